From an optimization exercise on the open Yosys and OpenROAD flow, aimed at small area, a short achievable clock period and few clock cycles; shortcuts taken in it are not production practice.
RTL that was checked went through simulation tests only; none was proved equivalent to the original.
The runs stand in the order in which they began. Some may have run side by side, so a run need not build on the results above it, and the first need not be the original design.
Some runs may be left out. An edit can pass the tests and still lose a function that they never use.
Function not checked in runs 7 to 10 and 20: the RTL went through the layout flow alone.
No activity file was given, so power comes from the tool's default toggle rates.

==> design/flow/run.sh <==
#!/bin/bash
# synth_recipe.tcl (not shown) runs the flow's synth.tcl, then flattens the netlist and writes it again
# the make line also repeats each setting of config.mk as NAME=value (left out here)
make -C /OpenROAD-flow-scripts/flow DESIGN_CONFIG=/design/flow/config.mk WORK_HOME=/design/flow/orfs CLKGATE_MAP_FILE= SYNTH_SCRIPT=/design/flow/synth_recipe.tcl finish
==> design/flow/config.mk <==
export PLATFORM = sky130hd
export DESIGN_NAME = chip8_cpu
export DESIGN_NICKNAME = chip8_cpu
export VERILOG_FILES = /design/flow/design.v
export SDC_FILE = /design/flow/constraint.sdc
export NUM_CORES = 4
export LEC_CHECK = 0
export CAP_MARGIN = 20
export CORE_MARGIN = 2
export CORE_UTILIZATION = 40
export SLEW_MARGIN = 20
==> design/flow/design.v <==
    `timescale 1ns / 1ps
    module chip8_cpu (
        input wire clk,
        input wire reset,
        input wire [7:0] mem_data_in,
        input wire [15:0] key_pressed,
        output reg mem_read,
        output reg [11:0] mem_addr_out,
        output reg [7:0] mem_data_out,
        output reg mem_write
    );
        reg [11:0]    pc;
        reg [11:0]    I;
        reg [7:0]     V[0:15];
        reg [15:0]    opcode;
        reg [3:0]     state;
        reg [3:0]     pc_data;
        reg [11:0]    stack[0:15];
        reg [7:0]     opcode_fh;
        reg [7:0]     opcode_sh;
        reg [7:0]     delay_timer,sound_timer; 
        reg [20:0]    one_hz;
        reg [3:0]     i;
        reg [15:0]    lfsr;       
        reg [1:0]     bcd_step;   
        wire [7:0]    vx = V[opcode[11:8]];
        wire [7:0]    vy = V[opcode[7:4]];
        wire [8:0]    add_xy = {1'b0, vx} + {1'b0, vy};
        wire [7:0]    bcd_h = vx / 8'd100;
        wire [7:0]    bcd_t = (vx / 8'd10) % 8'd10;
        wire [7:0]    bcd_o = vx % 8'd10;
        reg  [3:0]    key_idx;
        integer       k;
        always @(*) begin
            key_idx = 4'd0;
            for (k = 15; k >= 0; k = k - 1)
                if (key_pressed[k]) key_idx = k[3:0];
        end
        localparam FETCH1 = 0;
        localparam FETCH1_WAIT = 1;
        localparam FETCH2 = 2;
        localparam FETCH2_WAIT = 3;
        localparam LASTFETCH = 4;
        localparam EXECUTE = 5;
        localparam LASTFETCH_WAIT = 6;
        localparam STORE = 7;
        localparam RETRIEVE = 8;
        localparam RETRIEVE_WAIT = 9;
        localparam RETRIEVE_WAIT2 = 10;
        localparam BCD = 11;
        localparam KEYWAIT = 12;
        always @(posedge clk or posedge reset) begin
            if(reset) begin
                pc <= 12'h200;
                state <= FETCH1;
                opcode <= 0;
                I <= 12'd0;
                opcode_fh <= 0;
                opcode_sh <= 0;
                mem_read <= 0;
                mem_write <= 0;
                delay_timer <= 0;
                pc_data <= 0;
                one_hz <= 0;
                sound_timer <= 0;
                lfsr <= 16'hACE1;
                bcd_step <= 0;
            end else begin
                if (one_hz == 833333) begin  
                    one_hz <= 0;
                    if (delay_timer > 0)
                        delay_timer <= delay_timer - 1;
                    if (sound_timer > 0)
                        sound_timer <= sound_timer - 1;
                end else begin
                    one_hz <= one_hz + 1;
                end
                mem_read <= 0;
                mem_write <= 0;
            case(state)
                FETCH1: begin
                    mem_addr_out <= pc;
                    mem_read <= 1;
                    state <= FETCH1_WAIT;
                end
                FETCH1_WAIT: begin
                    state <= FETCH2;
                end
                FETCH2: begin
                    opcode_fh <= mem_data_in;
                    mem_addr_out <= pc + 1;
                    mem_read <= 1;
                    state <= FETCH2_WAIT;
                end
                FETCH2_WAIT: begin
                    state <= LASTFETCH;
                end
                LASTFETCH: begin
                    opcode_sh <= mem_data_in;
                    state <= LASTFETCH_WAIT;
                end 
                LASTFETCH_WAIT: begin
                    opcode <= {opcode_fh, opcode_sh};
                    state <= EXECUTE;
                end
                EXECUTE: begin
                    pc <= pc + 2;
                    state <= FETCH1;
                    case(opcode[15:12])                     
                        4'h6: begin
                            V[opcode[11:8]] <= opcode[7:0];
                        end
                        4'h7: begin
                            V[opcode[11:8]] <= V[opcode[11:8]] + opcode[7:0];
                        end
                        4'h1: begin
                            pc <= opcode[11:0];
                        end 
                        4'h2: begin
                            stack[pc_data] <= pc + 2;
                            pc <= opcode[11:0];
                            pc_data <= pc_data + 1;
                        end
                        4'h9: begin
                            if (vx != vy)
                                pc <= pc + 4;
                        end
                        4'h5: begin
                            if (vx == vy)
                                pc <= pc + 4;
                        end
                        4'h3: begin
                            if (vx == opcode[7:0])
                                pc <= pc + 4;
                        end
                        4'h4: begin
                            if (vx != opcode[7:0])
                                pc <= pc + 4;
                        end
                        4'h8: begin
                            case(opcode[3:0])
                                4'h0: V[opcode[11:8]] <= vy;
                                4'h1: V[opcode[11:8]] <= vx | vy;
                                4'h2: V[opcode[11:8]] <= vx & vy;
                                4'h3: V[opcode[11:8]] <= vx ^ vy;
                                4'h4: begin
                                    V[opcode[11:8]] <= add_xy[7:0];
                                    V[15] <= {7'd0, add_xy[8]};
                                end
                                4'h5: begin
                                    V[opcode[11:8]] <= vx - vy;
                                    V[15] <= {7'd0, vx >= vy};
                                end
                                4'h6: begin
                                    V[opcode[11:8]] <= vx >> 1;
                                    V[15] <= {7'd0, vx[0]};
                                end 
                                4'h7: begin
                                    V[opcode[11:8]] <= vy - vx;
                                    V[15] <= {7'd0, vy >= vx};
                                end
                                4'hE: begin
                                    V[opcode[11:8]] <= vx << 1;
                                    V[15] <= {7'd0, vx[7]};
                                end
                                default: ;
                            endcase
                        end
                        4'hA: begin 
                            I <= opcode[11:0];
                        end
                        4'hB: begin
                            pc <= opcode[11:0] + {4'd0, V[0]};
                        end
                        4'hC: begin
                            V[opcode[11:8]] <= opcode[7:0] & lfsr[7:0];
                            lfsr <= {lfsr[14:0], lfsr[15] ^ lfsr[13] ^ lfsr[12] ^ lfsr[10]};
                        end
                        4'hE: begin
                            case(opcode[7:0])
                                8'h9E: begin
                                    if (key_pressed[vx[3:0]])
                                        pc <= pc + 4;
                                end
                                8'hA1: begin
                                    if (key_pressed[vx[3:0]] != 1)
                                        pc <= pc + 4;
                                end
                                default: ;
                            endcase        
                        end    
                        4'hF: begin
                            case(opcode[7:0])
                                8'h07: begin
                                    V[opcode[11:8]] <= delay_timer;
                                end
                                8'h0A: begin
                                    pc <= pc;
                                    state <= KEYWAIT;
                                end
                                8'h15: begin
                                    delay_timer <= V[opcode[11:8]];
                                end
                                8'h18: begin
                                    sound_timer <= V[opcode[11:8]];
                                end
                                8'h1E: begin
                                    I <= I + V[opcode[11:8]];
                                end
                                8'h29: begin
                                    I <= {8'd0, vx[3:0]} * 12'd5;
                                end
                                8'h33: begin
                                    pc <= pc;
                                    bcd_step <= 0;
                                    state <= BCD;
                                end
                                8'h55: begin
                                    pc <= pc;
                                    i <= 0;
                                    state <= STORE;
                                end
                                8'h65: begin
                                    pc <= pc;
                                    i <= 0;
                                    state <= RETRIEVE;
                                end 
                                default: ;
                            endcase
                        end
                        4'hD: begin    
                        end
                        4'h0: begin
                            if (opcode[11:0] == 12'h0EE) begin
                                pc <= stack[pc_data - 1];
                                pc_data <= pc_data - 1;
                            end
                        end
                        default: ;
                    endcase 
                end
                STORE: begin 
                    mem_addr_out <= I + i;
                    mem_data_out <= V[i];
                    mem_write <= 1;
                    if (i == opcode[11:8]) begin
                        pc <= pc + 2;
                        state <= FETCH1;
                    end else begin
                        i <= i+1;
                        state <= STORE;
                    end
                end
                RETRIEVE: begin
                    mem_addr_out <= I + i;
                    mem_read <= 1;
                    state <= RETRIEVE_WAIT;
                end
                RETRIEVE_WAIT: begin
                    state <= RETRIEVE_WAIT2;
                end
                RETRIEVE_WAIT2: begin
                  V[i] <= mem_data_in;
                  if (i == opcode[11:8]) begin
                      pc <= pc + 2;
                      state <= FETCH1;
                  end else begin
                      i <= i + 1;
                      state <= RETRIEVE;
                  end
                end
                BCD: begin
                    mem_addr_out <= I + bcd_step;
                    mem_data_out <= (bcd_step == 0) ? bcd_h : (bcd_step == 1) ? bcd_t : bcd_o;
                    mem_write <= 1;
                    if (bcd_step == 2) begin
                        pc <= pc + 2;
                        state <= FETCH1;
                    end else begin
                        bcd_step <= bcd_step + 1;
                    end
                end
                KEYWAIT: begin
                    if (key_pressed != 16'd0) begin
                        V[opcode[11:8]] <= {4'd0, key_idx};
                        pc <= pc + 2;
                        state <= FETCH1;
                    end
                end
                default: state <= FETCH1;
            endcase
          end
        end
    endmodule
==> design/flow/constraint.sdc <==
create_clock -name core_clock -period 12.0 [get_ports {clk}]
set_input_delay 2.4000 -clock core_clock [delete_from_list [all_inputs] [get_ports {clk}]]
set_output_delay 2.4000 -clock core_clock [all_outputs]
set_load 0.01 [all_outputs]
==> results of run 1 <==
-- metrics by stage --
step                      instances  worst slack [ns]  util (%)  instance area, um2
after floorplan                2767              5.15         -               28000
after global placement         3649              3.91      42.9               29600
after detailed placement       3651              3.76      43.0               29600
after CTS                      3744              3.78      45.4               31300
after global routing           3744              3.11      45.4               31300
final                          3747              3.44      45.4               31300
-- sequential cells by signal (all words and copies together), names as in the netlist, 8 cells and up --
| signal | count |
|---|---|
| delay_timer | 8 |
| opcode | 16 |
| mem_addr_out | 12 |
| lfsr | 16 |
| pc | 12 |
| V | 128 |
| mem_data_out | 8 |
| opcode_fh | 8 |
| opcode_sh | 8 |
| I | 12 |
| stack | 192 |
| one_hz | 21 |
-- worst max-delay path, delay by kind of cell (launching register included) --
kind / cells / cell delay (ns)
AO/OA/AOI/OAI: 11 / 3.55
buffers and inverters: 4 / 1.40
flip-flops: 1 / 1.05
AND/OR/NAND/NOR: 3 / 0.83
multiplexers: 1 / 0.41
adder cells (fa/ha/maj): 3 / 0.88
XOR/XNOR: 1 / 0.21
-- per-layer routing --
layer	up-vias	GRT usage, %	share of wire [%]
met5	-	0	0.063
met4	10	11.3	4.3
met3	275	8.21	12
met2	1648	43.1	41
met1	12000	43.2	42
li1	10600	-	-
-- cells in the final DEF, fill, tap and decap left out, drive strengths merged, types with 60 or more instances in the layout --
cell,netlist,routed
inv,87,88
a22oi,94,94
nand2,254,254
mux2,60,60
dfrtp,104,104
edfxtp,344,344
a21oi,178,178
nand3,85,85
ha,97,97
clkbuf,139,62
xnor2,65,65
nor2,216,216
o21ai,181,181
a221oi,66,66
buf,46,91
-- logic make-up after synthesis --
family          count (synthesis)
xor+xnor                       96
simple gates                  849
buf+inv                       274
mux                           115
compound gates                871
flops                         457
fa+ha+maj                     105
-- path summary, 6_finish.rpt --
path                                    from               to  slack (ns)  depth (start not counted)
worst max-delay path               opcode[8]  mem_data_out[3]        3.44                         23
min in group asynchronous              reset         mem_read        2.56                          2
worst max register to register     opcode[8]  mem_data_out[3]        3.44                         23
worst min-delay path            opcode_fh[6]     opcode_fh[6]        0.47                          2
max in group asynchronous              reset       opcode[10]        7.96                          3
worst min register to register  opcode_fh[6]     opcode_fh[6]        0.47                          2
-- cell type report --
| class | count | area, um2 | share of cell area, % |
|---|---|---|---|
| Multi-Input combinational cell | 2036 | 13800 | 44.1 |
| Tap cell | 931 | 1160 | 3.72 |
| Sequential cell | 457 | 13200 | 42.1 |
| Clock buffer | 62 | 1340 | 4.28 |
| Inverter | 89 | 338 | 1.08 |
| Timing Repair Buffer | 138 | 1150 | 3.67 |
| Antenna cell | 3 | 7.51 | 0.0240 |
| Clock inverter | 31 | 339 | 1.08 |
==> insert_results.sql, run 1 <==
INSERT INTO impl_metrics (metric_group, metric, value, unit) VALUES
('placement', 'portBuffers', '47', ''),
('sta', 'period_minus_slack', '8.56', 'ns'),
('cts', 'clock_tree.root_cell', 'sky130_fd_sc_hd__clkbuf_16', ''),
('global_routing', 'global_route_wire_length_before_repair', '159000', 'um'),
('cts', 'cts_buffer_depth', '3', ''),
('placement', 'gp_routability_congestion', '1.04', ''),
('layout', 'fill_cells', '6481', ''),
('logic_synthesis', 'post_synth_mux_area_share', '4.72', '%'),
('logic_synthesis', 'synth.most_common_cell', 'sky130_fd_sc_hd__edfxtp_1', ''),
('global_routing', 'grt_pass1_vias', '23000', ''),
('sta', 'setup-tns-final', '0', 'ns'),
('sta', 'clock.fmax', '117', 'MHz'),
('layout', 'syn_to_final_growth', '11.9', '%'),
('logic_synthesis', 'yosys_register_bits', '457', ''),
('sta', 'rsz0062_at_grt', 'no', ''),
('logic_synthesis', 'yosys.cell_types.count', '106', ''),
('route', 'via_count', '24500', ''),
('worst_setup_path', 'cp_common_cell', 'sky130_fd_sc_hd__ha_1', ''),
('cts', 'clkSinkCount', '457', ''),
('sta', 'slew_viol_final', '0', ''),
('cts', 'post_cts_resize_count', '0', ''),
('logic_synthesis', 'synth_warnings', '3', ''),
('cts', 'cts_htree_levels', '2', ''),
('global_routing', 'initial_antenna_violation_count', '10', ''),
('min_path', 'worst_hold_path_type', 'reg2reg', ''),
('worst_setup_path', 'worst_stage_delay_on_the_critical_path', '1.05', 'ns'),
('cts', 'cts_hold_buf', '0', ''),
('die', 'chipWidth', '269', 'um'),
('die', 'num_rows', '96', ''),
('worst_setup_path', 'critical_path_peak_fanout', '48', ''),
('global_routing', 'pin_count_of_the_biggest_net_entering_global_routing', '76', ''),
('worst_setup_path', 'crit_required', '12.39', 'ns'),
('sta', 'max-slew-margin-rel', '15.9', '%'),
('logic_synthesis', 'synth_top_family_by_area', 'compound AO/OA/AOI/OAI gates', ''),
('die', 'start_util', '40.6', '%'),
('logic_synthesis', 'post_synth_most_frequent_cells', 'sky130_fd_sc_hd__edfxtp_1, sky130_fd_sc_hd__nand2_1, sky130_fd_sc_hd__nor2_1, sky130_fd_sc_hd__a21oi_1, sky130_fd_sc_hd__o21ai_0', ''),
('sta', 'period_utilisation_layout', '71.4', '%'),
('logic_synthesis', 'syn_avg_cell_area', '10.1', 'um2'),
('cts', 'clock_insertion_delay_worst_skew', '0.64', 'ns'),
('worst_setup_path', 'arrival', '8.96', 'ns'),
('route', 'routedWlPerCell', '29.4', 'um'),
('logic_synthesis', 'synth_fa_ha_area_share', '4.91', '%'),
('worst_setup_path', 'crit_slowest_cell', 'sky130_fd_sc_hd__dfrtp_2', ''),
('cts', 'clock_pin_slew_worst_setup_and_hold_paths', '0.06', 'ns'),
('die', 'floorplan.io_pins', '48', ''),
('logic_synthesis', 'synthXorXnorAreaFrac', '3.00', '%'),
('logic_synthesis', 'area_share_of_the_largest_cell_type_after_synthesis', '36.9', '%'),
('worst_setup_path', 'worst_setup_path_start_kind', 'flop', ''),
('logic_synthesis', 'synth.top_cells.by_area', 'sky130_fd_sc_hd__edfxtp_1, sky130_fd_sc_hd__dfrtp_1, sky130_fd_sc_hd__ha_1', ''),
('route', 'ratio_of_routed_vias_to_standard_cells', '6.54', ''),
('logic_synthesis', 'post_synth_instance_area', '28000', 'um2'),
('global_routing', 'grt_use_total', '30.1', '%'),
('worst_setup_path', 'timing.critical_path.cells', 'clkinv_1, o221a_2, a2111oi_2, a21oi_2, inv_1, ha_1, inv_1, a211oi_2, nor3_1, mux2_2, o41ai_1, a211o_1, inv_2, ha_1, or2_2, o32ai_1, a21oi_1, o31a_1, o21ai_1, xnor2_1, ha_1, or3b_1, a32o_1', ''),
('route', 'detail-route-antenna-nets', '0', ''),
('worst_setup_path', 'criticalPathCategory', 'reg2reg', ''),
('logic_synthesis', 'synth-seq-area-share', '47.0', '%'),
('worst_setup_path', 'timing.critical_path.to_type', 'flop', ''),
('die', 'floorplan.core_area', '68900', 'um2'),
('status', 'run_status', 'complete, no violations', ''),
('cts', 'cts_tree', 'yes', ''),
('logic_synthesis', 'async_flop_share', '24.7', '%'),
('sta', 'report.final.setup_viol', '0', ''),
('placement', 'post-dp-hpwl', '78000', 'um'),
('route', 'detailed_route_wl', '110000', 'um'),
('route', 'detail_route.drc_violations', '0', ''),
('logic_synthesis', 'top_cell_type_by_total_area_after_synthesis', 'sky130_fd_sc_hd__edfxtp_1', ''),
('cts', 'cts_buffers', '51', ''),
('logic_synthesis', 'yosys.area_share.simple', '14.7', '%'),
('die', 'dieHeight', '269', 'um'),
('sta', 'fin_skew', '0.0321', 'ns'),
('die', 'design.die.area', '72100', 'um2');
Testbench counts, summed over its fixed seeds: cycles 579,722.
Power of run 1 is not shown: the default activity estimate is doubtful for this run.
==> inputs of run 2 (changes only) <==
==> design/flow/design.v (replaced) <==
`timescale 1ns / 1ps
module chip8_cpu (
    input wire clk,
    input wire reset,
    input wire [7:0] mem_data_in,
    input wire [15:0] key_pressed,
    output reg mem_read,
    output reg [11:0] mem_addr_out,
    output reg [7:0] mem_data_out,
    output reg mem_write
);
    localparam K_NONE = 2'd0;
    localparam K_HI   = 2'd1;
    localparam K_LO   = 2'd2;
    localparam K_LD   = 2'd3;
    localparam M_STREAM = 3'd0;
    localparam M_STORE  = 3'd1;
    localparam M_LOAD   = 3'd2;
    localparam M_BCD    = 3'd3;
    localparam M_KEY    = 3'd4;
    localparam M_RESUME = 3'd5;
    reg [1:0]  qk;           
    reg [1:0]  tk;           
    reg [2:0]  mode;
    reg [3:0]  i;            
    reg [3:0]  mx;           
    reg [11:0] pcs;          
    reg [7:0]  ir_hi, ir_lo;
    reg        ev;           
    reg [11:0] I;
    reg [7:0]  V[0:15];
    reg [11:0] stack[0:15];
    reg [3:0]  sp;
    reg [7:0]  delay_timer, sound_timer;
    reg [20:0] one_hz;
    reg [15:0] lfsr;
    wire       dcy = (tk == K_LO);             
    wire [7:0] din = mem_data_in;
    wire [3:0] xa = (mode == M_STREAM) ? ir_hi[3:0] : (mode == M_STORE) ? i : mx;
    wire [3:0] yb = dcy ? din[7:4] : ir_lo[7:4];
    wire [7:0] vx = V[xa];
    wire [7:0] vy = V[yb];
    reg  [3:0] key_idx;
    integer    k;
    always @(*) begin
        key_idx = 4'd0;
        for (k = 15; k >= 0; k = k - 1)
            if (key_pressed[k]) key_idx = k[3:0];
    end
    wire any_key = |key_pressed;
    reg [19:0] dd;
    integer    b;
    always @(*) begin
        dd = {12'd0, vx};
        for (b = 0; b < 8; b = b + 1) begin
            if (dd[11:8]  >= 4'd5) dd[11:8]  = dd[11:8]  + 4'd3;
            if (dd[15:12] >= 4'd5) dd[15:12] = dd[15:12] + 4'd3;
            dd = dd << 1;
        end
    end
    wire [3:0] bcd_h = dd[19:16];
    wire [3:0] bcd_t = dd[15:12];
    wire [3:0] bcd_o = dd[11:8];
    wire [3:0]  dop   = ir_hi[7:4];
    wire [11:0] nnn   = {ir_hi[3:0], din};
    wire        d_jmp = (dop == 4'h1) || (dop == 4'h2);
    wire        d_bnn = (dop == 4'hB);
    wire        d_ret = (ir_hi == 8'h00) && (din == 8'hEE);
    wire        eq_nn = (vx == din);
    wire        eq_xy = (vx == vy);
    wire        key_x = key_pressed[vx[3:0]];
    reg         d_skip;
    always @(*) begin
        case (dop)
            4'h3: d_skip = eq_nn;
            4'h4: d_skip = !eq_nn;
            4'h5: d_skip = eq_xy;
            4'h9: d_skip = !eq_xy;
            4'hE: d_skip = ((din == 8'h9E) && key_x) || ((din == 8'hA1) && !key_x);
            default: d_skip = 1'b0;
        endcase
    end
    wire d_f    = (dop == 4'hF);
    wire d_st   = d_f && (din == 8'h55);
    wire d_ld   = d_f && (din == 8'h65);
    wire d_bcd  = d_f && (din == 8'h33);
    wire d_key  = d_f && (din == 8'h0A);
    wire d_redir = d_jmp || d_bnn || d_ret || d_skip;
    reg [11:0] target;
    always @(*) begin
        if (d_jmp)      target = nnn;
        else if (d_bnn) target = nnn + {4'd0, V[0]};
        else if (d_ret) target = stack[sp - 4'd1];
        else            target = mem_addr_out + 12'd2;
    end
    wire [3:0] eop = ir_hi[7:4];
    wire [3:0] en  = ir_lo[3:0];
    wire [7:0] nn  = ir_lo;
    wire       sub_xy = (eop == 4'h8) && (en == 4'h5);
    wire       sub_yx = (eop == 4'h8) && (en == 4'h7);
    wire [7:0] a_op = sub_yx ? ~vx : vx;
    wire [7:0] b_op = (eop == 4'h7) ? nn : sub_xy ? ~vy : vy;
    wire [8:0] sum  = {1'b0, a_op} + {1'b0, b_op} + {8'd0, sub_xy | sub_yx};
    reg        e_we, e_wf;
    reg [7:0]  e_wd;
    reg        e_f;
    always @(*) begin
        e_we = 1'b0; e_wf = 1'b0; e_wd = 8'd0; e_f = 1'b0;
        if (ev) begin
            case (eop)
                4'h6: begin e_we = 1'b1; e_wd = nn; end
                4'h7: begin e_we = 1'b1; e_wd = sum[7:0]; end
                4'h8: case (en)
                    4'h0: begin e_we = 1'b1; e_wd = vy; end
                    4'h1: begin e_we = 1'b1; e_wd = vx | vy; end
                    4'h2: begin e_we = 1'b1; e_wd = vx & vy; end
                    4'h3: begin e_we = 1'b1; e_wd = vx ^ vy; end
                    4'h4, 4'h5, 4'h7: begin e_we = 1'b1; e_wd = sum[7:0]; e_wf = 1'b1; e_f = sum[8]; end
                    4'h6: begin e_we = 1'b1; e_wd = {1'b0, vx[7:1]}; e_wf = 1'b1; e_f = vx[0]; end
                    4'hE: begin e_we = 1'b1; e_wd = {vx[6:0], 1'b0}; e_wf = 1'b1; e_f = vx[7]; end
                    default: ;
                endcase
                4'hC: begin e_we = 1'b1; e_wd = nn & lfsr[7:0]; end
                4'hF: if (nn == 8'h07) begin e_we = 1'b1; e_wd = delay_timer; end
                default: ;
            endcase
        end
    end
    reg        w_en;
    reg [3:0]  w_idx;
    reg [7:0]  w_dat;
    always @(*) begin
        w_en = 1'b0; w_idx = ir_hi[3:0]; w_dat = e_wd;
        if (tk == K_LD) begin
            w_en = 1'b1; w_idx = i - 4'd2; w_dat = din;
        end else if (mode == M_KEY) begin
            w_en = any_key; w_idx = mx; w_dat = {4'd0, key_idx};
        end else if (dcy && d_key) begin
            w_en = any_key; w_dat = {4'd0, key_idx};
        end else begin
            w_en = e_we;
        end
    end
    integer r;
    always @(posedge clk) begin
        for (r = 0; r < 16; r = r + 1)
            if (r == 15 && e_wf)
                V[r] <= {7'd0, e_f};
            else if (w_en && w_idx == r[3:0])
                V[r] <= w_dat;
        if (dcy && dop == 4'h2)
            stack[sp] <= mem_addr_out;
    end
    always @(posedge clk or posedge reset) begin
        if (reset) begin
            mem_addr_out <= 12'h200;
            mem_read <= 1'b1;
            mem_write <= 1'b0;
            qk <= K_HI;
            tk <= K_NONE;
            mode <= M_STREAM;
            ev <= 1'b0;
            I <= 12'd0;
            sp <= 4'd0;
            delay_timer <= 8'd0;
            sound_timer <= 8'd0;
            one_hz <= 21'd0;
            lfsr <= 16'hACE1;
        end else begin
            if (one_hz == 21'd833333) begin
                one_hz <= 21'd0;
                if (delay_timer != 8'd0) delay_timer <= delay_timer - 8'd1;
                if (sound_timer != 8'd0) sound_timer <= sound_timer - 8'd1;
            end else begin
                one_hz <= one_hz + 21'd1;
            end
            tk <= qk;
            ev <= dcy;
            mem_write <= 1'b0;
            case (mode)
                M_STREAM: begin
                    mem_read <= 1'b1;
                    mem_addr_out <= mem_addr_out + 12'd1;
                    qk <= (qk == K_HI) ? K_LO : K_HI;
                    if (dcy) begin
                        if (d_redir) begin
                            mem_addr_out <= target;
                            qk <= K_HI;
                            tk <= K_NONE;
                        end else if (d_st || d_ld || d_bcd || (d_key && !any_key)) begin
                            mx <= ir_hi[3:0];
                            pcs <= mem_addr_out + 12'd1;
                            mem_addr_out <= I;
                            i <= 4'd1;
                            if (d_st) begin
                                mem_read <= 1'b0;
                                mem_write <= 1'b1;
                                mem_data_out <= V[0];
                                qk <= K_NONE;
                                mode <= (ir_hi[3:0] == 4'd0) ? M_RESUME : M_STORE;
                            end else if (d_ld) begin
                                qk <= K_LD;
                                mode <= (ir_hi[3:0] == 4'd0) ? M_RESUME : M_LOAD;
                            end else if (d_bcd) begin
                                mem_read <= 1'b0;
                                mem_write <= 1'b1;
                                mem_data_out <= {4'd0, bcd_h};
                                qk <= K_NONE;
                                mode <= M_BCD;
                            end else begin
                                mem_read <= 1'b0;
                                qk <= K_NONE;
                                mode <= M_KEY;
                            end
                        end
                        if (dop == 4'h2) sp <= sp + 4'd1;
                        if (d_ret) sp <= sp - 4'd1;
                    end
                end
                M_STORE: begin
                    mem_read <= 1'b0;
                    mem_write <= 1'b1;
                    mem_addr_out <= mem_addr_out + 12'd1;
                    mem_data_out <= vx;
                    qk <= K_NONE;
                    i <= i + 4'd1;
                    if (i == mx) mode <= M_RESUME;
                end
                M_LOAD: begin
                    mem_read <= 1'b1;
                    mem_addr_out <= mem_addr_out + 12'd1;
                    qk <= K_LD;
                    i <= i + 4'd1;
                    if (i == mx) mode <= M_RESUME;
                end
                M_BCD: begin
                    mem_read <= 1'b0;
                    mem_write <= 1'b1;
                    mem_addr_out <= mem_addr_out + 12'd1;
                    mem_data_out <= {4'd0, (i == 4'd1) ? bcd_t : bcd_o};
                    qk <= K_NONE;
                    i <= i + 4'd1;
                    if (i == 4'd2) mode <= M_RESUME;
                end
                M_KEY: begin
                    mem_read <= 1'b0;
                    qk <= K_NONE;
                    if (any_key) begin
                        mem_read <= 1'b1;
                        mem_addr_out <= pcs;
                        qk <= K_LO;
                        mode <= M_STREAM;
                    end
                end
                default: begin  
                    mem_read <= 1'b1;
                    mem_addr_out <= pcs;
                    qk <= K_LO;
                    i <= i + 4'd1;
                    mode <= M_STREAM;
                end
            endcase
            if (ev) begin
                case (eop)
                    4'hA: I <= {ir_hi[3:0], ir_lo};
                    4'hC: lfsr <= {lfsr[14:0], lfsr[15] ^ lfsr[13] ^ lfsr[12] ^ lfsr[10]};
                    4'hF: case (nn)
                        8'h15: delay_timer <= vx;
                        8'h18: sound_timer <= vx;
                        8'h1E: I <= I + {4'd0, vx};
                        8'h29: I <= {6'd0, vx[3:0], 2'd0} + {8'd0, vx[3:0]};
                        default: ;
                    endcase
                    default: ;
                endcase
            end
        end
    end
    always @(posedge clk) begin
        if (tk == K_HI) ir_hi <= din;
        if (dcy) ir_lo <= din;
    end
endmodule
==> run 2 against run 1 <==
Still clean on timing, DRC and antenna. Register-to-register slack better by 0.04 ns. Synthesized area down 12%. Setup slack better by 0.035 ns. Clock skew up 0.0068 ns.
==> insert_results.sql, run 2 <==
INSERT INTO impl_metrics (metric_group, metric, value, unit) VALUES
('worst_setup_path', 'criticalPathCategory', 'reg2reg', ''),
('placement', 'placed_cells', '2947', ''),
('worst_setup_path', 'cp_common_cell', 'sky130_fd_sc_hd__ha_1', ''),
('die', 'design.die.area', '63400', 'um2'),
('layout', 'syn_to_final_growth', '13.7', '%'),
('sta', 'period_utilisation_layout', '71.1', '%'),
('logic_synthesis', 'yosys.cell_types.count', '98', ''),
('placement', 'gp_routability_congestion', '0.984', ''),
('logic_synthesis', 'synth.net_count', '2239', ''),
('logic_synthesis', 'synth.top_cells.by_area', 'sky130_fd_sc_hd__edfxtp_1, sky130_fd_sc_hd__dfrtp_1, sky130_fd_sc_hd__mux4_2', ''),
('pwr', 'leakagePower', '9.97', 'nW'),
('layout', 'layoutNonFillerInstCount', '3038', ''),
('logic_synthesis', 'async_flop_share', '18.6', '%'),
('die', 'start_util', '40.5', '%'),
('worst_setup_path', 'crit_required', '12.42', 'ns'),
('sta', 'finalHoldViolCount', '0', ''),
('global_routing', 'met2_usage', '37.4', '%'),
('cts', 'clock_pin_slew_worst_setup_and_hold_paths', '0.07', 'ns'),
('sta', 'setup-tns-final', '0', 'ns'),
('pwr', 'power.density', '294', 'nW/um2'),
('logic_synthesis', 'synth-main-ff-cell', 'sky130_fd_sc_hd__edfxtp_1', ''),
('logic_synthesis', 'top_cell_type_by_total_area_after_synthesis', 'sky130_fd_sc_hd__edfxtp_1', ''),
('global_routing', 'initial_antenna_violation_count', '3', ''),
('sta', 'max-slew-margin-rel', '31.8', '%'),
('cts', 'clkSinkCount', '447', ''),
('die', 'chipWidth', '252', 'um'),
('route', 'via_count', '18700', ''),
('sta', 'setup_slack', '3.47', 'ns'),
('layout', 'regMostFlops', 'stack', ''),
('cts', 'cts_tree', 'yes', ''),
('cts', 'cts_hold_buf', '0', ''),
('route', 'detailed_route_wl', '80000', 'um'),
('run', 'drv_cap', '0', ''),
('logic_synthesis', 'synth_warnings', '2', ''),
('sta', 'clock.fmax', '117', 'MHz'),
('die', 'num_rows', '90', ''),
('global_routing', 'grt_pass1_vias', '18000', ''),
('die', 'floorplan.io_pins', '48', ''),
('layout', 'fill_cells', '5518', ''),
('layout', 'antenna-diode-count', '0', ''),
('route', 'routedWlPerCell', '26.3', 'um'),
('sta', 'period_minus_slack', '8.53', 'ns'),
('worst_setup_path', 'crit_slowest_cell', 'sky130_fd_sc_hd__dfrtp_1', ''),
('placement', 'dpl_worst_slack', '3.31', 'ns'),
('worst_setup_path', 'worst_stage_delay_on_the_critical_path', '0.98', 'ns'),
('worst_setup_path', 'critical_path_peak_fanout', '36', ''),
('layout', 'fin_util', '46.1', '%'),
('route', 'ratio_of_routed_vias_to_standard_cells', '6.15', ''),
('sta', 'fin_skew', '0.0388', 'ns'),
('layout', 'largest_registers', 'stack (192), V (128), one_hz (21)', ''),
('layout', 'multiInputGateArea', '11000', 'um2'),
('cts', 'post_cts_resize_count', '0', ''),
('cts', 'cts_htree_levels', '2', ''),
('global_routing', 'total_overflow_reported_by_the_global_router', '0', ''),
('global_routing', 'global_route_wire_length_before_repair', '118000', 'um'),
('global_routing', 'pin_count_of_the_biggest_net_entering_global_routing', '68', ''),
('pwr', 'vdd_ir_drop_max', '0.299', 'mV'),
('sta', 'report.final.setup_viol', '0', ''),
('global_routing', 'top_usage_layer', 'met2', ''),
('placement', 'post-dp-hpwl', '56500', 'um'),
('layout', 'layout.area.seq', '13000', 'um2'),
('logic_synthesis', 'post_synth_most_frequent_cells', 'sky130_fd_sc_hd__edfxtp_1, sky130_fd_sc_hd__nor2_1, sky130_fd_sc_hd__nand2_1, sky130_fd_sc_hd__a21oi_1, sky130_fd_sc_hd__o21ai_0', ''),
('status', 'run_status', 'complete, no violations', ''),
('route', 'detail_route.drc_violations', '0', ''),
('die', 'dieHeight', '252', 'um'),
('layout', 'layout_commonest_cell', 'sky130_fd_sc_hd__edfxtp_1', ''),
('route', 'detail-route-antenna-nets', '0', ''),
('layout', 'largest_register_ff_count', '192', ''),
('cts', 'clock_insertion_delay_worst_skew', '0.62', 'ns'),
('pwr', 'report.power.total', '8.21', 'mW'),
('worst_setup_path', 'timing.critical_path.to_type', 'flop', ''),
('global_routing', 'grt.met3_usage', '4.38', '%'),
('die', 'floorplan.core_area', '60600', 'um2'),
('layout', 'layout-drive-gt1-share', '14.0', '%'),
('worst_setup_path', 'arrival', '8.95', 'ns'),
('min_path', 'worst_hold_path_type', 'reg2reg', ''),
('sta', 'slew_viol_final', '0', ''),
('route', 'detailedRoute.firstPassIterationCount', '7', ''),
('logic_synthesis', 'netlist_instances', '2141', ''),
('layout', 'layout.cells.most_common_list', 'sky130_fd_sc_hd__edfxtp_1, sky130_fd_sc_hd__nor2_1, sky130_fd_sc_hd__nand2_1, sky130_fd_sc_hd__o21ai_0, sky130_fd_sc_hd__a21oi_1', ''),
('layout', 'numnets_final', '2314', ''),
('sta', 'worst_slew_pin_slew', '1.02', 'ns'),
('logic_synthesis', 'synth-seq-area-share', '52.7', '%'),
('logic_synthesis', 'synth.most_common_cell', 'sky130_fd_sc_hd__edfxtp_1', ''),
('cts', 'cts_buffers', '49', ''),
('logic_synthesis', 'yosys_register_bits', '447', ''),
('logic_synthesis', 'edff_count_synth', '357', ''),
('route', 'drt_first_iter_violations', '1957', ''),
('logic_synthesis', 'area_share_of_the_largest_cell_type_after_synthesis', '43.6', '%'),
('placement', 'portBuffers', '47', ''),
('worst_setup_path', 'worst_setup_path_start_kind', 'flop', ''),
('cts', 'buffers_inserted_during_post_cts_setup_optimization', '0', ''),
('cts', 'clock_tree.root_cell', 'sky130_fd_sc_hd__clkbuf_16', ''),
('global_routing', 'met1_usage', '35.9', '%'),
('logic_synthesis', 'syn_avg_cell_area', '11.5', 'um2'),
('logic_synthesis', 'post_synth_instance_area', '24600', 'um2'),
('sta', 'rsz0062_at_grt', 'no', ''),
('global_routing', 'grt_use_total', '25.0', '%'),
('cts', 'cts_buffer_depth', '3', '');
run 2: changes by cell type in the layout (fill, tap and decap cells not counted), moves of 28 or more:
cell	change
sky130_fd_sc_hd__ha_1	-31
sky130_fd_sc_hd__a21oi_1	-68
sky130_fd_sc_hd__dfrtp_1	-28
sky130_fd_sc_hd__o21ai_0	-65
sky130_fd_sc_hd__a221oi_1	-39
sky130_fd_sc_hd__mux4_2	+48
sky130_fd_sc_hd__nand2_1	-76
sky130_fd_sc_hd__a22oi_1	-53
run 2: power breakdown:
part | internal (mW) | switching (mW)
sequential | 1.93 | 0.167
clock | 0.882 | 0.650
combinational | 1.81 | 2.77
run 2: per-layer routing:
layer	share of wire, %	vias up
met1	44	9306
met2	44	854
met3	7.8	187
met5	0.043	-
li1	-	8319
met4	4.5	6
run 2: metrics by stage:
step	hold slack [ns]	instance area, um2
after floorplan	0.421	24600
after global placement	0.464	26200
after detailed placement	0.465	26300
after CTS	0.479	27900
after global routing	0.487	27900
final	0.475	27900
run 2: critical path, delay by kind of cell (launching register included):
family | cells | cell delay (ns)
AOI/OAI and AO/OA | 14 | 3.14
and+or+nand+nor | 6 | 1.57
buffers and inverters | 7 | 1.33
adders and majority gates | 6 | 1.30
DFF | 1 | 0.98
run 2: cell type report:
class / instances / area share, %
tap: 782 / 3.50
multi-input combinational: 1526 / 39.5
clock buffer: 57 / 4.61
inverter: 64 / 0.865
sequential: 447 / 46.4
timing repair buffer: 128 / 3.86
clock inverter: 34 / 1.25
run 2: kinds of logic (layout without fill, tap and decap cells):
| group | Yosys count | in the layout | synth area share, % |
|---|---|---|---|
| DFF | 447 | 447 | 52.7 |
| xor gates and xnor gates | 105 | 105 | 3.80 |
| AOI/OAI and AO/OA | 515 | 515 | 14.4 |
| muxes | 149 | 149 | 9.12 |
| buffers and inverters | 168 | 283 | 2.90 |
| and+or+nand+nor | 685 | 685 | 13.2 |
| adders and majority gates | 72 | 72 | 3.82 |
run 2: worst paths after layout:
check	from	to	slack, ns	cells after the start
max	mode[1]	mem_data_out[2]	3.47	33
min	one_hz[20]	one_hz[20]	0.47	1
max reg2reg	mode[1]	mem_data_out[2]	3.47	33
min reg2reg	one_hz[20]	one_hz[20]	0.47	1
max in group asynchronous	reset	one_hz[9]	8.49	3
min in group asynchronous	reset	mem_addr_out[6]	2.29	2
Testbench counts for the RTL of run 2, summed over its fixed seeds: cycles 201,128.
==> inputs of run 3 (changes only) <==
--- a/design/flow/design.v
+++ b/design/flow/design.v
@@ -37,7 +37,7 @@
     wire       dcy = (tk == K_LO);             
     wire [7:0] din = mem_data_in;
     wire [3:0] xa = (mode == M_STREAM) ? ir_hi[3:0] : (mode == M_STORE) ? i : mx;
-    wire [3:0] yb = dcy ? din[7:4] : ir_lo[7:4];
+    wire [3:0] yb = ir_lo[7:4];
     wire [7:0] vx = V[xa];
     wire [7:0] vy = V[yb];
     reg  [3:0] key_idx;
@@ -48,34 +48,286 @@
             if (key_pressed[k]) key_idx = k[3:0];
     end
     wire any_key = |key_pressed;
-    reg [19:0] dd;
-    integer    b;
-    always @(*) begin
-        dd = {12'd0, vx};
-        for (b = 0; b < 8; b = b + 1) begin
-            if (dd[11:8]  >= 4'd5) dd[11:8]  = dd[11:8]  + 4'd3;
-            if (dd[15:12] >= 4'd5) dd[15:12] = dd[15:12] + 4'd3;
-            dd = dd << 1;
+    function [9:0] bcd8;
+        input [7:0] v;
+        begin
+            case (v)
+                8'd0: bcd8 = {2'd0, 4'd0, 4'd0};
+                8'd1: bcd8 = {2'd0, 4'd0, 4'd1};
+                8'd2: bcd8 = {2'd0, 4'd0, 4'd2};
+                8'd3: bcd8 = {2'd0, 4'd0, 4'd3};
+                8'd4: bcd8 = {2'd0, 4'd0, 4'd4};
+                8'd5: bcd8 = {2'd0, 4'd0, 4'd5};
+                8'd6: bcd8 = {2'd0, 4'd0, 4'd6};
+                8'd7: bcd8 = {2'd0, 4'd0, 4'd7};
+                8'd8: bcd8 = {2'd0, 4'd0, 4'd8};
+                8'd9: bcd8 = {2'd0, 4'd0, 4'd9};
+                8'd10: bcd8 = {2'd0, 4'd1, 4'd0};
+                8'd11: bcd8 = {2'd0, 4'd1, 4'd1};
+                8'd12: bcd8 = {2'd0, 4'd1, 4'd2};
+                8'd13: bcd8 = {2'd0, 4'd1, 4'd3};
+                8'd14: bcd8 = {2'd0, 4'd1, 4'd4};
+                8'd15: bcd8 = {2'd0, 4'd1, 4'd5};
+                8'd16: bcd8 = {2'd0, 4'd1, 4'd6};
+                8'd17: bcd8 = {2'd0, 4'd1, 4'd7};
+                8'd18: bcd8 = {2'd0, 4'd1, 4'd8};
+                8'd19: bcd8 = {2'd0, 4'd1, 4'd9};
+                8'd20: bcd8 = {2'd0, 4'd2, 4'd0};
+                8'd21: bcd8 = {2'd0, 4'd2, 4'd1};
+                8'd22: bcd8 = {2'd0, 4'd2, 4'd2};
+                8'd23: bcd8 = {2'd0, 4'd2, 4'd3};
+                8'd24: bcd8 = {2'd0, 4'd2, 4'd4};
+                8'd25: bcd8 = {2'd0, 4'd2, 4'd5};
+                8'd26: bcd8 = {2'd0, 4'd2, 4'd6};
+                8'd27: bcd8 = {2'd0, 4'd2, 4'd7};
+                8'd28: bcd8 = {2'd0, 4'd2, 4'd8};
+                8'd29: bcd8 = {2'd0, 4'd2, 4'd9};
+                8'd30: bcd8 = {2'd0, 4'd3, 4'd0};
+                8'd31: bcd8 = {2'd0, 4'd3, 4'd1};
+                8'd32: bcd8 = {2'd0, 4'd3, 4'd2};
+                8'd33: bcd8 = {2'd0, 4'd3, 4'd3};
+                8'd34: bcd8 = {2'd0, 4'd3, 4'd4};
+                8'd35: bcd8 = {2'd0, 4'd3, 4'd5};
+                8'd36: bcd8 = {2'd0, 4'd3, 4'd6};
+                8'd37: bcd8 = {2'd0, 4'd3, 4'd7};
+                8'd38: bcd8 = {2'd0, 4'd3, 4'd8};
+                8'd39: bcd8 = {2'd0, 4'd3, 4'd9};
+                8'd40: bcd8 = {2'd0, 4'd4, 4'd0};
+                8'd41: bcd8 = {2'd0, 4'd4, 4'd1};
+                8'd42: bcd8 = {2'd0, 4'd4, 4'd2};
+                8'd43: bcd8 = {2'd0, 4'd4, 4'd3};
+                8'd44: bcd8 = {2'd0, 4'd4, 4'd4};
+                8'd45: bcd8 = {2'd0, 4'd4, 4'd5};
+                8'd46: bcd8 = {2'd0, 4'd4, 4'd6};
+                8'd47: bcd8 = {2'd0, 4'd4, 4'd7};
+                8'd48: bcd8 = {2'd0, 4'd4, 4'd8};
+                8'd49: bcd8 = {2'd0, 4'd4, 4'd9};
+                8'd50: bcd8 = {2'd0, 4'd5, 4'd0};
+                8'd51: bcd8 = {2'd0, 4'd5, 4'd1};
+                8'd52: bcd8 = {2'd0, 4'd5, 4'd2};
+                8'd53: bcd8 = {2'd0, 4'd5, 4'd3};
+                8'd54: bcd8 = {2'd0, 4'd5, 4'd4};
+                8'd55: bcd8 = {2'd0, 4'd5, 4'd5};
+                8'd56: bcd8 = {2'd0, 4'd5, 4'd6};
+                8'd57: bcd8 = {2'd0, 4'd5, 4'd7};
+                8'd58: bcd8 = {2'd0, 4'd5, 4'd8};
+                8'd59: bcd8 = {2'd0, 4'd5, 4'd9};
+                8'd60: bcd8 = {2'd0, 4'd6, 4'd0};
+                8'd61: bcd8 = {2'd0, 4'd6, 4'd1};
+                8'd62: bcd8 = {2'd0, 4'd6, 4'd2};
+                8'd63: bcd8 = {2'd0, 4'd6, 4'd3};
+                8'd64: bcd8 = {2'd0, 4'd6, 4'd4};
+                8'd65: bcd8 = {2'd0, 4'd6, 4'd5};
+                8'd66: bcd8 = {2'd0, 4'd6, 4'd6};
+                8'd67: bcd8 = {2'd0, 4'd6, 4'd7};
+                8'd68: bcd8 = {2'd0, 4'd6, 4'd8};
+                8'd69: bcd8 = {2'd0, 4'd6, 4'd9};
+                8'd70: bcd8 = {2'd0, 4'd7, 4'd0};
+                8'd71: bcd8 = {2'd0, 4'd7, 4'd1};
+                8'd72: bcd8 = {2'd0, 4'd7, 4'd2};
+                8'd73: bcd8 = {2'd0, 4'd7, 4'd3};
+                8'd74: bcd8 = {2'd0, 4'd7, 4'd4};
+                8'd75: bcd8 = {2'd0, 4'd7, 4'd5};
+                8'd76: bcd8 = {2'd0, 4'd7, 4'd6};
+                8'd77: bcd8 = {2'd0, 4'd7, 4'd7};
+                8'd78: bcd8 = {2'd0, 4'd7, 4'd8};
+                8'd79: bcd8 = {2'd0, 4'd7, 4'd9};
+                8'd80: bcd8 = {2'd0, 4'd8, 4'd0};
+                8'd81: bcd8 = {2'd0, 4'd8, 4'd1};
+                8'd82: bcd8 = {2'd0, 4'd8, 4'd2};
+                8'd83: bcd8 = {2'd0, 4'd8, 4'd3};
+                8'd84: bcd8 = {2'd0, 4'd8, 4'd4};
+                8'd85: bcd8 = {2'd0, 4'd8, 4'd5};
+                8'd86: bcd8 = {2'd0, 4'd8, 4'd6};
+                8'd87: bcd8 = {2'd0, 4'd8, 4'd7};
+                8'd88: bcd8 = {2'd0, 4'd8, 4'd8};
+                8'd89: bcd8 = {2'd0, 4'd8, 4'd9};
+                8'd90: bcd8 = {2'd0, 4'd9, 4'd0};
+                8'd91: bcd8 = {2'd0, 4'd9, 4'd1};
+                8'd92: bcd8 = {2'd0, 4'd9, 4'd2};
+                8'd93: bcd8 = {2'd0, 4'd9, 4'd3};
+                8'd94: bcd8 = {2'd0, 4'd9, 4'd4};
+                8'd95: bcd8 = {2'd0, 4'd9, 4'd5};
+                8'd96: bcd8 = {2'd0, 4'd9, 4'd6};
+                8'd97: bcd8 = {2'd0, 4'd9, 4'd7};
+                8'd98: bcd8 = {2'd0, 4'd9, 4'd8};
+                8'd99: bcd8 = {2'd0, 4'd9, 4'd9};
+                8'd100: bcd8 = {2'd1, 4'd0, 4'd0};
+                8'd101: bcd8 = {2'd1, 4'd0, 4'd1};
+                8'd102: bcd8 = {2'd1, 4'd0, 4'd2};
+                8'd103: bcd8 = {2'd1, 4'd0, 4'd3};
+                8'd104: bcd8 = {2'd1, 4'd0, 4'd4};
+                8'd105: bcd8 = {2'd1, 4'd0, 4'd5};
+                8'd106: bcd8 = {2'd1, 4'd0, 4'd6};
+                8'd107: bcd8 = {2'd1, 4'd0, 4'd7};
+                8'd108: bcd8 = {2'd1, 4'd0, 4'd8};
+                8'd109: bcd8 = {2'd1, 4'd0, 4'd9};
+                8'd110: bcd8 = {2'd1, 4'd1, 4'd0};
+                8'd111: bcd8 = {2'd1, 4'd1, 4'd1};
+                8'd112: bcd8 = {2'd1, 4'd1, 4'd2};
+                8'd113: bcd8 = {2'd1, 4'd1, 4'd3};
+                8'd114: bcd8 = {2'd1, 4'd1, 4'd4};
+                8'd115: bcd8 = {2'd1, 4'd1, 4'd5};
+                8'd116: bcd8 = {2'd1, 4'd1, 4'd6};
+                8'd117: bcd8 = {2'd1, 4'd1, 4'd7};
+                8'd118: bcd8 = {2'd1, 4'd1, 4'd8};
+                8'd119: bcd8 = {2'd1, 4'd1, 4'd9};
+                8'd120: bcd8 = {2'd1, 4'd2, 4'd0};
+                8'd121: bcd8 = {2'd1, 4'd2, 4'd1};
+                8'd122: bcd8 = {2'd1, 4'd2, 4'd2};
+                8'd123: bcd8 = {2'd1, 4'd2, 4'd3};
+                8'd124: bcd8 = {2'd1, 4'd2, 4'd4};
+                8'd125: bcd8 = {2'd1, 4'd2, 4'd5};
+                8'd126: bcd8 = {2'd1, 4'd2, 4'd6};
+                8'd127: bcd8 = {2'd1, 4'd2, 4'd7};
+                8'd128: bcd8 = {2'd1, 4'd2, 4'd8};
+                8'd129: bcd8 = {2'd1, 4'd2, 4'd9};
+                8'd130: bcd8 = {2'd1, 4'd3, 4'd0};
+                8'd131: bcd8 = {2'd1, 4'd3, 4'd1};
+                8'd132: bcd8 = {2'd1, 4'd3, 4'd2};
+                8'd133: bcd8 = {2'd1, 4'd3, 4'd3};
+                8'd134: bcd8 = {2'd1, 4'd3, 4'd4};
+                8'd135: bcd8 = {2'd1, 4'd3, 4'd5};
+                8'd136: bcd8 = {2'd1, 4'd3, 4'd6};
+                8'd137: bcd8 = {2'd1, 4'd3, 4'd7};
+                8'd138: bcd8 = {2'd1, 4'd3, 4'd8};
+                8'd139: bcd8 = {2'd1, 4'd3, 4'd9};
+                8'd140: bcd8 = {2'd1, 4'd4, 4'd0};
+                8'd141: bcd8 = {2'd1, 4'd4, 4'd1};
+                8'd142: bcd8 = {2'd1, 4'd4, 4'd2};
+                8'd143: bcd8 = {2'd1, 4'd4, 4'd3};
+                8'd144: bcd8 = {2'd1, 4'd4, 4'd4};
+                8'd145: bcd8 = {2'd1, 4'd4, 4'd5};
+                8'd146: bcd8 = {2'd1, 4'd4, 4'd6};
+                8'd147: bcd8 = {2'd1, 4'd4, 4'd7};
+                8'd148: bcd8 = {2'd1, 4'd4, 4'd8};
+                8'd149: bcd8 = {2'd1, 4'd4, 4'd9};
+                8'd150: bcd8 = {2'd1, 4'd5, 4'd0};
+                8'd151: bcd8 = {2'd1, 4'd5, 4'd1};
+                8'd152: bcd8 = {2'd1, 4'd5, 4'd2};
+                8'd153: bcd8 = {2'd1, 4'd5, 4'd3};
+                8'd154: bcd8 = {2'd1, 4'd5, 4'd4};
+                8'd155: bcd8 = {2'd1, 4'd5, 4'd5};
+                8'd156: bcd8 = {2'd1, 4'd5, 4'd6};
+                8'd157: bcd8 = {2'd1, 4'd5, 4'd7};
+                8'd158: bcd8 = {2'd1, 4'd5, 4'd8};
+                8'd159: bcd8 = {2'd1, 4'd5, 4'd9};
+                8'd160: bcd8 = {2'd1, 4'd6, 4'd0};
+                8'd161: bcd8 = {2'd1, 4'd6, 4'd1};
+                8'd162: bcd8 = {2'd1, 4'd6, 4'd2};
+                8'd163: bcd8 = {2'd1, 4'd6, 4'd3};
+                8'd164: bcd8 = {2'd1, 4'd6, 4'd4};
+                8'd165: bcd8 = {2'd1, 4'd6, 4'd5};
+                8'd166: bcd8 = {2'd1, 4'd6, 4'd6};
+                8'd167: bcd8 = {2'd1, 4'd6, 4'd7};
+                8'd168: bcd8 = {2'd1, 4'd6, 4'd8};
+                8'd169: bcd8 = {2'd1, 4'd6, 4'd9};
+                8'd170: bcd8 = {2'd1, 4'd7, 4'd0};
+                8'd171: bcd8 = {2'd1, 4'd7, 4'd1};
+                8'd172: bcd8 = {2'd1, 4'd7, 4'd2};
+                8'd173: bcd8 = {2'd1, 4'd7, 4'd3};
+                8'd174: bcd8 = {2'd1, 4'd7, 4'd4};
+                8'd175: bcd8 = {2'd1, 4'd7, 4'd5};
+                8'd176: bcd8 = {2'd1, 4'd7, 4'd6};
+                8'd177: bcd8 = {2'd1, 4'd7, 4'd7};
+                8'd178: bcd8 = {2'd1, 4'd7, 4'd8};
+                8'd179: bcd8 = {2'd1, 4'd7, 4'd9};
+                8'd180: bcd8 = {2'd1, 4'd8, 4'd0};
+                8'd181: bcd8 = {2'd1, 4'd8, 4'd1};
+                8'd182: bcd8 = {2'd1, 4'd8, 4'd2};
+                8'd183: bcd8 = {2'd1, 4'd8, 4'd3};
+                8'd184: bcd8 = {2'd1, 4'd8, 4'd4};
+                8'd185: bcd8 = {2'd1, 4'd8, 4'd5};
+                8'd186: bcd8 = {2'd1, 4'd8, 4'd6};
+                8'd187: bcd8 = {2'd1, 4'd8, 4'd7};
+                8'd188: bcd8 = {2'd1, 4'd8, 4'd8};
+                8'd189: bcd8 = {2'd1, 4'd8, 4'd9};
+                8'd190: bcd8 = {2'd1, 4'd9, 4'd0};
+                8'd191: bcd8 = {2'd1, 4'd9, 4'd1};
+                8'd192: bcd8 = {2'd1, 4'd9, 4'd2};
+                8'd193: bcd8 = {2'd1, 4'd9, 4'd3};
+                8'd194: bcd8 = {2'd1, 4'd9, 4'd4};
+                8'd195: bcd8 = {2'd1, 4'd9, 4'd5};
+                8'd196: bcd8 = {2'd1, 4'd9, 4'd6};
+                8'd197: bcd8 = {2'd1, 4'd9, 4'd7};
+                8'd198: bcd8 = {2'd1, 4'd9, 4'd8};
+                8'd199: bcd8 = {2'd1, 4'd9, 4'd9};
+                8'd200: bcd8 = {2'd2, 4'd0, 4'd0};
+                8'd201: bcd8 = {2'd2, 4'd0, 4'd1};
+                8'd202: bcd8 = {2'd2, 4'd0, 4'd2};
+                8'd203: bcd8 = {2'd2, 4'd0, 4'd3};
+                8'd204: bcd8 = {2'd2, 4'd0, 4'd4};
+                8'd205: bcd8 = {2'd2, 4'd0, 4'd5};
+                8'd206: bcd8 = {2'd2, 4'd0, 4'd6};
+                8'd207: bcd8 = {2'd2, 4'd0, 4'd7};
+                8'd208: bcd8 = {2'd2, 4'd0, 4'd8};
+                8'd209: bcd8 = {2'd2, 4'd0, 4'd9};
+                8'd210: bcd8 = {2'd2, 4'd1, 4'd0};
+                8'd211: bcd8 = {2'd2, 4'd1, 4'd1};
+                8'd212: bcd8 = {2'd2, 4'd1, 4'd2};
+                8'd213: bcd8 = {2'd2, 4'd1, 4'd3};
+                8'd214: bcd8 = {2'd2, 4'd1, 4'd4};
+                8'd215: bcd8 = {2'd2, 4'd1, 4'd5};
+                8'd216: bcd8 = {2'd2, 4'd1, 4'd6};
+                8'd217: bcd8 = {2'd2, 4'd1, 4'd7};
+                8'd218: bcd8 = {2'd2, 4'd1, 4'd8};
+                8'd219: bcd8 = {2'd2, 4'd1, 4'd9};
+                8'd220: bcd8 = {2'd2, 4'd2, 4'd0};
+                8'd221: bcd8 = {2'd2, 4'd2, 4'd1};
+                8'd222: bcd8 = {2'd2, 4'd2, 4'd2};
+                8'd223: bcd8 = {2'd2, 4'd2, 4'd3};
+                8'd224: bcd8 = {2'd2, 4'd2, 4'd4};
+                8'd225: bcd8 = {2'd2, 4'd2, 4'd5};
+                8'd226: bcd8 = {2'd2, 4'd2, 4'd6};
+                8'd227: bcd8 = {2'd2, 4'd2, 4'd7};
+                8'd228: bcd8 = {2'd2, 4'd2, 4'd8};
+                8'd229: bcd8 = {2'd2, 4'd2, 4'd9};
+                8'd230: bcd8 = {2'd2, 4'd3, 4'd0};
+                8'd231: bcd8 = {2'd2, 4'd3, 4'd1};
+                8'd232: bcd8 = {2'd2, 4'd3, 4'd2};
+                8'd233: bcd8 = {2'd2, 4'd3, 4'd3};
+                8'd234: bcd8 = {2'd2, 4'd3, 4'd4};
+                8'd235: bcd8 = {2'd2, 4'd3, 4'd5};
+                8'd236: bcd8 = {2'd2, 4'd3, 4'd6};
+                8'd237: bcd8 = {2'd2, 4'd3, 4'd7};
+                8'd238: bcd8 = {2'd2, 4'd3, 4'd8};
+                8'd239: bcd8 = {2'd2, 4'd3, 4'd9};
+                8'd240: bcd8 = {2'd2, 4'd4, 4'd0};
+                8'd241: bcd8 = {2'd2, 4'd4, 4'd1};
+                8'd242: bcd8 = {2'd2, 4'd4, 4'd2};
+                8'd243: bcd8 = {2'd2, 4'd4, 4'd3};
+                8'd244: bcd8 = {2'd2, 4'd4, 4'd4};
+                8'd245: bcd8 = {2'd2, 4'd4, 4'd5};
+                8'd246: bcd8 = {2'd2, 4'd4, 4'd6};
+                8'd247: bcd8 = {2'd2, 4'd4, 4'd7};
+                8'd248: bcd8 = {2'd2, 4'd4, 4'd8};
+                8'd249: bcd8 = {2'd2, 4'd4, 4'd9};
+                8'd250: bcd8 = {2'd2, 4'd5, 4'd0};
+                8'd251: bcd8 = {2'd2, 4'd5, 4'd1};
+                8'd252: bcd8 = {2'd2, 4'd5, 4'd2};
+                8'd253: bcd8 = {2'd2, 4'd5, 4'd3};
+                8'd254: bcd8 = {2'd2, 4'd5, 4'd4};
+                8'd255: bcd8 = {2'd2, 4'd5, 4'd5};
+                default: bcd8 = 10'd0;
+            endcase
         end
-    end
-    wire [3:0] bcd_h = dd[19:16];
-    wire [3:0] bcd_t = dd[15:12];
-    wire [3:0] bcd_o = dd[11:8];
+    endfunction
+    wire [9:0] bcd = bcd8(vx);
+    wire [3:0] bcd_h = {2'd0, bcd[9:8]};
+    wire [3:0] bcd_t = bcd[7:4];
+    wire [3:0] bcd_o = bcd[3:0];
     wire [3:0]  dop   = ir_hi[7:4];
     wire [11:0] nnn   = {ir_hi[3:0], din};
     wire        d_jmp = (dop == 4'h1) || (dop == 4'h2);
     wire        d_bnn = (dop == 4'hB);
     wire        d_ret = (ir_hi == 8'h00) && (din == 8'hEE);
     wire        eq_nn = (vx == din);
-    wire        eq_xy = (vx == vy);
     wire        key_x = key_pressed[vx[3:0]];
     reg         d_skip;
     always @(*) begin
         case (dop)
             4'h3: d_skip = eq_nn;
             4'h4: d_skip = !eq_nn;
-            4'h5: d_skip = eq_xy;
-            4'h9: d_skip = !eq_xy;
             4'hE: d_skip = ((din == 8'h9E) && key_x) || ((din == 8'hA1) && !key_x);
             default: d_skip = 1'b0;
         endcase
@@ -174,7 +426,7 @@
             end else begin
                 one_hz <= one_hz + 21'd1;
             end
-            tk <= qk;
+            tk <= (ev && ((eop == 4'h5 && vx == vy) || (eop == 4'h9 && vx != vy))) ? K_NONE : qk;
             ev <= dcy;
             mem_write <= 1'b0;
             case (mode)
--- a/design/flow/config.mk
+++ b/design/flow/config.mk
@@ -7,5 +7,6 @@
 export LEC_CHECK = 0
 export CAP_MARGIN = 20
 export CORE_MARGIN = 2
-export CORE_UTILIZATION = 40
+export CORE_UTILIZATION = 60
+export SETUP_SLACK_MARGIN = 5
 export SLEW_MARGIN = 20
==> run 3 against run 2 <==
Clock-buffer cell count unchanged. Combinational power decreased by 12%. Routed wire length shrank 0.69%. Sequential cell count unchanged. Global-route usage up 11 points. Clock power about the same. Sequential power increased by 4%. Final area fell by 0.73%. Die area fell by 32%. Critical endpoint is now V[10][6].
==> insert_results.sql, run 3 <==
INSERT INTO impl_metrics (metric_group, metric, value, unit) VALUES
('logic_synthesis', 'synth_warnings', '2', ''),
('sta', 'worst_slew_pin_slew', '1.14', 'ns'),
('sta', 'slew_viol_final', '0', ''),
('layout', 'numnets_final', '2328', ''),
('logic_synthesis', 'yosys_register_bits', '447', ''),
('logic_synthesis', 'yosys.cell_types.count', '88', ''),
('pwr', 'leakagePower', '9.82', 'nW'),
('logic_synthesis', 'synth.most_common_cell', 'sky130_fd_sc_hd__edfxtp_1', ''),
('die', 'num_rows', '74', ''),
('global_routing', 'grt_pass1_vias', '18800', ''),
('placement', 'dpl_worst_slack', '5.28', 'ns'),
('layout', 'layout-drive-gt1-share', '13.7', '%'),
('worst_setup_path', 'critical_path_peak_fanout', '36', ''),
('logic_synthesis', 'post_synth_instance_area', '25000', 'um2'),
('route', 'drt_first_iter_violations', '2923', ''),
('global_routing', 'pin_count_of_the_biggest_net_entering_global_routing', '65', ''),
('logic_synthesis', 'netlist_instances', '2208', ''),
('logic_synthesis', 'area_share_of_the_largest_cell_type_after_synthesis', '42.9', '%'),
('sta', 'report.final.setup_viol', '0', ''),
('cts', 'buffers_inserted_during_post_cts_setup_optimization', '0', ''),
('min_path', 'worst_hold_path_type', 'reg2reg', ''),
('die', 'design.die.area', '43300', 'um2'),
('logic_synthesis', 'async_flop_share', '18.6', '%'),
('layout', 'postLayoutCellArea', '27700', 'um2'),
('layout', 'layoutNonFillerInstCount', '2806', ''),
('die', 'floorplan.core_area', '40900', 'um2'),
('route', 'detailed_route_wl', '79400', 'um'),
('logic_synthesis', 'top_cell_type_by_total_area_after_synthesis', 'sky130_fd_sc_hd__edfxtp_1', ''),
('cts', 'clkSinkCount', '447', ''),
('layout', 'layout_commonest_cell', 'sky130_fd_sc_hd__edfxtp_1', ''),
('global_routing', 'initial_antenna_violation_count', '1', ''),
('worst_setup_path', 'criticalPathCategory', 'reg2reg', ''),
('logic_synthesis', 'synth.top_cells.by_area', 'sky130_fd_sc_hd__edfxtp_1, sky130_fd_sc_hd__dfrtp_1, sky130_fd_sc_hd__mux4_2', ''),
('die', 'start_util', '61.0', '%'),
('sta', 'finalHoldViolCount', '0', ''),
('sta', 'setup-tns-final', '0', 'ns'),
('die', 'chipWidth', '208', 'um'),
('min_path', 'hold-path-cell-count', '1', ''),
('sta', 'setup_slack', '5.53', 'ns'),
('sta', 'period_minus_slack', '6.47', 'ns'),
('logic_synthesis', 'post_synth_most_frequent_cells', 'sky130_fd_sc_hd__edfxtp_1, sky130_fd_sc_hd__nor2_1, sky130_fd_sc_hd__nand2_1, sky130_fd_sc_hd__a21oi_1, sky130_fd_sc_hd__o21ai_0', ''),
('layout', 'largest_register_ff_count', '192', ''),
('cts', 'cts_htree_levels', '2', ''),
('logic_synthesis', 'synth-seq-area-share', '51.8', '%'),
('cts', 'clock_insertion_delay_worst_skew', '0.62', 'ns'),
('sta', 'fin_skew', '0.0344', 'ns'),
('placement', 'gp_routability_congestion', '1.02', ''),
('logic_synthesis', 'synth.net_count', '2301', ''),
('cts', 'clock_tree.root_cell', 'sky130_fd_sc_hd__clkbuf_16', ''),
('worst_setup_path', 'crit_slowest_cell', 'sky130_fd_sc_hd__dfrtp_2', ''),
('route', 'detail_route.drc_violations', '0', ''),
('sta', 'max-slew-margin-rel', '23.5', '%'),
('pwr', 'vdd_ir_drop_max', '0.176', 'mV'),
('cts', 'cts_tree', 'yes', ''),
('layout', 'layout.cells.most_common_list', 'sky130_fd_sc_hd__edfxtp_1, sky130_fd_sc_hd__nor2_1, sky130_fd_sc_hd__nand2_1, sky130_fd_sc_hd__a21oi_1, sky130_fd_sc_hd__o21ai_0', ''),
('global_routing', 'global_route_wire_length_before_repair', '119000', 'um'),
('die', 'dieHeight', '208', 'um'),
('run', 'drv_cap', '0', ''),
('route', 'detail-route-antenna-nets', '0', ''),
('worst_setup_path', 'worst_setup_path_start_kind', 'flop', ''),
('layout', 'syn_to_final_growth', '10.9', '%'),
('route', 'ratio_of_routed_vias_to_standard_cells', '7.02', ''),
('cts', 'cts_buffers', '47', ''),
('global_routing', 'total_overflow_reported_by_the_global_router', '0', ''),
('layout', 'fill_cells', '3040', ''),
('cts', 'clock_pin_slew_worst_setup_and_hold_paths', '0.06', 'ns'),
('logic_synthesis', 'edff_count_synth', '357', ''),
('pwr', 'report.power.total', '7.68', 'mW'),
('pwr', 'power.density', '277', 'nW/um2'),
('worst_setup_path', 'reg2regPathDepth', '24', ''),
('worst_setup_path', 'arrival', '6.79', 'ns'),
('worst_setup_path', 'timing.critical_path.to_type', 'flop', ''),
('route', 'detailedRoute.firstPassIterationCount', '6', ''),
('layout', 'largest_registers', 'stack (192), V (128), one_hz (21)', ''),
('route', 'routedWlPerCell', '28.3', 'um'),
('status', 'run_status', 'complete, no violations', ''),
('placement', 'placed_cells', '2718', ''),
('worst_setup_path', 'worst_stage_delay_on_the_critical_path', '0.64', 'ns'),
('worst_setup_path', 'crit_required', '12.31', 'ns'),
('die', 'floorplan.io_pins', '48', ''),
('logic_synthesis', 'syn_avg_cell_area', '11.3', 'um2'),
('worst_setup_path', 'timing.critical_path.cells', 'or2_0, o21a_1, buf_4, nor3_1, a221o_1, o21ai_1, nand4_1, and2_1, xnor2_1, fa_1, inv_1, fa_1, inv_1, a21oi_1, o21bai_1, a21oi_1, o21bai_1, xnor2_1, nor2_1, a21oi_1, a211oi_1, a31oi_1, o221ai_1, a22o_1', ''),
('cts', 'cts_buffer_depth', '3', ''),
('global_routing', 'grt_use_total', '36.3', '%'),
('placement', 'post-dp-hpwl', '53800', 'um'),
('placement', 'placed_cell_area', '26100', 'um2'),
('layout', 'fin_util', '67.7', '%'),
('sta', 'rsz0062_at_grt', 'no', ''),
('sta', 'clock.fmax', '154', 'MHz'),
('worst_setup_path', 'cp_common_cell', 'sky130_fd_sc_hd__a21oi_1', ''),
('layout', 'regMostFlops', 'stack', ''),
('sta', 'period_utilisation_layout', '53.9', '%'),
('route', 'via_count', '19700', ''),
('logic_synthesis', 'synth-main-ff-cell', 'sky130_fd_sc_hd__edfxtp_1', ''),
('sta', 'finalHoldWorstSlack', '0.479', 'ns'),
('placement', 'portBuffers', '47', '');
-- run 3: cell types whose count changed after synthesis, sizes merged, moves of 12 or more --
cell and change:
a21oi +25, a22oi -24, nand2 -23, buf +21, nand2b -19, xor2 -17
clkbuf +15, nand3 +12, xnor2 +12
-- run 3: routing by layer --
layer  global-route usage [%]  routed length, um  part of all wire (%)
met1                     52.0              31800                    40
met2                     54.6              35300                    44
met3                     7.09               8730                    11
met4                     15.4               3590                   4.5
met5                        0                  0                     0
-- run 3: timing repair --
| action | 4_1_cts | 5_1_grt |
|---|---|---|
| hold buffers | 0 | 0 |
| setup endpoints to repair | 0 | 32 |
| gates resized for setup | 0 | 2 |
-- run 3: logic make-up after synthesis --
group	synth area share (%)
simple gates	12.8
compound gates	15.1
flops	51.8
buf+inv	3.62
mux	9.66
xor+xnor	3.47
fa+ha+maj	3.55
-- run 3: final cells by class --
cell class | instances | area [um2] | share of cell area, %
flip-flops and latches | 447 | 13000 | 46.8
multi-input cells | 1554 | 11200 | 40.6
clock buffers | 57 | 1240 | 4.49
repair buffers | 118 | 1010 | 3.65
well taps | 532 | 666 | 2.40
clock inverters | 30 | 335 | 1.21
inverters | 67 | 255 | 0.921
diodes | 1 | 2.50 | 0.00903
-- run 3: path summary, 6_finish.rpt --
kind,startpoint,end,slack [ns]
worst max-delay path,mode[2],V[10][6],5.53
worst min-delay path,qk[1],tk[1],0.48
worst max register to register,mode[2],V[10][6],5.53
worst min register to register,qk[1],tk[1],0.48
max in group asynchronous,reset,sp[0],8.39
min in group asynchronous,reset,I[6],2.34
-- run 3: power by group --
| group | total, mW | switching (mW) | internal [mW] |
|---|---|---|---|
| Sequential | 2.18 | 0.209 | 1.97 |
| Clock | 1.50 | 0.638 | 0.858 |
| Combinational | 4.01 | 2.51 | 1.50 |
| Total | 7.68 | 3.36 | 4.33 |
-- run 3: worst max-delay path: cells and delay by family (launching register included) --
family	cells	cell delay [ns]
buffers and inverters	3	0.55
AND/OR/NAND/NOR	5	1.59
adder cells (fa/ha/maj)	2	0.68
flip-flops	1	0.64
XOR/XNOR	2	0.38
AO/OA/AOI/OAI	12	2.34
Testbench counts for the RTL of run 3, summed over its fixed seeds: cycles 202,604.
==> inputs of run 4 (changes only) <==
--- a/design/flow/config.mk
+++ b/design/flow/config.mk
@@ -7,6 +7,5 @@
 export LEC_CHECK = 0
 export CAP_MARGIN = 20
 export CORE_MARGIN = 2
-export CORE_UTILIZATION = 60
-export SETUP_SLACK_MARGIN = 5
+export CORE_UTILIZATION = 40
 export SLEW_MARGIN = 20
==> run 4 against run 3 <==
Still clean. Sequential share of layout area fell by 0.97 points. Final cell count is 11% higher. Setup slack got worse by 0.57 ns. Critical endpoint is now V[15][1]. Highest routed layer is now met5.
==> insert_results.sql, run 4 <==
INSERT INTO impl_metrics (metric_group, metric, value, unit) VALUES
('logic_synthesis', 'post_synth_most_frequent_cells', 'sky130_fd_sc_hd__edfxtp_1, sky130_fd_sc_hd__nor2_1, sky130_fd_sc_hd__nand2_1, sky130_fd_sc_hd__a21oi_1, sky130_fd_sc_hd__o21ai_0', ''),
('min_path', 'worst_hold_path_type', 'reg2reg', ''),
('route', 'routedWlPerCell', '26.5', 'um'),
('worst_setup_path', 'timing.critical_path.to_type', 'flop', ''),
('sta', 'rsz0062_at_grt', 'no', ''),
('die', 'design.die.area', '64500', 'um2'),
('global_routing', 'grt_use_total', '25.6', '%'),
('logic_synthesis', 'top_cell_type_by_total_area_after_synthesis', 'sky130_fd_sc_hd__edfxtp_1', ''),
('logic_synthesis', 'syn_avg_cell_area', '11.3', 'um2'),
('worst_setup_path', 'crit_slowest_cell', 'sky130_fd_sc_hd__dfrtp_1', ''),
('layout', 'numnets_final', '2340', ''),
('logic_synthesis', 'synth.top_cells.by_area', 'sky130_fd_sc_hd__edfxtp_1, sky130_fd_sc_hd__dfrtp_1, sky130_fd_sc_hd__mux4_2', ''),
('sta', 'clock.fmax', '142', 'MHz'),
('pwr', 'power.density', '276', 'nW/um2'),
('layout', 'regMostFlops', 'stack', ''),
('layout', 'postLayoutCellArea', '28300', 'um2'),
('die', 'floorplan.io_pins', '48', ''),
('cts', 'clock_pin_slew_worst_setup_and_hold_paths', '0.06', 'ns'),
('sta', 'max-slew-margin-rel', '24.1', '%'),
('worst_setup_path', 'regToRegStartpoint', 'mode[1]', ''),
('placement', 'gp_routability_congestion', '1.00', ''),
('sta', 'slew_viol_final', '0', ''),
('route', 'detailed_route_wl', '82700', 'um'),
('route', 'ratio_of_routed_vias_to_standard_cells', '6.22', ''),
('layout', 'layout.cells.most_common_list', 'sky130_fd_sc_hd__edfxtp_1, sky130_fd_sc_hd__nor2_1, sky130_fd_sc_hd__nand2_1, sky130_fd_sc_hd__a21oi_1, sky130_fd_sc_hd__o21ai_0', ''),
('route', 'detail-route-antenna-nets', '0', ''),
('cts', 'cts_tree', 'yes', ''),
('layout', 'largest_register_ff_count', '192', ''),
('logic_synthesis', 'yosys_register_bits', '447', ''),
('logic_synthesis', 'edff_count_synth', '357', ''),
('sta', 'report.final.setup_viol', '0', ''),
('die', 'num_rows', '91', ''),
('logic_synthesis', 'area_share_of_the_largest_cell_type_after_synthesis', '42.9', '%'),
('status', 'run_status', 'complete, no violations', ''),
('cts', 'cts_htree_levels', '2', ''),
('logic_synthesis', 'synth_warnings', '2', ''),
('cts', 'cts_buffers', '51', ''),
('worst_setup_path', 'critical_path_peak_fanout', '36', ''),
('route', 'detailedRoute.firstPassIterationCount', '8', ''),
('worst_setup_path', 'criticalPathCategory', 'reg2reg', ''),
('placement', 'post-dp-hpwl', '57100', 'um'),
('logic_synthesis', 'synth.net_count', '2301', ''),
('pwr', 'report.power.total', '7.80', 'mW'),
('logic_synthesis', 'yosys.cell_types.count', '88', ''),
('layout', 'largest_registers', 'stack (192), V (128), one_hz (21)', ''),
('logic_synthesis', 'post_synth_instance_area', '25000', 'um2'),
('sta', 'period_minus_slack', '7.04', 'ns'),
('sta', 'fin_skew', '0.0344', 'ns'),
('die', 'floorplan.core_area', '61700', 'um2'),
('logic_synthesis', 'synth-main-ff-cell', 'sky130_fd_sc_hd__edfxtp_1', ''),
('placement', 'placed_cell_area', '26500', 'um2'),
('min_path', 'hold_start', 'one_hz[20]', ''),
('layout', 'layout_commonest_cell', 'sky130_fd_sc_hd__edfxtp_1', ''),
('cts', 'clock_tree.root_cell', 'sky130_fd_sc_hd__clkbuf_16', ''),
('worst_setup_path', 'setup.worst_path.start', 'mode[1]', ''),
('cts', 'post_cts_resize_count', '0', ''),
('sta', 'setup-tns-final', '0', 'ns'),
('route', 'drt_first_iter_violations', '2325', ''),
('route', 'detail_route.drc_violations', '0', ''),
('cts', 'cts_hold_buf', '0', ''),
('global_routing', 'pin_count_of_the_biggest_net_entering_global_routing', '55', ''),
('logic_synthesis', 'async_flop_share', '18.6', '%'),
('layout', 'layout-drive-gt1-share', '13.8', '%'),
('pwr', 'leakagePower', '9.99', 'nW'),
('logic_synthesis', 'netlist_instances', '2208', ''),
('sta', 'worst_slew_pin_slew', '1.14', 'ns'),
('global_routing', 'initial_antenna_violation_count', '6', ''),
('logic_synthesis', 'synth.most_common_cell', 'sky130_fd_sc_hd__edfxtp_1', ''),
('global_routing', 'total_overflow_reported_by_the_global_router', '0', ''),
('layout', 'syn_to_final_growth', '13.3', '%'),
('die', 'start_util', '40.5', '%'),
('worst_setup_path', 'worst_setup_path_start_kind', 'flop', ''),
('worst_setup_path', 'worst_stage_delay_on_the_critical_path', '0.82', 'ns'),
('worst_setup_path', 'timing.critical_path.cells', 'or2_0, o21a_1, buf_4, nor3_1, a221o_1, o21ai_1, nand4_1, and2_1, xnor2_1, fa_1, inv_1, fa_1, nand2b_1, o31ai_1, a2bb2oi_1, o32ai_1, a221oi_1, o22ai_1, a221oi_1, o211ai_1, o21a_1, a22o_1', ''),
('cts', 'cts_buffer_depth', '3', ''),
('layout', 'antenna-diode-count', '0', ''),
('cts', 'clock_insertion_delay_worst_skew', '0.62', 'ns'),
('sta', 'period_utilisation_layout', '58.7', '%'),
('global_routing', 'grt_pass1_vias', '18900', ''),
('worst_setup_path', 'arrival', '7.55', 'ns'),
('pwr', 'vdd_ir_drop_max', '0.188', 'mV'),
('route', 'via_count', '19500', ''),
('run', 'drv_cap', '0', ''),
('logic_synthesis', 'synth-seq-area-share', '51.8', '%'),
('cts', 'buffers_inserted_during_post_cts_setup_optimization', '0', ''),
('worst_setup_path', 'crit_required', '12.51', 'ns'),
('sta', 'finalHoldViolCount', '0', ''),
('placement', 'portBuffers', '47', ''),
('die', 'chipWidth', '254', 'um'),
('cts', 'clkSinkCount', '447', ''),
('die', 'dieHeight', '254', 'um'),
('global_routing', 'global_route_wire_length_before_repair', '124000', 'um');
-- run 4: cell type report --
class                      instances  area, um2
multi-input combinational       1554      11200
fill                            5650      33400
clock inverter                    33        442
tap                              837       1050
sequential                       447      13000
clock buffer                      63       1340
inverter                          67        255
timing repair buffer             126       1070
-- run 4: kinds of logic after synthesis --
family,share of synthesized area [%]
multiplexers,9.66
adder cells (fa/ha/maj),3.55
buffers and inverters,3.62
flip-flops,51.8
XOR/XNOR,3.47
AND/OR/NAND/NOR,12.8
AO/OA/AOI/OAI,15.1
-- run 4: worst paths after layout --
path                              endpoint  slack, ns  depth (start not counted)
worst max-delay path              V[15][1]       4.96                         22
worst min-delay path            one_hz[20]       0.48                          1
worst max register to register    V[15][1]       4.96                         22
worst min register to register  one_hz[20]       0.48                          1
max in group asynchronous          lfsr[4]       8.44                          3
min in group asynchronous             I[8]       2.48                          2
-- run 4: critical path: cells and delay by family, from the launching register on --
family,cells,cell delay [ns]
and+or+nand+nor,5,1.65
AOI/OAI and AO/OA,12,2.89
buffers and inverters,2,0.46
adders and majority gates,2,0.80
DFF,1,0.82
xor gates and xnor gates,1,0.26
-- run 4: where the power goes --
| group | total [mW] | internal, mW | switching, mW |
|---|---|---|---|
| sequential | 2.16 | 1.97 | 0.191 |
| combinational | 3.98 | 1.49 | 2.49 |
| clock | 1.66 | 0.994 | 0.661 |
| total | 7.80 | 4.46 | 3.34 |
-- run 4: routing by layer --
metal  GRT usage (%)  up-vias  wire (um)
met2            40.6     1028      37900
met5               0        -         67
met1            35.2     9697      34600
met4            9.45       10       3200
li1                -     8525          -
met3            4.72      199       6960
-- run 4: through the flow --
| step | worst slack [ns] | std cells | hold slack, ns | util, % |
|---|---|---|---|---|
| 6_report | 4.96 | 3127 | 0.476 | 45.9 |
| 3_5_place_dp | 5.19 | 3031 | 0.472 | 43.0 |
| 5_1_grt | 4.61 | 3127 | 0.509 | 45.9 |
| 3_3_place_gp | 5.31 | 3031 | 0.467 | 43.0 |
| 2_1_floorplan | 6.51 | 2208 | 0.424 | - |
| 4_1_cts | 5.14 | 3127 | 0.479 | 45.9 |
==> inputs of run 5 (changes only) <==
--- a/design/flow/design.v
+++ b/design/flow/design.v
@@ -4,24 +4,14 @@
     input wire reset,
     input wire [7:0] mem_data_in,
     input wire [15:0] key_pressed,
-    output reg mem_read,
+    output wire mem_read,
     output reg [11:0] mem_addr_out,
     output reg [7:0] mem_data_out,
     output reg mem_write
 );
-    localparam K_NONE = 2'd0;
-    localparam K_HI   = 2'd1;
-    localparam K_LO   = 2'd2;
-    localparam K_LD   = 2'd3;
-    localparam M_STREAM = 3'd0;
-    localparam M_STORE  = 3'd1;
-    localparam M_LOAD   = 3'd2;
-    localparam M_BCD    = 3'd3;
-    localparam M_KEY    = 3'd4;
-    localparam M_RESUME = 3'd5;
-    reg [1:0]  qk;           
-    reg [1:0]  tk;           
-    reg [2:0]  mode;
+    reg        q_hi, q_lo, q_ld;
+    reg        t_hi, t_lo, t_ld;
+    reg        m_st, m_ld, m_bcd, m_key, m_res;
     reg [3:0]  i;            
     reg [3:0]  mx;           
     reg [11:0] pcs;          
@@ -34,12 +24,18 @@
     reg [7:0]  delay_timer, sound_timer;
     reg [20:0] one_hz;
     reg [15:0] lfsr;
-    wire       dcy = (tk == K_LO);             
+    wire       dcy = t_lo;               
     wire [7:0] din = mem_data_in;
-    wire [3:0] xa = (mode == M_STREAM) ? ir_hi[3:0] : (mode == M_STORE) ? i : mx;
-    wire [3:0] yb = ir_lo[7:4];
+    wire       stream = !(m_st || m_ld || m_bcd || m_key || m_res);
+    assign mem_read = !mem_write;        
+    wire [3:0] xa = m_st ? i : ir_hi[3:0];
     wire [7:0] vx = V[xa];
-    wire [7:0] vy = V[yb];
+    wire [7:0] vy = V[din[7:4]];
+    reg  [7:0] opx, opy;
+    always @(posedge clk) begin
+        opx <= vx;
+        opy <= vy;
+    end
     reg  [3:0] key_idx;
     integer    k;
     always @(*) begin
@@ -312,14 +308,10 @@
             endcase
         end
     endfunction
-    wire [9:0] bcd = bcd8(vx);
-    wire [3:0] bcd_h = {2'd0, bcd[9:8]};
-    wire [3:0] bcd_t = bcd[7:4];
-    wire [3:0] bcd_o = bcd[3:0];
+    wire [9:0] bcd_d = bcd8(vx);         
+    wire [9:0] bcd_e = bcd8(opx);        
     wire [3:0]  dop   = ir_hi[7:4];
-    wire [11:0] nnn   = {ir_hi[3:0], din};
     wire        d_jmp = (dop == 4'h1) || (dop == 4'h2);
-    wire        d_bnn = (dop == 4'hB);
     wire        d_ret = (ir_hi == 8'h00) && (din == 8'hEE);
     wire        eq_nn = (vx == din);
     wire        key_x = key_pressed[vx[3:0]];
@@ -332,44 +324,54 @@
             default: d_skip = 1'b0;
         endcase
     end
-    wire d_f    = (dop == 4'hF);
-    wire d_st   = d_f && (din == 8'h55);
-    wire d_ld   = d_f && (din == 8'h65);
-    wire d_bcd  = d_f && (din == 8'h33);
-    wire d_key  = d_f && (din == 8'h0A);
-    wire d_redir = d_jmp || d_bnn || d_ret || d_skip;
+    wire d_f     = (dop == 4'hF);
+    wire d_st    = d_f && (din == 8'h55);
+    wire d_ld    = d_f && (din == 8'h65);
+    wire d_bcd   = d_f && (din == 8'h33);
+    wire d_key   = d_f && (din == 8'h0A);
+    wire d_mem   = d_st || d_ld || d_bcd || d_key;
+    wire d_redir = d_jmp || d_ret || d_skip;
+    wire x_zero  = (ir_hi[3:0] == 4'd0);
     reg [11:0] target;
     always @(*) begin
-        if (d_jmp)      target = nnn;
-        else if (d_bnn) target = nnn + {4'd0, V[0]};
+        if (d_jmp)      target = {ir_hi[3:0], din};
         else if (d_ret) target = stack[sp - 4'd1];
-        else            target = mem_addr_out + 12'd2;
+        else            target = mem_addr_out + 12'd2;     
+    end
+    wire       d8     = (dop == 4'h8);
+    reg        c_sub_xy, c_sub_yx, c_nn, c_flag;
+    always @(posedge clk) begin
+        c_sub_xy <= d8 && (din[3:0] == 4'h5);
+        c_sub_yx <= d8 && (din[3:0] == 4'h7);
+        c_nn     <= (dop == 4'h7);
+        c_flag   <= dcy && d8 && (din[3:0] == 4'h4 || din[3:0] == 4'h5 || din[3:0] == 4'h6 ||
+                                  din[3:0] == 4'h7 || din[3:0] == 4'hE);
     end
     wire [3:0] eop = ir_hi[7:4];
     wire [3:0] en  = ir_lo[3:0];
     wire [7:0] nn  = ir_lo;
-    wire       sub_xy = (eop == 4'h8) && (en == 4'h5);
-    wire       sub_yx = (eop == 4'h8) && (en == 4'h7);
-    wire [7:0] a_op = sub_yx ? ~vx : vx;
-    wire [7:0] b_op = (eop == 4'h7) ? nn : sub_xy ? ~vy : vy;
-    wire [8:0] sum  = {1'b0, a_op} + {1'b0, b_op} + {8'd0, sub_xy | sub_yx};
+    wire [7:0] a_op = c_sub_yx ? ~opx : opx;
+    wire [7:0] b_op = c_nn ? nn : c_sub_xy ? ~opy : opy;
+    wire [8:0] sum  = {1'b0, a_op} + {1'b0, b_op} + {8'd0, c_sub_xy | c_sub_yx};
+    wire       e_bnn  = ev && (eop == 4'hB);
+    wire       e_skip = ev && (((eop == 4'h5) && (opx == opy)) || ((eop == 4'h9) && (opx != opy)));
     reg        e_we, e_wf;
     reg [7:0]  e_wd;
     reg        e_f;
     always @(*) begin
-        e_we = 1'b0; e_wf = 1'b0; e_wd = 8'd0; e_f = 1'b0;
+        e_we = 1'b0; e_wf = c_flag; e_wd = 8'd0; e_f = 1'b0;
         if (ev) begin
             case (eop)
                 4'h6: begin e_we = 1'b1; e_wd = nn; end
                 4'h7: begin e_we = 1'b1; e_wd = sum[7:0]; end
                 4'h8: case (en)
-                    4'h0: begin e_we = 1'b1; e_wd = vy; end
-                    4'h1: begin e_we = 1'b1; e_wd = vx | vy; end
-                    4'h2: begin e_we = 1'b1; e_wd = vx & vy; end
-                    4'h3: begin e_we = 1'b1; e_wd = vx ^ vy; end
-                    4'h4, 4'h5, 4'h7: begin e_we = 1'b1; e_wd = sum[7:0]; e_wf = 1'b1; e_f = sum[8]; end
-                    4'h6: begin e_we = 1'b1; e_wd = {1'b0, vx[7:1]}; e_wf = 1'b1; e_f = vx[0]; end
-                    4'hE: begin e_we = 1'b1; e_wd = {vx[6:0], 1'b0}; e_wf = 1'b1; e_f = vx[7]; end
+                    4'h0: begin e_we = 1'b1; e_wd = opy; end
+                    4'h1: begin e_we = 1'b1; e_wd = opx | opy; end
+                    4'h2: begin e_we = 1'b1; e_wd = opx & opy; end
+                    4'h3: begin e_we = 1'b1; e_wd = opx ^ opy; end
+                    4'h4, 4'h5, 4'h7: begin e_we = 1'b1; e_wd = sum[7:0]; e_f = sum[8]; end
+                    4'h6: begin e_we = 1'b1; e_wd = {1'b0, opx[7:1]}; e_f = opx[0]; end
+                    4'hE: begin e_we = 1'b1; e_wd = {opx[6:0], 1'b0}; e_f = opx[7]; end
                     default: ;
                 endcase
                 4'hC: begin e_we = 1'b1; e_wd = nn & lfsr[7:0]; end
@@ -382,15 +384,12 @@
     reg [3:0]  w_idx;
     reg [7:0]  w_dat;
     always @(*) begin
-        w_en = 1'b0; w_idx = ir_hi[3:0]; w_dat = e_wd;
-        if (tk == K_LD) begin
+        if (t_ld) begin
             w_en = 1'b1; w_idx = i - 4'd2; w_dat = din;
-        end else if (mode == M_KEY) begin
+        end else if (m_key) begin
             w_en = any_key; w_idx = mx; w_dat = {4'd0, key_idx};
-        end else if (dcy && d_key) begin
-            w_en = any_key; w_dat = {4'd0, key_idx};
         end else begin
-            w_en = e_we;
+            w_en = e_we; w_idx = ir_hi[3:0]; w_dat = e_wd;
         end
     end
     integer r;
@@ -403,14 +402,30 @@
         if (dcy && dop == 4'h2)
             stack[sp] <= mem_addr_out;
     end
+    always @(posedge clk) begin
+        if (t_hi) ir_hi <= din;
+        if (dcy) begin
+            ir_lo <= din;
+            mx <= ir_hi[3:0];
+            pcs <= mem_addr_out + 12'd1;
+            mem_data_out <= din[6] ? V[0] : {6'd0, bcd_d[9:8]};    
+        end else if (m_st) begin
+            mem_data_out <= vx;
+        end else if (m_bcd) begin
+            mem_data_out <= {4'd0, i[0] ? bcd_e[7:4] : bcd_e[3:0]};
+        end
+        if (dcy)
+            i <= 4'd1;
+        else if (m_st || m_ld || m_bcd || m_res)
+            i <= i + 4'd1;
+    end
     always @(posedge clk or posedge reset) begin
         if (reset) begin
             mem_addr_out <= 12'h200;
-            mem_read <= 1'b1;
             mem_write <= 1'b0;
-            qk <= K_HI;
-            tk <= K_NONE;
-            mode <= M_STREAM;
+            q_hi <= 1'b1; q_lo <= 1'b0; q_ld <= 1'b0;
+            t_hi <= 1'b0; t_lo <= 1'b0; t_ld <= 1'b0;
+            m_st <= 1'b0; m_ld <= 1'b0; m_bcd <= 1'b0; m_key <= 1'b0; m_res <= 1'b0;
             ev <= 1'b0;
             I <= 12'd0;
             sp <= 4'd0;
@@ -426,101 +441,73 @@
             end else begin
                 one_hz <= one_hz + 21'd1;
             end
-            tk <= (ev && ((eop == 4'h5 && vx == vy) || (eop == 4'h9 && vx != vy))) ? K_NONE : qk;
             ev <= dcy;
+            t_hi <= q_hi && !(dcy && d_redir);
+            t_lo <= q_lo && !e_skip && !e_bnn;
+            t_ld <= q_ld;
             mem_write <= 1'b0;
-            case (mode)
-                M_STREAM: begin
-                    mem_read <= 1'b1;
-                    mem_addr_out <= mem_addr_out + 12'd1;
-                    qk <= (qk == K_HI) ? K_LO : K_HI;
-                    if (dcy) begin
-                        if (d_redir) begin
-                            mem_addr_out <= target;
-                            qk <= K_HI;
-                            tk <= K_NONE;
-                        end else if (d_st || d_ld || d_bcd || (d_key && !any_key)) begin
-                            mx <= ir_hi[3:0];
-                            pcs <= mem_addr_out + 12'd1;
-                            mem_addr_out <= I;
-                            i <= 4'd1;
-                            if (d_st) begin
-                                mem_read <= 1'b0;
-                                mem_write <= 1'b1;
-                                mem_data_out <= V[0];
-                                qk <= K_NONE;
-                                mode <= (ir_hi[3:0] == 4'd0) ? M_RESUME : M_STORE;
-                            end else if (d_ld) begin
-                                qk <= K_LD;
-                                mode <= (ir_hi[3:0] == 4'd0) ? M_RESUME : M_LOAD;
-                            end else if (d_bcd) begin
-                                mem_read <= 1'b0;
-                                mem_write <= 1'b1;
-                                mem_data_out <= {4'd0, bcd_h};
-                                qk <= K_NONE;
-                                mode <= M_BCD;
-                            end else begin
-                                mem_read <= 1'b0;
-                                qk <= K_NONE;
-                                mode <= M_KEY;
-                            end
-                        end
-                        if (dop == 4'h2) sp <= sp + 4'd1;
-                        if (d_ret) sp <= sp - 4'd1;
+            q_ld <= 1'b0;
+            if (stream) begin
+                mem_addr_out <= mem_addr_out + 12'd1;
+                q_hi <= q_lo;
+                q_lo <= q_hi;
+                if (dcy) begin
+                    if (d_redir) begin
+                        mem_addr_out <= target;
+                        q_hi <= 1'b1;
+                        q_lo <= 1'b0;
+                    end else if (d_mem) begin
+                        mem_addr_out <= I;
+                        q_hi <= 1'b0;
+                        q_lo <= 1'b0;
+                        q_ld <= d_ld;
+                        mem_write <= d_st || d_bcd;
+                        m_st <= d_st && !x_zero;
+                        m_ld <= d_ld && !x_zero;
+                        m_bcd <= d_bcd;
+                        m_key <= d_key;
+                        m_res <= (d_st || d_ld) && x_zero;
                     end
+                    if (dop == 4'h2) sp <= sp + 4'd1;
+                    if (d_ret) sp <= sp - 4'd1;
                 end
-                M_STORE: begin
-                    mem_read <= 1'b0;
-                    mem_write <= 1'b1;
-                    mem_addr_out <= mem_addr_out + 12'd1;
-                    mem_data_out <= vx;
-                    qk <= K_NONE;
-                    i <= i + 4'd1;
-                    if (i == mx) mode <= M_RESUME;
+                if (e_bnn) begin
+                    mem_addr_out <= {ir_hi[3:0], ir_lo} + {4'd0, V[0]};
+                    q_hi <= 1'b1;
+                    q_lo <= 1'b0;
                 end
-                M_LOAD: begin
-                    mem_read <= 1'b1;
+            end else begin
+                if (m_st || m_ld || m_bcd)
                     mem_addr_out <= mem_addr_out + 12'd1;
-                    qk <= K_LD;
-                    i <= i + 4'd1;
-                    if (i == mx) mode <= M_RESUME;
-                end
-                M_BCD: begin
-                    mem_read <= 1'b0;
+                if (m_st || m_bcd)
                     mem_write <= 1'b1;
-                    mem_addr_out <= mem_addr_out + 12'd1;
-                    mem_data_out <= {4'd0, (i == 4'd1) ? bcd_t : bcd_o};
-                    qk <= K_NONE;
-                    i <= i + 4'd1;
-                    if (i == 4'd2) mode <= M_RESUME;
+                if (m_ld)
+                    q_ld <= 1'b1;
+                if ((m_st || m_ld) && i == mx) begin
+                    m_st <= 1'b0;
+                    m_ld <= 1'b0;
+                    m_res <= 1'b1;
                 end
-                M_KEY: begin
-                    mem_read <= 1'b0;
-                    qk <= K_NONE;
-                    if (any_key) begin
-                        mem_read <= 1'b1;
-                        mem_addr_out <= pcs;
-                        qk <= K_LO;
-                        mode <= M_STREAM;
-                    end
+                if (m_bcd && i[1]) begin
+                    m_bcd <= 1'b0;
+                    m_res <= 1'b1;
                 end
-                default: begin  
-                    mem_read <= 1'b1;
+                if (m_res || (m_key && any_key)) begin
                     mem_addr_out <= pcs;
-                    qk <= K_LO;
-                    i <= i + 4'd1;
-                    mode <= M_STREAM;
+                    q_lo <= 1'b1;
+                    m_res <= 1'b0;
+                    m_key <= 1'b0;
                 end
-            endcase
+            end
             if (ev) begin
                 case (eop)
                     4'hA: I <= {ir_hi[3:0], ir_lo};
                     4'hC: lfsr <= {lfsr[14:0], lfsr[15] ^ lfsr[13] ^ lfsr[12] ^ lfsr[10]};
                     4'hF: case (nn)
-                        8'h15: delay_timer <= vx;
-                        8'h18: sound_timer <= vx;
-                        8'h1E: I <= I + {4'd0, vx};
-                        8'h29: I <= {6'd0, vx[3:0], 2'd0} + {8'd0, vx[3:0]};
+                        8'h15: delay_timer <= opx;
+                        8'h18: sound_timer <= opx;
+                        8'h1E: I <= I + {4'd0, opx};
+                        8'h29: I <= {6'd0, opx[3:0], 2'd0} + {8'd0, opx[3:0]};
                         default: ;
                     endcase
                     default: ;
@@ -528,8 +515,4 @@
             end
         end
     end
-    always @(posedge clk) begin
-        if (tk == K_HI) ir_hi <= din;
-        if (dcy) ir_lo <= din;
-    end
 endmodule
==> run 5 against run 4 <==
Combinational power decreased by about 10%. Synthesized area grew 3.0%. Synthesized cell count is 3.8% higher. Final cell count grew 2.4%. Total power down 1.6%. Non-clock buffer count shrank 14. Utilization barely moved. Worst hold slack got worse by 0.11 ns. Setup slack improved by 0.85 ns. First-iteration DRC count rose by 3.2%. Sequential cell count is 30 higher. Critical endpoint is now mem_addr_out[4]. Clock power about the same.
==> insert_results.sql, run 5 <==
INSERT INTO impl_metrics (metric_group, metric, value, unit) VALUES
('status', 'run_status', 'complete, no violations', ''),
('pwr', 'netSwitchingFraction', '42.1', '%'),
('worst_setup_path', 'crit_slowest_cell', 'sky130_fd_sc_hd__a21oi_1', ''),
('sta', 'rsz0062_at_grt', 'no', ''),
('logic_synthesis', 'post_synth_most_frequent_cells', 'sky130_fd_sc_hd__edfxtp_1, sky130_fd_sc_hd__nor2_1, sky130_fd_sc_hd__nand2_1, sky130_fd_sc_hd__o21ai_0, sky130_fd_sc_hd__a21oi_1', ''),
('route', 'detailedRoute.firstPassIterationCount', '6', ''),
('cts', 'cts_hold_buf', '0', ''),
('die', 'num_rows', '92', ''),
('cts', 'cts_buffer_depth', '3', ''),
('logic_synthesis', 'post_synth_instance_area', '25700', 'um2'),
('placement', 'post-dp-hpwl', '62700', 'um'),
('sta', 'clock.fmax', '162', 'MHz'),
('cts', 'clock_pin_slew_worst_setup_and_hold_paths', '0.07', 'ns'),
('pwr', 'comb_power_share', '46.5', '%'),
('die', 'chipWidth', '258', 'um'),
('route', 'ratio_of_routed_vias_to_standard_cells', '6.28', ''),
('route', 'detail-route-antenna-nets', '0', ''),
('min_path', 'holdPathEnd', 't_ld', ''),
('worst_setup_path', 'critical_path_peak_fanout', '41', ''),
('logic_synthesis', 'synth_warnings', '2', ''),
('layout', 'largest_register_ff_count', '192', ''),
('route', 'routedWlPerCell', '27.5', 'um'),
('cts', 'clock_tree.root_cell', 'sky130_fd_sc_hd__clkbuf_16', ''),
('worst_setup_path', 'worst_setup_path_start_kind', 'flop', ''),
('pwr', 'internal_pwr_total', '4.45', 'mW'),
('route', 'via_count', '20100', ''),
('sta', 'finalHoldViolCount', '0', ''),
('route', 'drt_first_iter_violations', '2399', ''),
('worst_setup_path', 'arrival', '6.71', 'ns'),
('sta', 'worst_slew_pin_slew', '1.10', 'ns'),
('worst_setup_path', 'timing.critical_path.to_type', 'flop', ''),
('sta', 'slew_viol_final', '0', ''),
('sta', 'finalHoldWorstSlack', '0.367', 'ns'),
('layout', 'antenna-diode-count', '0', ''),
('min_path', 'hold-path-cell-count', '0', ''),
('min_path', 'hold_start', 'q_ld', ''),
('logic_synthesis', 'area_share_of_the_largest_cell_type_after_synthesis', '41.2', '%'),
('global_routing', 'global_route_wire_length_before_repair', '130000', 'um'),
('global_routing', 'pin_count_of_the_biggest_net_entering_global_routing', '70', ''),
('layout', 'layout.cells.most_common_list', 'sky130_fd_sc_hd__edfxtp_1, sky130_fd_sc_hd__nor2_1, sky130_fd_sc_hd__nand2_1, sky130_fd_sc_hd__o21ai_0, sky130_fd_sc_hd__a21oi_1', ''),
('die', 'floorplan.io_pins', '48', ''),
('logic_synthesis', 'yosys_register_bits', '477', ''),
('cts', 'buffers_inserted_during_post_cts_setup_optimization', '0', ''),
('sta', 'setup-tns-final', '0', 'ns'),
('layout', 'numnets_final', '2403', ''),
('placement', 'gp_routability_congestion', '0.992', ''),
('cts', 'clkSinkCount', '477', ''),
('layout', 'layout_commonest_cell', 'sky130_fd_sc_hd__edfxtp_1', ''),
('run', 'drv_cap', '0', ''),
('logic_synthesis', 'synth.top_cells.by_area', 'sky130_fd_sc_hd__edfxtp_1, sky130_fd_sc_hd__dfrtp_1, sky130_fd_sc_hd__mux4_2', ''),
('global_routing', 'grt_pass1_vias', '19100', ''),
('worst_setup_path', 'criticalPathCategory', 'reg2reg', ''),
('worst_setup_path', 'regToRegStartpoint', 'm_st', ''),
('worst_setup_path', 'timing.critical_path.cells', 'buf_4, nor3b_1, or2_1, o2bb2ai_1, a221oi_2, a21oi_1, mux4_2, a22o_1, or4_1, a211oi_2, or3_1, mux2_1, a31oi_1', ''),
('pwr', 'clock_power_share', '21.4', '%'),
('worst_setup_path', 'rr_endpoint', 'mem_addr_out[4]', ''),
('die', 'floorplan.core_area', '63300', 'um2'),
('die', 'start_util', '40.7', '%'),
('route', 'detailed_route_wl', '87900', 'um'),
('pwr', 'power.net_switching', '3.23', 'mW'),
('global_routing', 'total_overflow_reported_by_the_global_router', '0', ''),
('die', 'design.die.area', '66400', 'um2'),
('logic_synthesis', 'synth.net_count', '2381', ''),
('layout', 'syn_to_final_growth', '12.9', '%'),
('cts', 'clock_insertion_delay_worst_skew', '0.63', 'ns'),
('layout', 'layout-drive-gt1-share', '13.0', '%'),
('cts', 'cts_buffers', '53', ''),
('worst_setup_path', 'reg2regPathDepth', '13', ''),
('layout', 'fill_cells', '5769', ''),
('worst_setup_path', 'crit_required', '12.52', 'ns'),
('layout', 'largest_registers', 'stack (192), V (128), one_hz (21)', ''),
('pwr', 'vdd_ir_drop_max', '0.121', 'mV'),
('global_routing', 'grt_use_total', '26.1', '%'),
('sta', 'period_utilisation_layout', '51.6', '%'),
('cts', 'cts_tree', 'yes', ''),
('sta', 'fin_skew', '0.0337', 'ns'),
('pwr', 'report.power.total', '7.68', 'mW'),
('global_routing', 'initial_antenna_violation_count', '2', ''),
('die', 'dieHeight', '258', 'um'),
('logic_synthesis', 'netlist_instances', '2291', ''),
('worst_setup_path', 'reg2reg_slack', '5.81', 'ns'),
('logic_synthesis', 'synth-seq-area-share', '52.6', '%'),
('logic_synthesis', 'synth.most_common_cell', 'sky130_fd_sc_hd__edfxtp_1', ''),
('logic_synthesis', 'syn_avg_cell_area', '11.2', 'um2'),
('route', 'detail_route.drc_violations', '0', ''),
('logic_synthesis', 'yosys.cell_types.count', '88', ''),
('sta', 'report.final.setup_viol', '0', ''),
('pwr', 'leakagePower', '10.6', 'nW'),
('sta', 'period_minus_slack', '6.19', 'ns'),
('layout', 'regMostFlops', 'stack', ''),
('logic_synthesis', 'async_flop_share', '18.0', '%'),
('logic_synthesis', 'edff_count_synth', '353', ''),
('cts', 'post_cts_resize_count', '0', ''),
('pwr', 'share_seq_of_total_power', '32.1', '%'),
('min_path', 'worst_hold_path_type', 'reg2reg', ''),
('layout', 'layout.area.seq', '13500', 'um2'),
('pwr', 'power.density', '264', 'nW/um2'),
('sta', 'max-slew-margin-rel', '26.5', '%'),
('layout', 'multiInputGateArea', '11400', 'um2'),
('cts', 'cts_htree_levels', '2', ''),
('logic_synthesis', 'top_cell_type_by_total_area_after_synthesis', 'sky130_fd_sc_hd__edfxtp_1', ''),
('placement', 'portBuffers', '47', ''),
('worst_setup_path', 'worst_stage_delay_on_the_critical_path', '0.73', 'ns'),
('logic_synthesis', 'synth-main-ff-cell', 'sky130_fd_sc_hd__edfxtp_1', '');
==> run 5: cell types whose count changed in the layout (fill, tap and decap cells not counted), moves of 24 or more <==
cell                      before  now
sky130_fd_sc_hd__nor2_1      226  202
sky130_fd_sc_hd__dfxtp_1       7   38
sky130_fd_sc_hd__o21ai_0     112  149
sky130_fd_sc_hd__inv_1        57   84
sky130_fd_sc_hd__mux2i_1      44   68
==> run 5: power by group through the flow <==
stage / Combinational (mW) / Sequential [mW] / Clock, mW
after floorplan: 2.40 / 2.37 / 0
after global placement: 3.46 / 2.49 / 0
after detailed placement: 3.49 / 2.49 / 0
after CTS: 3.51 / 2.46 / 1.67
after global routing: 3.86 / 2.49 / 1.74
final: 3.57 / 2.47 / 1.64
==> run 5: routing by layer <==
layer	vias to the layer above	global-route usage (%)	share of wire, %
li1	8753	-	-
met1	10200	38.9	44
met2	1041	39.1	44
met3	148	4.33	9.2
met4	0	7.42	2.6
met5	-	0	0
==> run 5: layout make-up <==
cell class | instances | share of cell area [%]
repair buffers | 112 | 3.28
inverters | 86 | 1.12
clock inverters | 36 | 1.24
multi-input cells | 1583 | 39.3
flip-flops and latches | 477 | 46.6
clock buffers | 63 | 4.80
well taps | 846 | 3.64
==> run 5: cells by family after synthesis <==
group | synth area share [%]
AND/OR/NAND/NOR | 12.0
AO/OA/AOI/OAI | 15.1
flip-flops | 52.6
buffers and inverters | 3.46
multiplexers | 10.2
XOR/XNOR | 3.40
adder cells (fa/ha/maj) | 3.26
==> run 5: worst max-delay path by stage <==
stage,startpoint,end,slack (ns),depth (start not counted)
2_1_floorplan,mem_data_in[5],mem_addr_out[1],7.19,11
3_3_place_gp,mem_data_in[5],mem_addr_out[4],5.72,10
3_5_place_dp,mem_data_in[5],mem_addr_out[4],5.55,10
4_1_cts,m_st,mem_addr_out[4],5.99,13
5_1_grt,m_st,mem_addr_out[10],5.59,15
6_report,m_st,mem_addr_out[4],5.81,13
==> run 5: metrics by stage <==
stage / utilization, % / instance area [um2] / setup WS (ns) / std cells
2_1_floorplan: - / 25700 / 7.19 / 2291
5_1_grt: 45.9 / 29000 / 5.59 / 3203
3_5_place_dp: 43.1 / 27300 / 5.55 / 3103
4_1_cts: 45.8 / 29000 / 5.99 / 3202
3_3_place_gp: 43.0 / 27200 / 5.72 / 3103
6_report: 45.9 / 29000 / 5.81 / 3203
==> run 5: critical path: cells and delay by family, from the launching register on <==
kind                   cells  cell delay, ns
and+or+nand+nor            4            2.23
AOI/OAI and AO/OA          6            1.96
muxes                      2            0.98
DFF                        1            0.54
buffers and inverters      1            0.36
Testbench counts for the RTL of run 5, summed over its fixed seeds: cycles 204,165.
==> inputs of run 6 (changes only) <==
--- a/design/flow/design.v
+++ b/design/flow/design.v
@@ -22,7 +22,7 @@
     reg [11:0] stack[0:15];
     reg [3:0]  sp;
     reg [7:0]  delay_timer, sound_timer;
-    reg [20:0] one_hz;
+    reg [20:0] one_hz;       
     reg [15:0] lfsr;
     wire       dcy = t_lo;               
     wire [7:0] din = mem_data_in;
@@ -431,15 +431,15 @@
             sp <= 4'd0;
             delay_timer <= 8'd0;
             sound_timer <= 8'd0;
-            one_hz <= 21'd0;
+            one_hz <= 21'h1FFFFF;
             lfsr <= 16'hACE1;
         end else begin
-            if (one_hz == 21'd833333) begin
-                one_hz <= 21'd0;
+            if (one_hz == 21'h0E2A3E) begin
+                one_hz <= 21'h1FFFFF;
                 if (delay_timer != 8'd0) delay_timer <= delay_timer - 8'd1;
                 if (sound_timer != 8'd0) sound_timer <= sound_timer - 8'd1;
             end else begin
-                one_hz <= one_hz + 21'd1;
+                one_hz <= {one_hz[19:0], one_hz[20] ^ one_hz[18]};
             end
             ev <= dcy;
             t_hi <= q_hi && !(dcy && d_redir);
--- a/design/flow/config.mk
+++ b/design/flow/config.mk
@@ -7,5 +7,6 @@
 export LEC_CHECK = 0
 export CAP_MARGIN = 20
 export CORE_MARGIN = 2
-export CORE_UTILIZATION = 40
+export CORE_UTILIZATION = 60
+export SETUP_SLACK_MARGIN = 5
 export SLEW_MARGIN = 20
==> run 6 against run 5 <==
Sequential power barely moved. Routed wire length fell by 2.4%. Clock power barely moved. Combinational power rose by 3%. First-iteration DRC count rose by 23%. Utilization rose by 21 points. Die area fell by 33%. Final cell count fell by 9.9%. Clock-buffer cell count fell by 5. Still clean. Worst hold slack got worse by 0.015 ns. Final area fell by 0.94%. Setup slack improved by 0.36 ns.
==> insert_results.sql, run 6 <==
INSERT INTO impl_metrics (metric_group, metric, value, unit) VALUES
('route', 'detailedRoute.firstPassIterationCount', '10', ''),
('cts', 'post_cts_resize_count', '0', ''),
('placement', 'portBuffers', '47', ''),
('route', 'via_count', '20500', ''),
('global_routing', 'grt_use_total', '38.8', '%'),
('die', 'floorplan.core_area', '42800', 'um2'),
('pwr', 'report.power.total', '7.74', 'mW'),
('run', 'drv_cap', '0', ''),
('cts', 'clock_pin_slew_worst_setup_and_hold_paths', '0.07', 'ns'),
('route', 'ratio_of_routed_vias_to_standard_cells', '7.09', ''),
('logic_synthesis', 'synth.top_cells.by_area', 'sky130_fd_sc_hd__edfxtp_1, sky130_fd_sc_hd__mux4_2, sky130_fd_sc_hd__dfrtp_1', ''),
('pwr', 'internal_pwr_total', '4.48', 'mW'),
('worst_setup_path', 'worst_setup_path_start_kind', 'flop', ''),
('global_routing', 'initial_antenna_violation_count', '2', ''),
('layout', 'largest_registers', 'stack (192), V (128), one_hz (21)', ''),
('route', 'detailed_route_wl', '85800', 'um'),
('layout', 'numnets_final', '2387', ''),
('layout', 'largest_register_ff_count', '192', ''),
('pwr', 'netSwitchingFraction', '42.1', '%'),
('min_path', 'worst_hold_path_type', 'reg2reg', ''),
('route', 'detail_route.drc_violations', '0', ''),
('logic_synthesis', 'top_cell_type_by_total_area_after_synthesis', 'sky130_fd_sc_hd__edfxtp_1', ''),
('worst_setup_path', 'critical_path_peak_fanout', '31', ''),
('status', 'run_status', 'complete, no violations', ''),
('cts', 'cts_tree', 'yes', ''),
('sta', 'setup-tns-final', '0', 'ns'),
('sta', 'rsz0062_at_grt', 'no', ''),
('layout', 'layout-drive-gt1-share', '15.0', '%'),
('logic_synthesis', 'post_synth_most_frequent_cells', 'sky130_fd_sc_hd__edfxtp_1, sky130_fd_sc_hd__nor2_1, sky130_fd_sc_hd__nand2_1, sky130_fd_sc_hd__o21ai_0, sky130_fd_sc_hd__a21oi_1', ''),
('route', 'detail-route-antenna-nets', '0', ''),
('worst_setup_path', 'criticalPathCategory', 'reg2reg', ''),
('route', 'routedWlPerCell', '29.7', 'um'),
('pwr', 'share_seq_of_total_power', '31.5', '%'),
('layout', 'antenna-diode-count', '0', ''),
('cts', 'cts_buffer_depth', '3', ''),
('sta', 'max-slew-margin-rel', '30.0', '%'),
('cts', 'clkSinkCount', '477', ''),
('pwr', 'vdd_ir_drop_max', '0.179', 'mV'),
('pwr', 'leakagePower', '10.5', 'nW'),
('global_routing', 'total_overflow_reported_by_the_global_router', '0', ''),
('sta', 'period_utilisation_layout', '48.5', '%'),
('worst_setup_path', 'arrival', '6.33', 'ns'),
('logic_synthesis', 'yosys.cell_types.count', '100', ''),
('logic_synthesis', 'yosys_register_bits', '477', ''),
('logic_synthesis', 'synth-main-ff-cell', 'sky130_fd_sc_hd__edfxtp_1', ''),
('layout', 'syn_to_final_growth', '11.2', '%'),
('sta', 'period_minus_slack', '5.82', 'ns'),
('global_routing', 'global_route_wire_length_before_repair', '127000', 'um'),
('logic_synthesis', 'synth_warnings', '2', ''),
('route', 'drt_first_iter_violations', '2952', ''),
('die', 'chipWidth', '212', 'um'),
('logic_synthesis', 'synth.most_common_cell', 'sky130_fd_sc_hd__edfxtp_1', ''),
('logic_synthesis', 'syn_avg_cell_area', '11.4', 'um2'),
('cts', 'clock_tree.root_cell', 'sky130_fd_sc_hd__clkbuf_16', ''),
('global_routing', 'pin_count_of_the_biggest_net_entering_global_routing', '70', ''),
('pwr', 'power.net_switching', '3.26', 'mW'),
('cts', 'cts_htree_levels', '2', ''),
('sta', 'report.final.setup_viol', '0', ''),
('die', 'dieHeight', '212', 'um'),
('cts', 'clock_insertion_delay_worst_skew', '0.63', 'ns'),
('sta', 'slew_viol_final', '0', ''),
('cts', 'cts_hold_buf', '0', ''),
('die', 'start_util', '60.4', '%'),
('pwr', 'power.density', '269', 'nW/um2'),
('layout', 'layout_commonest_cell', 'sky130_fd_sc_hd__edfxtp_1', ''),
('layout', 'layout.cells.most_common_list', 'sky130_fd_sc_hd__edfxtp_1, sky130_fd_sc_hd__nor2_1, sky130_fd_sc_hd__nand2_1, sky130_fd_sc_hd__o21ai_0, sky130_fd_sc_hd__a21oi_1', ''),
('cts', 'cts_buffers', '49', ''),
('pwr', 'clock_power_share', '21.0', '%'),
('logic_synthesis', 'netlist_instances', '2270', ''),
('die', 'floorplan.io_pins', '48', ''),
('layout', 'regMostFlops', 'stack', ''),
('worst_setup_path', 'timing.critical_path.to_type', 'flop', ''),
('placement', 'gp_routability_congestion', '1.06', ''),
('sta', 'clock.fmax', '172', 'MHz'),
('die', 'design.die.area', '44800', 'um2'),
('pwr', 'comb_power_share', '47.5', '%'),
('placement', 'post-dp-hpwl', '59200', 'um'),
('sta', 'fin_skew', '0.0314', 'ns'),
('worst_setup_path', 'crit_required', '12.51', 'ns'),
('global_routing', 'grt_pass1_vias', '19300', ''),
('logic_synthesis', 'synth.net_count', '2358', ''),
('sta', 'worst_slew_pin_slew', '1.05', 'ns'),
('logic_synthesis', 'synth-seq-area-share', '52.4', '%'),
('logic_synthesis', 'area_share_of_the_largest_cell_type_after_synthesis', '41.0', '%'),
('sta', 'finalHoldViolCount', '0', ''),
('cts', 'buffers_inserted_during_post_cts_setup_optimization', '0', ''),
('logic_synthesis', 'edff_count_synth', '353', ''),
('logic_synthesis', 'post_synth_instance_area', '25900', 'um2'),
('logic_synthesis', 'async_flop_share', '18.0', '%'),
('die', 'num_rows', '76', '');
[run 6: stage by stage]
stage,cells,setup WS (ns),utilization (%),cell area [um2],hold WS [ns]
4_1_cts,2885,6.44,67.2,28800,0.349
3_3_place_gp,2794,6.06,63.2,27000,0.335
5_1_grt,2885,5.99,67.2,28800,0.366
6_report,2885,6.18,67.2,28800,0.352
2_1_floorplan,2270,6.86,-,25900,0.331
3_5_place_dp,2794,5.99,63.2,27000,0.335
[run 6: final timing paths]
check / end / slack (ns) / from / depth (start not counted)
setup / recovery: mem_addr_out[1] / 6.18 / m_st / 15
hold / removal: t_ld / 0.35 / q_ld / 0
setup reg to reg: mem_addr_out[1] / 6.18 / m_st / 15
hold reg to reg: t_ld / 0.35 / q_ld / 0
max in group asynchronous: sp[0] / 8.68 / reset / 3
min in group asynchronous: one_hz[6] / 2.29 / reset / 2
[run 6: worst max-delay path: stages (launching register included)]
cell and delay, ns:
sky130_fd_sc_hd__dfrtp_2 0.62, sky130_fd_sc_hd__buf_4 0.37, sky130_fd_sc_hd__nor3b_1 0.24, sky130_fd_sc_hd__buf_4 0.20
sky130_fd_sc_hd__or2_1 0.55, sky130_fd_sc_hd__a32oi_1 0.20, sky130_fd_sc_hd__o211ai_1 0.29, sky130_fd_sc_hd__o22a_1 0.67
sky130_fd_sc_hd__inv_1 0.33, sky130_fd_sc_hd__nand2_1 0.20, sky130_fd_sc_hd__a211oi_1 0.08, sky130_fd_sc_hd__nor4_2 0.47
sky130_fd_sc_hd__mux2_4 0.40, sky130_fd_sc_hd__nor2_1 0.54, sky130_fd_sc_hd__a211oi_1 0.15, sky130_fd_sc_hd__o41ai_1 0.36
[run 6: area by class of cell]
type	instances	area, um2
clock inverters	33	420
inverters	90	352
well taps	546	683
fillers	3202	14000
flip-flops and latches	477	13600
multi-input cells	1553	11400
repair buffers	128	1060
clock buffers	58	1300
[run 6: logic make-up (layout without fill, tap and decap cells)]
group / after synthesis / after routing / synth area share (%)
xor gates and xnor gates: 89 / 89 / 3.01
adders and majority gates: 62 / 62 / 3.14
buffers and inverters: 240 / 309 / 3.76
muxes: 164 / 164 / 9.63
DFF: 477 / 477 / 52.4
and+or+nand+nor: 643 / 643 / 12.4
AOI/OAI and AO/OA: 595 / 595 / 15.6
[run 6: metal layers]
metal  track usage (%)  up-vias  routed length [um]
li1                  -     8705                   -
met1              54.5    10000               33100
met2              57.4     1426               37800
met3              10.4      272               10800
met4              16.0        4                4000
met5                 0        -                  22
[run 6: power groups by stage]
| stage | Clock, mW | Combinational, mW | Sequential, mW |
|---|---|---|---|
| after CTS | 1.63 | 3.57 | 2.43 |
| after detailed placement | 0 | 3.55 | 2.46 |
| final | 1.63 | 3.67 | 2.44 |
| after global routing | 1.69 | 3.94 | 2.46 |
| after floorplan | 0 | 2.50 | 2.37 |
| after global placement | 0 | 3.48 | 2.46 |
Testbench counts for the RTL of run 6, summed over its fixed seeds: cycles 204,165.
==> inputs of run 7 (changes only) <==
==> design/flow/design.v (replaced) <==
`timescale 1ns / 1ps
module chip8_cpu (
    input wire clk,
    input wire reset,
    input wire [7:0] mem_data_in,
    input wire [15:0] key_pressed,
    output wire mem_read,
    output reg [11:0] mem_addr_out,
    output reg [7:0] mem_data_out,
    output reg mem_write
);
    reg        q_hi, q_lo, q_ld;
    reg        t_hi, t_lo, t_ld;
    reg        m_st, m_ld, m_bcd, m_key, m_res;
    reg [3:0]  i;            
    reg [3:0]  mx;           
    reg [11:0] pcs;          
    reg [7:0]  ir_hi, ir_lo;
    reg        ev;           
    reg [11:0] I;
    reg [7:0]  V[0:15];
    reg [11:0] stack[0:15];
    reg [3:0]  sp;
    reg [7:0]  delay_timer, sound_timer;
    reg [20:0] one_hz;       
    reg [15:0] lfsr;
    wire       dcy = t_lo;               
    wire [7:0] din = mem_data_in;
    wire       stream = !(m_st || m_ld || m_bcd || m_key || m_res);
    assign mem_read = !mem_write;        
    wire [7:0] vx = V[ir_hi[3:0]];
    wire [7:0] vy = V[m_st ? i : din[7:4]];
    reg  [7:0] opx, opy;
    always @(posedge clk) begin
        opx <= vx;
        opy <= vy;
    end
    reg  [3:0] key_idx;
    integer    k;
    always @(*) begin
        key_idx = 4'd0;
        for (k = 15; k >= 0; k = k - 1)
            if (key_pressed[k]) key_idx = k[3:0];
    end
    wire any_key = |key_pressed;
    wire [1:0] bcd_h = (vx >= 8'd200) ? 2'd2 : (vx >= 8'd100) ? 2'd1 : 2'd0;
    reg [19:0] dd;
    integer    b;
    always @(*) begin
        dd = {12'd0, opx};
        for (b = 0; b < 8; b = b + 1) begin
            if (dd[11:8]  >= 4'd5) dd[11:8]  = dd[11:8]  + 4'd3;
            if (dd[15:12] >= 4'd5) dd[15:12] = dd[15:12] + 4'd3;
            dd = dd << 1;
        end
    end
    wire [3:0] bcd_t = dd[15:12];
    wire [3:0] bcd_o = dd[11:8];
    wire [3:0]  dop   = ir_hi[7:4];
    wire        d_jmp = (dop == 4'h1) || (dop == 4'h2);
    wire        d_ret = (ir_hi == 8'h00) && (din == 8'hEE);
    wire        eq_nn = (vx == din);
    wire        key_x = key_pressed[vx[3:0]];
    reg         d_skip;
    always @(*) begin
        case (dop)
            4'h3: d_skip = eq_nn;
            4'h4: d_skip = !eq_nn;
            4'hE: d_skip = ((din == 8'h9E) && key_x) || ((din == 8'hA1) && !key_x);
            default: d_skip = 1'b0;
        endcase
    end
    wire d_f     = (dop == 4'hF);
    wire d_st    = d_f && (din == 8'h55);
    wire d_ld    = d_f && (din == 8'h65);
    wire d_bcd   = d_f && (din == 8'h33);
    wire d_key   = d_f && (din == 8'h0A);
    wire d_mem   = d_st || d_ld || d_bcd || d_key;
    wire d_redir = d_jmp || d_ret || d_skip;
    wire x_zero  = (ir_hi[3:0] == 4'd0);
    reg [11:0] target;
    always @(*) begin
        if (d_jmp)      target = {ir_hi[3:0], din};
        else if (d_ret) target = stack[sp - 4'd1];
        else            target = mem_addr_out + 12'd2;     
    end
    wire       d8     = (dop == 4'h8);
    reg        c_sub_xy, c_sub_yx, c_nn, c_flag;
    always @(posedge clk) begin
        c_sub_xy <= d8 && (din[3:0] == 4'h5);
        c_sub_yx <= d8 && (din[3:0] == 4'h7);
        c_nn     <= (dop == 4'h7);
        c_flag   <= dcy && d8 && (din[3:0] == 4'h4 || din[3:0] == 4'h5 || din[3:0] == 4'h6 ||
                                  din[3:0] == 4'h7 || din[3:0] == 4'hE);
    end
    wire [3:0] eop = ir_hi[7:4];
    wire [3:0] en  = ir_lo[3:0];
    wire [7:0] nn  = ir_lo;
    wire [7:0] a_op = c_sub_yx ? ~opx : opx;
    wire [7:0] b_op = c_nn ? nn : c_sub_xy ? ~opy : opy;
    wire [8:0] sum  = {1'b0, a_op} + {1'b0, b_op} + {8'd0, c_sub_xy | c_sub_yx};
    wire       e_bnn  = ev && (eop == 4'hB);
    wire       e_skip = ev && (((eop == 4'h5) && (opx == opy)) || ((eop == 4'h9) && (opx != opy)));
    reg        e_we, e_wf;
    reg [7:0]  e_wd;
    reg        e_f;
    always @(*) begin
        e_we = 1'b0; e_wf = c_flag; e_wd = 8'd0; e_f = 1'b0;
        if (ev) begin
            case (eop)
                4'h6: begin e_we = 1'b1; e_wd = nn; end
                4'h7: begin e_we = 1'b1; e_wd = sum[7:0]; end
                4'h8: case (en)
                    4'h0: begin e_we = 1'b1; e_wd = opy; end
                    4'h1: begin e_we = 1'b1; e_wd = opx | opy; end
                    4'h2: begin e_we = 1'b1; e_wd = opx & opy; end
                    4'h3: begin e_we = 1'b1; e_wd = opx ^ opy; end
                    4'h4, 4'h5, 4'h7: begin e_we = 1'b1; e_wd = sum[7:0]; e_f = sum[8]; end
                    4'h6: begin e_we = 1'b1; e_wd = {1'b0, opx[7:1]}; e_f = opx[0]; end
                    4'hE: begin e_we = 1'b1; e_wd = {opx[6:0], 1'b0}; e_f = opx[7]; end
                    default: ;
                endcase
                4'hC: begin e_we = 1'b1; e_wd = nn & lfsr[7:0]; end
                4'hF: if (nn == 8'h07) begin e_we = 1'b1; e_wd = delay_timer; end
                default: ;
            endcase
        end
    end
    reg        w_en;
    reg [3:0]  w_idx;
    reg [7:0]  w_dat;
    always @(*) begin
        if (t_ld) begin
            w_en = 1'b1; w_idx = i - 4'd2; w_dat = din;
        end else if (m_key) begin
            w_en = any_key; w_idx = mx; w_dat = {4'd0, key_idx};
        end else begin
            w_en = e_we; w_idx = ir_hi[3:0]; w_dat = e_wd;
        end
    end
    integer r;
    always @(posedge clk) begin
        for (r = 0; r < 16; r = r + 1)
            if (r == 15 && e_wf)
                V[r] <= {7'd0, e_f};
            else if (w_en && w_idx == r[3:0])
                V[r] <= w_dat;
        if (dcy && dop == 4'h2)
            stack[sp] <= mem_addr_out;
    end
    always @(posedge clk) begin
        if (t_hi) ir_hi <= din;
        if (dcy) begin
            ir_lo <= din;
            mx <= ir_hi[3:0];
            pcs <= mem_addr_out + 12'd1;
            mem_data_out <= din[6] ? V[0] : {6'd0, bcd_h};    
        end else if (m_st) begin
            mem_data_out <= vy;
        end else if (m_bcd) begin
            mem_data_out <= {4'd0, i[0] ? bcd_t : bcd_o};
        end
        if (dcy)
            i <= 4'd1;
        else if (m_st || m_ld || m_bcd || m_res)
            i <= i + 4'd1;
    end
    always @(posedge clk or posedge reset) begin
        if (reset) begin
            mem_addr_out <= 12'h200;
            mem_write <= 1'b0;
            q_hi <= 1'b1; q_lo <= 1'b0; q_ld <= 1'b0;
            t_hi <= 1'b0; t_lo <= 1'b0; t_ld <= 1'b0;
            m_st <= 1'b0; m_ld <= 1'b0; m_bcd <= 1'b0; m_key <= 1'b0; m_res <= 1'b0;
            ev <= 1'b0;
            I <= 12'd0;
            sp <= 4'd0;
            delay_timer <= 8'd0;
            sound_timer <= 8'd0;
            one_hz <= 21'h1FFFFF;
            lfsr <= 16'hACE1;
        end else begin
            if (one_hz == 21'h0E2A3E) begin
                one_hz <= 21'h1FFFFF;
                if (delay_timer != 8'd0) delay_timer <= delay_timer - 8'd1;
                if (sound_timer != 8'd0) sound_timer <= sound_timer - 8'd1;
            end else begin
                one_hz <= {one_hz[19:0], one_hz[20] ^ one_hz[18]};
            end
            ev <= dcy;
            t_hi <= q_hi && !(dcy && d_redir);
            t_lo <= q_lo && !e_skip && !e_bnn;
            t_ld <= q_ld;
            mem_write <= 1'b0;
            q_ld <= 1'b0;
            if (stream) begin
                mem_addr_out <= mem_addr_out + 12'd1;
                q_hi <= q_lo;
                q_lo <= q_hi;
                if (dcy) begin
                    if (d_redir) begin
                        mem_addr_out <= target;
                        q_hi <= 1'b1;
                        q_lo <= 1'b0;
                    end else if (d_mem) begin
                        mem_addr_out <= I;
                        q_hi <= 1'b0;
                        q_lo <= 1'b0;
                        q_ld <= d_ld;
                        mem_write <= d_st || d_bcd;
                        m_st <= d_st && !x_zero;
                        m_ld <= d_ld && !x_zero;
                        m_bcd <= d_bcd;
                        m_key <= d_key;
                        m_res <= (d_st || d_ld) && x_zero;
                    end
                    if (dop == 4'h2) sp <= sp + 4'd1;
                    if (d_ret) sp <= sp - 4'd1;
                end
                if (e_bnn) begin
                    mem_addr_out <= {ir_hi[3:0], ir_lo} + {4'd0, V[0]};
                    q_hi <= 1'b1;
                    q_lo <= 1'b0;
                end
            end else begin
                if (m_st || m_ld || m_bcd)
                    mem_addr_out <= mem_addr_out + 12'd1;
                if (m_st || m_bcd)
                    mem_write <= 1'b1;
                if (m_ld)
                    q_ld <= 1'b1;
                if ((m_st || m_ld) && i == mx) begin
                    m_st <= 1'b0;
                    m_ld <= 1'b0;
                    m_res <= 1'b1;
                end
                if (m_bcd && i[1]) begin
                    m_bcd <= 1'b0;
                    m_res <= 1'b1;
                end
                if (m_res || (m_key && any_key)) begin
                    mem_addr_out <= pcs;
                    q_lo <= 1'b1;
                    m_res <= 1'b0;
                    m_key <= 1'b0;
                end
            end
            if (ev) begin
                case (eop)
                    4'hA: I <= {ir_hi[3:0], ir_lo};
                    4'hC: lfsr <= {lfsr[14:0], lfsr[15] ^ lfsr[13] ^ lfsr[12] ^ lfsr[10]};
                    4'hF: case (nn)
                        8'h15: delay_timer <= opx;
                        8'h18: sound_timer <= opx;
                        8'h1E: I <= I + {4'd0, opx};
                        8'h29: I <= {6'd0, opx[3:0], 2'd0} + {8'd0, opx[3:0]};
                        default: ;
                    endcase
                    default: ;
                endcase
            end
        end
    end
endmodule
==> design/flow/flow/run.sh (new file) <==
#!/bin/bash
set -euo pipefail
export SETUP_SLACK_MARGIN=8.5
bash standard.sh > standard_make.log 2>&1
==> design/flow/standard.sh (new file) <==
#!/bin/bash
# synth_recipe.tcl (not shown) runs the flow's synth.tcl, then flattens the netlist and writes it again
# the make line also repeats each setting of config.mk as NAME=value (left out here)
make -C /OpenROAD-flow-scripts/flow DESIGN_CONFIG=/design/flow/config.mk WORK_HOME=/design/flow/orfs CLKGATE_MAP_FILE= SYNTH_SCRIPT=/design/flow/synth_recipe.tcl "${@:-finish}"
--- a/design/flow/config.mk
+++ b/design/flow/config.mk
@@ -8,5 +8,4 @@
 export CAP_MARGIN = 20
 export CORE_MARGIN = 2
 export CORE_UTILIZATION = 60
-export SETUP_SLACK_MARGIN = 5
 export SLEW_MARGIN = 20
removed: design/flow/run.sh
==> run 7 against run 6 <==
Setup slack better by 1.4 ns. Synthesized cell count is 7.7% lower. Still clean. Fmax is 31% higher. Final area is 8.3% higher. Combinational power is 21% higher. Critical endpoint is now mem_data_out[1]. Sequential power is 7% lower. Clock-buffer cell count is 7 higher. Critical path type unchanged. Final cell count hardly changed.
==> insert_results.sql, run 7 <==
INSERT INTO impl_metrics (metric_group, metric, value, unit) VALUES
('die', 'design.die.area', '42900', 'um2'),
('logic_synthesis', 'synth.most_common_cell', 'sky130_fd_sc_hd__edfxtp_1', ''),
('pwr', 'power.density', '263', 'nW/um2'),
('sta', 'clock.fmax', '226', 'MHz'),
('worst_setup_path', 'worst_setup_path_start_kind', 'flop', ''),
('sta', 'finalHoldViolCount', '0', ''),
('die', 'num_rows', '74', ''),
('sta', 'max-slew-margin-rel', '17.0', '%'),
('global_routing', 'met1_usage', '53.1', '%'),
('die', 'dieHeight', '207', 'um'),
('worst_setup_path', 'crit_required', '12.42', 'ns'),
('die', 'floorplan.core_area', '40800', 'um2'),
('logic_synthesis', 'synth.net_count', '2188', ''),
('worst_setup_path', 'worst_setup_path_endpoint', 'mem_data_out[1]', ''),
('route', 'drt_first_iter_violations', '3243', ''),
('sta', 'period_minus_slack', '4.43', 'ns'),
('logic_synthesis', 'async_flop_share', '18.3', '%'),
('cts', 'clock_pin_slew_worst_setup_and_hold_paths', '0.07', 'ns'),
('worst_setup_path', 'reg2regPathDepth', '24', ''),
('global_routing', 'grt.met3_usage', '7.38', '%'),
('worst_setup_path', 'timing.critical_path.to_type', 'flop', ''),
('die', 'start_util', '60.7', '%'),
('route', 'detail-route-antenna-nets', '0', ''),
('placement', 'post-dp-hpwl', '52100', 'um'),
('sta', 'report.final.setup_viol', '0', ''),
('route', 'ratio_of_routed_vias_to_standard_cells', '6.93', ''),
('logic_synthesis', 'yosys_register_bits', '470', ''),
('sta', 'period_utilisation_layout', '36.9', '%'),
('worst_setup_path', 'reg2reg_slack', '7.57', 'ns'),
('cts', 'cts_buffers', '50', ''),
('global_routing', 'grt_pass1_vias', '18600', ''),
('global_routing', 'met2_usage', '58.9', '%'),
('route', 'detailed_route_wl', '85100', 'um'),
('run', 'drv_cap', '0', ''),
('die', 'chipWidth', '207', 'um'),
('placement', 'gp_routability_congestion', '0.962', ''),
('cts', 'cts_hold_buf', '0', ''),
('pwr', 'vdd_ir_drop_max', '0.676', 'mV'),
('logic_synthesis', 'post_synth_mux_area_share', '9.05', '%'),
('global_routing', 'grt_use_total', '38.1', '%'),
('logic_synthesis', 'area_share_of_the_largest_cell_type_after_synthesis', '42.8', '%'),
('logic_synthesis', 'yosys.area_share.simple', '11.4', '%'),
('logic_synthesis', 'post_synth_instance_area', '24800', 'um2'),
('global_routing', 'total_overflow_reported_by_the_global_router', '0', ''),
('logic_synthesis', 'synth_compound_area_share', '14.9', '%'),
('logic_synthesis', 'netlist_instances', '2095', ''),
('cts', 'cts_tree', 'yes', ''),
('cts', 'clock_insertion_delay_worst_skew', '0.61', 'ns'),
('layout', 'largest_register_ff_count', '192', ''),
('logic_synthesis', 'yosys.cell_types.count', '98', ''),
('global_routing', 'global_route_wire_length_before_repair', '122000', 'um'),
('logic_synthesis', 'syn_avg_cell_area', '11.8', 'um2'),
('layout', 'syn_to_final_growth', '25.8', '%'),
('pwr', 'report.power.total', '8.20', 'mW'),
('global_routing', 'top_usage_layer', 'met2', ''),
('worst_setup_path', 'arrival', '4.86', 'ns'),
('cts', 'cts_htree_levels', '2', ''),
('layout', 'layout.cells.most_common_list', 'sky130_fd_sc_hd__edfxtp_1, sky130_fd_sc_hd__buf_4, sky130_fd_sc_hd__nand2_1, sky130_fd_sc_hd__nor2_1, sky130_fd_sc_hd__a21oi_1', ''),
('logic_synthesis', 'synth_top_family_by_area', 'compound AO/OA/AOI/OAI gates', ''),
('layout', 'numnets_final', '2405', ''),
('layout', 'layout_commonest_cell', 'sky130_fd_sc_hd__edfxtp_1', ''),
('cts', 'clkSinkCount', '470', ''),
('layout', 'largest_registers', 'stack (192), V (128), one_hz (21)', ''),
('logic_synthesis', 'synth_warnings', '2', ''),
('layout', 'fill_cells', '2504', ''),
('layout', 'regMostFlops', 'stack', ''),
('logic_synthesis', 'synth_fa_ha_area_share', '3.54', '%'),
('layout', 'antenna-diode-count', '0', ''),
('layout', 'layout-drive-gt1-share', '31.0', '%'),
('route', 'detailedRoute.firstPassIterationCount', '6', ''),
('status', 'run_status', 'complete, no violations', ''),
('global_routing', 'initial_antenna_violation_count', '1', ''),
('worst_setup_path', 'worst_stage_delay_on_the_critical_path', '0.41', 'ns'),
('worst_setup_path', 'criticalPathCategory', 'reg2reg', ''),
('placement', 'portBuffers', '47', ''),
('global_routing', 'pin_count_of_the_biggest_net_entering_global_routing', '60', ''),
('sta', 'setup-tns-final', '0', 'ns'),
('logic_synthesis', 'synth-main-ff-cell', 'sky130_fd_sc_hd__edfxtp_1', ''),
('die', 'floorplan.io_pins', '48', ''),
('worst_setup_path', 'regToRegStartpoint', 'opx[6]', ''),
('sta', 'fin_skew', '0.0338', 'ns'),
('worst_setup_path', 'rr_endpoint', 'mem_data_out[1]', ''),
('logic_synthesis', 'post_synth_most_frequent_cells', 'sky130_fd_sc_hd__edfxtp_1, sky130_fd_sc_hd__nor2_1, sky130_fd_sc_hd__nand2_1, sky130_fd_sc_hd__a21oi_1, sky130_fd_sc_hd__o21ai_0', ''),
('logic_synthesis', 'synthXorXnorAreaFrac', '3.43', '%'),
('pwr', 'leakagePower', '11.4', 'nW'),
('sta', 'slew_viol_final', '0', ''),
('cts', 'cts_buffer_depth', '3', ''),
('logic_synthesis', 'synth-seq-area-share', '54.1', '%'),
('worst_setup_path', 'critical_path_peak_fanout', '4', ''),
('worst_setup_path', 'timing.critical_path.cells', 'inv_4, ha_4, o21ai_4, xnor2_2, ha_1, nand2b_1, a32oi_2, xnor2_2, inv_2, buf_6, a21oi_4, mux2i_4, inv_1, nand2_2, ha_4, a21oi_4, xor2_2, ha_1, nand2b_1, a21boi_2, xnor2_1, nor2_1, a311o_1, a22oi_1', ''),
('route', 'detail_route.drc_violations', '0', ''),
('cts', 'clock_tree.root_cell', 'sky130_fd_sc_hd__clkbuf_16', ''),
('worst_setup_path', 'cp.depth', '24', ''),
('sta', 'worst_slew_pin_slew', '1.24', 'ns'),
('min_path', 'worst_hold_path_type', 'reg2reg', ''),
('sta', 'rsz0062_at_grt', 'yes', ''),
('route', 'routedWlPerCell', '29.5', 'um'),
('logic_synthesis', 'top_cell_type_by_total_area_after_synthesis', 'sky130_fd_sc_hd__edfxtp_1', ''),
('worst_setup_path', 'crit_slowest_cell', 'sky130_fd_sc_hd__a311o_1', ''),
('logic_synthesis', 'edff_count_synth', '353', ''),
('logic_synthesis', 'synth.top_cells.by_area', 'sky130_fd_sc_hd__edfxtp_1, sky130_fd_sc_hd__dfrtp_1, sky130_fd_sc_hd__mux4_2', ''),
('route', 'via_count', '20000', ''),
('worst_setup_path', 'setup.worst_path.start', 'opx[6]', ''),
('worst_setup_path', 'path_delay_family', 'compound AO/OA/AOI/OAI gates', ''),
('worst_setup_path', 'crit_buf_inv', '4', '');
-- run 7: cell types whose count changed after synthesis, moves of 9 or more --
cell and change:
sky130_fd_sc_hd__clkbuf_1 -20, sky130_fd_sc_hd__o22a_1 +10, sky130_fd_sc_hd__nand3_1 -13, sky130_fd_sc_hd__o21ai_0 -49
sky130_fd_sc_hd__a22o_1 +11, sky130_fd_sc_hd__mux4_2 -9, sky130_fd_sc_hd__and3_1 -12, sky130_fd_sc_hd__buf_4 +9
sky130_fd_sc_hd__o22ai_1 -19, sky130_fd_sc_hd__a22oi_1 +12, sky130_fd_sc_hd__a21oi_1 -19, sky130_fd_sc_hd__nand2_1 -11
sky130_fd_sc_hd__nor3b_1 -10
-- run 7: kinds of logic after synthesis --
logic type                 after synthesis
AOI/OAI and AO/OA                      530
adders and majority gates               67
muxes                                  150
xor gates and xnor gates                97
DFF                                    470
buffers and inverters                  208
and+or+nand+nor                        573
-- run 7: layout make-up --
type,instances,area (um2),area share (%)
sequential,470,13400,43.1
multi-input combinational,1420,12000,38.5
timing repair buffer,290,3160,10.1
clock buffer,65,1360,4.36
tap,532,666,2.14
inverter,79,335,1.08
clock inverter,27,203,0.650
timing repair inverter,1,5.00,0.0161
-- run 7: metrics by stage --
step	area (um2)	hold WS (ns)	utilization (%)	cells	setup slack [ns]
floorplan	25500	0.331	-	2095	7.61
global placement	26300	0.335	64.5	2591	6.27
detailed placement	26400	0.347	64.5	2591	6.22
CTS	30000	0.352	73.6	2819	7.65
global route	31200	0.357	76.3	2884	7.38
finish	31200	0.353	76.3	2884	7.57
-- run 7: timing repair --
item	4_1_cts	5_1_grt
gates resized for setup	448	114
buffers inserted	127	55
cloned	9	9
setup endpoints to repair	361	340
pin swaps	77	81
hold endpoints to repair	0	0
-- run 7: worst reg2reg max path, stage by stage, from the launching register on --
cell                       delay [ns]
sky130_fd_sc_hd__dfxtp_4         0.39
sky130_fd_sc_hd__inv_4           0.05
sky130_fd_sc_hd__ha_4            0.16
sky130_fd_sc_hd__o21ai_4         0.13
sky130_fd_sc_hd__xnor2_2         0.12
sky130_fd_sc_hd__ha_1            0.19
sky130_fd_sc_hd__nand2b_1        0.16
sky130_fd_sc_hd__a32oi_2         0.27
sky130_fd_sc_hd__xnor2_2         0.18
sky130_fd_sc_hd__inv_2           0.13
sky130_fd_sc_hd__buf_6           0.15
sky130_fd_sc_hd__a21oi_4         0.18
sky130_fd_sc_hd__mux2i_4         0.28
sky130_fd_sc_hd__inv_1           0.07
sky130_fd_sc_hd__nand2_2         0.08
sky130_fd_sc_hd__ha_4            0.15
sky130_fd_sc_hd__a21oi_4         0.05
sky130_fd_sc_hd__xor2_2          0.22
sky130_fd_sc_hd__ha_1            0.20
sky130_fd_sc_hd__nand2b_1        0.15
sky130_fd_sc_hd__a21boi_2        0.17
sky130_fd_sc_hd__xnor2_1         0.14
sky130_fd_sc_hd__nor2_1          0.07
sky130_fd_sc_hd__a311o_1         0.41
sky130_fd_sc_hd__a22oi_1         0.19
-- run 7: worst min path at each step --
stage               from   end  depth (start not counted)
global route        q_ld  t_ld                          0
detailed placement  q_ld  t_ld                          0
global placement    q_ld  t_ld                          0
finish              q_ld  t_ld                          0
floorplan           q_ld  t_ld                          0
CTS                 q_ld  t_ld                          0
-- run 7: metal layers --
metal  vias to the layer above  wire [um]
met5                         -          8
met2                      1476      38500
met1                      9702      32100
li1                       8460          -
met3                       339       9500
met4                         2       4960
-- run 7: where the power goes --
group,internal [mW],switching [mW]
logic,1.98,2.47
clock network,0.842,0.651
registers,2.02,0.232
==> inputs of run 8 (changes only) <==
==> design/flow/flow/run.sh (replaced) <==
#!/bin/bash
set -euo pipefail
export SETUP_SLACK_MARGIN=7
bash standard.sh > standard_make.log 2>&1
==> run 8 against run 7 <==
Still clean. Fmax fell by 11%. Global-route usage is 3.1 points lower. Final cell count is 6.2% lower. Combinational power shrank 25%. Setup slack got worse by 0.52 ns. Worst hold slack barely moved. Critical path type is now in2reg. Critical endpoint unchanged. Highest routed layer is now met4.
==> insert_results.sql, run 8 <==
INSERT INTO impl_metrics (metric_group, metric, value, unit) VALUES
('global_routing', 'grt_use_total', '35.0', '%'),
('logic_synthesis', 'netlist_instances', '2095', ''),
('logic_synthesis', 'post_synth_instance_area', '24800', 'um2'),
('cts', 'clock_tree.root_cell', 'sky130_fd_sc_hd__clkbuf_16', ''),
('layout', 'layout.area.seq', '13400', 'um2'),
('worst_setup_path', 'arrival', '5.26', 'ns'),
('min_path', 'worst_hold_path_type', 'reg2reg', ''),
('logic_synthesis', 'yosys_register_bits', '470', ''),
('sta', 'worst_slew_pin_slew', '1.17', 'ns'),
('layout', 'numnets_final', '2224', ''),
('cts', 'clock_insertion_delay_worst_skew', '0.62', 'ns'),
('die', 'design.die.area', '42900', 'um2'),
('sta', 'max-slew-margin-rel', '21.5', '%'),
('die', 'chipWidth', '207', 'um'),
('sta', 'slew_viol_final', '0', ''),
('cts', 'clkSinkCount', '470', ''),
('sta', 'finalHoldViolCount', '0', ''),
('logic_synthesis', 'edff_count_synth', '353', ''),
('logic_synthesis', 'post_synth_most_frequent_cells', 'sky130_fd_sc_hd__edfxtp_1, sky130_fd_sc_hd__nor2_1, sky130_fd_sc_hd__nand2_1, sky130_fd_sc_hd__a21oi_1, sky130_fd_sc_hd__o21ai_0', ''),
('die', 'num_rows', '74', ''),
('placement', 'post-dp-hpwl', '51800', 'um'),
('route', 'drt_first_iter_violations', '2326', ''),
('layout', 'layout.cells.most_common_list', 'sky130_fd_sc_hd__edfxtp_1, sky130_fd_sc_hd__nand2_1, sky130_fd_sc_hd__nor2_1, sky130_fd_sc_hd__a21oi_1, sky130_fd_sc_hd__o21ai_0', ''),
('layout', 'postLayoutCellArea', '27700', 'um2'),
('logic_synthesis', 'synth.net_count', '2188', ''),
('logic_synthesis', 'synth-seq-area-share', '54.1', '%'),
('worst_setup_path', 'worst_setup_path_start_kind', 'input port', ''),
('placement', 'dpl_worst_slack', '6.25', 'ns'),
('global_routing', 'grt_pass1_vias', '17900', ''),
('layout', 'layout-drive-gt1-share', '15.4', '%'),
('worst_setup_path', 'criticalPathCategory', 'in2reg', ''),
('die', 'floorplan.core_area', '40800', 'um2'),
('layout', 'largest_registers', 'stack (192), V (128), one_hz (21)', ''),
('sta', 'report.final.setup_viol', '0', ''),
('layout', 'fill_cells', '2940', ''),
('layout', 'largest_register_ff_count', '192', ''),
('layout', 'antenna-diode-count', '0', ''),
('sta', 'setup-tns-final', '0', 'ns'),
('global_routing', 'global_route_wire_length_before_repair', '114000', 'um'),
('pwr', 'leakagePower', '9.98', 'nW'),
('logic_synthesis', 'synth_warnings', '2', ''),
('route', 'detail-route-antenna-nets', '0', ''),
('sta', 'fin_skew', '0.0272', 'ns'),
('logic_synthesis', 'syn_avg_cell_area', '11.8', 'um2'),
('global_routing', 'pin_count_of_the_biggest_net_entering_global_routing', '68', ''),
('sta', 'finalHoldWorstSlack', '0.353', 'ns'),
('worst_setup_path', 'crit_required', '12.31', 'ns'),
('route', 'detail_route.drc_violations', '0', ''),
('status', 'run_status', 'complete, no violations', ''),
('logic_synthesis', 'synth-main-ff-cell', 'sky130_fd_sc_hd__edfxtp_1', ''),
('run', 'drv_cap', '0', ''),
('cts', 'cts_buffers', '49', ''),
('sta', 'setup_slack', '7.05', 'ns'),
('sta', 'clock.fmax', '202', 'MHz'),
('cts', 'cts_htree_levels', '2', ''),
('worst_setup_path', 'timing.critical_path.to_type', 'flop', ''),
('logic_synthesis', 'top_cell_type_by_total_area_after_synthesis', 'sky130_fd_sc_hd__edfxtp_1', ''),
('cts', 'cts_buffer_depth', '3', ''),
('placement', 'placed_cell_area', '25800', 'um2'),
('die', 'dieHeight', '207', 'um'),
('sta', 'rsz0062_at_grt', 'yes', ''),
('cts', 'cts_hold_buf', '0', ''),
('logic_synthesis', 'async_flop_share', '18.3', '%'),
('global_routing', 'total_overflow_reported_by_the_global_router', '0', ''),
('layout', 'syn_to_final_growth', '11.9', '%'),
('logic_synthesis', 'area_share_of_the_largest_cell_type_after_synthesis', '42.8', '%'),
('sta', 'period_utilisation_layout', '41.3', '%'),
('route', 'routedWlPerCell', '28.2', 'um'),
('layout', 'regMostFlops', 'stack', ''),
('global_routing', 'initial_antenna_violation_count', '0', ''),
('route', 'via_count', '18600', ''),
('cts', 'clock_pin_slew_worst_setup_and_hold_paths', '0.06', 'ns'),
('placement', 'gp_routability_congestion', '0.949', ''),
('pwr', 'vdd_ir_drop_max', '0.204', 'mV'),
('layout', 'multiInputGateArea', '10700', 'um2'),
('worst_setup_path', 'critical_path_peak_fanout', '12', ''),
('logic_synthesis', 'synth.most_common_cell', 'sky130_fd_sc_hd__edfxtp_1', ''),
('pwr', 'power.density', '258', 'nW/um2'),
('layout', 'layout_commonest_cell', 'sky130_fd_sc_hd__edfxtp_1', ''),
('placement', 'portBuffers', '47', ''),
('die', 'floorplan.io_pins', '48', ''),
('route', 'detailed_route_wl', '76200', 'um'),
('die', 'start_util', '60.7', '%'),
('route', 'detailedRoute.firstPassIterationCount', '6', ''),
('sta', 'period_minus_slack', '4.95', 'ns'),
('logic_synthesis', 'synth.top_cells.by_area', 'sky130_fd_sc_hd__edfxtp_1, sky130_fd_sc_hd__dfrtp_1, sky130_fd_sc_hd__mux4_2', ''),
('route', 'ratio_of_routed_vias_to_standard_cells', '6.89', ''),
('cts', 'cts_tree', 'yes', ''),
('logic_synthesis', 'yosys.cell_types.count', '98', '');
## run 8: metrics by stage
| step | power (mW) | cells | utilization [%] |
|---|---|---|---|
| 2_1_floorplan | 4.46 | 2095 | - |
| 3_3_place_gp | 5.33 | 2599 | 63.1 |
| 3_5_place_dp | 5.40 | 2602 | 63.2 |
| 4_1_cts | 7.01 | 2699 | 67.5 |
| 5_1_grt | 7.54 | 2704 | 67.9 |
| 6_report | 7.16 | 2704 | 67.9 |
## run 8: cell type report
class	count	share of cell area [%]
Tap cell	532	2.40
Clock inverter	29	1.31
Inverter	79	1.09
Timing Repair Buffer	114	3.66
Clock buffer	63	4.65
Sequential cell	470	48.4
Multi-Input combinational cell	1417	38.5
## run 8: timing repair
| action | 4_1_cts | 5_1_grt |
|---|---|---|
| buffers inserted | 5 | 5 |
| setup endpoints to repair | 36 | 117 |
| pin swaps | 2 | 5 |
| resized for setup | 14 | 37 |
| hold endpoints to repair | 0 | 0 |
## run 8: worst max-delay path, cell delays in order
cell and delay (ns):
sky130_fd_sc_hd__dlygate4sd2_1 0.42, sky130_fd_sc_hd__nand2b_1 0.27, sky130_fd_sc_hd__nor2_1 0.06, sky130_fd_sc_hd__a31oi_1 0.48
sky130_fd_sc_hd__nor2_1 0.37, sky130_fd_sc_hd__a22o_1 0.32, sky130_fd_sc_hd__a221oi_1 0.23, sky130_fd_sc_hd__nand4_1 0.14
sky130_fd_sc_hd__o22a_1 0.28, sky130_fd_sc_hd__a21oi_1 0.17, sky130_fd_sc_hd__a22oi_1 0.11
## run 8: layer usage
layer | share of wire, % | global-route usage (%) | vias to the layer above
li1 | - | - | 8065
met3 | 11 | 7.23 | 224
met1 | 40 | 49.9 | 9242
met2 | 45 | 52.6 | 1111
met5 | 0 | 0 | -
met4 | 4.4 | 14.8 | 0
## run 8: power breakdown
group          leakage, nW  switching [mW]  internal, mW
registers             4.52           0.217          2.02
logic                 4.65            1.99          1.36
clock network        0.809           0.660         0.915
total                 9.98            2.87          4.30
## run 8: logic make-up (layout without fill, tap and decap cells)
| logic type | count (synthesis) | in the layout | share of synthesized area (%) |
|---|---|---|---|
| fa+ha+maj | 67 | 67 | 3.54 |
| flops | 470 | 470 | 54.1 |
| xor+xnor | 97 | 97 | 3.43 |
| compound gates | 530 | 530 | 14.9 |
| simple gates | 573 | 573 | 11.4 |
| mux | 150 | 150 | 9.05 |
| buf+inv | 208 | 285 | 3.57 |
## run 8: path summary, 6_finish.rpt
kind | endpoint | start | slack (ns) | cells after the start
setup / recovery | mem_data_out[1] | mem_data_in[5] | 7.05 | 11
hold / removal | t_ld | q_ld | 0.35 | 0
setup reg to reg | mem_addr_out[4] | ir_hi[0] | 7.11 | 14
hold reg to reg | t_ld | q_ld | 0.35 | 0
max in group asynchronous | t_lo | reset | 8.62 | 3
min in group asynchronous | mem_addr_out[1] | reset | 2.10 | 2
==> inputs of run 9 (changes only) <==
--- a/design/flow/design.v
+++ b/design/flow/design.v
@@ -29,7 +29,7 @@
     wire       stream = !(m_st || m_ld || m_bcd || m_key || m_res);
     assign mem_read = !mem_write;        
     wire [7:0] vx = V[ir_hi[3:0]];
-    wire [7:0] vy = V[m_st ? i : din[7:4]];
+    wire [7:0] vy = V[din[7:4]];
     reg  [7:0] opx, opy;
     always @(posedge clk) begin
         opx <= vx;
@@ -44,18 +44,273 @@
     end
     wire any_key = |key_pressed;
     wire [1:0] bcd_h = (vx >= 8'd200) ? 2'd2 : (vx >= 8'd100) ? 2'd1 : 2'd0;
-    reg [19:0] dd;
-    integer    b;
-    always @(*) begin
-        dd = {12'd0, opx};
-        for (b = 0; b < 8; b = b + 1) begin
-            if (dd[11:8]  >= 4'd5) dd[11:8]  = dd[11:8]  + 4'd3;
-            if (dd[15:12] >= 4'd5) dd[15:12] = dd[15:12] + 4'd3;
-            dd = dd << 1;
+    function [7:0] bcd_to;
+        input [7:0] v;
+        begin
+            case (v)
+                8'd0: bcd_to = {4'd0, 4'd0};
+                8'd1: bcd_to = {4'd0, 4'd1};
+                8'd2: bcd_to = {4'd0, 4'd2};
+                8'd3: bcd_to = {4'd0, 4'd3};
+                8'd4: bcd_to = {4'd0, 4'd4};
+                8'd5: bcd_to = {4'd0, 4'd5};
+                8'd6: bcd_to = {4'd0, 4'd6};
+                8'd7: bcd_to = {4'd0, 4'd7};
+                8'd8: bcd_to = {4'd0, 4'd8};
+                8'd9: bcd_to = {4'd0, 4'd9};
+                8'd10: bcd_to = {4'd1, 4'd0};
+                8'd11: bcd_to = {4'd1, 4'd1};
+                8'd12: bcd_to = {4'd1, 4'd2};
+                8'd13: bcd_to = {4'd1, 4'd3};
+                8'd14: bcd_to = {4'd1, 4'd4};
+                8'd15: bcd_to = {4'd1, 4'd5};
+                8'd16: bcd_to = {4'd1, 4'd6};
+                8'd17: bcd_to = {4'd1, 4'd7};
+                8'd18: bcd_to = {4'd1, 4'd8};
+                8'd19: bcd_to = {4'd1, 4'd9};
+                8'd20: bcd_to = {4'd2, 4'd0};
+                8'd21: bcd_to = {4'd2, 4'd1};
+                8'd22: bcd_to = {4'd2, 4'd2};
+                8'd23: bcd_to = {4'd2, 4'd3};
+                8'd24: bcd_to = {4'd2, 4'd4};
+                8'd25: bcd_to = {4'd2, 4'd5};
+                8'd26: bcd_to = {4'd2, 4'd6};
+                8'd27: bcd_to = {4'd2, 4'd7};
+                8'd28: bcd_to = {4'd2, 4'd8};
+                8'd29: bcd_to = {4'd2, 4'd9};
+                8'd30: bcd_to = {4'd3, 4'd0};
+                8'd31: bcd_to = {4'd3, 4'd1};
+                8'd32: bcd_to = {4'd3, 4'd2};
+                8'd33: bcd_to = {4'd3, 4'd3};
+                8'd34: bcd_to = {4'd3, 4'd4};
+                8'd35: bcd_to = {4'd3, 4'd5};
+                8'd36: bcd_to = {4'd3, 4'd6};
+                8'd37: bcd_to = {4'd3, 4'd7};
+                8'd38: bcd_to = {4'd3, 4'd8};
+                8'd39: bcd_to = {4'd3, 4'd9};
+                8'd40: bcd_to = {4'd4, 4'd0};
+                8'd41: bcd_to = {4'd4, 4'd1};
+                8'd42: bcd_to = {4'd4, 4'd2};
+                8'd43: bcd_to = {4'd4, 4'd3};
+                8'd44: bcd_to = {4'd4, 4'd4};
+                8'd45: bcd_to = {4'd4, 4'd5};
+                8'd46: bcd_to = {4'd4, 4'd6};
+                8'd47: bcd_to = {4'd4, 4'd7};
+                8'd48: bcd_to = {4'd4, 4'd8};
+                8'd49: bcd_to = {4'd4, 4'd9};
+                8'd50: bcd_to = {4'd5, 4'd0};
+                8'd51: bcd_to = {4'd5, 4'd1};
+                8'd52: bcd_to = {4'd5, 4'd2};
+                8'd53: bcd_to = {4'd5, 4'd3};
+                8'd54: bcd_to = {4'd5, 4'd4};
+                8'd55: bcd_to = {4'd5, 4'd5};
+                8'd56: bcd_to = {4'd5, 4'd6};
+                8'd57: bcd_to = {4'd5, 4'd7};
+                8'd58: bcd_to = {4'd5, 4'd8};
+                8'd59: bcd_to = {4'd5, 4'd9};
+                8'd60: bcd_to = {4'd6, 4'd0};
+                8'd61: bcd_to = {4'd6, 4'd1};
+                8'd62: bcd_to = {4'd6, 4'd2};
+                8'd63: bcd_to = {4'd6, 4'd3};
+                8'd64: bcd_to = {4'd6, 4'd4};
+                8'd65: bcd_to = {4'd6, 4'd5};
+                8'd66: bcd_to = {4'd6, 4'd6};
+                8'd67: bcd_to = {4'd6, 4'd7};
+                8'd68: bcd_to = {4'd6, 4'd8};
+                8'd69: bcd_to = {4'd6, 4'd9};
+                8'd70: bcd_to = {4'd7, 4'd0};
+                8'd71: bcd_to = {4'd7, 4'd1};
+                8'd72: bcd_to = {4'd7, 4'd2};
+                8'd73: bcd_to = {4'd7, 4'd3};
+                8'd74: bcd_to = {4'd7, 4'd4};
+                8'd75: bcd_to = {4'd7, 4'd5};
+                8'd76: bcd_to = {4'd7, 4'd6};
+                8'd77: bcd_to = {4'd7, 4'd7};
+                8'd78: bcd_to = {4'd7, 4'd8};
+                8'd79: bcd_to = {4'd7, 4'd9};
+                8'd80: bcd_to = {4'd8, 4'd0};
+                8'd81: bcd_to = {4'd8, 4'd1};
+                8'd82: bcd_to = {4'd8, 4'd2};
+                8'd83: bcd_to = {4'd8, 4'd3};
+                8'd84: bcd_to = {4'd8, 4'd4};
+                8'd85: bcd_to = {4'd8, 4'd5};
+                8'd86: bcd_to = {4'd8, 4'd6};
+                8'd87: bcd_to = {4'd8, 4'd7};
+                8'd88: bcd_to = {4'd8, 4'd8};
+                8'd89: bcd_to = {4'd8, 4'd9};
+                8'd90: bcd_to = {4'd9, 4'd0};
+                8'd91: bcd_to = {4'd9, 4'd1};
+                8'd92: bcd_to = {4'd9, 4'd2};
+                8'd93: bcd_to = {4'd9, 4'd3};
+                8'd94: bcd_to = {4'd9, 4'd4};
+                8'd95: bcd_to = {4'd9, 4'd5};
+                8'd96: bcd_to = {4'd9, 4'd6};
+                8'd97: bcd_to = {4'd9, 4'd7};
+                8'd98: bcd_to = {4'd9, 4'd8};
+                8'd99: bcd_to = {4'd9, 4'd9};
+                8'd100: bcd_to = {4'd0, 4'd0};
+                8'd101: bcd_to = {4'd0, 4'd1};
+                8'd102: bcd_to = {4'd0, 4'd2};
+                8'd103: bcd_to = {4'd0, 4'd3};
+                8'd104: bcd_to = {4'd0, 4'd4};
+                8'd105: bcd_to = {4'd0, 4'd5};
+                8'd106: bcd_to = {4'd0, 4'd6};
+                8'd107: bcd_to = {4'd0, 4'd7};
+                8'd108: bcd_to = {4'd0, 4'd8};
+                8'd109: bcd_to = {4'd0, 4'd9};
+                8'd110: bcd_to = {4'd1, 4'd0};
+                8'd111: bcd_to = {4'd1, 4'd1};
+                8'd112: bcd_to = {4'd1, 4'd2};
+                8'd113: bcd_to = {4'd1, 4'd3};
+                8'd114: bcd_to = {4'd1, 4'd4};
+                8'd115: bcd_to = {4'd1, 4'd5};
+                8'd116: bcd_to = {4'd1, 4'd6};
+                8'd117: bcd_to = {4'd1, 4'd7};
+                8'd118: bcd_to = {4'd1, 4'd8};
+                8'd119: bcd_to = {4'd1, 4'd9};
+                8'd120: bcd_to = {4'd2, 4'd0};
+                8'd121: bcd_to = {4'd2, 4'd1};
+                8'd122: bcd_to = {4'd2, 4'd2};
+                8'd123: bcd_to = {4'd2, 4'd3};
+                8'd124: bcd_to = {4'd2, 4'd4};
+                8'd125: bcd_to = {4'd2, 4'd5};
+                8'd126: bcd_to = {4'd2, 4'd6};
+                8'd127: bcd_to = {4'd2, 4'd7};
+                8'd128: bcd_to = {4'd2, 4'd8};
+                8'd129: bcd_to = {4'd2, 4'd9};
+                8'd130: bcd_to = {4'd3, 4'd0};
+                8'd131: bcd_to = {4'd3, 4'd1};
+                8'd132: bcd_to = {4'd3, 4'd2};
+                8'd133: bcd_to = {4'd3, 4'd3};
+                8'd134: bcd_to = {4'd3, 4'd4};
+                8'd135: bcd_to = {4'd3, 4'd5};
+                8'd136: bcd_to = {4'd3, 4'd6};
+                8'd137: bcd_to = {4'd3, 4'd7};
+                8'd138: bcd_to = {4'd3, 4'd8};
+                8'd139: bcd_to = {4'd3, 4'd9};
+                8'd140: bcd_to = {4'd4, 4'd0};
+                8'd141: bcd_to = {4'd4, 4'd1};
+                8'd142: bcd_to = {4'd4, 4'd2};
+                8'd143: bcd_to = {4'd4, 4'd3};
+                8'd144: bcd_to = {4'd4, 4'd4};
+                8'd145: bcd_to = {4'd4, 4'd5};
+                8'd146: bcd_to = {4'd4, 4'd6};
+                8'd147: bcd_to = {4'd4, 4'd7};
+                8'd148: bcd_to = {4'd4, 4'd8};
+                8'd149: bcd_to = {4'd4, 4'd9};
+                8'd150: bcd_to = {4'd5, 4'd0};
+                8'd151: bcd_to = {4'd5, 4'd1};
+                8'd152: bcd_to = {4'd5, 4'd2};
+                8'd153: bcd_to = {4'd5, 4'd3};
+                8'd154: bcd_to = {4'd5, 4'd4};
+                8'd155: bcd_to = {4'd5, 4'd5};
+                8'd156: bcd_to = {4'd5, 4'd6};
+                8'd157: bcd_to = {4'd5, 4'd7};
+                8'd158: bcd_to = {4'd5, 4'd8};
+                8'd159: bcd_to = {4'd5, 4'd9};
+                8'd160: bcd_to = {4'd6, 4'd0};
+                8'd161: bcd_to = {4'd6, 4'd1};
+                8'd162: bcd_to = {4'd6, 4'd2};
+                8'd163: bcd_to = {4'd6, 4'd3};
+                8'd164: bcd_to = {4'd6, 4'd4};
+                8'd165: bcd_to = {4'd6, 4'd5};
+                8'd166: bcd_to = {4'd6, 4'd6};
+                8'd167: bcd_to = {4'd6, 4'd7};
+                8'd168: bcd_to = {4'd6, 4'd8};
+                8'd169: bcd_to = {4'd6, 4'd9};
+                8'd170: bcd_to = {4'd7, 4'd0};
+                8'd171: bcd_to = {4'd7, 4'd1};
+                8'd172: bcd_to = {4'd7, 4'd2};
+                8'd173: bcd_to = {4'd7, 4'd3};
+                8'd174: bcd_to = {4'd7, 4'd4};
+                8'd175: bcd_to = {4'd7, 4'd5};
+                8'd176: bcd_to = {4'd7, 4'd6};
+                8'd177: bcd_to = {4'd7, 4'd7};
+                8'd178: bcd_to = {4'd7, 4'd8};
+                8'd179: bcd_to = {4'd7, 4'd9};
+                8'd180: bcd_to = {4'd8, 4'd0};
+                8'd181: bcd_to = {4'd8, 4'd1};
+                8'd182: bcd_to = {4'd8, 4'd2};
+                8'd183: bcd_to = {4'd8, 4'd3};
+                8'd184: bcd_to = {4'd8, 4'd4};
+                8'd185: bcd_to = {4'd8, 4'd5};
+                8'd186: bcd_to = {4'd8, 4'd6};
+                8'd187: bcd_to = {4'd8, 4'd7};
+                8'd188: bcd_to = {4'd8, 4'd8};
+                8'd189: bcd_to = {4'd8, 4'd9};
+                8'd190: bcd_to = {4'd9, 4'd0};
+                8'd191: bcd_to = {4'd9, 4'd1};
+                8'd192: bcd_to = {4'd9, 4'd2};
+                8'd193: bcd_to = {4'd9, 4'd3};
+                8'd194: bcd_to = {4'd9, 4'd4};
+                8'd195: bcd_to = {4'd9, 4'd5};
+                8'd196: bcd_to = {4'd9, 4'd6};
+                8'd197: bcd_to = {4'd9, 4'd7};
+                8'd198: bcd_to = {4'd9, 4'd8};
+                8'd199: bcd_to = {4'd9, 4'd9};
+                8'd200: bcd_to = {4'd0, 4'd0};
+                8'd201: bcd_to = {4'd0, 4'd1};
+                8'd202: bcd_to = {4'd0, 4'd2};
+                8'd203: bcd_to = {4'd0, 4'd3};
+                8'd204: bcd_to = {4'd0, 4'd4};
+                8'd205: bcd_to = {4'd0, 4'd5};
+                8'd206: bcd_to = {4'd0, 4'd6};
+                8'd207: bcd_to = {4'd0, 4'd7};
+                8'd208: bcd_to = {4'd0, 4'd8};
+                8'd209: bcd_to = {4'd0, 4'd9};
+                8'd210: bcd_to = {4'd1, 4'd0};
+                8'd211: bcd_to = {4'd1, 4'd1};
+                8'd212: bcd_to = {4'd1, 4'd2};
+                8'd213: bcd_to = {4'd1, 4'd3};
+                8'd214: bcd_to = {4'd1, 4'd4};
+                8'd215: bcd_to = {4'd1, 4'd5};
+                8'd216: bcd_to = {4'd1, 4'd6};
+                8'd217: bcd_to = {4'd1, 4'd7};
+                8'd218: bcd_to = {4'd1, 4'd8};
+                8'd219: bcd_to = {4'd1, 4'd9};
+                8'd220: bcd_to = {4'd2, 4'd0};
+                8'd221: bcd_to = {4'd2, 4'd1};
+                8'd222: bcd_to = {4'd2, 4'd2};
+                8'd223: bcd_to = {4'd2, 4'd3};
+                8'd224: bcd_to = {4'd2, 4'd4};
+                8'd225: bcd_to = {4'd2, 4'd5};
+                8'd226: bcd_to = {4'd2, 4'd6};
+                8'd227: bcd_to = {4'd2, 4'd7};
+                8'd228: bcd_to = {4'd2, 4'd8};
+                8'd229: bcd_to = {4'd2, 4'd9};
+                8'd230: bcd_to = {4'd3, 4'd0};
+                8'd231: bcd_to = {4'd3, 4'd1};
+                8'd232: bcd_to = {4'd3, 4'd2};
+                8'd233: bcd_to = {4'd3, 4'd3};
+                8'd234: bcd_to = {4'd3, 4'd4};
+                8'd235: bcd_to = {4'd3, 4'd5};
+                8'd236: bcd_to = {4'd3, 4'd6};
+                8'd237: bcd_to = {4'd3, 4'd7};
+                8'd238: bcd_to = {4'd3, 4'd8};
+                8'd239: bcd_to = {4'd3, 4'd9};
+                8'd240: bcd_to = {4'd4, 4'd0};
+                8'd241: bcd_to = {4'd4, 4'd1};
+                8'd242: bcd_to = {4'd4, 4'd2};
+                8'd243: bcd_to = {4'd4, 4'd3};
+                8'd244: bcd_to = {4'd4, 4'd4};
+                8'd245: bcd_to = {4'd4, 4'd5};
+                8'd246: bcd_to = {4'd4, 4'd6};
+                8'd247: bcd_to = {4'd4, 4'd7};
+                8'd248: bcd_to = {4'd4, 4'd8};
+                8'd249: bcd_to = {4'd4, 4'd9};
+                8'd250: bcd_to = {4'd5, 4'd0};
+                8'd251: bcd_to = {4'd5, 4'd1};
+                8'd252: bcd_to = {4'd5, 4'd2};
+                8'd253: bcd_to = {4'd5, 4'd3};
+                8'd254: bcd_to = {4'd5, 4'd4};
+                8'd255: bcd_to = {4'd5, 4'd5};
+                default: bcd_to = 8'd0;
+            endcase
         end
-    end
-    wire [3:0] bcd_t = dd[15:12];
-    wire [3:0] bcd_o = dd[11:8];
+    endfunction
+    wire [7:0] bcd_e = bcd_to(opx);
+    wire [3:0] bcd_t = bcd_e[7:4];
+    wire [3:0] bcd_o = bcd_e[3:0];
     wire [3:0]  dop   = ir_hi[7:4];
     wire        d_jmp = (dop == 4'h1) || (dop == 4'h2);
     wire        d_ret = (ir_hi == 8'h00) && (din == 8'hEE);
@@ -149,14 +404,23 @@
             stack[sp] <= mem_addr_out;
     end
     always @(posedge clk) begin
-        if (t_hi) ir_hi <= din;
+        if (t_hi && stream)
+            ir_hi <= din;
+        else if (m_res || (m_key && any_key))
+            ir_hi <= t_hi ? din : ir_lo;
+        else if (dcy && d_st)
+            ir_hi[3:0] <= 4'd1;
+        else if (m_st)
+            ir_hi[3:0] <= ir_hi[3:0] + 4'd1;
+        if (t_hi && !stream)
+            ir_lo <= din;
         if (dcy) begin
             ir_lo <= din;
             mx <= ir_hi[3:0];
             pcs <= mem_addr_out + 12'd1;
             mem_data_out <= din[6] ? V[0] : {6'd0, bcd_h};    
         end else if (m_st) begin
-            mem_data_out <= vy;
+            mem_data_out <= vx;
         end else if (m_bcd) begin
             mem_data_out <= {4'd0, i[0] ? bcd_t : bcd_o};
         end
@@ -229,7 +493,7 @@
                     mem_write <= 1'b1;
                 if (m_ld)
                     q_ld <= 1'b1;
-                if ((m_st || m_ld) && i == mx) begin
+                if ((m_st && ir_hi[3:0] == mx) || (m_ld && i == mx)) begin
                     m_st <= 1'b0;
                     m_ld <= 1'b0;
                     m_res <= 1'b1;
==> design/flow/flow/run.sh (replaced) <==
#!/bin/bash
set -euo pipefail
export SETUP_SLACK_MARGIN=8
bash standard.sh > standard_make.log 2>&1
==> run 9 against run 8 <==
Still clean. First-iteration DRC count is 25% higher. Synthesized cell count increased by 4.9%. Combinational power up 46%. Synthesized area is 2.2% higher. Register-to-register slack gained 0.57 ns. Global-route usage grew 2.7 points. Clock power about the same. Sequential power up 5%. Largest power group unchanged.
==> insert_results.sql, run 9 <==
INSERT INTO impl_metrics (metric_group, metric, value, unit) VALUES
('layout', 'multiInputGateArea', '11900', 'um2'),
('cts', 'clock_insertion_delay_worst_skew', '0.60', 'ns'),
('worst_setup_path', 'cp_common_cell', 'sky130_fd_sc_hd__buf_6', ''),
('route', 'detailed_route_wl', '84400', 'um'),
('logic_synthesis', 'synth-main-ff-cell', 'sky130_fd_sc_hd__edfxtp_1', ''),
('sta', 'period_utilisation_layout', '36.0', '%'),
('sta', 'clock.fmax', '231', 'MHz'),
('sta', 'slew_viol_final', '0', ''),
('layout', 'layout_commonest_cell', 'sky130_fd_sc_hd__edfxtp_1', ''),
('sta', 'finalHoldViolCount', '0', ''),
('worst_setup_path', 'worst_setup_path_start_kind', 'flop', ''),
('die', 'dieHeight', '209', 'um'),
('route', 'via_count', '20300', ''),
('cts', 'cts_htree_levels', '2', ''),
('cts', 'clock_tree.root_cell', 'sky130_fd_sc_hd__clkbuf_16', ''),
('route', 'detailedRoute.firstPassIterationCount', '8', ''),
('layout', 'numnets_final', '2425', ''),
('logic_synthesis', 'edff_count_synth', '353', ''),
('global_routing', 'grt_use_total', '37.7', '%'),
('pwr', 'leakagePower', '11.3', 'nW'),
('logic_synthesis', 'synth-seq-area-share', '53.6', '%'),
('layout', 'layout.area.seq', '13600', 'um2'),
('layout', 'syn_to_final_growth', '19.5', '%'),
('sta', 'period_minus_slack', '4.32', 'ns'),
('worst_setup_path', 'timing.critical_path.to_type', 'flop', ''),
('logic_synthesis', 'post_synth_most_frequent_cells', 'sky130_fd_sc_hd__edfxtp_1, sky130_fd_sc_hd__nand2_1, sky130_fd_sc_hd__nor2_1, sky130_fd_sc_hd__a21oi_1, sky130_fd_sc_hd__clkbuf_1', ''),
('layout', 'antenna-diode-count', '0', ''),
('worst_setup_path', 'criticalPathCategory', 'reg2reg', ''),
('logic_synthesis', 'syn_avg_cell_area', '11.5', 'um2'),
('layout', 'layout-drive-gt1-share', '25.4', '%'),
('sta', 'fin_skew', '0.0260', 'ns'),
('die', 'design.die.area', '43800', 'um2'),
('route', 'ratio_of_routed_vias_to_standard_cells', '6.98', ''),
('logic_synthesis', 'top_cell_type_by_total_area_after_synthesis', 'sky130_fd_sc_hd__edfxtp_1', ''),
('sta', 'max-slew-margin-rel', '30.0', '%'),
('global_routing', 'pin_count_of_the_biggest_net_entering_global_routing', '80', ''),
('status', 'run_status', 'complete, no violations', ''),
('route', 'detail-route-antenna-nets', '0', ''),
('logic_synthesis', 'post_synth_instance_area', '25300', 'um2'),
('sta', 'worst_slew_pin_slew', '1.04', 'ns'),
('pwr', 'power.density', '291', 'nW/um2'),
('layout', 'fill_cells', '2871', ''),
('worst_setup_path', 'worst_stage_delay_on_the_critical_path', '0.68', 'ns'),
('logic_synthesis', 'area_share_of_the_largest_cell_type_after_synthesis', '41.9', '%'),
('route', 'detail_route.drc_violations', '0', ''),
('cts', 'cts_tree', 'yes', ''),
('cts', 'clkSinkCount', '477', ''),
('logic_synthesis', 'async_flop_share', '18.0', '%'),
('layout', 'largest_registers', 'stack (192), V (128), one_hz (21)', ''),
('placement', 'placed_cell_area', '26600', 'um2'),
('worst_setup_path', 'crit_required', '12.47', 'ns'),
('route', 'routedWlPerCell', '29.0', 'um'),
('worst_setup_path', 'timing.critical_path.cells', 'buf_6, nor2b_1, a21oi_2, a41oi_4, xnor2_2, nand4_1, buf_6, or4_4, a21oi_4, or3_4, buf_12, nor3_2, o32a_1', ''),
('global_routing', 'global_route_wire_length_before_repair', '123000', 'um'),
('cts', 'clock_pin_slew_worst_setup_and_hold_paths', '0.06', 'ns'),
('sta', 'finalHoldWorstSlack', '0.364', 'ns'),
('placement', 'gp_routability_congestion', '0.980', ''),
('logic_synthesis', 'netlist_instances', '2197', ''),
('route', 'drt_first_iter_violations', '2896', ''),
('logic_synthesis', 'synth.most_common_cell', 'sky130_fd_sc_hd__edfxtp_1', ''),
('cts', 'cts_buffer_depth', '3', ''),
('sta', 'setup-tns-final', '0', 'ns'),
('pwr', 'vdd_ir_drop_max', '0.365', 'mV'),
('die', 'num_rows', '75', ''),
('sta', 'report.final.setup_viol', '0', ''),
('layout', 'postLayoutCellArea', '30200', 'um2'),
('global_routing', 'grt_pass1_vias', '19400', ''),
('die', 'floorplan.core_area', '41800', 'um2'),
('cts', 'cts_buffers', '50', ''),
('placement', 'post-dp-hpwl', '52600', 'um'),
('run', 'drv_cap', '0', ''),
('global_routing', 'initial_antenna_violation_count', '0', ''),
('die', 'start_util', '60.6', '%'),
('worst_setup_path', 'arrival', '4.79', 'ns'),
('layout', 'regMostFlops', 'stack', ''),
('min_path', 'worst_hold_path_type', 'reg2reg', ''),
('logic_synthesis', 'yosys.cell_types.count', '95', ''),
('sta', 'rsz0062_at_grt', 'yes', ''),
('logic_synthesis', 'synth_warnings', '2', ''),
('layout', 'largest_register_ff_count', '192', ''),
('placement', 'portBuffers', '47', ''),
('global_routing', 'total_overflow_reported_by_the_global_router', '0', ''),
('die', 'floorplan.io_pins', '48', ''),
('logic_synthesis', 'yosys_register_bits', '477', ''),
('layout', 'layout.cells.most_common_list', 'sky130_fd_sc_hd__edfxtp_1, sky130_fd_sc_hd__nand2_1, sky130_fd_sc_hd__nor2_1, sky130_fd_sc_hd__buf_4, sky130_fd_sc_hd__a21oi_1', ''),
('logic_synthesis', 'synth.top_cells.by_area', 'sky130_fd_sc_hd__edfxtp_1, sky130_fd_sc_hd__dfrtp_1, sky130_fd_sc_hd__mux4_2', ''),
('logic_synthesis', 'synth.net_count', '2289', ''),
('die', 'chipWidth', '209', 'um'),
('worst_setup_path', 'crit_slowest_cell', 'sky130_fd_sc_hd__nor2b_1', ''),
('worst_setup_path', 'critical_path_peak_fanout', '44', ''),
('layout', 'fin_util', '72.4', '%');
run 9: layout make-up:
class,instances,share of cell area [%]
clock buffers,59,4.37
clock inverters,34,0.977
inverters,79,1.07
multi-input cells,1498,39.3
flip-flops and latches,477,44.9
well taps,539,2.23
repair buffers,226,7.12
repair inverters,1,0.0166
run 9: cell families (layout without fill, tap and decap cells):
logic type | after synthesis | count (layout) | synth area share [%]
muxes | 175 | 176 | 10.0
DFF | 477 | 477 | 53.6
AOI/OAI and AO/OA | 556 | 560 | 15.0
buffers and inverters | 228 | 399 | 3.57
and+or+nand+nor | 601 | 602 | 11.2
adders and majority gates | 66 | 66 | 3.41
xor gates and xnor gates | 94 | 94 | 3.25
run 9: worst paths after layout:
kind	startpoint	to	slack, ns	cells after the start
setup / recovery	ir_hi[2]	mem_addr_out[3]	7.68	13
min in group asynchronous	reset	one_hz[7]	2.47	2
hold / removal	one_hz[1]	one_hz[2]	0.36	0
hold reg to reg	one_hz[1]	one_hz[2]	0.36	0
max in group asynchronous	reset	mem_addr_out[11]	8.48	3
setup reg to reg	ir_hi[2]	mem_addr_out[3]	7.68	13
run 9: what timing repair did:
action	CTS	global route
pin swaps	52	48
setup buffers	75	41
setup endpoints to repair	222	202
gates cloned	9	5
resized for setup	220	83
hold buffers	0	0
run 9: report_power, final:
part           total, mW  internal [mW]  switching [mW]
Combinational       4.89           2.03            2.86
Clock               1.54          0.876           0.666
Sequential          2.36           2.09           0.269
Total               8.80           5.00            3.79
run 9: per-stage QoR:
stage	setup WS, ns	std cells	total power [mW]
after global routing	7.70	2913	9.16
final	7.68	2913	8.80
after global placement	6.25	2688	6.15
after floorplan	7.72	2197	5.12
after detailed placement	6.18	2690	6.22
after CTS	7.82	2867	8.40
run 9: worst max-delay path, delay by kind of cell, from the launching register on:
| kind | cells | cell delay, ns |
|---|---|---|
| DFF | 1 | 0.37 |
| buffers and inverters | 3 | 0.51 |
| AOI/OAI and AO/OA | 4 | 1.48 |
| and+or+nand+nor | 5 | 1.60 |
| xor gates and xnor gates | 1 | 0.19 |
run 9: metal layers:
metal | routed length [um] | vias up | global-route usage [%]
met1 | 31000 | 9779 | 50.0
li1 | - | 8611 | -
met4 | 5960 | 0 | 20.3
met3 | 10000 | 402 | 8.16
met5 | 0 | - | 0
met2 | 37400 | 1548 | 58.7
==> inputs of run 10 (changes only) <==
--- a/design/flow/design.v
+++ b/design/flow/design.v
@@ -29,12 +29,9 @@
     wire       stream = !(m_st || m_ld || m_bcd || m_key || m_res);
     assign mem_read = !mem_write;        
     wire [7:0] vx = V[ir_hi[3:0]];
-    wire [7:0] vy = V[din[7:4]];
-    reg  [7:0] opx, opy;
-    always @(posedge clk) begin
-        opx <= vx;
-        opy <= vy;
-    end
+    wire [7:0] vy = V[ir_lo[7:4]];
+    wire [7:0] opx = vx;
+    wire [7:0] opy = vy;
     reg  [3:0] key_idx;
     integer    k;
     always @(*) begin
==> run 10 against run 9 <==
Still clean. Final area is 2.0% higher. Synthesized cell count increased by 1.5%. Worst hold slack worse by 0.013 ns. Sequential share of layout area fell by 2.4 points. Clock-buffer cell count decreased by 3. Die area fell by 0.39%. Register-to-register slack worse by 0.71 ns. Setup slack got worse by 0.71 ns. Critical path type unchanged. First-iteration DRC count increased by 8.4%. Global-route usage is 2.5 points higher. Non-clock buffer count increased by 50.
==> insert_results.sql, run 10 <==
INSERT INTO impl_metrics (metric_group, metric, value, unit) VALUES
('status', 'run_status', 'complete, no violations', ''),
('die', 'chipWidth', '209', 'um'),
('worst_setup_path', 'timing.critical_path.cells', 'buf_6, inv_8, ha_4, bufbuf_16, buf_4, a22oi_1, a311oi_1, nor3_1, a22oi_2, buf_12, xor2_1, inv_1, fa_2, xnor2_2, a31oi_1, o22ai_1, a21oi_1, o221ai_1, a221o_1, a222oi_1, buf_4, clkinvlp_4', ''),
('sta', 'worst_slew_pin_slew', '1.16', 'ns'),
('route', 'detail-route-antenna-nets', '0', ''),
('logic_synthesis', 'synth_warnings', '2', ''),
('route', 'detail_route.drc_violations', '0', ''),
('logic_synthesis', 'synth-seq-area-share', '51.9', '%'),
('sta', 'report.final.setup_viol', '0', ''),
('layout', 'largest_register_ff_count', '192', ''),
('die', 'floorplan.core_area', '41700', 'um2'),
('logic_synthesis', 'top_cell_type_by_total_area_after_synthesis', 'sky130_fd_sc_hd__edfxtp_1', ''),
('cts', 'clock_pin_slew_worst_setup_and_hold_paths', '0.06', 'ns'),
('sta', 'finalHoldViolCount', '0', ''),
('layout', 'layout.cells.most_common_list', 'sky130_fd_sc_hd__edfxtp_1, sky130_fd_sc_hd__nand2_1, sky130_fd_sc_hd__buf_4, sky130_fd_sc_hd__nor2_1, sky130_fd_sc_hd__a21oi_1', ''),
('worst_setup_path', 'worst_setup_path_start_kind', 'flop', ''),
('placement', 'gp_routability_congestion', '0.999', ''),
('route', 'detailed_route_wl', '88900', 'um'),
('layout', 'layout_commonest_cell', 'sky130_fd_sc_hd__edfxtp_1', ''),
('layout', 'layout-drive-gt1-share', '27.9', '%'),
('run', 'drv_cap', '0', ''),
('placement', 'placed_cells', '2716', ''),
('route', 'detailedRoute.firstPassIterationCount', '7', ''),
('sta', 'period_utilisation_layout', '41.9', '%'),
('global_routing', 'grt_use_total', '40.3', '%'),
('min_path', 'worst_hold_path_type', 'reg2reg', ''),
('worst_setup_path', 'arrival', '5.32', 'ns'),
('logic_synthesis', 'synth.net_count', '2322', ''),
('logic_synthesis', 'post_synth_instance_area', '25200', 'um2'),
('cts', 'cts_hold_buf', '0', ''),
('worst_setup_path', 'timing.critical_path.to_type', 'flop', ''),
('logic_synthesis', 'yosys.cell_types.count', '90', ''),
('layout', 'largest_registers', 'stack (192), V (128), one_hz (21)', ''),
('sta', 'max-slew-margin-rel', '22.0', '%'),
('logic_synthesis', 'edff_count_synth', '353', ''),
('worst_setup_path', 'worst_stage_delay_on_the_critical_path', '0.50', 'ns'),
('cts', 'cts_tree', 'yes', ''),
('route', 'drt_first_iter_violations', '3140', ''),
('die', 'num_rows', '75', ''),
('sta', 'setup_slack', '6.97', 'ns'),
('global_routing', 'pin_count_of_the_biggest_net_entering_global_routing', '62', ''),
('sta', 'rsz0062_at_grt', 'yes', ''),
('logic_synthesis', 'syn_avg_cell_area', '11.3', 'um2'),
('layout', 'numnets_final', '2486', ''),
('sta', 'slew_viol_final', '0', ''),
('sta', 'fin_skew', '0.0304', 'ns'),
('placement', 'dpl_worst_slack', '5.69', 'ns'),
('cts', 'clock_insertion_delay_worst_skew', '0.61', 'ns'),
('sta', 'period_minus_slack', '5.03', 'ns'),
('worst_setup_path', 'crit_required', '12.29', 'ns'),
('worst_setup_path', 'criticalPathCategory', 'reg2reg', ''),
('layout', 'layoutNonFillerInstCount', '2972', ''),
('placement', 'post-dp-hpwl', '54800', 'um'),
('die', 'start_util', '60.5', '%'),
('worst_setup_path', 'crit_buf_inv', '8', ''),
('cts', 'cts_buffers', '48', ''),
('cts', 'cts_buffer_depth', '3', ''),
('die', 'dieHeight', '209', 'um'),
('logic_synthesis', 'yosys_register_bits', '454', ''),
('route', 'ratio_of_routed_vias_to_standard_cells', '7.06', ''),
('die', 'design.die.area', '43700', 'um2'),
('logic_synthesis', 'area_share_of_the_largest_cell_type_after_synthesis', '42.1', '%'),
('logic_synthesis', 'synth-main-ff-cell', 'sky130_fd_sc_hd__edfxtp_1', ''),
('logic_synthesis', 'synth.top_cells.by_area', 'sky130_fd_sc_hd__edfxtp_1, sky130_fd_sc_hd__mux4_2, sky130_fd_sc_hd__dfrtp_1', ''),
('logic_synthesis', 'post_synth_most_frequent_cells', 'sky130_fd_sc_hd__edfxtp_1, sky130_fd_sc_hd__nand2_1, sky130_fd_sc_hd__nor2_1, sky130_fd_sc_hd__a21oi_1, sky130_fd_sc_hd__clkbuf_1', ''),
('placement', 'portBuffers', '47', ''),
('logic_synthesis', 'netlist_instances', '2229', ''),
('placement', 'placed_cell_area', '26500', 'um2'),
('global_routing', 'global_route_wire_length_before_repair', '130000', 'um'),
('worst_setup_path', 'cp_common_cell', 'sky130_fd_sc_hd__buf_4', ''),
('route', 'via_count', '21000', ''),
('logic_synthesis', 'async_flop_share', '18.9', '%'),
('cts', 'cts_htree_levels', '2', ''),
('layout', 'regMostFlops', 'stack', ''),
('global_routing', 'initial_antenna_violation_count', '2', ''),
('worst_setup_path', 'path_delay_family', 'compound AO/OA/AOI/OAI gates', ''),
('sta', 'clock.fmax', '199', 'MHz'),
('cts', 'clock_tree.root_cell', 'sky130_fd_sc_hd__clkbuf_16', ''),
('worst_setup_path', 'critical_path_peak_fanout', '20', ''),
('logic_synthesis', 'synth.most_common_cell', 'sky130_fd_sc_hd__edfxtp_1', ''),
('worst_setup_path', 'crit_slowest_cell', 'sky130_fd_sc_hd__edfxtp_1', ''),
('layout', 'syn_to_final_growth', '22.3', '%'),
('sta', 'setup-tns-final', '0', 'ns'),
('global_routing', 'total_overflow_reported_by_the_global_router', '0', ''),
('cts', 'clkSinkCount', '454', ''),
('layout', 'postLayoutCellArea', '30800', 'um2'),
('route', 'routedWlPerCell', '29.9', 'um'),
('die', 'floorplan.io_pins', '48', ''),
('global_routing', 'grt_pass1_vias', '20200', '');
[run 10: worst register-to-register path: stages, from the launching register on]
cell	delay (ns)
sky130_fd_sc_hd__edfxtp_1	0.50
sky130_fd_sc_hd__buf_6	0.18
sky130_fd_sc_hd__inv_8	0.06
sky130_fd_sc_hd__ha_4	0.17
sky130_fd_sc_hd__bufbuf_16	0.28
sky130_fd_sc_hd__buf_4	0.12
sky130_fd_sc_hd__a22oi_1	0.07
sky130_fd_sc_hd__a311oi_1	0.33
sky130_fd_sc_hd__nor3_1	0.11
sky130_fd_sc_hd__a22oi_2	0.18
sky130_fd_sc_hd__buf_12	0.22
sky130_fd_sc_hd__xor2_1	0.22
sky130_fd_sc_hd__inv_1	0.10
sky130_fd_sc_hd__fa_2	0.43
sky130_fd_sc_hd__xnor2_2	0.16
sky130_fd_sc_hd__a31oi_1	0.18
sky130_fd_sc_hd__o22ai_1	0.09
sky130_fd_sc_hd__a21oi_1	0.13
sky130_fd_sc_hd__o221ai_1	0.12
sky130_fd_sc_hd__a221o_1	0.32
sky130_fd_sc_hd__a222oi_1	0.30
sky130_fd_sc_hd__buf_4	0.25
sky130_fd_sc_hd__clkinvlp_4	0.19
[run 10: final timing paths]
path | from | end | slack [ns] | cells past startpoint
max | ir_hi[0] | V[1][2] | 6.97 | 22
min | q_ld | t_ld | 0.35 | 0
max reg2reg | ir_hi[0] | V[1][2] | 6.97 | 22
min reg2reg | q_ld | t_ld | 0.35 | 0
max in group asynchronous | reset | mem_addr_out[10] | 8.29 | 3
min in group asynchronous | reset | lfsr[14] | 2.26 | 2
[run 10: layout make-up]
type / instances / area (um2)
Clock buffer: 56 / 1290
Fill cell: 2744 / 10800
Multi-Input combinational cell: 1540 / 12200
Antenna cell: 2 / 5.00
Sequential cell: 454 / 13100
Inverter: 71 / 344
Timing Repair inverter: 2 / 18.8
Clock inverter: 32 / 327
Tap cell: 539 / 674
Timing Repair Buffer: 276 / 2820
[run 10: cells by family after synthesis]
family / synth area share [%]
simple gates: 11.9
compound gates: 15.6
flops: 51.9
buf+inv: 3.80
mux: 9.65
xor+xnor: 3.65
fa+ha+maj: 3.47
[run 10: per-layer routing]
layer  GRT usage (%)  up-vias  routed length (um)
met5               0        -                   0
met4            25.4        0                6720
met3            11.1      406               11600
met2            59.8     1622               38400
met1            52.6    10200               32200
li1                -     8793                   -
[run 10: what timing repair did]
item	in CTS	in global routing
cloned	11	2
gates resized for setup	282	91
pin swaps	76	58
buffers inserted	121	31
setup endpoints to repair	316	271
[run 10: through the flow]
| stage | util (%) | hold slack [ns] |
|---|---|---|
| 2_1_floorplan | - | 0.331 |
| 3_3_place_gp | 63.5 | 0.334 |
| 3_5_place_dp | 63.6 | 0.336 |
| 4_1_cts | 72.5 | 0.349 |
| 5_1_grt | 74.0 | 0.357 |
| 6_report | 74.0 | 0.351 |
Power of run 10 is not shown: the default activity estimate is doubtful for this run.
==> inputs of run 11 (changes only) <==
--- a/design/flow/design.v
+++ b/design/flow/design.v
@@ -29,9 +29,12 @@
     wire       stream = !(m_st || m_ld || m_bcd || m_key || m_res);
     assign mem_read = !mem_write;        
     wire [7:0] vx = V[ir_hi[3:0]];
-    wire [7:0] vy = V[ir_lo[7:4]];
-    wire [7:0] opx = vx;
-    wire [7:0] opy = vy;
+    wire [7:0] vy = V[m_st ? i : din[7:4]];
+    reg  [7:0] opx, opy;
+    always @(posedge clk) begin
+        opx <= vx;
+        opy <= vy;
+    end
     reg  [3:0] key_idx;
     integer    k;
     always @(*) begin
@@ -401,23 +404,14 @@
             stack[sp] <= mem_addr_out;
     end
     always @(posedge clk) begin
-        if (t_hi && stream)
-            ir_hi <= din;
-        else if (m_res || (m_key && any_key))
-            ir_hi <= t_hi ? din : ir_lo;
-        else if (dcy && d_st)
-            ir_hi[3:0] <= 4'd1;
-        else if (m_st)
-            ir_hi[3:0] <= ir_hi[3:0] + 4'd1;
-        if (t_hi && !stream)
-            ir_lo <= din;
+        if (t_hi) ir_hi <= din;
         if (dcy) begin
             ir_lo <= din;
             mx <= ir_hi[3:0];
             pcs <= mem_addr_out + 12'd1;
             mem_data_out <= din[6] ? V[0] : {6'd0, bcd_h};    
         end else if (m_st) begin
-            mem_data_out <= vx;
+            mem_data_out <= vy;
         end else if (m_bcd) begin
             mem_data_out <= {4'd0, i[0] ? bcd_t : bcd_o};
         end
@@ -490,7 +484,7 @@
                     mem_write <= 1'b1;
                 if (m_ld)
                     q_ld <= 1'b1;
-                if ((m_st && ir_hi[3:0] == mx) || (m_ld && i == mx)) begin
+                if ((m_st || m_ld) && i == mx) begin
                     m_st <= 1'b0;
                     m_ld <= 1'b0;
                     m_res <= 1'b1;
==> run 11 against run 10 <==
Still clean. Clock-buffer cell count increased by 11. Final area decreased by 4.5%. Non-clock buffer count decreased by 111. Fmax increased by 26%. Critical path type is now in2reg. Critical endpoint is now V[15][1]. Largest cell class unchanged.
==> insert_results.sql, run 11 <==
INSERT INTO impl_metrics (metric_group, metric, value, unit) VALUES
('status', 'run_status', 'complete, no violations', ''),
('placement', 'portBuffers', '47', ''),
('sta', 'report.final.setup_viol', '0', ''),
('sta', 'finalHoldWorstSlack', '0.363', 'ns'),
('worst_setup_path', 'crit_slowest_cell', 'sky130_fd_sc_hd__nor4_4', ''),
('worst_setup_path', 'worst_stage_delay_on_the_critical_path', '0.36', 'ns'),
('logic_synthesis', 'synth.net_count', '2204', ''),
('logic_synthesis', 'edff_count_synth', '353', ''),
('die', 'chipWidth', '208', 'um'),
('worst_setup_path', 'arrival', '4.53', 'ns'),
('route', 'detailed_route_wl', '79100', 'um'),
('placement', 'dpl_worst_slack', '6.39', 'ns'),
('die', 'num_rows', '74', ''),
('sta', 'slew_viol_final', '0', ''),
('route', 'via_count', '19300', ''),
('logic_synthesis', 'post_synth_instance_area', '25000', 'um2'),
('cts', 'cts_htree_levels', '2', ''),
('route', 'route.top_layer_used', 'met4', ''),
('global_routing', 'pin_count_of_the_biggest_net_entering_global_routing', '64', ''),
('die', 'design.die.area', '43300', 'um2'),
('sta', 'period_minus_slack', '3.99', 'ns'),
('sta', 'setup-tns-final', '0', 'ns'),
('placement', 'gp_routability_congestion', '0.955', ''),
('route', 'met1_wire_length', '31000', 'um'),
('sta', 'setup_slack', '8.01', 'ns'),
('route', 'detailedRoute.firstPassIterationCount', '5', ''),
('logic_synthesis', 'netlist_instances', '2116', ''),
('route', 'met3WireLength', '8270', 'um'),
('global_routing', 'grt_pass1_vias', '18200', ''),
('layout', 'largest_register_ff_count', '192', ''),
('logic_synthesis', 'synth-main-ff-cell', 'sky130_fd_sc_hd__edfxtp_1', ''),
('cts', 'clkSinkCount', '477', ''),
('placement', 'post-dp-hpwl', '51800', 'um'),
('sta', 'worst_slew_pin_slew', '1.16', 'ns'),
('layout', 'layout.cells.most_common_list', 'sky130_fd_sc_hd__edfxtp_1, sky130_fd_sc_hd__nand2_1, sky130_fd_sc_hd__nor2_1, sky130_fd_sc_hd__o21ai_0, sky130_fd_sc_hd__a21oi_1', ''),
('layout', 'fill_cells', '2801', ''),
('cts', 'clock_tree.root_cell', 'sky130_fd_sc_hd__clkbuf_16', ''),
('die', 'dieHeight', '208', 'um'),
('sta', 'rsz0062_at_grt', 'yes', ''),
('pwr', 'vdd_ir_drop_max', '0.312', 'mV'),
('global_routing', 'initial_antenna_violation_count', '1', ''),
('run', 'drv_cap', '0', ''),
('route', 'routedWlPerCell', '28.5', 'um'),
('logic_synthesis', 'synth.most_common_cell', 'sky130_fd_sc_hd__edfxtp_1', ''),
('logic_synthesis', 'syn_avg_cell_area', '11.8', 'um2'),
('worst_setup_path', 'crit_buf_inv', '2', ''),
('logic_synthesis', 'synth.top_cells.by_area', 'sky130_fd_sc_hd__edfxtp_1, sky130_fd_sc_hd__mux4_2, sky130_fd_sc_hd__dfrtp_1', ''),
('worst_setup_path', 'timing.critical_path.to_type', 'flop', ''),
('global_routing', 'total_overflow_reported_by_the_global_router', '0', ''),
('logic_synthesis', 'yosys.cell_types.count', '101', ''),
('cts', 'cts_buffer_depth', '3', ''),
('layout', 'antenna-diode-count', '0', ''),
('sta', 'clock.fmax', '251', 'MHz'),
('sta', 'period_utilisation_layout', '33.2', '%'),
('layout', 'layout-drive-gt1-share', '22.9', '%'),
('worst_setup_path', 'crit_required', '12.54', 'ns'),
('cts', 'clock_pin_slew_worst_setup_and_hold_paths', '0.06', 'ns'),
('logic_synthesis', 'async_flop_share', '18.0', '%'),
('worst_setup_path', 'timing.critical_path.cells', 'dlygate4sd2_1, nor4_4, nand2b_4, o31a_4, nor2_4, o21ai_4, nor2b_4, nand4_1, nor2b_4, buf_12, a22o_1', ''),
('layout', 'numnets_final', '2289', ''),
('worst_setup_path', 'criticalPathCategory', 'in2reg', ''),
('min_path', 'worst_hold_path_type', 'reg2reg', ''),
('die', 'floorplan.core_area', '40900', 'um2'),
('cts', 'clock_insertion_delay_worst_skew', '0.61', 'ns'),
('route', 'ratio_of_routed_vias_to_standard_cells', '6.95', ''),
('worst_setup_path', 'worst_setup_path_start_kind', 'input port', ''),
('logic_synthesis', 'yosys_register_bits', '477', ''),
('worst_setup_path', 'cp_common_cell', 'sky130_fd_sc_hd__nor2b_4', ''),
('global_routing', 'global_route_wire_length_before_repair', '116000', 'um'),
('layout', 'syn_to_final_growth', '17.9', '%'),
('route', 'drt_first_iter_violations', '2652', ''),
('sta', 'max-slew-margin-rel', '22.1', '%'),
('sta', 'finalHoldViolCount', '0', ''),
('pwr', 'power.density', '257', 'nW/um2'),
('layout', 'layout_commonest_cell', 'sky130_fd_sc_hd__edfxtp_1', ''),
('route', 'wl_met2', '36100', 'um'),
('cts', 'cts_tree', 'yes', ''),
('sta', 'fin_skew', '0.0435', 'ns'),
('logic_synthesis', 'synth_warnings', '2', ''),
('logic_synthesis', 'top_cell_type_by_total_area_after_synthesis', 'sky130_fd_sc_hd__edfxtp_1', ''),
('route', 'detail-route-antenna-nets', '0', ''),
('layout', 'regMostFlops', 'stack', ''),
('pwr', 'leakagePower', '10.9', 'nW'),
('layout', 'fin_util', '71.9', '%'),
('worst_setup_path', 'critical_path_peak_fanout', '7', ''),
('global_routing', 'grt_use_total', '35.7', '%'),
('die', 'floorplan.io_pins', '48', ''),
('cts', 'cts_buffers', '49', ''),
('logic_synthesis', 'post_synth_most_frequent_cells', 'sky130_fd_sc_hd__edfxtp_1, sky130_fd_sc_hd__nor2_1, sky130_fd_sc_hd__nand2_1, sky130_fd_sc_hd__o21ai_0, sky130_fd_sc_hd__a21oi_1', ''),
('route', 'detail_route.drc_violations', '0', ''),
('logic_synthesis', 'area_share_of_the_largest_cell_type_after_synthesis', '42.4', '%'),
('logic_synthesis', 'synth-seq-area-share', '54.3', '%'),
('worst_setup_path', 'path_delay_family', 'simple AND/OR/NAND/NOR gates', ''),
('die', 'start_util', '61.0', '%'),
('layout', 'largest_registers', 'stack (192), V (128), one_hz (21)', '');
[run 11: final timing paths]
kind	end	cells after the start	from	slack [ns]
max	V[15][1]	11	key_pressed[6]	8.01
min	one_hz[2]	0	one_hz[1]	0.36
max reg2reg	t_hi	13	ir_hi[1]	8.07
min reg2reg	one_hz[2]	0	one_hz[1]	0.36
max in group asynchronous	sp[0]	3	reset	8.50
min in group asynchronous	lfsr[2]	2	reset	2.23
[run 11: logic make-up after synthesis]
| family | count (synthesis) | share of synthesized area [%] |
|---|---|---|
| compound gates | 531 | 14.6 |
| xor+xnor | 98 | 3.44 |
| buf+inv | 222 | 3.72 |
| mux | 155 | 9.66 |
| simple gates | 571 | 11.0 |
| fa+ha+maj | 62 | 3.26 |
| flops | 477 | 54.3 |
[run 11: repair_timing]
item / CTS / global route
endpoints found under the setup margin: 201 / 187
hold buffers: 0 / 0
pin swaps: 21 / 33
resized for setup: 179 / 89
gates cloned: 4 / 1
buffers inserted: 43 / 26
[run 11: per-layer routing]
layer / vias to the layer above / track usage [%]
met5: - / 0
met4: 0 / 15.4
met3: 247 / 6.57
met2: 1228 / 54.2
met1: 9550 / 51.0
li1: 8227 / -
[run 11: area by class of cell]
type,instances,area (um2),share of cell area (%)
Clock buffer,67,1380,4.68
Clock inverter,23,262,0.888
Inverter,90,353,1.20
Multi-Input combinational cell,1418,11500,39.0
Sequential cell,477,13600,46.1
Tap cell,532,666,2.26
Timing Repair Buffer,165,1730,5.87
[run 11: through the flow]
stage                     power [mW]  cells  instance area (um2)
after floorplan                 4.61   2116                25400
after global placement          5.58   2607                26300
after detailed placement        5.64   2608                26300
after CTS                       7.37   2745                28900
after global routing            7.86   2772                29400
final                           7.55   2772                29400
[run 11: power breakdown]
part / switching (mW) / total, mW / internal [mW]
Combinational: 2.18 / 3.59 / 1.41
Clock: 0.658 / 1.55 / 0.894
Sequential: 0.281 / 2.41 / 2.13
[run 11: worst reg2reg max path, cell delays in order (launching register included)]
cell,delay (ns)
sky130_fd_sc_hd__edfxtp_1,0.52
sky130_fd_sc_hd__buf_12,0.24
sky130_fd_sc_hd__and2b_1,0.33
sky130_fd_sc_hd__a22o_1,0.21
sky130_fd_sc_hd__a222oi_1,0.54
sky130_fd_sc_hd__o221ai_2,0.15
sky130_fd_sc_hd__buf_4,0.26
sky130_fd_sc_hd__xnor2_1,0.20
sky130_fd_sc_hd__nor3_1,0.20
sky130_fd_sc_hd__and4_4,0.29
sky130_fd_sc_hd__mux2_4,0.39
sky130_fd_sc_hd__nand2_4,0.17
sky130_fd_sc_hd__nand2_1,0.09
sky130_fd_sc_hd__and2_1,0.21
Testbench counts for the RTL of run 11, summed over its fixed seeds: cycles 204,165.
==> inputs of run 12 (changes only) <==
--- a/design/flow/design.v
+++ b/design/flow/design.v
@@ -43,6 +43,12 @@
             if (key_pressed[k]) key_idx = k[3:0];
     end
     wire any_key = |key_pressed;
+    reg  [3:0] key_idx_r;
+    reg        any_key_r;
+    always @(posedge clk) begin
+        key_idx_r <= key_idx;
+        any_key_r <= any_key;
+    end
     wire [1:0] bcd_h = (vx >= 8'd200) ? 2'd2 : (vx >= 8'd100) ? 2'd1 : 2'd0;
     function [7:0] bcd_to;
         input [7:0] v;
@@ -388,7 +394,7 @@
         if (t_ld) begin
             w_en = 1'b1; w_idx = i - 4'd2; w_dat = din;
         end else if (m_key) begin
-            w_en = any_key; w_idx = mx; w_dat = {4'd0, key_idx};
+            w_en = any_key_r; w_idx = mx; w_dat = {4'd0, key_idx_r};
         end else begin
             w_en = e_we; w_idx = ir_hi[3:0]; w_dat = e_wd;
         end
@@ -493,7 +499,7 @@
                     m_bcd <= 1'b0;
                     m_res <= 1'b1;
                 end
-                if (m_res || (m_key && any_key)) begin
+                if (m_res || (m_key && any_key_r)) begin
                     mem_addr_out <= pcs;
                     q_lo <= 1'b1;
                     m_res <= 1'b0;
==> run 12 against run 11 <==
Final cell count about the same. Setup slack got worse by 0.076 ns. Register-to-register slack got worse by 0.12 ns. Critical path depth unchanged. Via count decreased by 1.1%. Clock-buffer cell count decreased by 4. Fmax decreased by 1.9%. Clock power about the same. Largest power group unchanged.
==> insert_results.sql, run 12 <==
INSERT INTO impl_metrics (metric_group, metric, value, unit) VALUES
('status', 'run_status', 'complete, no violations', ''),
('logic_synthesis', 'yosys_register_bits', '482', ''),
('worst_setup_path', 'critical_path_peak_fanout', '11', ''),
('sta', 'finalHoldViolCount', '0', ''),
('logic_synthesis', 'synth-main-ff-cell', 'sky130_fd_sc_hd__edfxtp_1', ''),
('layout', 'numnets_final', '2286', ''),
('route', 'ratio_of_routed_vias_to_standard_cells', '6.87', ''),
('die', 'design.die.area', '43000', 'um2'),
('die', 'num_rows', '74', ''),
('global_routing', 'grt_use_total', '35.6', '%'),
('die', 'floorplan.core_area', '40800', 'um2'),
('worst_setup_path', 'crit_buf_inv', '2', ''),
('sta', 'finalHoldWorstSlack', '0.365', 'ns'),
('route', 'detailed_route_wl', '78500', 'um'),
('worst_setup_path', 'worst_setup_path_start_kind', 'input port', ''),
('layout', 'regMostFlops', 'stack', ''),
('logic_synthesis', 'synth-seq-area-share', '55.0', '%'),
('global_routing', 'initial_antenna_violation_count', '1', ''),
('layout', 'layout_commonest_cell', 'sky130_fd_sc_hd__edfxtp_1', ''),
('cts', 'clkSinkCount', '482', ''),
('global_routing', 'pin_count_of_the_biggest_net_entering_global_routing', '67', ''),
('cts', 'clock_insertion_delay_worst_skew', '0.61', 'ns'),
('sta', 'slew_viol_final', '0', ''),
('worst_setup_path', 'timing.critical_path.cells', 'clkdlybuf4s18_2, nand2_1, nor3_2, nand4_1, buf_12, nand2_8, nor3_4, nand3_4, mux2_4, a31oi_4, o22a_1', ''),
('pwr', 'internal_pwr_total', '4.22', 'mW'),
('die', 'floorplan.io_pins', '48', ''),
('logic_synthesis', 'post_synth_most_frequent_cells', 'sky130_fd_sc_hd__edfxtp_1, sky130_fd_sc_hd__nor2_1, sky130_fd_sc_hd__nand2_1, sky130_fd_sc_hd__o21ai_0, sky130_fd_sc_hd__a21oi_1', ''),
('logic_synthesis', 'async_flop_share', '17.8', '%'),
('pwr', 'netSwitchingFraction', '38.7', '%'),
('pwr', 'leakagePower', '10.7', 'nW'),
('logic_synthesis', 'edff_count_synth', '353', ''),
('route', 'detail_route.drc_violations', '0', ''),
('logic_synthesis', 'area_share_of_the_largest_cell_type_after_synthesis', '42.7', '%'),
('global_routing', 'global_route_wire_length_before_repair', '115000', 'um'),
('layout', 'largest_registers', 'stack (192), V (128), one_hz (21)', ''),
('logic_synthesis', 'top_cell_type_by_total_area_after_synthesis', 'sky130_fd_sc_hd__edfxtp_1', ''),
('route', 'detail-route-antenna-nets', '0', ''),
('pwr', 'report.power.total', '6.88', 'mW'),
('sta', 'max-slew-margin-rel', '23.8', '%'),
('layout', 'postLayoutCellArea', '29000', 'um2'),
('sta', 'report.final.setup_viol', '0', ''),
('worst_setup_path', 'criticalPathCategory', 'in2reg', ''),
('placement', 'portBuffers', '47', ''),
('cts', 'cts_buffer_depth', '3', ''),
('die', 'dieHeight', '207', 'um'),
('cts', 'cts_buffers', '49', ''),
('layout', 'layout.cells.most_common_list', 'sky130_fd_sc_hd__edfxtp_1, sky130_fd_sc_hd__nand2_1, sky130_fd_sc_hd__nor2_1, sky130_fd_sc_hd__o21ai_0, sky130_fd_sc_hd__a21oi_1', ''),
('layout', 'layout-drive-gt1-share', '21.6', '%'),
('global_routing', 'total_overflow_reported_by_the_global_router', '0', ''),
('run', 'drv_cap', '0', ''),
('pwr', 'comb_power_share', '43.5', '%'),
('sta', 'fin_skew', '0.0140', 'ns'),
('logic_synthesis', 'post_synth_instance_area', '24800', 'um2'),
('logic_synthesis', 'synth_warnings', '2', ''),
('cts', 'cts_htree_levels', '2', ''),
('sta', 'setup-tns-final', '0', 'ns'),
('placement', 'post-dp-hpwl', '50900', 'um'),
('sta', 'period_utilisation_layout', '33.9', '%'),
('sta', 'period_minus_slack', '4.06', 'ns'),
('worst_setup_path', 'crit_required', '12.54', 'ns'),
('pwr', 'clock_power_share', '22.8', '%'),
('route', 'detailedRoute.firstPassIterationCount', '9', ''),
('logic_synthesis', 'netlist_instances', '2106', ''),
('layout', 'fin_util', '71.1', '%'),
('route', 'drt_first_iter_violations', '2748', ''),
('placement', 'gp_routability_congestion', '0.962', ''),
('placement', 'placed_cell_area', '26200', 'um2'),
('layout', 'largest_register_ff_count', '192', ''),
('cts', 'clock_pin_slew_worst_setup_and_hold_paths', '0.06', 'ns'),
('logic_synthesis', 'synth.most_common_cell', 'sky130_fd_sc_hd__edfxtp_1', ''),
('logic_synthesis', 'syn_avg_cell_area', '11.8', 'um2'),
('route', 'via_count', '19000', ''),
('min_path', 'worst_hold_path_type', 'reg2reg', ''),
('sta', 'worst_slew_pin_slew', '1.14', 'ns'),
('sta', 'clock.fmax', '246', 'MHz'),
('sta', 'rsz0062_at_grt', 'yes', ''),
('logic_synthesis', 'synth.net_count', '2194', ''),
('global_routing', 'grt_pass1_vias', '18100', ''),
('worst_setup_path', 'worst_stage_delay_on_the_critical_path', '0.35', 'ns'),
('pwr', 'power.density', '237', 'nW/um2'),
('pwr', 'share_seq_of_total_power', '33.6', '%'),
('logic_synthesis', 'yosys.cell_types.count', '99', ''),
('die', 'chipWidth', '207', 'um'),
('pwr', 'vdd_ir_drop_max', '0.266', 'mV'),
('layout', 'antenna-diode-count', '0', ''),
('pwr', 'power.net_switching', '2.66', 'mW'),
('route', 'routedWlPerCell', '28.3', 'um'),
('worst_setup_path', 'crit_slowest_cell', 'sky130_fd_sc_hd__clkdlybuf4s18_2', ''),
('die', 'start_util', '60.7', '%'),
('worst_setup_path', 'timing.critical_path.to_type', 'flop', ''),
('logic_synthesis', 'synth.top_cells.by_area', 'sky130_fd_sc_hd__edfxtp_1, sky130_fd_sc_hd__mux4_2, sky130_fd_sc_hd__dfrtp_1', ''),
('worst_setup_path', 'path_delay_family', 'simple AND/OR/NAND/NOR gates', ''),
('cts', 'cts_tree', 'yes', ''),
('worst_setup_path', 'arrival', '4.61', 'ns'),
('layout', 'syn_to_final_growth', '17.0', '%'),
('cts', 'clock_tree.root_cell', 'sky130_fd_sc_hd__clkbuf_16', '');
-- run 12: stage by stage --
step           worst slack, ns  std cells
2_1_floorplan             7.77       2106
6_report                  7.94       2771
4_1_cts                   7.97       2744
5_1_grt                   7.88       2771
3_5_place_dp              6.44       2619
3_3_place_gp              6.52       2619
-- run 12: kinds of logic after synthesis --
group,Yosys count,synth area share [%]
and+or+nand+nor,587,11.1
AOI/OAI and AO/OA,533,14.6
adders and majority gates,62,3.28
buffers and inverters,210,3.67
DFF,482,55.0
muxes,140,9.03
xor gates and xnor gates,92,3.28
-- run 12: power groups by stage --
stage	logic (mW)	registers, mW	clock network (mW)
floorplan	1.89	2.29	0
global placement	2.62	2.34	0
detailed placement	2.67	2.35	0
CTS	2.83	2.30	1.58
global route	3.21	2.33	1.64
finish	2.99	2.31	1.57
-- run 12: area by class of cell --
type	instances	area [um2]
Tap cell	532	666
Inverter	81	328
Clock inverter	29	328
Fill cell	2909	11800
Clock buffer	63	1310
Timing Repair Buffer	166	1660
Sequential cell	482	13700
Timing Repair inverter	1	5.00
Multi-Input combinational cell	1417	11100
-- run 12: worst reg2reg max path, delay by kind of cell, from the launching register on --
family	cells	cell delay, ns
AND/OR/NAND/NOR	2	0.46
multiplexers	1	0.35
buffers and inverters	3	0.64
flip-flops	1	0.38
AO/OA/AOI/OAI	8	2.17
-- run 12: final timing paths --
path | start | to | slack, ns | cells past startpoint
max | mem_data_in[2] | mem_addr_out[3] | 7.94 | 11
min | q_ld | t_ld | 0.37 | 0
max reg2reg | ir_hi[2] | mem_addr_out[3] | 7.95 | 14
min reg2reg | q_ld | t_ld | 0.37 | 0
max in group asynchronous | reset | sp[0] | 8.49 | 3
min in group asynchronous | reset | one_hz[15] | 2.42 | 2
-- run 12: metal layers --
metal	global-route usage [%]	up-vias	wire, um
li1	-	8177	-
met1	50.9	9316	31300
met2	53.7	1308	34900
met3	6.58	230	8810
met4	15.4	0	3570
met5	0	-	0
-- run 12: timing repair --
action / 4_1_cts / 5_1_grt
buffers inserted: 27 / 24
gates resized for setup: 151 / 80
setup endpoints to repair: 129 / 73
pin swaps: 20 / 47
hold buffers: 0 / 0
gates cloned: 6 / 3
Testbench counts for the RTL of run 12, summed over its fixed seeds: cycles 204,165.
==> inputs of run 13 (changes only) <==
==> design/flow/flow/run.sh (replaced) <==
#!/bin/bash
# Standard ORFS layout (standard.sh: unchanged synthesis and steps), with
# - the port buffers that buffer_ports adds made buf_4 instead of its default
#   (a slow delay buffer), so input and output paths start from a fast buffer.
set -euo pipefail
export SETUP_SLACK_MARGIN=8
export BUFFER_PORTS_ARGS="-buffer_cell sky130_fd_sc_hd__buf_4"
bash standard.sh > standard_make.log 2>&1
--- a/design/flow/config.mk
+++ b/design/flow/config.mk
@@ -8,4 +8,7 @@
 export CAP_MARGIN = 20
 export CORE_MARGIN = 2
 export CORE_UTILIZATION = 60
+export CTS_BUF_LIST = sky130_fd_sc_hd__clkbuf_16
+export CTS_CLUSTER_DIAMETER = 60
+export CTS_CLUSTER_SIZE = 30
 export SLEW_MARGIN = 20
==> run 13 against run 12 <==
Critical endpoint is now mem_data_out[3]. Clock-buffer cell count decreased by 26. Register-to-register slack improved by 0.04 ns. Highest routed layer unchanged. Sequential share of layout area is 1.2 points higher. Critical path depth did not move. Worst hold slack got worse by 0.0077 ns. First-iteration DRC count decreased by 6.0%. Largest power group unchanged. Clock skew rose by 0.013 ns. Still clean. Synthesized area unchanged. Die area is the same. Utilization shrank 1.7 points.
==> insert_results.sql, run 13 <==
INSERT INTO impl_metrics (metric_group, metric, value, unit) VALUES
('status', 'run_status', 'complete, no violations', ''),
('logic_synthesis', 'yosys.cell_types.count', '99', ''),
('layout', 'multiInputGateArea', '11000', 'um2'),
('worst_setup_path', 'worst_setup_path_start_kind', 'input port', ''),
('sta', 'rsz0062_at_grt', 'yes', ''),
('die', 'floorplan.core_area', '40800', 'um2'),
('worst_setup_path', 'reg2reg_slack', '7.99', 'ns'),
('logic_synthesis', 'synth-main-ff-cell', 'sky130_fd_sc_hd__edfxtp_1', ''),
('worst_setup_path', 'crit_buf_inv', '2', ''),
('global_routing', 'initial_antenna_violation_count', '1', ''),
('sta', 'period_minus_slack', '4.02', 'ns'),
('layout', 'largest_register_ff_count', '192', ''),
('route', 'detail_route.drc_violations', '0', ''),
('logic_synthesis', 'post_synth_instance_area', '24800', 'um2'),
('layout', 'numnets_final', '2265', ''),
('pwr', 'internal_pwr_total', '3.89', 'mW'),
('layout', 'layout.area.seq', '13700', 'um2'),
('logic_synthesis', 'area_share_of_the_largest_cell_type_after_synthesis', '42.7', '%'),
('min_path', 'hold-path-cell-count', '0', ''),
('worst_setup_path', 'timing.critical_path.to_type', 'flop', ''),
('logic_synthesis', 'synth.net_count', '2194', ''),
('worst_setup_path', 'rr_endpoint', 'mem_addr_out[4]', ''),
('global_routing', 'grt_use_total', '33.9', '%'),
('layout', 'syn_to_final_growth', '14.1', '%'),
('cts', 'clkSinkCount', '482', ''),
('worst_setup_path', 'critical_path_peak_fanout', '11', ''),
('logic_synthesis', 'synth_warnings', '2', ''),
('sta', 'fin_skew', '0.0269', 'ns'),
('cts', 'cts_buffer_depth', '3', ''),
('cts', 'cts_hold_buf', '0', ''),
('min_path', 'holdPathEnd', 't_ld', ''),
('route', 'routedWlPerCell', '27.9', 'um'),
('sta', 'clock.fmax', '249', 'MHz'),
('global_routing', 'pin_count_of_the_biggest_net_entering_global_routing', '54', ''),
('logic_synthesis', 'synth-seq-area-share', '55.0', '%'),
('route', 'drt_first_iter_violations', '2584', ''),
('layout', 'layout_commonest_cell', 'sky130_fd_sc_hd__edfxtp_1', ''),
('worst_setup_path', 'arrival', '4.43', 'ns'),
('layout', 'layoutNonFillerInstCount', '2735', ''),
('pwr', 'netSwitchingFraction', '40.1', '%'),
('die', 'dieHeight', '207', 'um'),
('worst_setup_path', 'reg2regPathDepth', '15', ''),
('layout', 'regMostFlops', 'stack', ''),
('pwr', 'leakagePower', '10.4', 'nW'),
('min_path', 'hold_start', 'q_ld', ''),
('logic_synthesis', 'edff_count_synth', '353', ''),
('cts', 'cts_htree_levels', '2', ''),
('route', 'detailedRoute.firstPassIterationCount', '8', ''),
('sta', 'finalHoldViolCount', '0', ''),
('pwr', 'share_seq_of_total_power', '35.4', '%'),
('logic_synthesis', 'synth.top_cells.by_area', 'sky130_fd_sc_hd__edfxtp_1, sky130_fd_sc_hd__mux4_2, sky130_fd_sc_hd__dfrtp_1', ''),
('worst_setup_path', 'crit_required', '12.41', 'ns'),
('pwr', 'power.density', '230', 'nW/um2'),
('die', 'floorplan.io_pins', '48', ''),
('worst_setup_path', 'timing.critical_path.cells', 'buf_12, nand2b_4, nor2_1, a31oi_4, buf_4, nor2_4, a22oi_1, nand3_1, o22a_1, a21oi_1, o21ai_0', ''),
('layout', 'antenna-diode-count', '0', ''),
('route', 'detailed_route_wl', '76300', 'um'),
('worst_setup_path', 'path_delay_family', 'simple AND/OR/NAND/NOR gates', ''),
('logic_synthesis', 'top_cell_type_by_total_area_after_synthesis', 'sky130_fd_sc_hd__edfxtp_1', ''),
('worst_setup_path', 'crit_slowest_cell', 'sky130_fd_sc_hd__nor2_4', ''),
('die', 'start_util', '60.7', '%'),
('sta', 'max-slew-margin-rel', '23.0', '%'),
('placement', 'placed_cells', '2614', ''),
('pwr', 'comb_power_share', '44.5', '%'),
('cts', 'clock_pin_slew_worst_setup_and_hold_paths', '0.08', 'ns'),
('die', 'chipWidth', '207', 'um'),
('route', 'ratio_of_routed_vias_to_standard_cells', '6.88', ''),
('sta', 'slew_viol_final', '0', ''),
('route', 'via_count', '18800', ''),
('min_path', 'worst_hold_path_type', 'reg2reg', ''),
('layout', 'largest_registers', 'stack (192), V (128), one_hz (21)', ''),
('global_routing', 'grt_pass1_vias', '17600', ''),
('logic_synthesis', 'post_synth_most_frequent_cells', 'sky130_fd_sc_hd__edfxtp_1, sky130_fd_sc_hd__nor2_1, sky130_fd_sc_hd__nand2_1, sky130_fd_sc_hd__o21ai_0, sky130_fd_sc_hd__a21oi_1', ''),
('logic_synthesis', 'syn_avg_cell_area', '11.8', 'um2'),
('placement', 'gp_routability_congestion', '0.990', ''),
('worst_setup_path', 'criticalPathCategory', 'in2reg', ''),
('pwr', 'vdd_ir_drop_max', '0.205', 'mV'),
('cts', 'cts_buffers', '36', ''),
('sta', 'report.final.setup_viol', '0', ''),
('cts', 'cts_tree', 'yes', ''),
('cts', 'clock_tree.root_cell', 'sky130_fd_sc_hd__clkbuf_16', ''),
('pwr', 'clock_power_share', '20.1', '%'),
('sta', 'period_utilisation_layout', '33.5', '%'),
('placement', 'post-dp-hpwl', '50200', 'um'),
('logic_synthesis', 'synth.most_common_cell', 'sky130_fd_sc_hd__edfxtp_1', ''),
('die', 'num_rows', '74', ''),
('placement', 'portBuffers', '47', ''),
('global_routing', 'global_route_wire_length_before_repair', '110000', 'um'),
('logic_synthesis', 'netlist_instances', '2106', ''),
('sta', 'worst_slew_pin_slew', '1.16', 'ns'),
('pwr', 'power.net_switching', '2.61', 'mW'),
('run', 'drv_cap', '0', ''),
('worst_setup_path', 'regToRegStartpoint', 'ir_hi[2]', ''),
('global_routing', 'total_overflow_reported_by_the_global_router', '0', ''),
('sta', 'finalHoldWorstSlack', '0.358', 'ns'),
('die', 'design.die.area', '43000', 'um2'),
('layout', 'fill_cells', '2965', ''),
('route', 'detail-route-antenna-nets', '0', ''),
('cts', 'clock_insertion_delay_worst_skew', '0.58', 'ns'),
('logic_synthesis', 'yosys_register_bits', '482', ''),
('sta', 'setup-tns-final', '0', 'ns'),
('layout', 'layout.cells.most_common_list', 'sky130_fd_sc_hd__edfxtp_1, sky130_fd_sc_hd__nand2_1, sky130_fd_sc_hd__nor2_1, sky130_fd_sc_hd__buf_4, sky130_fd_sc_hd__o21ai_0', ''),
('worst_setup_path', 'worst_stage_delay_on_the_critical_path', '0.37', 'ns'),
('layout', 'layout-drive-gt1-share', '22.0', '%'),
('logic_synthesis', 'async_flop_share', '17.8', '%');
## run 13: kinds of logic (layout without fill, tap and decap cells)
logic type / Yosys count / after routing / synth area share, %
AND/OR/NAND/NOR: 587 / 587 / 11.1
multiplexers: 140 / 140 / 9.03
adder cells (fa/ha/maj): 62 / 62 / 3.28
buffers and inverters: 210 / 305 / 3.67
XOR/XNOR: 92 / 92 / 3.28
flip-flops: 482 / 482 / 55.0
AO/OA/AOI/OAI: 533 / 535 / 14.6
## run 13: worst max-delay path by stage
stage	depth (start not counted)	start	slack, ns	to
after CTS	13	ir_hi[3]	7.92	mem_addr_out[3]
after global placement	13	mem_data_in[0]	7.14	mem_addr_out[3]
after floorplan	10	mem_data_in[6]	7.77	mem_data_out[1]
final	11	mem_data_in[4]	7.98	mem_data_out[3]
after detailed placement	15	ir_hi[2]	7.10	mem_addr_out[3]
after global routing	15	ir_hi[1]	7.92	mem_addr_out[4]
## run 13: layout make-up
cell class / count / area share [%]
timing repair inverter: 1 / 0.0177
sequential: 482 / 48.3
clock inverter: 27 / 1.22
inverter: 81 / 1.15
multi-input combinational: 1416 / 38.7
clock buffer: 37 / 3.27
tap: 532 / 2.35
timing repair buffer: 159 / 5.00
## run 13: worst reg2reg max path, stage by stage, from the launching register on
cell and delay, ns:
sky130_fd_sc_hd__edfxtp_1 0.40, sky130_fd_sc_hd__buf_12 0.22, sky130_fd_sc_hd__inv_1 0.07, sky130_fd_sc_hd__buf_4 0.23, sky130_fd_sc_hd__a31oi_1 0.28, sky130_fd_sc_hd__o211ai_1 0.16
sky130_fd_sc_hd__o32a_4 0.50, sky130_fd_sc_hd__nand2b_1 0.18, sky130_fd_sc_hd__a22oi_1 0.27, sky130_fd_sc_hd__a22oi_1 0.23, sky130_fd_sc_hd__a2111o_1 0.49, sky130_fd_sc_hd__nand3_4 0.17
sky130_fd_sc_hd__buf_6 0.14, sky130_fd_sc_hd__o21ai_2 0.06, sky130_fd_sc_hd__a222oi_1 0.35, sky130_fd_sc_hd__o31ai_1 0.11
## run 13: what timing repair did
| action | CTS | global route |
|---|---|---|
| gates resized for setup | 42 | 65 |
| setup endpoints to repair | 60 | 54 |
| pin swaps | 7 | 30 |
| buffers inserted | 13 | 36 |
| cloned | 1 | 7 |
## run 13: power by group through the flow
stage          clock network (mW)  logic [mW]  registers (mW)
2_1_floorplan                   0        1.89            2.29
3_3_place_gp                    0        2.62            2.32
3_5_place_dp                    0        2.66            2.32
4_1_cts                      1.32        2.71            2.29
5_1_grt                      1.38        3.10            2.32
6_report                     1.31        2.89            2.30
## run 13: layer usage
| layer | wire, um | global-route usage (%) | part of all wire [%] | up-vias |
|---|---|---|---|---|
| li1 | - | - | - | 8116 |
| met1 | 30600 | 49.1 | 40 | 9277 |
| met2 | 34100 | 51.6 | 45 | 1178 |
| met3 | 8250 | 6.19 | 11 | 234 |
| met4 | 3330 | 13.2 | 4.4 | 0 |
| met5 | 0 | 0 | 0 | - |
## run 13: through the flow
| step | total power, mW | worst slack (ns) | area (um2) | util (%) |
|---|---|---|---|---|
| after floorplan | 4.18 | 7.77 | 25200 | - |
| after global placement | 4.94 | 7.14 | 26000 | 63.8 |
| after detailed placement | 4.98 | 7.10 | 26100 | 63.8 |
| after CTS | 6.33 | 7.92 | 27600 | 67.6 |
| after global routing | 6.79 | 7.92 | 28300 | 69.3 |
| final | 6.50 | 7.98 | 28300 | 69.3 |
==> inputs of run 14 (changes only) <==
==> design/flow/flow/run.sh (replaced) <==
#!/bin/bash
# Standard ORFS layout (standard.sh: unchanged synthesis and steps), with
# - the port buffers that buffer_ports adds made buf_4 instead of its default
#   (a slow delay buffer), so input and output paths start from a fast buffer.
set -euo pipefail
export SETUP_SLACK_MARGIN=8.7
export BUFFER_PORTS_ARGS="-buffer_cell sky130_fd_sc_hd__buf_4"
bash standard.sh > standard_make.log 2>&1
--- a/design/flow/config.mk
+++ b/design/flow/config.mk
@@ -8,7 +8,7 @@
 export CAP_MARGIN = 20
 export CORE_MARGIN = 2
 export CORE_UTILIZATION = 60
-export CTS_BUF_LIST = sky130_fd_sc_hd__clkbuf_16
-export CTS_CLUSTER_DIAMETER = 60
-export CTS_CLUSTER_SIZE = 30
+export CTS_BUF_LIST = sky130_fd_sc_hd__clkbuf_8
+export CTS_CLUSTER_DIAMETER = 50
+export CTS_CLUSTER_SIZE = 16
 export SLEW_MARGIN = 20
==> run 14 against run 13 <==
Still clean on timing, DRC and antenna. Fmax down 2.9%. Via count grew 9.9%. Total power grew 12%. Global-route usage up 6.1 points. First-iteration DRC count rose by 18%. Final cell count grew 6.2%. Worst hold slack gained 0.0036 ns. Clock skew rose by 0.015 ns. Clock power fell by 19%. Sequential power about the same. Final area increased by 9.7%.
==> insert_results.sql, run 14 <==
INSERT INTO impl_metrics (metric_group, metric, value, unit) VALUES
('route', 'routedWlPerCell', '30.6', 'um'),
('sta', 'fin_skew', '0.0414', 'ns'),
('worst_setup_path', 'crit_slowest_cell', 'sky130_fd_sc_hd__a2111o_1', ''),
('sta', 'setup-tns-final', '0', 'ns'),
('worst_setup_path', 'timing.critical_path.to_type', 'flop', ''),
('global_routing', 'total_overflow_reported_by_the_global_router', '0', ''),
('layout', 'largest_register_ff_count', '192', ''),
('placement', 'gp_routability_congestion', '0.981', ''),
('logic_synthesis', 'syn_avg_cell_area', '11.8', 'um2'),
('die', 'floorplan.io_pins', '48', ''),
('pwr', 'power.net_switching', '3.04', 'mW'),
('worst_setup_path', 'criticalPathCategory', 'reg2reg', ''),
('route', 'ratio_of_routed_vias_to_standard_cells', '7.12', ''),
('die', 'num_rows', '74', ''),
('logic_synthesis', 'netlist_instances', '2106', ''),
('layout', 'layout-drive-gt1-share', '33.2', '%'),
('cts', 'cts_buffers', '45', ''),
('logic_synthesis', 'area_share_of_the_largest_cell_type_after_synthesis', '42.7', '%'),
('layout', 'syn_to_final_growth', '25.2', '%'),
('sta', 'worst_slew_pin_slew', '1.01', 'ns'),
('logic_synthesis', 'edff_count_synth', '353', ''),
('min_path', 'hold_start', 'q_ld', ''),
('die', 'chipWidth', '207', 'um'),
('logic_synthesis', 'synth.top_cells.by_area', 'sky130_fd_sc_hd__edfxtp_1, sky130_fd_sc_hd__mux4_2, sky130_fd_sc_hd__dfrtp_1', ''),
('logic_synthesis', 'synth-main-ff-cell', 'sky130_fd_sc_hd__edfxtp_1', ''),
('worst_setup_path', 'setup.worst_path.start', 'ir_hi[1]', ''),
('route', 'detailed_route_wl', '88900', 'um'),
('route', 'detail-route-antenna-nets', '0', ''),
('run', 'drv_cap', '0', ''),
('worst_setup_path', 'worst_stage_delay_on_the_critical_path', '0.54', 'ns'),
('worst_setup_path', 'path_delay_family', 'compound AO/OA/AOI/OAI gates', ''),
('logic_synthesis', 'post_synth_instance_area', '24800', 'um2'),
('worst_setup_path', 'crit_required', '12.53', 'ns'),
('cts', 'cts_htree_levels', '2', ''),
('logic_synthesis', 'async_flop_share', '17.8', '%'),
('route', 'detail_route.drc_violations', '0', ''),
('global_routing', 'global_route_wire_length_before_repair', '128000', 'um'),
('pwr', 'internal_pwr_total', '4.25', 'mW'),
('status', 'run_status', 'complete, no violations', ''),
('layout', 'fill_cells', '2533', ''),
('route', 'detailedRoute.firstPassIterationCount', '7', ''),
('pwr', 'clock_power_share', '14.5', '%'),
('global_routing', 'grt_use_total', '40.0', '%'),
('cts', 'cts_buffer_depth', '3', ''),
('layout', 'layout_commonest_cell', 'sky130_fd_sc_hd__edfxtp_1', ''),
('placement', 'portBuffers', '47', ''),
('sta', 'slew_viol_final', '0', ''),
('layout', 'layout.cells.most_common_list', 'sky130_fd_sc_hd__edfxtp_1, sky130_fd_sc_hd__buf_4, sky130_fd_sc_hd__nand2_1, sky130_fd_sc_hd__nor2_1, sky130_fd_sc_hd__o21ai_0', ''),
('logic_synthesis', 'yosys_register_bits', '482', ''),
('sta', 'clock.fmax', '242', 'MHz'),
('logic_synthesis', 'synth.net_count', '2194', ''),
('min_path', 'worst_hold_path_type', 'reg2reg', ''),
('pwr', 'power.density', '235', 'nW/um2'),
('sta', 'finalHoldViolCount', '0', ''),
('pwr', 'netSwitchingFraction', '41.7', '%'),
('placement', 'post-dp-hpwl', '53400', 'um'),
('die', 'dieHeight', '207', 'um'),
('worst_setup_path', 'critical_path_peak_fanout', '7', ''),
('worst_setup_path', 'arrival', '4.67', 'ns'),
('worst_setup_path', 'timing.critical_path.cells', 'buf_6, buf_6, buf_16, buf_6, and3b_1, a31oi_2, o211ai_1, buf_4, o32a_4, nand2b_4, a22oi_2, a22oi_2, a2111o_1, nand3_4, o21ai_2, a222oi_1, o31ai_1', ''),
('route', 'drt_first_iter_violations', '3057', ''),
('sta', 'period_minus_slack', '4.13', 'ns'),
('logic_synthesis', 'top_cell_type_by_total_area_after_synthesis', 'sky130_fd_sc_hd__edfxtp_1', ''),
('cts', 'cts_tree', 'yes', ''),
('route', 'via_count', '20700', ''),
('die', 'floorplan.core_area', '40800', 'um2'),
('layout', 'largest_registers', 'stack (192), V (128), one_hz (21)', ''),
('cts', 'clock_insertion_delay_worst_skew', '0.69', 'ns'),
('layout', 'regMostFlops', 'stack', ''),
('sta', 'max-slew-margin-rel', '32.0', '%'),
('global_routing', 'initial_antenna_violation_count', '7', ''),
('pwr', 'comb_power_share', '53.6', '%'),
('sta', 'report.final.setup_viol', '0', ''),
('die', 'design.die.area', '43000', 'um2'),
('worst_setup_path', 'worst_setup_path_start_kind', 'flop', ''),
('worst_setup_path', 'cp_common_cell', 'sky130_fd_sc_hd__buf_6', ''),
('pwr', 'leakagePower', '11.6', 'nW'),
('worst_setup_path', 'regToRegStartpoint', 'ir_hi[1]', ''),
('sta', 'finalHoldWorstSlack', '0.361', 'ns'),
('logic_synthesis', 'yosys.cell_types.count', '99', ''),
('cts', 'cts_hold_buf', '0', ''),
('logic_synthesis', 'synth_warnings', '2', ''),
('global_routing', 'grt_pass1_vias', '19600', ''),
('worst_setup_path', 'crit_buf_inv', '5', ''),
('layout', 'numnets_final', '2421', ''),
('logic_synthesis', 'synth-seq-area-share', '55.0', '%'),
('cts', 'clock_pin_slew_worst_setup_and_hold_paths', '0.11', 'ns'),
('logic_synthesis', 'synth.most_common_cell', 'sky130_fd_sc_hd__edfxtp_1', ''),
('pwr', 'share_seq_of_total_power', '31.9', '%'),
('sta', 'period_utilisation_layout', '34.5', '%'),
('global_routing', 'pin_count_of_the_biggest_net_entering_global_routing', '54', ''),
('logic_synthesis', 'post_synth_most_frequent_cells', 'sky130_fd_sc_hd__edfxtp_1, sky130_fd_sc_hd__nor2_1, sky130_fd_sc_hd__nand2_1, sky130_fd_sc_hd__o21ai_0, sky130_fd_sc_hd__a21oi_1', ''),
('cts', 'clkSinkCount', '482', ''),
('sta', 'rsz0062_at_grt', 'yes', ''),
('cts', 'clock_tree.root_cell', 'sky130_fd_sc_hd__clkbuf_8', ''),
('die', 'start_util', '60.7', '%'),
('pwr', 'vdd_ir_drop_max', '0.166', 'mV');
[run 14: cell types whose count changed in the layout (fill, tap and decap cells not counted), moves of 12 or more]
| cell | delta |
|---|---|
| sky130_fd_sc_hd__clkbuf_8 | +46 |
| sky130_fd_sc_hd__dfrtp_1 | -12 |
| sky130_fd_sc_hd__nor2_4 | +20 |
| sky130_fd_sc_hd__buf_4 | +52 |
| sky130_fd_sc_hd__nor2_1 | -18 |
| sky130_fd_sc_hd__a21oi_1 | -18 |
| sky130_fd_sc_hd__buf_6 | +47 |
| sky130_fd_sc_hd__o21ai_0 | -25 |
| sky130_fd_sc_hd__buf_12 | +26 |
| sky130_fd_sc_hd__clkbuf_16 | -41 |
| sky130_fd_sc_hd__o21ai_1 | +13 |
| sky130_fd_sc_hd__bufbuf_16 | +13 |
| sky130_fd_sc_hd__a21oi_2 | +16 |
[run 14: area by class of cell]
cell class,instances,area [um2],area share [%]
Tap cell,532,666,2.14
Timing Repair Buffer,303,3410,11.0
Clock inverter,35,315,1.02
Sequential cell,482,13700,44.1
Multi-Input combinational cell,1419,12000,38.5
Clock buffer,46,633,2.04
Antenna cell,5,12.5,0.0403
Timing Repair inverter,1,5.00,0.0161
Inverter,81,358,1.15
[run 14: kinds of logic after synthesis]
logic type               count (synthesis)  share of synthesized area, %
flip-flops                             482                          55.0
AND/OR/NAND/NOR                        587                          11.1
buffers and inverters                  210                          3.67
AO/OA/AOI/OAI                          533                          14.6
adder cells (fa/ha/maj)                 62                          3.28
XOR/XNOR                                92                          3.28
multiplexers                           140                          9.03
[run 14: timing repair]
| action | in CTS | in global routing |
|---|---|---|
| pin swaps | 88 | 91 |
| gates cloned | 24 | 2 |
| setup buffers | 136 | 52 |
| endpoints found under the setup margin | 297 | 289 |
| gates resized for setup | 341 | 109 |
[run 14: final timing paths]
kind / end / slack, ns / depth (start not counted)
max: mem_addr_out[4] / 7.87 / 17
min: t_ld / 0.36 / 0
max reg2reg: mem_addr_out[4] / 7.87 / 17
min reg2reg: t_ld / 0.36 / 0
max in group asynchronous: sp[0] / 9.19 / 3
min in group asynchronous: lfsr[3] / 1.84 / 2
[run 14: metrics by stage]
stage	setup WS (ns)	util, %	std cells	area [um2]	total power [mW]
2_1_floorplan	7.79	-	2106	25300	4.18
3_3_place_gp	6.99	63.6	2599	26000	4.96
3_5_place_dp	7.04	63.7	2603	26000	5.02
4_1_cts	8.10	73.8	2844	30100	6.89
5_1_grt	7.89	76.0	2899	31000	7.54
6_report	7.87	76.0	2904	31000	7.29
[run 14: power by group through the flow]
stage,logic (mW),clock network (mW),registers [mW]
final,3.91,1.06,2.33
after global routing,4.08,1.12,2.34
after CTS,3.52,1.06,2.32
after detailed placement,2.66,0,2.36
after global placement,2.61,0,2.35
after floorplan,1.89,0,2.29
[run 14: layer usage]
metal / GRT usage, % / share of wire [%]
met1: 55.8 / 37
met2: 57.6 / 42
met3: 12.3 / 14
met4: 18.8 / 5.9
met5: 0 / 0.058
==> inputs of run 15 (changes only) <==
==> design/flow/flow/run.sh (replaced) <==
#!/bin/bash
# Standard ORFS layout (standard.sh: unchanged synthesis and steps), with
# - the port buffers that buffer_ports adds made buf_4 instead of its default
#   (a slow delay buffer), so input and output paths start from a fast buffer.
set -euo pipefail
export SETUP_SLACK_MARGIN=8
export BUFFER_PORTS_ARGS="-buffer_cell sky130_fd_sc_hd__buf_4"
bash standard.sh > standard_make.log 2>&1
--- a/design/flow/config.mk
+++ b/design/flow/config.mk
@@ -7,7 +7,7 @@
 export LEC_CHECK = 0
 export CAP_MARGIN = 20
 export CORE_MARGIN = 2
-export CORE_UTILIZATION = 60
+export CORE_UTILIZATION = 70
 export CTS_BUF_LIST = sky130_fd_sc_hd__clkbuf_8
 export CTS_CLUSTER_DIAMETER = 50
 export CTS_CLUSTER_SIZE = 16
==> run 15 against run 14 <==
Utilization up 3.4 points. Setup slack better by 0.023 ns. Critical path depth down 9. Critical path type unchanged. Critical endpoint is now V[1][6].
==> insert_results.sql, run 15 <==
INSERT INTO impl_metrics (metric_group, metric, value, unit) VALUES
('layout', 'layout.cells.most_common_list', 'sky130_fd_sc_hd__edfxtp_1, sky130_fd_sc_hd__nand2_1, sky130_fd_sc_hd__nor2_1, sky130_fd_sc_hd__buf_4, sky130_fd_sc_hd__o21ai_0', ''),
('cts', 'clock_insertion_delay_worst_skew', '0.71', 'ns'),
('pwr', 'power.density', '228', 'nW/um2'),
('route', 'detailedRoute.firstPassIterationCount', '10', ''),
('layout', 'layout_commonest_cell', 'sky130_fd_sc_hd__edfxtp_1', ''),
('die', 'floorplan.io_pins', '48', ''),
('global_routing', 'pin_count_of_the_biggest_net_entering_global_routing', '61', ''),
('worst_setup_path', 'critical_path_peak_fanout', '21', ''),
('layout', 'regMostFlops', 'stack', ''),
('logic_synthesis', 'netlist_instances', '2106', ''),
('global_routing', 'grt_pass1_vias', '18400', ''),
('sta', 'worst_slew_pin_slew', '1.11', 'ns'),
('run', 'drv_cap', '0', ''),
('worst_setup_path', 'criticalPathCategory', 'reg2reg', ''),
('sta', 'finalHoldViolCount', '0', ''),
('placement', 'placed_cells', '2531', ''),
('route', 'detail_route.drc_violations', '0', ''),
('layout', 'syn_to_final_growth', '11.2', '%'),
('layout', 'layout.area.seq', '13700', 'um2'),
('global_routing', 'initial_antenna_violation_count', '2', ''),
('layout', 'multiInputGateArea', '10900', 'um2'),
('cts', 'cts_htree_levels', '2', ''),
('layout', 'layoutNonFillerInstCount', '2648', ''),
('cts', 'cts_tree', 'yes', ''),
('cts', 'cts_buffer_depth', '3', ''),
('route', 'detailed_route_wl', '77100', 'um'),
('route', 'ratio_of_routed_vias_to_standard_cells', '7.27', ''),
('cts', 'clock_pin_slew_worst_setup_and_hold_paths', '0.09', 'ns'),
('status', 'run_status', 'complete, no violations', ''),
('cts', 'cts_hold_buf', '0', ''),
('sta', 'clock.fmax', '243', 'MHz'),
('pwr', 'comb_power_share', '45.9', '%'),
('pwr', 'share_seq_of_total_power', '37.3', '%'),
('die', 'num_rows', '68', ''),
('worst_setup_path', 'crit_required', '12.30', 'ns'),
('logic_synthesis', 'syn_avg_cell_area', '11.8', 'um2'),
('pwr', 'clock_power_share', '16.8', '%'),
('route', 'detail-route-antenna-nets', '0', ''),
('layout', 'layout-drive-gt1-share', '20.7', '%'),
('route', 'drt_first_iter_violations', '2989', ''),
('route', 'via_count', '19300', ''),
('logic_synthesis', 'synth-main-ff-cell', 'sky130_fd_sc_hd__edfxtp_1', ''),
('layout', 'fill_cells', '2020', ''),
('worst_setup_path', 'arrival', '4.42', 'ns'),
('layout', 'numnets_final', '2247', ''),
('logic_synthesis', 'async_flop_share', '17.8', '%'),
('placement', 'portBuffers', '47', ''),
('logic_synthesis', 'yosys_register_bits', '482', ''),
('logic_synthesis', 'synth.net_count', '2194', ''),
('cts', 'clock_tree.root_cell', 'sky130_fd_sc_hd__clkbuf_8', ''),
('sta', 'setup-tns-final', '0', 'ns'),
('die', 'start_util', '71.5', '%'),
('logic_synthesis', 'synth.top_cells.by_area', 'sky130_fd_sc_hd__edfxtp_1, sky130_fd_sc_hd__mux4_2, sky130_fd_sc_hd__dfrtp_1', ''),
('logic_synthesis', 'yosys.cell_types.count', '99', ''),
('placement', 'post-dp-hpwl', '50700', 'um'),
('pwr', 'power.net_switching', '2.61', 'mW'),
('global_routing', 'grt_use_total', '41.5', '%'),
('pwr', 'internal_pwr_total', '3.67', 'mW'),
('sta', 'period_minus_slack', '4.11', 'ns'),
('logic_synthesis', 'post_synth_most_frequent_cells', 'sky130_fd_sc_hd__edfxtp_1, sky130_fd_sc_hd__nor2_1, sky130_fd_sc_hd__nand2_1, sky130_fd_sc_hd__o21ai_0, sky130_fd_sc_hd__a21oi_1', ''),
('logic_synthesis', 'synth_warnings', '2', ''),
('placement', 'gp_routability_congestion', '1.02', ''),
('worst_setup_path', 'worst_setup_path_start_kind', 'flop', ''),
('sta', 'report.final.setup_viol', '0', ''),
('pwr', 'netSwitchingFraction', '41.6', '%'),
('die', 'dieHeight', '192', 'um'),
('sta', 'slew_viol_final', '0', ''),
('layout', 'largest_registers', 'stack (192), V (128), one_hz (21)', ''),
('logic_synthesis', 'post_synth_instance_area', '24800', 'um2'),
('logic_synthesis', 'area_share_of_the_largest_cell_type_after_synthesis', '42.7', '%'),
('global_routing', 'total_overflow_reported_by_the_global_router', '0', ''),
('logic_synthesis', 'synth.most_common_cell', 'sky130_fd_sc_hd__edfxtp_1', ''),
('pwr', 'vdd_ir_drop_max', '0.173', 'mV'),
('logic_synthesis', 'synth-seq-area-share', '55.0', '%'),
('logic_synthesis', 'top_cell_type_by_total_area_after_synthesis', 'sky130_fd_sc_hd__edfxtp_1', ''),
('sta', 'period_utilisation_layout', '34.3', '%'),
('cts', 'cts_buffers', '45', ''),
('die', 'floorplan.core_area', '34700', 'um2'),
('die', 'chipWidth', '192', 'um'),
('logic_synthesis', 'edff_count_synth', '353', ''),
('pwr', 'leakagePower', '10.1', 'nW'),
('worst_setup_path', 'timing.critical_path.to_type', 'flop', ''),
('sta', 'fin_skew', '0.0538', 'ns'),
('sta', 'max-slew-margin-rel', '25.8', '%'),
('min_path', 'worst_hold_path_type', 'reg2reg', ''),
('layout', 'largest_register_ff_count', '192', ''),
('global_routing', 'global_route_wire_length_before_repair', '112000', 'um'),
('sta', 'rsz0062_at_grt', 'yes', ''),
('cts', 'clkSinkCount', '482', ''),
('route', 'routedWlPerCell', '29.1', 'um'),
('die', 'design.die.area', '37000', 'um2');
run 15: cell counts after synthesis:
Identical to the previous run, type by type.
run 15: stage by stage:
stage                     setup slack [ns]  power (mW)  area [um2]  utilization [%]  hold WS (ns)
final                                 7.89        6.29       27600             79.5         0.370
after global routing                  7.76        6.53       27600             79.5         0.373
after CTS                             8.00        6.07       27100             78.1         0.371
after detailed placement              6.50        4.98       25900             74.6         0.342
after global placement                6.61        4.90       25900             74.5         0.333
after floorplan                       7.77        4.18       25200                -         0.331
run 15: final timing paths:
check                                   to  cells after the start        from  slack (ns)
max reg2reg                        V[1][6]                      8    ir_hi[4]        7.89
min                             one_hz[14]                      0  one_hz[13]        0.37
min reg2reg                     one_hz[14]                      0  one_hz[13]        0.37
max in group asynchronous             t_lo                      3       reset        8.99
max                                V[1][6]                      8    ir_hi[4]        7.89
min in group asynchronous  mem_addr_out[8]                      2       reset        1.80
run 15: final cells by class:
cell class / instances / share of cell area (%)
antenna: 1 / 0.00907
clock buffer: 49 / 2.44
clock inverter: 31 / 0.943
inverter: 81 / 1.19
multi-input combinational: 1417 / 39.6
sequential: 482 / 49.5
tap: 455 / 2.06
timing repair buffer: 131 / 4.18
timing repair inverter: 1 / 0.0181
run 15: power by group through the flow:
stage / combinational (mW) / sequential (mW) / clock [mW]
floorplan: 1.89 / 2.29 / 0
global placement: 2.54 / 2.36 / 0
detailed placement: 2.61 / 2.37 / 0
CTS: 2.69 / 2.33 / 1.05
global route: 3.05 / 2.36 / 1.11
finish: 2.88 / 2.35 / 1.06
run 15: layer usage:
layer  track usage [%]  part of all wire, %  up-vias
met3              11.9                   13      401
met1              52.6                   34     9144
met2              63.8                   45     1636
met4              25.1                  7.2        2
li1                  -                    -     8081
met5                 0                0.018        -
run 15: repair_timing:
action | 4_1_cts | 5_1_grt
resized for setup | 51 | 47
endpoints found under the setup margin | 165 | 142
setup buffers | 10 | 19
gates cloned | 3 | 4
pin swaps | 5 | 15
run 15: cells by family after synthesis:
family                     after synthesis  synth area share, %
and+or+nand+nor                        587                 11.1
buffers and inverters                  210                 3.67
AOI/OAI and AO/OA                      533                 14.6
muxes                                  140                 9.03
xor gates and xnor gates                92                 3.28
DFF                                    482                 55.0
adders and majority gates               62                 3.28
run 15: critical path, cell delays in order, from the launching register on:
cell,delay (ns)
sky130_fd_sc_hd__edfxtp_1,0.58
sky130_fd_sc_hd__nand4_1,0.12
sky130_fd_sc_hd__buf_4,0.25
sky130_fd_sc_hd__or3b_2,0.52
sky130_fd_sc_hd__nor4_4,0.49
sky130_fd_sc_hd__o21ai_0,0.40
sky130_fd_sc_hd__a21oi_1,0.39
sky130_fd_sc_hd__nand2_1,0.29
sky130_fd_sc_hd__nor2_2,0.68
==> inputs of run 16 (changes only) <==
--- a/design/flow/config.mk
+++ b/design/flow/config.mk
@@ -7,7 +7,7 @@
 export LEC_CHECK = 0
 export CAP_MARGIN = 20
 export CORE_MARGIN = 2
-export CORE_UTILIZATION = 70
+export CORE_UTILIZATION = 60
 export CTS_BUF_LIST = sky130_fd_sc_hd__clkbuf_8
 export CTS_CLUSTER_DIAMETER = 50
 export CTS_CLUSTER_SIZE = 16
==> run 16 against run 15 <==
Setup slack gained 0.073 ns. Synthesized cell count did not move. Clock-buffer cell count is 5 higher. First-iteration DRC count down 15%. Final area rose by 1.3%. Critical endpoint is now mem_data_out[7]. Combinational power about the same. Highest routed layer is now met4. Fmax is 1.8% higher. Via count is 3.0% lower. Total power about the same. Critical path depth grew 2.
==> insert_results.sql, run 16 <==
INSERT INTO impl_metrics (metric_group, metric, value, unit) VALUES
('sta', 'setup_slack', '7.96', 'ns'),
('worst_setup_path', 'worst_setup_path_start_kind', 'input port', ''),
('placement', 'dpl_worst_slack', '7.10', 'ns'),
('cts', 'cts_buffer_depth', '3', ''),
('worst_setup_path', 'crit_slowest_cell', 'sky130_fd_sc_hd__a31oi_4', ''),
('logic_synthesis', 'syn_avg_cell_area', '11.8', 'um2'),
('layout', 'numnets_final', '2265', ''),
('cts', 'clock_insertion_delay_worst_skew', '0.69', 'ns'),
('pwr', 'clock_power_share', '17.3', '%'),
('cts', 'clock_tree.root_cell', 'sky130_fd_sc_hd__clkbuf_8', ''),
('cts', 'cts_hold_buf', '0', ''),
('sta', 'max-slew-margin-rel', '25.0', '%'),
('logic_synthesis', 'synth.top_cells.by_area', 'sky130_fd_sc_hd__edfxtp_1, sky130_fd_sc_hd__mux4_2, sky130_fd_sc_hd__dfrtp_1', ''),
('global_routing', 'initial_antenna_violation_count', '0', ''),
('sta', 'report.final.setup_viol', '0', ''),
('layout', 'regMostFlops', 'stack', ''),
('placement', 'post-dp-hpwl', '50200', 'um'),
('die', 'num_rows', '74', ''),
('sta', 'finalHoldViolCount', '0', ''),
('die', 'chipWidth', '207', 'um'),
('worst_setup_path', 'setup.worst_path.start', 'mem_data_in[4]', ''),
('logic_synthesis', 'synth-seq-area-share', '55.0', '%'),
('sta', 'clock.fmax', '248', 'MHz'),
('cts', 'clock_pin_slew_worst_setup_and_hold_paths', '0.11', 'ns'),
('global_routing', 'grt_use_total', '33.9', '%'),
('logic_synthesis', 'netlist_instances', '2106', ''),
('logic_synthesis', 'synth.most_common_cell', 'sky130_fd_sc_hd__edfxtp_1', ''),
('die', 'start_util', '60.7', '%'),
('logic_synthesis', 'yosys_register_bits', '482', ''),
('placement', 'placed_cell_area', '26100', 'um2'),
('sta', 'fin_skew', '0.0359', 'ns'),
('logic_synthesis', 'top_cell_type_by_total_area_after_synthesis', 'sky130_fd_sc_hd__edfxtp_1', ''),
('layout', 'layout.cells.most_common_list', 'sky130_fd_sc_hd__edfxtp_1, sky130_fd_sc_hd__nand2_1, sky130_fd_sc_hd__nor2_1, sky130_fd_sc_hd__buf_4, sky130_fd_sc_hd__o21ai_0', ''),
('layout', 'postLayoutCellArea', '28000', 'um2'),
('placement', 'portBuffers', '47', ''),
('cts', 'cts_htree_levels', '2', ''),
('pwr', 'power.net_switching', '2.58', 'mW'),
('placement', 'gp_routability_congestion', '0.990', ''),
('layout', 'syn_to_final_growth', '12.7', '%'),
('global_routing', 'global_route_wire_length_before_repair', '110000', 'um'),
('cts', 'clkSinkCount', '482', ''),
('route', 'detail-route-antenna-nets', '0', ''),
('min_path', 'worst_hold_path_type', 'reg2reg', ''),
('route', 'via_count', '18700', ''),
('logic_synthesis', 'synth.net_count', '2194', ''),
('route', 'detailed_route_wl', '76200', 'um'),
('die', 'floorplan.core_area', '40800', 'um2'),
('sta', 'slew_viol_final', '0', ''),
('sta', 'period_minus_slack', '4.04', 'ns'),
('logic_synthesis', 'synth-main-ff-cell', 'sky130_fd_sc_hd__edfxtp_1', ''),
('logic_synthesis', 'post_synth_instance_area', '24800', 'um2'),
('worst_setup_path', 'crit_required', '12.45', 'ns'),
('layout', 'layout-drive-gt1-share', '22.0', '%'),
('sta', 'setup-tns-final', '0', 'ns'),
('logic_synthesis', 'synth_warnings', '2', ''),
('min_path', 'hold-path-cell-count', '0', ''),
('global_routing', 'total_overflow_reported_by_the_global_router', '0', ''),
('sta', 'rsz0062_at_grt', 'yes', ''),
('die', 'design.die.area', '43000', 'um2'),
('pwr', 'internal_pwr_total', '3.71', 'mW'),
('die', 'floorplan.io_pins', '48', ''),
('logic_synthesis', 'edff_count_synth', '353', ''),
('cts', 'cts_tree', 'yes', ''),
('pwr', 'leakagePower', '10.3', 'nW'),
('pwr', 'report.power.total', '6.29', 'mW'),
('layout', 'largest_registers', 'stack (192), V (128), one_hz (21)', ''),
('worst_setup_path', 'worst_stage_delay_on_the_critical_path', '0.38', 'ns'),
('logic_synthesis', 'post_synth_most_frequent_cells', 'sky130_fd_sc_hd__edfxtp_1, sky130_fd_sc_hd__nor2_1, sky130_fd_sc_hd__nand2_1, sky130_fd_sc_hd__o21ai_0, sky130_fd_sc_hd__a21oi_1', ''),
('route', 'ratio_of_routed_vias_to_standard_cells', '6.80', ''),
('pwr', 'comb_power_share', '46.2', '%'),
('route', 'drt_first_iter_violations', '2540', ''),
('pwr', 'netSwitchingFraction', '41.0', '%'),
('run', 'drv_cap', '0', ''),
('logic_synthesis', 'area_share_of_the_largest_cell_type_after_synthesis', '42.7', '%'),
('route', 'detail_route.drc_violations', '0', ''),
('global_routing', 'grt_pass1_vias', '17600', ''),
('worst_setup_path', 'arrival', '4.49', 'ns'),
('worst_setup_path', 'criticalPathCategory', 'in2reg', ''),
('pwr', 'share_seq_of_total_power', '36.5', '%'),
('layout', 'antenna-diode-count', '0', ''),
('pwr', 'power.density', '225', 'nW/um2'),
('logic_synthesis', 'yosys.cell_types.count', '99', ''),
('route', 'detailedRoute.firstPassIterationCount', '6', ''),
('sta', 'period_utilisation_layout', '33.7', '%'),
('global_routing', 'pin_count_of_the_biggest_net_entering_global_routing', '54', ''),
('worst_setup_path', 'timing.critical_path.to_type', 'flop', ''),
('worst_setup_path', 'regToRegStartpoint', 'ir_hi[0]', ''),
('pwr', 'vdd_ir_drop_max', '0.159', 'mV'),
('cts', 'cts_buffers', '47', ''),
('worst_setup_path', 'timing.critical_path.cells', 'buf_6, nand2b_4, nor2_1, a31oi_4, nor2_4, a22o_1, a221oi_1, nand3_1, o22a_1, a32o_1', ''),
('status', 'run_status', 'complete, no violations', ''),
('die', 'dieHeight', '207', 'um'),
('worst_setup_path', 'reg2regPathDepth', '16', ''),
('layout', 'fin_util', '68.5', '%'),
('logic_synthesis', 'async_flop_share', '17.8', '%'),
('worst_setup_path', 'critical_path_peak_fanout', '14', ''),
('min_path', 'hold_start', 'q_ld', ''),
('sta', 'worst_slew_pin_slew', '1.13', 'ns'),
('layout', 'largest_register_ff_count', '192', ''),
('layout', 'layout_commonest_cell', 'sky130_fd_sc_hd__edfxtp_1', ''),
('route', 'routedWlPerCell', '27.7', 'um');
==> run 16: cell count changes in the layout (fill, tap and decap cells not counted), sizes merged <==
cell,change
clkbuf,+7
diode,-1
nand3,+1
bufinv,-1
nand4,-1
clkinvlp,+5
buf,+14
inv,-5
clkinv,+3
==> run 16: worst max-delay path, delay by kind of cell <==
family                 cells  cell delay (ns)
AND/OR/NAND/NOR            4             0.54
buffers and inverters      1             0.15
AO/OA/AOI/OAI              5             1.39
==> run 16: final timing paths <==
kind,endpoint,slack [ns]
worst max-delay path,mem_data_out[7],7.96
worst min-delay path,t_ld,0.34
worst max register to register,mem_addr_out[3],8.03
worst min register to register,t_ld,0.34
max in group asynchronous,sp[0],8.94
min in group asynchronous,lfsr[4],1.84
==> run 16: cells by family (layout without fill, tap and decap cells) <==
kind of cell / count (synthesis) / after routing / synth area share [%]
multiplexers: 140 / 140 / 9.03
XOR/XNOR: 92 / 92 / 3.28
flip-flops: 482 / 482 / 55.0
adder cells (fa/ha/maj): 62 / 62 / 3.28
buffers and inverters: 210 / 316 / 3.67
AO/OA/AOI/OAI: 533 / 535 / 14.6
AND/OR/NAND/NOR: 587 / 588 / 11.1
==> run 16: layer usage <==
metal / track usage (%) / vias up / share of wire, % / wire, um
li1: - / 8131 / - / -
met5: 0 / - / 0 / 0
met2: 50.9 / 1166 / 44 / 33800
met1: 49.4 / 9144 / 40 / 30700
met4: 14.0 / 0 / 4.7 / 3540
met3: 5.89 / 246 / 11 / 8160
==> run 16: area by class of cell <==
type                    instances  area (um2)
clock buffers                  54         743
repair inverters                1        5.00
clock inverters                33         280
inverters                      81         328
fillers                      3049       12900
well taps                     532         666
flip-flops and latches        482       13700
multi-input cells            1417       11000
repair buffers                147        1310
==> run 16: what timing repair did <==
item                                   CTS  global route
cloned                                   1             8
endpoints found under the hold margin    0             0
setup endpoints to repair               59           105
pin swaps                                2            17
buffers inserted                         6            31
gates resized for setup                 29            67
==> run 16: stage by stage <==
stage	hold slack (ns)	instances
final	0.340	2747
after CTS	0.342	2708
after global routing	0.348	2747
after global placement	0.332	2614
after floorplan	0.331	2106
after detailed placement	0.336	2614
==> run 16: power by group through the flow <==
| stage | logic (mW) | registers [mW] | clock network (mW) |
|---|---|---|---|
| 5_1_grt | 3.12 | 2.31 | 1.16 |
| 4_1_cts | 2.72 | 2.29 | 1.10 |
| 3_3_place_gp | 2.62 | 2.32 | 0 |
| 6_report | 2.91 | 2.29 | 1.09 |
| 3_5_place_dp | 2.66 | 2.32 | 0 |
| 2_1_floorplan | 1.89 | 2.29 | 0 |
==> inputs of run 17 (changes only) <==
==> design/flow/flow/run.sh (replaced) <==
#!/bin/bash
# Standard ORFS layout (standard.sh: unchanged synthesis and steps), with
# - the port buffers that buffer_ports adds made buf_4 instead of its default
#   (a slow delay buffer), so input and output paths start from a fast buffer.
set -euo pipefail
export SETUP_SLACK_MARGIN=7.5
export BUFFER_PORTS_ARGS="-buffer_cell sky130_fd_sc_hd__buf_4"
bash standard.sh > standard_make.log 2>&1
==> run 17 against run 16 <==
Still clean. Final area decreased by 4.0%. Sequential share of layout area increased by 2.0 points. Via count decreased by 1.8%. Routed wire length decreased by 3.0%. Combinational power decreased by 6%. Clock power about the same. Critical path depth unchanged. First-iteration DRC count increased by 1.1%. Synthesized cell count unchanged. Global-route usage increased by 0.15 points. Worst hold slack improved by 0.017 ns. Non-clock buffer count decreased by 36. Critical path type unchanged. Largest power group unchanged.
==> insert_results.sql, run 17 <==
INSERT INTO impl_metrics (metric_group, metric, value, unit) VALUES
('sta', 'slew_viol_final', '0', ''),
('layout', 'largest_registers', 'stack (192), V (128), one_hz (21)', ''),
('status', 'run_status', 'complete, no violations', ''),
('pwr', 'power.density', '228', 'nW/um2'),
('worst_setup_path', 'arrival', '4.94', 'ns'),
('die', 'design.die.area', '43000', 'um2'),
('placement', 'gp_routability_congestion', '0.959', ''),
('worst_setup_path', 'crit_buf_inv', '1', ''),
('cts', 'cts_hold_buf', '0', ''),
('sta', 'max-slew-margin-rel', '25.8', '%'),
('route', 'routedWlPerCell', '27.4', 'um'),
('pwr', 'vdd_ir_drop_max', '0.153', 'mV'),
('run', 'drv_cap', '0', ''),
('logic_synthesis', 'synth.most_common_cell', 'sky130_fd_sc_hd__edfxtp_1', ''),
('placement', 'portBuffers', '47', ''),
('layout', 'antenna-diode-count', '0', ''),
('worst_setup_path', 'worst_setup_path_start_kind', 'input port', ''),
('layout', 'layout.cells.most_common_list', 'sky130_fd_sc_hd__edfxtp_1, sky130_fd_sc_hd__nand2_1, sky130_fd_sc_hd__nor2_1, sky130_fd_sc_hd__o21ai_0', ''),
('cts', 'clkSinkCount', '482', ''),
('logic_synthesis', 'synth.net_count', '2194', ''),
('global_routing', 'total_overflow_reported_by_the_global_router', '0', ''),
('cts', 'cts_tree', 'yes', ''),
('layout', 'fill_cells', '3141', ''),
('route', 'detailedRoute.firstPassIterationCount', '7', ''),
('die', 'chipWidth', '207', 'um'),
('logic_synthesis', 'post_synth_instance_area', '24800', 'um2'),
('sta', 'fin_skew', '0.0372', 'ns'),
('route', 'detail_route.drc_violations', '0', ''),
('sta', 'report.final.setup_viol', '0', ''),
('logic_synthesis', 'netlist_instances', '2106', ''),
('global_routing', 'grt_pass1_vias', '17400', ''),
('pwr', 'leakagePower', '9.81', 'nW'),
('cts', 'clock_pin_slew_worst_setup_and_hold_paths', '0.10', 'ns'),
('route', 'detail-route-antenna-nets', '0', ''),
('sta', 'period_minus_slack', '4.45', 'ns'),
('worst_setup_path', 'timing.critical_path.to_type', 'flop', ''),
('worst_setup_path', 'path_delay_family', 'simple AND/OR/NAND/NOR gates', ''),
('global_routing', 'initial_antenna_violation_count', '2', ''),
('logic_synthesis', 'yosys.cell_types.count', '99', ''),
('cts', 'clock_tree.root_cell', 'sky130_fd_sc_hd__clkbuf_8', ''),
('logic_synthesis', 'yosys_register_bits', '482', ''),
('cts', 'clock_insertion_delay_worst_skew', '0.67', 'ns'),
('logic_synthesis', 'syn_avg_cell_area', '11.8', 'um2'),
('logic_synthesis', 'synth-seq-area-share', '55.0', '%'),
('worst_setup_path', 'timing.critical_path.cells', 'buf_4, nor3b_1, a31oi_1, nor2_1, a22o_1, a221oi_1, nand4_1, o22a_1, a21oi_1, o21ai_0', ''),
('min_path', 'worst_hold_path_type', 'reg2reg', ''),
('sta', 'finalHoldViolCount', '0', ''),
('cts', 'cts_buffers', '45', ''),
('sta', 'rsz0062_at_grt', 'no', ''),
('logic_synthesis', 'synth-main-ff-cell', 'sky130_fd_sc_hd__edfxtp_1', ''),
('sta', 'clock.fmax', '225', 'MHz'),
('sta', 'setup-tns-final', '0', 'ns'),
('logic_synthesis', 'synth.top_cells.by_area', 'sky130_fd_sc_hd__edfxtp_1, sky130_fd_sc_hd__mux4_2, sky130_fd_sc_hd__dfrtp_1', ''),
('route', 'ratio_of_routed_vias_to_standard_cells', '6.79', ''),
('logic_synthesis', 'area_share_of_the_largest_cell_type_after_synthesis', '42.7', '%'),
('placement', 'post-dp-hpwl', '50800', 'um'),
('layout', 'layout_commonest_cell', 'sky130_fd_sc_hd__edfxtp_1', ''),
('global_routing', 'pin_count_of_the_biggest_net_entering_global_routing', '79', ''),
('cts', 'cts_buffer_depth', '3', ''),
('layout', 'multiInputGateArea', '10400', 'um2'),
('route', 'drt_first_iter_violations', '2567', ''),
('die', 'floorplan.io_pins', '48', ''),
('logic_synthesis', 'async_flop_share', '17.8', '%'),
('sta', 'finalHoldWorstSlack', '0.357', 'ns'),
('route', 'via_count', '18300', ''),
('logic_synthesis', 'edff_count_synth', '353', ''),
('layout', 'syn_to_final_growth', '8.14', '%'),
('worst_setup_path', 'crit_slowest_cell', 'sky130_fd_sc_hd__nor2_1', ''),
('worst_setup_path', 'worst_stage_delay_on_the_critical_path', '0.88', 'ns'),
('layout', 'layout.area.seq', '13700', 'um2'),
('layout', 'largest_register_ff_count', '192', ''),
('route', 'detailed_route_wl', '73900', 'um'),
('die', 'floorplan.core_area', '40800', 'um2'),
('logic_synthesis', 'post_synth_most_frequent_cells', 'sky130_fd_sc_hd__edfxtp_1, sky130_fd_sc_hd__nor2_1, sky130_fd_sc_hd__nand2_1, sky130_fd_sc_hd__o21ai_0, sky130_fd_sc_hd__a21oi_1', ''),
('die', 'num_rows', '74', ''),
('logic_synthesis', 'synth_warnings', '2', ''),
('die', 'start_util', '60.7', '%'),
('layout', 'numnets_final', '2224', ''),
('worst_setup_path', 'criticalPathCategory', 'in2reg', ''),
('layout', 'regMostFlops', 'stack', ''),
('worst_setup_path', 'crit_required', '12.49', 'ns'),
('die', 'dieHeight', '207', 'um'),
('logic_synthesis', 'top_cell_type_by_total_area_after_synthesis', 'sky130_fd_sc_hd__edfxtp_1', ''),
('worst_setup_path', 'critical_path_peak_fanout', '22', ''),
('layout', 'layout-drive-gt1-share', '16.7', '%'),
('global_routing', 'global_route_wire_length_before_repair', '111000', 'um'),
('cts', 'cts_htree_levels', '2', ''),
('sta', 'period_utilisation_layout', '37.1', '%'),
('sta', 'worst_slew_pin_slew', '1.11', 'ns'),
('global_routing', 'grt_use_total', '34.1', '%');
[run 17: metal layers]
layer	share of wire, %	track usage [%]
met1	40	48.4
met2	45	52.2
met3	11	7.13
met4	4.1	12.7
met5	0.018	0
[run 17: cell type report]
class	instances	share of cell area [%]
repair inverters	1	0.0187
multi-input cells	1414	38.6
flip-flops and latches	482	50.9
clock inverters	34	1.32
clock buffers	45	2.31
well taps	532	2.48
inverters	81	1.18
repair buffers	111	3.18
[run 17: final timing paths]
path | cells after the start | startpoint | end | slack, ns
max | 10 | mem_data_in[6] | mem_data_out[2] | 7.55
max in group asynchronous | 3 | reset | sp[0] | 9.32
min in group asynchronous | 2 | reset | lfsr[14] | 1.66
max reg2reg | 13 | ir_hi[0] | mem_addr_out[2] | 7.63
min reg2reg | 0 | q_ld | t_ld | 0.36
min | 0 | q_ld | t_ld | 0.36
[run 17: stage by stage]
| stage | power (mW) | cells | worst slack, ns | area [um2] | utilization, % |
|---|---|---|---|---|---|
| 6_report | 6.12 | 2700 | 7.55 | 26800 | 65.7 |
| 5_1_grt | 6.43 | 2700 | 7.51 | 26800 | 65.7 |
| 4_1_cts | 6.08 | 2698 | 7.50 | 26800 | 65.5 |
| 3_5_place_dp | 5.00 | 2618 | 6.98 | 25800 | 63.1 |
| 3_3_place_gp | 4.95 | 2616 | 6.99 | 25700 | 63.0 |
| 2_1_floorplan | 4.15 | 2106 | 7.52 | 24800 | - |
[run 17: timing repair]
| item | 4_1_cts | 5_1_grt |
|---|---|---|
| gates resized for setup | 7 | 10 |
| endpoints found under the setup margin | 13 | 15 |
| gates cloned | 1 | 0 |
| buffers inserted | 0 | 2 |
| endpoints found under the hold margin | 0 | 0 |
[run 17: worst register-to-register path: stages (launching register included)]
cell and delay, ns:
sky130_fd_sc_hd__edfxtp_1 0.39, sky130_fd_sc_hd__buf_6 0.39, sky130_fd_sc_hd__clkinvlp_4 0.48, sky130_fd_sc_hd__a31oi_1 0.27
sky130_fd_sc_hd__o221ai_1 0.16, sky130_fd_sc_hd__a2111oi_2 0.77, sky130_fd_sc_hd__o21a_1 0.20, sky130_fd_sc_hd__o2111ai_1 0.16
sky130_fd_sc_hd__o31a_1 0.37, sky130_fd_sc_hd__nor3_4 0.29, sky130_fd_sc_hd__nand3_4 0.19, sky130_fd_sc_hd__o21a_2 0.32
sky130_fd_sc_hd__o221ai_1 0.21, sky130_fd_sc_hd__nand2_1 0.08
[run 17: logic make-up (layout without fill, tap and decap cells)]
family,count (synthesis),in the layout,share of synthesized area (%)
XOR/XNOR,92,92,3.28
AO/OA/AOI/OAI,533,533,14.6
adder cells (fa/ha/maj),62,62,3.28
buffers and inverters,210,272,3.67
flip-flops,482,482,55.0
multiplexers,140,140,9.03
AND/OR/NAND/NOR,587,587,11.1
[run 17: where the power goes]
group          leakage (nW)  switching [mW]  internal, mW
Combinational          4.67            1.66          1.07
Sequential             4.64           0.220          2.08
Clock                 0.498           0.618         0.465
Total                  9.81            2.50          3.62
==> inputs of run 18 (changes only) <==
==> design/flow/flow/run.sh (replaced) <==
#!/bin/bash
# Standard ORFS layout (standard.sh: unchanged synthesis and steps), with
# - the port buffers that buffer_ports adds made buf_4 instead of its default
#   (a slow delay buffer), so input and output paths start from a fast buffer.
set -euo pipefail
export SETUP_SLACK_MARGIN=8
export BUFFER_PORTS_ARGS="-buffer_cell sky130_fd_sc_hd__buf_4"
bash standard.sh > standard_make.log 2>&1
--- a/design/flow/config.mk
+++ b/design/flow/config.mk
@@ -5,10 +5,10 @@
 export SDC_FILE = /design/flow/constraint.sdc
 export NUM_CORES = 4
 export LEC_CHECK = 0
-export CAP_MARGIN = 20
+export CAP_MARGIN = 5
 export CORE_MARGIN = 2
 export CORE_UTILIZATION = 60
 export CTS_BUF_LIST = sky130_fd_sc_hd__clkbuf_8
 export CTS_CLUSTER_DIAMETER = 50
 export CTS_CLUSTER_SIZE = 16
-export SLEW_MARGIN = 20
+export SLEW_MARGIN = 5
==> run 18 against run 17 <==
Synthesized cell count is the same. Register-to-register slack gained 0.16 ns. Synthesized area is the same. Critical endpoint is now V[6][0]. Largest power group unchanged.
==> insert_results.sql, run 18 <==
INSERT INTO impl_metrics (metric_group, metric, value, unit) VALUES
('status', 'run_status', 'complete, no violations', ''),
('cts', 'clock_tree.root_cell', 'sky130_fd_sc_hd__clkbuf_8', ''),
('layout', 'layout.cells.most_common_list', 'sky130_fd_sc_hd__edfxtp_1, sky130_fd_sc_hd__nand2_1, sky130_fd_sc_hd__nor2_1, sky130_fd_sc_hd__buf_4, sky130_fd_sc_hd__o21ai_0', ''),
('cts', 'cts_tree', 'yes', ''),
('die', 'dieHeight', '207', 'um'),
('run', 'drv_cap', '0', ''),
('logic_synthesis', 'synth.top_cells.by_area', 'sky130_fd_sc_hd__edfxtp_1, sky130_fd_sc_hd__mux4_2, sky130_fd_sc_hd__dfrtp_1', ''),
('sta', 'rsz0062_at_grt', 'yes', ''),
('logic_synthesis', 'async_flop_share', '17.8', '%'),
('sta', 'period_utilisation_layout', '35.1', '%'),
('route', 'wl_met2', '34200', 'um'),
('pwr', 'leakagePower', '10.2', 'nW'),
('sta', 'period_minus_slack', '4.21', 'ns'),
('cts', 'cts_buffer_depth', '3', ''),
('sta', 'fin_skew', '0.0304', 'ns'),
('global_routing', 'total_overflow_reported_by_the_global_router', '0', ''),
('route', 'detail-route-antenna-nets', '0', ''),
('logic_synthesis', 'netlist_instances', '2106', ''),
('sta', 'setup-tns-final', '0', 'ns'),
('global_routing', 'initial_antenna_violation_count', '0', ''),
('route', 'ratio_of_routed_vias_to_standard_cells', '6.85', ''),
('layout', 'syn_to_final_growth', '12.3', '%'),
('route', 'route.top_layer_used', 'met4', ''),
('cts', 'clock_insertion_delay_worst_skew', '0.67', 'ns'),
('placement', 'dpl_worst_slack', '7.11', 'ns'),
('route', 'via_count', '18800', ''),
('cts', 'cts_buffers', '46', ''),
('die', 'chipWidth', '207', 'um'),
('sta', 'worst_slew_pin_slew', '1.24', 'ns'),
('die', 'start_util', '60.7', '%'),
('logic_synthesis', 'post_synth_instance_area', '24800', 'um2'),
('global_routing', 'grt_pass1_vias', '17700', ''),
('logic_synthesis', 'synth.net_count', '2194', ''),
('layout', 'numnets_final', '2261', ''),
('worst_setup_path', 'criticalPathCategory', 'reg2reg', ''),
('sta', 'setup_slack', '7.79', 'ns'),
('layout', 'layout-drive-gt1-share', '21.5', '%'),
('logic_synthesis', 'edff_count_synth', '353', ''),
('logic_synthesis', 'yosys.cell_types.count', '99', ''),
('layout', 'antenna-diode-count', '0', ''),
('logic_synthesis', 'syn_avg_cell_area', '11.8', 'um2'),
('worst_setup_path', 'critical_path_peak_fanout', '15', ''),
('route', 'detail_route.drc_violations', '0', ''),
('sta', 'clock.fmax', '238', 'MHz'),
('cts', 'cts_htree_levels', '2', ''),
('route', 'drt_first_iter_violations', '2474', ''),
('min_path', 'worst_hold_path_type', 'reg2reg', ''),
('die', 'design.die.area', '43000', 'um2'),
('pwr', 'vdd_ir_drop_max', '0.187', 'mV'),
('route', 'met1_wire_length', '31000', 'um'),
('route', 'met3WireLength', '8210', 'um'),
('cts', 'clkSinkCount', '482', ''),
('worst_setup_path', 'timing.critical_path.to_type', 'flop', ''),
('logic_synthesis', 'yosys_register_bits', '482', ''),
('cts', 'clock_pin_slew_worst_setup_and_hold_paths', '0.11', 'ns'),
('placement', 'post-dp-hpwl', '50300', 'um'),
('logic_synthesis', 'post_synth_most_frequent_cells', 'sky130_fd_sc_hd__edfxtp_1, sky130_fd_sc_hd__nor2_1, sky130_fd_sc_hd__nand2_1, sky130_fd_sc_hd__o21ai_0, sky130_fd_sc_hd__a21oi_1', ''),
('global_routing', 'pin_count_of_the_biggest_net_entering_global_routing', '54', ''),
('sta', 'slew_viol_final', '0', ''),
('logic_synthesis', 'synth-main-ff-cell', 'sky130_fd_sc_hd__edfxtp_1', ''),
('worst_setup_path', 'crit_required', '12.28', 'ns'),
('route', 'detailedRoute.firstPassIterationCount', '9', ''),
('layout', 'regMostFlops', 'stack', ''),
('layout', 'largest_register_ff_count', '192', ''),
('global_routing', 'global_route_wire_length_before_repair', '111000', 'um'),
('route', 'routedWlPerCell', '28.0', 'um'),
('layout', 'largest_registers', 'stack (192), V (128), one_hz (21)', ''),
('logic_synthesis', 'synth_warnings', '2', ''),
('die', 'num_rows', '74', ''),
('placement', 'gp_routability_congestion', '0.990', ''),
('pwr', 'power.density', '224', 'nW/um2'),
('logic_synthesis', 'top_cell_type_by_total_area_after_synthesis', 'sky130_fd_sc_hd__edfxtp_1', ''),
('sta', 'report.final.setup_viol', '0', ''),
('logic_synthesis', 'synth-seq-area-share', '55.0', '%'),
('logic_synthesis', 'synth.most_common_cell', 'sky130_fd_sc_hd__edfxtp_1', ''),
('die', 'floorplan.core_area', '40800', 'um2'),
('sta', 'finalHoldViolCount', '0', ''),
('global_routing', 'grt_use_total', '34.1', '%'),
('logic_synthesis', 'area_share_of_the_largest_cell_type_after_synthesis', '42.7', '%'),
('worst_setup_path', 'arrival', '4.48', 'ns'),
('worst_setup_path', 'worst_setup_path_start_kind', 'flop', ''),
('die', 'floorplan.io_pins', '48', ''),
('sta', 'max-slew-margin-rel', '17.2', '%'),
('layout', 'layout_commonest_cell', 'sky130_fd_sc_hd__edfxtp_1', ''),
('route', 'detailed_route_wl', '76700', 'um'),
('placement', 'portBuffers', '47', '');
run 18: critical path, cell delays in order, from the launching register on:
cell	delay [ns]
sky130_fd_sc_hd__edfxtp_1	0.34
sky130_fd_sc_hd__buf_4	0.26
sky130_fd_sc_hd__inv_1	0.25
sky130_fd_sc_hd__nor2_1	0.55
sky130_fd_sc_hd__nand2_1	0.29
sky130_fd_sc_hd__nand2_1	0.13
sky130_fd_sc_hd__nand2_1	0.14
sky130_fd_sc_hd__nand2_1	0.09
sky130_fd_sc_hd__o21ai_0	0.22
sky130_fd_sc_hd__a21boi_0	0.37
sky130_fd_sc_hd__nand2_1	0.19
sky130_fd_sc_hd__nor2_1	0.97
run 18: stage by stage:
| step | cells | hold slack, ns | utilization (%) | total power, mW | area [um2] |
|---|---|---|---|---|---|
| finish | 2741 | 0.360 | 68.2 | 6.25 | 27900 |
| global route | 2741 | 0.362 | 68.2 | 6.55 | 27900 |
| CTS | 2706 | 0.358 | 66.6 | 6.08 | 27200 |
| detailed placement | 2614 | 0.336 | 63.8 | 4.98 | 26000 |
| global placement | 2614 | 0.332 | 63.8 | 4.94 | 26000 |
| floorplan | 2106 | 0.331 | - | 4.18 | 25200 |
run 18: area by class of cell:
cell class / instances / area (um2)
Inverter: 81 / 328
Timing Repair Buffer: 145 / 1300
Fill cell: 3007 / 13000
Multi-Input combinational cell: 1416 / 10900
Clock inverter: 35 / 294
Timing Repair inverter: 1 / 5.00
Sequential cell: 482 / 13700
Clock buffer: 49 / 674
Tap cell: 532 / 666
run 18: kinds of logic after synthesis:
logic type | count (synthesis) | synth area share (%)
flops | 482 | 55.0
fa+ha+maj | 62 | 3.28
mux | 140 | 9.03
compound gates | 533 | 14.6
simple gates | 587 | 11.1
buf+inv | 210 | 3.67
xor+xnor | 92 | 3.28
run 18: per-layer routing:
layer  vias to the layer above  track usage [%]
met5                         -                0
met4                         0             13.9
met3                       242             7.13
met2                      1154             51.0
met1                      9266             49.0
li1                       8110                -
run 18: report_power, final:
group          total, mW  switching, mW  internal, mW  leakage (nW)
Sequential          2.29          0.211          2.08          4.64
Clock               1.06          0.631         0.430         0.533
Combinational       2.90           1.73          1.17          5.06
run 18: worst paths after layout:
| check | startpoint | slack (ns) | cells after the start | end |
|---|---|---|---|---|
| worst max-delay path | ir_lo[1] | 7.79 | 11 | V[6][0] |
| worst min-delay path | q_ld | 0.36 | 0 | t_ld |
| worst max register to register | ir_lo[1] | 7.79 | 11 | V[6][0] |
| worst min register to register | q_ld | 0.36 | 0 | t_ld |
| max in group asynchronous | reset | 8.91 | 3 | sp[0] |
| min in group asynchronous | reset | 1.86 | 2 | lfsr[3] |
run 18: timing repair:
action	4_1_cts	5_1_grt
pin swaps	2	15
gates resized for setup	36	65
hold buffers	0	0
setup endpoints to repair	123	85
cloned	1	8
setup buffers	7	26
==> inputs of run 19 (changes only) <==
==> design/flow/flow/run.sh (replaced) <==
#!/bin/bash
# Standard ORFS layout (standard.sh: unchanged synthesis and steps), with
# - the port buffers that buffer_ports adds made buf_4 instead of its default
#   (a slow delay buffer), so input and output paths start from a fast buffer.
set -euo pipefail
export SETUP_SLACK_MARGIN=8.3
export BUFFER_PORTS_ARGS="-buffer_cell sky130_fd_sc_hd__buf_4"
bash standard.sh > standard_make.log 2>&1
--- a/design/flow/config.mk
+++ b/design/flow/config.mk
@@ -5,10 +5,10 @@
 export SDC_FILE = /design/flow/constraint.sdc
 export NUM_CORES = 4
 export LEC_CHECK = 0
-export CAP_MARGIN = 5
+export CAP_MARGIN = 20
 export CORE_MARGIN = 2
 export CORE_UTILIZATION = 60
 export CTS_BUF_LIST = sky130_fd_sc_hd__clkbuf_8
 export CTS_CLUSTER_DIAMETER = 50
 export CTS_CLUSTER_SIZE = 16
-export SLEW_MARGIN = 5
+export SLEW_MARGIN = 20
==> run 19 against run 18 <==
Non-clock buffer count grew 89. Combinational power rose by 18%. Synthesized cell count is the same. Critical path depth stayed put. Sequential share of layout area decreased by 2.9 points. Clock power about the same. Total power rose by 9.1%. Final cell count grew 3.2%. Sequential cell count is the same. Critical path type is now in2reg. Highest routed layer is now met5.
==> insert_results.sql, run 19 <==
INSERT INTO impl_metrics (metric_group, metric, value, unit) VALUES
('status', 'run_status', 'complete, no violations', ''),
('route', 'met1_wire_length', '31800', 'um'),
('die', 'dieHeight', '207', 'um'),
('global_routing', 'grt_use_total', '37.9', '%'),
('logic_synthesis', 'area_share_of_the_largest_cell_type_after_synthesis', '42.7', '%'),
('worst_setup_path', 'timing.critical_path.to_type', 'flop', ''),
('route', 'met3WireLength', '10600', 'um'),
('worst_setup_path', 'criticalPathCategory', 'in2reg', ''),
('die', 'chipWidth', '207', 'um'),
('sta', 'report.final.setup_viol', '0', ''),
('die', 'start_util', '60.7', '%'),
('worst_setup_path', 'regToRegStartpoint', 'ir_hi[0]', ''),
('layout', 'layout-drive-gt1-share', '28.0', '%'),
('worst_setup_path', 'crit_required', '12.39', 'ns'),
('layout', 'largest_registers', 'stack (192), V (128), one_hz (21)', ''),
('route', 'via_count', '19800', ''),
('placement', 'gp_routability_congestion', '0.948', ''),
('layout', 'numnets_final', '2352', ''),
('min_path', 'hold-path-cell-count', '0', ''),
('logic_synthesis', 'synth.net_count', '2194', ''),
('cts', 'clock_insertion_delay_worst_skew', '0.69', 'ns'),
('sta', 'period_utilisation_layout', '32.5', '%'),
('cts', 'cts_buffer_depth', '3', ''),
('route', 'wl_met2', '35600', 'um'),
('placement', 'post-dp-hpwl', '51200', 'um'),
('layout', 'largest_register_ff_count', '192', ''),
('sta', 'slew_viol_final', '0', ''),
('cts', 'clock_pin_slew_worst_setup_and_hold_paths', '0.10', 'ns'),
('logic_synthesis', 'edff_count_synth', '353', ''),
('sta', 'setup-tns-final', '0', 'ns'),
('placement', 'placed_cell_area', '26100', 'um2'),
('route', 'detail_route.drc_violations', '0', ''),
('logic_synthesis', 'post_synth_instance_area', '24800', 'um2'),
('sta', 'worst_slew_pin_slew', '0.885', 'ns'),
('min_path', 'worst_hold_path_type', 'reg2reg', ''),
('global_routing', 'pin_count_of_the_biggest_net_entering_global_routing', '53', ''),
('logic_synthesis', 'async_flop_share', '17.8', '%'),
('logic_synthesis', 'synth-main-ff-cell', 'sky130_fd_sc_hd__edfxtp_1', ''),
('cts', 'cts_tree', 'yes', ''),
('worst_setup_path', 'worst_setup_path_start_kind', 'input port', ''),
('sta', 'max-slew-margin-rel', '40.8', '%'),
('die', 'design.die.area', '43000', 'um2'),
('layout', 'regMostFlops', 'stack', ''),
('cts', 'clkSinkCount', '482', ''),
('route', 'routedWlPerCell', '29.2', 'um'),
('route', 'detailed_route_wl', '82700', 'um'),
('global_routing', 'initial_antenna_violation_count', '3', ''),
('die', 'floorplan.core_area', '40800', 'um2'),
('logic_synthesis', 'synth.most_common_cell', 'sky130_fd_sc_hd__edfxtp_1', ''),
('pwr', 'vdd_ir_drop_max', '0.141', 'mV'),
('pwr', 'leakagePower', '11.0', 'nW'),
('worst_setup_path', 'arrival', '4.29', 'ns'),
('sta', 'period_minus_slack', '3.90', 'ns'),
('worst_setup_path', 'reg2regPathDepth', '14', ''),
('global_routing', 'grt_pass1_vias', '18700', ''),
('layout', 'layout.cells.most_common_list', 'sky130_fd_sc_hd__edfxtp_1, sky130_fd_sc_hd__nand2_1, sky130_fd_sc_hd__buf_4, sky130_fd_sc_hd__nor2_1, sky130_fd_sc_hd__o21ai_0', ''),
('layout', 'postLayoutCellArea', '29600', 'um2'),
('logic_synthesis', 'post_synth_most_frequent_cells', 'sky130_fd_sc_hd__edfxtp_1, sky130_fd_sc_hd__nor2_1, sky130_fd_sc_hd__nand2_1, sky130_fd_sc_hd__o21ai_0, sky130_fd_sc_hd__a21oi_1', ''),
('min_path', 'holdPathEnd', 't_ld', ''),
('route', 'detail-route-antenna-nets', '0', ''),
('layout', 'syn_to_final_growth', '19.4', '%'),
('sta', 'rsz0062_at_grt', 'yes', ''),
('logic_synthesis', 'synth.top_cells.by_area', 'sky130_fd_sc_hd__edfxtp_1, sky130_fd_sc_hd__mux4_2, sky130_fd_sc_hd__dfrtp_1', ''),
('route', 'ratio_of_routed_vias_to_standard_cells', '7.00', ''),
('logic_synthesis', 'netlist_instances', '2106', ''),
('pwr', 'report.power.total', '6.82', 'mW'),
('global_routing', 'total_overflow_reported_by_the_global_router', '0', ''),
('logic_synthesis', 'yosys_register_bits', '482', ''),
('cts', 'cts_htree_levels', '2', ''),
('pwr', 'power.density', '230', 'nW/um2'),
('layout', 'antenna-diode-count', '0', ''),
('logic_synthesis', 'synth_warnings', '2', ''),
('logic_synthesis', 'yosys.cell_types.count', '99', ''),
('layout', 'layout_commonest_cell', 'sky130_fd_sc_hd__edfxtp_1', ''),
('cts', 'clock_tree.root_cell', 'sky130_fd_sc_hd__clkbuf_8', ''),
('worst_setup_path', 'critical_path_peak_fanout', '7', ''),
('worst_setup_path', 'reg2reg_slack', '8.13', 'ns'),
('sta', 'clock.fmax', '256', 'MHz'),
('die', 'floorplan.io_pins', '48', ''),
('layout', 'fin_util', '72.5', '%'),
('route', 'route.top_layer_used', 'met5', ''),
('route', 'detailedRoute.firstPassIterationCount', '9', ''),
('layout', 'fill_cells', '2778', ''),
('logic_synthesis', 'syn_avg_cell_area', '11.8', 'um2'),
('global_routing', 'global_route_wire_length_before_repair', '122000', 'um'),
('run', 'drv_cap', '0', ''),
('placement', 'portBuffers', '47', ''),
('logic_synthesis', 'synth-seq-area-share', '55.0', '%'),
('worst_setup_path', 'rr_endpoint', 'mem_addr_out[3]', ''),
('cts', 'cts_buffers', '47', ''),
('sta', 'finalHoldViolCount', '0', ''),
('placement', 'placed_cells', '2611', ''),
('sta', 'fin_skew', '0.0506', 'ns'),
('layout', 'layoutNonFillerInstCount', '2828', ''),
('min_path', 'hold_start', 'q_ld', ''),
('logic_synthesis', 'top_cell_type_by_total_area_after_synthesis', 'sky130_fd_sc_hd__edfxtp_1', ''),
('route', 'drt_first_iter_violations', '2732', ''),
('die', 'num_rows', '74', '');
## run 19: layout make-up
type | instances | area [um2] | area share, %
Sequential cell | 482 | 13700 | 46.2
Multi-Input combinational cell | 1416 | 11300 | 38.2
Timing Repair Buffer | 234 | 2610 | 8.81
Tap cell | 532 | 666 | 2.25
Clock buffer | 48 | 661 | 2.23
Inverter | 81 | 350 | 1.18
Clock inverter | 33 | 327 | 1.10
Timing Repair inverter | 2 | 12.5 | 0.0422
## run 19: logic make-up (layout without fill, tap and decap cells)
logic type	count (synthesis)	after routing	share of synthesized area, %
buffers and inverters	210	398	3.67
muxes	140	140	9.03
adders and majority gates	62	62	3.28
and+or+nand+nor	587	587	11.1
xor gates and xnor gates	92	92	3.28
AOI/OAI and AO/OA	533	535	14.6
DFF	482	482	55.0
## run 19: how the worst max path moves through the flow
stage / from / to / slack (ns) / cells past startpoint
6_report: mem_data_in[7] / mem_data_out[2] / 8.10 / 11
5_1_grt: ir_hi[3] / mem_addr_out[4] / 8.02 / 15
4_1_cts: mem_addr_out[9] / mem_addr_out[9] / 8.15 / 1
3_5_place_dp: ir_hi[2] / mem_addr_out[3] / 6.95 / 14
3_3_place_gp: ir_hi[2] / mem_addr_out[3] / 6.96 / 14
2_1_floorplan: mem_data_in[6] / mem_data_out[1] / 7.77 / 10
## run 19: repair_timing
item                                    in CTS  in global routing
pin swaps                                   47                 61
hold buffers                                 0                  0
buffers inserted                            81                 34
endpoints found under the setup margin     224                151
cloned                                      20                  1
endpoints found under the hold margin        0                  0
resized for setup                          188                 72
## run 19: metal layers
metal  vias up  track usage, %
li1       8332               -
met1      9701            54.4
met2      1408            54.3
met3       346            9.64
met4         6            18.4
met5         -               0
## run 19: through the flow
| step | setup WS (ns) | hold slack [ns] |
|---|---|---|
| 3_3_place_gp | 6.96 | 0.336 |
| 5_1_grt | 8.02 | 0.368 |
| 4_1_cts | 8.15 | 0.363 |
| 6_report | 8.10 | 0.365 |
| 2_1_floorplan | 7.77 | 0.331 |
| 3_5_place_dp | 6.95 | 0.340 |
## run 19: where the power goes
part | internal (mW) | switching [mW] | total, mW
registers | 2.09 | 0.227 | 2.31
logic | 1.48 | 1.94 | 3.42
clock network | 0.449 | 0.643 | 1.09
## run 19: critical path: stages
cell                       delay, ns
sky130_fd_sc_hd__buf_16         0.10
sky130_fd_sc_hd__buf_4          0.17
sky130_fd_sc_hd__nor3b_4        0.06
sky130_fd_sc_hd__a31oi_4        0.30
sky130_fd_sc_hd__nor2_4         0.15
sky130_fd_sc_hd__a22o_1         0.25
sky130_fd_sc_hd__a221oi_2       0.18
sky130_fd_sc_hd__nand4_1        0.15
sky130_fd_sc_hd__o22a_1         0.29
sky130_fd_sc_hd__a21oi_2        0.15
sky130_fd_sc_hd__o21ai_0        0.08
==> inputs of run 20 (changes only) <==
--- a/design/flow/design.v
+++ b/design/flow/design.v
@@ -29,7 +29,7 @@
     wire       stream = !(m_st || m_ld || m_bcd || m_key || m_res);
     assign mem_read = !mem_write;        
     wire [7:0] vx = V[ir_hi[3:0]];
-    wire [7:0] vy = V[m_st ? i : din[7:4]];
+    wire [7:0] vy = V[m_st ? i + 4'd1 : din[7:4]];
     reg  [7:0] opx, opy;
     always @(posedge clk) begin
         opx <= vx;
@@ -417,7 +417,7 @@
             pcs <= mem_addr_out + 12'd1;
             mem_data_out <= din[6] ? V[0] : {6'd0, bcd_h};    
         end else if (m_st) begin
-            mem_data_out <= vy;
+            mem_data_out <= (i == 4'd1) ? V[1] : opy;
         end else if (m_bcd) begin
             mem_data_out <= {4'd0, i[0] ? bcd_t : bcd_o};
         end
==> design/flow/flow/run.sh (replaced) <==
#!/bin/bash
# Standard ORFS layout (standard.sh: unchanged synthesis and steps), with
# - the port buffers that buffer_ports adds made buf_4 instead of its default
#   (a slow delay buffer), so input and output paths start from a fast buffer.
set -euo pipefail
export SETUP_SLACK_MARGIN=8
export BUFFER_PORTS_ARGS="-buffer_cell sky130_fd_sc_hd__buf_4"
bash standard.sh > standard_make.log 2>&1
==> run 20 against run 19 <==
Combinational power is 12% lower. Worst hold slack better by 0.0011 ns. Fmax is 5.0% lower. Utilization is 5.2 points lower. Critical path type unchanged. Largest power group unchanged.
==> insert_results.sql, run 20 <==
INSERT INTO impl_metrics (metric_group, metric, value, unit) VALUES
('worst_setup_path', 'arrival', '4.75', 'ns'),
('worst_setup_path', 'crit_slowest_cell', 'sky130_fd_sc_hd__nor2_1', ''),
('layout', 'largest_registers', 'stack (192), V (128), one_hz (21)', ''),
('sta', 'finalHoldViolCount', '0', ''),
('die', 'floorplan.io_pins', '48', ''),
('cts', 'clock_tree.root_cell', 'sky130_fd_sc_hd__clkbuf_8', ''),
('sta', 'clock.fmax', '243', 'MHz'),
('logic_synthesis', 'post_synth_most_frequent_cells', 'sky130_fd_sc_hd__edfxtp_1, sky130_fd_sc_hd__nor2_1, sky130_fd_sc_hd__nand2_1, sky130_fd_sc_hd__o21ai_0, sky130_fd_sc_hd__a21oi_1', ''),
('logic_synthesis', 'async_flop_share', '17.8', '%'),
('pwr', 'leakagePower', '10.4', 'nW'),
('logic_synthesis', 'syn_avg_cell_area', '11.6', 'um2'),
('min_path', 'hold_start', 'one_hz[4]', ''),
('global_routing', 'grt_use_total', '35.9', '%'),
('worst_setup_path', 'timing.critical_path.to_type', 'flop', ''),
('sta', 'fin_skew', '0.0435', 'ns'),
('layout', 'syn_to_final_growth', '11.4', '%'),
('route', 'detailed_route_wl', '80600', 'um'),
('layout', 'layoutNonFillerInstCount', '2804', ''),
('sta', 'slew_viol_final', '0', ''),
('logic_synthesis', 'synth-main-ff-cell', 'sky130_fd_sc_hd__edfxtp_1', ''),
('worst_setup_path', 'cp_common_cell', 'sky130_fd_sc_hd__nor2_1', ''),
('sta', 'period_utilisation_layout', '34.3', '%'),
('logic_synthesis', 'synth-seq-area-share', '54.1', '%'),
('route', 'detail-route-antenna-nets', '0', ''),
('cts', 'cts_buffers', '48', ''),
('cts', 'clkSinkCount', '482', ''),
('layout', 'layout.cells.most_common_list', 'sky130_fd_sc_hd__edfxtp_1, sky130_fd_sc_hd__nor2_1, sky130_fd_sc_hd__nand2_1, sky130_fd_sc_hd__buf_4, sky130_fd_sc_hd__o21ai_0', ''),
('placement', 'portBuffers', '47', ''),
('layout', 'layout_commonest_cell', 'sky130_fd_sc_hd__edfxtp_1', ''),
('global_routing', 'grt_pass1_vias', '18400', ''),
('placement', 'post-dp-hpwl', '53500', 'um'),
('layout', 'multiInputGateArea', '11100', 'um2'),
('layout', 'largest_register_ff_count', '192', ''),
('logic_synthesis', 'netlist_instances', '2170', ''),
('layout', 'numnets_final', '2314', ''),
('worst_setup_path', 'timing.critical_path.cells', 'buf_4, nor2_1, a21oi_2, or2_2, nor2_1, a22oi_1, nand4_1, o32a_1', ''),
('route', 'detailedRoute.firstPassIterationCount', '9', ''),
('die', 'chipWidth', '209', 'um'),
('layout', 'regMostFlops', 'stack', ''),
('sta', 'max-slew-margin-rel', '22.0', '%'),
('cts', 'cts_buffer_depth', '3', ''),
('logic_synthesis', 'area_share_of_the_largest_cell_type_after_synthesis', '42.0', '%'),
('worst_setup_path', 'criticalPathCategory', 'in2reg', ''),
('logic_synthesis', 'edff_count_synth', '353', ''),
('pwr', 'power.density', '230', 'nW/um2'),
('layout', 'fin_util', '67.4', '%'),
('global_routing', 'total_overflow_reported_by_the_global_router', '0', ''),
('status', 'run_status', 'complete, no violations', ''),
('worst_setup_path', 'critical_path_peak_fanout', '10', ''),
('pwr', 'vdd_ir_drop_max', '0.173', 'mV'),
('logic_synthesis', 'yosys.cell_types.count', '93', ''),
('logic_synthesis', 'synth.most_common_cell', 'sky130_fd_sc_hd__edfxtp_1', ''),
('sta', 'report.final.setup_viol', '0', ''),
('cts', 'clock_insertion_delay_worst_skew', '0.69', 'ns'),
('worst_setup_path', 'crit_required', '12.64', 'ns'),
('worst_setup_path', 'regToRegStartpoint', 'ir_hi[0]', ''),
('logic_synthesis', 'synth.net_count', '2259', ''),
('die', 'floorplan.core_area', '41800', 'um2'),
('logic_synthesis', 'synth.top_cells.by_area', 'sky130_fd_sc_hd__edfxtp_1, sky130_fd_sc_hd__dfrtp_1, sky130_fd_sc_hd__mux4_2', ''),
('cts', 'cts_tree', 'yes', ''),
('route', 'via_count', '19400', ''),
('sta', 'period_minus_slack', '4.11', 'ns'),
('global_routing', 'pin_count_of_the_biggest_net_entering_global_routing', '76', ''),
('worst_setup_path', 'worst_setup_path_start_kind', 'input port', ''),
('layout', 'layout-drive-gt1-share', '20.5', '%'),
('route', 'detail_route.drc_violations', '0', ''),
('layout', 'antenna-diode-count', '0', ''),
('global_routing', 'global_route_wire_length_before_repair', '116000', 'um'),
('placement', 'gp_routability_congestion', '1.01', ''),
('logic_synthesis', 'yosys_register_bits', '482', ''),
('layout', 'fill_cells', '3154', ''),
('route', 'ratio_of_routed_vias_to_standard_cells', '6.90', ''),
('route', 'routedWlPerCell', '28.7', 'um'),
('logic_synthesis', 'top_cell_type_by_total_area_after_synthesis', 'sky130_fd_sc_hd__edfxtp_1', ''),
('logic_synthesis', 'post_synth_instance_area', '25300', 'um2'),
('layout', 'layout.area.seq', '13700', 'um2'),
('sta', 'rsz0062_at_grt', 'yes', ''),
('die', 'start_util', '60.5', '%'),
('die', 'num_rows', '75', ''),
('worst_setup_path', 'setup.worst_path.start', 'mem_data_in[7]', ''),
('sta', 'setup-tns-final', '0', 'ns'),
('die', 'design.die.area', '43800', 'um2'),
('die', 'dieHeight', '209', 'um'),
('route', 'drt_first_iter_violations', '2456', ''),
('sta', 'worst_slew_pin_slew', '1.17', 'ns'),
('cts', 'cts_htree_levels', '2', ''),
('run', 'drv_cap', '0', ''),
('global_routing', 'initial_antenna_violation_count', '0', ''),
('worst_setup_path', 'worst_stage_delay_on_the_critical_path', '0.89', 'ns'),
('logic_synthesis', 'synth_warnings', '2', ''),
('min_path', 'worst_hold_path_type', 'reg2reg', ''),
('placement', 'placed_cells', '2676', ''),
('pwr', 'report.power.total', '6.47', 'mW'),
('cts', 'clock_pin_slew_worst_setup_and_hold_paths', '0.10', 'ns');
## run 20: cell count changes after synthesis, sizes merged, moves of 7 or more
cell    previous run  this run
nor3              47        40
mux2              27        44
and3b              1        11
a211oi            20        35
o22ai             16        23
nand3b             4        15
nand2            176       153
and3               7        16
clkbuf            93       102
## run 20: what timing repair did
action	in CTS	in global routing
pin swaps	4	14
gates resized for setup	45	67
setup endpoints to repair	92	92
hold buffers	0	0
setup buffers	11	22
gates cloned	0	5
## run 20: path summary, 6_finish.rpt
path | endpoint | slack (ns) | depth (start not counted)
min | one_hz[5] | 0.37 | 0
min reg2reg | one_hz[5] | 0.37 | 0
min in group asynchronous | lfsr[1] | 1.90 | 2
max in group asynchronous | sp[0] | 8.94 | 3
max reg2reg | mem_addr_out[9] | 7.94 | 14
max | opy[0] | 7.89 | 8
## run 20: kinds of logic (layout without fill, tap and decap cells)
group	after synthesis	after routing	share of synthesized area [%]
AND/OR/NAND/NOR	607	607	11.8
AO/OA/AOI/OAI	550	550	14.8
flip-flops	482	482	54.1
buffers and inverters	221	315	3.68
multiplexers	153	154	9.20
XOR/XNOR	94	94	3.26
adder cells (fa/ha/maj)	63	63	3.27
## run 20: per-stage QoR
step | instance area, um2 | hold WS [ns] | setup WS (ns)
floorplan | 25400 | 0.331 | 7.55
global placement | 26200 | 0.343 | 6.84
detailed placement | 26200 | 0.336 | 6.78
CTS | 27600 | 0.367 | 7.94
global route | 28100 | 0.373 | 7.91
finish | 28100 | 0.366 | 7.89
## run 20: layout make-up
type                    instances  share of cell area [%]
flip-flops and latches        482                    48.6
multi-input cells            1468                    39.3
repair buffers                145                    4.58
well taps                     539                    2.40
inverters                      80                    1.12
clock inverters                39                    1.48
clock buffers                  51                    2.49
## run 20: critical path, delay by kind of cell
kind / cells / cell delay [ns]
simple gates: 4 / 1.59
buf+inv: 1 / 0.17
compound gates: 3 / 0.57
## run 20: layer usage
layer	global-route usage [%]	share of wire, %	vias to the layer above	wire (um)
met5	0	0	-	0
met1	48.3	38	9449	30800
met2	55.6	45	1264	35900
met4	18.5	6.3	0	5100
li1	-	-	8325	-
met3	7.30	11	313	8780
## run 20: report_power, final
| part | switching, mW | leakage (nW) | internal (mW) |
|---|---|---|---|
| combinational | 1.79 | 5.16 | 1.21 |
| clock | 0.659 | 0.584 | 0.517 |
| sequential | 0.235 | 4.62 | 2.06 |
| total | 2.68 | 10.4 | 3.78 |
==> inputs of run 21 (changes only) <==
--- a/design/flow/design.v
+++ b/design/flow/design.v
@@ -29,7 +29,7 @@
     wire       stream = !(m_st || m_ld || m_bcd || m_key || m_res);
     assign mem_read = !mem_write;        
     wire [7:0] vx = V[ir_hi[3:0]];
-    wire [7:0] vy = V[m_st ? i + 4'd1 : din[7:4]];
+    wire [7:0] vy = V[m_st ? i : din[7:4]];
     reg  [7:0] opx, opy;
     always @(posedge clk) begin
         opx <= vx;
@@ -417,7 +417,7 @@
             pcs <= mem_addr_out + 12'd1;
             mem_data_out <= din[6] ? V[0] : {6'd0, bcd_h};    
         end else if (m_st) begin
-            mem_data_out <= (i == 4'd1) ? V[1] : opy;
+            mem_data_out <= vy;
         end else if (m_bcd) begin
             mem_data_out <= {4'd0, i[0] ? bcd_t : bcd_o};
         end
--- a/design/flow/config.mk
+++ b/design/flow/config.mk
@@ -9,6 +9,6 @@
 export CORE_MARGIN = 2
 export CORE_UTILIZATION = 60
 export CTS_BUF_LIST = sky130_fd_sc_hd__clkbuf_8
-export CTS_CLUSTER_DIAMETER = 50
-export CTS_CLUSTER_SIZE = 16
+export CTS_CLUSTER_DIAMETER = 40
+export CTS_CLUSTER_SIZE = 12
 export SLEW_MARGIN = 20
==> run 21 against run 20 <==
Critical path type unchanged. Sequential power about the same. Combinational power decreased by 2%. Critical endpoint is now mem_data_out[7]. Synthesized area decreased by 1.8%. Critical path depth increased by 2. Total power increased by 2.6%. Routed wire length decreased by 4.4%. Clock power increased by 19%. Sequential cell count unchanged. Utilization increased by 2.5 points.
==> insert_results.sql, run 21 <==
INSERT INTO impl_metrics (metric_group, metric, value, unit) VALUES
('logic_synthesis', 'yosys.cell_types.count', '99', ''),
('logic_synthesis', 'area_share_of_the_largest_cell_type_after_synthesis', '42.7', '%'),
('cts', 'clock_insertion_delay_worst_skew', '0.67', 'ns'),
('cts', 'clock_pin_slew_worst_setup_and_hold_paths', '0.07', 'ns'),
('route', 'detailedRoute.firstPassIterationCount', '8', ''),
('worst_setup_path', 'timing.critical_path.to_type', 'flop', ''),
('logic_synthesis', 'synth-seq-area-share', '55.0', '%'),
('run', 'drv_cap', '0', ''),
('logic_synthesis', 'synth.top_cells.by_area', 'sky130_fd_sc_hd__edfxtp_1, sky130_fd_sc_hd__mux4_2, sky130_fd_sc_hd__dfrtp_1', ''),
('logic_synthesis', 'post_synth_most_frequent_cells', 'sky130_fd_sc_hd__edfxtp_1, sky130_fd_sc_hd__nor2_1, sky130_fd_sc_hd__nand2_1, sky130_fd_sc_hd__o21ai_0, sky130_fd_sc_hd__a21oi_1', ''),
('route', 'detailed_route_wl', '77000', 'um'),
('cts', 'cts_tree', 'yes', ''),
('worst_setup_path', 'critical_path_peak_fanout', '14', ''),
('die', 'floorplan.core_area', '40800', 'um2'),
('cts', 'cts_htree_levels', '3', ''),
('worst_setup_path', 'arrival', '4.46', 'ns'),
('placement', 'post-dp-hpwl', '50200', 'um'),
('route', 'detail-route-antenna-nets', '0', ''),
('logic_synthesis', 'synth_warnings', '2', ''),
('worst_setup_path', 'setup.worst_path.start', 'mem_data_in[4]', ''),
('sta', 'slew_viol_final', '0', ''),
('worst_setup_path', 'regToRegStartpoint', 'ir_hi[3]', ''),
('placement', 'dpl_worst_slack', '7.10', 'ns'),
('global_routing', 'grt_pass1_vias', '17900', ''),
('sta', 'period_minus_slack', '4.05', 'ns'),
('worst_setup_path', 'worst_setup_path_endpoint', 'mem_data_out[7]', ''),
('placement', 'gp_routability_congestion', '0.990', ''),
('sta', 'setup-tns-final', '0', 'ns'),
('layout', 'fill_cells', '2931', ''),
('logic_synthesis', 'synth.most_common_cell', 'sky130_fd_sc_hd__edfxtp_1', ''),
('status', 'run_status', 'complete, no violations', ''),
('cts', 'clkSinkCount', '482', ''),
('logic_synthesis', 'synth-main-ff-cell', 'sky130_fd_sc_hd__edfxtp_1', ''),
('logic_synthesis', 'edff_count_synth', '353', ''),
('worst_setup_path', 'reg2reg_slack', '8.00', 'ns'),
('layout', 'regMostFlops', 'stack', ''),
('logic_synthesis', 'netlist_instances', '2106', ''),
('die', 'chipWidth', '207', 'um'),
('sta', 'max-slew-margin-rel', '25.6', '%'),
('sta', 'fin_skew', '0.0325', 'ns'),
('worst_setup_path', 'worst_setup_path_start_kind', 'input port', ''),
('global_routing', 'pin_count_of_the_biggest_net_entering_global_routing', '54', ''),
('layout', 'syn_to_final_growth', '15.0', '%'),
('sta', 'setup_slack', '7.95', 'ns'),
('logic_synthesis', 'async_flop_share', '17.8', '%'),
('layout', 'antenna-diode-count', '0', ''),
('sta', 'worst_slew_pin_slew', '1.12', 'ns'),
('layout', 'layout-drive-gt1-share', '23.6', '%'),
('global_routing', 'total_overflow_reported_by_the_global_router', '0', ''),
('cts', 'cts_buffer_depth', '3', ''),
('route', 'routedWlPerCell', '27.6', 'um'),
('worst_setup_path', 'reg2regPathDepth', '14', ''),
('worst_setup_path', 'crit_required', '12.41', 'ns'),
('worst_setup_path', 'rr_endpoint', 'mem_addr_out[3]', ''),
('cts', 'cts_buffers', '69', ''),
('die', 'dieHeight', '207', 'um'),
('layout', 'largest_register_ff_count', '192', ''),
('placement', 'portBuffers', '47', ''),
('sta', 'period_utilisation_layout', '33.7', '%'),
('min_path', 'worst_hold_path_type', 'reg2reg', ''),
('route', 'drt_first_iter_violations', '2687', ''),
('logic_synthesis', 'post_synth_instance_area', '24800', 'um2'),
('die', 'start_util', '60.7', '%'),
('global_routing', 'grt_use_total', '34.3', '%'),
('logic_synthesis', 'synth.net_count', '2194', ''),
('layout', 'numnets_final', '2294', ''),
('layout', 'layoutNonFillerInstCount', '2791', ''),
('logic_synthesis', 'yosys_register_bits', '482', ''),
('sta', 'report.final.setup_viol', '0', ''),
('sta', 'rsz0062_at_grt', 'yes', ''),
('sta', 'finalHoldWorstSlack', '0.352', 'ns'),
('layout', 'layout_commonest_cell', 'sky130_fd_sc_hd__edfxtp_1', ''),
('layout', 'fin_util', '69.9', '%'),
('sta', 'finalHoldViolCount', '0', ''),
('layout', 'layout.cells.most_common_list', 'sky130_fd_sc_hd__edfxtp_1, sky130_fd_sc_hd__nand2_1, sky130_fd_sc_hd__nor2_1, sky130_fd_sc_hd__buf_4, sky130_fd_sc_hd__o21ai_0', ''),
('sta', 'clock.fmax', '247', 'MHz'),
('route', 'ratio_of_routed_vias_to_standard_cells', '6.81', ''),
('cts', 'clock_tree.root_cell', 'sky130_fd_sc_hd__clkbuf_8', ''),
('route', 'via_count', '19000', ''),
('route', 'detail_route.drc_violations', '0', ''),
('logic_synthesis', 'syn_avg_cell_area', '11.8', 'um2'),
('placement', 'placed_cells', '2614', ''),
('worst_setup_path', 'criticalPathCategory', 'in2reg', ''),
('layout', 'largest_registers', 'stack (192), V (128), one_hz (21)', ''),
('global_routing', 'initial_antenna_violation_count', '0', ''),
('cts', 'cts_hold_buf', '0', ''),
('die', 'num_rows', '74', ''),
('die', 'design.die.area', '43000', 'um2'),
('pwr', 'power.density', '232', 'nW/um2'),
('global_routing', 'global_route_wire_length_before_repair', '111000', 'um'),
('die', 'floorplan.io_pins', '48', ''),
('logic_synthesis', 'top_cell_type_by_total_area_after_synthesis', 'sky130_fd_sc_hd__edfxtp_1', ''),
('pwr', 'vdd_ir_drop_max', '0.217', 'mV'),
('pwr', 'leakagePower', '10.5', 'nW');
-- run 21: cell types whose count changed after synthesis, sizes merged, moves of 7 or more --
cell    change
nand3b     -11
clkbuf      -9
nor3        +7
a211oi     -15
o22ai       -7
nand2      +23
mux2       -17
and3        -9
and3b      -10
-- run 21: per-layer routing --
| metal | vias up | wire [um] | global-route usage [%] |
|---|---|---|---|
| li1 | 8196 | - | - |
| met1 | 9339 | 31200 | 49.3 |
| met2 | 1213 | 34100 | 50.8 |
| met3 | 262 | 8190 | 7.64 |
| met4 | 0 | 3580 | 14.4 |
| met5 | - | 0 | 0 |
-- run 21: logic make-up (layout without fill, tap and decap cells) --
kind of cell / count (synthesis) / count (layout) / share of synthesized area (%)
buffers and inverters: 210 / 360 / 3.67
multiplexers: 140 / 140 / 9.03
adder cells (fa/ha/maj): 62 / 62 / 3.28
AND/OR/NAND/NOR: 587 / 588 / 11.1
flip-flops: 482 / 482 / 55.0
AO/OA/AOI/OAI: 533 / 535 / 14.6
XOR/XNOR: 92 / 92 / 3.28
-- run 21: what timing repair did --
action | 4_1_cts | 5_1_grt
buffers inserted | 8 | 35
gates cloned | 1 | 9
resized for setup | 31 | 80
setup endpoints to repair | 60 | 66
pin swaps | 2 | 23
hold endpoints to repair | 0 | 0
-- run 21: final cells by class --
| class | instances | area [um2] | area share [%] |
|---|---|---|---|
| clock buffers | 76 | 1050 | 3.67 |
| clock inverters | 48 | 422 | 1.48 |
| inverters | 81 | 338 | 1.18 |
| multi-input cells | 1417 | 11000 | 38.5 |
| flip-flops and latches | 482 | 13700 | 47.9 |
| well taps | 532 | 666 | 2.33 |
| repair buffers | 154 | 1400 | 4.92 |
| repair inverters | 1 | 5.00 | 0.0175 |
-- run 21: critical path, cell delays in order --
cell                       delay [ns]
sky130_fd_sc_hd__buf_6           0.14
sky130_fd_sc_hd__nand2b_4        0.16
sky130_fd_sc_hd__nor2_1          0.07
sky130_fd_sc_hd__a31oi_4         0.34
sky130_fd_sc_hd__nor2_4          0.14
sky130_fd_sc_hd__a22o_1          0.26
sky130_fd_sc_hd__a221oi_1        0.22
sky130_fd_sc_hd__nand3_1         0.17
sky130_fd_sc_hd__o22a_1          0.29
sky130_fd_sc_hd__a32o_1          0.25
-- run 21: power breakdown --
part | switching (mW) | total (mW) | internal [mW] | leakage, nW
clock network | 0.697 | 1.40 | 0.698 | 0.761
logic | 1.74 | 2.94 | 1.20 | 5.14
registers | 0.213 | 2.30 | 2.08 | 4.64
-- run 21: how the worst min path moves through the flow --
stage,from,to,cells past startpoint,slack (ns)
CTS,q_ld,t_ld,0,0.35
global route,q_ld,t_ld,0,0.37
finish,q_ld,t_ld,0,0.35
global placement,q_ld,t_ld,0,0.33
floorplan,q_ld,t_ld,0,0.33
detailed placement,q_ld,t_ld,0,0.34
-- run 21: stage by stage --
step | instance area [um2] | total power, mW
2_1_floorplan | 25200 | 4.18
3_3_place_gp | 26000 | 4.94
3_5_place_dp | 26100 | 4.98
4_1_cts | 27700 | 6.42
5_1_grt | 28500 | 6.94
6_report | 28500 | 6.63
Testbench counts for the RTL of run 21, summed over its fixed seeds: cycles 204,165.
==> inputs of run 22 (changes only) <==
--- a/design/flow/config.mk
+++ b/design/flow/config.mk
@@ -7,8 +7,8 @@
 export LEC_CHECK = 0
 export CAP_MARGIN = 20
 export CORE_MARGIN = 2
-export CORE_UTILIZATION = 60
+export CORE_UTILIZATION = 55
 export CTS_BUF_LIST = sky130_fd_sc_hd__clkbuf_8
-export CTS_CLUSTER_DIAMETER = 40
-export CTS_CLUSTER_SIZE = 12
+export CTS_CLUSTER_DIAMETER = 50
+export CTS_CLUSTER_SIZE = 16
 export SLEW_MARGIN = 20
==> run 22 against run 21 <==
Still clean. Combinational power is 3% higher. Fmax is 0.40% higher. Total power is 2.0% lower. Final area is 0.66% lower. Synthesized area stayed put. Sequential cell count stayed put. Non-clock buffer count is 10 higher. Critical path depth is 4 higher. Largest cell class unchanged. Largest power group unchanged.
==> insert_results.sql, run 22 <==
INSERT INTO impl_metrics (metric_group, metric, value, unit) VALUES
('route', 'via_count', '19000', ''),
('die', 'dieHeight', '216', 'um'),
('sta', 'slew_viol_final', '0', ''),
('die', 'floorplan.core_area', '44400', 'um2'),
('sta', 'finalHoldWorstSlack', '0.362', 'ns'),
('cts', 'clock_tree.root_cell', 'sky130_fd_sc_hd__clkbuf_8', ''),
('worst_setup_path', 'regToRegStartpoint', 'ir_hi[3]', ''),
('logic_synthesis', 'synth_warnings', '2', ''),
('cts', 'cts_htree_levels', '2', ''),
('pwr', 'share_seq_of_total_power', '35.5', '%'),
('route', 'detail_route.drc_violations', '0', ''),
('min_path', 'worst_hold_path_type', 'reg2reg', ''),
('logic_synthesis', 'syn_avg_cell_area', '11.8', 'um2'),
('logic_synthesis', 'synth-main-ff-cell', 'sky130_fd_sc_hd__edfxtp_1', ''),
('sta', 'period_utilisation_layout', '33.6', '%'),
('placement', 'portBuffers', '47', ''),
('pwr', 'internal_pwr_total', '3.79', 'mW'),
('logic_synthesis', 'post_synth_instance_area', '24800', 'um2'),
('sta', 'clock.fmax', '248', 'MHz'),
('worst_setup_path', 'criticalPathCategory', 'reg2reg', ''),
('route', 'detailedRoute.firstPassIterationCount', '8', ''),
('global_routing', 'grt_use_total', '33.1', '%'),
('layout', 'postLayoutCellArea', '28300', 'um2'),
('global_routing', 'pin_count_of_the_biggest_net_entering_global_routing', '58', ''),
('route', 'detail-route-antenna-nets', '0', ''),
('pwr', 'power.net_switching', '2.71', 'mW'),
('sta', 'finalHoldViolCount', '0', ''),
('layout', 'largest_register_ff_count', '192', ''),
('route', 'ratio_of_routed_vias_to_standard_cells', '6.73', ''),
('layout', 'syn_to_final_growth', '14.3', '%'),
('layout', 'largest_registers', 'stack (192), V (128), one_hz (21)', ''),
('layout', 'fill_cells', '3473', ''),
('logic_synthesis', 'netlist_instances', '2106', ''),
('min_path', 'hold_start', 'q_ld', ''),
('layout', 'layout_commonest_cell', 'sky130_fd_sc_hd__edfxtp_1', ''),
('die', 'chipWidth', '216', 'um'),
('run', 'drv_cap', '0', ''),
('worst_setup_path', 'worst_setup_path_start_kind', 'flop', ''),
('sta', 'period_minus_slack', '4.03', 'ns'),
('pwr', 'power.density', '229', 'nW/um2'),
('layout', 'numnets_final', '2284', ''),
('placement', 'placed_cell_area', '26100', 'um2'),
('pwr', 'clock_power_share', '17.8', '%'),
('sta', 'max-slew-margin-rel', '16.7', '%'),
('die', 'num_rows', '77', ''),
('placement', 'post-dp-hpwl', '52800', 'um'),
('logic_synthesis', 'top_cell_type_by_total_area_after_synthesis', 'sky130_fd_sc_hd__edfxtp_1', ''),
('logic_synthesis', 'post_synth_most_frequent_cells', 'sky130_fd_sc_hd__edfxtp_1, sky130_fd_sc_hd__nor2_1, sky130_fd_sc_hd__nand2_1, sky130_fd_sc_hd__o21ai_0, sky130_fd_sc_hd__a21oi_1', ''),
('global_routing', 'initial_antenna_violation_count', '2', ''),
('logic_synthesis', 'edff_count_synth', '353', ''),
('logic_synthesis', 'yosys.cell_types.count', '99', ''),
('sta', 'setup_slack', '7.97', 'ns'),
('die', 'start_util', '55.8', '%'),
('logic_synthesis', 'area_share_of_the_largest_cell_type_after_synthesis', '42.7', '%'),
('cts', 'cts_buffer_depth', '3', ''),
('layout', 'layout-drive-gt1-share', '22.6', '%'),
('sta', 'setup-tns-final', '0', 'ns'),
('logic_synthesis', 'yosys_register_bits', '482', ''),
('worst_setup_path', 'reg2regPathDepth', '14', ''),
('worst_setup_path', 'arrival', '4.63', 'ns'),
('logic_synthesis', 'synth.most_common_cell', 'sky130_fd_sc_hd__edfxtp_1', ''),
('logic_synthesis', 'async_flop_share', '17.8', '%'),
('route', 'drt_first_iter_violations', '2896', ''),
('layout', 'layout.cells.most_common_list', 'sky130_fd_sc_hd__edfxtp_1, sky130_fd_sc_hd__nand2_1, sky130_fd_sc_hd__nor2_1, sky130_fd_sc_hd__buf_4, sky130_fd_sc_hd__o21ai_0', ''),
('global_routing', 'total_overflow_reported_by_the_global_router', '0', ''),
('cts', 'clock_pin_slew_worst_setup_and_hold_paths', '0.10', 'ns'),
('placement', 'gp_routability_congestion', '0.958', ''),
('layout', 'regMostFlops', 'stack', ''),
('worst_setup_path', 'reg2reg_slack', '7.97', 'ns'),
('sta', 'rsz0062_at_grt', 'yes', ''),
('worst_setup_path', 'critical_path_peak_fanout', '13', ''),
('cts', 'cts_buffers', '50', ''),
('cts', 'cts_hold_buf', '0', ''),
('min_path', 'hold-path-cell-count', '0', ''),
('logic_synthesis', 'synth.net_count', '2194', ''),
('cts', 'clkSinkCount', '482', ''),
('route', 'routedWlPerCell', '28.4', 'um'),
('worst_setup_path', 'setup.worst_path.start', 'ir_hi[3]', ''),
('pwr', 'vdd_ir_drop_max', '0.153', 'mV'),
('worst_setup_path', 'rr_endpoint', 'mem_addr_out[3]', ''),
('sta', 'worst_slew_pin_slew', '1.25', 'ns'),
('worst_setup_path', 'crit_required', '12.60', 'ns'),
('global_routing', 'global_route_wire_length_before_repair', '115000', 'um'),
('logic_synthesis', 'synth.top_cells.by_area', 'sky130_fd_sc_hd__edfxtp_1, sky130_fd_sc_hd__mux4_2, sky130_fd_sc_hd__dfrtp_1', ''),
('cts', 'clock_insertion_delay_worst_skew', '0.69', 'ns'),
('route', 'detailed_route_wl', '80200', 'um'),
('placement', 'dpl_worst_slack', '6.77', 'ns'),
('pwr', 'leakagePower', '10.4', 'nW'),
('min_path', 'holdPathEnd', 't_ld', ''),
('pwr', 'netSwitchingFraction', '41.7', '%'),
('worst_setup_path', 'timing.critical_path.to_type', 'flop', ''),
('status', 'run_status', 'complete, no violations', ''),
('cts', 'cts_tree', 'yes', ''),
('die', 'floorplan.io_pins', '48', ''),
('logic_synthesis', 'synth-seq-area-share', '55.0', '%'),
('global_routing', 'grt_pass1_vias', '17800', ''),
('pwr', 'comb_power_share', '46.6', '%'),
('die', 'design.die.area', '46800', 'um2'),
('sta', 'fin_skew', '0.0669', 'ns'),
('sta', 'report.final.setup_viol', '0', '');
## run 22: layout make-up
cell class,instances,area (um2),area share [%]
repair buffers,164,1550,5.48
multi-input cells,1415,10900,38.6
clock buffers,53,729,2.57
inverters,81,329,1.16
repair inverters,2,12.5,0.0441
diodes,1,2.50,0.00883
clock inverters,35,374,1.32
flip-flops and latches,482,13700,48.2
well taps,592,741,2.61
## run 22: what timing repair did
item / 4_1_cts / 5_1_grt
setup endpoints to repair: 64 / 135
cloned: 3 / 9
pin swaps: 6 / 32
resized for setup: 41 / 65
buffers inserted: 16 / 35
## run 22: power by group through the flow
stage / Sequential (mW) / Combinational [mW] / Clock, mW
after floorplan: 2.29 / 1.89 / 0
after global placement: 2.34 / 2.69 / 0
after detailed placement: 2.34 / 2.73 / 0
after CTS: 2.30 / 2.84 / 1.18
after global routing: 2.32 / 3.24 / 1.24
final: 2.31 / 3.03 / 1.16
## run 22: logic make-up (layout without fill, tap and decap cells)
kind of cell	Yosys count	after routing	synth area share, %
other	0	1	0
and+or+nand+nor	587	587	11.1
DFF	482	482	55.0
AOI/OAI and AO/OA	533	534	14.6
xor gates and xnor gates	92	92	3.28
muxes	140	140	9.03
adders and majority gates	62	62	3.28
buffers and inverters	210	335	3.67
## run 22: stage by stage
step                      std cells  power (mW)  utilization [%]
after CTS                      2780        6.32             62.0
after global routing           2824        6.80             63.8
after detailed placement       2673        5.07             58.8
after floorplan                2106        4.18                -
final                          2825        6.50             63.8
after global placement         2671        5.03             58.7
## run 22: worst max path at each step
stage	depth (start not counted)	slack, ns	to
after floorplan	10	7.77	mem_data_out[1]
after global placement	14	6.95	mem_addr_out[3]
after detailed placement	14	6.77	mem_addr_out[3]
after CTS	13	7.96	mem_addr_out[3]
after global routing	16	7.95	bcd_e[4]
final	14	7.97	mem_addr_out[3]
## run 22: critical path, stage by stage, from the launching register on
cell and delay [ns]:
sky130_fd_sc_hd__edfxtp_1 0.46, sky130_fd_sc_hd__buf_12 0.18, sky130_fd_sc_hd__buf_16 0.15, sky130_fd_sc_hd__mux2i_2 0.20, sky130_fd_sc_hd__o221ai_2 0.12, sky130_fd_sc_hd__a222oi_1 0.60
sky130_fd_sc_hd__a31oi_4 0.22, sky130_fd_sc_hd__mux2i_1 0.17, sky130_fd_sc_hd__a22o_1 0.24, sky130_fd_sc_hd__o22a_1 0.28, sky130_fd_sc_hd__a2111o_1 0.50, sky130_fd_sc_hd__nand3_4 0.19
sky130_fd_sc_hd__mux2_4 0.31, sky130_fd_sc_hd__a31oi_1 0.17, sky130_fd_sc_hd__o22a_1 0.15
## run 22: per-layer routing
metal	up-vias	track usage [%]	part of all wire [%]
met5	-	0	0.010
met4	2	14.2	4.6
met3	253	5.77	11
met2	1229	49.0	44
met1	9346	48.5	41
li1	8171	-	-
==> inputs of run 23 (changes only) <==
--- a/design/flow/config.mk
+++ b/design/flow/config.mk
@@ -7,8 +7,9 @@
 export LEC_CHECK = 0
 export CAP_MARGIN = 20
 export CORE_MARGIN = 2
-export CORE_UTILIZATION = 55
+export CORE_UTILIZATION = 60
 export CTS_BUF_LIST = sky130_fd_sc_hd__clkbuf_8
 export CTS_CLUSTER_DIAMETER = 50
 export CTS_CLUSTER_SIZE = 16
+export GPL_ROUTABILITY_DRIVEN = 0
 export SLEW_MARGIN = 20
==> run 23 against run 22 <==
Utilization grew 4.5 points. Synthesized cell count is the same. Largest power group unchanged. Clock power shrank 5%. Clock skew shrank 0.034 ns. Still clean on timing, DRC and antenna. Setup slack lost 0.021 ns. Synthesized area is the same. Routed wire length shrank 5.0%. Clock-buffer cell count shrank 3. Combinational power shrank 4%. Sequential cell count is the same.
==> insert_results.sql, run 23 <==
INSERT INTO impl_metrics (metric_group, metric, value, unit) VALUES
('logic_synthesis', 'netlist_instances', '2106', ''),
('worst_setup_path', 'crit_slowest_cell', 'sky130_fd_sc_hd__nor3_4', ''),
('worst_setup_path', 'crit_buf_inv', '3', ''),
('layout', 'layout.area.seq', '13700', 'um2'),
('global_routing', 'initial_antenna_violation_count', '1', ''),
('sta', 'worst_slew_pin_slew', '1.32', 'ns'),
('logic_synthesis', 'synth_warnings', '2', ''),
('route', 'ratio_of_routed_vias_to_standard_cells', '6.84', ''),
('route', 'detail-route-antenna-nets', '0', ''),
('pwr', 'internal_pwr_total', '3.73', 'mW'),
('logic_synthesis', 'yosys.cell_types.count', '99', ''),
('global_routing', 'grt_use_total', '34.5', '%'),
('die', 'design.die.area', '43000', 'um2'),
('layout', 'regMostFlops', 'stack', ''),
('layout', 'layout_commonest_cell', 'sky130_fd_sc_hd__edfxtp_1', ''),
('pwr', 'power.net_switching', '2.57', 'mW'),
('die', 'floorplan.core_area', '40800', 'um2'),
('cts', 'cts_buffer_depth', '3', ''),
('logic_synthesis', 'synth.top_cells.by_area', 'sky130_fd_sc_hd__edfxtp_1, sky130_fd_sc_hd__mux4_2, sky130_fd_sc_hd__dfrtp_1', ''),
('route', 'via_count', '18800', ''),
('global_routing', 'total_overflow_reported_by_the_global_router', '0', ''),
('sta', 'slew_viol_final', '0', ''),
('logic_synthesis', 'synth-seq-area-share', '55.0', '%'),
('cts', 'clock_pin_slew_worst_setup_and_hold_paths', '0.10', 'ns'),
('run', 'drv_cap', '0', ''),
('layout', 'layout-drive-gt1-share', '21.4', '%'),
('logic_synthesis', 'yosys_register_bits', '482', ''),
('worst_setup_path', 'criticalPathCategory', 'in2reg', ''),
('global_routing', 'global_route_wire_length_before_repair', '112000', 'um'),
('logic_synthesis', 'synth.most_common_cell', 'sky130_fd_sc_hd__edfxtp_1', ''),
('die', 'start_util', '60.7', '%'),
('sta', 'clock.fmax', '247', 'MHz'),
('sta', 'fin_skew', '0.0327', 'ns'),
('layout', 'largest_register_ff_count', '192', ''),
('worst_setup_path', 'setup.worst_path.start', 'mem_data_in[3]', ''),
('placement', 'post-dp-hpwl', '50700', 'um'),
('sta', 'period_utilisation_layout', '33.7', '%'),
('die', 'floorplan.io_pins', '48', ''),
('cts', 'cts_hold_buf', '0', ''),
('min_path', 'hold_start', 'q_ld', ''),
('logic_synthesis', 'top_cell_type_by_total_area_after_synthesis', 'sky130_fd_sc_hd__edfxtp_1', ''),
('cts', 'clock_insertion_delay_worst_skew', '0.69', 'ns'),
('worst_setup_path', 'timing.critical_path.to_type', 'flop', ''),
('layout', 'largest_registers', 'stack (192), V (128), one_hz (21)', ''),
('worst_setup_path', 'regToRegStartpoint', 'ir_hi[2]', ''),
('cts', 'clkSinkCount', '482', ''),
('layout', 'antenna-diode-count', '0', ''),
('route', 'detail_route.drc_violations', '0', ''),
('die', 'chipWidth', '207', 'um'),
('worst_setup_path', 'worst_setup_path_start_kind', 'input port', ''),
('worst_setup_path', 'critical_path_peak_fanout', '9', ''),
('die', 'dieHeight', '207', 'um'),
('min_path', 'worst_hold_path_type', 'reg2reg', ''),
('cts', 'clock_tree.root_cell', 'sky130_fd_sc_hd__clkbuf_8', ''),
('logic_synthesis', 'edff_count_synth', '353', ''),
('layout', 'multiInputGateArea', '10900', 'um2'),
('logic_synthesis', 'post_synth_instance_area', '24800', 'um2'),
('logic_synthesis', 'post_synth_most_frequent_cells', 'sky130_fd_sc_hd__edfxtp_1, sky130_fd_sc_hd__nor2_1, sky130_fd_sc_hd__nand2_1, sky130_fd_sc_hd__o21ai_0, sky130_fd_sc_hd__a21oi_1', ''),
('status', 'run_status', 'complete, no violations', ''),
('worst_setup_path', 'worst_stage_delay_on_the_critical_path', '0.33', 'ns'),
('cts', 'cts_buffers', '47', ''),
('sta', 'period_minus_slack', '4.05', 'ns'),
('layout', 'layoutNonFillerInstCount', '2745', ''),
('worst_setup_path', 'path_delay_family', 'simple AND/OR/NAND/NOR gates', ''),
('layout', 'layout.cells.most_common_list', 'sky130_fd_sc_hd__edfxtp_1, sky130_fd_sc_hd__nand2_1, sky130_fd_sc_hd__nor2_1, sky130_fd_sc_hd__buf_4, sky130_fd_sc_hd__o21ai_0', ''),
('placement', 'portBuffers', '47', ''),
('layout', 'syn_to_final_growth', '12.5', '%'),
('sta', 'setup-tns-final', '0', 'ns'),
('logic_synthesis', 'area_share_of_the_largest_cell_type_after_synthesis', '42.7', '%'),
('route', 'drt_first_iter_violations', '2662', ''),
('placement', 'placed_cells', '2613', ''),
('route', 'detailedRoute.firstPassIterationCount', '8', ''),
('layout', 'numnets_final', '2269', ''),
('layout', 'fill_cells', '3043', ''),
('die', 'num_rows', '74', ''),
('route', 'routedWlPerCell', '27.8', 'um'),
('sta', 'rsz0062_at_grt', 'yes', ''),
('cts', 'cts_htree_levels', '2', ''),
('logic_synthesis', 'synth.net_count', '2194', ''),
('cts', 'cts_tree', 'yes', ''),
('logic_synthesis', 'async_flop_share', '17.8', '%'),
('pwr', 'comb_power_share', '46.3', '%'),
('route', 'detailed_route_wl', '76200', 'um'),
('worst_setup_path', 'crit_required', '12.61', 'ns'),
('pwr', 'power.density', '226', 'nW/um2'),
('sta', 'finalHoldViolCount', '0', ''),
('worst_setup_path', 'arrival', '4.66', 'ns'),
('sta', 'max-slew-margin-rel', '11.6', '%'),
('pwr', 'netSwitchingFraction', '40.8', '%'),
('worst_setup_path', 'timing.critical_path.cells', 'buf_4, and3_4, nand2_1, nor3_1, nand4_1, buf_12, nand2_8, nor3_4, buf_6, nand3_4, mux2_4, a31oi_1, o22a_1', ''),
('pwr', 'share_seq_of_total_power', '36.3', '%'),
('global_routing', 'pin_count_of_the_biggest_net_entering_global_routing', '54', ''),
('pwr', 'vdd_ir_drop_max', '0.141', 'mV'),
('sta', 'report.final.setup_viol', '0', ''),
('pwr', 'clock_power_share', '17.4', '%'),
('logic_synthesis', 'synth-main-ff-cell', 'sky130_fd_sc_hd__edfxtp_1', ''),
('logic_synthesis', 'syn_avg_cell_area', '11.8', 'um2'),
('pwr', 'leakagePower', '10.2', 'nW'),
('global_routing', 'grt_pass1_vias', '18100', '');
==> run 23: cell counts after synthesis <==
Identical to the previous run, type by type.
==> run 23: cell families after synthesis <==
family	after synthesis	synth area share [%]
simple gates	587	11.1
compound gates	533	14.6
flops	482	55.0
buf+inv	210	3.67
mux	140	9.03
xor+xnor	92	3.28
fa+ha+maj	62	3.28
==> run 23: timing repair <==
action / CTS / global route
hold endpoints to repair: 0 / 0
gates resized for setup: 34 / 52
endpoints found under the setup margin: 141 / 42
pin swaps: 4 / 18
gates cloned: 3 / 4
setup buffers: 15 / 29
==> run 23: path summary, 6_finish.rpt <==
| check | slack [ns] | to | depth (start not counted) |
|---|---|---|---|
| worst max-delay path | 7.95 | mem_addr_out[3] | 13 |
| worst min-delay path | 0.36 | t_ld | 0 |
| worst max register to register | 7.96 | mem_addr_out[3] | 14 |
| worst min register to register | 0.36 | t_ld | 0 |
| max in group asynchronous | 8.95 | sp[0] | 3 |
| min in group asynchronous | 1.84 | lfsr[9] | 2 |
==> run 23: power groups by stage <==
stage	logic (mW)	registers (mW)	clock network, mW
6_report	2.92	2.29	1.10
5_1_grt	3.14	2.30	1.17
4_1_cts	2.74	2.28	1.11
3_5_place_dp	2.66	2.32	0
3_3_place_gp	2.61	2.32	0
2_1_floorplan	1.89	2.29	0
==> run 23: routing by layer <==
metal	global-route usage, %	vias up	share of wire [%]
met4	14.8	2	4.3
met2	51.3	1182	44
li1	-	8117	-
met5	0	-	0.024
met1	48.9	9249	39
met3	8.11	220	12
==> run 23: final cells by class <==
class,count,area share (%)
flip-flops and latches,482,49.0
repair buffers,152,4.92
inverters,81,1.18
well taps,532,2.39
clock buffers,50,2.47
repair inverters,2,0.0448
multi-input cells,1415,38.9
clock inverters,31,1.11
==> run 23: through the flow <==
step                power (mW)  worst slack (ns)  area (um2)  hold slack, ns  util [%]
floorplan                 4.18              7.77       25200           0.331         -
global placement          4.93              6.95       26000           0.334      63.7
detailed placement        4.98              6.88       26100           0.340      63.8
CTS                       6.13              7.88       27400           0.364      67.0
global route              6.61              7.92       27900           0.366      68.3
finish                    6.30              7.95       27900           0.364      68.3
==> inputs of run 24 (changes only) <==
==> design/flow/flow/run.sh (replaced) <==
#!/bin/bash
# Standard ORFS layout (standard.sh: unchanged synthesis and steps), with
# - the port buffers that buffer_ports adds made buf_4 instead of its default
#   (a slow delay buffer), so input and output paths start from a fast buffer.
set -euo pipefail
export SETUP_SLACK_MARGIN=8.6
export BUFFER_PORTS_ARGS="-buffer_cell sky130_fd_sc_hd__buf_4"
bash standard.sh > standard_make.log 2>&1
--- a/design/flow/config.mk
+++ b/design/flow/config.mk
@@ -11,5 +11,5 @@
 export CTS_BUF_LIST = sky130_fd_sc_hd__clkbuf_8
 export CTS_CLUSTER_DIAMETER = 50
 export CTS_CLUSTER_SIZE = 16
-export GPL_ROUTABILITY_DRIVEN = 0
 export SLEW_MARGIN = 20
+export TNS_END_PERCENT = 10
==> run 24 against run 23 <==
Total power grew 5.9%. Clock power up 4%. Non-clock buffer count is 69 higher. Fmax is 3.5% higher. Critical path type is now reg2reg. Register-to-register slack gained 0.13 ns. Clock skew increased by 0.0088 ns. Sequential share of layout area is 2.1 points lower. Highest routed layer unchanged. Utilization increased by 3.2 points. Synthesized area unchanged.
==> insert_results.sql, run 24 <==
INSERT INTO impl_metrics (metric_group, metric, value, unit) VALUES
('status', 'run_status', 'complete, no violations', ''),
('placement', 'post-dp-hpwl', '51400', 'um'),
('route', 'detailedRoute.firstPassIterationCount', '6', ''),
('min_path', 'holdPathEnd', 't_ld', ''),
('logic_synthesis', 'async_flop_share', '17.8', '%'),
('min_path', 'hold_start', 'q_ld', ''),
('logic_synthesis', 'top_cell_type_by_total_area_after_synthesis', 'sky130_fd_sc_hd__edfxtp_1', ''),
('global_routing', 'initial_antenna_violation_count', '2', ''),
('worst_setup_path', 'timing.critical_path.to_type', 'flop', ''),
('logic_synthesis', 'synth-main-ff-cell', 'sky130_fd_sc_hd__edfxtp_1', ''),
('pwr', 'leakagePower', '10.9', 'nW'),
('logic_synthesis', 'area_share_of_the_largest_cell_type_after_synthesis', '42.7', '%'),
('layout', 'largest_registers', 'stack (192), V (128), one_hz (21)', ''),
('logic_synthesis', 'synth-seq-area-share', '55.0', '%'),
('sta', 'rsz0062_at_grt', 'yes', ''),
('layout', 'regMostFlops', 'stack', ''),
('logic_synthesis', 'synth.net_count', '2194', ''),
('logic_synthesis', 'syn_avg_cell_area', '11.8', 'um2'),
('layout', 'largest_register_ff_count', '192', ''),
('cts', 'cts_buffers', '47', ''),
('route', 'routedWlPerCell', '28.8', 'um'),
('logic_synthesis', 'synth.most_common_cell', 'sky130_fd_sc_hd__edfxtp_1', ''),
('layout', 'layout.cells.most_common_list', 'sky130_fd_sc_hd__edfxtp_1, sky130_fd_sc_hd__nand2_1, sky130_fd_sc_hd__buf_4, sky130_fd_sc_hd__nor2_1, sky130_fd_sc_hd__o21ai_0', ''),
('worst_setup_path', 'reg2reg_slack', '8.09', 'ns'),
('cts', 'clock_tree.root_cell', 'sky130_fd_sc_hd__clkbuf_8', ''),
('sta', 'worst_slew_pin_slew', '1.18', 'ns'),
('logic_synthesis', 'yosys.cell_types.count', '99', ''),
('logic_synthesis', 'synth.top_cells.by_area', 'sky130_fd_sc_hd__edfxtp_1, sky130_fd_sc_hd__mux4_2, sky130_fd_sc_hd__dfrtp_1', ''),
('sta', 'max-slew-margin-rel', '21.4', '%'),
('pwr', 'vdd_ir_drop_max', '0.163', 'mV'),
('die', 'num_rows', '74', ''),
('logic_synthesis', 'edff_count_synth', '353', ''),
('pwr', 'power.net_switching', '2.73', 'mW'),
('min_path', 'hold-path-cell-count', '0', ''),
('worst_setup_path', 'crit_required', '12.54', 'ns'),
('worst_setup_path', 'arrival', '4.45', 'ns'),
('die', 'floorplan.io_pins', '48', ''),
('sta', 'period_minus_slack', '3.91', 'ns'),
('cts', 'clock_pin_slew_worst_setup_and_hold_paths', '0.09', 'ns'),
('route', 'ratio_of_routed_vias_to_standard_cells', '6.90', ''),
('sta', 'finalHoldViolCount', '0', ''),
('cts', 'clock_insertion_delay_worst_skew', '0.68', 'ns'),
('worst_setup_path', 'rr_endpoint', 'mem_addr_out[2]', ''),
('layout', 'layout-drive-gt1-share', '26.2', '%'),
('logic_synthesis', 'post_synth_most_frequent_cells', 'sky130_fd_sc_hd__edfxtp_1, sky130_fd_sc_hd__nor2_1, sky130_fd_sc_hd__nand2_1, sky130_fd_sc_hd__o21ai_0, sky130_fd_sc_hd__a21oi_1', ''),
('global_routing', 'grt_pass1_vias', '18400', ''),
('worst_setup_path', 'reg2regPathDepth', '15', ''),
('sta', 'report.final.setup_viol', '0', ''),
('layout', 'antenna-diode-count', '0', ''),
('logic_synthesis', 'post_synth_instance_area', '24800', 'um2'),
('pwr', 'comb_power_share', '48.6', '%'),
('sta', 'clock.fmax', '256', 'MHz'),
('die', 'chipWidth', '207', 'um'),
('global_routing', 'pin_count_of_the_biggest_net_entering_global_routing', '63', ''),
('run', 'drv_cap', '0', ''),
('global_routing', 'global_route_wire_length_before_repair', '118000', 'um'),
('worst_setup_path', 'worst_setup_path_start_kind', 'flop', ''),
('cts', 'cts_tree', 'yes', ''),
('cts', 'clkSinkCount', '482', ''),
('layout', 'numnets_final', '2340', ''),
('route', 'drt_first_iter_violations', '2950', ''),
('logic_synthesis', 'yosys_register_bits', '482', ''),
('route', 'detailed_route_wl', '81100', 'um'),
('sta', 'slew_viol_final', '0', ''),
('worst_setup_path', 'regToRegStartpoint', 'ir_hi[1]', ''),
('cts', 'cts_htree_levels', '2', ''),
('min_path', 'worst_hold_path_type', 'reg2reg', ''),
('worst_setup_path', 'critical_path_peak_fanout', '27', ''),
('logic_synthesis', 'netlist_instances', '2106', ''),
('die', 'design.die.area', '43000', 'um2'),
('pwr', 'power.density', '229', 'nW/um2'),
('layout', 'fill_cells', '2821', ''),
('route', 'detail_route.drc_violations', '0', ''),
('placement', 'gp_routability_congestion', '1.04', ''),
('sta', 'fin_skew', '0.0415', 'ns'),
('global_routing', 'total_overflow_reported_by_the_global_router', '0', ''),
('die', 'floorplan.core_area', '40800', 'um2'),
('sta', 'period_utilisation_layout', '32.6', '%'),
('cts', 'cts_hold_buf', '0', ''),
('pwr', 'share_seq_of_total_power', '34.2', '%'),
('pwr', 'clock_power_share', '17.1', '%'),
('sta', 'setup-tns-final', '0', 'ns'),
('pwr', 'internal_pwr_total', '3.94', 'mW'),
('worst_setup_path', 'criticalPathCategory', 'reg2reg', ''),
('cts', 'cts_buffer_depth', '3', ''),
('placement', 'portBuffers', '47', ''),
('route', 'via_count', '19500', ''),
('pwr', 'netSwitchingFraction', '40.9', '%'),
('global_routing', 'grt_use_total', '36.7', '%'),
('die', 'start_util', '60.7', '%'),
('route', 'detail-route-antenna-nets', '0', ''),
('layout', 'syn_to_final_growth', '17.7', '%'),
('die', 'dieHeight', '207', 'um'),
('layout', 'layout_commonest_cell', 'sky130_fd_sc_hd__edfxtp_1', ''),
('logic_synthesis', 'synth_warnings', '2', ''),
('layout', 'fin_util', '71.5', '%');
[run 24: cell types whose count changed in the layout (fill, tap and decap cells not counted), moves of 8 or more]
cell                      before  now
sky130_fd_sc_hd__o21ai_0     115  101
sky130_fd_sc_hd__inv_1        74   82
sky130_fd_sc_hd__a21oi_2       2   12
sky130_fd_sc_hd__buf_6        12   27
sky130_fd_sc_hd__buf_4       126  165
sky130_fd_sc_hd__a21oi_1     105   96
sky130_fd_sc_hd__o21ai_2       2   11
[run 24: cells by family after synthesis]
kind of cell,Yosys count,share of synthesized area [%]
AOI/OAI and AO/OA,533,14.6
xor gates and xnor gates,92,3.28
adders and majority gates,62,3.28
buffers and inverters,210,3.67
DFF,482,55.0
muxes,140,9.03
and+or+nand+nor,587,11.1
[run 24: power groups by stage]
| stage | logic, mW | registers [mW] | clock network (mW) |
|---|---|---|---|
| 5_1_grt | 3.45 | 2.30 | 1.21 |
| 3_5_place_dp | 2.69 | 2.33 | 0 |
| 4_1_cts | 3.08 | 2.28 | 1.15 |
| 2_1_floorplan | 1.86 | 2.29 | 0 |
| 3_3_place_gp | 2.65 | 2.32 | 0 |
| 6_report | 3.25 | 2.29 | 1.14 |
[run 24: timing repair]
item / 4_1_cts / 5_1_grt
pin swaps: 54 / 41
endpoints found under the setup margin: 311 / 313
setup buffers: 66 / 36
cloned: 13 / 4
resized for setup: 191 / 94
[run 24: worst max-delay path, cell delays in order, from the launching register on]
cell,delay (ns)
sky130_fd_sc_hd__edfxtp_1,0.41
sky130_fd_sc_hd__buf_12,0.24
sky130_fd_sc_hd__and2b_1,0.35
sky130_fd_sc_hd__a22o_1,0.23
sky130_fd_sc_hd__a222oi_1,0.49
sky130_fd_sc_hd__a31oi_4,0.17
sky130_fd_sc_hd__buf_12,0.18
sky130_fd_sc_hd__xnor2_2,0.14
sky130_fd_sc_hd__o2111ai_2,0.16
sky130_fd_sc_hd__o31a_1,0.30
sky130_fd_sc_hd__nor3_4,0.20
sky130_fd_sc_hd__buf_6,0.13
sky130_fd_sc_hd__nand3_4,0.13
sky130_fd_sc_hd__o21a_4,0.30
sky130_fd_sc_hd__o221ai_1,0.22
sky130_fd_sc_hd__nand2_1,0.10
[run 24: stage by stage]
stage          cell area (um2)  worst slack, ns  hold WS [ns]  cells  power (mW)
2_1_floorplan            24800             7.45         0.331   2106        4.15
3_3_place_gp             25700             6.97         0.333   2616        4.97
3_5_place_dp             25700             6.84         0.346   2616        5.01
4_1_cts                  28400             8.13         0.363   2782        6.51
5_1_grt                  29200             8.03         0.366   2822        6.96
6_report                 29200             8.09         0.365   2822        6.67
[run 24: routing by layer]
metal | wire (um) | up-vias | track usage, %
met3 | 10500 | 305 | 8.84
met1 | 30600 | 9467 | 51.4
met2 | 35800 | 1405 | 55.2
met4 | 4300 | 2 | 15.9
met5 | 12 | - | 0
li1 | - | 8293 | -
[run 24: final cells by class]
class                   instances  area [um2]  share of cell area, %
well taps                     532         666                   2.28
clock buffers                  53         729                   2.50
clock inverters                34         335                   1.15
inverters                      81         324                   1.11
flip-flops and latches        482       13700                   46.8
repair buffers                221        2230                   7.64
multi-input cells            1418       11200                   38.5
repair inverters                1        5.00                 0.0171
[run 24: how the worst max path moves through the flow]
stage	startpoint	end	slack [ns]
finish	ir_hi[1]	mem_addr_out[2]	8.09
global route	ir_hi[2]	mem_addr_out[2]	8.03
CTS	mem_addr_out[9]	mem_addr_out[9]	8.13
detailed placement	mem_data_in[3]	m_ld	6.84
global placement	mem_data_in[0]	mem_addr_out[2]	6.97
floorplan	sp[0]	mem_addr_out[6]	7.45
==> inputs of run 25 (changes only) <==
==> design/flow/flow/run.sh (replaced) <==
#!/bin/bash
# Standard ORFS layout (standard.sh: unchanged synthesis and steps), with
# - the port buffers that buffer_ports adds made buf_4 instead of its default
#   (a slow delay buffer), so input and output paths start from a fast buffer.
set -euo pipefail
export SETUP_SLACK_MARGIN=8
export BUFFER_PORTS_ARGS="-buffer_cell sky130_fd_sc_hd__buf_4"
bash standard.sh > standard_make.log 2>&1
==> run 25 against run 24 <==
Sequential share of layout area is 2.9 points higher. Synthesized area stayed put. Setup slack worse by 0.20 ns. Utilization is 4.2 points lower. Fmax is 4.8% lower. Total power is 5.9% lower. Non-clock buffer count is 93 lower. Combinational power is 12% lower. Final area is 5.9% lower. Worst hold slack better by 0.0012 ns. Still clean on timing, DRC and antenna.
==> insert_results.sql, run 25 <==
INSERT INTO impl_metrics (metric_group, metric, value, unit) VALUES
('status', 'run_status', 'complete, no violations', ''),
('logic_synthesis', 'yosys_register_bits', '482', ''),
('route', 'routedWlPerCell', '27.8', 'um'),
('route', 'via_count', '18600', ''),
('route', 'detailedRoute.firstPassIterationCount', '9', ''),
('cts', 'cts_buffers', '47', ''),
('layout', 'layout_commonest_cell', 'sky130_fd_sc_hd__edfxtp_1', ''),
('cts', 'clock_insertion_delay_worst_skew', '0.68', 'ns'),
('logic_synthesis', 'netlist_instances', '2106', ''),
('layout', 'syn_to_final_growth', '10.7', '%'),
('global_routing', 'pin_count_of_the_biggest_net_entering_global_routing', '63', ''),
('worst_setup_path', 'worst_stage_delay_on_the_critical_path', '0.52', 'ns'),
('sta', 'slew_viol_final', '0', ''),
('pwr', 'vdd_ir_drop_max', '0.164', 'mV'),
('logic_synthesis', 'async_flop_share', '17.8', '%'),
('worst_setup_path', 'critical_path_peak_fanout', '10', ''),
('logic_synthesis', 'synth-main-ff-cell', 'sky130_fd_sc_hd__edfxtp_1', ''),
('layout', 'regMostFlops', 'stack', ''),
('sta', 'fin_skew', '0.0374', 'ns'),
('sta', 'rsz0062_at_grt', 'yes', ''),
('sta', 'clock.fmax', '243', 'MHz'),
('pwr', 'power.density', '229', 'nW/um2'),
('placement', 'gp_routability_congestion', '1.04', ''),
('global_routing', 'grt_use_total', '34.4', '%'),
('global_routing', 'grt_pass1_vias', '17700', ''),
('logic_synthesis', 'yosys.cell_types.count', '99', ''),
('route', 'detail-route-antenna-nets', '0', ''),
('sta', 'worst_slew_pin_slew', '1.04', 'ns'),
('worst_setup_path', 'cp_common_cell', 'sky130_fd_sc_hd__buf_4', ''),
('global_routing', 'global_route_wire_length_before_repair', '112000', 'um'),
('cts', 'clkSinkCount', '482', ''),
('die', 'dieHeight', '207', 'um'),
('logic_synthesis', 'synth.net_count', '2194', ''),
('logic_synthesis', 'area_share_of_the_largest_cell_type_after_synthesis', '42.7', '%'),
('logic_synthesis', 'synth_warnings', '2', ''),
('layout', 'largest_register_ff_count', '192', ''),
('worst_setup_path', 'arrival', '4.61', 'ns'),
('layout', 'layout-drive-gt1-share', '19.4', '%'),
('logic_synthesis', 'edff_count_synth', '353', ''),
('cts', 'cts_hold_buf', '0', ''),
('cts', 'cts_htree_levels', '2', ''),
('layout', 'numnets_final', '2244', ''),
('logic_synthesis', 'synth-seq-area-share', '55.0', '%'),
('worst_setup_path', 'timing.critical_path.cells', 'buf_4, nor3_1, a31oi_2, buf_4, nor2_2, a22o_1, a221oi_2, nand3_1, o22a_1, a21oi_1, o21ai_0', ''),
('sta', 'period_utilisation_layout', '34.2', '%'),
('sta', 'finalHoldViolCount', '0', ''),
('min_path', 'worst_hold_path_type', 'reg2reg', ''),
('sta', 'setup-tns-final', '0', 'ns'),
('global_routing', 'total_overflow_reported_by_the_global_router', '0', ''),
('route', 'drt_first_iter_violations', '2677', ''),
('pwr', 'leakagePower', '10.1', 'nW'),
('logic_synthesis', 'synth.most_common_cell', 'sky130_fd_sc_hd__edfxtp_1', ''),
('sta', 'report.final.setup_viol', '0', ''),
('cts', 'cts_buffer_depth', '3', ''),
('die', 'chipWidth', '207', 'um'),
('die', 'floorplan.core_area', '40800', 'um2'),
('worst_setup_path', 'crit_required', '12.50', 'ns'),
('die', 'num_rows', '74', ''),
('cts', 'cts_tree', 'yes', ''),
('worst_setup_path', 'reg2reg_slack', '8.02', 'ns'),
('cts', 'clock_pin_slew_worst_setup_and_hold_paths', '0.08', 'ns'),
('die', 'floorplan.io_pins', '48', ''),
('worst_setup_path', 'criticalPathCategory', 'in2reg', ''),
('layout', 'largest_registers', 'stack (192), V (128), one_hz (21)', ''),
('route', 'ratio_of_routed_vias_to_standard_cells', '6.81', ''),
('sta', 'finalHoldWorstSlack', '0.367', 'ns'),
('route', 'detailed_route_wl', '75700', 'um'),
('global_routing', 'initial_antenna_violation_count', '0', ''),
('placement', 'post-dp-hpwl', '51400', 'um'),
('logic_synthesis', 'post_synth_most_frequent_cells', 'sky130_fd_sc_hd__edfxtp_1, sky130_fd_sc_hd__nor2_1, sky130_fd_sc_hd__nand2_1, sky130_fd_sc_hd__o21ai_0, sky130_fd_sc_hd__a21oi_1', ''),
('run', 'drv_cap', '0', ''),
('placement', 'portBuffers', '47', ''),
('layout', 'layout.cells.most_common_list', 'sky130_fd_sc_hd__edfxtp_1, sky130_fd_sc_hd__nand2_1, sky130_fd_sc_hd__nor2_1, sky130_fd_sc_hd__o21ai_0, sky130_fd_sc_hd__buf_4', ''),
('route', 'detail_route.drc_violations', '0', ''),
('sta', 'max-slew-margin-rel', '30.4', '%'),
('logic_synthesis', 'synth.top_cells.by_area', 'sky130_fd_sc_hd__edfxtp_1, sky130_fd_sc_hd__mux4_2, sky130_fd_sc_hd__dfrtp_1', ''),
('layout', 'antenna-diode-count', '0', ''),
('logic_synthesis', 'post_synth_instance_area', '24800', 'um2'),
('die', 'start_util', '60.7', '%'),
('worst_setup_path', 'crit_slowest_cell', 'sky130_fd_sc_hd__nor2_2', ''),
('logic_synthesis', 'syn_avg_cell_area', '11.8', 'um2'),
('sta', 'period_minus_slack', '4.11', 'ns'),
('cts', 'clock_tree.root_cell', 'sky130_fd_sc_hd__clkbuf_8', ''),
('die', 'design.die.area', '43000', 'um2'),
('worst_setup_path', 'path_delay_family', 'simple AND/OR/NAND/NOR gates', ''),
('worst_setup_path', 'crit_buf_inv', '2', ''),
('worst_setup_path', 'worst_setup_path_start_kind', 'input port', ''),
('pwr', 'report.power.total', '6.28', 'mW'),
('logic_synthesis', 'top_cell_type_by_total_area_after_synthesis', 'sky130_fd_sc_hd__edfxtp_1', ''),
('worst_setup_path', 'timing.critical_path.to_type', 'flop', ''),
('layout', 'fill_cells', '3020', '');
==> run 25: path summary, 6_finish.rpt <==
kind | depth (start not counted) | endpoint | startpoint
max | 11 | mem_data_out[3] | mem_data_in[5]
min | 0 | t_ld | q_ld
max reg2reg | 15 | mem_addr_out[9] | ir_hi[1]
min reg2reg | 0 | t_ld | q_ld
max in group asynchronous | 3 | sp[0] | reset
min in group asynchronous | 2 | lfsr[1] | reset
==> run 25: metrics by stage <==
stage | setup WS, ns | cell area [um2] | std cells | util (%)
2_1_floorplan | 7.45 | 24800 | 2106 | -
3_3_place_gp | 6.97 | 25700 | 2616 | 63.0
3_5_place_dp | 6.84 | 25700 | 2616 | 63.0
4_1_cts | 7.76 | 27000 | 2708 | 66.2
5_1_grt | 7.89 | 27500 | 2726 | 67.2
6_report | 7.89 | 27500 | 2726 | 67.2
==> run 25: area by class of cell <==
type	instances	area (um2)	area share, %
Tap cell	532	666	2.42
Timing Repair inverter	1	5.00	0.0182
Clock buffer	53	729	2.66
Sequential cell	482	13700	49.8
Inverter	81	315	1.15
Timing Repair Buffer	128	1080	3.93
Multi-Input combinational cell	1415	10700	38.8
Clock inverter	34	335	1.22
==> run 25: per-layer routing <==
layer | GRT usage, % | up-vias | routed length (um) | part of all wire [%]
met1 | 48.6 | 9101 | 29500 | 39
met2 | 52.4 | 1178 | 34100 | 45
met3 | 7.37 | 220 | 8700 | 11
li1 | - | 8077 | - | -
met5 | 0 | - | 0 | 0
met4 | 13.9 | 0 | 3350 | 4.4
==> run 25: where the power goes <==
group	total, mW	internal [mW]	switching [mW]
clock	1.14	0.516	0.622
combinational	2.85	1.13	1.72
sequential	2.30	2.08	0.215
total	6.28	3.72	2.56
==> run 25: cell families (layout without fill, tap and decap cells) <==
kind of cell	Yosys count	after routing	share of synthesized area (%)
multiplexers	140	140	9.03
buffers and inverters	210	297	3.67
XOR/XNOR	92	92	3.28
AND/OR/NAND/NOR	587	587	11.1
adder cells (fa/ha/maj)	62	62	3.28
AO/OA/AOI/OAI	533	534	14.6
flip-flops	482	482	55.0
==> run 25: what timing repair did <==
action	in CTS	in global routing
gates resized for setup	41	65
pin swaps	2	14
setup buffers	4	16
endpoints found under the setup margin	123	36
gates cloned	1	2
==> run 25: worst reg2reg max path, stage by stage (launching register included) <==
cell                         delay (ns)
sky130_fd_sc_hd__edfxtp_1          0.42
sky130_fd_sc_hd__buf_12            0.21
sky130_fd_sc_hd__nor2_2            0.40
sky130_fd_sc_hd__nand2_4           0.27
sky130_fd_sc_hd__nor2_2            0.37
sky130_fd_sc_hd__a31o_4            0.28
sky130_fd_sc_hd__clkinvlp_4        0.20
sky130_fd_sc_hd__xnor2_1           0.16
sky130_fd_sc_hd__nand3_1           0.12
sky130_fd_sc_hd__o31a_1            0.35
sky130_fd_sc_hd__nor3_4            0.28
sky130_fd_sc_hd__nand3_4           0.18
sky130_fd_sc_hd__buf_4             0.21
sky130_fd_sc_hd__nand2_1           0.11
sky130_fd_sc_hd__o221ai_1          0.16
sky130_fd_sc_hd__o21ai_1           0.21

==> static timing again, ports no longer ideal <==
The flow's constraints put no driver on any port. The routed layouts listed below were extracted and timed again, unchanged, in two steps. Step 1 (the two cells are an assumption about what drives the block):
set clk [get_ports {clk}]
set_driving_cell -lib_cell sky130_fd_sc_hd__clkbuf_16 $clk
set_driving_cell -lib_cell sky130_fd_sc_hd__buf_2 [delete_from_list [all_inputs] $clk]
Step 2 adds t to the input delays and takes it off the output delays; t is the mean of the earliest and latest rising clock arrival at the registers after step 1. Input paths then give back, and output paths get back, about the clock's delay inside the block. Three values: ideal, step 1, step 2; two values: the first two.
| run | t (ns) | setup slack, ns | clock arrival spread, ns | worst register clock-pin slew, ns |
|---|---|---|---|---|
| run 1 | 0.693 | 3.435 / 3.435 / 3.435 | 0.032 / 0.032 | 0.07 / 0.07 |
| run 2 | 0.661 | 3.470 / 3.470 / 3.103 | 0.039 / 0.039 | 0.07 / 0.07 |
| run 3 | 0.657 | 5.526 / 5.526 / 5.526 | 0.035 / 0.035 | 0.07 / 0.07 |
| run 4 | 0.657 | 4.960 / 4.960 / 4.960 | 0.040 / 0.039 | 0.07 / 0.07 |
| run 5 | 0.666 | 5.813 / 5.813 / 5.478 | 0.039 / 0.040 | 0.07 / 0.07 |
| run 6 | 0.675 | 6.178 / 6.178 / 5.897 | 0.032 / 0.032 | 0.07 / 0.07 |
| run 7 | 0.653 | 7.568 / 7.568 / 7.201 | 0.035 / 0.035 | 0.07 / 0.07 |
| run 8 | 0.669 | 7.046 / 7.062 / 6.393 | 0.027 / 0.027 | 0.07 / 0.07 |
| run 9 | 0.651 | 7.679 / 7.679 / 7.201 | 0.027 / 0.027 | 0.07 / 0.07 |
| run 10 | 0.648 | 6.967 / 6.967 / 6.850 | 0.030 / 0.030 | 0.07 / 0.07 |
| run 11 | 0.645 | 8.013 / 7.997 / 7.360 | 0.044 / 0.043 | 0.07 / 0.07 |
| run 12 | 0.657 | 7.937 / 7.937 / 7.280 | 0.018 / 0.018 | 0.07 / 0.07 |
| run 13 | 0.623 | 7.984 / 7.982 / 7.358 | 0.029 / 0.029 | 0.10 / 0.10 |
| run 14 | 0.727 | 7.866 / 7.866 / 7.245 | 0.042 / 0.042 | 0.12 / 0.12 |
| run 15 | 0.743 | 7.889 / 7.889 / 7.254 | 0.054 / 0.054 | 0.11 / 0.11 |
| run 16 | 0.722 | 7.961 / 7.952 / 7.229 | 0.047 / 0.047 | 0.11 / 0.11 |
| run 17 | 0.710 | 7.553 / 7.541 / 6.831 | 0.037 / 0.038 | 0.10 / 0.10 |
| run 18 | 0.708 | 7.792 / 7.792 / 7.233 | 0.033 / 0.032 | 0.11 / 0.11 |
| run 19 | 0.721 | 8.097 / 8.020 / 7.299 | 0.052 / 0.052 | 0.10 / 0.10 |
| run 20 | 0.723 | 7.890 / 7.916 / 7.193 | 0.043 / 0.044 | 0.10 / 0.10 |
| run 21 | 0.708 | 7.955 / 7.948 / 7.240 | 0.033 / 0.033 | 0.08 / 0.08 |
| run 22 | 0.710 | 7.971 / 7.971 / 7.300 | 0.067 / 0.067 | 0.10 / 0.10 |
| run 23 | 0.726 | 7.950 / 7.960 / 7.257 | 0.036 / 0.035 | 0.10 / 0.10 |
| run 24 | 0.714 | 8.087 / 7.977 / 7.264 | 0.042 / 0.041 | 0.10 / 0.10 |
| run 25 | 0.712 | 7.890 / 7.888 / 7.176 | 0.037 / 0.037 | 0.10 / 0.10 |
After both steps every run listed still meets setup and hold. The setup slack of run 24, which loses most, moves by -0.110 ns with the drivers and by -0.823 ns with both steps.
